Context: an optimization exercise on an open-source flow, tuned for small area, a short achievable clock period and few clock cycles per item. The choices shown serve that exercise and are no tape-out recipe.
Where RTL was checked, it was by simulation tests only, not by an equivalence proof against the original.
The runs stand in the order in which they began. Some may have run side by side, so a run need not build on the results above it, and the first need not be the original design.
Some runs may be left out. An edit can pass the tests and still lose a function that they never use.
No functional check of the RTL was part of runs 2 to 5, 14, 15, 17, 18, 20, 25 and 35 to 43.
Power figures rest on the tool's default switching activity, not on a simulated workload.

### design/flow/run.sh
#!/bin/bash
# synth_recipe.tcl (not shown) runs the flow's synth.tcl, then flattens the netlist and writes it again
# the make line also repeats each setting of config.mk as NAME=value (left out here)
make -C /OpenROAD-flow-scripts/flow DESIGN_CONFIG=/design/flow/config.mk WORK_HOME=/design/flow/orfs CLKGATE_MAP_FILE= SYNTH_SCRIPT=/design/flow/synth_recipe.tcl finish
### design/flow/config.mk
export PLATFORM = sky130hd
export DESIGN_NAME = huffman
export DESIGN_NICKNAME = huffman
export VERILOG_FILES = /design/flow/design.v
export SDC_FILE = /design/flow/constraint.sdc
export NUM_CORES = 4
export LEC_CHECK = 0
export CAP_MARGIN = 20
export CORE_MARGIN = 2
export CORE_UTILIZATION = 40
export SLEW_MARGIN = 20
### design/flow/constraint.sdc
create_clock -name core_clock -period 5.0 [get_ports {clk}]
set_input_delay 1.0000 -clock core_clock [delete_from_list [all_inputs] [get_ports {clk}]]
set_output_delay 1.0000 -clock core_clock [all_outputs]
set_load 0.01 [all_outputs]
### design/flow/design.v
module huffman(clk, reset, gray_valid, gray_data, CNT_valid, CNT1, CNT2, CNT3, CNT4, CNT5, CNT6,
    code_valid, HC1, HC2, HC3, HC4, HC5, HC6, M1, M2, M3, M4, M5, M6 );
input clk;
input reset;
input gray_valid;
input [7:0] gray_data;
output reg CNT_valid;
output reg [7:0] CNT1, CNT2, CNT3, CNT4, CNT5, CNT6;
output reg code_valid;
output reg [7:0] HC1, HC2, HC3, HC4, HC5, HC6;
output reg [7:0] M1, M2, M3, M4, M5, M6;
	reg[2:0] HC_length[0:5] ;  
	reg[5:0] symbol[0:5] ;  
	reg[7:0] symbol_value[0:5] ;  
	reg[5:0] C1_symbol[0:4] ;  
	reg[5:0] C2_symbol[0:3] ;
	reg[5:0] C3_symbol[0:2] ;
	reg[5:0] C4_symbol[0:1] ;
	reg[7:0] C1[0:4] ;
	reg[7:0] C2[0:3] ;
	reg[7:0] C3[0:2] ;
	reg[7:0] C4[0:1] ;
	reg C1_sort ;  
	reg C2_sort ;
	reg C3_sort ;
	reg C4_sort ;
	reg[3:0] state ;
	reg[2:0] sort_stage ;
	always@( posedge clk or posedge reset )begin
		if( reset ) begin
			HC_length[0] <= 0 ;
			HC_length[1] <= 0 ;
			HC_length[2] <= 0 ;
			HC_length[3] <= 0 ;
			HC_length[4] <= 0 ;
			HC_length[5] <= 0 ;
			C1_symbol[0] <= 0 ;
			C1_symbol[1] <= 0 ;
			C1_symbol[2] <= 0 ;
			C1_symbol[3] <= 0 ;
			C1_symbol[4] <= 0 ;
			C2_symbol[0] <= 0 ;
			C2_symbol[1] <= 0 ;
			C2_symbol[2] <= 0 ;
			C2_symbol[3] <= 0 ;
			C3_symbol[0] <= 0 ;
			C3_symbol[1] <= 0 ;
			C3_symbol[2] <= 0 ;
			C4_symbol[0] <= 0 ;
			C4_symbol[1] <= 0 ;
			C1_sort <= 0 ;
			C2_sort <= 0 ;
			C3_sort <= 0 ;
			C4_sort <= 0 ;
			C1[0] <= 0 ;
			C1[1] <= 0 ;
			C1[2] <= 0 ;
			C1[3] <= 0 ;
			C1[4] <= 0 ;
			C2[0] <= 0 ;
			C2[1] <= 0 ;
			C2[2] <= 0 ;
			C2[3] <= 0 ;
			C3[0] <= 0 ;
			C3[1] <= 0 ;
			C3[2] <= 0 ;
			C4[0] <= 0 ;
			C4[1] <= 0 ;
			symbol_value[0] <= 0 ;
			symbol_value[1] <= 0 ;
			symbol_value[2] <= 0 ;
			symbol_value[3] <= 0 ;
			symbol_value[4] <= 0 ;
			symbol_value[5] <= 0 ;
			symbol[0] <= 6'b000001 ;  
			symbol[1] <= 6'b000010 ;  
			symbol[2] <= 6'b000100 ;  
			symbol[3] <= 6'b001000 ;  
			symbol[4] <= 6'b010000 ;  
			symbol[5] <= 6'b100000 ;  
			sort_stage <= 0 ;
			state <= 0 ;
			CNT_valid <= 0 ;
			CNT1 <= 0 ;
			CNT2 <= 0 ;
			CNT3 <= 0 ;
			CNT4 <= 0 ;
			CNT5 <= 0 ;
			CNT6 <= 0 ;
			code_valid <= 0 ;
			HC1 <= 0 ;
			HC2 <= 0 ;
			HC3 <= 0 ;
			HC4 <= 0 ;
			HC5 <= 0 ;
			HC6 <= 0 ;
			M1 <= 0 ;
			M2 <= 0 ;
			M3 <= 0 ;
			M4 <= 0 ;
			M5 <= 0 ;
			M6 <= 0 ;
		end
		else begin
			if( gray_valid )begin
				if( gray_data == 1 ) begin
					CNT1 <= CNT1 + 1 ;
					symbol_value[0] <= symbol_value[0] + 1 ;
				end
				if( gray_data == 2 ) begin
					CNT2 <= CNT2 + 1 ;
					symbol_value[1] <= symbol_value[1] + 1 ;
				end
				if( gray_data == 3 ) begin
					CNT3 <= CNT3 + 1 ;
					symbol_value[2] <= symbol_value[2] + 1 ;
				end
				if( gray_data == 4 ) begin
					CNT4 <= CNT4 + 1 ;
					symbol_value[3] <= symbol_value[3] + 1 ;
				end
				if( gray_data == 5 ) begin
					CNT5 <= CNT5 + 1 ;
					symbol_value[4] <= symbol_value[4] + 1 ;
				end
				if( gray_data == 6 ) begin
					CNT6 <= CNT6 + 1 ;
					symbol_value[5] <= symbol_value[5] + 1 ;
				end
			end
			else if ( state == 0 )begin
				if( sort_stage == 0 || sort_stage == 2 || sort_stage == 4 || sort_stage == 6 ) begin
					if( symbol_value[0] < symbol_value[1] ) begin
						symbol[0] <= symbol[1] ;
						symbol[1] <= symbol[0] ;
						symbol_value[0] <= symbol_value[1] ;
						symbol_value[1] <= symbol_value[0] ;
					end
					if( symbol_value[2] < symbol_value[3] ) begin
						symbol[2] <= symbol[3] ;
						symbol[3] <= symbol[2] ;
						symbol_value[2] <= symbol_value[3] ;
						symbol_value[3] <= symbol_value[2] ;
					end
					if( symbol_value[4] < symbol_value[5] ) begin
						symbol[4] <= symbol[5] ;
						symbol[5] <= symbol[4] ;
						symbol_value[4] <= symbol_value[5] ;
						symbol_value[5] <= symbol_value[4] ;
					end
				end
				else if( sort_stage == 1 || sort_stage == 3 || sort_stage == 5 || sort_stage == 7 ) begin
					if( symbol_value[1] < symbol_value[2] ) begin
						symbol[1] <= symbol[2] ;
						symbol[2] <= symbol[1] ;
						symbol_value[1] <= symbol_value[2] ;
						symbol_value[2] <= symbol_value[1] ;
					end
					if( symbol_value[3] < symbol_value[4] ) begin
						symbol[3] <= symbol[4] ;
						symbol[4] <= symbol[3] ;
						symbol_value[3] <= symbol_value[4] ;
						symbol_value[4] <= symbol_value[3] ;
					end
				end
				sort_stage <= sort_stage + 1 ;
				if ( sort_stage == 7 ) begin
					CNT_valid <= 1 ;
					state <= 1 ;
					sort_stage <= 0 ;
				end
			end  
			else if( state == 1 ) begin
				CNT_valid <= 0 ;
				if( !C1_sort ) begin
					if( symbol[5][0] == 1 ) begin
						HC1 <= 8'b00000001 ;
						M1 <= 8'b00000001 ;
						HC_length[0] <= HC_length[0] + 1 ;
					end
					if( symbol[5][1] == 1 ) begin
						HC2 <= 8'b00000001 ;
						M2 <= 8'b00000001 ;
						HC_length[1] <= HC_length[1] + 1 ;
					end
					if( symbol[5][2] == 1 ) begin
						HC3 <= 8'b00000001 ;
						M3 <= 8'b00000001 ;
						HC_length[2] <= HC_length[2] + 1 ;
					end
					if( symbol[5][3] == 1 ) begin
						HC4 <= 8'b00000001 ;
						M4 <= 8'b00000001 ;
						HC_length[3] <= HC_length[3] + 1 ;
					end
					if( symbol[5][4] == 1 ) begin
						HC5 <= 8'b00000001 ;
						M5 <= 8'b00000001 ;
						HC_length[4] <= HC_length[4] + 1 ;
					end
					if( symbol[5][5] == 1 ) begin
						HC6 <= 8'b00000001 ;
						M6 <= 8'b00000001 ;
						HC_length[5] <= HC_length[5] + 1 ;
					end
					if( symbol[4][0] == 1 ) begin
						HC1 <= 8'b00000000 ;
						M1 <= 8'b00000001 ;
						HC_length[0] <= HC_length[0] + 1 ;
					end
					if( symbol[4][1] == 1 ) begin
						HC2 <= 8'b00000000 ;
						M2 <= 8'b00000001 ;
						HC_length[1] <= HC_length[1] + 1 ;
					end
					if( symbol[4][2] == 1 ) begin
						HC3 <= 8'b00000000 ;
						M3 <= 8'b00000001 ;
						HC_length[2] <= HC_length[2] + 1 ;
					end
					if( symbol[4][3] == 1 ) begin
						HC4 <= 8'b00000000 ;
						M4 <= 8'b00000001 ;
						HC_length[3] <= HC_length[3] + 1 ;
					end
					if( symbol[4][4] == 1 ) begin
						HC5 <= 8'b00000000 ;
						M5 <= 8'b00000001 ;
						HC_length[4] <= HC_length[4] + 1 ;
					end
					if( symbol[4][5] == 1 ) begin
						HC6 <= 8'b00000000 ;
						M6 <= 8'b00000001 ;
						HC_length[5] <= HC_length[5] + 1 ;
					end
					C1_symbol[4] <= symbol[4] | symbol[5] ;
					C1_symbol[3] <= symbol[3] ;
					C1_symbol[2] <= symbol[2] ;
					C1_symbol[1] <= symbol[1] ;
					C1_symbol[0] <= symbol[0] ;
					C1[4] <= symbol_value[4] + symbol_value[5] ;
					C1[3] <= symbol_value[3] ;
					C1[2] <= symbol_value[2] ;
					C1[1] <= symbol_value[1] ;
					C1[0] <= symbol_value[0] ;
					C1_sort <= 1 ;
				end
				else if( C1_sort ) begin
					if( sort_stage == 0 ) begin
						if( C1[4] > C1[3]) begin
							C1[4] <= C1[3] ;
							C1[3] <= C1[4] ;
							C1_symbol[4] <= C1_symbol[3] ;
							C1_symbol[3] <= C1_symbol[4] ;
						end
						sort_stage <= sort_stage + 1 ;
					end
					if( sort_stage == 1 ) begin
						if( C1[3] > C1[2]) begin
							C1[3] <= C1[2] ;
							C1[2] <= C1[3] ;
							C1_symbol[2] <= C1_symbol[3] ;
							C1_symbol[3] <= C1_symbol[2] ;
						end
						sort_stage <= sort_stage + 1 ;
					end
					if( sort_stage == 2 ) begin
						if( C1[2] > C1[1]) begin
							C1[2] <= C1[1] ;
							C1[1] <= C1[2] ;
							C1_symbol[2] <= C1_symbol[1] ;
							C1_symbol[1] <= C1_symbol[2] ;
						end
						sort_stage <= sort_stage + 1 ;
					end
					if( sort_stage == 3 ) begin
						if( C1[1] > C1[0]) begin
							C1[1] <= C1[0] ;
							C1[0] <= C1[1] ;
							C1_symbol[0] <= C1_symbol[1] ;
							C1_symbol[1] <= C1_symbol[0] ;
						end
						sort_stage <= 0 ;
						state <= 2 ;
					end
				end  
			end  
			else if( state == 2 ) begin
				if( !C2_sort ) begin
					if( C1_symbol[4][0] == 1 ) begin
						HC1[HC_length[0]] <= 1 ;
						M1 <= ( M1 << 1 ) | 8'b00000001 ;
						HC_length[0] <= HC_length[0] + 1 ;
					end
					if( C1_symbol[4][1] == 1 ) begin
						HC2[HC_length[1]] <= 1 ;
						M2 <= ( M2 << 1 ) | 8'b00000001 ;
						HC_length[1] <= HC_length[1] + 1 ;
					end
					if( C1_symbol[4][2] == 1 ) begin
						HC3[HC_length[2]] <= 1 ;
						M3 <= ( M3 << 1 ) | 8'b00000001 ;
						HC_length[2] <= HC_length[2] + 1 ;
					end
					if( C1_symbol[4][3] == 1 ) begin
						HC4[HC_length[3]] <= 1 ;
						M4 <= ( M4 << 1 ) | 8'b00000001 ;
						HC_length[3] <= HC_length[3] + 1 ;
					end
					if( C1_symbol[4][4] == 1 ) begin
						HC5[HC_length[4]] <= 1 ;
						M5 <= ( M5 << 1 ) | 8'b00000001 ;
						HC_length[4] <= HC_length[4] + 1 ;
					end
					if( C1_symbol[4][5] == 1 ) begin
						HC6[HC_length[5]] <= 1 ;
						M6 <= ( M6 << 1 ) | 8'b00000001 ;
						HC_length[5] <= HC_length[5] + 1 ;
					end
					if( C1_symbol[3][0] == 1 ) begin
						HC1[HC_length[0]] <= 0 ;
						M1 <= ( M1 << 1 ) | 8'b00000001 ;
						HC_length[0] <= HC_length[0] + 1 ;
					end
					if( C1_symbol[3][1] == 1 ) begin
						HC2[HC_length[1]] <= 0 ;
						M2 <= ( M2 << 1 ) | 8'b00000001 ;
						HC_length[1] <= HC_length[1] + 1 ;
					end
					if( C1_symbol[3][2] == 1 ) begin
						HC3[HC_length[2]] <= 0 ;
						M3 <= ( M3 << 1 ) | 8'b00000001 ;
						HC_length[2] <= HC_length[2] + 1 ;
					end
					if( C1_symbol[3][3] == 1 ) begin
						HC4[HC_length[3]] <= 0 ;
						M4 <= ( M4 << 1 ) | 8'b00000001 ;
						HC_length[3] <= HC_length[3] + 1 ;
					end
					if( C1_symbol[3][4] == 1 ) begin
						HC5[HC_length[4]] <= 0 ;
						M5 <= ( M5 << 1 ) | 8'b00000001 ;
						HC_length[4] <= HC_length[4] + 1 ;
					end
					if( C1_symbol[3][5] == 1 ) begin
						HC6[HC_length[5]] <= 0 ;
						M6 <= ( M6 << 1 ) | 8'b00000001 ;
						HC_length[5] <= HC_length[5] + 1 ;
					end
					C2_symbol[3] <= C1_symbol[3] | C1_symbol[4] ;
					C2_symbol[2] <= C1_symbol[2] ;
					C2_symbol[1] <= C1_symbol[1] ;
					C2_symbol[0] <= C1_symbol[0] ;
					C2[3] <= C1[3] + C1[4] ;
					C2[2] <= C1[2] ;
					C2[1] <= C1[1] ;
					C2[0] <= C1[0] ;
					C2_sort <= 1 ;
				end
				else if( C2_sort ) begin
					if( sort_stage == 0 ) begin
						if( C2[3] > C2[2]) begin
							C2[3] <= C2[2] ;
							C2[2] <= C2[3] ;
							C2_symbol[3] <= C2_symbol[2] ;
							C2_symbol[2] <= C2_symbol[3] ;
						end
						sort_stage <= sort_stage + 1 ;
					end
					if( sort_stage == 1 ) begin
						if( C2[2] > C2[1]) begin
							C2[2] <= C2[1] ;
							C2[1] <= C2[2] ;
							C2_symbol[1] <= C2_symbol[2] ;
							C2_symbol[2] <= C2_symbol[1] ;
						end
						sort_stage <= sort_stage + 1 ;
					end
					if( sort_stage == 2 ) begin
						if( C2[1] > C2[0]) begin
							C2[1] <= C2[0] ;
							C2[0] <= C2[1] ;
							C2_symbol[1] <= C2_symbol[0] ;
							C2_symbol[0] <= C2_symbol[1] ;
						end
						sort_stage <= 0 ;
						state <= 3 ;
					end
				end  
			end  
			else if( state == 3 ) begin
				if( !C3_sort )begin
					if( C2_symbol[2][0] == 1 ) begin
						HC1[HC_length[0]] <= 0 ;
						M1 <= ( M1 << 1 ) | 8'b00000001 ;
						HC_length[0] <= HC_length[0] + 1 ;
					end
					if( C2_symbol[2][1] == 1 ) begin
						HC2[HC_length[1]] <=  0 ;
						M2 <= ( M2 << 1 ) | 8'b00000001 ;
						HC_length[1] <= HC_length[1] + 1 ;
					end
					if( C2_symbol[2][2] == 1 ) begin
						HC3[HC_length[2]] <=  0 ;
						M3 <= ( M3 << 1 ) | 8'b00000001 ;
						HC_length[2] <= HC_length[2] + 1 ;
					end
					if( C2_symbol[2][3] == 1 ) begin
						HC4[HC_length[3]] <=  0 ;
						M4 <= ( M4 << 1 ) | 8'b00000001 ;
						HC_length[3] <= HC_length[3] + 1 ;
					end
					if( C2_symbol[2][4] == 1 ) begin
						HC5[HC_length[4]] <=  0 ;
						M5 <= ( M5 << 1 ) | 8'b00000001 ;
						HC_length[4] <= HC_length[4] + 1 ;
					end
					if( C2_symbol[2][5] == 1 ) begin
						HC6[HC_length[5]] <=  0 ;
						M6 <= ( M6 << 1 ) | 8'b00000001 ;
						HC_length[5] <= HC_length[5] + 1 ;
					end
					if( C2_symbol[3][0] == 1 ) begin
						HC1[HC_length[0]] <= 1 ;
						M1 <= ( M1 << 1 ) | 8'b00000001 ;
						HC_length[0] <= HC_length[0] + 1 ;
					end
					if( C2_symbol[3][1] == 1 ) begin
						HC2[HC_length[1]] <= 1 ;
						M2 <= ( M2 << 1 ) | 8'b00000001 ;
						HC_length[1] <= HC_length[1] + 1 ;
					end
					if( C2_symbol[3][2] == 1 ) begin
						HC3[HC_length[2]] <= 1 ;
						M3 <= ( M3 << 1 ) | 8'b00000001 ;
						HC_length[2] <= HC_length[2] + 1 ;
					end
					if( C2_symbol[3][3] == 1 ) begin
						HC4[HC_length[3]] <= 1 ;
						M4 <= ( M4 << 1 ) | 8'b00000001 ;
						HC_length[3] <= HC_length[3] + 1 ;
					end
					if( C2_symbol[3][4] == 1 ) begin
						HC5[HC_length[4]] <= 1 ;
						M5 <= ( M5 << 1 ) | 8'b00000001 ;
						HC_length[4] <= HC_length[4] + 1 ;
					end
					if( C2_symbol[3][5] == 1 ) begin
						HC6[HC_length[5]] <= 1 ;
						M6 <= ( M6 << 1 ) | 8'b00000001 ;
						HC_length[5] <= HC_length[5] + 1 ;
					end
					C3_symbol[2] <= C2_symbol[2] | C2_symbol[3] ;
					C3_symbol[1] <= C2_symbol[1] ;
					C3_symbol[0] <= C2_symbol[0] ;
					C3[2] <= C2[2] + C2[3] ;
					C3[1] <= C2[1] ;
					C3[0] <= C2[0] ;
					C3_sort <= 1 ;
				end
				else if( C3_sort ) begin
					if( sort_stage == 0 ) begin
						if( C3[2] > C3[1]) begin
							C3_symbol[1] <= C3_symbol[2] ;
							C3_symbol[2] <= C3_symbol[1] ;
							C3[2] <= C3[1] ;
							C3[1] <= C3[2] ;
						end
						sort_stage <= sort_stage + 1 ;
					end
					if( sort_stage == 1 ) begin
						if( C3[1] > C3[0]) begin
							C3_symbol[1] <= C3_symbol[0] ;
							C3_symbol[0] <= C3_symbol[1] ;
							C3[1] <= C3[0] ;
							C3[0] <= C3[1] ;
						end
						sort_stage <= 0 ;
						state <= 4 ;
					end
				end  
			end  
			else if( state == 4 ) begin
				if( !C4_sort )begin
					if( C3_symbol[2][0] == 1 ) begin
						HC1[HC_length[0]] <=   1 ;
						M1 <= ( M1 << 1 ) | 8'b00000001 ;
						HC_length[0] <= HC_length[0] + 1 ;
					end
					if( C3_symbol[2][1] == 1 ) begin
						HC2[HC_length[1]] <=    1 ;
						M2 <= ( M2 << 1 ) | 8'b00000001 ;
						HC_length[1] <= HC_length[1] + 1 ;
					end
					if( C3_symbol[2][2] == 1 ) begin
						HC3[HC_length[2]] <=   1 ;
						M3 <= ( M3 << 1 ) | 8'b00000001 ;
						HC_length[2] <= HC_length[2] + 1 ;
					end
					if( C3_symbol[2][3] == 1 ) begin
						HC4[HC_length[3]] <=   1 ;
						M4 <= ( M4 << 1 ) | 8'b00000001 ;
						HC_length[3] <= HC_length[3] + 1 ;
					end
					if( C3_symbol[2][4] == 1 ) begin
						HC5[HC_length[4]] <=   1 ;
						M5 <= ( M5 << 1 ) | 8'b00000001 ;
                        HC_length[4] <= HC_length[4] + 1 ;
					end
					if( C3_symbol[2][5] == 1 ) begin
						HC6[HC_length[5]] <=   1 ;
						M6 <= ( M6 << 1 ) | 8'b00000001 ;
						HC_length[5] <= HC_length[5] + 1 ;
					end
					if( C3_symbol[1][0] == 1 ) begin
						HC1[HC_length[0]] <= 0 ;
						M1 <= ( M1 << 1 ) | 8'b00000001 ;
						HC_length[0] <= HC_length[0] + 1 ;
					end
					if( C3_symbol[1][1] == 1 ) begin
						HC2[HC_length[1]] <= 0 ;
						M2 <= ( M2 << 1 ) | 8'b00000001 ;
						HC_length[1] <= HC_length[1] + 1 ;
					end
					if( C3_symbol[1][2] == 1 ) begin
						HC3[HC_length[2]] <= 0 ;
						M3 <= ( M3 << 1 ) | 8'b00000001 ;
						HC_length[2] <= HC_length[2] + 1 ;
					end
					if( C3_symbol[1][3] == 1 ) begin
						HC4[HC_length[3]] <= 0 ;
						M4 <= ( M4 << 1 ) | 8'b00000001 ;
						HC_length[3] <= HC_length[3] + 1 ;
					end
					if( C3_symbol[1][4] == 1 ) begin
						HC5[HC_length[4]] <= 0 ;
						M5 <= ( M5 << 1 ) | 8'b00000001 ;
						HC_length[4] <= HC_length[4] + 1 ;
					end
					if( C3_symbol[1][5] == 1 ) begin
						HC6[HC_length[5]] <= 0 ;
						M6 <= ( M6 << 1 ) | 8'b00000001 ;
						HC_length[5] <= HC_length[5] + 1 ;
					end
					C4_symbol[1] <= C3_symbol[1] | C3_symbol[2] ;
					C4_symbol[0] <= C3_symbol[0] ;
					C4[1] <= C3[1] + C3[2];
					C4[0] <= C3[0] ;
					C4_sort <= 1 ;
				end
				else if( C4_sort ) begin
					if( sort_stage == 0 ) begin
						if( C4[1] > C4[0]) begin
							C4_symbol[1] <= C4_symbol[0] ;
							C4_symbol[0] <= C4_symbol[1] ;
							C4[1] <= C4[0] ;
							C4[0] <= C4[1] ;
						end
						sort_stage <= 0 ;
						state <= 5 ;
					end
				end  
			end  
			else if ( state == 5 )begin
					if( C4_symbol[0][0] == 1 ) begin
						HC1[HC_length[0]] <=  0 ;
						M1 <= ( M1 << 1 ) | 8'b00000001 ;
						HC_length[0] <= HC_length[0] + 1 ;
					end
					if( C4_symbol[0][1] == 1 ) begin
						HC2[HC_length[1]] <=  0 ;
						M2 <= ( M2 << 1 ) | 8'b00000001 ;
						HC_length[1] <= HC_length[1] + 1 ;
					end
					if( C4_symbol[0][2] == 1 ) begin
						HC3[HC_length[2]] <=  0 ;
						M3 <= ( M3 << 1 ) | 8'b00000001 ;
						HC_length[2] <= HC_length[2] + 1 ;
					end
					if( C4_symbol[0][3] == 1 ) begin
						HC4[HC_length[3]] <=  0 ;
						M4 <= ( M4 << 1 ) | 8'b00000001 ;
						HC_length[3] <= HC_length[3] + 1 ;
					end
					if( C4_symbol[0][4] == 1 ) begin
						HC5[HC_length[4]] <=  0 ;
						M5 <= ( M5 << 1 ) | 8'b00000001 ;
						HC_length[4] <= HC_length[4] + 1 ;
					end
					if( C4_symbol[0][5] == 1 ) begin
						HC6[HC_length[5]] <=  0 ;
						M6 <= ( M6 << 1 ) | 8'b00000001 ;
						HC_length[5] <= HC_length[5] + 1 ;
					end
					if( C4_symbol[1][0] == 1 ) begin
						HC1[HC_length[0]] <=  1 ;
						M1 <= ( M1 << 1 ) | 8'b00000001 ;
						HC_length[0] <= HC_length[0] + 1 ;
					end
					if( C4_symbol[1][1] == 1 ) begin
						HC2[HC_length[1]] <=  1 ;
						M2 <= ( M2 << 1 ) | 8'b00000001 ;
						HC_length[1] <= HC_length[1] + 1 ;
					end
					if( C4_symbol[1][2] == 1 ) begin
						HC3[HC_length[2]] <=  1 ;
						M3 <= ( M3 << 1 ) | 8'b00000001 ;
						HC_length[2] <= HC_length[2] + 1 ;
					end
					if( C4_symbol[1][3] == 1 ) begin
						HC4[HC_length[3]] <=  1 ;
						M4 <= ( M4 << 1 ) | 8'b00000001 ;
						HC_length[3] <= HC_length[3] + 1 ;
					end
					if( C4_symbol[1][4] == 1 ) begin
						HC5[HC_length[4]] <=  1 ;
						M5 <= ( M5 << 1 ) | 8'b00000001 ;
						HC_length[4] <= HC_length[4] + 1 ;
					end
					if( C4_symbol[1][5] == 1 ) begin
						HC6[HC_length[5]] <=  1 ;
						M6 <= ( M6 << 1 ) | 8'b00000001 ;
						HC_length[5] <= HC_length[5] + 1 ;
					end
					code_valid <= 1 ;
					state <= 6 ;
			end
		end
	end
endmodule
==> results of run 1 <==
metrics by stage:
| stage | total power, mW | instance area, um^2 | setup TNS (ns) | hold WS (ns) |
|---|---|---|---|---|
| floorplan | 4.13 | 31200 | -959.61 | 0.450 |
| global placement | 4.29 | 33700 | 0 | 0.456 |
| detailed placement | 4.29 | 33700 | 0 | 0.466 |
| CTS | 8.46 | 35500 | 0 | 0.480 |
| global route | 8.67 | 35600 | 0 | 0.492 |
| finish | 8.39 | 35600 | 0 | 0.476 |
sequential cells by signal (all words and copies together) (netlist names), 12 cells and up:
register / flops
C2: 32
C1: 40
C1_symbol: 30
HC_length: 18
C4_symbol: 12
symbol_value: 48
symbol: 36
C2_symbol: 24
C4: 16
C3: 24
C3_symbol: 18
critical path: cells and delay by family, from the launching register on:
kind	cells	cell delay, ns
DFF	1	1.11
AOI/OAI and AO/OA	1	0.24
xor gates and xnor gates	1	0.78
and+or+nand+nor	2	0.90
muxes	1	0.54
Yosys cell counts (14+ instances only):
| cell | instances | area [um^2] |
|---|---|---|
| dfrtp_1 | 448 | 11200 |
| nor3_1 | 121 | 606 |
| clkbuf_1 | 200 | 751 |
| mux2i_1 | 39 | 390 |
| or3_1 | 23 | 144 |
| a211oi_1 | 97 | 728 |
| o22ai_1 | 52 | 325 |
| buf_2 | 32 | 160 |
| nor2b_1 | 41 | 257 |
| nand2_1 | 349 | 1310 |
| nor3b_1 | 28 | 210 |
| o31ai_1 | 20 | 150 |
| xnor2_1 | 67 | 587 |
| and3_1 | 49 | 307 |
| ha_1 | 189 | 2360 |
| a31oi_1 | 82 | 513 |
| or2_2 | 16 | 100 |
| a21o_1 | 28 | 210 |
| inv_1 | 231 | 867 |
| o21a_1 | 14 | 105 |
| nand2b_1 | 55 | 344 |
| o22a_1 | 14 | 123 |
| a22o_1 | 27 | 236 |
| nor2_1 | 185 | 694 |
| o21ai_0 | 467 | 2340 |
| a22oi_1 | 17 | 128 |
| o211ai_1 | 48 | 360 |
| xor2_1 | 22 | 193 |
| nand3_1 | 109 | 546 |
| nand4_1 | 41 | 257 |
| a21oi_1 | 273 | 1370 |
| buf_1 | 20 | 75.1 |
| mux2_2 | 44 | 495 |
final timing paths:
kind	to	cells after the start	start
min in group asynchronous	C4[0][1]$_DFFE_PP0P_	2	reset
worst max-delay path	HC_length[3][1]$_DFFE_PP0P_	5	state[1]$_DFFE_PP0P_
worst max register to register	HC_length[3][1]$_DFFE_PP0P_	5	state[1]$_DFFE_PP0P_
worst min register to register	CNT3[7]$_DFFE_PP0P_	1	CNT3[7]$_DFFE_PP0P_
worst min-delay path	CNT3[7]$_DFFE_PP0P_	1	CNT3[7]$_DFFE_PP0P_
max in group asynchronous	M1[6]$_DFFE_PP0P_	4	reset
cell families after synthesis:
| family | Yosys count | synth area share, % |
|---|---|---|
| multiplexers | 84 | 2.89 |
| flip-flops | 454 | 36.5 |
| AO/OA/AOI/OAI | 1345 | 27.2 |
| adder cells (fa/ha/maj) | 193 | 7.84 |
| XOR/XNOR | 89 | 2.50 |
| buffers and inverters | 495 | 6.21 |
| AND/OR/NAND/NOR | 1072 | 16.9 |
power by group through the flow:
| stage | sequential [mW] | clock (mW) | combinational [mW] |
|---|---|---|---|
| detailed placement | 3.85 | 0 | 0.441 |
| CTS | 3.79 | 4.23 | 0.443 |
| finish | 3.79 | 4.16 | 0.439 |
| global route | 3.79 | 4.38 | 0.501 |
| global placement | 3.85 | 0 | 0.435 |
| floorplan | 3.82 | 0 | 0.308 |
metal layers:
metal  vias up  GRT usage (%)  wire length (um)
met5         -              0                 0
met4         0           6.47              2170
met3       147           3.48              6540
met2      1062           39.2             47100
met1     14100           35.7             46800
li1      13700              -                 -
cell type report:
type	count	area share, %
inverter	234	2.48
tap	1040	3.66
clock buffer	69	4.26
antenna	2	0.0141
clock inverter	30	0.915
timing repair buffer	231	6.18
multi-input combinational	2783	50.5
sequential	454	32.0
==> results.txt, run 1 <==
status=no timing/DRC/antenna violations; WL/cell=21.2 um; total track usage=24.9%; antenna violations before repair=1; root buf cell=clkbuf_16; CTS resizes=0; Comb power frac=5.2%; worst slack, placed=1.16 ns; Starting Density=40.3%; worst-path fanout max=30; Leakage Power=15.1 nW; P&R area growth vs syn=14.1%; Tcrit/Tclk final=74.2%; slowest CP cell=dfrtp_1; Startpoint Class=flop; cells after synthesis=3,732; Max Buffers Root-to-Sink=3; Flop pwr share=45.2%; footprint of the multi-input gates=18,000 um^2; Hold/Removal Path Class=reg2reg; core area=77,300 um^2; chip width=283 um; fraction of registers with async set/reset=100%; clock transition at the registers of the reported paths=0.07 ns; final setup violation count=0; CTS Buf Count=53; final WL=103,000 um; Hold Buf Count CTS=0; DR pass1 iterations=6; Cell Chain, Critical Path=nor2_1 -> xnor2_1 -> o32a_1 -> nand4b_1 -> mux2_2; FMAX=0.269 GHz; commonest non-fill, non-tap cell in the layout=o21ai_0; first-pass GRT wire length=162,000 um; 1st-iter DRT viols=2,788; Max Cap Viol=0; antenna-violating nets left=0; sequential share of the synthesized area=36.5%; H-tree levels=2; layout cells sized above 1=8.02%; post-DP HPWL=72,900 um; Reg2Reg Setup Slack=1.29 ns; drc violations=0; vias in the first global route=27,400; Final Hold Vio Count=0; Slew Limit Headroom=21.7%; Worst-Margin Slew=1.17 ns; Power Internal=6.28 mW; # IOs=157; DP Cell Count=4,742; I/O Buffers=156; Layout Cells excl Fill=4,843; CP peak stage delay=1.11 ns; post-route setup slack=1.29 ns; # Post-CTS Setup Buffers=0; Power per Cell Area=236 nW/um^2; largest net degree at the start of global routing=89; Final Skew=0.0229 ns; row count=102; EDFF count, synth=0; Max Slew Vio Count=0; NetSw=2.11 mW; die height=283 um; Core Util, Final=46.0%; Synth cell types=95; clock latency on the worst-skew pair=0.63 ns; Synth Area per Inst=8.36 um^2; peak supply drop=246 uV; routed vias/inst=5.99; fin nets=3,961; CTS tree=built; Final Critical Period=3.71 ns; GP Congestion=0.895; CP Class=reg2reg; post-synthesis register bit count=454; Most used DFF post-synth=dfrtp_1; full die area=80,200 um^2; total gr overflow=0; critical path arrival=4.22 ns; most frequent cells in the layout=466 x o21ai_0, 447 x dfrtp_1, 347 x nand2_1; Crit. End Element=flop; Critical Path RT=5.51 ns; Net Sw Frac=25.2%; clock sinks=454; clock share of power=49.6%; fill count=7,685; Mapped Area=31,200 um^2; RSZ-0062 raised after global routing=no; Reg area=11,400 um^2; yosys warns=12; vias=29,000
Testbench counts, summed over its fixed seeds: cycles 11,904, items 96.
==> run 2, diff against run 1 <==
==> design/flow/design.v (replaced) <==
module huffman(clk, reset, gray_valid, gray_data, CNT_valid, CNT1, CNT2, CNT3, CNT4, CNT5, CNT6,
    code_valid, HC1, HC2, HC3, HC4, HC5, HC6, M1, M2, M3, M4, M5, M6 );
input clk;
input reset;
input gray_valid;
input [7:0] gray_data;
output reg CNT_valid;
output [7:0] CNT1, CNT2, CNT3, CNT4, CNT5, CNT6;
output reg code_valid;
output [7:0] HC1, HC2, HC3, HC4, HC5, HC6;
output [7:0] M1, M2, M3, M4, M5, M6;
	reg [6:0] w0, w1, w2, w3, w4, w5;
	reg [5:0] m0, m1, m2, m3, m4, m5;
	reg [4:0] hc [0:5];
	reg [4:0] mk [0:5];
	reg started;
	reg [3:0] st;  
	assign CNT1 = {1'b0, w5};
	assign CNT2 = {1'b0, w0};
	assign CNT3 = {1'b0, w1};
	assign CNT4 = {1'b0, w2};
	assign CNT5 = {1'b0, w3};
	assign CNT6 = {1'b0, w4};
	assign HC1 = {3'b0, hc[0]};
	assign HC2 = {3'b0, hc[1]};
	assign HC3 = {3'b0, hc[2]};
	assign HC4 = {3'b0, hc[3]};
	assign HC5 = {3'b0, hc[4]};
	assign HC6 = {3'b0, hc[5]};
	assign M1 = {3'b0, mk[0]};
	assign M2 = {3'b0, mk[1]};
	assign M3 = {3'b0, mk[2]};
	assign M4 = {3'b0, mk[3]};
	assign M5 = {3'b0, mk[4]};
	assign M6 = {3'b0, mk[5]};
	wire ins = (st >= 4'd1) && (st <= 4'd5);
	wire mrg = (st >= 4'd6) && (st <= 4'd10);
	wire cnt = gray_valid && (st == 4'd0);
	wire [6:0] nw = w0 + (mrg ? w1 : 7'd0);
	wire [5:0] nm = m0 | (mrg ? m1 : 6'd0);
	wire l1 = w1 < nw, l2 = w2 < nw, l3 = w3 < nw, l4 = w4 < nw, l5 = w5 < nw;
	wire c1 = l1 | (st <= 4'd4);
	wire c2 = l2 | (st <= 4'd3);
	wire c3 = l3 | (st <= 4'd2);
	wire c4 = l4 | (st <= 4'd1);
	wire c5 = l5;
	wire [2:0] g = gray_data[2:0];
	wire i1 = cnt && g == 3'd1, i2 = cnt && g == 3'd2, i3 = cnt && g == 3'd3;
	wire i4 = cnt && g == 3'd4, i5 = cnt && g == 3'd5, i6 = cnt && g == 3'd6;
	always @(posedge clk or posedge reset) begin
		if (reset) begin
			w0 <= 0; w1 <= 0; w2 <= 0; w3 <= 0; w4 <= 0; w5 <= 0;
			m5 <= 6'b000001; m0 <= 6'b000010; m1 <= 6'b000100;
			m2 <= 6'b001000; m3 <= 6'b010000; m4 <= 6'b100000;
			started <= 0;
			st <= 0;
			CNT_valid <= 0;
			code_valid <= 0;
		end else begin
			if (gray_valid) started <= 1;
			CNT_valid <= (st == 4'd0) && started && !gray_valid;
			if ((st == 4'd0 && started && !gray_valid) || (st != 4'd0 && st != 4'd11)) st <= st + 1;
			if (st == 4'd10) code_valid <= 1;
			if (st == 4'd0) begin
				w5 <= w5 + i1; w0 <= w0 + i2; w1 <= w1 + i3;
				w2 <= w2 + i4; w3 <= w3 + i5; w4 <= w4 + i6;
			end else if (ins) begin
				if (c1) begin w0 <= w1; m0 <= m1; end else begin w0 <= nw; m0 <= nm; end
				if (c2) begin w1 <= w2; m1 <= m2; end else if (c1) begin w1 <= nw; m1 <= nm; end
				if (c3) begin w2 <= w3; m2 <= m3; end else if (c2) begin w2 <= nw; m2 <= nm; end
				if (c4) begin w3 <= w4; m3 <= m4; end else if (c3) begin w3 <= nw; m3 <= nm; end
				if (c5) begin w4 <= w5; m4 <= m5; end else if (c4) begin w4 <= nw; m4 <= nm; end
				if (c5) begin w5 <= nw; m5 <= nm; end
			end else if (mrg) begin
				if (l2) begin w0 <= w2; m0 <= m2; end else begin w0 <= nw; m0 <= nm; end
				if (l3) begin w1 <= w3; m1 <= m3; end else if (l2) begin w1 <= nw; m1 <= nm; end else begin w1 <= w2; m1 <= m2; end
				if (l4) begin w2 <= w4; m2 <= m4; end else if (l3) begin w2 <= nw; m2 <= nm; end else begin w2 <= w3; m2 <= m3; end
				if (l5) begin w3 <= w5; m3 <= m5; end else if (l4) begin w3 <= nw; m3 <= nm; end else begin w3 <= w4; m3 <= m4; end
				if (l5) begin w4 <= nw; m4 <= nm; end else begin w4 <= w5; m4 <= m5; end
				w5 <= 7'h7f; m5 <= 6'b0;
			end
		end
	end
	genvar i;
	generate for (i = 0; i < 6; i = i + 1) begin : sym
		wire a0 = mrg && m0[i];
		wire a = mrg && (m0[i] || m1[i]);
		always @(posedge clk or posedge reset) begin
			if (reset) begin
				hc[i] <= 0;
				mk[i] <= 0;
			end else if (a) begin
				mk[i] <= {mk[i][3:0], 1'b1};
				hc[i] <= hc[i] | ({5{a0}} & ({mk[i][3:0], 1'b1} & ~mk[i]));
			end
		end
	end endgenerate
endmodule
==> results.txt, run 2 <==
yosys warns=3 (-9); clock transition at the registers of the reported paths=0.08 ns (about the same); slowest CP cell=fa_1; post-synthesis register bit count=145 (-68%); dominant cell type by area after synthesis=dfrtp_1; antenna diode count=0 (-2); layout cells sized above 1=14.7% (+6.7 points); Most used DFF post-synth=dfrtp_1; GP Congestion=0.929 (+3.9%); I/O Buffers=109 (-30%); cells after synthesis=1,195 (-68%); # IOs=157 (unchanged); final WL=33,200 um (-68%); die height=166 um (-42%); CP Class=reg2reg; total gr overflow=0 (unchanged); Endpoint, Worst Hold=hc[0][0]$_DFFE_PP0P_; Synth cell types=92 (-3.2%); total track usage=23.6% (-1.3 points); sequential share of the synthesized area=34.8% (-1.7 points); routed vias/inst=5.88 (-1.9%); FF-to-FF End=w2[1]$_DFFE_PP0P_; full die area=27,400 um^2 (-66%); P&R area growth vs syn=21.8%; CTS tree=built; worst hold slack=0.458 ns (-0.0189 ns); Worst Reg-to-Reg Cells=21 (+16); most frequent cells in the layout=138 x dfrtp_1, 121 x nand2_1, 109 x clkdlybuf4s50_1; vias=9,831 (-66%); synth top area cells=dfrtp_1 33%, mux2i_1 5.1%, ha_1 5.0%; root buf cell=clkbuf_16; Startpoint Class=flop; EDFF count, synth=0 (unchanged); post-DP HPWL=23,800 um (-67%); CP peak stage delay=0.44 ns (-0.67 ns); fraction of registers with async set/reset=100% (unchanged); R2R Path Start=st[0]$_DFFE_PP0P_; Final Critical Period=4.80 ns (+1.09 ns); commonest non-fill, non-tap cell in the layout=dfrtp_1; core area=25,800 um^2 (-67%); final setup violation count=0 (unchanged); Final Skew=0.0159 ns (-0.00698 ns); hold path cells=1 (unchanged); post-synth top area share=33.3% (-2.7 points); Largest regs=hc x30, mk x30; Max Buffers Root-to-Sink=2 (-1); antenna violations before repair=0 (-1); status=no timing/DRC/antenna violations; Final Hold Vio Count=0 (unchanged); clock latency on the worst-skew pair=0.43 ns (-0.20 ns); Crit. End Element=flop; chip width=166 um (-42%); Synth top cells by count=139 x dfrtp_1, 120 x nand2_1, 86 x o21ai_0; largest net degree at the start of global routing=146 (+64%); Cell Chain, Critical Path=inv_1 -> ha_1 -> o21ai_2 -> o2bb2ai_4 -> and2_1 -> ha_1 -> fa_1 -> a211oi_2 -> o21bai_1 -> a21oi_1 -> xor3_2 -> inv_2 -> ha_1 -> and2_1 -> and2_1 -> o221ai_2 -> nand2_2 -> a31oi_1 -> buf_4 -> o21ai_0 -> o21ai_0; Max Slew Vio Count=0 (unchanged); row count=59 (-42%); Critical Path RT=5.31 ns (-0.20 ns); WP buf/inv=3 (+3); antenna-violating nets left=0 (unchanged); H-tree levels=4 (+2); FMAX=0.208 GHz (-23%); most frequent cell after synthesis=dfrtp_1; Slew Limit Headroom=23.8% (+2.1 points); Worst-Margin Slew=1.14 ns (-0.0283 ns); Reg2Reg Setup Slack=0.20 ns (-1.09 ns); WL/cell=19.9 um (-6.2%); Hold/Removal Path Class=reg2reg; CTS Buf Count=17 (-68%); first-pass GRT wire length=52,400 um (-68%); Tcrit/Tclk final=96.0% (+22 points); worst-path fanout max=6 (-80%); 1st-iter DRT viols=957 (-66%); Starting Density=40.4% (+0.12 points); Max Cap Viol=0 (unchanged); CP top delay family=compound AO/OA/AOI/OAI gates; DR pass1 iterations=12 (+6); Synth Area per Inst=8.74 um^2 (+4.6%); Mapped Area=10,400 um^2 (-66%); critical path arrival=5.11 ns (+0.89 ns); fin nets=1,378 (-65%); vias in the first global route=9,283 (-66%); HP Start=hc[0][0]$_DFFE_PP0P_; drc violations=0 (unchanged); clock sinks=145 (-68%)
run 2: cell count changes after synthesis, moves of 60 or more:
cell	before	now
o21ai_0	467	86
nor2_1	185	77
a21oi_1	273	60
xnor2_1	67	7
nor3_1	121	19
nand2_1	349	120
a31oi_1	82	21
ha_1	189	42
clkbuf_1	200	37
inv_1	231	44
nand3_1	109	36
a211oi_1	97	12
dfrtp_1	448	139
run 2: what timing repair did:
item                                    in CTS  in global routing
hold buffers                                 0                  0
gates resized for setup                      2                 13
setup buffers                                0                  2
pin swaps                                    0                  3
endpoints found under the setup margin       1                 59
cloned                                       0                  1
run 2: worst max-delay path by stage:
| stage | cells past startpoint | endpoint | from | slack [ns] |
|---|---|---|---|---|
| floorplan | 23 | w3[3]$_DFFE_PP0P_ | st[0]$_DFFE_PP0P_ | -0.01 |
| global placement | 21 | w3[3]$_DFFE_PP0P_ | st[0]$_DFFE_PP0P_ | 0.03 |
| detailed placement | 20 | w3[2]$_DFFE_PP0P_ | st[0]$_DFFE_PP0P_ | 0.02 |
| CTS | 21 | w3[3]$_DFFE_PP0P_ | st[0]$_DFFE_PP0P_ | 0.09 |
| global route | 20 | w2[6]$_DFFE_PP0P_ | st[0]$_DFFE_PP0P_ | -0.02 |
| finish | 21 | w2[1]$_DFFE_PP0P_ | st[0]$_DFFE_PP0P_ | 0.20 |
run 2: stage by stage:
step / setup WS, ns / util, % / cells / cell area, um^2 / setup TNS [ns]
2_1_floorplan: -0.0136 / - / 1236 / 10600 / -0.0136
3_3_place_gp: 0.0318 / 46.5 / 1637 / 12000 / 0
3_5_place_dp: 0.0183 / 46.5 / 1637 / 12000 / 0
4_1_cts: 0.0938 / 49.0 / 1669 / 12700 / 0
5_1_grt: -0.0179 / 49.3 / 1672 / 12700 / -0.0709
6_report: 0.199 / 49.3 / 1672 / 12700 / 0
run 2: worst reg2reg max path: cells and delay by family, from the launching register on:
kind | cells | cell delay (ns)
AOI/OAI and AO/OA | 9 | 1.72
xor gates and xnor gates | 1 | 0.30
adders and majority gates | 4 | 1.15
buffers and inverters | 3 | 0.41
DFF | 1 | 0.36
and+or+nand+nor | 4 | 0.76
run 2: cell type report:
type	instances	area, um^2
clock buffer	17	425
clock inverter	15	193
fill	2452	13100
inverter	44	169
multi-input combinational	940	6270
sequential	145	3640
tap	335	419
timing repair buffer	176	1620
run 2: cells by family (layout without fill, tap and decap cells):
kind of cell               count (synthesis)  after routing  synth area share (%)
buffers and inverters                    152            252                  7.60
adders and majority gates                 44             44                  5.32
and+or+nand+nor                          340            341                  15.3
AOI/OAI and AO/OA                        427            427                  28.4
DFF                                      145            145                  34.8
other                                      1             42                0.0359
muxes                                     76             76                  7.56
xor gates and xnor gates                  10             10                 0.982
run 2: per-layer routing:
metal	up-vias	share of wire (%)	track usage (%)
met5	-	0	0
met4	0	1.7	8.05
met3	55	8.5	5.73
met2	433	44	35.3
met1	4713	45	33.4
li1	4630	-	-
Power of run 2 is not shown: the default activity estimate is doubtful for this run.
==> run 3, diff against run 2 <==
==> design/flow/design.v (replaced) <==
module huffman(clk, reset, gray_valid, gray_data, CNT_valid, CNT1, CNT2, CNT3, CNT4, CNT5, CNT6,
    code_valid, HC1, HC2, HC3, HC4, HC5, HC6, M1, M2, M3, M4, M5, M6 );
input clk;
input reset;
input gray_valid;
input [7:0] gray_data;
output reg CNT_valid;
output [7:0] CNT1, CNT2, CNT3, CNT4, CNT5, CNT6;
output reg code_valid;
output [7:0] HC1, HC2, HC3, HC4, HC5, HC6;
output [7:0] M1, M2, M3, M4, M5, M6;
	reg [6:0] w [0:5];    
	reg [6:0] S;          
	reg [2:0] ptr [0:5];  
	reg [4:0] hc [0:5];
	reg [4:0] mk [0:5];
	reg started;
	reg [3:0] st;  
	assign CNT1 = {1'b0, w[5]};
	assign CNT2 = {1'b0, w[0]};
	assign CNT3 = {1'b0, w[1]};
	assign CNT4 = {1'b0, w[2]};
	assign CNT5 = {1'b0, w[3]};
	assign CNT6 = {1'b0, w[4]};
	assign HC1 = {3'b0, hc[0]};
	assign HC2 = {3'b0, hc[1]};
	assign HC3 = {3'b0, hc[2]};
	assign HC4 = {3'b0, hc[3]};
	assign HC5 = {3'b0, hc[4]};
	assign HC6 = {3'b0, hc[5]};
	assign M1 = {3'b0, mk[0]};
	assign M2 = {3'b0, mk[1]};
	assign M3 = {3'b0, mk[2]};
	assign M4 = {3'b0, mk[3]};
	assign M5 = {3'b0, mk[4]};
	assign M6 = {3'b0, mk[5]};
	wire ins = (st >= 4'd1) && (st <= 4'd5);
	wire mrg = (st >= 4'd6) && (st <= 4'd10);
	wire cnt = gray_valid && (st == 4'd0);
	wire [6:0] N = ins ? w[0] : S;
	wire [5:0] l;
	assign l[0] = 1'b1;
	genvar k;
	generate for (k = 1; k < 6; k = k + 1) begin : cmp
		assign l[k] = w[k] < N;
	end endgenerate
	wire [7:0] c = {2'b00, l[5], l[4] | (st <= 4'd1), l[3] | (st <= 4'd2),
	                l[2] | (st <= 4'd3), l[1] | (st <= 4'd4), 1'b1};
	wire [7:0] b = {2'b00, l[5:2], 2'b11};
	wire [2:0] qi = c[1] + c[2] + c[3] + c[4] + c[5];
	wire [2:0] qm = b[2] + b[3] + b[4] + b[5];
	wire [6:0] w6 = 7'h7f;
	wire [6:0] X = ins ? w[1] : w[2];
	wire [6:0] Y = ins ? w[2] : w[3];
	wire [6:0] Sn = (ins ? l[2] : l[3]) ? X + Y : X + N;
	wire [2:0] g = gray_data[2:0];
	always @(posedge clk or posedge reset) begin
		if (reset) begin
			started <= 0;
			st <= 0;
			CNT_valid <= 0;
			code_valid <= 0;
		end else begin
			if (gray_valid) started <= 1;
			CNT_valid <= (st == 4'd0) && started && !gray_valid;
			if ((st == 4'd0 && started && !gray_valid) || (st != 4'd0 && st != 4'd11)) st <= st + 1;
			if (st == 4'd10) code_valid <= 1;
		end
	end
	always @(posedge clk) if (ins || mrg) S <= Sn;
	always @(posedge clk or posedge reset) begin
		if (reset) begin
			w[0] <= 0; w[1] <= 0; w[2] <= 0; w[3] <= 0; w[4] <= 0; w[5] <= 0;
		end else if (st == 4'd0) begin
			if (cnt && g == 3'd1) w[5] <= w[5] + 1'b1;
			if (cnt && g == 3'd2) w[0] <= w[0] + 1'b1;
			if (cnt && g == 3'd3) w[1] <= w[1] + 1'b1;
			if (cnt && g == 3'd4) w[2] <= w[2] + 1'b1;
			if (cnt && g == 3'd5) w[3] <= w[3] + 1'b1;
			if (cnt && g == 3'd6) w[4] <= w[4] + 1'b1;
		end else if (ins) begin
			w[0] <= c[1] ? w[1] : N;
			w[1] <= c[2] ? w[2] : c[1] ? N : w[1];
			w[2] <= c[3] ? w[3] : c[2] ? N : w[2];
			w[3] <= c[4] ? w[4] : c[3] ? N : w[3];
			w[4] <= c[5] ? w[5] : c[4] ? N : w[4];
			w[5] <= c[5] ? N : w[5];
		end else if (mrg) begin
			w[0] <= b[2] ? w[2] : N;
			w[1] <= b[3] ? w[3] : b[2] ? N : w[2];
			w[2] <= b[4] ? w[4] : b[3] ? N : w[3];
			w[3] <= b[5] ? w[5] : b[4] ? N : w[4];
			w[4] <= b[5] ? N : w[5];
			w[5] <= w6;
		end
	end
	genvar i;
	generate for (i = 0; i < 6; i = i + 1) begin : sym
		wire [2:0] p = ptr[i];
		wire a0 = mrg && p == 3'd0;
		wire a = mrg && p <= 3'd1;
		always @(posedge clk or posedge reset) begin
			if (reset) begin
				ptr[i] <= (i == 0) ? 3'd5 : i - 1;
				hc[i] <= 0;
				mk[i] <= 0;
			end else begin
				if (ins) ptr[i] <= (p == 3'd0) ? qi : (c[p] ? p - 3'd1 : p);
				else if (mrg) ptr[i] <= (p <= 3'd1) ? qm : (b[p] ? p - 3'd2 : p - 3'd1);
				if (a) begin
					mk[i] <= {mk[i][3:0], 1'b1};
					hc[i] <= hc[i] | ({5{a0}} & ({mk[i][3:0], 1'b1} & ~mk[i]));
				end
			end
		end
	end endgenerate
endmodule
--- a/design/flow/config.mk
+++ b/design/flow/config.mk
@@ -5,7 +5,9 @@
 export SDC_FILE = /design/flow/constraint.sdc
 export NUM_CORES = 4
 export LEC_CHECK = 0
+export ABC_CLOCK_PERIOD_IN_PS = 2000
 export CAP_MARGIN = 20
 export CORE_MARGIN = 2
 export CORE_UTILIZATION = 40
+export SETUP_SLACK_MARGIN = 3.0
 export SLEW_MARGIN = 20
==> results.txt, run 3 <==
row count=62 (+5.1%); sequential share of the synthesized area=29.0% (-5.8 points); Core Util, Final=60.9% (+12 points); Most used DFF post-synth=dfrtp_1; layout cells sized above 1=40.0% (+25 points); dominant cell type by area after synthesis=dfrtp_1; vias=14,200 (+44%); Reg2Reg Setup Slack=0.43 ns (+0.24 ns); total track usage=31.8% (+8.2 points); total gr overflow=0 (unchanged); chip width=175 um (+5.7%); Critical Path RT=5.20 ns (-0.11 ns); Layout Cells excl Fill=2,262 (+35%); setup TNS=0 ns (unchanged); Max Cap Viol=0 (unchanged); yosys warns=5 (+2); commonest non-fill, non-tap cell in the layout=buf_4; clock transition at the registers of the reported paths=0.08 ns (about the same); Mapped Area=11,700 um^2 (+12%); CTS tree=built; met3 WL=6160 um (+120%); Max Slew Vio Count=0 (unchanged); CP Class=reg2reg; Slew Limit Headroom=31.2% (+7.4 points); CP most frequent cell=inv_2; vias in the first global route=12,700 (+37%); Final Critical Period=4.57 ns (-0.235 ns); Hold Buf Count CTS=0 (unchanged); Startpoint Class=flop; die height=175 um (+5.7%); post-DP HPWL=31,600 um (+33%); routed wl met2=21,800 um (+47%); Max Buffers Root-to-Sink=2 (unchanged); max FFs per register=42; Synth Area per Inst=7.85 um^2 (-10%); routed vias/inst=6.26 (+6.5%); CP peak stage delay=0.41 ns (-0.03 ns); Reg with most FFs=w; H-tree levels=4 (unchanged); post-synthesis register bit count=134 (-7.6%); antenna-violating nets left=0 (unchanged); Hold/Removal Path Class=reg2reg; DP Cell Count=1,980 (+21%); Largest regs=w x42, hc x30, mk x30; slowest CP cell=dfrtp_2; # IOs=157 (unchanged); antenna violations before repair=0 (unchanged); WL/cell=22.8 um (+15%); FMAX=0.219 GHz (+5.2%); CP top delay family=compound AO/OA/AOI/OAI gates; worst-path fanout max=7 (+1); Starting Density=40.7% (+0.26 points); Crit. End Element=flop; Final Hold Vio Count=0 (unchanged); cells after synthesis=1,493 (+25%); DRT met1 WL=20,600 um (+37%); root buf cell=clkbuf_16; fin nets=1,935 (+40%); clock latency on the worst-skew pair=0.46 ns (+0.03 ns); antenna diode count=0 (unchanged); RSZ-0062 raised after global routing=yes; Worst-Margin Slew=1.02 ns (-0.117 ns); final WL=51,500 um (+55%); status=no timing/DRC/antenna violations; Synth top cells by count=185 x nand2_1, 124 x o21ai_0, 120 x dfrtp_1; fraction of registers with async set/reset=94.8% (-5.2 points); drc violations=0 (unchanged); most frequent cell after synthesis=nand2_1; Synth cell types=92 (unchanged); final setup violation count=0 (unchanged); I/O Buffers=109 (unchanged); GP Congestion=1.03 (+11%); Max Used Layer=met4; 1st-iter DRT viols=1,822 (+90%); most frequent cells in the layout=200 x buf_4, 170 x nand2_1, 141 x buf_6; post-synth top area share=25.6% (-7.7 points); synth top area cells=dfrtp_1 26%, nand2_1 5.9%, ha_1 5.9%; P&R area growth vs syn=49.6%; full die area=30,700 um^2 (+12%); clock sinks=134 (-7.6%); critical path arrival=4.77 ns (-0.34 ns); EDFF count, synth=7 (+7); Final Skew=0.0153 ns (-0.000673 ns); core area=28,800 um^2 (+11%); largest net degree at the start of global routing=46 (-68%); DR pass1 iterations=8 (-4); Tcrit/Tclk final=91.3% (-4.7 points); first-pass GRT wire length=75,100 um (+43%); CTS Buf Count=17 (unchanged); WP buf/inv=7 (+4)
==> run 3: timing repair <==
item	in CTS	in global routing
setup buffers	162	83
gates resized for setup	702	186
pin swaps	76	98
endpoints found under the setup margin	237	207
gates cloned	5	0
==> run 3: worst reg2reg max path, cell delays in order, from the launching register on <==
cell	delay (ns)
dfrtp_2	0.41
inv_4	0.05
ha_4	0.19
xor2_4	0.21
buf_6	0.18
a21o_1	0.19
nand2_2	0.08
inv_2	0.05
buf_4	0.13
buf_4	0.17
a211o_1	0.33
a41oi_2	0.32
nand2_4	0.09
a21oi_4	0.32
nor2_2	0.11
a31oi_4	0.21
ha_4	0.17
inv_2	0.03
fa_2	0.34
inv_2	0.06
a21oi_2	0.05
o21bai_2	0.15
a21o_1	0.17
a21oi_2	0.06
xnor2_1	0.13
xnor2_1	0.13
==> run 3: layout make-up <==
cell class | instances | area (um^2)
Fill cell | 2475 | 11300
Multi-Input combinational cell | 1172 | 8480
Inverter | 95 | 404
Timing Repair Buffer | 445 | 4120
Tap cell | 384 | 480
Clock buffer | 17 | 425
Sequential cell | 134 | 3440
Clock inverter | 15 | 179
==> run 3: final timing paths <==
path                                 startpoint                   end  cells past startpoint
hold reg to reg            hc[1][0]$_DFFE_PP0P_  hc[1][0]$_DFFE_PP0P_                      1
hold / removal             hc[1][0]$_DFFE_PP0P_  hc[1][0]$_DFFE_PP0P_                      1
setup reg to reg              st[0]$_DFFE_PP0P_        S[6]$_DFFE_PP_                     25
max in group asynchronous                 reset   w[1][4]$_DFFE_PP0P_                      3
setup / recovery              st[0]$_DFFE_PP0P_        S[6]$_DFFE_PP_                     25
min in group asynchronous                 reset  hc[3][4]$_DFFE_PP0P_                      2
==> run 3: kinds of logic (layout without fill, tap and decap cells) <==
family                     count (synthesis)  after routing  synth area share [%]
muxes                                     65             65                  5.79
other                                      1             42                0.0320
buffers and inverters                    229            572                  8.86
adders and majority gates                 61             61                  6.73
AOI/OAI and AO/OA                        518            519                  30.1
and+or+nand+nor                          465            465                  17.8
xor gates and xnor gates                  20             20                  1.69
DFF                                      134            134                  29.0
==> run 3: stage by stage <==
stage	area [um^2]	hold slack [ns]	setup slack (ns)
after floorplan	12200	0.438	0.314
after detailed placement	13600	0.445	0.143
after CTS	16300	0.458	0.445
after global placement	13600	0.440	0.187
final	17500	0.448	0.434
after global routing	17500	0.474	0.320
==> run 3: routing by layer <==
layer  vias up  GRT usage, %
li1       6152             -
met1      6654          43.2
met2      1076          47.1
met3       280          7.92
met4         0          15.0
met5         -             0
Power of run 3 is not shown: the default activity estimate is doubtful for this run.
==> run 4, diff against run 3 <==
==> design/flow/design.v (replaced) <==
module huffman(clk, reset, gray_valid, gray_data, CNT_valid, CNT1, CNT2, CNT3, CNT4, CNT5, CNT6,
    code_valid, HC1, HC2, HC3, HC4, HC5, HC6, M1, M2, M3, M4, M5, M6 );
input clk;
input reset;
input gray_valid;
input [7:0] gray_data;
output reg CNT_valid;
output [7:0] CNT1, CNT2, CNT3, CNT4, CNT5, CNT6;
output reg code_valid;
output [7:0] HC1, HC2, HC3, HC4, HC5, HC6;
output [7:0] M1, M2, M3, M4, M5, M6;
	reg [6:0] w [0:5];    
	reg [2:0] ptr [0:5];  
	reg [4:0] hc [0:5];
	reg [4:0] mk [0:5];   
	reg started;          
	reg act;              
	reg ph;               
	reg [4:1] fm;         
	assign CNT1 = {1'b0, w[5]};
	assign CNT2 = {1'b0, w[0]};
	assign CNT3 = {1'b0, w[1]};
	assign CNT4 = {1'b0, w[2]};
	assign CNT5 = {1'b0, w[3]};
	assign CNT6 = {1'b0, w[4]};
	assign HC1 = {3'b0, hc[0]};
	assign HC2 = {3'b0, hc[1]};
	assign HC3 = {3'b0, hc[2]};
	assign HC4 = {3'b0, hc[3]};
	assign HC5 = {3'b0, hc[4]};
	assign HC6 = {3'b0, hc[5]};
	assign M1 = {3'b0, mk[0][4:1], 1'b1};
	assign M2 = {3'b0, mk[1][4:1], 1'b1};
	assign M3 = {3'b0, mk[2][4:1], 1'b1};
	assign M4 = {3'b0, mk[3][4:1], 1'b1};
	assign M5 = {3'b0, mk[4][4:1], 1'b1};
	assign M6 = {3'b0, mk[5][4:1], 1'b1};
	wire detect = started && !gray_valid;
	wire sum = act && ph;
	wire ins = act && !ph;
	wire last = sum && w[2][6] && w[2][5] && w[2][4];
	function lt;
		input [6:0] a, b;
		integer n;
		begin
			lt = 1'b0;
			for (n = 0; n < 7; n = n + 1) lt = (a[n] == b[n]) ? lt : b[n];
		end
	endfunction
	wire [6:0] N = w[0];
	wire [5:1] l;
	genvar k;
	generate for (k = 1; k < 6; k = k + 1) begin : cmp
		assign l[k] = lt(w[k], N);
	end endgenerate
	wire [6:0] c = {1'b0, l[5], l[4:1] | fm, 1'b1};
	wire [2:0] q = {c[4], c[2] & !c[4], (c[1] & !c[2]) | (c[3] & !c[4]) | c[5]};
	wire [6:0] ap = w[0] ^ w[1], ag = w[0] & w[1];
	wire [6:0] cy;
	assign cy[0] = 1'b0;
	assign cy[1] = ag[0];
	assign cy[2] = ag[1] | (ap[1] & ag[0]);
	wire g32 = ag[3] | (ap[3] & ag[2]), p32 = ap[3] & ap[2];
	wire g54 = ag[5] | (ap[5] & ag[4]), p54 = ap[5] & ap[4];
	assign cy[3] = ag[2] | (ap[2] & cy[2]);
	assign cy[4] = g32 | (p32 & cy[2]);
	assign cy[5] = ag[4] | (ap[4] & cy[4]);
	assign cy[6] = g54 | (p54 & cy[4]);
	wire [6:0] ws = ap ^ cy;
	always @(posedge clk or posedge reset) begin
		if (reset) begin
			started <= 0;
			act <= 0;
			ph <= 0;
			fm <= 4'b1111;
			CNT_valid <= 0;
			code_valid <= 0;
		end else begin
			started <= gray_valid || (started && !detect);
			CNT_valid <= detect;
			act <= detect || (act && !last);
			ph <= ins && !fm[1];
			if (ins) fm <= {1'b0, fm[4:2]};
			if (last) code_valid <= 1;
		end
	end
	wire [2:0] g = gray_data[2:0];
	wire [5:0] en = {gray_valid && g == 3'd6, gray_valid && g == 3'd5, gray_valid && g == 3'd4,
	                 gray_valid && g == 3'd3, gray_valid && g == 3'd2, gray_valid && g == 3'd1};
	wire [2:0] slot [0:5];
	assign slot[0] = 3'd5; assign slot[1] = 3'd0; assign slot[2] = 3'd1;
	assign slot[3] = 3'd2; assign slot[4] = 3'd3; assign slot[5] = 3'd4;
	genvar j;
	generate for (j = 0; j < 6; j = j + 1) begin : ent
		localparam integer s = (j == 5) ? 0 : j + 1;
		wire [6:0] up = (j < 5) ? w[j + 1] : 7'h7f;
		wire [6:0] ones;    
		assign ones[0] = 1'b1;
		genvar n;
		for (n = 1; n < 7; n = n + 1) begin : pre
			assign ones[n] = &w[j][n - 1:0];
		end
		wire [6:0] inc = w[j] ^ (ones & {7{en[s]}});
		always @(posedge clk or posedge reset) begin
			if (reset) w[j] <= 0;
			else if (gray_valid) w[j] <= inc;
			else if (sum) w[j] <= (j == 0) ? ws : up;
			else if (ins) w[j] <= c[j + 1] ? up : c[j] ? N : w[j];
		end
	end endgenerate
	genvar i;
	generate for (i = 0; i < 6; i = i + 1) begin : sym
		wire [2:0] p = ptr[i];
		wire [2:0] pm1 = {p[2] & (p[1] | p[0]), p[1] ^ !p[0], !p[0]};  
		wire dec = sum | c[p];
		always @(posedge clk or posedge reset) begin
			if (reset) begin
				ptr[i] <= slot[i];
				hc[i] <= 0;
				mk[i] <= 0;
			end else begin
				if (act) ptr[i] <= (p == 3'd0) ? (sum ? 3'd0 : q) : (dec ? pm1 : p);
				if (sum && p <= 3'd1) begin
					mk[i] <= {mk[i][3:0], 1'b1};
					hc[i] <= hc[i] | ({5{p == 3'd0}} & ({mk[i][3:0], 1'b1} & ~mk[i]));
				end
			end
		end
	end endgenerate
endmodule
==> design/flow/config.mk (replaced) <==
export PLATFORM = sky130hd
export DESIGN_NAME = huffman
export DESIGN_NICKNAME = huffman
export VERILOG_FILES = /design/flow/design.v
export SDC_FILE = /design/flow/constraint.sdc
export NUM_CORES = 4
export LEC_CHECK = 0
export CAP_MARGIN = 20
export CORE_MARGIN = 2
export CORE_UTILIZATION = 40
export SLEW_MARGIN = 20
==> results.txt, run 4 <==
FMAX=0.275 GHz (+26%); Synth top cells by count=118 x dfrtp_1, 82 x nand2_1, 78 x a21oi_1; Hold/Removal Path Class=reg2reg; fraction of registers with async set/reset=100% (+5.2 points); Critical Path RT=5.30 ns (+0.10 ns); Tcrit/Tclk final=72.6% (-19 points); 1st-iter DRT viols=551 (-70%); Startpoint Class=flop; routed vias/inst=5.42 (-13%); I/O Buffers=103 (-5.5%); FF-to-FF End=ptr[5][0]$_DFFE_PP0P_; vias=6,948 (-51%); final setup violation count=0 (unchanged); clock transition at the registers of the reported paths=0.07 ns (about the same); clock latency on the worst-skew pair=0.43 ns (-0.03 ns); Largest regs=w x42, hc x30, mk x30; layout cells sized above 1=10.7% (-29 points); Crit. End Element=flop; CP peak stage delay=0.83 ns (+0.42 ns); antenna diode count=0 (unchanged); setup TNS=0 ns (unchanged); WL/cell=16.8 um (-26%); critical path arrival=3.94 ns (-0.83 ns); die height=148 um (-15%); DR pass1 iterations=7 (-1); Mapped Area=8320 um^2 (-29%); slowest CP cell=a221oi_2; P&R area growth vs syn=17.8%; Crit. path cell count=8 (-68%); EDFF count, synth=0 (-7); Final Hold Vio Count=0 (unchanged); row count=52 (-16%); Cell Chain, Critical Path=clkinv_1 -> a22oi_1 -> o311ai_1 -> a21oi_1 -> nor2_1 -> a221oi_2 -> o21ai_0 -> a22o_1; R2R Path Start=w[0][5]$_DFFE_PP0P_; yosys warns=5 (unchanged); chip width=148 um (-15%); Reg2Reg Setup Slack=1.37 ns (+0.93 ns); Hold Buf Count CTS=0 (unchanged); worst hold slack=0.465 ns (+0.0167 ns); max FFs per register=42 (unchanged); core area=20,300 um^2 (-29%); Final Critical Period=3.63 ns (-0.935 ns); fill count=2,001 (-19%); worst-path fanout max=14 (+7); commonest non-fill, non-tap cell in the layout=dfrtp_1; H-tree levels=4 (unchanged); fin nets=1,039 (-46%); first-pass GRT wire length=34,300 um (-54%); sequential share of the synthesized area=39.0% (+10 points); total track usage=19.5% (-12 points); CP Class=reg2reg; most frequent cells in the layout=118 x dfrtp_1, 102 x clkdlybuf4s50_1, 82 x nand2_1; antenna violations before repair=0 (unchanged); most frequent cell after synthesis=dfrtp_1; Final Skew=0.0135 ns (-0.00178 ns); WP buf/inv=1 (-6); root buf cell=clkbuf_16; Slew Limit Headroom=34.3% (+3.1 points); antenna-violating nets left=0 (unchanged); Max Cap Viol=0 (unchanged); Synth Area per Inst=8.91 um^2 (+14%); drc violations=0 (unchanged); GP Congestion=0.807 (-21%); largest net degree at the start of global routing=108 (+130%); CP top delay family=compound AO/OA/AOI/OAI gates; CTS tree=built; Core Util, Final=48.3% (-13 points); clock sinks=129 (-3.7%); status=no timing/DRC/antenna violations; Max Slew Vio Count=0 (unchanged); vias in the first global route=6,423 (-50%); Reg with most FFs=w; final WL=21,600 um (-58%); Worst Reg-to-Reg Cells=8 (-68%); crit path capture=ptr[5][0]$_DFFE_PP0P_; synth top area cells=dfrtp_1 35%, buf_4 6.6%, a21oi_1 4.7%; post-synth top area share=35.5% (+9.9 points); CP startpoint=w[0][5]$_DFFE_PP0P_; Worst-Margin Slew=0.986 ns (-0.0357 ns); CTS Buf Count=17 (unchanged); # Post-CTS Setup Buffers=0 (-100%); cells after synthesis=934 (-37%); dominant cell type by area after synthesis=dfrtp_1; Synth cell types=81 (-12%); Max Buffers Root-to-Sink=2 (unchanged); RSZ-0062 raised after global routing=no; Starting Density=41.0% (+0.28 points); Most used DFF post-synth=dfrtp_1; post-synthesis register bit count=129 (-3.7%); post-DP HPWL=14,400 um (-54%); # IOs=157 (unchanged); full die area=22,000 um^2 (-28%); CTS resizes=0 (-100%); total gr overflow=0 (unchanged)
-- run 4: changes by cell type after synthesis, sizes merged, moves of 23 or more --
cell / previous run / this run
ha: 55 / 26
nor2: 116 / 47
nand2: 185 / 82
clkbuf: 75 / 25
o21ai: 133 / 66
buf: 59 / 86
nor3: 36 / 13
mux2i: 43 / 9
a21oi: 105 / 79
nand3: 41 / 17
-- run 4: through the flow --
stage	instance area, um^2	setup WS (ns)	cells
CTS	9800	1.42	1282
detailed placement	9200	1.51	1250
finish	9800	1.37	1282
floorplan	8490	0.577	980
global route	9800	1.18	1282
global placement	9200	1.59	1250
-- run 4: layout make-up --
| type | instances | area, um^2 | share of cell area [%] |
|---|---|---|---|
| clock buffers | 18 | 439 | 4.48 |
| clock inverters | 14 | 165 | 1.68 |
| inverters | 72 | 275 | 2.81 |
| multi-input cells | 668 | 4260 | 43.4 |
| flip-flops and latches | 129 | 3240 | 33.1 |
| well taps | 270 | 338 | 3.45 |
| repair buffers | 111 | 1090 | 11.1 |
-- run 4: worst min-delay path by stage --
stage / slack [ns] / endpoint / start / cells after the start
floorplan: 0.44 / fm[3]$_DFFE_PP1P_ / fm[4]$_DFFE_PP1P_ / 2
global placement: 0.45 / hc[4][0]$_DFFE_PP0P_ / hc[4][0]$_DFFE_PP0P_ / 1
detailed placement: 0.45 / hc[4][0]$_DFFE_PP0P_ / hc[4][0]$_DFFE_PP0P_ / 1
CTS: 0.47 / hc[4][0]$_DFFE_PP0P_ / hc[4][0]$_DFFE_PP0P_ / 1
global route: 0.49 / hc[0][1]$_DFFE_PP0P_ / hc[0][1]$_DFFE_PP0P_ / 1
finish: 0.47 / hc[4][0]$_DFFE_PP0P_ / hc[4][0]$_DFFE_PP0P_ / 1
-- run 4: cell families (layout without fill, tap and decap cells) --
logic type	Yosys count	in the layout	synth area share [%]
buffers and inverters	183	215	12.0
other	2	48	0.0903
xor gates and xnor gates	3	3	0.316
adders and majority gates	29	29	4.63
DFF	129	129	39.0
muxes	23	23	2.98
AOI/OAI and AO/OA	301	301	25.1
and+or+nand+nor	264	264	16.0
-- run 4: layer usage --
layer	track usage, %	wire (um)
met2	29.9	9720
met1	28.2	10200
met3	3.99	1390
met4	5.43	289
met5	0	0
Power of run 4 is not shown: the default activity estimate is doubtful for this run.
==> run 5, diff against run 4 <==
--- a/design/flow/config.mk
+++ b/design/flow/config.mk
@@ -8,4 +8,5 @@
 export CAP_MARGIN = 20
 export CORE_MARGIN = 2
 export CORE_UTILIZATION = 40
+export SETUP_SLACK_MARGIN = 2.8
 export SLEW_MARGIN = 20
==> results.txt, run 5 <==
status=no timing/DRC/antenna violations; H-tree levels=4 (unchanged); Hold/Removal Path Class=reg2reg; fin nets=1,213 (+17%); commonest non-fill, non-tap cell in the layout=buf_4; Final Skew=0.0166 ns (+0.00309 ns); yosys warns=5 (unchanged); Synth cell types=81 (unchanged); CTS tree=built; most frequent cell after synthesis=dfrtp_1; Reg area=3290 um^2 (+1.6%); most frequent cells in the layout=123 x buf_4, 81 x dlygate4sd2_1, 78 x dfrtp_1, 78 x nand2_1, 60 x inv_1; Endpoint, Worst Hold=hc[4][0]$_DFFE_PP0P_; clock sinks=129 (unchanged); root buf cell=clkbuf_16; dominant cell type by area after synthesis=dfrtp_1; antenna-violating nets left=0 (unchanged); CP top delay family=simple AND/OR/NAND/NOR gates; Mapped Area=8320 um^2 (unchanged); die height=148 um (unchanged); WP buf/inv=5 (+4); drc violations=0 (unchanged); layout cells sized above 1=41.0% (+30 points); vias in the first global route=7,437 (+16%); WL/cell=18.8 um (+12%); full die area=22,000 um^2 (unchanged); Most used DFF post-synth=dfrtp_1; Reg2Reg Setup Slack=2.29 ns (+0.92 ns); Layout Cells excl Fill=1,456 (+14%); sequential share of the synthesized area=39.0% (unchanged); row count=52 (unchanged); final setup violation count=0 (unchanged); HP Start=hc[4][0]$_DFFE_PP0P_; post-synthesis register bit count=129 (unchanged); Max Cap Viol=0 (unchanged); core area=20,300 um^2 (unchanged); FF-to-FF End=w[4][0]$_DFFE_PP0P_; largest net degree at the start of global routing=77 (-29%); Worst Reg-to-Reg Cells=12 (+4); Tcrit/Tclk final=54.2% (-18 points); FMAX=0.369 GHz (+34%); total track usage=23.1% (+3.6 points); Synth Area per Inst=8.91 um^2 (unchanged); footprint of the multi-input gates=5330 um^2 (+25%); # IOs=157 (unchanged); post-route setup slack=2.29 ns (+0.920 ns); clock transition at the registers of the reported paths=0.06 ns (about the same); Synth top cells by count=118 x dfrtp_1, 82 x nand2_1, 78 x a21oi_1; DP Cell Count=1,249 (-0.080%); slowest CP cell=dfrtp_2; Startpoint Class=flop; DR pass1 iterations=7 (unchanged); Max Buffers Root-to-Sink=2 (unchanged); total gr overflow=0 (unchanged); Final Critical Period=2.71 ns (-0.920 ns); fill count=1,695 (-15%); I/O Buffers=103 (unchanged); RSZ-0062 raised after global routing=yes; Largest regs=w x42, hc x30, mk x30; hold path cells=1 (unchanged); Critical Path RT=5.32 ns (+0.02 ns); Slew Limit Headroom=50.6% (+16 points); P&R area growth vs syn=48.5%; setup TNS=0 ns (unchanged); CP Class=reg2reg; CP most frequent cell=buf_6; final WL=27,300 um (+27%); Cell Chain, Critical Path=buf_6 -> buf_6 -> nor2b_4 -> a221oi_4 -> buf_4 -> nor3_4 -> a21oi_4 -> buf_6 -> or3_4 -> a21oi_4 -> buf_12 -> mux2_4; CP peak stage delay=0.46 ns (-0.37 ns); R2R Path Start=w[0][1]$_DFFE_PP0P_; EDFF count, synth=0 (unchanged); max FFs per register=42 (unchanged); clock latency on the worst-skew pair=0.44 ns (about the same); Final Hold Vio Count=0 (unchanged); worst-path fanout max=5 (-9); post-DP HPWL=14,900 um (+3.1%); antenna violations before repair=0 (unchanged); Max Slew Vio Count=0 (unchanged); antenna diode count=0 (unchanged); CTS Buf Count=17 (unchanged); cells after synthesis=934 (unchanged); critical path arrival=3.03 ns (-0.91 ns); post-synth top area share=35.5% (unchanged); chip width=148 um (unchanged); Crit. End Element=flop; routed vias/inst=5.62 (+3.7%); fraction of registers with async set/reset=100% (unchanged); Starting Density=41.0% (unchanged); first-pass GRT wire length=40,000 um (+17%); vias=8,183 (+18%); synth top area cells=dfrtp_1 35%, buf_4 6.6%, a21oi_1 4.7%; 1st-iter DRT viols=623 (+13%); worst slack, placed=1.64 ns (+0.125 ns); GP Congestion=0.819 (+1.4%); Reg with most FFs=w; Worst-Margin Slew=0.741 ns (-0.245 ns); Hold Buf Count CTS=0 (unchanged)
==> run 5: layout make-up <==
| type | instances | share of cell area, % |
|---|---|---|
| Timing Repair inverter | 1 | 0.0405 |
| Sequential cell | 129 | 26.7 |
| Tap cell | 270 | 2.73 |
| Clock buffer | 19 | 3.50 |
| Clock inverter | 13 | 0.840 |
| Multi-Input combinational cell | 672 | 43.1 |
| Timing Repair Buffer | 280 | 20.7 |
| Inverter | 72 | 2.45 |
==> run 5: logic make-up (layout without fill, tap and decap cells) <==
| family | count (synthesis) | in the layout | synth area share [%] |
|---|---|---|---|
| AOI/OAI and AO/OA | 301 | 303 | 25.1 |
| and+or+nand+nor | 264 | 266 | 16.0 |
| DFF | 129 | 129 | 39.0 |
| xor gates and xnor gates | 3 | 3 | 0.316 |
| muxes | 23 | 23 | 2.98 |
| other | 2 | 48 | 0.0903 |
| buffers and inverters | 183 | 385 | 12.0 |
| adders and majority gates | 29 | 29 | 4.63 |
==> run 5: worst max-delay path by stage <==
stage,startpoint,slack (ns),end,cells past startpoint
2_1_floorplan,reset,2.41,CNT_valid$_DFF_PP0_,1
3_3_place_gp,gray_data[1],1.70,w[4][5]$_DFFE_PP0P_,9
3_5_place_dp,act$_DFF_PP0_,1.64,ptr[5][1]$_DFFE_PP0P_,7
4_1_cts,w[5][6]$_DFFE_PP0P_,2.33,w[4][0]$_DFFE_PP0P_,10
5_1_grt,w[0][1]$_DFFE_PP0P_,2.23,w[4][0]$_DFFE_PP0P_,12
6_report,w[0][1]$_DFFE_PP0P_,2.29,w[4][0]$_DFFE_PP0P_,12
==> run 5: through the flow <==
stage | instance area (um^2) | hold slack [ns] | util, %
4_1_cts | 11500 | 0.456 | 56.5
3_3_place_gp | 9300 | 0.441 | 45.8
5_1_grt | 12400 | 0.478 | 60.9
6_report | 12400 | 0.452 | 60.9
3_5_place_dp | 9300 | 0.448 | 45.8
2_1_floorplan | 8630 | 0.441 | -
==> run 5: worst register-to-register path: cells and delay by family (launching register included) <==
family | cells | cell delay, ns
AOI/OAI and AO/OA | 3 | 0.37
and+or+nand+nor | 3 | 0.76
DFF | 1 | 0.46
muxes | 1 | 0.29
buffers and inverters | 5 | 0.72
==> run 5: what timing repair did <==
action | CTS | global route
resized for setup | 321 | 127
gates cloned | 8 | 1
pin swaps | 61 | 45
hold endpoints to repair | 0 | 0
endpoints found under the setup margin | 218 | 86
setup buffers | 123 | 43
==> run 5: layer usage <==
layer  vias to the layer above  track usage [%]  wire length, um
met3                        53             4.88             2100
met5                         -                0                0
met1                      4002             32.8            11900
met4                         0             8.14              609
li1                       3722                -                -
met2                       406             35.0            12700
Power of run 5 is not shown: the default activity estimate is doubtful for this run.
==> run 6, diff against run 5 <==
--- a/design/flow/design.v
+++ b/design/flow/design.v
@@ -54,6 +54,7 @@
 		assign l[k] = lt(w[k], N);
 	end endgenerate
 	wire [6:0] c = {1'b0, l[5], l[4:1] | fm, 1'b1};
+	wire [6:1] mv = {sum, {5{act}} & (c[5:1] | {5{ph}})};
 	wire [2:0] q = {c[4], c[2] & !c[4], (c[1] & !c[2]) | (c[3] & !c[4]) | c[5]};
 	wire [6:0] ap = w[0] ^ w[1], ag = w[0] & w[1];
 	wire [6:0] cy;
@@ -103,9 +104,13 @@
 		wire [6:0] inc = w[j] ^ (ones & {7{en[s]}});
 		always @(posedge clk or posedge reset) begin
 			if (reset) w[j] <= 0;
-			else if (gray_valid) w[j] <= inc;
-			else if (sum) w[j] <= (j == 0) ? ws : up;
-			else if (ins) w[j] <= c[j + 1] ? up : c[j] ? N : w[j];
+			else if (en[s]) w[j] <= inc;
+			else if (j == 0) begin
+				if (sum) w[j] <= ws;
+				else if (ins) w[j] <= c[1] ? up : N;
+			end
+			else if (mv[j + 1]) w[j] <= up;
+			else if (mv[j]) w[j] <= N;
 		end
 	end endgenerate
 	genvar i;
@@ -113,6 +118,8 @@
 		wire [2:0] p = ptr[i];
 		wire [2:0] pm1 = {p[2] & (p[1] | p[0]), p[1] ^ !p[0], !p[0]};  
 		wire dec = sum | c[p];
+		wire a = sum && p[2:1] == 2'd0;
+		wire a0 = sum && p == 3'd0;
 		always @(posedge clk or posedge reset) begin
 			if (reset) begin
 				ptr[i] <= slot[i];
@@ -120,10 +127,8 @@
 				mk[i] <= 0;
 			end else begin
 				if (act) ptr[i] <= (p == 3'd0) ? (sum ? 3'd0 : q) : (dec ? pm1 : p);
-				if (sum && p <= 3'd1) begin
-					mk[i] <= {mk[i][3:0], 1'b1};
-					hc[i] <= hc[i] | ({5{p == 3'd0}} & ({mk[i][3:0], 1'b1} & ~mk[i]));
-				end
+				mk[i] <= mk[i] | ({5{a}} & {mk[i][3:0], 1'b1});
+				hc[i] <= hc[i] | ({5{a0}} & {mk[i][3:0], 1'b1} & ~mk[i]);
 			end
 		end
 	end endgenerate
--- a/design/flow/config.mk
+++ b/design/flow/config.mk
@@ -8,5 +8,4 @@
 export CAP_MARGIN = 20
 export CORE_MARGIN = 2
 export CORE_UTILIZATION = 40
-export SETUP_SLACK_MARGIN = 2.8
 export SLEW_MARGIN = 20
==> results.txt, run 6 <==
vias=7,007 (-14%); Worst-Margin Slew=0.967 ns (+0.226 ns); RSZ-0062 raised after global routing=no; clock latency on the worst-skew pair=0.42 ns (-0.02 ns); first-pass GRT wire length=35,300 um (-12%); Final Hold Vio Count=0 (unchanged); routed vias/inst=5.53 (-1.5%); Reg2Reg Setup Slack=1.61 ns (-0.68 ns); Final Critical Period=3.39 ns (+0.680 ns); synth top area cells=dfrtp_1 36%, buf_4 7.0%, nand2_1 4.1%; cells after synthesis=920 (-1.5%); FMAX=0.295 GHz (-20%); Synth Area per Inst=8.99 um^2 (+0.91%); Synth cell types=86 (+6.2%); clock sinks=129 (unchanged); GR Layer Usage met2=32.1% (-2.9 points); CTS resizes=0 (-100%); layout cells sized above 1=11.9% (-29 points); fraction of registers with async set/reset=100% (unchanged); largest family of logic cells by synthesized area=compound AO/OA/AOI/OAI gates; chip width=148 um (-0.29%); placement-stage cell area=9160 um^2 (-1.5%); yosys warns=5 (unchanged); DR pass1 iterations=5 (-2); mux share of post-synthesis cell area=4.07% (+1.1 points); Cell Chain, Critical Path=inv_2 -> a222oi_1 -> nand3_1 -> o211ai_2 -> a21o_2 -> o21ai_2 -> or3_1 -> a32o_1; Max Cap Viol=0 (unchanged); total track usage=20.2% (-2.9 points); final instance area=9720 um^2 (-21%); status=no timing/DRC/antenna violations; Startpoint Class=flop; vias in the first global route=6,510 (-12%); max FFs per register=42 (unchanged); met1 usage=28.4% (-4.4 points); Tcrit/Tclk final=67.8% (+14 points); CP startpoint=w[0][3]$_DFFE_PP0P_; dominant cell type by area after synthesis=dfrtp_1; # IOs=157 (unchanged); die height=148 um (-0.29%); Simple-Gate Fraction of Synth Area=17.4% (+1.5 points); Slew Limit Headroom=35.5% (-15 points); most frequent cell after synthesis=dfrtp_1; commonest non-fill, non-tap cell in the layout=dfrtp_1; WL/cell=17.2 um (-8.5%); post-synthesis register bit count=129 (unchanged); antenna-violating nets left=0 (unchanged); CP peak stage delay=0.80 ns (+0.34 ns); root buf cell=clkbuf_16; Hold Buf Count CTS=0 (unchanged); R2R Path Start=w[0][3]$_DFFE_PP0P_; GP Congestion=0.884 (+8.0%); CTS Buf Count=17 (unchanged); core area=20,200 um^2 (-0.32%); FF-to-FF End=w[3][0]$_DFFE_PP0P_; full die area=21,800 um^2 (-0.59%); CP Class=reg2reg; fin nets=1,011 (-17%); final setup violation count=0 (unchanged); P&R area growth vs syn=17.6%; Synth top cells by count=118 x dfrtp_1, 90 x nand2_1, 77 x buf_4; clock transition at the registers of the reported paths=0.06 ns (about the same); Critical Path RT=5.31 ns (about the same); Crit. End Element=flop; post-DP HPWL=15,000 um (+0.74%); antenna diode count=0 (unchanged); Hold/Removal Path Class=reg2reg; largest net degree at the start of global routing=103 (+34%); Most used DFF post-synth=dfrtp_1; Synth Area in Compound Gates=23.9% (-1.1 points); # Post-CTS Setup Buffers=0 (-100%); CP top delay family=compound AO/OA/AOI/OAI gates; worst-path fanout max=16 (+11); sequential share of the synthesized area=39.2% (+0.24 points); 1st-iter DRT viols=485 (-22%); Reg with most FFs=w; Final Skew=0.00907 ns (-0.00749 ns); drc violations=0 (unchanged); post-synth top area share=35.7% (+0.21 points); EDFF count, synth=0 (unchanged); H-tree levels=4 (unchanged); slowest CP cell=dfrtp_1; critical path arrival=3.70 ns (+0.67 ns); Largest regs=w x42, hc x30, mk x30; final WL=21,800 um (-20%); antenna violations before repair=0 (unchanged); Starting Density=40.9% (-0.12 points); crit path capture=w[3][0]$_DFFE_PP0P_; Max Buffers Root-to-Sink=2 (unchanged); I/O Buffers=103 (unchanged); Crit. path cell count=8 (-4); most frequent cells in the layout=118 x dfrtp_1, 103 x clkdlybuf4s50_1, 90 x nand2_1; row count=52 (unchanged); met3 usage=3.70% (-1.2 points); GR peak layer=met2; CTS tree=built; Adder-Cell Fraction of Synth Area=2.97% (-1.7 points); setup TNS=0 ns (unchanged); total gr overflow=0 (unchanged); Worst Reg-to-Reg Cells=8 (-4); Max Slew Vio Count=0 (unchanged); WP buf/inv=1 (-4); Mapped Area=8270 um^2 (-0.60%); xor and xnor area share after synthesis=0.635% (+0.32 points)
-- run 6: changes by cell type in the layout (fill, tap and decap cells not counted), sizes merged, moves of 14 or more --
| cell | previous run | this run |
|---|---|---|
| dlygate4sd2 | 81 | 0 |
| buf | 183 | 10 |
| o22a | 14 | 0 |
| nor3 | 13 | 28 |
| a21oi | 79 | 49 |
| clkdlybuf4s50 | 1 | 103 |
| o21ai | 66 | 36 |
-- run 6: layout make-up --
cell class / count / area (um^2)
fill: 1943 / 10500
timing repair buffer: 113 / 1110
inverter: 62 / 238
clock buffer: 24 / 482
tap: 270 / 338
clock inverter: 8 / 82.6
sequential: 129 / 3240
multi-input combinational: 660 / 4240
-- run 6: per-stage QoR --
step	hold slack (ns)	setup slack (ns)	utilization (%)	instances
after global routing	0.473	1.44	48.1	1266
final	0.453	1.61	48.1	1266
after CTS	0.458	1.70	48.1	1266
after floorplan	0.441	0.577	-	966
after detailed placement	0.445	1.38	45.3	1234
after global placement	0.442	1.45	45.3	1234
-- run 6: worst min path at each step --
stage / cells after the start / slack, ns / startpoint / end
floorplan: 2 / 0.44 / mk[1][4]$_DFF_PP0_ / mk[1][4]$_DFF_PP0_
global placement: 1 / 0.44 / hc[4][0]$_DFF_PP0_ / hc[4][0]$_DFF_PP0_
detailed placement: 1 / 0.45 / hc[1][0]$_DFF_PP0_ / hc[1][0]$_DFF_PP0_
CTS: 1 / 0.46 / hc[1][0]$_DFF_PP0_ / hc[1][0]$_DFF_PP0_
global route: 1 / 0.47 / hc[1][0]$_DFF_PP0_ / hc[1][0]$_DFF_PP0_
finish: 1 / 0.45 / hc[1][0]$_DFF_PP0_ / hc[1][0]$_DFF_PP0_
-- run 6: kinds of logic after synthesis --
family                   Yosys count
multiplexers                      32
other                              2
adder cells (fa/ha/maj)           18
AO/OA/AOI/OAI                    267
XOR/XNOR                           6
AND/OR/NAND/NOR                  289
buffers and inverters            177
flip-flops                       129
-- run 6: layer usage --
layer | wire length, um | vias to the layer above | part of all wire [%]
li1 | - | 3353 | -
met1 | 10200 | 3377 | 47
met2 | 10100 | 254 | 46
met3 | 1220 | 23 | 5.6
met4 | 314 | 0 | 1.4
met5 | 0 | - | 0
Testbench counts for the RTL of run 6, summed over its fixed seeds: cycles 11,136, items 96.
Power of run 6 is not shown: the default activity estimate is doubtful for this run.
==> run 7, diff against run 6 <==
==> design/flow/flow/run.sh (new file) <==
#!/bin/bash
# The standard layout, with plain buffers on the ports instead of the
# resizer's default pick (a slow delay cell).
set -euo pipefail
export BUFFER_PORTS_ARGS="-buffer_cell sky130_fd_sc_hd__buf_2"
bash standard.sh > standard.log 2>&1
==> design/flow/standard.sh (new file) <==
#!/bin/bash
# synth_recipe.tcl (not shown) runs the flow's synth.tcl, then flattens the netlist and writes it again
# the make line also repeats each setting of config.mk as NAME=value (left out here)
make -C /OpenROAD-flow-scripts/flow DESIGN_CONFIG=/design/flow/config.mk WORK_HOME=/design/flow/orfs CLKGATE_MAP_FILE= SYNTH_SCRIPT=/design/flow/synth_recipe.tcl "${@:-finish}"
removed: design/flow/run.sh
==> results.txt, run 7 <==
vias=7,053 (+0.66%); antenna diode count=0 (unchanged); core area=20,200 um^2 (unchanged); RSZ-0062 raised after global routing=no; full die area=21,800 um^2 (unchanged); CTS resizes=0 (unchanged); Most used DFF post-synth=dfrtp_1; fill count=1,985 (+2.2%); Synth Area per Inst=8.99 um^2 (unchanged); Max Slew Vio Count=0 (unchanged); antenna violations before repair=0 (unchanged); Synth cell types=86 (unchanged); H-tree levels=4 (unchanged); Reg with most FFs=w; row count=52 (unchanged); drc violations=0 (unchanged); post-synth top area share=35.7% (unchanged); total gr overflow=0 (unchanged); 1st-iter DRT viols=512 (+5.6%); Critical Path RT=5.33 ns (+0.02 ns); Synth top cells by count=118 x dfrtp_1, 90 x nand2_1, 77 x buf_4; Crit. End Element=flop; xor and xnor area share after synthesis=0.635% (unchanged); post-DP HPWL=15,100 um (+0.84%); dominant cell type by area after synthesis=dfrtp_1; DR pass1 iterations=5 (unchanged); synth top area cells=dfrtp_1 36%, buf_4 7.0%, nand2_1 4.1%; fin nets=1,011 (unchanged); layout cells sized above 1=22.1% (+10 points); CTS tree=built; critical path arrival=3.78 ns (+0.08 ns); Tcrit/Tclk final=68.8% (+1.0 points); FMAX=0.291 GHz (-1.5%); post-synthesis register bit count=129 (unchanged); sequential share of the synthesized area=39.2% (unchanged); Worst-Margin Slew=0.983 ns (+0.0163 ns); largest family of logic cells by synthesized area=compound AO/OA/AOI/OAI gates; Final Critical Period=3.44 ns (+0.0503 ns); final WL=21,900 um (+0.42%); Final Hold Vio Count=0 (unchanged); Adder-Cell Fraction of Synth Area=2.97% (unchanged); root buf cell=clkbuf_16; CP Class=reg2reg; Final Skew=0.0106 ns (+0.00152 ns); mux share of post-synthesis cell area=4.07% (unchanged); most frequent cells in the layout=118 x dfrtp_1, 104 x buf_2, 90 x nand2_1; Layout Cells excl Fill=1,266 (unchanged); vias in the first global route=6,576 (+1.0%); Simple-Gate Fraction of Synth Area=17.4% (unchanged); Hold Buf Count CTS=0 (unchanged); routed vias/inst=5.57 (+0.66%); clock sinks=129 (unchanged); # IOs=157 (unchanged); final setup violation count=0 (unchanged); most frequent cell after synthesis=dfrtp_1; Hold/Removal Path Class=reg2reg; max FFs per register=42 (unchanged); Reg area=3240 um^2 (unchanged); yosys warns=5 (unchanged); setup TNS=0 ns (unchanged); GP Congestion=0.898 (+1.6%); Starting Density=40.9% (unchanged); footprint of the multi-input gates=4240 um^2 (unchanged); worst-path fanout max=16 (unchanged); Largest regs=w x42, hc x30, mk x30; I/O Buffers=103 (unchanged); Synth Area in Compound Gates=23.9% (unchanged); commonest non-fill, non-tap cell in the layout=dfrtp_1; first-pass GRT wire length=35,500 um (+0.66%); Slew Limit Headroom=34.3% (-1.2 points); P&R area growth vs syn=11.7%; largest net degree at the start of global routing=84 (-18%); Startpoint Class=flop; cells after synthesis=920 (unchanged); clock transition at the registers of the reported paths=0.05 ns (about the same); fraction of registers with async set/reset=100% (unchanged); DP Cell Count=1,234 (unchanged); Max Buffers Root-to-Sink=2 (unchanged); CTS Buf Count=17 (unchanged); chip width=148 um (unchanged); Core Util, Final=45.6% (-2.4 points); clock latency on the worst-skew pair=0.42 ns (about the same); Mapped Area=8270 um^2 (unchanged); worst hold slack=0.446 ns (-0.00699 ns); status=no timing/DRC/antenna violations; EDFF count, synth=0 (unchanged); Max Cap Viol=0 (unchanged); total track usage=20.3% (+0.11 points); # Post-CTS Setup Buffers=0 (unchanged); antenna-violating nets left=0 (unchanged); die height=148 um (unchanged); WL/cell=17.3 um (+0.42%)
[run 7: cell counts after synthesis]
Identical to the previous run, type by type.
[run 7: final cells by class]
type,count,share of cell area [%]
multi-input cells,660,45.9
flip-flops and latches,129,35.1
repair buffers,113,6.37
clock buffers,26,5.30
well taps,270,3.66
inverters,62,2.57
clock inverters,6,1.14
[run 7: per-layer routing]
| layer | part of all wire [%] | routed length, um | vias up | GRT usage [%] |
|---|---|---|---|---|
| li1 | - | - | 3349 | - |
| met4 | 1.5 | 326 | 0 | 6.35 |
| met1 | 47 | 10300 | 3434 | 28.9 |
| met3 | 5.4 | 1170 | 22 | 3.21 |
| met2 | 46 | 10000 | 248 | 31.8 |
| met5 | 0 | 0 | - | 0 |
[run 7: through the flow]
stage          cell area (um^2)  setup WS, ns
2_1_floorplan              8440         0.577
3_3_place_gp               8640          1.69
3_5_place_dp               8640          1.63
4_1_cts                    9240          1.60
5_1_grt                    9240          1.36
6_report                   9240          1.56
[run 7: cell families after synthesis]
group | count (synthesis)
multiplexers | 32
adder cells (fa/ha/maj) | 18
buffers and inverters | 177
XOR/XNOR | 6
flip-flops | 129
AO/OA/AOI/OAI | 267
other | 2
AND/OR/NAND/NOR | 289
[run 7: path summary, 6_finish.rpt]
| check | startpoint | to | slack (ns) | cells past startpoint |
|---|---|---|---|---|
| max | w[0][4]$_DFFE_PP0P_ | ptr[1][1]$_DFFE_PP0P_ | 1.56 | 9 |
| min in group asynchronous | reset | hc[0][4]$_DFF_PP0_ | 0.74 | 2 |
| max reg2reg | w[0][4]$_DFFE_PP0P_ | ptr[1][1]$_DFFE_PP0P_ | 1.56 | 9 |
| min | hc[4][0]$_DFF_PP0_ | hc[4][0]$_DFF_PP0_ | 0.45 | 1 |
| min reg2reg | hc[4][0]$_DFF_PP0_ | hc[4][0]$_DFF_PP0_ | 0.45 | 1 |
| max in group asynchronous | reset | fm[4]$_DFFE_PP1P_ | 3.33 | 3 |
[run 7: critical path: stages (launching register included)]
cell,delay [ns]
dfrtp_1,0.84
ha_1,0.39
a211o_1,0.32
o32ai_2,0.53
buf_4,0.26
nor2_1,0.05
a211oi_1,0.27
a21oi_1,0.17
a31oi_1,0.30
mux2i_1,0.24
Power of run 7 is not shown: the default activity estimate is doubtful for this run.
==> run 8, diff against run 7 <==
--- a/design/flow/config.mk
+++ b/design/flow/config.mk
@@ -8,4 +8,5 @@
 export CAP_MARGIN = 20
 export CORE_MARGIN = 2
 export CORE_UTILIZATION = 40
+export SETUP_SLACK_MARGIN = 2.6
 export SLEW_MARGIN = 20
==> results.txt, run 8 <==
row count=52 (unchanged); CTS tree=built; Synth top cells by count=118 x dfrtp_1, 90 x nand2_1, 77 x buf_4; Tcrit/Tclk final=52.6% (-16 points); WL/cell=18.8 um (+8.6%); post-synthesis register bit count=129 (unchanged); DR pass1 iterations=6 (+1); Final Skew=0.00965 ns (-0.000940 ns); FF-to-FF End=ptr[3][1]$_DFFE_PP1P_; CP Class=reg2reg; critical path arrival=2.98 ns (-0.80 ns); H-tree levels=4 (unchanged); first-pass GRT wire length=39,000 um (+9.8%); Largest regs=w x42, hc x30, mk x30; HP Start=hc[3][0]$_DFF_PP0_; total track usage=22.3% (+2.0 points); synth top area cells=dfrtp_1 36%, buf_4 7.0%, nand2_1 4.1%; Final Critical Period=2.63 ns (-0.810 ns); Worst Reg-to-Reg Cells=9 (unchanged); Endpoint, Worst Hold=hc[3][0]$_DFF_PP0_; Max Buffers Root-to-Sink=2 (unchanged); cells after synthesis=920 (unchanged); R2R Path Start=w[0][4]$_DFFE_PP0P_; RSZ-0062 raised after global routing=yes; Hold/Removal Path Class=reg2reg; fraction of registers with async set/reset=100% (unchanged); most frequent cell after synthesis=dfrtp_1; most frequent cells in the layout=105 x dfrtp_1, 100 x buf_2, 84 x nand2_1; sequential share of the synthesized area=39.2% (unchanged); setup TNS=0 ns (unchanged); EDFF count, synth=0 (unchanged); Starting Density=40.9% (unchanged); final WL=25,700 um (+17%); Max Cap Viol=0 (unchanged); Mapped Area=8270 um^2 (unchanged); worst-path fanout max=7 (-9); drc violations=0 (unchanged); Synth Area per Inst=8.99 um^2 (unchanged); status=no timing/DRC/antenna violations; Final Hold Vio Count=0 (unchanged); hold path cells=1 (unchanged); Crit. End Element=flop; Worst-Margin Slew=0.733 ns (-0.250 ns); fin nets=1,113 (+10%); # IOs=157 (unchanged); Slew Limit Headroom=51.1% (+17 points); vias=7,764 (+10%); FMAX=0.380 GHz (+31%); post-route setup slack=2.37 ns (+0.811 ns); post-DP HPWL=15,000 um (-0.75%); total gr overflow=0 (unchanged); antenna diode count=0 (unchanged); Critical Path RT=5.35 ns (+0.02 ns); commonest non-fill, non-tap cell in the layout=dfrtp_1; Hold Buf Count CTS=0 (unchanged); Reg2Reg Setup Slack=2.37 ns (+0.81 ns); core area=20,200 um^2 (unchanged); clock transition at the registers of the reported paths=0.06 ns (about the same); P&R area growth vs syn=36.9%; final setup violation count=0 (unchanged); full die area=21,800 um^2 (unchanged); Startpoint Class=flop; 1st-iter DRT viols=607 (+19%); clock sinks=129 (unchanged); vias in the first global route=7,180 (+9.2%); Max Slew Vio Count=0 (unchanged); GP Congestion=0.880 (-2.0%); CTS Buf Count=17 (unchanged); die height=148 um (unchanged); root buf cell=clkbuf_16; clock latency on the worst-skew pair=0.43 ns (about the same); post-synth top area share=35.7% (unchanged); antenna violations before repair=0 (unchanged); layout cells sized above 1=42.7% (+21 points); Most used DFF post-synth=dfrtp_1; max FFs per register=42 (unchanged); I/O Buffers=103 (unchanged); Synth cell types=86 (unchanged); yosys warns=5 (unchanged); dominant cell type by area after synthesis=dfrtp_1; antenna-violating nets left=0 (unchanged); largest net degree at the start of global routing=130 (+55%); Reg with most FFs=w; routed vias/inst=5.68 (+1.9%); chip width=148 um (unchanged); worst slack, placed=1.63 ns (+0.00185 ns)
run 8: how the worst max path moves through the flow:
| stage | start | end | slack, ns | cells after the start |
|---|---|---|---|---|
| 5_1_grt | w[0][2]$_DFFE_PP0P_ | ptr[1][0]$_DFFE_PP0P_ | 2.26 | 10 |
| 2_1_floorplan | reset | CNT_valid$_DFF_PP0_ | 2.41 | 1 |
| 3_3_place_gp | w[0][3]$_DFFE_PP0P_ | w[3][2]$_DFFE_PP0P_ | 1.64 | 8 |
| 6_report | w[0][4]$_DFFE_PP0P_ | ptr[3][1]$_DFFE_PP1P_ | 2.37 | 9 |
| 3_5_place_dp | w[0][3]$_DFFE_PP0P_ | w[3][2]$_DFFE_PP0P_ | 1.63 | 8 |
| 4_1_cts | w[0][4]$_DFFE_PP0P_ | ptr[3][1]$_DFFE_PP1P_ | 2.37 | 10 |
run 8: repair_timing:
action / 4_1_cts / 5_1_grt
resized for setup: 166 / 108
cloned: 2 / 1
pin swaps: 68 / 66
hold endpoints to repair: 0 / 0
buffers inserted: 81 / 21
setup endpoints to repair: 89 / 103
run 8: per-stage QoR:
stage | area, um^2 | std cells | hold WS (ns) | utilization [%]
floorplan | 8530 | 966 | 0.441 | -
global placement | 8710 | 1231 | 0.436 | 43.1
detailed placement | 8710 | 1231 | 0.445 | 43.1
CTS | 10600 | 1346 | 0.456 | 52.6
global route | 11300 | 1368 | 0.471 | 56.0
finish | 11300 | 1368 | 0.452 | 56.0
run 8: critical path: stages, from the launching register on:
cell      delay [ns]
dfrtp_4         0.56
buf_12          0.17
nor2b_4         0.12
maj3_2          0.34
nor2_4          0.11
o21ai_4         0.11
a2111o_1        0.56
buf_4           0.19
mux2_2          0.25
mux2i_1         0.14
run 8: layout make-up:
class                   instances  area [um^2]
clock buffers                  21          480
clock inverters                11          104
fillers                      1756         8910
inverters                      62          253
multi-input cells             662         5290
flip-flops and latches        129         3280
well taps                     270          338
repair buffers                213         1580
run 8: cell families after synthesis:
family	Yosys count	synth area share, %
AND/OR/NAND/NOR	289	17.4
adder cells (fa/ha/maj)	18	2.97
flip-flops	129	39.2
AO/OA/AOI/OAI	267	23.9
XOR/XNOR	6	0.636
buffers and inverters	177	11.7
multiplexers	32	4.07
other	2	0.0908
run 8: metal layers:
layer  vias up  GRT usage, %  wire length (um)
met2       324          35.5             12200
met3        51          3.21              1640
met4         0          8.46               676
li1       3549             -                 -
met1      3840          30.9             11200
met5         -             0                 0
Power of run 8 is not shown: the default activity estimate is doubtful for this run.
==> run 9, diff against run 8 <==
--- a/design/flow/config.mk
+++ b/design/flow/config.mk
@@ -8,5 +8,5 @@
 export CAP_MARGIN = 20
 export CORE_MARGIN = 2
 export CORE_UTILIZATION = 40
-export SETUP_SLACK_MARGIN = 2.6
+export SETUP_SLACK_MARGIN = 2.0
 export SLEW_MARGIN = 20
==> results.txt, run 9 <==
RSZ-0062 raised after global routing=yes; vias in the first global route=6,380 (-11%); Max Cap Viol=0 (unchanged); die height=148 um (unchanged); slowest CP cell=dfrtp_4; fin nets=1,013 (-9.0%); drc violations=0 (unchanged); synth top area cells=dfrtp_1 36%, buf_4 7.0%, nand2_1 4.1%; Reg area=3250 um^2 (-0.73%); status=no timing/DRC/antenna violations; largest net degree at the start of global routing=82 (-37%); Synth Area per Inst=8.99 um^2 (unchanged); FMAX=0.334 GHz (-12%); H-tree levels=4 (unchanged); post-synthesis register bit count=129 (unchanged); total track usage=20.2% (-2.1 points); first-pass GRT wire length=35,000 um (-10%); routed vias/inst=5.57 (-1.9%); Startpoint Class=flop; dominant cell type by area after synthesis=dfrtp_1; CP Class=reg2reg; critical path arrival=3.26 ns (+0.28 ns); yosys warns=5 (unchanged); met3 usage=3.49% (+0.28 points); root buf cell=clkbuf_16; DP Cell Count=1,234 (+0.24%); post-route setup slack=2.01 ns (-0.359 ns); GR Layer Usage met2=31.1% (-4.4 points); Synth cell types=86 (unchanged); vias=7,059 (-9.1%); core area=20,200 um^2 (unchanged); post-synth top area share=35.7% (unchanged); CP peak stage delay=0.58 ns (+0.02 ns); Hold/Removal Path Class=reg2reg; fill count=2,008 (+14%); CTS Buf Count=17 (unchanged); Starting Density=40.9% (unchanged); most frequent cell after synthesis=dfrtp_1; chip width=148 um (unchanged); met1 usage=28.9% (-1.9 points); final setup violation count=0 (unchanged); Worst-Margin Slew=0.967 ns (+0.234 ns); row count=52 (unchanged); most frequent cells in the layout=114 x dfrtp_1, 103 x buf_2, 90 x nand2_1; I/O Buffers=103 (unchanged); clock transition at the registers of the reported paths=0.05 ns (about the same); total gr overflow=0 (unchanged); Max Slew Vio Count=0 (unchanged); sequential share of the synthesized area=39.2% (unchanged); GP Congestion=0.907 (+3.1%); clock latency on the worst-skew pair=0.42 ns (about the same); worst slack, placed=1.48 ns (-0.148 ns); fraction of registers with async set/reset=100% (unchanged); Critical Path RT=5.26 ns (-0.09 ns); Final Hold Vio Count=0 (unchanged); # IOs=157 (unchanged); worst-path fanout max=16 (+9); Slew Limit Headroom=35.4% (-16 points); final WL=21,900 um (-15%); Reg with most FFs=w; commonest non-fill, non-tap cell in the layout=dfrtp_1; Tcrit/Tclk final=59.8% (+7.2 points); GR peak layer=met2; antenna diode count=0 (unchanged); Mapped Area=8270 um^2 (unchanged); Final Skew=0.0103 ns (+0.000612 ns); DR pass1 iterations=5 (-1); 1st-iter DRT viols=458 (-25%); Synth top cells by count=118 x dfrtp_1, 90 x nand2_1, 77 x buf_4; cells after synthesis=920 (unchanged); Largest regs=w x42, hc x30, mk x30; WL/cell=17.3 um (-7.9%); setup TNS=0 ns (unchanged); antenna-violating nets left=0 (unchanged); Final Critical Period=2.99 ns (+0.359 ns); Crit. End Element=flop; EDFF count, synth=0 (unchanged); post-DP HPWL=15,000 um (about the same); full die area=21,800 um^2 (unchanged); P&R area growth vs syn=12.6%; antenna violations before repair=0 (unchanged); CTS tree=built; Cell Chain, Critical Path=ha_1 -> nor4b_1 -> a31o_2 -> o32ai_2 -> or3_1 -> o21ai_0 -> a21oi_1 -> a21o_1 -> a41oi_1; layout cells sized above 1=24.1% (-19 points); clock sinks=129 (unchanged); max FFs per register=42 (unchanged); Hold Buf Count CTS=0 (unchanged); Most used DFF post-synth=dfrtp_1; Layout Cells excl Fill=1,268 (-7.3%); Max Buffers Root-to-Sink=2 (unchanged); footprint of the multi-input gates=4340 um^2 (-18%)
[run 9: repair_timing]
action	in CTS	in global routing
setup endpoints to repair	47	29
cloned	1	0
resized for setup	10	14
setup buffers	0	1
pin swaps	1	3
hold endpoints to repair	0	0
[run 9: layer usage]
| metal | up-vias | part of all wire (%) |
|---|---|---|
| met2 | 232 | 46 |
| met1 | 3432 | 46 |
| met4 | 0 | 1.7 |
| met5 | - | 0 |
| met3 | 25 | 5.7 |
| li1 | 3370 | - |
[run 9: kinds of logic after synthesis]
logic type | Yosys count | synth area share, %
AO/OA/AOI/OAI | 267 | 23.9
AND/OR/NAND/NOR | 289 | 17.4
flip-flops | 129 | 39.2
buffers and inverters | 177 | 11.7
adder cells (fa/ha/maj) | 18 | 2.97
XOR/XNOR | 6 | 0.636
other | 2 | 0.0908
multiplexers | 32 | 4.07
[run 9: worst max-delay path, delay by kind of cell, from the launching register on]
kind | cells | cell delay, ns
AOI/OAI and AO/OA | 6 | 1.53
and+or+nand+nor | 2 | 0.28
adders and majority gates | 1 | 0.45
DFF | 1 | 0.58
[run 9: path summary, 6_finish.rpt]
kind                            depth (start not counted)  slack (ns)                     to           startpoint
min in group asynchronous                               3        0.78     mk[0][1]$_DFF_PP0_                reset
worst max-delay path                                    9        2.01  ptr[2][1]$_DFFE_PP0P_  w[0][3]$_DFFE_PP0P_
max in group asynchronous                               3        3.63    w[0][0]$_DFFE_PP0P_                reset
worst min-delay path                                    1        0.45     hc[3][0]$_DFF_PP0_   hc[3][0]$_DFF_PP0_
worst max register to register                          9        2.01  ptr[2][1]$_DFFE_PP0P_  w[0][3]$_DFFE_PP0P_
worst min register to register                          1        0.45     hc[3][0]$_DFF_PP0_   hc[3][0]$_DFF_PP0_
[run 9: area by class of cell]
| cell class | count | share of cell area (%) |
|---|---|---|
| multi-input combinational | 661 | 46.6 |
| tap | 270 | 3.63 |
| sequential | 129 | 34.9 |
| timing repair buffer | 114 | 6.60 |
| clock inverter | 10 | 0.685 |
| inverter | 62 | 2.54 |
| clock buffer | 22 | 4.99 |
[run 9: stage by stage]
stage	util [%]	hold WS (ns)	instance area (um^2)
final	46.0	0.452	9310
after global routing	46.0	0.471	9310
after CTS	45.6	0.456	9230
after detailed placement	42.7	0.443	8640
after global placement	42.7	0.436	8640
after floorplan	-	0.441	8450
Power of run 9 is not shown: the default activity estimate is doubtful for this run.
==> run 10, diff against run 9 <==
--- a/design/flow/design.v
+++ b/design/flow/design.v
@@ -102,31 +102,45 @@
 			assign ones[n] = &w[j][n - 1:0];
 		end
 		wire [6:0] inc = w[j] ^ (ones & {7{en[s]}});
+		wire tu = (j == 0) ? ins && c[1] : mv[j + 1];
+		wire tn = (j == 0) ? act && !tu : mv[j] && !mv[j + 1];
+		wire [6:0] nv = (j == 0) ? (sum ? ws : N) : N;
+		wire [6:0] d = ({7{tu}} & up) | ({7{tn}} & nv) | ({7{!tu && !tn}} & inc);
 		always @(posedge clk or posedge reset) begin
 			if (reset) w[j] <= 0;
-			else if (en[s]) w[j] <= inc;
-			else if (j == 0) begin
-				if (sum) w[j] <= ws;
-				else if (ins) w[j] <= c[1] ? up : N;
-			end
-			else if (mv[j + 1]) w[j] <= up;
-			else if (mv[j]) w[j] <= N;
+			else w[j] <= d;
 		end
 	end endgenerate
+	reg [5:1] cr;
+	reg sr, ir;
+	always @(posedge clk or posedge reset) begin
+		if (reset) begin
+			cr <= 0;
+			sr <= 0;
+			ir <= 0;
+		end else begin
+			cr <= c[5:1];
+			sr <= sum;
+			ir <= ins;
+		end
+	end
+	wire [6:0] crx = {1'b0, cr, 1'b1};
+	wire [2:0] qr = {cr[4], cr[2] & !cr[4], (cr[1] & !cr[2]) | (cr[3] & !cr[4]) | cr[5]};
 	genvar i;
 	generate for (i = 0; i < 6; i = i + 1) begin : sym
 		wire [2:0] p = ptr[i];
 		wire [2:0] pm1 = {p[2] & (p[1] | p[0]), p[1] ^ !p[0], !p[0]};  
-		wire dec = sum | c[p];
-		wire a = sum && p[2:1] == 2'd0;
-		wire a0 = sum && p == 3'd0;
+		wire z = p == 3'd0;
+		wire [2:0] pe = (sr || ir) ? (z ? (sr ? 3'd0 : qr) : ((sr || crx[p]) ? pm1 : p)) : p;
+		wire a = sum && pe[2:1] == 2'd0;
+		wire a0 = sum && pe == 3'd0;
 		always @(posedge clk or posedge reset) begin
 			if (reset) begin
 				ptr[i] <= slot[i];
 				hc[i] <= 0;
 				mk[i] <= 0;
 			end else begin
-				if (act) ptr[i] <= (p == 3'd0) ? (sum ? 3'd0 : q) : (dec ? pm1 : p);
+				ptr[i] <= pe;
 				mk[i] <= mk[i] | ({5{a}} & {mk[i][3:0], 1'b1});
 				hc[i] <= hc[i] | ({5{a0}} & {mk[i][3:0], 1'b1} & ~mk[i]);
 			end
==> results.txt, run 10 <==
status=no timing/DRC/antenna violations; slowest CP cell=dfrtp_1; placement-stage cell area=8780 um^2 (+1.7%); layout cells sized above 1=20.5% (-3.6 points); CP top delay family=adder cells; Mapped Area=8380 um^2 (+1.3%); GP Congestion=0.863 (-4.9%); final instance area=9450 um^2 (+1.5%); Reg with most FFs=w; worst slack, placed=2.01 ns (+0.533 ns); core area=20,400 um^2 (+0.64%); synth top area cells=dfrtp_1 37%, buf_4 6.5%, dfstp_2 3.4%; Max Buffers Root-to-Sink=2 (unchanged); Synth cell types=78 (-9.3%); # IOs=157 (unchanged); chip width=149 um (+0.63%); critical path arrival=3.16 ns (-0.10 ns); CP peak stage delay=0.72 ns (+0.14 ns); fin nets=969 (-4.3%); antenna violations before repair=0 (unchanged); yosys warns=5 (unchanged); Final Hold Vio Count=0 (unchanged); worst-path fanout max=14 (-2); drc violations=0 (unchanged); vias in the first global route=6,371 (-0.14%); total track usage=19.5% (-0.64 points); max FFs per register=42 (unchanged); most frequent cells in the layout=123 x dfrtp_1, 103 x buf_2, 69 x inv_1; post-synth top area share=37.3% (+1.6 points); Crit. End Element=flop; final WL=21,100 um (-3.8%); Worst-Margin Slew=0.803 ns (-0.164 ns); FMAX=0.351 GHz (+5.0%); CTS tree=built; P&R area growth vs syn=12.8%; 1st-iter DRT viols=437 (-4.6%); Synth top cells by count=125 x dfrtp_1, 72 x buf_4, 70 x inv_1; post-synthesis register bit count=136 (+5.4%); vias=6,637 (-6.0%); RSZ-0062 raised after global routing=no; post-route setup slack=2.15 ns (+0.143 ns); WP buf/inv=1 (+1); fraction of registers with async set/reset=100% (unchanged); post-DP HPWL=14,300 um (-4.6%); full die area=22,100 um^2 (+1.3%); I/O Buffers=103 (unchanged); sequential share of the synthesized area=40.8% (+1.6 points); CP Class=reg2reg; Starting Density=41.1% (+0.27 points); EDFF count, synth=0 (unchanged); CTS resizes=0 (-10); antenna-violating nets left=0 (unchanged); Cell Chain, Critical Path=ha_1 -> inv_1 -> fa_1 -> nor2b_1 -> o21ai_0 -> nor2b_1 -> fa_1 -> xnor2_1 -> nand2_1 -> a21oi_1 -> a221o_1; clock sinks=136 (+5.4%); WL/cell=17.3 um (+0.10%); row count=52 (unchanged); Final Skew=0.0118 ns (+0.00154 ns); Slew Limit Headroom=46.0% (+11 points); commonest non-fill, non-tap cell in the layout=dfrtp_1; die height=149 um (+0.63%); Hold/Removal Path Class=reg2reg; final setup violation count=0 (unchanged); # Post-CTS Setup Buffers=0 (unchanged); DR pass1 iterations=5 (unchanged); Critical Path RT=5.31 ns (+0.05 ns); Max Slew Vio Count=0 (unchanged); CTS Buf Count=17 (unchanged); cells after synthesis=868 (-5.7%); routed vias/inst=5.44 (-2.2%); Hold Buf Count CTS=0 (unchanged); clock transition at the registers of the reported paths=0.06 ns (about the same); root buf cell=clkbuf_16; Final Critical Period=2.85 ns (-0.143 ns); setup TNS=0 ns (unchanged); largest net degree at the start of global routing=137 (+67%); Startpoint Class=flop; Synth Area per Inst=9.65 um^2 (+7.4%); Most used DFF post-synth=dfrtp_1; Reg2Reg Setup Slack=2.15 ns (+0.14 ns); clock latency on the worst-skew pair=0.44 ns (+0.02 ns); most frequent cell after synthesis=dfrtp_1; Core Util, Final=46.4% (+0.38 points); total gr overflow=0 (unchanged); dominant cell type by area after synthesis=dfrtp_1; H-tree levels=4 (unchanged); Max Cap Viol=0 (unchanged); antenna diode count=0 (unchanged); Largest regs=w x42, hc x30, mk x30; Tcrit/Tclk final=57.0% (-2.9 points); first-pass GRT wire length=34,200 um (-2.2%)
[run 10: area by class of cell]
type / instances / area (um^2)
clock buffers: 18 / 429
clock inverters: 14 / 211
fillers: 1977 / 10900
inverters: 75 / 289
multi-input cells: 597 / 4190
flip-flops and latches: 136 / 3420
well taps: 270 / 338
repair buffers: 109 / 573
[run 10: kinds of logic after synthesis]
| kind of cell | after synthesis | share of synthesized area [%] |
|---|---|---|
| adders and majority gates | 27 | 4.15 |
| other | 2 | 0.0896 |
| AOI/OAI and AO/OA | 253 | 23.4 |
| xor gates and xnor gates | 32 | 3.35 |
| muxes | 17 | 2.08 |
| buffers and inverters | 181 | 11.6 |
| DFF | 136 | 40.8 |
| and+or+nand+nor | 220 | 14.6 |
[run 10: stage by stage]
stage	instances	hold slack, ns
after floorplan	914	0.441
after global placement	1187	0.437
after detailed placement	1187	0.443
after CTS	1219	0.458
after global routing	1219	0.474
final	1219	0.457
[run 10: worst paths after layout]
check / startpoint / end / depth (start not counted)
worst max-delay path: w[0][0]$_DFF_PP0_ / w[0][5]$_DFF_PP0_ / 11
worst min-delay path: hc[5][0]$_DFF_PP0_ / hc[5][0]$_DFF_PP0_ / 1
worst max register to register: w[0][0]$_DFF_PP0_ / w[0][5]$_DFF_PP0_ / 11
worst min register to register: hc[5][0]$_DFF_PP0_ / hc[5][0]$_DFF_PP0_ / 1
max in group asynchronous: reset / w[0][1]$_DFF_PP0_ / 3
min in group asynchronous: reset / hc[5][0]$_DFF_PP0_ / 3
[run 10: metal layers]
metal  track usage, %  vias up  wire length, um
li1                 -     3174                -
met1             25.7     3264             9340
met2             32.3      172            10500
met3             4.79       27              996
met4             5.14        0              268
met5                0        -                0
Testbench counts for the RTL of run 10, summed over its fixed seeds: cycles 11,136, items 96.
Power of run 10 is not shown: the default activity estimate is doubtful for this run.
==> run 11, diff against run 10 <==
--- a/design/flow/config.mk
+++ b/design/flow/config.mk
@@ -8,5 +8,5 @@
 export CAP_MARGIN = 20
 export CORE_MARGIN = 2
 export CORE_UTILIZATION = 40
-export SETUP_SLACK_MARGIN = 2.0
+export SETUP_SLACK_MARGIN = 2.5
 export SLEW_MARGIN = 20
==> results.txt, run 11 <==
status=no timing/DRC/antenna violations; Largest regs=w x42, hc x30, mk x30; P&R area growth vs syn=16.7%; final setup violation count=0 (unchanged); final WL=21,600 um (+2.5%); most frequent cell after synthesis=dfrtp_1; cells after synthesis=868 (unchanged); routed vias/inst=5.41 (-0.63%); Mapped Area=8380 um^2 (unchanged); max FFs per register=42 (unchanged); CP top delay family=compound AO/OA/AOI/OAI gates; vias in the first global route=6,400 (+0.46%); full die area=22,100 um^2 (unchanged); DR pass1 iterations=5 (unchanged); Max Buffers Root-to-Sink=2 (unchanged); die height=149 um (unchanged); core area=20,400 um^2 (unchanged); EDFF count, synth=0 (unchanged); I/O Buffers=103 (unchanged); post-DP HPWL=14,300 um (unchanged); vias=6,714 (+1.2%); RSZ-0062 raised after global routing=yes; Most used DFF post-synth=dfrtp_1; Crit. End Element=flop; Max Cap Viol=0 (unchanged); total gr overflow=0 (unchanged); Hold/Removal Path Class=reg2reg; Synth Area per Inst=9.65 um^2 (unchanged); layout cells sized above 1=25.3% (+4.8 points); drc violations=0 (unchanged); antenna violations before repair=0 (unchanged); # IOs=157 (unchanged); dominant cell type by area after synthesis=dfrtp_1; fin nets=991 (+2.3%); sequential share of the synthesized area=40.8% (unchanged); CTS tree=built; WP buf/inv=2 (+1); critical path arrival=2.83 ns (-0.33 ns); most frequent cells in the layout=115 x dfrtp_1, 103 x buf_2, 66 x inv_1; commonest non-fill, non-tap cell in the layout=dfrtp_1; Worst-Margin Slew=0.730 ns (-0.0727 ns); setup TNS=0 ns (unchanged); worst-path fanout max=7 (-7); Starting Density=41.1% (unchanged); clock latency on the worst-skew pair=0.43 ns (about the same); FMAX=0.397 GHz (+13%); yosys warns=5 (unchanged); Synth top cells by count=125 x dfrtp_1, 72 x buf_4, 70 x inv_1; H-tree levels=4 (unchanged); GP Congestion=0.863 (unchanged); Synth cell types=78 (unchanged); WL/cell=17.4 um (+0.71%); first-pass GRT wire length=34,500 um (+0.69%); Max Slew Vio Count=0 (unchanged); Tcrit/Tclk final=50.3% (-6.6 points); Final Critical Period=2.52 ns (-0.332 ns); root buf cell=clkbuf_16; total track usage=19.7% (+0.16 points); post-synthesis register bit count=136 (unchanged); CP peak stage delay=0.45 ns (-0.27 ns); Startpoint Class=flop; slowest CP cell=dfrtp_2; fraction of registers with async set/reset=100% (unchanged); CP Class=reg2reg; largest net degree at the start of global routing=137 (unchanged); Cell Chain, Critical Path=buf_6 -> ha_4 -> mux2i_2 -> a2111oi_2 -> a2111oi_2 -> buf_4 -> a211o_1 -> o22a_1 -> o22a_1; row count=52 (unchanged); antenna-violating nets left=0 (unchanged); Slew Limit Headroom=51.3% (+5.3 points); chip width=149 um (unchanged); Final Hold Vio Count=0 (unchanged); antenna diode count=0 (unchanged); clock sinks=136 (unchanged); post-synth top area share=37.3% (unchanged); Reg2Reg Setup Slack=2.48 ns (+0.33 ns); Final Skew=0.0125 ns (+0.000736 ns); 1st-iter DRT viols=407 (-6.9%); CTS Buf Count=17 (unchanged); Critical Path RT=5.31 ns (about the same); synth top area cells=dfrtp_1 37%, buf_4 6.5%, dfstp_2 3.4%; Reg with most FFs=w; clock transition at the registers of the reported paths=0.06 ns (about the same)
==> run 11: changes by cell type in the layout (fill, tap and decap cells not counted), moves of 3 or more <==
cell     change
ha_1         -3
buf_4       +20
dfrtp_1      -8
dfrtp_4      +3
inv_1        -3
dfrtp_2      +5
==> run 11: cell type report <==
type | count | area [um^2]
fillers | 1944 | 10600
multi-input cells | 597 | 4310
flip-flops and latches | 136 | 3440
repair buffers | 131 | 746
clock buffers | 18 | 429
well taps | 270 | 338
inverters | 75 | 302
clock inverters | 14 | 211
==> run 11: stage by stage <==
stage / cells / utilization, % / hold WS [ns] / setup WS (ns) / cell area [um^2]
5_1_grt: 1241 / 48.0 / 0.474 / 2.44 / 9780
2_1_floorplan: 914 / - / 0.441 / 2.32 / 8550
6_report: 1241 / 48.0 / 0.456 / 2.48 / 9780
3_5_place_dp: 1187 / 43.1 / 0.443 / 2.01 / 8780
4_1_cts: 1227 / 46.8 / 0.458 / 2.41 / 9540
3_3_place_gp: 1187 / 43.1 / 0.437 / 1.98 / 8780
==> run 11: routing by layer <==
metal  vias up  track usage [%]  share of wire (%)
li1       3210                -                  -
met1      3282             25.9                 44
met2       193             32.6                 49
met3        29             4.63                5.1
met4         0             5.48                1.5
met5         -                0                  0
==> run 11: what timing repair did <==
| action | CTS | global route |
|---|---|---|
| endpoints found under the setup margin | 63 | 56 |
| resized for setup | 18 | 31 |
| pin swaps | 2 | 6 |
| buffers inserted | 8 | 14 |
| hold buffers | 0 | 0 |
==> run 11: cell families after synthesis <==
kind of cell | share of synthesized area (%)
fa+ha+maj | 4.15
buf+inv | 11.6
simple gates | 14.6
mux | 2.08
other cells | 0.0896
xor+xnor | 3.35
flops | 40.8
compound gates | 23.4
==> run 11: worst paths after layout <==
check,endpoint,startpoint,cells after the start
max,w[1][4]$_DFF_PP0_,w[0][1]$_DFF_PP0_,9
min,hc[5][0]$_DFF_PP0_,hc[5][0]$_DFF_PP0_,1
max reg2reg,w[1][4]$_DFF_PP0_,w[0][1]$_DFF_PP0_,9
min reg2reg,hc[5][0]$_DFF_PP0_,hc[5][0]$_DFF_PP0_,1
max in group asynchronous,w[0][3]$_DFF_PP0_,reset,3
min in group asynchronous,hc[5][1]$_DFF_PP0_,reset,3
Power of run 11 is not shown: the default activity estimate is doubtful for this run.
==> run 12, diff against run 11 <==
--- a/design/flow/config.mk
+++ b/design/flow/config.mk
@@ -8,5 +8,8 @@
 export CAP_MARGIN = 20
 export CORE_MARGIN = 2
 export CORE_UTILIZATION = 40
-export SETUP_SLACK_MARGIN = 2.5
+export CTS_BUF_LIST = sky130_fd_sc_hd__clkbuf_4 sky130_fd_sc_hd__clkbuf_8
+export CTS_CLUSTER_DIAMETER = 60
+export CTS_CLUSTER_SIZE = 30
+export SETUP_SLACK_MARGIN = 2.8
 export SLEW_MARGIN = 20
==> results.txt, run 12 <==
sequential share of the synthesized area=40.8% (unchanged); Worst-Margin Slew=0.876 ns (+0.145 ns); layout cells sized above 1=36.5% (+11 points); I/O Buffers=103 (unchanged); max FFs per register=42 (unchanged); FMAX=0.413 GHz (+4.0%); root buf cell=clkbuf_8; Cell Chain, Critical Path=ha_2 -> inv_2 -> fa_2 -> nor2b_1 -> o21ai_1 -> nor2b_4 -> fa_2 -> xnor2_1 -> nand2_1 -> a21oi_1 -> a221o_1; Mapped Area=8380 um^2 (unchanged); Max Cap Viol=0 (unchanged); fraction of registers with async set/reset=100% (unchanged); footprint of the multi-input gates=4750 um^2 (+10%); status=no timing/DRC/antenna violations; post-synthesis register bit count=136 (unchanged); routed vias/inst=5.54 (+2.3%); Largest regs=w x42, hc x30, mk x30; met3 usage=4.02% (-0.61 points); Hold Buf Count CTS=0 (unchanged); Reg with most FFs=w; setup TNS=0 ns (unchanged); 1st-iter DRT viols=353 (-13%); Startpoint Class=flop; clock latency on the worst-skew pair=0.45 ns (+0.02 ns); Synth Area per Inst=9.65 um^2 (unchanged); Starting Density=41.1% (unchanged); worst-path fanout max=4 (-3); met1 usage=27.6% (+1.7 points); yosys warns=5 (unchanged); Final Skew=0.0175 ns (+0.00497 ns); post-synth top area share=37.3% (unchanged); Synth cell types=78 (unchanged); fin nets=1,040 (+4.9%); CP Class=reg2reg; most frequent cells in the layout=103 x dfrtp_1, 98 x buf_2, 62 x inv_1; drc violations=0 (unchanged); antenna-violating nets left=0 (unchanged); chip width=149 um (unchanged); antenna violations before repair=0 (unchanged); slowest CP cell=dfrtp_1; total track usage=20.4% (+0.68 points); most frequent cell after synthesis=dfrtp_1; CP most frequent cell=fa_2; Synth top cells by count=125 x dfrtp_1, 72 x buf_4, 70 x inv_1; final setup violation count=0 (unchanged); clock transition at the registers of the reported paths=0.08 ns (+0.02 ns); Tcrit/Tclk final=48.4% (-1.9 points); post-route setup slack=2.58 ns (+0.0973 ns); final WL=23,200 um (+7.2%); dominant cell type by area after synthesis=dfrtp_1; Final Hold Vio Count=0 (unchanged); commonest non-fill, non-tap cell in the layout=dfrtp_1; Crit. End Element=flop; synth top area cells=dfrtp_1 37%, buf_4 6.5%, dfstp_2 3.4%; Slew Limit Headroom=41.5% (-9.8 points); WL/cell=18.0 um (+3.1%); CTS Buf Count=17 (unchanged); core area=20,400 um^2 (unchanged); critical path arrival=2.74 ns (-0.09 ns); vias=7,142 (+6.4%); GP Congestion=0.832 (-3.5%); die height=149 um (unchanged); # IOs=157 (unchanged); row count=52 (unchanged); Most used DFF post-synth=dfrtp_1; clock sinks=136 (unchanged); Critical Path RT=5.32 ns (about the same); DR pass1 iterations=6 (+1); cells after synthesis=868 (unchanged); Hold/Removal Path Class=reg2reg; full die area=22,100 um^2 (unchanged); H-tree levels=4 (unchanged); P&R area growth vs syn=25.4%; CP peak stage delay=0.44 ns (about the same); total gr overflow=0 (unchanged); fill count=1,863 (-4.2%); largest net degree at the start of global routing=103 (-25%); GR peak layer=met2; Reg area=3460 um^2 (+0.66%); post-DP HPWL=14,500 um (+1.1%); vias in the first global route=6,750 (+5.5%); CTS tree=built; EDFF count, synth=0 (unchanged); Final Critical Period=2.42 ns (-0.0973 ns); first-pass GRT wire length=35,700 um (+3.4%); worst slack, placed=2.07 ns (+0.0597 ns); Max Slew Vio Count=0 (unchanged); Max Buffers Root-to-Sink=2 (unchanged); antenna diode count=0 (unchanged); GR Layer Usage met2=32.2% (-0.39 points); RSZ-0062 raised after global routing=yes
run 12: worst paths after layout:
kind	start	end	slack (ns)	cells past startpoint
hold / removal	hc[2][0]$_DFF_PP0_	hc[2][0]$_DFF_PP0_	0.45	1
max in group asynchronous	reset	ptr[1][0]$_DFF_PP0_	3.23	3
setup reg to reg	w[1][0]$_DFF_PP0_	w[0][5]$_DFF_PP0_	2.58	11
hold reg to reg	hc[2][0]$_DFF_PP0_	hc[2][0]$_DFF_PP0_	0.45	1
min in group asynchronous	reset	w[0][3]$_DFF_PP0_	0.70	2
setup / recovery	w[1][0]$_DFF_PP0_	w[0][5]$_DFF_PP0_	2.58	11
run 12: area by class of cell:
cell class / count / area share (%)
tap: 270 / 3.21
clock inverter: 11 / 1.44
timing repair buffer: 179 / 11.7
inverter: 75 / 2.96
sequential: 136 / 32.9
clock buffer: 21 / 2.57
multi-input combinational: 598 / 45.2
run 12: repair_timing:
item                       CTS  global route
gates resized for setup     68            94
buffers inserted            41            29
pin swaps                   13            44
cloned                       0             1
setup endpoints to repair  111            85
run 12: cell families after synthesis:
group,count (synthesis),synth area share (%)
compound gates,253,23.4
flops,136,40.8
other cells,2,0.0896
fa+ha+maj,27,4.15
mux,17,2.08
simple gates,220,14.6
xor+xnor,32,3.35
buf+inv,181,11.6
run 12: per-layer routing:
| metal | vias up | part of all wire, % |
|---|---|---|
| li1 | 3321 | - |
| met1 | 3506 | 43 |
| met2 | 265 | 48 |
| met3 | 50 | 6.5 |
| met4 | 0 | 2.6 |
| met5 | - | 0 |
run 12: per-stage QoR:
stage	area (um^2)	util [%]	hold WS, ns	std cells
after floorplan	8640	-	0.441	914
after global placement	8860	43.5	0.435	1187
after detailed placement	8860	43.5	0.439	1187
after CTS	9860	48.4	0.458	1260
after global routing	10500	51.6	0.476	1290
final	10500	51.6	0.453	1290
run 12: worst max-delay path, delay by kind of cell (launching register included):
| kind | cells | cell delay [ns] |
|---|---|---|
| and+or+nand+nor | 3 | 0.34 |
| adders and majority gates | 3 | 0.91 |
| DFF | 1 | 0.44 |
| AOI/OAI and AO/OA | 3 | 0.43 |
| buffers and inverters | 1 | 0.04 |
| xor gates and xnor gates | 1 | 0.14 |
Power of run 12 is not shown: the default activity estimate is doubtful for this run.
==> run 13, diff against run 12 <==
--- a/design/flow/config.mk
+++ b/design/flow/config.mk
@@ -11,5 +11,5 @@
 export CTS_BUF_LIST = sky130_fd_sc_hd__clkbuf_4 sky130_fd_sc_hd__clkbuf_8
 export CTS_CLUSTER_DIAMETER = 60
 export CTS_CLUSTER_SIZE = 30
-export SETUP_SLACK_MARGIN = 2.8
+export SETUP_SLACK_MARGIN = 2.5
 export SLEW_MARGIN = 20
==> results.txt, run 13 <==
status=no timing/DRC/antenna violations; CTS tree=built; setup TNS=0 ns (unchanged); WL/cell=17.4 um (-3.2%); drc violations=0 (unchanged); worst-path fanout max=8 (+4); CP peak stage delay=0.53 ns (+0.09 ns); sequential share of the synthesized area=40.8% (unchanged); cells after synthesis=868 (unchanged); Most used DFF post-synth=dfrtp_1; total track usage=19.6% (-0.74 points); vias=6,723 (-5.9%); Max Slew Vio Count=0 (unchanged); first-pass GRT wire length=34,500 um (-3.1%); met3 usage=4.51% (+0.49 points); clock transition at the registers of the reported paths=0.08 ns (about the same); Startpoint Class=flop; full die area=22,100 um^2 (unchanged); Worst-Margin Slew=0.816 ns (-0.0600 ns); die height=149 um (unchanged); root buf cell=clkbuf_8; routed vias/inst=5.41 (-2.3%); Hold Buf Count CTS=0 (unchanged); Starting Density=41.1% (unchanged); dominant cell type by area after synthesis=dfrtp_1; Slew Limit Headroom=45.1% (+3.6 points); core area=20,400 um^2 (unchanged); clock latency on the worst-skew pair=0.47 ns (+0.02 ns); GR peak layer=met2; vias in the first global route=6,477 (-4.0%); Synth Area per Inst=9.65 um^2 (unchanged); synth top area cells=dfrtp_1 37%, buf_4 6.5%, dfstp_2 3.4%; FMAX=0.400 GHz (-3.2%); Cell Chain, Critical Path=ha_1 -> nor2_1 -> a2111oi_2 -> a2111oi_2 -> buf_4 -> a211o_1 -> o22a_1 -> o22a_1; Mapped Area=8380 um^2 (unchanged); Largest regs=w x42, hc x30, mk x30; # IOs=157 (unchanged); Final Hold Vio Count=0 (unchanged); Final Skew=0.0219 ns (+0.00444 ns); GP Congestion=0.863 (+3.6%); DR pass1 iterations=5 (-1); Synth top cells by count=125 x dfrtp_1, 72 x buf_4, 70 x inv_1; total gr overflow=0 (unchanged); Max Cap Viol=0 (unchanged); commonest non-fill, non-tap cell in the layout=dfrtp_1; clock sinks=136 (unchanged); antenna-violating nets left=0 (unchanged); Synth cell types=78 (unchanged); antenna violations before repair=0 (unchanged); max FFs per register=42 (unchanged); fill count=1,962 (+5.3%); largest net degree at the start of global routing=137 (+33%); I/O Buffers=103 (unchanged); Max Buffers Root-to-Sink=2 (unchanged); most frequent cell after synthesis=dfrtp_1; post-synth top area share=37.3% (unchanged); Final Critical Period=2.50 ns (+0.0812 ns); met1 usage=25.6% (-2.0 points); Reg with most FFs=w; antenna diode count=0 (unchanged); RSZ-0062 raised after global routing=yes; H-tree levels=4 (unchanged); Reg2Reg Setup Slack=2.50 ns (-0.08 ns); layout cells sized above 1=25.6% (-11 points); Tcrit/Tclk final=50.0% (+1.6 points); P&R area growth vs syn=14.6%; yosys warns=5 (unchanged); chip width=149 um (unchanged); hold path cells=1 (unchanged); GR Layer Usage met2=32.5% (+0.37 points); critical path arrival=2.85 ns (+0.11 ns); EDFF count, synth=0 (unchanged); most frequent cells in the layout=115 x dfrtp_1, 103 x buf_2, 66 x inv_1; CTS Buf Count=17 (unchanged); Critical Path RT=5.35 ns (+0.03 ns); final setup violation count=0 (unchanged); fin nets=993 (-4.5%); CP Class=reg2reg; Hold/Removal Path Class=reg2reg; post-synthesis register bit count=136 (unchanged); slowest CP cell=dfrtp_1; Crit. End Element=flop; post-DP HPWL=14,300 um (-1.1%); 1st-iter DRT viols=460 (+30%); row count=52 (unchanged); fraction of registers with async set/reset=100% (unchanged); Worst Reg-to-Reg Cells=8 (-3); final WL=21,600 um (-6.7%)
## run 13: changes by cell type in the layout (fill, tap and decap cells not counted), moves of 9 or more
cell / before / now
buf_6: 17 / 2
dfrtp_1: 103 / 115
dfrtp_2: 16 / 7
o21ai_0: 14 / 24
o21ai_1: 11 / 1
buf_4: 58 / 27
## run 13: critical path, delay by kind of cell (launching register included)
kind / cells / cell delay [ns]
AO/OA/AOI/OAI: 5 / 1.22
flip-flops: 1 / 0.53
adder cells (fa/ha/maj): 1 / 0.38
buffers and inverters: 1 / 0.19
AND/OR/NAND/NOR: 1 / 0.06
## run 13: cells by family after synthesis
| logic type | count (synthesis) | synth area share, % |
|---|---|---|
| xor+xnor | 32 | 3.35 |
| flops | 136 | 40.8 |
| simple gates | 220 | 14.6 |
| other cells | 2 | 0.0896 |
| mux | 17 | 2.08 |
| fa+ha+maj | 27 | 4.15 |
| compound gates | 253 | 23.4 |
| buf+inv | 181 | 11.6 |
## run 13: per-layer routing
metal | wire length, um | up-vias
met5 | 0 | -
met2 | 10700 | 196
li1 | - | 3212
met3 | 1090 | 32
met4 | 327 | 0
met1 | 9480 | 3283
## run 13: final cells by class
cell class / instances / area [um^2] / share of cell area [%]
Inverter: 75 / 302 / 3.14
Timing Repair Buffer: 133 / 761 / 7.92
Multi-Input combinational cell: 597 / 4310 / 44.9
Clock buffer: 18 / 241 / 2.52
Clock inverter: 14 / 211 / 2.20
Tap cell: 270 / 338 / 3.52
Sequential cell: 136 / 3440 / 35.8
## run 13: path summary, 6_finish.rpt
path	end	start
max in group asynchronous	w[0][3]$_DFF_PP0_	reset
setup / recovery	w[1][4]$_DFF_PP0_	w[1][2]$_DFF_PP0_
min in group asynchronous	hc[5][0]$_DFF_PP0_	reset
setup reg to reg	w[1][4]$_DFF_PP0_	w[1][2]$_DFF_PP0_
hold / removal	hc[5][0]$_DFF_PP0_	hc[5][0]$_DFF_PP0_
hold reg to reg	hc[5][0]$_DFF_PP0_	hc[5][0]$_DFF_PP0_
## run 13: stage by stage
stage	cell area [um^2]	utilization (%)	hold WS, ns	instances	setup WS [ns]
6_report	9600	47.1	0.462	1243	2.50
5_1_grt	9600	47.1	0.483	1243	2.44
4_1_cts	9360	46.0	0.465	1229	2.40
3_5_place_dp	8780	43.1	0.443	1187	2.01
3_3_place_gp	8780	43.1	0.437	1187	1.98
2_1_floorplan	8550	-	0.441	914	2.32
## run 13: timing repair
action                     CTS  global route
setup endpoints to repair   64            53
resized for setup           18            30
setup buffers               10            14
gates cloned                 0             0
pin swaps                    2             5
Power of run 13 is not shown: the default activity estimate is doubtful for this run.
==> run 14, diff against run 13 <==
--- a/design/flow/design.v
+++ b/design/flow/design.v
@@ -4,9 +4,9 @@
 input reset;
 input gray_valid;
 input [7:0] gray_data;
-output reg CNT_valid;
+output CNT_valid;
 output [7:0] CNT1, CNT2, CNT3, CNT4, CNT5, CNT6;
-output reg code_valid;
+output code_valid;
 output [7:0] HC1, HC2, HC3, HC4, HC5, HC6;
 output [7:0] M1, M2, M3, M4, M5, M6;
 	reg [6:0] w [0:5];    
@@ -36,6 +36,8 @@
 	assign M5 = {3'b0, mk[4][4:1], 1'b1};
 	assign M6 = {3'b0, mk[5][4:1], 1'b1};
 	wire detect = started && !gray_valid;
+	assign CNT_valid = act && fm[4];
+	assign code_valid = !act && !fm[1];
 	wire sum = act && ph;
 	wire ins = act && !ph;
 	wire last = sum && w[2][6] && w[2][5] && w[2][4];
@@ -74,15 +76,11 @@
 			act <= 0;
 			ph <= 0;
 			fm <= 4'b1111;
-			CNT_valid <= 0;
-			code_valid <= 0;
 		end else begin
 			started <= gray_valid || (started && !detect);
-			CNT_valid <= detect;
 			act <= detect || (act && !last);
 			ph <= ins && !fm[1];
 			if (ins) fm <= {1'b0, fm[4:2]};
-			if (last) code_valid <= 1;
 		end
 	end
 	wire [2:0] g = gray_data[2:0];
--- a/design/flow/config.mk
+++ b/design/flow/config.mk
@@ -7,9 +7,8 @@
 export LEC_CHECK = 0
 export CAP_MARGIN = 20
 export CORE_MARGIN = 2
-export CORE_UTILIZATION = 40
+export CORE_UTILIZATION = 65
 export CTS_BUF_LIST = sky130_fd_sc_hd__clkbuf_4 sky130_fd_sc_hd__clkbuf_8
-export CTS_CLUSTER_DIAMETER = 60
-export CTS_CLUSTER_SIZE = 30
+export PLACE_DENSITY = 0.75
 export SETUP_SLACK_MARGIN = 2.5
 export SLEW_MARGIN = 20
==> results.txt, run 14 <==
status=no timing/DRC/antenna violations; first-pass GRT wire length=35,900 um (+4.0%); antenna-violating nets left=0 (unchanged); CP Class=reg2reg; fraction of registers with async set/reset=100% (unchanged); EDFF count, synth=0 (unchanged); CP peak stage delay=0.51 ns (-0.02 ns); Startpoint Class=flop; Worst-Margin Slew=0.883 ns (+0.0673 ns); Slew Limit Headroom=41.1% (-4.1 points); Largest regs=w x42, hc x30, mk x30; full die area=13,800 um^2 (-38%); max FFs per register=42 (unchanged); total track usage=32.0% (+12 points); Hold Buf Count CTS=0 (unchanged); CP most frequent cell=a2111oi_4; Reg with most FFs=w; Hold/Removal Path Class=reg2reg; I/O Buffers=103 (unchanged); DR pass1 iterations=9 (+4); antenna violations before repair=0 (unchanged); antenna diode count=0 (unchanged); routed vias/inst=6.34 (+17%); sequential share of the synthesized area=40.2% (-0.62 points); clock latency on the worst-skew pair=0.47 ns (about the same); vias in the first global route=7,119 (+9.9%); Final Skew=0.0141 ns (-0.00788 ns); GP Congestion=0.922 (+6.8%); most frequent cell after synthesis=dfrtp_1; cells after synthesis=887 (+2.2%); synth top area cells=dfrtp_1 37%, buf_4 6.4%, inv_1 3.5%; Starting Density=66.4% (+25 points); Synth Area per Inst=9.45 um^2 (-2.1%); largest net degree at the start of global routing=135 (-1.5%); post-DP HPWL=14,400 um (+0.66%); Cell Chain, Critical Path=ha_4 -> a2111oi_4 -> a2111oi_4 -> or3_4 -> inv_8 -> o21ai_4 -> a221o_1; slowest CP cell=a2111oi_4; Crit. End Element=flop; Tcrit/Tclk final=53.3% (+3.3 points); drc violations=0 (unchanged); clock transition at the registers of the reported paths=0.08 ns (about the same); critical path arrival=3.00 ns (+0.15 ns); layout cells sized above 1=31.1% (+5.5 points); WL/cell=19.7 um (+14%); dominant cell type by area after synthesis=dfrtp_1; RSZ-0062 raised after global routing=yes; Most used DFF post-synth=dfrtp_1; H-tree levels=4 (unchanged); total gr overflow=0 (unchanged); root buf cell=clkbuf_8; worst-path fanout max=8 (unchanged); CTS tree=built; setup TNS=0 ns (unchanged); chip width=118 um (-21%); die height=118 um (-21%); Max Slew Vio Count=0 (unchanged); final WL=23,400 um (+8.3%); 1st-iter DRT viols=1,015 (+120%); # IOs=157 (unchanged); P&R area growth vs syn=18.8%; post-synthesis register bit count=134 (-1.5%); commonest non-fill, non-tap cell in the layout=dfrtp_1; yosys warns=5 (unchanged); Synth cell types=80 (+2.6%); most frequent cells in the layout=106 x dfrtp_1, 103 x buf_2, 75 x inv_1; Max Buffers Root-to-Sink=2 (unchanged); Final Hold Vio Count=0 (unchanged); Critical Path RT=5.34 ns (about the same); core area=12,600 um^2 (-38%); post-synth top area share=36.7% (-0.61 points); CTS Buf Count=17 (unchanged); fill count=833 (-58%); row count=41 (-21%); Max Cap Viol=0 (unchanged); fin nets=1,034 (+4.1%); Final Critical Period=2.66 ns (+0.165 ns); vias=7,514 (+12%); Mapped Area=8380 um^2 (about the same); FMAX=0.375 GHz (-6.2%); clock sinks=134 (-1.5%); final setup violation count=0 (unchanged); Synth top cells by count=123 x dfrtp_1, 79 x inv_1, 72 x buf_4
[run 14: cell count changes after synthesis, sizes merged, moves of 10 or more]
cell	change
o31ai	+10
nor2	+26
nor3	+13
buf	-10
o211ai	-16
a31o	-11
clkbuf	+11
o22a	-13
nand2b	-10
inv	+13
[run 14: critical path: cells and delay by family (launching register included)]
family / cells / cell delay [ns]
compound gates: 4 / 1.12
simple gates: 1 / 0.50
flops: 1 / 0.49
fa+ha+maj: 1 / 0.31
buf+inv: 1 / 0.11
[run 14: what timing repair did]
item,in CTS,in global routing
setup endpoints to repair,106,79
hold endpoints to repair,0,0
pin swaps,16,18
cloned,0,0
gates resized for setup,52,66
setup buffers,32,18
[run 14: path summary, 6_finish.rpt]
kind	startpoint	endpoint	slack, ns	cells after the start
setup / recovery	w[1][3]$_DFF_PP0_	w[1][3]$_DFF_PP0_	2.34	7
hold / removal	hc[3][2]$_DFF_PP0_	hc[3][2]$_DFF_PP0_	0.47	2
setup reg to reg	w[1][3]$_DFF_PP0_	w[1][3]$_DFF_PP0_	2.34	7
hold reg to reg	hc[3][2]$_DFF_PP0_	hc[3][2]$_DFF_PP0_	0.47	2
max in group asynchronous	reset	ph$_DFF_PP0_	3.66	3
min in group asynchronous	reset	started$_DFF_PP0_	0.68	3
[run 14: final cells by class]
cell class	count	area, um^2	share of cell area, %
Clock buffer	18	248	2.49
Clock inverter	14	129	1.29
Inverter	84	334	3.35
Multi-Input combinational cell	608	4670	46.9
Sequential cell	134	3400	34.1
Tap cell	172	215	2.16
Timing Repair Buffer	156	965	9.69
[run 14: cell families (layout without fill, tap and decap cells)]
family / count (synthesis) / after routing / synth area share (%)
compound gates: 228 / 228 / 22.5
flops: 134 / 134 / 40.2
other cells: 2 / 48 / 0.0896
simple gates: 260 / 260 / 16.2
buf+inv: 191 / 272 / 11.9
fa+ha+maj: 26 / 26 / 4.03
xor+xnor: 30 / 30 / 3.13
mux: 16 / 16 / 1.99
[run 14: through the flow]
step	util (%)	cell area [um^2]	cells	hold WS (ns)	worst slack, ns
finish	78.9	9960	1186	0.465	2.34
CTS	75.5	9530	1168	0.468	2.38
detailed placement	68.8	8680	1104	0.448	1.81
floorplan	-	8590	933	0.449	2.34
global placement	68.8	8680	1104	0.445	1.88
global route	78.9	9960	1186	0.485	2.29
[run 14: per-layer routing]
layer	vias to the layer above	GRT usage (%)	routed length, um
met4	0	12.5	707
met3	89	6.73	2060
met2	452	50.0	11200
met5	-	0	0
li1	3328	-	-
met1	3645	44.2	9470
Power of run 14 is not shown: the default activity estimate is doubtful for this run.
==> run 15, diff against run 14 <==
==> design/flow/flow/run.sh (replaced) <==
#!/bin/bash
# The standard layout, with plain buffers on the ports instead of the
# resizer's default pick (a slow delay cell), and a clock tree without the
# dummy balancing loads.
set -euo pipefail
export BUFFER_PORTS_ARGS="-buffer_cell sky130_fd_sc_hd__buf_2"
export CTS_ARGS="-sink_clustering_enable -repair_clock_nets -dont_use_dummy_load -buf_list {sky130_fd_sc_hd__clkbuf_4 sky130_fd_sc_hd__clkbuf_8}"
bash standard.sh > standard.log 2>&1
==> design/flow/config.mk (replaced) <==
export PLATFORM = sky130hd
export DESIGN_NAME = huffman
export DESIGN_NICKNAME = huffman
export VERILOG_FILES = /design/flow/design.v
export SDC_FILE = /design/flow/constraint.sdc
export NUM_CORES = 4
export LEC_CHECK = 0
export CAP_MARGIN = 20
export CORE_MARGIN = 2
export CORE_UTILIZATION = 40
export SETUP_SLACK_MARGIN = 2.5
export SLEW_MARGIN = 20
==> results.txt, run 15 <==
max FFs per register=42 (unchanged); Largest regs=w x42, hc x30, mk x30; CTS Buf Count=17 (unchanged); total gr overflow=0 (unchanged); Cell Chain, Critical Path=buf_12 -> ha_4 -> nor3b_4 -> a2111oi_4 -> buf_4 -> a2111oi_4 -> or3_4 -> buf_12 -> clkinv_8 -> o21ai_4 -> a221o_1; GP Congestion=0.844 (-8.5%); yosys warns=5 (unchanged); final WL=22,300 um (-4.6%); Mapped Area=8380 um^2 (unchanged); status=no timing/DRC/antenna violations; Synth cell types=80 (unchanged); Critical Path RT=5.31 ns (-0.03 ns); Worst Reg-to-Reg Cells=11 (+4); post-synthesis register bit count=134 (unchanged); cells after synthesis=887 (unchanged); CP peak stage delay=0.42 ns (-0.09 ns); chip width=149 um (+27%); Synth top cells by count=123 x dfrtp_1, 79 x inv_1, 72 x buf_4; antenna violations before repair=0 (unchanged); antenna diode count=0 (unchanged); post-synth top area share=36.7% (unchanged); vias=6,973 (-7.2%); row count=52 (+27%); setup TNS=0 ns (unchanged); Most used DFF post-synth=dfrtp_1; Reg with most FFs=w; Slew Limit Headroom=46.3% (+5.2 points); Worst-Margin Slew=0.805 ns (-0.0776 ns); clock transition at the registers of the reported paths=0.06 ns (-0.02 ns); sequential share of the synthesized area=40.2% (unchanged); FMAX=0.397 GHz (+5.8%); Reg2Reg Setup Slack=2.48 ns (+0.15 ns); Hold Buf Count CTS=0 (unchanged); # IOs=157 (unchanged); fin nets=1,041 (+0.68%); routed vias/inst=5.46 (-14%); Startpoint Class=flop; most frequent cell after synthesis=dfrtp_1; commonest non-fill, non-tap cell in the layout=dfrtp_1; first-pass GRT wire length=35,500 um (-1.2%); DR pass1 iterations=5 (-4); Tcrit/Tclk final=50.4% (-2.9 points); antenna-violating nets left=0 (unchanged); WL/cell=17.5 um (-11%); die height=149 um (+27%); Starting Density=41.0% (-25 points); root buf cell=clkbuf_8; Synth Area per Inst=9.45 um^2 (unchanged); RSZ-0062 raised after global routing=yes; Max Slew Vio Count=0 (unchanged); Reg area=3390 um^2 (-0.26%); dominant cell type by area after synthesis=dfrtp_1; P&R area growth vs syn=17.9%; layout cells sized above 1=28.7% (-2.3 points); largest net degree at the start of global routing=57 (-58%); CTS tree=built; slowest CP cell=or3_4; Final Skew=0.0387 ns (+0.0246 ns); total track usage=20.3% (-12 points); synth top area cells=dfrtp_1 37%, buf_4 6.4%, inv_1 3.5%; EDFF count, synth=0 (unchanged); critical path arrival=2.83 ns (-0.17 ns); CP Class=reg2reg; Crit. End Element=flop; clock latency on the worst-skew pair=0.46 ns (about the same); hold path cells=1 (-1); Hold/Removal Path Class=reg2reg; post-DP HPWL=15,100 um (+4.9%); final setup violation count=0 (unchanged); fill count=1,995 (+140%); full die area=22,100 um^2 (+60%); worst-path fanout max=6 (-2); footprint of the multi-input gates=4540 um^2 (-2.8%); drc violations=0 (unchanged); Max Cap Viol=0 (unchanged); most frequent cells in the layout=109 x dfrtp_1, 103 x buf_2, 75 x inv_1; Final Hold Vio Count=0 (unchanged); 1st-iter DRT viols=554 (-45%); vias in the first global route=6,612 (-7.1%); Final Critical Period=2.52 ns (-0.145 ns); core area=20,400 um^2 (+62%); I/O Buffers=103 (unchanged); fraction of registers with async set/reset=100% (unchanged); H-tree levels=4 (unchanged); Max Buffers Root-to-Sink=2 (unchanged); clock sinks=134 (unchanged)
run 15: cell counts after synthesis:
No cell type changed its count.
run 15: final timing paths:
kind / end / startpoint
setup / recovery: w[1][1]$_DFF_PP0_ / w[0][3]$_DFF_PP0_
hold / removal: hc[3][3]$_DFF_PP0_ / hc[3][3]$_DFF_PP0_
setup reg to reg: w[1][1]$_DFF_PP0_ / w[0][3]$_DFF_PP0_
hold reg to reg: hc[3][3]$_DFF_PP0_ / hc[3][3]$_DFF_PP0_
max in group asynchronous: ptr[1][0]$_DFF_PP0_ / reset
min in group asynchronous: w[4][6]$_DFF_PP0_ / reset
run 15: logic make-up (layout without fill, tap and decap cells):
family,count (synthesis),in the layout,synth area share (%)
AOI/OAI and AO/OA,228,228,22.5
xor gates and xnor gates,30,30,3.13
adders and majority gates,26,26,4.03
buffers and inverters,191,264,11.9
DFF,134,134,40.2
muxes,16,16,1.99
other,2,48,0.0896
and+or+nand+nor,260,260,16.2
run 15: cell type report:
class / count / share of cell area, %
Tap cell: 270 / 3.42
Timing Repair Buffer: 163 / 10.6
Clock buffer: 17 / 2.37
Multi-Input combinational cell: 608 / 46.0
Inverter: 84 / 3.39
Sequential cell: 134 / 34.3
run 15: worst max-delay path: cells and delay by family, from the launching register on:
family,cells,cell delay [ns]
AOI/OAI and AO/OA,4,0.67
adders and majority gates,1,0.30
buffers and inverters,4,0.54
DFF,1,0.40
and+or+nand+nor,2,0.48
run 15: through the flow:
step                      setup WS, ns  cell area, um^2  cells  hold WS, ns  util (%)
after floorplan                   2.34             8590    933        0.449         -
after global placement            1.89             8820   1206        0.440      43.2
after detailed placement          1.79             8820   1206        0.448      43.2
after CTS                         2.44             9490   1256        0.462      46.5
after global routing              2.41             9880   1276        0.485      48.4
final                             2.48             9880   1276        0.458      48.4
run 15: metal layers:
| metal | share of wire (%) | vias to the layer above | GRT usage (%) |
|---|---|---|---|
| met5 | 0 | - | 0 |
| met4 | 1.6 | 0 | 5.14 |
| met3 | 5.5 | 29 | 5.63 |
| li1 | - | 3325 | - |
| met1 | 43 | 3458 | 26.1 |
| met2 | 50 | 161 | 33.8 |
run 15: repair_timing:
| item | in CTS | in global routing |
|---|---|---|
| setup endpoints to repair | 95 | 81 |
| pin swaps | 13 | 26 |
| resized for setup | 39 | 49 |
| setup buffers | 33 | 20 |
| endpoints found under the hold margin | 0 | 0 |
| cloned | 0 | 0 |
Power of run 15 is not shown: the default activity estimate is doubtful for this run.
==> run 16, diff against run 15 <==
--- a/design/flow/design.v
+++ b/design/flow/design.v
@@ -4,9 +4,9 @@
 input reset;
 input gray_valid;
 input [7:0] gray_data;
-output CNT_valid;
+output reg CNT_valid;
 output [7:0] CNT1, CNT2, CNT3, CNT4, CNT5, CNT6;
-output code_valid;
+output reg code_valid;
 output [7:0] HC1, HC2, HC3, HC4, HC5, HC6;
 output [7:0] M1, M2, M3, M4, M5, M6;
 	reg [6:0] w [0:5];    
@@ -36,8 +36,6 @@
 	assign M5 = {3'b0, mk[4][4:1], 1'b1};
 	assign M6 = {3'b0, mk[5][4:1], 1'b1};
 	wire detect = started && !gray_valid;
-	assign CNT_valid = act && fm[4];
-	assign code_valid = !act && !fm[1];
 	wire sum = act && ph;
 	wire ins = act && !ph;
 	wire last = sum && w[2][6] && w[2][5] && w[2][4];
@@ -76,11 +74,15 @@
 			act <= 0;
 			ph <= 0;
 			fm <= 4'b1111;
+			CNT_valid <= 0;
+			code_valid <= 0;
 		end else begin
 			started <= gray_valid || (started && !detect);
+			CNT_valid <= detect;
 			act <= detect || (act && !last);
 			ph <= ins && !fm[1];
 			if (ins) fm <= {1'b0, fm[4:2]};
+			if (last) code_valid <= 1;
 		end
 	end
 	wire [2:0] g = gray_data[2:0];
==> results.txt, run 16 <==
status=no timing/DRC/antenna violations; total track usage=19.5% (-0.77 points); EDFF count, synth=0 (unchanged); FF-to-FF End=w[1][4]$_DFF_PP0_; footprint of the multi-input gates=4240 um^2 (-6.5%); Startpoint Class=flop; 1st-iter DRT viols=477 (-14%); Synth top cells by count=125 x dfrtp_1, 72 x buf_4, 70 x inv_1; Reg with most FFs=w; row count=52 (unchanged); most frequent cell after synthesis=dfrtp_1; routed wl met2=10,500 um (-5.5%); H-tree levels=4 (unchanged); Largest regs=w x42, hc x30, mk x30; Max Slew Vio Count=0 (unchanged); Worst-Margin Slew=0.818 ns (+0.0128 ns); Crit. End Element=flop; met3 WL=1040 um (-15%); Cell Chain, Critical Path=ha_1 -> nor2_1 -> a2111oi_2 -> a2111oi_2 -> buf_4 -> a211o_1 -> o22a_1 -> o22a_1; setup TNS=0 ns (unchanged); CP top delay family=compound AO/OA/AOI/OAI gates; placement-stage cell area=8780 um^2 (-0.43%); CP startpoint=w[0][2]$_DFF_PP0_; RSZ-0062 raised after global routing=yes; slowest CP cell=dfrtp_4; CP peak stage delay=0.58 ns (+0.16 ns); Final Hold Vio Count=0 (unchanged); CP Class=reg2reg; GP Congestion=0.863 (+2.2%); WL/cell=17.4 um (-0.50%); CTS Buf Count=17 (unchanged); I/O Buffers=103 (unchanged); # IOs=157 (unchanged); final setup violation count=0 (unchanged); DR pass1 iterations=5 (unchanged); Critical Path RT=5.35 ns (+0.04 ns); drc violations=0 (unchanged); antenna diode count=0 (unchanged); Tcrit/Tclk final=49.4% (-1.0 points); P&R area growth vs syn=10.3%; Max Used Layer=met4; sequential share of the synthesized area=40.8% (+0.62 points); antenna-violating nets left=0 (unchanged); vias=6,643 (-4.7%); max FFs per register=42 (unchanged); R2R Path Start=w[0][2]$_DFF_PP0_; antenna violations before repair=0 (unchanged); Core Util, Final=45.4% (-3.0 points); first-pass GRT wire length=34,200 um (-3.7%); worst-path fanout max=17 (+11); final WL=21,300 um (-4.9%); Final Skew=0.0435 ns (+0.00484 ns); Max Buffers Root-to-Sink=2 (unchanged); fraction of registers with async set/reset=100% (unchanged); FMAX=0.405 GHz (+2.0%); fin nets=985 (-5.4%); Synth cell types=78 (-2.5%); worst slack, placed=2.01 ns (+0.227 ns); WP buf/inv=1 (-3); commonest non-fill, non-tap cell in the layout=dfrtp_1; vias in the first global route=6,421 (-2.9%); Max Cap Viol=0 (unchanged); Most used DFF post-synth=dfrtp_1; clock sinks=136 (+1.5%); Synth Area per Inst=9.65 um^2 (+2.1%); core area=20,400 um^2 (-0.32%); routed vias/inst=5.45 (-0.36%); critical path arrival=2.82 ns (about the same); fill count=1,992 (-0.15%); total gr overflow=0 (unchanged); clock latency on the worst-skew pair=0.47 ns (about the same); Worst Reg-to-Reg Cells=8 (-3); crit path capture=w[1][4]$_DFF_PP0_; final instance area=9240 um^2 (-6.4%); full die area=22,100 um^2 (about the same); post-DP HPWL=14,300 um (-5.3%); Reg area=3430 um^2 (+1.4%); Final Critical Period=2.47 ns (-0.0503 ns); CTS tree=built; cells after synthesis=868 (-2.1%); HP Start=hc[5][0]$_DFF_PP0_; most frequent cells in the layout=116 x dfrtp_1, 103 x buf_2, 67 x inv_1; Starting Density=41.1% (+0.11 points); largest net degree at the start of global routing=137 (+140%); DRT met1 WL=9480 um (-2.2%); Slew Limit Headroom=45.0% (-1.3 points); yosys warns=5 (unchanged); layout cells sized above 1=22.7% (-6.0 points); Hold/Removal Path Class=reg2reg; Hold Buf Count CTS=0 (unchanged); post-synthesis register bit count=136 (+1.5%); clock transition at the registers of the reported paths=0.08 ns (+0.02 ns); root buf cell=clkbuf_8; die height=149 um (about the same); synth top area cells=dfrtp_1 37%, buf_4 6.5%, dfstp_2 3.4%; post-route setup slack=2.53 ns (+0.0503 ns); post-synth top area share=37.3% (+0.61 points); dominant cell type by area after synthesis=dfrtp_1; Reg2Reg Setup Slack=2.53 ns (+0.05 ns); Mapped Area=8380 um^2 (about the same); chip width=149 um (about the same); Crit. path cell count=8 (-3)
run 16: cell types whose count changed after synthesis, sizes merged, moves of 8 or more:
cell,previous run,this run
nor2,48,22
o211ai,3,19
inv,84,71
nor3,25,12
o22a,1,14
a31o,4,15
clkbuf,29,18
buf,78,88
nand2b,17,27
o31ai,17,7
a221o,19,10
a31oi,14,5
a2bb2oi,4,12
a41o,12,4
run 16: cell type report:
class | instances | share of cell area (%)
clock buffer | 17 | 2.53
inverter | 75 | 3.22
multi-input combinational | 597 | 45.9
sequential | 136 | 37.1
tap | 270 | 3.65
timing repair buffer | 125 | 7.54
run 16: timing repair:
| action | in CTS | in global routing |
|---|---|---|
| endpoints found under the setup margin | 62 | 51 |
| gates resized for setup | 19 | 13 |
| setup buffers | 13 | 3 |
| pin swaps | 2 | 3 |
run 16: how the worst min path moves through the flow:
stage,cells after the start,endpoint,slack (ns)
after floorplan,2,mk[2][4]$_DFF_PP0_,0.44
after global placement,1,hc[2][0]$_DFF_PP0_,0.44
after detailed placement,1,hc[2][0]$_DFF_PP0_,0.44
after CTS,1,hc[2][0]$_DFF_PP0_,0.47
after global routing,1,code_valid$_DFFE_PP0P_,0.48
final,1,hc[5][0]$_DFF_PP0_,0.46
run 16: kinds of logic (layout without fill, tap and decap cells):
family | count (synthesis) | after routing | share of synthesized area, %
buffers and inverters | 181 | 217 | 11.6
xor gates and xnor gates | 32 | 32 | 3.35
muxes | 17 | 17 | 2.08
other | 2 | 48 | 0.0896
adders and majority gates | 27 | 27 | 4.15
DFF | 136 | 136 | 40.8
AOI/OAI and AO/OA | 253 | 253 | 23.4
and+or+nand+nor | 220 | 220 | 14.6
run 16: layer usage:
| metal | GRT usage [%] | vias to the layer above |
|---|---|---|
| met1 | 25.4 | 3253 |
| met2 | 32.4 | 184 |
| li1 | - | 3182 |
| met3 | 4.79 | 24 |
| met4 | 5.38 | 0 |
| met5 | 0 | - |
run 16: stage by stage:
step	hold WS [ns]	instances
4_1_cts	0.465	1217
5_1_grt	0.478	1220
3_5_place_dp	0.443	1187
6_report	0.459	1220
2_1_floorplan	0.441	914
3_3_place_gp	0.437	1187
Testbench counts for the RTL of run 16, summed over its fixed seeds: cycles 11,136, items 96.
Power of run 16 is not shown: the default activity estimate is doubtful for this run.
==> run 17, diff against run 16 <==
--- a/design/flow/design.v
+++ b/design/flow/design.v
@@ -4,15 +4,15 @@
 input reset;
 input gray_valid;
 input [7:0] gray_data;
-output reg CNT_valid;
+output CNT_valid;
 output [7:0] CNT1, CNT2, CNT3, CNT4, CNT5, CNT6;
-output reg code_valid;
+output code_valid;
 output [7:0] HC1, HC2, HC3, HC4, HC5, HC6;
 output [7:0] M1, M2, M3, M4, M5, M6;
 	reg [6:0] w [0:5];    
 	reg [2:0] ptr [0:5];  
-	reg [4:0] hc [0:5];
-	reg [4:0] mk [0:5];   
+	reg [3:0] hc [0:5];
+	reg [3:0] mk [0:5];   
 	reg started;          
 	reg act;              
 	reg ph;               
@@ -23,19 +23,21 @@
 	assign CNT4 = {1'b0, w[2]};
 	assign CNT5 = {1'b0, w[3]};
 	assign CNT6 = {1'b0, w[4]};
-	assign HC1 = {3'b0, hc[0]};
-	assign HC2 = {3'b0, hc[1]};
-	assign HC3 = {3'b0, hc[2]};
-	assign HC4 = {3'b0, hc[3]};
-	assign HC5 = {3'b0, hc[4]};
-	assign HC6 = {3'b0, hc[5]};
-	assign M1 = {3'b0, mk[0][4:1], 1'b1};
-	assign M2 = {3'b0, mk[1][4:1], 1'b1};
-	assign M3 = {3'b0, mk[2][4:1], 1'b1};
-	assign M4 = {3'b0, mk[3][4:1], 1'b1};
-	assign M5 = {3'b0, mk[4][4:1], 1'b1};
-	assign M6 = {3'b0, mk[5][4:1], 1'b1};
+	assign HC1 = {3'b0, ptr[0][1], hc[0]};
+	assign HC2 = {3'b0, ptr[1][1], hc[1]};
+	assign HC3 = {3'b0, ptr[2][1], hc[2]};
+	assign HC4 = {3'b0, ptr[3][1], hc[3]};
+	assign HC5 = {3'b0, ptr[4][1], hc[4]};
+	assign HC6 = {3'b0, ptr[5][1], hc[5]};
+	assign M1 = {3'b0, ptr[0][0], mk[0][3:1], 1'b1};
+	assign M2 = {3'b0, ptr[1][0], mk[1][3:1], 1'b1};
+	assign M3 = {3'b0, ptr[2][0], mk[2][3:1], 1'b1};
+	assign M4 = {3'b0, ptr[3][0], mk[3][3:1], 1'b1};
+	assign M5 = {3'b0, ptr[4][0], mk[4][3:1], 1'b1};
+	assign M6 = {3'b0, ptr[5][0], mk[5][3:1], 1'b1};
 	wire detect = started && !gray_valid;
+	assign CNT_valid = act && fm[4];
+	assign code_valid = !act && !fm[1];
 	wire sum = act && ph;
 	wire ins = act && !ph;
 	wire last = sum && w[2][6] && w[2][5] && w[2][4];
@@ -74,15 +76,11 @@
 			act <= 0;
 			ph <= 0;
 			fm <= 4'b1111;
-			CNT_valid <= 0;
-			code_valid <= 0;
 		end else begin
 			started <= gray_valid || (started && !detect);
-			CNT_valid <= detect;
 			act <= detect || (act && !last);
 			ph <= ins && !fm[1];
 			if (ins) fm <= {1'b0, fm[4:2]};
-			if (last) code_valid <= 1;
 		end
 	end
 	wire [2:0] g = gray_data[2:0];
@@ -120,7 +118,7 @@
 			ir <= 0;
 		end else begin
 			cr <= c[5:1];
-			sr <= sum;
+			sr <= sum && !last;
 			ir <= ins;
 		end
 	end
@@ -140,9 +138,9 @@
 				hc[i] <= 0;
 				mk[i] <= 0;
 			end else begin
-				ptr[i] <= pe;
-				mk[i] <= mk[i] | ({5{a}} & {mk[i][3:0], 1'b1});
-				hc[i] <= hc[i] | ({5{a0}} & {mk[i][3:0], 1'b1} & ~mk[i]);
+				ptr[i] <= last ? {1'b0, mk[i][3] && a0, mk[i][3]} : pe;
+				mk[i] <= mk[i] | ({4{a}} & {mk[i][2:0], 1'b1});
+				hc[i] <= hc[i] | ({4{a0}} & {mk[i][2:0], 1'b1} & ~mk[i]);
 			end
 		end
 	end endgenerate
==> results.txt, run 17 <==
status=no timing/DRC/antenna violations; Most used DFF post-synth=dfrtp_1; vias=7,078 (+6.5%); sequential share of the synthesized area=37.1% (-3.7 points); Final Hold Vio Count=0 (unchanged); yosys warns=5 (unchanged); post-DP HPWL=14,900 um (+4.2%); critical path arrival=2.79 ns (-0.03 ns); Synth cell types=80 (+2.6%); Adder-Cell Fraction of Synth Area=4.10% (-0.051 points); WL/cell=17.9 um (+3.0%); drc violations=0 (unchanged); Slew Limit Headroom=44.4% (-0.53 points); fin nets=1,037 (+5.3%); Max Cap Viol=0 (unchanged); fraction of registers with async set/reset=100% (unchanged); FMAX=0.402 GHz (-0.64%); Crit. End Element=flop; clock latency on the worst-skew pair=0.44 ns (-0.03 ns); CTS tree=built; row count=52 (unchanged); Hold Buf Count CTS=0 (unchanged); Synth top cells by count=111 x dfrtp_1, 80 x buf_4, 76 x inv_1; Hold/Removal Path Class=reg2reg; first-pass GRT wire length=35,500 um (+4.0%); mux share of post-synthesis cell area=2.51% (+0.44 points); setup TNS=0 ns (unchanged); Final Critical Period=2.49 ns (+0.0160 ns); total track usage=20.5% (+1.0 points); I/O Buffers=103 (unchanged); most frequent cell after synthesis=dfrtp_1; Worst-Margin Slew=0.832 ns (+0.0136 ns); clock sinks=122 (-10%); Largest regs=w x42, hc x24, mk x24; most frequent cells in the layout=104 x dfrtp_1, 103 x buf_2, 71 x inv_1; post-synth top area share=33.6% (-3.7 points); CP Class=reg2reg; die height=148 um (-0.64%); Synth Area in Compound Gates=22.5% (-0.93 points); dominant cell type by area after synthesis=dfrtp_1; Startpoint Class=flop; CTS Buf Count=17 (unchanged); largest net degree at the start of global routing=123 (-10%); # IOs=157 (unchanged); largest family of logic cells by synthesized area=compound AO/OA/AOI/OAI gates; RSZ-0062 raised after global routing=no; CP peak stage delay=0.47 ns (-0.11 ns); antenna violations before repair=0 (unchanged); final WL=22,800 um (+7.4%); GR Layer Usage met2=34.2% (+1.8 points); full die area=21,800 um^2 (-1.3%); total gr overflow=0 (unchanged); xor and xnor area share after synthesis=3.28% (-0.061 points); vias in the first global route=6,619 (+3.1%); Reg with most FFs=w; GR peak layer=met2; post-synthesis register bit count=122 (-10%); root buf cell=clkbuf_8; EDFF count, synth=0 (unchanged); Simple-Gate Fraction of Synth Area=17.5% (+2.9 points); core area=20,200 um^2 (-0.64%); commonest non-fill, non-tap cell in the layout=dfrtp_1; worst-path fanout max=6 (-11); GP Congestion=0.872 (+1.1%); routed vias/inst=5.56 (+2.2%); P&R area growth vs syn=13.3%; synth top area cells=dfrtp_1 34%, buf_4 7.3%, dfstp_2 3.5%; Max Slew Vio Count=0 (unchanged); 1st-iter DRT viols=492 (+3.1%); clock transition at the registers of the reported paths=0.08 ns (about the same); Final Skew=0.0210 ns (-0.0225 ns); Synth Area per Inst=9.05 um^2 (-6.3%); final setup violation count=0 (unchanged); met1 usage=28.1% (+2.6 points); Cell Chain, Critical Path=ha_1 -> mux2i_1 -> nand2_1 -> a221oi_4 -> nor2_4 -> buf_6 -> buf_4 -> and4_1 -> a221o_1; Max Buffers Root-to-Sink=2 (unchanged); Mapped Area=8270 um^2 (-1.3%); DR pass1 iterations=5 (unchanged); H-tree levels=4 (unchanged); Critical Path RT=5.30 ns (-0.05 ns); chip width=148 um (-0.64%); cells after synthesis=914 (+5.3%); max FFs per register=42 (unchanged); met3 usage=3.18% (-1.6 points); Starting Density=40.9% (-0.28 points); layout cells sized above 1=25.7% (+3.0 points); antenna-violating nets left=0 (unchanged); Tcrit/Tclk final=49.7% (+0.32 points); slowest CP cell=dfrtp_1; antenna diode count=0 (unchanged)
[run 17: changes by cell type after synthesis, moves of 11 or more]
cell / delta
a21oi_1: +19
nor2_1: +39
a31oi_1: +12
dfrtp_1: -14
and4_1: +11
clkbuf_1: +11
a2bb2oi_1: -11
o22a_1: -13
[run 17: cell type report]
type	count	area (um^2)
Timing Repair Buffer	145	888
Inverter	78	315
Clock buffer	17	234
Tap cell	270	338
Sequential cell	122	3080
Multi-Input combinational cell	640	4510
Fill cell	2045	10900
[run 17: per-layer routing]
metal | vias up | wire [um]
met5 | - | 0
met4 | 0 | 276
met3 | 19 | 1030
met2 | 199 | 11100
met1 | 3521 | 10500
li1 | 3339 | -
[run 17: through the flow]
step	hold slack [ns]	instance area (um^2)	utilization [%]	std cells	setup slack, ns
floorplan	0.449	8440	-	960	2.50
global placement	0.437	8600	42.5	1220	1.76
detailed placement	0.439	8600	42.5	1220	1.72
CTS	0.458	9060	44.8	1253	2.49
global route	0.470	9370	46.3	1272	2.45
finish	0.450	9370	46.3	1272	2.51
[run 17: path summary, 6_finish.rpt]
kind	startpoint	to	slack, ns	cells after the start
max	w[1][1]$_DFF_PP0_	w[1][6]$_DFF_PP0_	2.51	9
min in group asynchronous	reset	hc[3][3]$_DFF_PP0_	0.76	3
max in group asynchronous	reset	act$_DFF_PP0_	3.68	3
min reg2reg	hc[4][0]$_DFF_PP0_	hc[4][0]$_DFF_PP0_	0.45	1
max reg2reg	w[1][1]$_DFF_PP0_	w[1][6]$_DFF_PP0_	2.51	9
min	hc[4][0]$_DFF_PP0_	hc[4][0]$_DFF_PP0_	0.45	1
[run 17: critical path, delay by kind of cell, from the launching register on]
family                     cells  cell delay, ns
adders and majority gates      1            0.33
and+or+nand+nor                3            0.44
AOI/OAI and AO/OA              2            0.64
buffers and inverters          2            0.30
DFF                            1            0.47
muxes                          1            0.20
[run 17: kinds of logic (layout without fill, tap and decap cells)]
logic type               Yosys count  after routing
AO/OA/AOI/OAI                    246            247
adder cells (fa/ha/maj)           26             26
XOR/XNOR                          31             31
flip-flops                       122            122
buffers and inverters            199            240
multiplexers                      20             20
AND/OR/NAND/NOR                  268            268
other                              2             48
[run 17: what timing repair did]
| action | 4_1_cts | 5_1_grt |
|---|---|---|
| endpoints found under the hold margin | 0 | 0 |
| setup endpoints to repair | 97 | 40 |
| buffers inserted | 16 | 17 |
| gates cloned | 0 | 2 |
| gates resized for setup | 30 | 33 |
| pin swaps | 3 | 8 |
Power of run 17 is not shown: the default activity estimate is doubtful for this run.
==> run 18, diff against run 17 <==
--- a/design/flow/design.v
+++ b/design/flow/design.v
@@ -46,7 +46,7 @@
 		integer n;
 		begin
 			lt = 1'b0;
-			for (n = 0; n < 7; n = n + 1) lt = (a[n] == b[n]) ? lt : b[n];
+			for (n = 0; n < 7; n = n + 1) lt = (!a[n] && b[n]) || (!(a[n] && !b[n]) && lt);
 		end
 	endfunction
 	wire [6:0] N = w[0];
==> results.txt, run 18 <==
post-synth top area share=32.2% (-1.4 points); Tcrit/Tclk final=48.2% (-1.5 points); fraction of registers with async set/reset=100% (unchanged); total track usage=20.8% (+0.26 points); Worst-Margin Slew=0.909 ns (+0.0775 ns); core area=21,100 um^2 (+4.2%); most frequent cell after synthesis=dfrtp_1; antenna violations before repair=0 (unchanged); largest family of logic cells by synthesized area=compound AO/OA/AOI/OAI gates; total gr overflow=0 (unchanged); Max Slew Vio Count=0 (unchanged); Largest regs=w x42, hc x24, mk x24; Critical Path RT=5.31 ns (about the same); Worst Reg-to-Reg Cells=7 (-2); Most used DFF post-synth=dfrtp_1; row count=53 (+1.9%); root buf cell=clkbuf_8; antenna diode count=0 (unchanged); layout cells sized above 1=23.6% (-2.2 points); clock latency on the worst-skew pair=0.45 ns (about the same); fill count=2,068 (+1.1%); dominant cell type by area after synthesis=dfrtp_1; Synth Area per Inst=9.26 um^2 (+2.4%); Hold/Removal Path Class=reg2reg; CTS tree=built; Startpoint Class=flop; GP Congestion=0.853 (-2.1%); clock sinks=122 (unchanged); cells after synthesis=931 (+1.9%); FMAX=0.415 GHz (+3.1%); Endpoint, Worst Hold=hc[5][0]$_DFF_PP0_; status=no timing/DRC/antenna violations; Starting Density=40.9% (about the same); Synth Area in Compound Gates=22.4% (-0.13 points); vias=7,287 (+3.0%); Max Buffers Root-to-Sink=2 (unchanged); largest net degree at the start of global routing=83 (-33%); Final Critical Period=2.41 ns (-0.0758 ns); Reg2Reg Setup Slack=2.59 ns (+0.08 ns); final instance area=9550 um^2 (+2.0%); Final Hold Vio Count=0 (unchanged); critical path arrival=2.72 ns (-0.07 ns); # IOs=157 (unchanged); Max Cap Viol=0 (unchanged); final setup violation count=0 (unchanged); I/O Buffers=103 (unchanged); Reg with most FFs=w; max FFs per register=42 (unchanged); antenna-violating nets left=0 (unchanged); 1st-iter DRT viols=520 (+5.7%); full die area=22,800 um^2 (+4.2%); routed vias/inst=5.66 (+1.7%); Adder-Cell Fraction of Synth Area=5.99% (+1.9 points); mux share of post-synthesis cell area=3.02% (+0.51 points); hold path cells=1 (unchanged); post-synthesis register bit count=122 (unchanged); R2R Path Start=w[0][3]$_DFF_PP0_; placement-stage cell area=8930 um^2 (+3.9%); synth top area cells=dfrtp_1 32%, buf_4 6.8%, ha_1 4.4%; Hold Buf Count CTS=0 (unchanged); worst-path fanout max=12 (+6); RSZ-0062 raised after global routing=yes; P&R area growth vs syn=10.8%; Final Skew=0.0278 ns (+0.00679 ns); vias in the first global route=6,765 (+2.2%); yosys warns=5 (unchanged); clock transition at the registers of the reported paths=0.07 ns (about the same); final WL=23,600 um (+3.3%); Synth top cells by count=111 x dfrtp_1, 78 x buf_4, 74 x inv_1; chip width=151 um (+2.1%); most frequent cells in the layout=103 x buf_2, 100 x dfrtp_1, 71 x inv_1; Synth cell types=94 (+18%); drc violations=0 (unchanged); H-tree levels=4 (unchanged); die height=151 um (+2.1%); FF-to-FF End=w[2][0]$_DFF_PP0_; worst hold slack=0.452 ns (+0.00212 ns); EDFF count, synth=0 (unchanged); first-pass GRT wire length=36,800 um (+3.6%); sequential share of the synthesized area=35.6% (-1.5 points); Simple-Gate Fraction of Synth Area=16.4% (-1.1 points); Mapped Area=8620 um^2 (+4.3%); post-DP HPWL=16,000 um (+7.0%); xor and xnor area share after synthesis=3.55% (+0.27 points); commonest non-fill, non-tap cell in the layout=buf_2; Crit. End Element=flop; fin nets=1,059 (+2.1%); setup TNS=0 ns (unchanged); HP Start=mk[5][0]$_DFF_PP0_; Slew Limit Headroom=39.3% (-5.2 points); DR pass1 iterations=7 (+2); CTS Buf Count=17 (unchanged); CP Class=reg2reg; WL/cell=18.3 um (+2.0%)
run 18: cell count changes after synthesis, moves of 11 or more:
cell | before | now
a22oi_1 | 15 | 2
and4_1 | 13 | 2
a31o_2 | 20 | 0
o31ai_1 | 1 | 12
ha_1 | 19 | 30
a21oi_1 | 42 | 29
nor2_1 | 60 | 44
nor3_1 | 16 | 28
run 18: cell families (layout without fill, tap and decap cells):
family          count (synthesis)  in the layout
other cells                     2             48
flops                         122            122
xor+xnor                       35             35
fa+ha+maj                      41             41
mux                            25             25
buf+inv                       206            241
simple gates                  259            260
compound gates                241            241
run 18: critical path: stages (launching register included):
cell	delay (ns)
dfrtp_2	0.53
inv_2	0.21
a222oi_1	0.35
a222oi_1	0.11
buf_4	0.17
o22ai_4	0.27
mux2_2	0.38
mux2_2	0.25
run 18: cell type report:
| cell class | count | area, um^2 | area share, % |
|---|---|---|---|
| Timing Repair Buffer | 138 | 802 | 8.40 |
| Tap cell | 275 | 344 | 3.60 |
| Clock buffer | 17 | 234 | 2.45 |
| Inverter | 86 | 347 | 3.63 |
| Multi-Input combinational cell | 650 | 4740 | 49.7 |
| Sequential cell | 122 | 3080 | 32.3 |
run 18: through the flow:
step                utilization (%)  worst slack [ns]  std cells
detailed placement             42.4              2.01       1242
CTS                            44.2              2.50       1273
finish                         45.3              2.59       1288
global route                   45.3              2.47       1288
floorplan                         -              2.51        977
global placement               42.3              2.02       1241
run 18: worst max-delay path by stage:
stage / start / to / slack [ns] / depth (start not counted)
floorplan: reset / act$_DFF_PP0_ / 2.51 / 1
detailed placement: gray_valid / w[2][5]$_DFF_PP0_ / 2.01 / 7
global placement: gray_valid / w[2][5]$_DFF_PP0_ / 2.02 / 7
global route: ptr[5][1]$_DFF_PP0_ / hc[5][2]$_DFF_PP0_ / 2.47 / 8
CTS: w[0][3]$_DFF_PP0_ / w[1][2]$_DFF_PP0_ / 2.50 / 6
finish: w[0][3]$_DFF_PP0_ / w[2][0]$_DFF_PP0_ / 2.59 / 7
run 18: routing by layer:
metal | part of all wire (%) | GRT usage (%) | wire length (um)
met5 | 0 | 0 | 0
met4 | 2.6 | 6.59 | 612
met3 | 5.2 | 3.73 | 1220
met2 | 49 | 34.4 | 11400
met1 | 44 | 27.6 | 10300
run 18: what timing repair did:
action	in CTS	in global routing
endpoints found under the setup margin	61	59
resized for setup	19	26
pin swaps	2	10
endpoints found under the hold margin	0	0
setup buffers	14	14
cloned	0	1
Power of run 18 is not shown: the default activity estimate is doubtful for this run.
==> run 19, diff against run 18 <==
--- a/design/flow/design.v
+++ b/design/flow/design.v
@@ -46,7 +46,7 @@
 		integer n;
 		begin
 			lt = 1'b0;
-			for (n = 0; n < 7; n = n + 1) lt = (!a[n] && b[n]) || (!(a[n] && !b[n]) && lt);
+			for (n = 0; n < 7; n = n + 1) lt = (a[n] == b[n]) ? lt : b[n];
 		end
 	endfunction
 	wire [6:0] N = w[0];
@@ -109,27 +109,17 @@
 			else w[j] <= d;
 		end
 	end endgenerate
-	reg [5:1] cr;
-	reg sr, ir;
+	reg [2:0] qr;
 	always @(posedge clk or posedge reset) begin
-		if (reset) begin
-			cr <= 0;
-			sr <= 0;
-			ir <= 0;
-		end else begin
-			cr <= c[5:1];
-			sr <= sum && !last;
-			ir <= ins;
-		end
+		if (reset) qr <= 0;
+		else qr <= (sum && !last) ? 3'd7 : ins ? q : 3'd0;
 	end
-	wire [6:0] crx = {1'b0, cr, 1'b1};
-	wire [2:0] qr = {cr[4], cr[2] & !cr[4], (cr[1] & !cr[2]) | (cr[3] & !cr[4]) | cr[5]};
 	genvar i;
 	generate for (i = 0; i < 6; i = i + 1) begin : sym
 		wire [2:0] p = ptr[i];
 		wire [2:0] pm1 = {p[2] & (p[1] | p[0]), p[1] ^ !p[0], !p[0]};  
 		wire z = p == 3'd0;
-		wire [2:0] pe = (sr || ir) ? (z ? (sr ? 3'd0 : qr) : ((sr || crx[p]) ? pm1 : p)) : p;
+		wire [2:0] pe = z ? ((qr == 3'd7) ? 3'd0 : qr) : ((p <= qr) ? pm1 : p);
 		wire a = sum && pe[2:1] == 2'd0;
 		wire a0 = sum && pe == 3'd0;
 		always @(posedge clk or posedge reset) begin
==> results.txt, run 19 <==
status=no timing/DRC/antenna violations; H-tree levels=4 (unchanged); Mapped Area=7920 um^2 (-8.2%); row count=51 (-3.8%); RSZ-0062 raised after global routing=yes; WP buf/inv=0 (-2); Max Cap Viol=0 (unchanged); fraction of registers with async set/reset=100% (unchanged); layout cells sized above 1=24.9% (+1.3 points); total track usage=20.1% (-0.67 points); root buf cell=clkbuf_8; worst-path fanout max=16 (+4); Reg area=2990 um^2 (-3.1%); WL/cell=17.8 um (-3.0%); post-DP HPWL=14,300 um (-10%); CP peak stage delay=0.59 ns (+0.06 ns); final WL=20,600 um (-12%); Hold/Removal Path Class=reg2reg; antenna violations before repair=0 (unchanged); Hold Buf Count CTS=0 (unchanged); max FFs per register=42 (unchanged); DR pass1 iterations=5 (-2); Reg2Reg Setup Slack=2.56 ns (-0.03 ns); EDFF count, synth=0 (unchanged); Reg with most FFs=w; Max Buffers Root-to-Sink=2 (unchanged); yosys warns=5 (unchanged); clock transition at the registers of the reported paths=0.06 ns (about the same); clock latency on the worst-skew pair=0.45 ns (about the same); commonest non-fill, non-tap cell in the layout=buf_2; Critical Path RT=5.32 ns (about the same); first-pass GRT wire length=32,300 um (-12%); I/O Buffers=103 (unchanged); routed wl met2=10,300 um (-10%); Largest regs=w x42, hc x24, mk x24; CP most frequent cell=nor3_4; Max Slew Vio Count=0 (unchanged); dominant cell type by area after synthesis=dfrtp_1; Crit. End Element=flop; Synth top cells by count=107 x dfrtp_1, 79 x buf_4, 62 x inv_1; FMAX=0.410 GHz (-1.2%); Synth Area per Inst=9.62 um^2 (+3.9%); post-synth top area share=33.8% (+1.6 points); Tcrit/Tclk final=48.8% (+0.60 points); DRT met1 WL=8920 um (-13%); Cell Chain, Critical Path=ha_2 -> nand3b_1 -> a21oi_1 -> nor3_4 -> nor3_4 -> and2_2 -> a221o_1; placement-stage cell area=8270 um^2 (-7.5%); Startpoint Class=flop; FF-to-FF End=w[1][1]$_DFF_PP0_; Worst-Margin Slew=1.06 ns (+0.147 ns); final instance area=8770 um^2 (-8.2%); CP Class=reg2reg; final setup violation count=0 (unchanged); CTS Buf Count=17 (unchanged); clock sinks=118 (-3.3%); 1st-iter DRT viols=367 (-29%); total gr overflow=0 (unchanged); die height=145 um (-4.1%); slowest CP cell=dfrtp_4; met3 WL=1120 um (-7.8%); critical path arrival=2.76 ns (+0.04 ns); R2R Path Start=w[0][3]$_DFF_PP0_; setup TNS=0 ns (unchanged); largest net degree at the start of global routing=119 (+43%); cells after synthesis=823 (-12%); most frequent cells in the layout=103 x buf_2, 99 x dfrtp_1, 60 x inv_1; fill count=1,922 (-7.1%); Final Hold Vio Count=0 (unchanged); post-synthesis register bit count=118 (-3.3%); most frequent cell after synthesis=dfrtp_1; Starting Density=40.7% (-0.20 points); sequential share of the synthesized area=37.5% (+1.9 points); Worst Reg-to-Reg Cells=7 (unchanged); antenna diode count=0 (unchanged); footprint of the multi-input gates=4370 um^2 (-8.0%); drc violations=0 (unchanged); Max Used Layer=met4; DP Cell Count=1,138 (-8.4%); vias=6,272 (-14%); GP Congestion=0.799 (-6.3%); Crit. path cell count=7 (unchanged); Synth cell types=74 (-21%); synth top area cells=dfrtp_1 34%, buf_4 7.5%, ha_1 5.8%; CP startpoint=w[0][3]$_DFF_PP0_; core area=19,500 um^2 (-7.7%); worst slack, placed=2.14 ns (+0.125 ns); fin nets=950 (-10%); Most used DFF post-synth=dfrtp_1; CTS tree=built; chip width=145 um (-4.1%); P&R area growth vs syn=10.7% (about the same); CP top delay family=simple AND/OR/NAND/NOR gates; Layout Cells excl Fill=1,162 (-9.8%); Final Skew=0.0192 ns (-0.00854 ns); # IOs=157 (unchanged); post-route setup slack=2.56 ns (-0.0299 ns); routed vias/inst=5.40 (-4.6%); antenna-violating nets left=0 (unchanged); vias in the first global route=5,906 (-13%); crit path capture=w[1][1]$_DFF_PP0_; Slew Limit Headroom=28.9% (-10 points); Final Critical Period=2.44 ns (+0.0299 ns); full die area=20,900 um^2 (-7.9%)
==> run 19: kinds of logic after synthesis <==
group,synth area share (%)
buf+inv,12.1
simple gates,14.1
fa+ha+maj,7.42
flops,37.5
compound gates,20.6
xor+xnor,4.42
mux,3.73
other cells,0.0948
==> run 19: area by class of cell <==
cell class              count  area share, %
clock buffers              17           2.67
inverters                  65           2.82
multi-input cells         584           49.8
flip-flops and latches    118           34.0
well taps                 265           3.78
repair buffers            113           6.92
==> run 19: per-layer routing <==
metal / GRT usage, % / up-vias
li1: - / 2981
met1: 25.7 / 3087
met2: 34.7 / 179
met3: 4.18 / 25
met4: 5.26 / 0
met5: 0 / -
==> run 19: repair_timing <==
item | in CTS | in global routing
resized for setup | 28 | 19
setup endpoints to repair | 68 | 52
setup buffers | 5 | 2
endpoints found under the hold margin | 0 | 0
pin swaps | 2 | 3
==> run 19: worst min-delay path by stage <==
| stage | startpoint | endpoint | slack, ns | depth (start not counted) |
|---|---|---|---|---|
| finish | hc[4][2]$_DFF_PP0_ | hc[4][2]$_DFF_PP0_ | 0.46 | 1 |
| global route | hc[3][0]$_DFF_PP0_ | hc[3][0]$_DFF_PP0_ | 0.48 | 1 |
| CTS | hc[4][2]$_DFF_PP0_ | hc[4][2]$_DFF_PP0_ | 0.46 | 1 |
| detailed placement | hc[4][2]$_DFF_PP0_ | hc[4][2]$_DFF_PP0_ | 0.45 | 1 |
| global placement | hc[2][3]$_DFF_PP0_ | hc[2][3]$_DFF_PP0_ | 0.44 | 1 |
| floorplan | mk[1][0]$_DFF_PP0_ | mk[1][0]$_DFF_PP0_ | 0.45 | 2 |
==> run 19: metrics by stage <==
stage	hold slack (ns)	utilization, %
floorplan	0.449	-
global placement	0.442	42.5
detailed placement	0.450	42.5
CTS	0.463	44.5
global route	0.480	45.1
finish	0.458	45.1
Testbench counts for the RTL of run 19, summed over its fixed seeds: cycles 11,136, items 96.
Power of run 19 is not shown: the default activity estimate is doubtful for this run.
==> run 20, diff against run 19 <==
--- a/design/flow/design.v
+++ b/design/flow/design.v
@@ -11,8 +11,12 @@
 output [7:0] M1, M2, M3, M4, M5, M6;
 	reg [6:0] w [0:5];    
 	reg [2:0] ptr [0:5];  
-	reg [3:0] hc [0:5];
-	reg [3:0] mk [0:5];   
+	reg [2:0] hco [0:5];
+	reg [2:0] mko [0:5];
+	wire [3:0] hc [0:5];  
+	wire [3:0] mk [0:5];
+	wire [3:0] hcn [0:5];  
+	wire [3:0] mkn [0:5];
 	reg started;          
 	reg act;              
 	reg ph;               
@@ -23,18 +27,18 @@
 	assign CNT4 = {1'b0, w[2]};
 	assign CNT5 = {1'b0, w[3]};
 	assign CNT6 = {1'b0, w[4]};
-	assign HC1 = {3'b0, ptr[0][1], hc[0]};
-	assign HC2 = {3'b0, ptr[1][1], hc[1]};
-	assign HC3 = {3'b0, ptr[2][1], hc[2]};
-	assign HC4 = {3'b0, ptr[3][1], hc[3]};
-	assign HC5 = {3'b0, ptr[4][1], hc[4]};
-	assign HC6 = {3'b0, ptr[5][1], hc[5]};
-	assign M1 = {3'b0, ptr[0][0], mk[0][3:1], 1'b1};
-	assign M2 = {3'b0, ptr[1][0], mk[1][3:1], 1'b1};
-	assign M3 = {3'b0, ptr[2][0], mk[2][3:1], 1'b1};
-	assign M4 = {3'b0, ptr[3][0], mk[3][3:1], 1'b1};
-	assign M5 = {3'b0, ptr[4][0], mk[4][3:1], 1'b1};
-	assign M6 = {3'b0, ptr[5][0], mk[5][3:1], 1'b1};
+	assign HC1 = {3'b0, ptr[0][1], w[2][1], w[5][1], hco[0][1:0]};
+	assign HC2 = {3'b0, ptr[1][1], w[2][3], w[5][3], hco[1][1:0]};
+	assign HC3 = {3'b0, ptr[2][1], w[3][1], hco[2]};
+	assign HC4 = {3'b0, ptr[3][1], w[3][3], hco[3]};
+	assign HC5 = {3'b0, ptr[4][1], w[4][1], hco[4]};
+	assign HC6 = {3'b0, ptr[5][1], w[4][3], hco[5]};
+	assign M1 = {3'b0, ptr[0][0], w[2][0], w[5][0], mko[0][1], 1'b1};
+	assign M2 = {3'b0, ptr[1][0], w[2][2], w[5][2], mko[1][1], 1'b1};
+	assign M3 = {3'b0, ptr[2][0], w[3][0], mko[2][2:1], 1'b1};
+	assign M4 = {3'b0, ptr[3][0], w[3][2], mko[3][2:1], 1'b1};
+	assign M5 = {3'b0, ptr[4][0], w[4][0], mko[4][2:1], 1'b1};
+	assign M6 = {3'b0, ptr[5][0], w[4][2], mko[5][2:1], 1'b1};
 	wire detect = started && !gray_valid;
 	assign CNT_valid = act && fm[4];
 	assign code_valid = !act && !fm[1];
@@ -89,6 +93,30 @@
 	wire [2:0] slot [0:5];
 	assign slot[0] = 3'd5; assign slot[1] = 3'd0; assign slot[2] = 3'd1;
 	assign slot[3] = 3'd2; assign slot[4] = 3'd3; assign slot[5] = 3'd4;
+	wire [5:2] dead;
+	wire [3:0] sv [2:5];  
+	wire [3:0] cn [2:5];
+	genvar e;
+	generate for (e = 2; e < 6; e = e + 1) begin : dd
+		assign dead[e] = &w[e][6:4];
+		assign sv[e] = {4{dead[e]}} & w[e][3:0];
+	end endgenerate
+	assign cn[2] = {hcn[1][3], mkn[1][3], hcn[0][3], mkn[0][3]};
+	assign cn[3] = {hcn[3][3], mkn[3][3], hcn[2][3], mkn[2][3]};
+	assign cn[4] = {hcn[5][3], mkn[5][3], hcn[4][3], mkn[4][3]};
+	assign cn[5] = {hcn[1][2], mkn[1][2], hcn[0][2], mkn[0][2]};
+	assign hc[0] = {sv[2][1], sv[5][1], hco[0][1:0]};
+	assign mk[0] = {sv[2][0], sv[5][0], mko[0][1:0]};
+	assign hc[1] = {sv[2][3], sv[5][3], hco[1][1:0]};
+	assign mk[1] = {sv[2][2], sv[5][2], mko[1][1:0]};
+	assign hc[2] = {sv[3][1], hco[2]};
+	assign mk[2] = {sv[3][0], mko[2]};
+	assign hc[3] = {sv[3][3], hco[3]};
+	assign mk[3] = {sv[3][2], mko[3]};
+	assign hc[4] = {sv[4][1], hco[4]};
+	assign mk[4] = {sv[4][0], mko[4]};
+	assign hc[5] = {sv[4][3], hco[5]};
+	assign mk[5] = {sv[4][2], mko[5]};
 	genvar j;
 	generate for (j = 0; j < 6; j = j + 1) begin : ent
 		localparam integer s = (j == 5) ? 0 : j + 1;
@@ -104,9 +132,17 @@
 		wire tn = (j == 0) ? act && !tu : mv[j] && !mv[j + 1];
 		wire [6:0] nv = (j == 0) ? (sum ? ws : N) : N;
 		wire [6:0] d = ({7{tu}} & up) | ({7{tn}} & nv) | ({7{!tu && !tn}} & inc);
-		always @(posedge clk or posedge reset) begin
-			if (reset) w[j] <= 0;
-			else w[j] <= d;
+		if (j < 2) begin : live
+			always @(posedge clk or posedge reset) begin
+				if (reset) w[j] <= 0;
+				else w[j] <= d;
+			end
+		end else begin : spare
+			wire cm = dead[j] || (sum && (j == 5 || dead[j + 1]));
+			always @(posedge clk or posedge reset) begin
+				if (reset) w[j] <= 0;
+				else w[j] <= {d[6:4], cm ? cn[j] : d[3:0]};
+			end
 		end
 	end endgenerate
 	reg [2:0] qr;
@@ -122,15 +158,17 @@
 		wire [2:0] pe = z ? ((qr == 3'd7) ? 3'd0 : qr) : ((p <= qr) ? pm1 : p);
 		wire a = sum && pe[2:1] == 2'd0;
 		wire a0 = sum && pe == 3'd0;
+		assign mkn[i] = mk[i] | ({4{a}} & {mk[i][2:0], 1'b1});
+		assign hcn[i] = hc[i] | ({4{a0}} & {mk[i][2:0], 1'b1} & ~mk[i]);
 		always @(posedge clk or posedge reset) begin
 			if (reset) begin
 				ptr[i] <= slot[i];
-				hc[i] <= 0;
-				mk[i] <= 0;
+				hco[i] <= 0;
+				mko[i] <= 0;
 			end else begin
 				ptr[i] <= last ? {1'b0, mk[i][3] && a0, mk[i][3]} : pe;
-				mk[i] <= mk[i] | ({4{a}} & {mk[i][2:0], 1'b1});
-				hc[i] <= hc[i] | ({4{a0}} & {mk[i][2:0], 1'b1} & ~mk[i]);
+				mko[i] <= mkn[i][2:0];
+				hco[i] <= hcn[i][2:0];
 			end
 		end
 	end endgenerate
==> results.txt, run 20 <==
Synth cell types=81 (+9.5%); antenna diode count=0 (unchanged); max FFs per register=42 (unchanged); final WL=22,800 um (+10%); antenna violations before repair=0 (unchanged); clock sinks=102 (-14%); Slew Limit Headroom=57.6% (+29 points); 1st-iter DRT viols=539 (+47%); root buf cell=clkbuf_8; FMAX=0.392 GHz (-4.3%); EDFF count, synth=0 (unchanged); I/O Buffers=103 (unchanged); row count=51 (unchanged); GP Congestion=0.864 (+8.1%); Tcrit/Tclk final=51.0% (+2.2 points); sequential share of the synthesized area=32.6% (-4.9 points); post-synth top area share=28.9% (-4.9 points); Final Critical Period=2.55 ns (+0.109 ns); commonest non-fill, non-tap cell in the layout=buf_2; full die area=20,800 um^2 (-0.54%); Final Skew=0.0291 ns (+0.00990 ns); core area=19,400 um^2 (-0.33%); Reg area=2590 um^2 (-13%); Hold/Removal Path Class=reg2reg; total gr overflow=0 (unchanged); yosys warns=6 (+1); clock transition at the registers of the reported paths=0.09 ns (+0.03 ns); post-DP HPWL=16,000 um (+12%); routed vias/inst=5.46 (+1.1%); worst-path fanout max=5 (-11); layout cells sized above 1=29.2% (+4.3 points); Synth Area per Inst=8.72 um^2 (-9.4%); CTS tree=built; Max Cap Viol=0 (unchanged); cells after synthesis=903 (+9.7%); Most used DFF post-synth=dfrtp_1; most frequent cells in the layout=103 x buf_2, 86 x nand2_1, 79 x dfrtp_1; Hold Buf Count CTS=0 (unchanged); CP peak stage delay=0.40 ns (-0.19 ns); Max Slew Vio Count=0 (unchanged); critical path arrival=2.84 ns (+0.08 ns); footprint of the multi-input gates=4730 um^2 (+8.3%); dominant cell type by area after synthesis=dfrtp_1; P&R area growth vs syn=15.1%; Final Hold Vio Count=0 (unchanged); CP top delay family=compound AO/OA/AOI/OAI gates; CTS Buf Count=9 (-8); # IOs=157 (unchanged); status=no timing/DRC/antenna violations; Synth top cells by count=91 x dfrtp_1, 91 x nand2_1, 88 x buf_4; Crit. End Element=flop; Startpoint Class=flop; WL/cell=18.0 um (+1.5%); fraction of registers with async set/reset=100% (unchanged); antenna-violating nets left=0 (unchanged); Critical Path RT=5.29 ns (-0.03 ns); first-pass GRT wire length=35,200 um (+9.0%); final setup violation count=0 (unchanged); DR pass1 iterations=7 (+2); WP buf/inv=3 (+3); fin nets=1,053 (+11%); largest net degree at the start of global routing=52 (-56%); Reg with most FFs=w; Max Buffers Root-to-Sink=2 (unchanged); H-tree levels=3 (-1); total track usage=21.7% (+1.6 points); Largest regs=w x42, ptr x18; Cell Chain, Critical Path=clkinvlp_4 -> buf_12 -> buf_4 -> ha_1 -> nand3b_1 -> a32o_2 -> mux2i_4 -> a2111oi_4 -> and2_1 -> nand4_1 -> o2111ai_1; synth top area cells=dfrtp_1 29%, buf_4 8.4%, ha_1 5.9%; clock latency on the worst-skew pair=0.40 ns (-0.05 ns); CP Class=reg2reg; fill count=1,946 (+1.2%); die height=144 um (-0.27%); RSZ-0062 raised after global routing=yes; drc violations=0 (unchanged); vias=6,905 (+10%); Starting Density=40.6% (-0.092 points); Worst-Margin Slew=0.637 ns (-0.420 ns); Mapped Area=7880 um^2 (-0.55%); setup TNS=0 ns (unchanged); chip width=144 um (-0.27%); slowest CP cell=dfrtp_1; post-synthesis register bit count=102 (-14%); vias in the first global route=6,385 (+8.1%)
-- run 20: cell type report --
class / instances / area share (%)
clock buffer: 9 / 1.37
inverter: 62 / 2.69
multi-input combinational: 661 / 52.2
sequential: 102 / 28.5
tap: 265 / 3.66
timing repair buffer: 166 / 11.6
-- run 20: worst reg2reg max path, cell delays in order (launching register included) --
cell	delay [ns]
dfrtp_1	0.40
clkinvlp_4	0.12
buf_12	0.15
buf_4	0.12
ha_1	0.28
nand3b_1	0.08
a32o_2	0.30
mux2i_4	0.21
a2111oi_4	0.31
and2_1	0.23
nand4_1	0.12
o2111ai_1	0.14
-- run 20: per-layer routing --
| layer | global-route usage (%) | routed length, um |
|---|---|---|
| met1 | 30.7 | 10200 |
| met2 | 33.4 | 10600 |
| met3 | 3.41 | 1260 |
| met4 | 8.43 | 687 |
| met5 | 0 | 0 |
-- run 20: kinds of logic after synthesis --
group,Yosys count,synth area share (%)
muxes,22,2.94
and+or+nand+nor,272,17.6
AOI/OAI and AO/OA,239,22.1
adders and majority gates,44,7.19
DFF,102,32.6
xor gates and xnor gates,36,4.00
buffers and inverters,186,13.5
other,2,0.0953
-- run 20: path summary, 6_finish.rpt --
| kind | from | endpoint | slack, ns | cells past startpoint |
|---|---|---|---|---|
| min in group asynchronous | reset | hco[5][1]$_DFF_PP0_ | 0.59 | 2 |
| worst min-delay path | hco[0][1]$_DFF_PP0_ | hco[0][1]$_DFF_PP0_ | 0.47 | 1 |
| max in group asynchronous | reset | w[0][2]$_DFF_PP0_ | 3.39 | 3 |
| worst max register to register | qr[1]$_DFF_PP0_ | w[2][1]$_DFF_PP0_ | 2.45 | 11 |
| worst max-delay path | qr[1]$_DFF_PP0_ | w[2][1]$_DFF_PP0_ | 2.45 | 11 |
| worst min register to register | hco[0][1]$_DFF_PP0_ | hco[0][1]$_DFF_PP0_ | 0.47 | 1 |
-- run 20: what timing repair did --
action / CTS / global route
setup buffers: 22 / 35
endpoints found under the hold margin: 0 / 0
gates resized for setup: 45 / 54
setup endpoints to repair: 70 / 60
pin swaps: 16 / 25
-- run 20: per-stage QoR --
| step | hold slack [ns] | std cells | instance area [um^2] | utilization (%) | setup slack [ns] |
|---|---|---|---|---|---|
| 3_5_place_dp | 0.451 | 1199 | 8120 | 41.9 | 1.96 |
| 5_1_grt | 0.491 | 1265 | 9070 | 46.7 | 2.30 |
| 4_1_cts | 0.473 | 1230 | 8570 | 44.2 | 2.41 |
| 2_1_floorplan | 0.463 | 949 | 8060 | - | 2.53 |
| 6_report | 0.467 | 1265 | 9070 | 46.7 | 2.45 |
| 3_3_place_gp | 0.447 | 1199 | 8120 | 41.9 | 1.99 |
Power of run 20 is not shown: the default activity estimate is doubtful for this run.
==> run 21, diff against run 20 <==
==> design/flow/design.v: back to that of run 19 <==
--- a/design/flow/config.mk
+++ b/design/flow/config.mk
@@ -8,5 +8,5 @@
 export CAP_MARGIN = 20
 export CORE_MARGIN = 2
 export CORE_UTILIZATION = 40
-export SETUP_SLACK_MARGIN = 2.5
+export SETUP_SLACK_MARGIN = 2.2
 export SLEW_MARGIN = 20
==> results.txt, run 21 <==
antenna violations before repair=0 (unchanged); row count=51 (unchanged); clock sinks=118 (+16%); CP peak stage delay=0.64 ns (+0.24 ns); final setup violation count=0 (unchanged); Largest regs=w x42, hc x24, mk x24; routed vias/inst=5.34 (-2.3%); Startpoint Class=flop; Worst Reg-to-Reg Cells=8 (-3); Reg2Reg Setup Slack=2.37 ns (-0.08 ns); Max Buffers Root-to-Sink=2 (unchanged); Simple-Gate Fraction of Synth Area=14.1% (-3.5 points); Max Cap Viol=0 (unchanged); vias=6,162 (-11%); Crit. End Element=output pin; WL/cell=16.7 um (-7.4%); Worst-Margin Slew=0.872 ns (+0.236 ns); sequential share of the synthesized area=37.5% (+4.9 points); max FFs per register=42 (unchanged); H-tree levels=4 (+1); 1st-iter DRT viols=354 (-34%); RSZ-0062 raised after global routing=no; Tcrit/Tclk final=54.2% (+3.2 points); mux share of post-synthesis cell area=3.73% (+0.79 points); Mapped Area=7920 um^2 (+0.56%); Final Skew=0.0237 ns (-0.00546 ns); Starting Density=40.7% (+0.092 points); HP Start=hc[2][0]$_DFF_PP0_; most frequent cells in the layout=103 x buf_2, 102 x dfrtp_1, 61 x inv_1; Reg area=2970 um^2 (+15%); antenna diode count=0 (unchanged); final WL=19,300 um (-15%); FF-to-FF End=hc[3][1]$_DFF_PP0_; post-synthesis register bit count=118 (+16%); CTS tree=built; total gr overflow=0 (unchanged); Endpoint, Worst Hold=hc[2][0]$_DFF_PP0_; xor and xnor area share after synthesis=4.42% (+0.42 points); synth top area cells=dfrtp_1 34%, buf_4 7.5%, ha_1 5.8%; hold path cells=1 (unchanged); Synth cell types=74 (-8.6%); die height=145 um (+0.27%); worst-path fanout max=30 (+25); Final Hold Vio Count=0 (unchanged); WP buf/inv=2 (-1); EDFF count, synth=0 (unchanged); clock transition at the registers of the reported paths=0.07 ns (-0.02 ns); most frequent cell after synthesis=dfrtp_1; drc violations=0 (unchanged); CTS Buf Count=17 (+8); # Post-CTS Setup Buffers=0 (-100%); fin nets=943 (-10%); Slew Limit Headroom=41.7% (-16 points); R2R Path Start=qr[1]$_DFF_PP0_; largest net degree at the start of global routing=99 (+90%); status=no timing/DRC/antenna violations; core area=19,500 um^2 (+0.33%); post-route setup slack=2.29 ns (-0.160 ns); Cell Chain, Critical Path=buf_6 -> and2_1 -> buf_2; CP Class=reg2out; Synth Area per Inst=9.62 um^2 (+10%); total track usage=18.9% (-2.9 points); yosys warns=5 (-1); GP Congestion=0.848 (-1.9%); full die area=20,900 um^2 (+0.54%); cells after synthesis=823 (-8.9%); dominant cell type by area after synthesis=dfrtp_1; fraction of registers with async set/reset=100% (unchanged); # IOs=157 (unchanged); first-pass GRT wire length=30,600 um (-13%); commonest non-fill, non-tap cell in the layout=buf_2; Synth top cells by count=107 x dfrtp_1, 79 x buf_4, 62 x inv_1; Final Critical Period=2.71 ns (+0.160 ns); slowest CP cell=dfrtp_1; Synth Area in Compound Gates=20.6% (-1.5 points); P&R area growth vs syn=8.09%; worst hold slack=0.464 ns (-0.00278 ns); Reg with most FFs=w; critical path arrival=1.71 ns (-1.13 ns); I/O Buffers=103 (unchanged); Max Slew Vio Count=0 (unchanged); root buf cell=clkbuf_8; largest family of logic cells by synthesized area=compound AO/OA/AOI/OAI gates; layout cells sized above 1=21.7% (-7.5 points); Hold/Removal Path Class=reg2reg; vias in the first global route=5,897 (-7.6%); DR pass1 iterations=5 (-2); clock latency on the worst-skew pair=0.44 ns (+0.04 ns); Most used DFF post-synth=dfrtp_1; post-DP HPWL=14,000 um (-13%); Critical Path RT=4.00 ns (-1.29 ns); worst slack, placed=1.86 ns (-0.106 ns); antenna-violating nets left=0 (unchanged); CP top delay family=flip-flops; footprint of the multi-input gates=4220 um^2 (-11%); fill count=1,908 (-2.0%); setup TNS=0 ns (unchanged); FMAX=0.369 GHz (-5.9%); Adder-Cell Fraction of Synth Area=7.42% (+0.23 points); post-synth top area share=33.8% (+4.9 points); chip width=145 um (+0.27%); Hold Buf Count CTS=0 (unchanged)
[run 21: metrics by stage]
step	area [um^2]	cells	util (%)
6_report	8560	1155	44.0
5_1_grt	8560	1155	44.0
2_1_floorplan	8100	869	-
4_1_cts	8510	1155	43.7
3_3_place_gp	8260	1138	42.4
3_5_place_dp	8260	1138	42.4
[run 21: how the worst max path moves through the flow]
stage                                   end               from  depth (start not counted)
final                             CNT_valid      act$_DFF_PP0_                          3
after global routing              CNT_valid      act$_DFF_PP0_                          3
after CTS                 w[0][4]$_DFF_PP0_  w[0][1]$_DFF_PP0_                          7
after detailed placement  w[2][5]$_DFF_PP0_         gray_valid                          7
after global placement    w[2][5]$_DFF_PP0_         gray_valid                          7
after floorplan           w[2][5]$_DFF_PP0_         gray_valid                          6
[run 21: kinds of logic (layout without fill, tap and decap cells)]
group | count (synthesis) | after routing
muxes | 28 | 28
AOI/OAI and AO/OA | 208 | 208
other | 2 | 48
adders and majority gates | 46 | 46
xor gates and xnor gates | 40 | 40
and+or+nand+nor | 214 | 214
buffers and inverters | 167 | 188
DFF | 118 | 118
[run 21: timing repair]
| action | CTS | global route |
|---|---|---|
| endpoints found under the setup margin | 9 | 30 |
| gates resized for setup | 3 | 11 |
| endpoints found under the hold margin | 0 | 0 |
[run 21: layout make-up]
cell class	count	area share, %
Sequential cell	118	34.7
Inverter	65	2.89
Timing Repair Buffer	106	6.47
Tap cell	265	3.87
Multi-Input combinational cell	584	49.3
Clock buffer	17	2.73
[run 21: per-layer routing]
metal | vias up | track usage, % | wire length [um]
met4 | 0 | 4.45 | 184
met5 | - | 0 | 0
met1 | 3035 | 23.7 | 8400
met3 | 13 | 4.94 | 1040
met2 | 152 | 32.6 | 9650
li1 | 2962 | - | -
Testbench counts for the RTL of run 21, summed over its fixed seeds: cycles 11,136, items 96.
Power of run 21 is not shown: the default activity estimate is doubtful for this run.
==> run 22, diff against run 21 <==
--- a/design/flow/config.mk
+++ b/design/flow/config.mk
@@ -8,5 +8,5 @@
 export CAP_MARGIN = 20
 export CORE_MARGIN = 2
 export CORE_UTILIZATION = 40
-export SETUP_SLACK_MARGIN = 2.2
+export SETUP_SLACK_MARGIN = 2.7
 export SLEW_MARGIN = 20
==> results.txt, run 22 <==
status=no timing/DRC/antenna violations; row count=51 (unchanged); hold path cells=1 (unchanged); 1st-iter DRT viols=434 (+23%); Starting Density=40.7% (unchanged); CTS tree=built; clock latency on the worst-skew pair=0.44 ns (about the same); Endpoint, Worst Hold=hc[2][2]$_DFF_PP0_; RSZ-0062 raised after global routing=yes; largest net degree at the start of global routing=49 (-51%); CP Class=reg2reg; CTS Buf Count=17 (unchanged); R2R Path Start=w[0][0]$_DFF_PP0_; Hold/Removal Path Class=reg2reg; final setup violation count=0 (unchanged); vias in the first global route=6,276 (+6.4%); Final Skew=0.0263 ns (+0.00265 ns); Max Buffers Root-to-Sink=2 (unchanged); Crit. End Element=flop; fraction of registers with async set/reset=100% (unchanged); Mapped Area=7920 um^2 (unchanged); chip width=145 um (unchanged); FMAX=0.441 GHz (+20%); drc violations=0 (unchanged); setup TNS=0 ns (unchanged); WL/cell=18.4 um (+10%); total gr overflow=0 (unchanged); fin nets=1,000 (+6.0%); sequential share of the synthesized area=37.5% (unchanged); P&R area growth vs syn=21.6%; Largest regs=w x42, hc x24, mk x24; Synth Area per Inst=9.62 um^2 (unchanged); cells after synthesis=823 (unchanged); I/O Buffers=103 (unchanged); commonest non-fill, non-tap cell in the layout=buf_2; synth top area cells=dfrtp_1 34%, buf_4 7.5%, ha_1 5.8%; most frequent cells in the layout=100 x buf_2, 96 x dfrtp_1, 58 x inv_1; critical path arrival=2.57 ns (+0.86 ns); H-tree levels=4 (unchanged); Critical Path RT=5.30 ns (+1.30 ns); Synth top cells by count=107 x dfrtp_1, 79 x buf_4, 62 x inv_1; DR pass1 iterations=6 (+1); Startpoint Class=flop; root buf cell=clkbuf_8; placement-stage cell area=8340 um^2 (+0.97%); vias=6,636 (+7.7%); Final Hold Vio Count=0 (unchanged); core area=19,500 um^2 (unchanged); worst-path fanout max=10 (-67%); Synth cell types=74 (unchanged); most frequent cell after synthesis=dfrtp_1; max FFs per register=42 (unchanged); antenna-violating nets left=0 (unchanged); Worst Reg-to-Reg Cells=9 (+1); Slew Limit Headroom=44.9% (+3.2 points); # IOs=157 (unchanged); Worst-Margin Slew=0.825 ns (-0.0472 ns); worst hold slack=0.458 ns (-0.00570 ns); Most used DFF post-synth=dfrtp_1; Reg area=2990 um^2 (+0.59%); post-synth top area share=33.8% (unchanged); FF-to-FF End=w[1][6]$_DFF_PP0_; die height=145 um (unchanged); yosys warns=5 (unchanged); Max Cap Viol=0 (unchanged); post-DP HPWL=14,500 um (+3.6%); total track usage=21.1% (+2.2 points); footprint of the multi-input gates=4730 um^2 (+12%); EDFF count, synth=0 (unchanged); final WL=22,300 um (+16%); HP Start=hc[2][2]$_DFF_PP0_; clock transition at the registers of the reported paths=0.06 ns (about the same); first-pass GRT wire length=33,900 um (+11%); Tcrit/Tclk final=45.3% (-8.9 points); dominant cell type by area after synthesis=dfrtp_1; post-synthesis register bit count=118 (unchanged); layout cells sized above 1=32.9% (+11 points); antenna violations before repair=0 (unchanged); Reg with most FFs=w; clock sinks=118 (unchanged); GP Congestion=0.851 (+0.40%); full die area=20,900 um^2 (unchanged); fill count=1,858 (-2.6%); Max Slew Vio Count=0 (unchanged); routed vias/inst=5.48 (+2.6%); final instance area=9630 um^2 (+12%); Final Critical Period=2.27 ns (-0.443 ns); antenna diode count=0 (unchanged); Reg2Reg Setup Slack=2.73 ns (+0.36 ns)
## run 22: repair_timing
item,CTS,global route
gates resized for setup,51,73
hold buffers,0,0
setup endpoints to repair,107,94
pin swaps,13,36
buffers inserted,26,24
gates cloned,1,1
## run 22: cell type report
class                   count  area share (%)
inverters                  65            2.66
repair buffers            163            11.3
well taps                 265            3.44
clock buffers              17            2.43
multi-input cells         584            49.1
flip-flops and latches    118            31.1
## run 22: cells by family (layout without fill, tap and decap cells)
group	count (synthesis)	in the layout	synth area share [%]
AND/OR/NAND/NOR	214	214	14.1
AO/OA/AOI/OAI	208	208	20.6
buffers and inverters	167	245	12.1
flip-flops	118	118	37.5
multiplexers	28	28	3.73
XOR/XNOR	40	40	4.42
adder cells (fa/ha/maj)	46	46	7.42
other	2	48	0.0948
## run 22: through the flow
step | worst slack (ns) | util [%] | cells
5_1_grt | 2.63 | 49.5 | 1212
2_1_floorplan | 2.57 | - | 869
3_3_place_gp | 2.18 | 42.9 | 1143
3_5_place_dp | 2.18 | 42.9 | 1143
4_1_cts | 2.68 | 46.7 | 1187
6_report | 2.73 | 49.5 | 1212
## run 22: metal layers
layer  wire length, um  up-vias  global-route usage (%)  share of wire [%]
li1                  -     3076                       -                  -
met1              9570     3294                    27.9                 43
met2             11300      236                    35.4                 50
met3              1210       30                    4.18                5.4
met4               265        0                    5.77                1.2
met5                 0        -                       0                  0
## run 22: critical path, cell delays in order, from the launching register on
cell and delay (ns):
dfrtp_2 0.40, buf_12 0.14, buf_4 0.10, nand2b_1 0.06, maj3_2 0.34, o2111ai_4 0.26
nand3_4 0.20, buf_4 0.19, o311a_4 0.15, a221o_1 0.31
## run 22: how the worst max path moves through the flow
stage / endpoint / from / cells past startpoint
after floorplan: act$_DFF_PP0_ / reset / 1
after global placement: w[2][3]$_DFF_PP0_ / w[0][2]$_DFF_PP0_ / 6
after detailed placement: w[2][3]$_DFF_PP0_ / w[0][2]$_DFF_PP0_ / 6
after CTS: ptr[0][1]$_DFF_PP0_ / ph$_DFF_PP0_ / 6
after global routing: w[4][4]$_DFF_PP0_ / w[0][0]$_DFF_PP0_ / 7
final: w[1][6]$_DFF_PP0_ / w[0][0]$_DFF_PP0_ / 9
Power of run 22 is not shown: the default activity estimate is doubtful for this run.
==> run 23, diff against run 22 <==
==> design/flow/flow/run.sh (replaced) <==
#!/bin/bash
# The standard layout, with plain buffers on the ports instead of the
# resizer's default pick (a slow delay cell), and a shallow clock tree of
# large clusters without dummy balancing loads.
set -euo pipefail
export BUFFER_PORTS_ARGS="-buffer_cell sky130_fd_sc_hd__buf_2"
export CTS_ARGS="-sink_clustering_enable -repair_clock_nets -dont_use_dummy_load -sink_clustering_size 30 -sink_clustering_max_diameter 150 -buf_list {sky130_fd_sc_hd__clkbuf_16}"
bash standard.sh > standard.log 2>&1
--- a/design/flow/config.mk
+++ b/design/flow/config.mk
@@ -8,5 +8,5 @@
 export CAP_MARGIN = 20
 export CORE_MARGIN = 2
 export CORE_UTILIZATION = 40
-export SETUP_SLACK_MARGIN = 2.7
+export SETUP_SLACK_MARGIN = 2.5
 export SLEW_MARGIN = 20
==> results.txt, run 23 <==
status=no timing/DRC/antenna violations; CP startpoint=gray_valid; CTS tree=built; total gr overflow=0 (unchanged); RSZ-0062 raised after global routing=yes; Slew Limit Headroom=27.5% (-17 points); antenna-violating nets left=0 (unchanged); CTS Buf Count=17 (unchanged); 1st-iter DRT viols=405 (-6.7%); Hold/Removal Path Class=reg2reg; Final Skew=0.0136 ns (-0.0127 ns); Endpoint, Worst Hold=hc[4][2]$_DFF_PP0_; most frequent cells in the layout=103 x buf_2, 99 x dfrtp_1, 60 x inv_1; antenna violations before repair=0 (unchanged); clock transition at the registers of the reported paths=0.05 ns (about the same); H-tree levels=4 (unchanged); drc violations=0 (unchanged); WP buf/inv=1 (-2); final WL=20,700 um (-7.2%); fraction of registers with async set/reset=100% (unchanged); first-pass GRT wire length=32,000 um (-5.6%); sequential share of the synthesized area=37.5% (unchanged); dominant cell type by area after synthesis=dfrtp_1; Reg2Reg Setup Slack=2.53 ns (-0.21 ns); Adder-Cell Fraction of Synth Area=7.42% (unchanged); Final Hold Vio Count=0 (unchanged); Max Cap Viol=0 (unchanged); cells after synthesis=823 (unchanged); clock latency on the worst-skew pair=0.41 ns (-0.03 ns); Simple-Gate Fraction of Synth Area=14.1% (unchanged); Mapped Area=7920 um^2 (unchanged); Synth Area in Compound Gates=20.6% (unchanged); max FFs per register=42 (unchanged); root buf cell=clkbuf_16; Synth cell types=74 (unchanged); Crit. End Element=flop; yosys warns=5 (unchanged); hold path cells=1 (unchanged); Final Critical Period=2.47 ns (+0.208 ns); xor and xnor area share after synthesis=4.42% (unchanged); antenna diode count=0 (unchanged); fill count=1,894 (+1.9%); EDFF count, synth=0 (unchanged); most frequent cell after synthesis=dfrtp_1; largest net degree at the start of global routing=119 (+140%); Starting Density=40.7% (unchanged); worst-path fanout max=7 (-3); HP Start=hc[4][2]$_DFF_PP0_; Max Buffers Root-to-Sink=2 (unchanged); vias in the first global route=5,902 (-6.0%); core area=19,500 um^2 (unchanged); post-DP HPWL=14,300 um (-1.1%); Synth Area per Inst=9.62 um^2 (unchanged); critical path arrival=2.77 ns (+0.20 ns); FF-to-FF End=w[3][1]$_DFF_PP0_; Max Slew Vio Count=0 (unchanged); commonest non-fill, non-tap cell in the layout=buf_2; R2R Path Start=w[0][0]$_DFF_PP0_; layout cells sized above 1=25.5% (-7.5 points); post-synth top area share=33.8% (unchanged); routed vias/inst=5.40 (-1.4%); WL/cell=17.7 um (-3.7%); Hold Buf Count CTS=0 (unchanged); I/O Buffers=103 (unchanged); DR pass1 iterations=5 (-1); # IOs=157 (unchanged); Largest regs=w x42, hc x24, mk x24; Crit. path cell count=7 (-2); final setup violation count=0 (unchanged); Worst-Margin Slew=1.08 ns (+0.252 ns); row count=51 (unchanged); chip width=145 um (unchanged); Tcrit/Tclk final=49.5% (+4.2 points); CP Class=in2reg; full die area=20,900 um^2 (unchanged); setup TNS=0 ns (unchanged); synth top area cells=dfrtp_1 34%, buf_4 7.5%, ha_1 5.8%; P&R area growth vs syn=13.9%; Reg with most FFs=w; post-synthesis register bit count=118 (unchanged); FMAX=0.404 GHz (-8.4%); die height=145 um (unchanged); largest family of logic cells by synthesized area=compound AO/OA/AOI/OAI gates; slowest CP cell=nor4_2; GP Congestion=0.799 (-6.1%); clock sinks=118 (unchanged); Synth top cells by count=107 x dfrtp_1, 79 x buf_4, 62 x inv_1; Startpoint Class=input port; Most used DFF post-synth=dfrtp_1; mux share of post-synthesis cell area=3.73% (unchanged); fin nets=956 (-4.4%); CP top delay family=simple AND/OR/NAND/NOR gates; CP peak stage delay=0.53 ns (+0.13 ns); Critical Path RT=5.29 ns (about the same); Cell Chain, Critical Path=buf_2 -> nand2_1 -> nor4_2 -> nand4_1 -> xnor2_1 -> mux2_1 -> mux2_2; Worst Reg-to-Reg Cells=7 (-2); vias=6,306 (-5.0%); total track usage=19.9% (-1.2 points)
## run 23: cell counts after synthesis
Identical to the previous run, type by type.
## run 23: through the flow
step           instance area [um^2]  worst slack (ns)  util (%)  instances  hold WS, ns
4_1_cts                        8790              2.39      45.2       1155        0.460
5_1_grt                        9020              2.40      46.4       1168        0.475
3_3_place_gp                   8270              2.16      42.5       1138        0.442
6_report                       9020              2.53      46.4       1168        0.455
2_1_floorplan                  8100              2.54         -        869        0.449
3_5_place_dp                   8270              2.14      42.5       1138        0.450
## run 23: kinds of logic (layout without fill, tap and decap cells)
logic type | after synthesis | in the layout
compound gates | 208 | 208
xor+xnor | 40 | 40
fa+ha+maj | 46 | 46
buf+inv | 167 | 200
flops | 118 | 118
mux | 28 | 28
other cells | 2 | 48
simple gates | 214 | 215
## run 23: layer usage
layer	vias to the layer above	track usage (%)	wire length, um
li1	2998	-	-
met1	3107	25.3	8970
met2	184	34.7	10500
met3	17	4.08	1060
met4	0	5.31	219
met5	-	0	0
## run 23: worst max path at each step
stage	endpoint	slack, ns
2_1_floorplan	w[4][6]$_DFF_PP0_	2.54
3_5_place_dp	w[2][5]$_DFF_PP0_	2.14
3_3_place_gp	w[4][5]$_DFF_PP0_	2.16
6_report	w[2][5]$_DFF_PP0_	2.53
4_1_cts	w[0][4]$_DFF_PP0_	2.39
5_1_grt	w[2][5]$_DFF_PP0_	2.40
## run 23: timing repair
| action | 4_1_cts | 5_1_grt |
|---|---|---|
| setup endpoints to repair | 64 | 72 |
| setup buffers | 0 | 12 |
| resized for setup | 23 | 27 |
| cloned | 0 | 1 |
| pin swaps | 2 | 5 |
## run 23: layout make-up
| type | instances | area (um^2) | area share [%] |
|---|---|---|---|
| clock buffer | 17 | 425 | 4.72 |
| inverter | 65 | 248 | 2.75 |
| multi-input combinational | 585 | 4380 | 48.6 |
| sequential | 118 | 2990 | 33.2 |
| tap | 265 | 332 | 3.68 |
| timing repair buffer | 118 | 644 | 7.14 |
Power of run 23 is not shown: the default activity estimate is doubtful for this run.
==> run 24, diff against run 23 <==
--- a/design/flow/design.v
+++ b/design/flow/design.v
@@ -50,10 +50,11 @@
 		end
 	endfunction
 	wire [6:0] N = w[0];
+	reg [6:0] Nc;
 	wire [5:1] l;
 	genvar k;
 	generate for (k = 1; k < 6; k = k + 1) begin : cmp
-		assign l[k] = lt(w[k], N);
+		assign l[k] = lt(w[k], Nc);
 	end endgenerate
 	wire [6:0] c = {1'b0, l[5], l[4:1] | fm, 1'b1};
 	wire [6:1] mv = {sum, {5{act}} & (c[5:1] | {5{ph}})};
@@ -108,6 +109,9 @@
 			if (reset) w[j] <= 0;
 			else w[j] <= d;
 		end
+		if (j == 0) begin : copy
+			always @(posedge clk) Nc <= d;
+		end
 	end endgenerate
 	reg [2:0] qr;
 	always @(posedge clk or posedge reset) begin
==> design/flow/flow/run.sh (replaced) <==
#!/bin/bash
# The standard layout, with plain buffers on the ports instead of the
# resizer's default pick (a slow delay cell), and a clock tree without the
# dummy balancing loads.
set -euo pipefail
export BUFFER_PORTS_ARGS="-buffer_cell sky130_fd_sc_hd__buf_2"
export CTS_ARGS="-sink_clustering_enable -repair_clock_nets -dont_use_dummy_load -buf_list {sky130_fd_sc_hd__clkbuf_4 sky130_fd_sc_hd__clkbuf_8}"
bash standard.sh > standard.log 2>&1
==> results.txt, run 24 <==
status=no timing/DRC/antenna violations; RSZ-0062 raised after global routing=yes; CP top delay family=buffers and inverters; fin nets=942 (-1.5%); antenna diode count=0 (unchanged); Final Critical Period=2.36 ns (-0.118 ns); vias in the first global route=6,127 (+3.8%); largest net degree at the start of global routing=75 (-37%); Final Hold Vio Count=0 (unchanged); row count=51 (unchanged); most frequent cell after synthesis=dfrtp_1; fraction of registers with async set/reset=94.4% (-5.6 points); sequential share of the synthesized area=39.0% (+1.6 points); clock latency on the worst-skew pair=0.45 ns (+0.04 ns); vias=6,136 (-2.7%); Synth cell types=82 (+11%); Slew Limit Headroom=25.0% (-2.6 points); WP buf/inv=2 (+1); Startpoint Class=flop; clock transition at the registers of the reported paths=0.07 ns (+0.02 ns); H-tree levels=4 (unchanged); max FFs per register=42 (unchanged); Final Skew=0.0176 ns (+0.00399 ns); GP Congestion=0.822 (+2.9%); cells after synthesis=805 (-2.2%); final setup violation count=0 (unchanged); R2R Path Start=qr[0]$_DFF_PP0_; full die area=21,100 um^2 (+0.51%); chip width=145 um (+0.25%); EDFF count, synth=0 (unchanged); Most used DFF post-synth=dfrtp_1; Critical Path RT=4.00 ns (-1.29 ns); CTS Buf Count=17 (unchanged); Starting Density=40.8% (+0.078 points); post-synthesis register bit count=125 (+5.9%); Mapped Area=7960 um^2 (+0.52%); total gr overflow=0 (unchanged); post-synth top area share=33.6% (-0.18 points); CP startpoint=act$_DFF_PP0_; WL/cell=17.1 um (-3.7%); most frequent cells in the layout=103 x buf_2, 101 x dfrtp_1, 63 x inv_1; critical path arrival=1.36 ns (-1.41 ns); post-DP HPWL=14,500 um (+1.5%); Max Cap Viol=0 (unchanged); total track usage=19.1% (-0.82 points); layout cells sized above 1=24.0% (-1.4 points); antenna-violating nets left=0 (unchanged); Tcrit/Tclk final=47.1% (-2.4 points); FMAX=0.424 GHz (+5.0%); GR peak layer=met2; yosys warns=5 (unchanged); Largest regs=w x42, hc x24, mk x24; final WL=19,700 um (-4.7%); GR Layer Usage met2=31.5% (-3.1 points); core area=19,500 um^2 (+0.33%); # IOs=157 (unchanged); I/O Buffers=103 (unchanged); Worst-Margin Slew=1.12 ns (+0.0380 ns); first-pass GRT wire length=32,500 um (+1.4%); antenna violations before repair=0 (unchanged); commonest non-fill, non-tap cell in the layout=buf_2; CP Class=reg2out; P&R area growth vs syn=10.4%; Hold Buf Count CTS=0 (unchanged); Synth top cells by count=107 x dfrtp_1, 78 x buf_4, 67 x inv_1; die height=145 um (+0.25%); Crit. End Element=output pin; worst-path fanout max=21 (+14); crit path capture=CNT_valid; met3 usage=4.12% (+0.039 points); Reg2Reg Setup Slack=2.65 ns (+0.12 ns); Hold/Removal Path Class=reg2reg; Synth Area per Inst=9.89 um^2 (+2.8%); DR pass1 iterations=7 (+2); Cell Chain, Critical Path=buf_4 -> and2_1 -> buf_2; routed vias/inst=5.31 (-1.6%); Worst Reg-to-Reg Cells=3 (-4); Max Buffers Root-to-Sink=2 (unchanged); synth top area cells=dfrtp_1 34%, buf_4 7.4%, ha_1 5.7%; root buf cell=clkbuf_8; dominant cell type by area after synthesis=dfrtp_1; 1st-iter DRT viols=350 (-14%); clock sinks=125 (+5.9%); met1 usage=25.6% (+0.32 points); Reg with most FFs=w; CTS tree=built; Max Slew Vio Count=0 (unchanged); Crit. path cell count=3 (-4); CP peak stage delay=0.32 ns (-0.21 ns); setup TNS=0 ns (unchanged); FF-to-FF End=hc[1][3]$_DFF_PP0_; slowest CP cell=dfrtp_1; drc violations=0 (unchanged)
run 24: cell count changes in the layout (fill, tap and decap cells not counted), sizes merged, moves of 7 or more:
cell / previous run / this run
nand2: 51 / 62
mux2: 12 / 0
a21oi: 34 / 26
dfxtp: 0 / 7
o22ai: 17 / 7
o221ai: 3 / 29
a221o: 16 / 2
nand3: 30 / 18
nor2: 43 / 34
nor3: 13 / 4
run 24: worst min path at each step:
| stage | cells past startpoint | slack [ns] | end | start |
|---|---|---|---|---|
| CTS | 1 | 0.46 | hc[4][3]$_DFF_PP0_ | hc[4][3]$_DFF_PP0_ |
| detailed placement | 1 | 0.45 | hc[4][3]$_DFF_PP0_ | hc[4][3]$_DFF_PP0_ |
| global route | 1 | 0.48 | hc[4][3]$_DFF_PP0_ | hc[4][3]$_DFF_PP0_ |
| global placement | 1 | 0.44 | hc[2][2]$_DFF_PP0_ | hc[2][2]$_DFF_PP0_ |
| finish | 1 | 0.46 | hc[4][3]$_DFF_PP0_ | hc[4][3]$_DFF_PP0_ |
| floorplan | 2 | 0.44 | fm[1]$_DFFE_PP1P_ | fm[2]$_DFFE_PP1P_ |
run 24: logic make-up (layout without fill, tap and decap cells):
logic type | Yosys count | after routing | synth area share, %
compound gates | 216 | 216 | 22.4
simple gates | 206 | 206 | 14.4
flops | 125 | 125 | 39.0
buf+inv | 162 | 201 | 11.5
mux | 10 | 10 | 1.26
xor+xnor | 44 | 44 | 4.84
other cells | 2 | 48 | 0.0943
fa+ha+maj | 40 | 40 | 6.55
run 24: per-stage QoR:
| stage | cell area [um^2] | std cells | hold slack [ns] | util (%) | setup WS, ns |
|---|---|---|---|---|---|
| floorplan | 8140 | 851 | 0.442 | - | 2.57 |
| global placement | 8380 | 1131 | 0.444 | 42.9 | 2.22 |
| detailed placement | 8380 | 1131 | 0.450 | 42.9 | 2.22 |
| CTS | 8710 | 1152 | 0.464 | 44.6 | 2.51 |
| global route | 8790 | 1155 | 0.485 | 45.0 | 2.49 |
| finish | 8790 | 1155 | 0.459 | 45.0 | 2.64 |
run 24: worst register-to-register path, stage by stage, from the launching register on:
cell      delay (ns)
dfrtp_1         0.52
a21boi_0        0.92
mux2i_1         0.44
a41o_1          0.36
run 24: layer usage:
metal / vias to the layer above / wire length (um)
met5: - / 0
met4: 0 / 267
met3: 18 / 926
met2: 158 / 9460
met1: 2998 / 9070
li1: 2962 / -
run 24: repair_timing:
item,CTS,global route
resized for setup,13,14
pin swaps,3,1
setup buffers,4,2
setup endpoints to repair,54,68
run 24: layout make-up:
type | instances | area [um^2]
clock buffer | 17 | 234
tap | 265 | 332
fill | 1950 | 10700
sequential | 125 | 3120
timing repair buffer | 115 | 631
inverter | 69 | 267
multi-input combinational | 564 | 4210
Testbench counts for the RTL of run 24, summed over its fixed seeds: cycles 11,136, items 96.
Power of run 24 is not shown: the default activity estimate is doubtful for this run.
==> run 25, diff against run 24 <==
--- a/design/flow/design.v
+++ b/design/flow/design.v
@@ -40,7 +40,7 @@
 	assign code_valid = !act && !fm[1];
 	wire sum = act && ph;
 	wire ins = act && !ph;
-	wire last = sum && w[2][6] && w[2][5] && w[2][4];
+	wire last = ins && w[2][6] && w[2][5] && w[2][4];
 	function lt;
 		input [6:0] a, b;
 		integer n;
@@ -116,7 +116,7 @@
 	reg [2:0] qr;
 	always @(posedge clk or posedge reset) begin
 		if (reset) qr <= 0;
-		else qr <= (sum && !last) ? 3'd7 : ins ? q : 3'd0;
+		else qr <= last ? 3'd0 : sum ? 3'd7 : ins ? q : 3'd0;
 	end
 	genvar i;
 	generate for (i = 0; i < 6; i = i + 1) begin : sym
@@ -124,8 +124,8 @@
 		wire [2:0] pm1 = {p[2] & (p[1] | p[0]), p[1] ^ !p[0], !p[0]};  
 		wire z = p == 3'd0;
 		wire [2:0] pe = z ? ((qr == 3'd7) ? 3'd0 : qr) : ((p <= qr) ? pm1 : p);
-		wire a = sum && pe[2:1] == 2'd0;
-		wire a0 = sum && pe == 3'd0;
+		wire a = (sum && pe[2:1] == 2'd0) || last;
+		wire a0 = (sum && pe == 3'd0) || (last && ((pe == 3'd0) ^ c[1]));
 		always @(posedge clk or posedge reset) begin
 			if (reset) begin
 				ptr[i] <= slot[i];
==> results.txt, run 25 <==
Reg2Reg Setup Slack=2.59 ns (-0.06 ns); Synth Area per Inst=9.14 um^2 (-7.6%); I/O Buffers=103 (unchanged); H-tree levels=4 (unchanged); Max Slew Vio Count=0 (unchanged); GR peak layer=met2; GP Congestion=0.838 (+1.9%); core area=20,100 um^2 (+3.0%); 1st-iter DRT viols=393 (+12%); fin nets=1,020 (+8.3%); Max Cap Viol=0 (unchanged); met1 usage=25.2% (-0.42 points); Hold/Removal Path Class=reg2reg; commonest non-fill, non-tap cell in the layout=buf_2; antenna-violating nets left=0 (unchanged); DR pass1 iterations=5 (-2); clock sinks=125 (unchanged); routed vias/inst=5.30 (-0.23%); Largest regs=w x42, hc x24, mk x24; most frequent cell after synthesis=dfrtp_1; synth top area cells=dfrtp_1 33%, buf_4 7.3%, ha_1 5.5%; Worst Reg-to-Reg Cells=11 (+8); critical path arrival=1.45 ns (+0.09 ns); FF-to-FF End=hc[5][1]$_DFF_PP0_; Critical Path RT=4.00 ns (about the same); final WL=20,800 um (+5.3%); full die area=21,500 um^2 (+1.9%); most frequent cells in the layout=103 x buf_2, 102 x dfrtp_1, 82 x nand2_1; status=no timing/DRC/antenna violations; total gr overflow=0 (unchanged); max FFs per register=42 (unchanged); setup TNS=0 ns (unchanged); die height=146 um (+0.96%); Tcrit/Tclk final=49.0% (+1.8 points); fraction of registers with async set/reset=94.4% (unchanged); row count=52 (+2.0%); CP Class=reg2out; met3 usage=3.62% (-0.49 points); EDFF count, synth=0 (unchanged); slowest CP cell=dfrtp_1; largest net degree at the start of global routing=119 (+59%); Final Hold Vio Count=0 (unchanged); total track usage=19.4% (+0.23 points); HP Start=hc[2][0]$_DFF_PP0_; Final Skew=0.0297 ns (+0.0121 ns); Most used DFF post-synth=dfrtp_1; Worst-Margin Slew=0.717 ns (-0.398 ns); Startpoint Class=flop; CTS Buf Count=17 (unchanged); Starting Density=40.4% (-0.39 points); hold path cells=1 (unchanged); dominant cell type by area after synthesis=dfrtp_1; vias in the first global route=6,227 (+1.6%); R2R Path Start=qr[1]$_DFF_PP0_; first-pass GRT wire length=32,900 um (+1.3%); # IOs=157 (unchanged); Synth top cells by count=107 x dfrtp_1, 87 x nand2_1, 79 x buf_4; final setup violation count=0 (unchanged); chip width=146 um (+0.96%); FMAX=0.408 GHz (-3.7%); clock latency on the worst-skew pair=0.44 ns (about the same); Max Buffers Root-to-Sink=2 (unchanged); Synth cell types=65 (-21%); sequential share of the synthesized area=38.3% (-0.76 points); Hold Buf Count CTS=0 (unchanged); layout cells sized above 1=21.6% (-2.5 points); drc violations=0 (unchanged); vias=6,562 (+6.9%); CP peak stage delay=0.75 ns (+0.43 ns); CP startpoint=w[0][4]$_DFF_PP0_; Crit. End Element=output pin; root buf cell=clkbuf_8; Slew Limit Headroom=52.1% (+27 points); Final Critical Period=2.45 ns (+0.0918 ns); Endpoint, Worst Hold=hc[2][0]$_DFF_PP0_; WL/cell=16.8 um (-1.7%); Cell Chain, Critical Path=buf_2; cells after synthesis=888 (+10%); yosys warns=5 (unchanged); post-synthesis register bit count=125 (unchanged); post-DP HPWL=14,300 um (-1.5%); GR Layer Usage met2=33.0% (+1.5 points); P&R area growth vs syn=11.4%; worst-path fanout max=11 (-48%); antenna diode count=0 (unchanged); CP top delay family=flip-flops; Reg with most FFs=w; CTS tree=built; post-synth top area share=33.0% (-0.65 points); RSZ-0062 raised after global routing=yes; antenna violations before repair=0 (unchanged); Mapped Area=8120 um^2 (+2.0%); clock transition at the registers of the reported paths=0.07 ns (about the same); WP buf/inv=1 (-1)
==> run 25: layout make-up <==
cell class | count | area [um^2]
clock buffers | 17 | 234
repair buffers | 121 | 667
fillers | 1955 | 11100
flip-flops and latches | 125 | 3110
multi-input cells | 640 | 4440
well taps | 270 | 338
inverters | 65 | 250
==> run 25: worst max-delay path by stage <==
stage / cells past startpoint / slack (ns) / to
6_report: 1 / 2.55 / CNT2[4]
5_1_grt: 9 / 2.45 / w[0][2]$_DFF_PP0_
4_1_cts: 11 / 2.50 / w[0][5]$_DFF_PP0_
3_5_place_dp: 8 / 1.95 / w[5][6]$_DFF_PP0_
3_3_place_gp: 8 / 1.95 / w[5][6]$_DFF_PP0_
2_1_floorplan: 1 / 2.57 / act$_DFF_PP0_
==> run 25: stage by stage <==
stage               util (%)  hold slack [ns]  std cells  setup WS, ns  cell area [um^2]
finish                  45.0            0.459       1238          2.55              9050
global route            45.0            0.479       1238          2.45              9050
CTS                     44.0            0.465       1230          2.50              8840
detailed placement      42.4            0.450       1209          1.95              8510
global placement        42.4            0.447       1209          1.95              8510
floorplan                  -            0.468        934          2.57              8300
==> run 25: cell families (layout without fill, tap and decap cells) <==
logic type / count (synthesis) / in the layout / share of synthesized area [%]
and+or+nand+nor: 252 / 252 / 15.3
adders and majority gates: 43 / 43 / 6.81
DFF: 125 / 125 / 38.3
buffers and inverters: 169 / 203 / 11.5
AOI/OAI and AO/OA: 235 / 235 / 21.0
xor gates and xnor gates: 42 / 42 / 4.53
muxes: 20 / 20 / 2.53
other: 2 / 48 / 0.0925
==> run 25: layer usage <==
layer  part of all wire (%)  vias up
li1                       -     3170
met1                     45     3188
met2                     49      188
met3                    4.7       16
met4                    1.1        0
met5                      0        -
==> run 25: what timing repair did <==
| action | CTS | global route |
|---|---|---|
| pin swaps | 1 | 5 |
| resized for setup | 20 | 32 |
| endpoints found under the setup margin | 44 | 43 |
| hold endpoints to repair | 0 | 0 |
| buffers inserted | 4 | 8 |
Power of run 25 is not shown: the default activity estimate is doubtful for this run.
==> run 26, diff against run 25 <==
--- a/design/flow/design.v
+++ b/design/flow/design.v
@@ -40,7 +40,7 @@
 	assign code_valid = !act && !fm[1];
 	wire sum = act && ph;
 	wire ins = act && !ph;
-	wire last = ins && w[2][6] && w[2][5] && w[2][4];
+	wire last = sum && w[2][6] && w[2][5] && w[2][4];
 	function lt;
 		input [6:0] a, b;
 		integer n;
@@ -116,7 +116,7 @@
 	reg [2:0] qr;
 	always @(posedge clk or posedge reset) begin
 		if (reset) qr <= 0;
-		else qr <= last ? 3'd0 : sum ? 3'd7 : ins ? q : 3'd0;
+		else qr <= (sum && !last) ? 3'd7 : ins ? q : 3'd0;
 	end
 	genvar i;
 	generate for (i = 0; i < 6; i = i + 1) begin : sym
@@ -124,8 +124,8 @@
 		wire [2:0] pm1 = {p[2] & (p[1] | p[0]), p[1] ^ !p[0], !p[0]};  
 		wire z = p == 3'd0;
 		wire [2:0] pe = z ? ((qr == 3'd7) ? 3'd0 : qr) : ((p <= qr) ? pm1 : p);
-		wire a = (sum && pe[2:1] == 2'd0) || last;
-		wire a0 = (sum && pe == 3'd0) || (last && ((pe == 3'd0) ^ c[1]));
+		wire a = sum && pe[2:1] == 2'd0;
+		wire a0 = sum && pe == 3'd0;
 		always @(posedge clk or posedge reset) begin
 			if (reset) begin
 				ptr[i] <= slot[i];
==> design/flow/flow/run.sh (replaced) <==
#!/bin/bash
# The standard layout, with plain buffers on the ports instead of the
# resizer's default pick (a slow delay cell), a clock tree without the
# dummy balancing loads, and synthesis's single tie cells kept.
set -euo pipefail
export BUFFER_PORTS_ARGS="-buffer_cell sky130_fd_sc_hd__buf_2"
export CTS_ARGS="-sink_clustering_enable -repair_clock_nets -dont_use_dummy_load -buf_list {sky130_fd_sc_hd__clkbuf_4 sky130_fd_sc_hd__clkbuf_8}"
export SKIP_REPAIR_TIE_FANOUT=1
bash standard.sh > standard.log 2>&1
==> results.txt, run 26 <==
Tcrit/Tclk final=47.4% (-1.5 points); RSZ-0062 raised after global routing=yes; Most used DFF post-synth=dfrtp_1; Largest regs=w x42, hc x24, mk x24; Reg2Reg Setup Slack=2.63 ns (+0.04 ns); CTS Buf Count=17 (unchanged); drc violations=0 (unchanged); antenna-violating nets left=0 (unchanged); Reg area=3110 um^2 (about the same); Worst Reg-to-Reg Cells=5 (-6); most frequent cells in the layout=103 x buf_2, 101 x dfrtp_1, 63 x inv_1; antenna violations before repair=0 (unchanged); row count=51 (-1.9%); Final Critical Period=2.37 ns (-0.0770 ns); I/O Buffers=103 (unchanged); Max Slew Vio Count=0 (unchanged); die height=145 um (-0.95%); slowest CP cell=dfrtp_2; critical path arrival=2.66 ns (+1.21 ns); yosys warns=5 (unchanged); footprint of the multi-input gates=4040 um^2 (-9.1%); DR pass1 iterations=5 (unchanged); Cell Chain, Critical Path=clkinvlp_4 -> nand2_1 -> nor3_4 -> nand2_1 -> o2111ai_1; Synth top cells by count=107 x dfrtp_1, 78 x buf_4, 67 x inv_1; Reg with most FFs=w; fin nets=897 (-12%); fraction of registers with async set/reset=94.4% (unchanged); total gr overflow=0 (unchanged); Max Buffers Root-to-Sink=2 (unchanged); clock sinks=125 (unchanged); final WL=19,600 um (-5.9%); GP Congestion=0.806 (-3.8%); Startpoint Class=flop; fill count=1,922 (-1.7%); CP Class=reg2reg; Slew Limit Headroom=44.5% (-7.6 points); CP peak stage delay=0.65 ns (-0.10 ns); setup TNS=0 ns (unchanged); first-pass GRT wire length=32,100 um (-2.6%); Worst-Margin Slew=0.830 ns (+0.113 ns); CP startpoint=ph$_DFF_PP0_; total track usage=18.9% (-0.50 points); H-tree levels=4 (unchanged); CP most frequent cell=nand2_1; layout cells sized above 1=25.3% (+3.7 points); 1st-iter DRT viols=276 (-30%); CTS tree=built; Final Hold Vio Count=0 (unchanged); Hold/Removal Path Class=reg2reg; WL/cell=17.6 um (+5.0%); post-synth top area share=33.6% (+0.65 points); Synth Area per Inst=9.89 um^2 (+8.2%); commonest non-fill, non-tap cell in the layout=buf_2; crit path capture=qr[0]$_DFF_PP0_; core area=19,500 um^2 (-2.9%); post-synthesis register bit count=125 (unchanged); Critical Path RT=5.29 ns (+1.29 ns); synth top area cells=dfrtp_1 34%, buf_4 7.4%, ha_1 5.7%; final setup violation count=0 (unchanged); clock latency on the worst-skew pair=0.44 ns (about the same); Hold Buf Count CTS=0 (unchanged); Synth cell types=82 (+26%); FF-to-FF End=qr[0]$_DFF_PP0_; worst-path fanout max=16 (+5); full die area=21,100 um^2 (-1.9%); Mapped Area=7960 um^2 (-1.9%); Starting Density=40.8% (+0.39 points); sequential share of the synthesized area=39.0% (+0.76 points); most frequent cell after synthesis=dfrtp_1; EDFF count, synth=0 (unchanged); FMAX=0.422 GHz (+3.2%); R2R Path Start=ph$_DFF_PP0_; Crit. End Element=flop; Max Cap Viol=0 (unchanged); vias=6,054 (-7.7%); # IOs=157 (unchanged); dominant cell type by area after synthesis=dfrtp_1; clock transition at the registers of the reported paths=0.07 ns (about the same); Final Skew=0.0207 ns (-0.00898 ns); root buf cell=clkbuf_8; P&R area growth vs syn=7.97%; post-DP HPWL=14,500 um (+1.1%); status=no timing/DRC/antenna violations; largest net degree at the start of global routing=48 (-60%); cells after synthesis=805 (-9.3%); routed vias/inst=5.45 (+2.9%); vias in the first global route=6,011 (-3.5%); antenna diode count=0 (unchanged); chip width=145 um (-0.95%); max FFs per register=42 (unchanged)
-- run 26: layer usage --
metal | vias up | routed length (um) | global-route usage (%)
met4 | 0 | 237 | 4.12
li1 | 2919 | - | -
met3 | 19 | 904 | 4.40
met2 | 152 | 9280 | 31.3
met1 | 2964 | 9140 | 25.2
met5 | - | 0 | 0
-- run 26: metrics by stage --
stage / hold WS [ns] / instances / setup slack (ns) / utilization (%) / area, um^2
floorplan: 0.442 / 805 / 2.57 / - / 7970
global placement: 0.441 / 1085 / 2.10 / 42.0 / 8200
detailed placement: 0.451 / 1085 / 2.02 / 42.0 / 8200
CTS: 0.467 / 1106 / 2.51 / 43.6 / 8520
global route: 0.479 / 1110 / 2.50 / 44.0 / 8600
finish: 0.461 / 1110 / 2.63 / 44.0 / 8600
-- run 26: worst min-delay path by stage --
stage | end | slack (ns) | cells after the start | start
2_1_floorplan | fm[1]$_DFFE_PP1P_ | 0.44 | 2 | fm[2]$_DFFE_PP1P_
3_3_place_gp | hc[2][3]$_DFF_PP0_ | 0.44 | 1 | hc[2][3]$_DFF_PP0_
3_5_place_dp | hc[4][2]$_DFF_PP0_ | 0.45 | 1 | hc[4][2]$_DFF_PP0_
4_1_cts | hc[4][2]$_DFF_PP0_ | 0.47 | 1 | hc[4][2]$_DFF_PP0_
5_1_grt | hc[4][2]$_DFF_PP0_ | 0.48 | 1 | hc[4][2]$_DFF_PP0_
6_report | hc[1][2]$_DFF_PP0_ | 0.46 | 1 | hc[1][2]$_DFF_PP0_
-- run 26: worst max-delay path: cells and delay by family, from the launching register on --
kind	cells	cell delay, ns
simple gates	3	0.91
buf+inv	1	0.47
compound gates	1	0.17
flops	1	0.65
-- run 26: cells by family after synthesis --
logic type,Yosys count,synth area share [%]
DFF,125,39.0
muxes,10,1.26
and+or+nand+nor,206,14.4
AOI/OAI and AO/OA,216,22.4
xor gates and xnor gates,44,4.84
adders and majority gates,40,6.55
buffers and inverters,162,11.5
other,2,0.0943
-- run 26: area by class of cell --
class	instances	area share [%]
clock buffer	17	2.72
inverter	69	3.10
multi-input combinational	518	47.0
sequential	125	36.2
tap	265	3.86
timing repair buffer	116	7.13
-- run 26: repair_timing --
| action | 4_1_cts | 5_1_grt |
|---|---|---|
| setup endpoints to repair | 70 | 62 |
| gates resized for setup | 14 | 14 |
| pin swaps | 2 | 0 |
| buffers inserted | 4 | 4 |
Testbench counts for the RTL of run 26, summed over its fixed seeds: cycles 11,136, items 96.
Power of run 26 is not shown: the default activity estimate is doubtful for this run.
==> run 27, diff against run 26 <==
==> design/flow/flow/run.sh (replaced) <==
#!/bin/bash
# The standard layout, with plain buffers on the ports instead of the
# resizer's default pick (a slow delay cell), a clock tree without the
# dummy balancing loads, and synthesis's single tie cells kept.
set -euo pipefail
export BUFFER_PORTS_ARGS="-buffer_cell sky130_fd_sc_hd__buf_1"
export CTS_ARGS="-sink_clustering_enable -repair_clock_nets -dont_use_dummy_load -buf_list {sky130_fd_sc_hd__clkbuf_4 sky130_fd_sc_hd__clkbuf_8}"
export SKIP_REPAIR_TIE_FANOUT=1
bash standard.sh > standard.log 2>&1
==> results.txt, run 27 <==
CTS Buf Count=17 (unchanged); post-synth top area share=33.6% (unchanged); # IOs=157 (unchanged); fin nets=895 (-0.22%); CP Class=reg2reg; Critical Path RT=5.33 ns (+0.04 ns); critical path arrival=2.72 ns (+0.06 ns); most frequent cell after synthesis=dfrtp_1; row count=51 (unchanged); clock sinks=125 (unchanged); antenna diode count=0 (unchanged); sequential share of the synthesized area=39.0% (unchanged); CP top delay family=compound AO/OA/AOI/OAI gates; total track usage=19.1% (+0.20 points); DR pass1 iterations=5 (unchanged); RSZ-0062 raised after global routing=yes; setup TNS=0 ns (unchanged); status=no timing/DRC/antenna violations; WL/cell=17.8 um (+1.0%); Synth Area per Inst=9.89 um^2 (unchanged); post-route setup slack=2.61 ns (-0.0214 ns); root buf cell=clkbuf_8; slowest CP cell=a21boi_0; most frequent cells in the layout=103 x buf_1, 102 x dfrtp_1, 63 x inv_1; Starting Density=40.8% (unchanged); clock transition at the registers of the reported paths=0.07 ns (about the same); cells after synthesis=805 (unchanged); fraction of registers with async set/reset=94.4% (unchanged); 1st-iter DRT viols=338 (+22%); FMAX=0.418 GHz (-0.89%); commonest non-fill, non-tap cell in the layout=buf_1; Worst-Margin Slew=1.17 ns (+0.344 ns); full die area=21,100 um^2 (unchanged); largest net degree at the start of global routing=47 (-2.1%); Crit. End Element=flop; antenna violations before repair=0 (unchanged); Cell Chain, Critical Path=a21boi_0 -> mux2i_1 -> a41o_1; chip width=145 um (unchanged); Hold/Removal Path Class=reg2reg; Mapped Area=7960 um^2 (unchanged); Max Cap Viol=0 (unchanged); EDFF count, synth=0 (unchanged); Final Skew=0.0239 ns (+0.00315 ns); worst-path fanout max=9 (-7); Max Buffers Root-to-Sink=2 (unchanged); final setup violation count=0 (unchanged); Core Util, Final=43.3% (-0.72 points); GP Congestion=0.820 (+1.8%); final WL=19,700 um (+0.84%); P&R area growth vs syn=6.21%; WP buf/inv=0 (-1); H-tree levels=4 (unchanged); CP peak stage delay=0.97 ns (+0.32 ns); Final Hold Vio Count=0 (unchanged); Synth top cells by count=107 x dfrtp_1, 78 x buf_4, 67 x inv_1; worst slack, placed=2.01 ns (-0.00561 ns); Startpoint Class=flop; post-synthesis register bit count=125 (unchanged); synth top area cells=dfrtp_1 34%, buf_4 7.4%, ha_1 5.7%; Synth cell types=82 (unchanged); total gr overflow=0 (unchanged); drc violations=0 (unchanged); CTS tree=built; Most used DFF post-synth=dfrtp_1; Largest regs=w x42, hc x24, mk x24; first-pass GRT wire length=32,200 um (+0.34%); die height=145 um (unchanged); vias in the first global route=5,874 (-2.3%); Hold Buf Count CTS=0 (unchanged); max FFs per register=42 (unchanged); post-DP HPWL=14,300 um (-1.0%); dominant cell type by area after synthesis=dfrtp_1; Final Critical Period=2.39 ns (+0.0214 ns); core area=19,500 um^2 (unchanged); Tcrit/Tclk final=47.9% (+0.43 points); routed vias/inst=5.46 (about the same); Slew Limit Headroom=21.0% (-24 points); antenna-violating nets left=0 (unchanged); layout cells sized above 1=12.8% (-13 points); clock latency on the worst-skew pair=0.45 ns (about the same); yosys warns=5 (unchanged); Max Slew Vio Count=0 (unchanged); Reg with most FFs=w; vias=6,048 (-0.099%); I/O Buffers=103 (unchanged)
-- run 27: changes by cell type in the layout (fill, tap and decap cells not counted), sizes merged --
cell	delta
buf	-3
nor4b	+1
-- run 27: metal layers --
layer,track usage [%],vias to the layer above,routed length [um]
met1,26.2,2946,9280
met2,30.1,173,9140
met4,5.78,0,316
li1,-,2908,-
met5,0,-,0
met3,4.25,21,994
-- run 27: worst paths after layout --
check | slack (ns) | from | depth (start not counted) | endpoint
worst max-delay path | 2.61 | qr[0]$_DFF_PP0_ | 3 | ptr[1][1]$_DFF_PP0_
min in group asynchronous | 0.74 | reset | 2 | mk[1][0]$_DFF_PP0_
worst min-delay path | 0.46 | hc[0][1]$_DFF_PP0_ | 1 | hc[0][1]$_DFF_PP0_
max in group asynchronous | 3.13 | reset | 3 | qr[1]$_DFF_PP0_
worst min register to register | 0.46 | hc[0][1]$_DFF_PP0_ | 1 | hc[0][1]$_DFF_PP0_
worst max register to register | 2.61 | qr[0]$_DFF_PP0_ | 3 | ptr[1][1]$_DFF_PP0_
-- run 27: final cells by class --
class | instances | area (um^2)
Multi-Input combinational cell | 519 | 4050
Sequential cell | 125 | 3110
Tap cell | 265 | 332
Timing Repair Buffer | 113 | 462
Fill cell | 1967 | 11100
Clock buffer | 17 | 234
Inverter | 69 | 267
-- run 27: stage by stage --
stage / instance area (um^2) / hold slack (ns) / cells
finish: 8460 / 0.463 / 1108
floorplan: 7970 / 0.442 / 805
global placement: 8070 / 0.445 / 1085
CTS: 8400 / 0.472 / 1105
detailed placement: 8070 / 0.454 / 1085
global route: 8460 / 0.487 / 1108
-- run 27: repair_timing --
| item | 4_1_cts | 5_1_grt |
|---|---|---|
| gates resized for setup | 14 | 12 |
| cloned | 1 | 0 |
| pin swaps | 3 | 3 |
| setup buffers | 2 | 3 |
| setup endpoints to repair | 62 | 65 |
-- run 27: cell families (layout without fill, tap and decap cells) --
kind of cell / after synthesis / after routing / share of synthesized area [%]
buffers and inverters: 162 / 199 / 11.5
xor gates and xnor gates: 44 / 44 / 4.84
other: 2 / 2 / 0.0943
muxes: 10 / 10 / 1.26
adders and majority gates: 40 / 40 / 6.55
AOI/OAI and AO/OA: 216 / 216 / 22.4
DFF: 125 / 125 / 39.0
and+or+nand+nor: 206 / 207 / 14.4
Power of run 27 is not shown: the default activity estimate is doubtful for this run.
==> run 28, diff against run 27 <==
--- a/design/flow/config.mk
+++ b/design/flow/config.mk
@@ -8,5 +8,5 @@
 export CAP_MARGIN = 20
 export CORE_MARGIN = 2
 export CORE_UTILIZATION = 40
-export SETUP_SLACK_MARGIN = 2.5
+export SETUP_SLACK_MARGIN = 2.4
 export SLEW_MARGIN = 20
==> results.txt, run 28 <==
cells after synthesis=805 (unchanged); Hold Buf Count CTS=0 (unchanged); P&R area growth vs syn=5.59%; Max Slew Vio Count=0 (unchanged); final WL=19,600 um (-0.62%); Final Hold Vio Count=0 (unchanged); Max Buffers Root-to-Sink=2 (unchanged); root buf cell=clkbuf_8; Synth Area per Inst=9.89 um^2 (unchanged); CTS tree=built; DR pass1 iterations=5 (unchanged); most frequent cells in the layout=104 x dfrtp_1, 103 x buf_1, 64 x inv_1; core area=19,500 um^2 (unchanged); Most used DFF post-synth=dfrtp_1; post-DP HPWL=14,300 um (unchanged); vias=6,046 (-0.033%); Mapped Area=7960 um^2 (unchanged); Worst-Margin Slew=1.11 ns (-0.0644 ns); antenna violations before repair=0 (unchanged); antenna diode count=0 (unchanged); Final Critical Period=2.44 ns (+0.0425 ns); total track usage=18.9% (-0.20 points); EDFF count, synth=0 (unchanged); yosys warns=5 (unchanged); Tcrit/Tclk final=48.7% (+0.85 points); worst hold slack=0.463 ns (+0.0000110 ns); clock sinks=125 (unchanged); FMAX=0.411 GHz (-1.7%); Critical Path RT=5.29 ns (-0.04 ns); RSZ-0062 raised after global routing=no; total gr overflow=0 (unchanged); Synth top cells by count=107 x dfrtp_1, 78 x buf_4, 67 x inv_1; sequential share of the synthesized area=39.0% (unchanged); fraction of registers with async set/reset=94.4% (unchanged); Starting Density=40.8% (unchanged); layout cells sized above 1=11.6% (-1.2 points); Worst Reg-to-Reg Cells=10 (+7); post-synthesis register bit count=125 (unchanged); most frequent cell after synthesis=dfrtp_1; worst-path fanout max=8 (-1); hold path cells=1 (unchanged); Largest regs=w x42, hc x24, mk x24; Synth cell types=82 (unchanged); row count=51 (unchanged); HP Start=hc[0][1]$_DFF_PP0_; antenna-violating nets left=0 (unchanged); drc violations=0 (unchanged); Hold/Removal Path Class=reg2reg; vias in the first global route=5,851 (-0.39%); Reg2Reg Setup Slack=2.57 ns (-0.04 ns); commonest non-fill, non-tap cell in the layout=dfrtp_1; routed vias/inst=5.46 (about the same); Core Util, Final=43.1% (-0.25 points); CP Class=in2reg; fin nets=894 (-0.11%); post-synth top area share=33.6% (unchanged); Startpoint Class=input port; final setup violation count=0 (unchanged); first-pass GRT wire length=31,900 um (-0.98%); chip width=145 um (unchanged); worst slack, placed=2.01 ns (unchanged); synth top area cells=dfrtp_1 34%, buf_4 7.4%, ha_1 5.7%; die height=145 um (unchanged); CTS Buf Count=17 (unchanged); WL/cell=17.7 um (-0.53%); Crit. End Element=flop; clock transition at the registers of the reported paths=0.06 ns (about the same); FF-to-FF End=w[0][4]$_DFF_PP0_; max FFs per register=42 (unchanged); Final Skew=0.0232 ns (-0.000681 ns); setup TNS=0 ns (unchanged); # IOs=157 (unchanged); largest net degree at the start of global routing=47 (unchanged); Reg with most FFs=w; Slew Limit Headroom=25.7% (+4.7 points); Max Cap Viol=0 (unchanged); critical path arrival=2.72 ns (about the same); Endpoint, Worst Hold=hc[0][1]$_DFF_PP0_; 1st-iter DRT viols=304 (-10%); dominant cell type by area after synthesis=dfrtp_1; GP Congestion=0.820 (unchanged); status=no timing/DRC/antenna violations; post-route setup slack=2.56 ns (-0.0425 ns); clock latency on the worst-skew pair=0.45 ns (about the same); full die area=21,100 um^2 (unchanged); H-tree levels=4 (unchanged); R2R Path Start=w[1][0]$_DFF_PP0_; I/O Buffers=103 (unchanged)
## run 28: cell families after synthesis
family / share of synthesized area (%)
simple gates: 14.4
buf+inv: 11.5
compound gates: 22.4
xor+xnor: 4.84
other cells: 0.0943
fa+ha+maj: 6.55
mux: 1.26
flops: 39.0
## run 28: how the worst max path moves through the flow
| stage | from | endpoint | cells past startpoint |
|---|---|---|---|
| final | gray_valid | w[2][6]$_DFF_PP0_ | 7 |
| after global routing | w[1][0]$_DFF_PP0_ | w[0][4]$_DFF_PP0_ | 10 |
| after CTS | w[0][0]$_DFF_PP0_ | w[0][4]$_DFF_PP0_ | 10 |
| after detailed placement | ph$_DFF_PP0_ | w[0][6]$_DFF_PP0_ | 6 |
| after global placement | ph$_DFF_PP0_ | w[0][6]$_DFF_PP0_ | 6 |
| after floorplan | reset | act$_DFF_PP0_ | 1 |
## run 28: timing repair
action	4_1_cts	5_1_grt
endpoints found under the setup margin	30	38
gates resized for setup	5	10
setup buffers	2	3
pin swaps	2	1
gates cloned	0	0
## run 28: metrics by stage
stage / cells / cell area (um^2)
after floorplan: 805 / 7970
final: 1107 / 8410
after global placement: 1085 / 8070
after detailed placement: 1085 / 8070
after global routing: 1107 / 8410
after CTS: 1104 / 8340
## run 28: final cells by class
cell class,instances,area [um^2]
Fill cell,1977,11100
Multi-Input combinational cell,518,4000
Clock buffer,17,234
Tap cell,265,332
Inverter,69,267
Timing Repair Buffer,113,462
Sequential cell,125,3110
## run 28: routing by layer
metal | share of wire (%) | track usage, % | wire, um | vias up
met4 | 1.7 | 5.78 | 326 | 0
li1 | - | - | - | 2905
met3 | 5.0 | 4.25 | 980 | 23
met2 | 46 | 29.7 | 8990 | 170
met5 | 0 | 0 | 0 | -
met1 | 47 | 25.9 | 9310 | 2948
## run 28: worst max-delay path: stages
cell and delay (ns):
buf_1 0.30, nand2_1 0.12, nor4_1 0.63, nand3_1 0.24, nor2_1 0.16, xnor2_1 0.15, o221ai_2 0.12
Power of run 28 is not shown: the default activity estimate is doubtful for this run.
==> run 29, diff against run 28 <==
==> design/flow/flow/run.sh (replaced) <==
#!/bin/bash
# The standard layout, with plain buffers on the ports instead of the
# resizer's default pick (a slow delay cell), a clock tree without the
# dummy balancing loads, and synthesis's single tie cells kept.
set -euo pipefail
export BUFFER_PORTS_ARGS="-buffer_cell sky130_fd_sc_hd__buf_1"
export CTS_ARGS="-sink_clustering_enable -repair_clock_nets -dont_use_dummy_load -sink_buffer_max_cap_derate 1.0 -sink_clustering_size 40 -sink_clustering_max_diameter 150 -buf_list {sky130_fd_sc_hd__clkbuf_4 sky130_fd_sc_hd__clkbuf_8}"
export SKIP_REPAIR_TIE_FANOUT=1
bash standard.sh > standard.log 2>&1
--- a/design/flow/config.mk
+++ b/design/flow/config.mk
@@ -8,5 +8,5 @@
 export CAP_MARGIN = 20
 export CORE_MARGIN = 2
 export CORE_UTILIZATION = 40
-export SETUP_SLACK_MARGIN = 2.4
+export SETUP_SLACK_MARGIN = 2.5
 export SLEW_MARGIN = 20
==> results.txt, run 29 <==
clock transition at the registers of the reported paths=0.06 ns (about the same); Tcrit/Tclk final=48.6% (-0.10 points); Final Critical Period=2.43 ns (-0.00508 ns); Critical Path RT=4.00 ns (-1.29 ns); DR pass1 iterations=5 (unchanged); critical path arrival=1.43 ns (-1.29 ns); vias=6,077 (+0.51%); Startpoint Class=flop; commonest non-fill, non-tap cell in the layout=buf_1; fin nets=898 (+0.45%); cells after synthesis=805 (unchanged); Starting Density=40.8% (unchanged); antenna-violating nets left=0 (unchanged); Max Cap Viol=0 (unchanged); Slew Limit Headroom=20.9% (-4.9 points); max FFs per register=42 (unchanged); die height=145 um (unchanged); fraction of registers with async set/reset=94.4% (unchanged); Hold Buf Count CTS=0 (unchanged); antenna violations before repair=0 (unchanged); Synth top cells by count=107 x dfrtp_1, 78 x buf_4, 67 x inv_1; 1st-iter DRT viols=321 (+5.6%); Largest regs=w x42, hc x24, mk x24; Worst-Margin Slew=1.18 ns (+0.0668 ns); EDFF count, synth=0 (unchanged); Max Slew Vio Count=0 (unchanged); post-synth top area share=33.6% (unchanged); P&R area growth vs syn=6.74%; total gr overflow=0 (unchanged); post-DP HPWL=14,300 um (unchanged); full die area=21,100 um^2 (unchanged); vias in the first global route=5,875 (+0.41%); root buf cell=clkbuf_4; clock latency on the worst-skew pair=0.59 ns (+0.14 ns); # IOs=157 (unchanged); H-tree levels=4 (unchanged); setup TNS=0 ns (unchanged); Reg2Reg Setup Slack=2.61 ns (+0.04 ns); most frequent cells in the layout=102 x buf_1, 101 x dfrtp_1, 63 x inv_1; yosys warns=5 (unchanged); Mapped Area=7960 um^2 (unchanged); Reg with most FFs=w; Synth cell types=82 (unchanged); synth top area cells=dfrtp_1 34%, buf_4 7.4%, ha_1 5.7%; total track usage=19.1% (+0.20 points); Cell Chain, Critical Path=buf_12 -> nor2_1 -> buf_1; Hold/Removal Path Class=reg2reg; post-synthesis register bit count=125 (unchanged); WL/cell=17.9 um (+1.3%); sequential share of the synthesized area=39.0% (unchanged); slowest CP cell=dfrtp_2; Final Hold Vio Count=0 (unchanged); final setup violation count=0 (unchanged); GP Congestion=0.820 (unchanged); Max Buffers Root-to-Sink=2 (unchanged); CTS Buf Count=17 (unchanged); Synth Area per Inst=9.89 um^2 (unchanged); final WL=19,900 um (+1.7%); Final Skew=0.0229 ns (-0.000256 ns); layout cells sized above 1=13.2% (+1.6 points); Most used DFF post-synth=dfrtp_1; RSZ-0062 raised after global routing=yes; routed vias/inst=5.47 (+0.15%); largest net degree at the start of global routing=47 (unchanged); drc violations=0 (unchanged); fill count=1,965 (-0.61%); antenna diode count=0 (unchanged); I/O Buffers=103 (unchanged); worst-path fanout max=11 (+3); clock sinks=125 (unchanged); first-pass GRT wire length=32,200 um (+1.0%); row count=51 (unchanged); FMAX=0.411 GHz (+0.21%); CP Class=reg2out; CP peak stage delay=0.42 ns (-0.21 ns); core area=19,500 um^2 (unchanged); most frequent cell after synthesis=dfrtp_1; chip width=145 um (unchanged); Crit. End Element=output pin; status=no timing/DRC/antenna violations; CTS tree=built; dominant cell type by area after synthesis=dfrtp_1
[run 29: cell counts after synthesis]
Identical to the previous run, type by type.
[run 29: metal layers]
metal / share of wire, % / global-route usage, %
met1: 47 / 26.2
met2: 46 / 30.1
met3: 4.8 / 4.25
met4: 1.5 / 5.78
met5: 0 / 0
[run 29: cells by family (layout without fill, tap and decap cells)]
kind of cell	count (synthesis)	after routing	synth area share, %
AOI/OAI and AO/OA	216	216	22.4
xor gates and xnor gates	44	44	4.84
and+or+nand+nor	206	207	14.4
adders and majority gates	40	40	6.55
buffers and inverters	162	202	11.5
DFF	125	125	39.0
muxes	10	10	1.26
other	2	2	0.0943
[run 29: critical path, delay by kind of cell, from the launching register on]
family | cells | cell delay [ns]
DFF | 1 | 0.42
and+or+nand+nor | 1 | 0.12
buffers and inverters | 2 | 0.31
[run 29: repair_timing]
action | 4_1_cts | 5_1_grt
gates cloned | 1 | 1
setup endpoints to repair | 63 | 65
pin swaps | 3 | 4
gates resized for setup | 16 | 14
buffers inserted | 2 | 5
[run 29: cell type report]
type,instances,area (um^2),area share [%]
Timing Repair Buffer,116,515,6.07
Multi-Input combinational cell,519,4040,47.6
Inverter,69,267,3.14
Sequential cell,125,3110,36.6
Tap cell,265,332,3.90
Clock buffer,17,228,2.68
[run 29: final timing paths]
kind	endpoint	cells after the start	from
max in group asynchronous	qr[1]$_DFF_PP0_	3	reset
worst min register to register	hc[0][1]$_DFF_PP0_	1	hc[0][1]$_DFF_PP0_
worst min-delay path	hc[0][1]$_DFF_PP0_	1	hc[0][1]$_DFF_PP0_
worst max-delay path	code_valid	3	act$_DFF_PP0_
worst max register to register	ptr[1][1]$_DFF_PP0_	3	qr[0]$_DFF_PP0_
min in group asynchronous	mk[1][0]$_DFF_PP0_	2	reset
[run 29: per-stage QoR]
stage	std cells	hold WS, ns	worst slack (ns)	instance area, um^2	util (%)
3_5_place_dp	1085	0.454	2.01	8070	41.3
3_3_place_gp	1085	0.445	2.02	8070	41.3
4_1_cts	1105	0.473	2.50	8400	43.0
2_1_floorplan	805	0.442	2.57	7970	-
5_1_grt	1111	0.488	2.50	8500	43.5
6_report	1111	0.463	2.57	8500	43.5
Power of run 29 is not shown: the default activity estimate is doubtful for this run.
==> run 30, diff against run 29 <==
==> design/flow/flow/run.sh (replaced) <==
#!/bin/bash
# The standard layout, with plain buffers on the ports instead of the
# resizer's default pick (a slow delay cell), a clock tree without the
# dummy balancing loads, and synthesis's single tie cells kept.
set -euo pipefail
export BUFFER_PORTS_ARGS="-buffer_cell sky130_fd_sc_hd__buf_1"
export CTS_ARGS="-sink_clustering_enable -repair_clock_nets -dont_use_dummy_load -buf_list {sky130_fd_sc_hd__clkbuf_4 sky130_fd_sc_hd__clkbuf_8}"
export SKIP_REPAIR_TIE_FANOUT=1
bash standard.sh > standard.log 2>&1
--- a/design/flow/config.mk
+++ b/design/flow/config.mk
@@ -8,5 +8,5 @@
 export CAP_MARGIN = 20
 export CORE_MARGIN = 2
 export CORE_UTILIZATION = 40
-export SETUP_SLACK_MARGIN = 2.5
+export SETUP_SLACK_MARGIN = 2.7
 export SLEW_MARGIN = 20
==> results.txt, run 30 <==
post-synthesis register bit count=125 (unchanged); final setup violation count=0 (unchanged); Most used DFF post-synth=dfrtp_1; final WL=20,300 um (+1.8%); clock sinks=125 (unchanged); FMAX=0.438 GHz (+6.3%); Tcrit/Tclk final=45.7% (-2.9 points); yosys warns=5 (unchanged); routed vias/inst=5.48 (+0.11%); CP most frequent cell=fa_2; sequential share of the synthesized area=39.0% (unchanged); setup TNS=0 ns (unchanged); die height=145 um (unchanged); Final Hold Vio Count=0 (unchanged); Cell Chain, Critical Path=ha_4 -> inv_2 -> fa_2 -> nor2b_2 -> o21ai_1 -> nand2b_1 -> fa_2 -> nand2_1 -> o31ai_1 -> a221o_1; slowest CP cell=fa_2; largest net degree at the start of global routing=47 (unchanged); CTS Buf Count=17 (unchanged); Synth cell types=82 (unchanged); dominant cell type by area after synthesis=dfrtp_1; Worst-Margin Slew=1.08 ns (-0.0923 ns); worst-path fanout max=2 (-9); commonest non-fill, non-tap cell in the layout=buf_1; antenna diode count=0 (unchanged); WP buf/inv=1 (-1); RSZ-0062 raised after global routing=yes; Synth top cells by count=107 x dfrtp_1, 78 x buf_4, 67 x inv_1; clock transition at the registers of the reported paths=0.06 ns (about the same); Reg2Reg Setup Slack=2.71 ns (+0.10 ns); drc violations=0 (unchanged); synth top area cells=dfrtp_1 34%, buf_4 7.4%, ha_1 5.7%; Starting Density=40.8% (unchanged); CP top delay family=adder cells; most frequent cell after synthesis=dfrtp_1; vias in the first global route=5,939 (+1.1%); Startpoint Class=flop; Critical Path RT=5.30 ns (+1.30 ns); Core Util, Final=45.4% (+1.8 points); Reg with most FFs=w; max FFs per register=42 (unchanged); CP peak stage delay=0.44 ns (+0.02 ns); Final Critical Period=2.29 ns (-0.145 ns); first-pass GRT wire length=32,700 um (+1.6%); clock latency on the worst-skew pair=0.45 ns (-0.14 ns); fin nets=916 (+2.0%); vias=6,182 (+1.7%); total track usage=19.4% (+0.35 points); final instance area=8860 um^2 (+4.2%); Max Slew Vio Count=0 (unchanged); DR pass1 iterations=5 (unchanged); antenna violations before repair=0 (unchanged); Hold/Removal Path Class=reg2reg; antenna-violating nets left=0 (unchanged); # IOs=157 (unchanged); WL/cell=18.0 um (+0.14%); Max Cap Viol=0 (unchanged); CP Class=reg2reg; Mapped Area=7960 um^2 (unchanged); 1st-iter DRT viols=297 (-7.5%); placement-stage cell area=8070 um^2 (unchanged); EDFF count, synth=0 (unchanged); root buf cell=clkbuf_8; GP Congestion=0.820 (unchanged); Max Buffers Root-to-Sink=2 (unchanged); I/O Buffers=103 (unchanged); chip width=145 um (unchanged); critical path arrival=2.59 ns (+1.16 ns); core area=19,500 um^2 (unchanged); post-synth top area share=33.6% (unchanged); row count=51 (unchanged); Synth Area per Inst=9.89 um^2 (unchanged); CTS tree=built; H-tree levels=4 (unchanged); total gr overflow=0 (unchanged); fill count=1,934 (-1.6%); Largest regs=w x42, hc x24, mk x24; fraction of registers with async set/reset=94.4% (unchanged); Slew Limit Headroom=27.5% (+6.6 points); full die area=21,100 um^2 (unchanged); post-DP HPWL=14,300 um (unchanged); cells after synthesis=805 (unchanged); P&R area growth vs syn=11.2%; Crit. End Element=flop; Final Skew=0.0238 ns (+0.000873 ns); most frequent cells in the layout=100 x buf_1, 99 x dfrtp_1, 62 x inv_1; status=no timing/DRC/antenna violations; layout cells sized above 1=18.2% (+4.9 points)
## run 30: cell counts after synthesis
Identical to the previous run, type by type.
## run 30: cell type report
class	count	area [um^2]	area share [%]
Multi-Input combinational cell	519	4240	47.9
Tap cell	265	332	3.74
Timing Repair Buffer	134	664	7.50
Clock buffer	17	234	2.64
Sequential cell	125	3120	35.2
Inverter	69	269	3.04
## run 30: kinds of logic after synthesis
family / count (synthesis) / synth area share [%]
AO/OA/AOI/OAI: 216 / 22.4
AND/OR/NAND/NOR: 206 / 14.4
buffers and inverters: 162 / 11.5
flip-flops: 125 / 39.0
XOR/XNOR: 44 / 4.84
adder cells (fa/ha/maj): 40 / 6.55
multiplexers: 10 / 1.26
other: 2 / 0.0943
## run 30: per-stage QoR
stage,hold slack (ns),instances,worst slack [ns]
CTS,0.472,1115,2.69
global placement,0.445,1085,2.02
floorplan,0.442,805,2.57
finish,0.463,1129,2.71
detailed placement,0.454,1085,2.01
global route,0.487,1129,2.63
## run 30: path summary, 6_finish.rpt
path,depth (start not counted),end,start
setup / recovery,10,w[0][4]$_DFF_PP0_,w[1][0]$_DFF_PP0_
hold / removal,1,hc[0][1]$_DFF_PP0_,hc[0][1]$_DFF_PP0_
setup reg to reg,10,w[0][4]$_DFF_PP0_,w[1][0]$_DFF_PP0_
hold reg to reg,1,hc[0][1]$_DFF_PP0_,hc[0][1]$_DFF_PP0_
max in group asynchronous,3,qr[1]$_DFF_PP0_,reset
min in group asynchronous,2,hc[0][3]$_DFF_PP0_,reset
## run 30: routing by layer
metal  GRT usage, %  vias up  wire length, um
met1           26.8     2991             9510
li1               -     2965                -
met3           4.25       29              996
met5              0        -                0
met2           30.5      197             9390
met4           6.03        0              391
## run 30: repair_timing
item / CTS / global route
gates resized for setup: 34 / 41
hold buffers: 0 / 0
buffers inserted: 11 / 14
pin swaps: 7 / 21
cloned: 2 / 0
setup endpoints to repair: 91 / 97
Power of run 30 is not shown: the default activity estimate is doubtful for this run.
==> run 31, diff against run 30 <==
--- a/design/flow/config.mk
+++ b/design/flow/config.mk
@@ -8,5 +8,5 @@
 export CAP_MARGIN = 20
 export CORE_MARGIN = 2
 export CORE_UTILIZATION = 40
-export SETUP_SLACK_MARGIN = 2.7
+export SETUP_SLACK_MARGIN = 2.8
 export SLEW_MARGIN = 20
==> results.txt, run 31 <==
Max Slew Vio Count=0 (unchanged); Final Skew=0.0222 ns (-0.00159 ns); antenna-violating nets left=0 (unchanged); total gr overflow=0 (unchanged); Max Cap Viol=0 (unchanged); 1st-iter DRT viols=351 (+18%); Most used DFF post-synth=dfrtp_1; first-pass GRT wire length=33,000 um (+1.0%); core area=19,500 um^2 (unchanged); Crit. End Element=output pin; antenna violations before repair=0 (unchanged); Max Buffers Root-to-Sink=2 (unchanged); Simple-Gate Fraction of Synth Area=14.4% (unchanged); CTS tree=built; full die area=21,100 um^2 (unchanged); post-DP HPWL=14,100 um (-1.3%); Final Hold Vio Count=0 (unchanged); worst-path fanout max=8 (+6); GP Congestion=0.798 (-2.7%); clock latency on the worst-skew pair=0.46 ns (about the same); Mapped Area=7960 um^2 (unchanged); Synth Area in Compound Gates=22.4% (unchanged); FF-to-FF End=w[0][4]$_DFF_PP0_; Startpoint Class=flop; setup TNS=0 ns (unchanged); synth top area cells=dfrtp_1 34%, buf_4 7.4%, ha_1 5.7%; DR pass1 iterations=5 (unchanged); fin nets=922 (+0.66%); total track usage=19.6% (+0.16 points); Critical Path RT=4.00 ns (-1.30 ns); WL/cell=18.4 um (+2.3%); Reg area=3140 um^2 (+0.52%); commonest non-fill, non-tap cell in the layout=buf_1; routed wl met2=9840 um (+4.8%); sequential share of the synthesized area=39.0% (unchanged); root buf cell=clkbuf_8; layout cells sized above 1=22.6% (+4.5 points); Synth Area per Inst=9.89 um^2 (unchanged); final setup violation count=0 (unchanged); RSZ-0062 raised after global routing=yes; FMAX=0.438 GHz (+0.18%); final WL=20,900 um (+2.9%); Largest regs=w x42, hc x24, mk x24; mux share of post-synthesis cell area=1.26% (unchanged); post-synth top area share=33.6% (unchanged); hold path cells=1 (unchanged); Adder-Cell Fraction of Synth Area=6.55% (unchanged); clock transition at the registers of the reported paths=0.07 ns (about the same); CTS Buf Count=17 (unchanged); most frequent cell after synthesis=dfrtp_1; max FFs per register=42 (unchanged); CP Class=reg2out; Starting Density=40.8% (unchanged); Endpoint, Worst Hold=hc[0][0]$_DFF_PP0_; fraction of registers with async set/reset=94.4% (unchanged); met3 WL=1160 um (+16%); CP startpoint=w[0][0]$_DFF_PP0_; Synth cell types=82 (unchanged); Synth top cells by count=107 x dfrtp_1, 78 x buf_4, 67 x inv_1; clock sinks=125 (unchanged); R2R Path Start=w[1][0]$_DFF_PP0_; vias=6,245 (+1.0%); yosys warns=5 (unchanged); P&R area growth vs syn=14.2%; Hold/Removal Path Class=reg2reg; most frequent cells in the layout=96 x buf_1, 89 x dfrtp_1, 61 x inv_1; Final Critical Period=2.28 ns (-0.00404 ns); xor and xnor area share after synthesis=4.84% (unchanged); dominant cell type by area after synthesis=dfrtp_1; Reg2Reg Setup Slack=2.76 ns (+0.05 ns); status=no timing/DRC/antenna violations; cells after synthesis=805 (unchanged); I/O Buffers=103 (unchanged); Tcrit/Tclk final=45.6% (-0.081 points); Worst-Margin Slew=0.779 ns (-0.306 ns); vias in the first global route=5,958 (+0.32%); post-synthesis register bit count=125 (unchanged); footprint of the multi-input gates=4370 um^2 (+3.1%); Reg with most FFs=w; Max Used Layer=met4; antenna diode count=0 (unchanged); EDFF count, synth=0 (unchanged); routed vias/inst=5.50 (+0.49%); Hold Buf Count CTS=0 (unchanged); Slew Limit Headroom=48.0% (+21 points); Worst Reg-to-Reg Cells=10 (unchanged); DRT met1 WL=9490 um (-0.19%); critical path arrival=1.28 ns (-1.31 ns); chip width=145 um (unchanged); fill count=1,886 (-2.5%); largest net degree at the start of global routing=119 (+150%); largest family of logic cells by synthesized area=compound AO/OA/AOI/OAI gates; HP Start=hc[0][0]$_DFF_PP0_; row count=51 (unchanged); H-tree levels=4 (unchanged); die height=145 um (unchanged); drc violations=0 (unchanged); # IOs=157 (unchanged)
-- run 31: cell counts after synthesis --
No cell type changed its count.
-- run 31: critical path, stage by stage (launching register included) --
cell and delay [ns]:
dfrtp_2 0.43, buf_4 0.14, buf_6 0.13, buf_1 0.12
-- run 31: area by class of cell --
type	instances	area share [%]
clock buffers	17	2.57
inverters	69	3.01
flip-flops and latches	125	34.5
repair buffers	139	8.22
well taps	265	3.65
multi-input cells	520	48.1
-- run 31: worst max path at each step --
stage                                     to  slack (ns)
after CTS                          CNT_valid        2.75
after floorplan                act$_DFF_PP0_        2.57
after global routing      hc[4][2]$_DFF_PP0_        2.68
after global placement     w[1][1]$_DFF_PP0_        2.25
after detailed placement   w[1][4]$_DFF_PP0_        2.19
final                                CNT2[0]        2.72
-- run 31: cells by family (layout without fill, tap and decap cells) --
logic type | Yosys count | count (layout)
AOI/OAI and AO/OA | 216 | 216
and+or+nand+nor | 206 | 208
buffers and inverters | 162 | 225
DFF | 125 | 125
xor gates and xnor gates | 44 | 44
adders and majority gates | 40 | 40
muxes | 10 | 10
other | 2 | 2
-- run 31: timing repair --
item                       in CTS  in global routing
setup buffers                  24                  6
resized for setup              59                 71
setup endpoints to repair     100                104
pin swaps                      18                 32
gates cloned                    3                  0
-- run 31: per-stage QoR --
step | cells | cell area, um^2 | util [%] | hold slack (ns) | setup slack [ns]
floorplan | 805 | 7980 | - | 0.442 | 2.57
global placement | 1085 | 8090 | 41.4 | 0.445 | 2.25
detailed placement | 1085 | 8090 | 41.4 | 0.456 | 2.19
CTS | 1129 | 8800 | 45.0 | 0.470 | 2.75
global route | 1135 | 9090 | 46.6 | 0.482 | 2.68
finish | 1135 | 9090 | 46.6 | 0.465 | 2.72
-- run 31: metal layers --
metal  up-vias  track usage, %
li1       2975               -
met3        32            4.65
met5         -               0
met4         0            5.05
met1      3054            27.0
met2       184            31.1
Power of run 31 is not shown: the default activity estimate is doubtful for this run.
==> run 32, diff against run 31 <==
--- a/design/flow/config.mk
+++ b/design/flow/config.mk
@@ -8,5 +8,5 @@
 export CAP_MARGIN = 20
 export CORE_MARGIN = 2
 export CORE_UTILIZATION = 40
-export SETUP_SLACK_MARGIN = 2.8
+export SETUP_SLACK_MARGIN = 2.6
 export SLEW_MARGIN = 20
==> results.txt, run 32 <==
full die area=21,100 um^2 (unchanged); Tcrit/Tclk final=46.1% (+0.51 points); cells after synthesis=805 (unchanged); Crit. End Element=output pin; Reg2Reg Setup Slack=2.69 ns (-0.07 ns); core area=19,500 um^2 (unchanged); FMAX=0.433 GHz (-1.1%); final WL=19,800 um (-4.9%); Worst Reg-to-Reg Cells=9 (-1); most frequent cells in the layout=103 x buf_1, 100 x dfrtp_1, 63 x inv_1; # IOs=157 (unchanged); crit path capture=CNT_valid; Slew Limit Headroom=25.0% (-23 points); final setup violation count=0 (unchanged); RSZ-0062 raised after global routing=no; I/O Buffers=103 (unchanged); worst-path fanout max=21 (+13); Startpoint Class=flop; Final Hold Vio Count=0 (unchanged); status=no timing/DRC/antenna violations; first-pass GRT wire length=32,200 um (-2.5%); post-DP HPWL=14,300 um (+1.3%); vias in the first global route=5,889 (-1.2%); placement-stage cell area=8070 um^2 (-0.29%); Max Buffers Root-to-Sink=2 (unchanged); Reg with most FFs=w; Starting Density=40.8% (unchanged); fill count=1,962 (+4.0%); Final Critical Period=2.31 ns (+0.0254 ns); antenna diode count=0 (unchanged); vias=6,080 (-2.6%); Largest regs=w x42, hc x24, mk x24; Synth top cells by count=107 x dfrtp_1, 78 x buf_4, 67 x inv_1; clock sinks=125 (unchanged); total track usage=19.1% (-0.50 points); critical path arrival=1.31 ns (+0.03 ns); clock latency on the worst-skew pair=0.45 ns (about the same); final instance area=8580 um^2 (-5.6%); row count=51 (unchanged); Reg area=3120 um^2 (-0.60%); CP startpoint=act$_DFF_PP0_; Critical Path RT=4.00 ns (about the same); post-synthesis register bit count=125 (unchanged); DR pass1 iterations=5 (unchanged); CTS Buf Count=17 (unchanged); P&R area growth vs syn=7.78%; EDFF count, synth=0 (unchanged); Final Skew=0.0224 ns (+0.000219 ns); Core Util, Final=44.0% (-2.6 points); total gr overflow=0 (unchanged); routed vias/inst=5.45 (-0.90%); drc violations=0 (unchanged); WL/cell=17.8 um (-3.2%); layout cells sized above 1=14.9% (-7.7 points); sequential share of the synthesized area=39.0% (unchanged); CTS tree=built; commonest non-fill, non-tap cell in the layout=buf_1; max FFs per register=42 (unchanged); setup TNS=0 ns (unchanged); FF-to-FF End=mk[2][0]$_DFF_PP0_; synth top area cells=dfrtp_1 34%, buf_4 7.4%, ha_1 5.7%; 1st-iter DRT viols=327 (-6.8%); fraction of registers with async set/reset=94.4% (unchanged); die height=145 um (unchanged); GP Congestion=0.820 (+2.8%); largest net degree at the start of global routing=47 (-61%); Worst-Margin Slew=1.12 ns (+0.342 ns); fin nets=902 (-2.2%); Most used DFF post-synth=dfrtp_1; worst hold slack=0.463 ns (-0.00176 ns); dominant cell type by area after synthesis=dfrtp_1; Synth cell types=82 (unchanged); Mapped Area=7960 um^2 (unchanged); chip width=145 um (unchanged); root buf cell=clkbuf_8; most frequent cell after synthesis=dfrtp_1; CP Class=reg2out; post-synth top area share=33.6% (unchanged); H-tree levels=4 (unchanged); Max Slew Vio Count=0 (unchanged); Max Cap Viol=0 (unchanged); yosys warns=5 (unchanged); antenna violations before repair=0 (unchanged); clock transition at the registers of the reported paths=0.06 ns (about the same); R2R Path Start=qr[1]$_DFF_PP0_; footprint of the multi-input gates=4110 um^2 (-5.9%); Hold/Removal Path Class=reg2reg; antenna-violating nets left=0 (unchanged); Synth Area per Inst=9.89 um^2 (unchanged)
## run 32: cell counts after synthesis
Identical to the previous run, type by type.
## run 32: critical path, cell delays in order (launching register included)
cell     delay [ns]
dfrtp_1        0.35
buf_8          0.20
and2_1         0.17
buf_1          0.15
## run 32: worst min-delay path by stage
stage | startpoint | end | slack, ns | depth (start not counted)
floorplan | fm[2]$_DFFE_PP1P_ | fm[1]$_DFFE_PP1P_ | 0.44 | 2
global placement | hc[2][2]$_DFF_PP0_ | hc[2][2]$_DFF_PP0_ | 0.44 | 1
finish | hc[0][1]$_DFF_PP0_ | hc[0][1]$_DFF_PP0_ | 0.46 | 1
detailed placement | hc[4][1]$_DFF_PP0_ | hc[4][1]$_DFF_PP0_ | 0.45 | 1
global route | hc[4][2]$_DFF_PP0_ | hc[4][2]$_DFF_PP0_ | 0.49 | 1
CTS | hc[1][1]$_DFF_PP0_ | hc[1][1]$_DFF_PP0_ | 0.47 | 1
## run 32: per-layer routing
metal	global-route usage [%]	up-vias	share of wire, %
met3	4.25	22	4.5
met5	0	-	0
met4	5.78	0	1.6
met2	30.1	154	47
met1	26.2	2977	47
li1	-	2927	-
## run 32: cell families (layout without fill, tap and decap cells)
family | Yosys count | in the layout | share of synthesized area [%]
AOI/OAI and AO/OA | 216 | 216 | 22.4
xor gates and xnor gates | 44 | 44 | 4.84
adders and majority gates | 40 | 40 | 6.55
buffers and inverters | 162 | 206 | 11.5
DFF | 125 | 125 | 39.0
muxes | 10 | 10 | 1.26
other | 2 | 2 | 0.0943
and+or+nand+nor | 206 | 207 | 14.4
## run 32: final cells by class
type	count	share of cell area (%)
repair buffers	120	6.08
inverters	69	3.11
multi-input cells	519	47.9
flip-flops and latches	125	36.3
well taps	265	3.86
clock buffers	17	2.73
## run 32: stage by stage
stage                     setup slack [ns]  std cells
final                                 2.69       1115
after global routing                  2.60       1115
after CTS                             2.61       1107
after detailed placement              2.01       1085
after global placement                2.02       1085
after floorplan                       2.57        805
## run 32: timing repair
| item | in CTS | in global routing |
|---|---|---|
| resized for setup | 19 | 26 |
| gates cloned | 1 | 0 |
| setup buffers | 4 | 8 |
| setup endpoints to repair | 75 | 87 |
| hold buffers | 0 | 0 |
| pin swaps | 4 | 6 |
Power of run 32 is not shown: the default activity estimate is doubtful for this run.
==> run 33, diff against run 32 <==
--- a/design/flow/config.mk
+++ b/design/flow/config.mk
@@ -10,3 +10,4 @@
 export CORE_UTILIZATION = 40
 export SETUP_SLACK_MARGIN = 2.6
 export SLEW_MARGIN = 20
+export TNS_END_PERCENT = 50
==> results.txt, run 33 <==
status=no timing/DRC/antenna violations; worst hold slack=0.463 ns (+0.0000270 ns); mux share of post-synthesis cell area=1.26% (unchanged); yosys warns=5 (unchanged); P&R area growth vs syn=6.58%; Largest regs=w x42, hc x24, mk x24; EDFF count, synth=0 (unchanged); Final Critical Period=2.39 ns (+0.0798 ns); clock transition at the registers of the reported paths=0.06 ns (about the same); Tcrit/Tclk final=47.7% (+1.6 points); Final Skew=0.0222 ns (-0.000192 ns); Slew Limit Headroom=26.4% (+1.4 points); CTS Buf Count=17 (unchanged); 1st-iter DRT viols=301 (-8.0%); routed vias/inst=5.49 (+0.72%); vias=6,091 (+0.18%); Core Util, Final=43.5% (-0.49 points); final WL=19,700 um (-0.83%); total track usage=18.9% (-0.15 points); layout cells sized above 1=13.9% (-1.1 points); critical path arrival=1.39 ns (+0.08 ns); setup TNS=0 ns (unchanged); Critical Path RT=4.00 ns (about the same); Hold/Removal Path Class=reg2reg; Reg with most FFs=w; CTS tree=built; Synth Area in Compound Gates=22.4% (unchanged); Mapped Area=7960 um^2 (unchanged); Reg area=3120 um^2 (unchanged); WL/cell=17.7 um (-0.29%); Max Buffers Root-to-Sink=2 (unchanged); most frequent cell after synthesis=dfrtp_1; die height=145 um (unchanged); total gr overflow=0 (unchanged); Synth top cells by count=107 x dfrtp_1, 78 x buf_4, 67 x inv_1; most frequent cells in the layout=103 x buf_1, 100 x dfrtp_1, 63 x inv_1; DR pass1 iterations=5 (unchanged); placement-stage cell area=8070 um^2 (unchanged); Final Hold Vio Count=0 (unchanged); commonest non-fill, non-tap cell in the layout=buf_1; Crit. End Element=output pin; cells after synthesis=805 (unchanged); root buf cell=clkbuf_8; Synth cell types=82 (unchanged); Synth Area per Inst=9.89 um^2 (unchanged); CP Class=reg2out; core area=19,500 um^2 (unchanged); post-synth top area share=33.6% (unchanged); row count=51 (unchanged); final setup violation count=0 (unchanged); fraction of registers with async set/reset=94.4% (unchanged); fill count=1,962 (unchanged); antenna-violating nets left=0 (unchanged); max FFs per register=42 (unchanged); Startpoint Class=flop; footprint of the multi-input gates=4060 um^2 (-1.2%); first-pass GRT wire length=32,000 um (-0.79%); H-tree levels=4 (unchanged); GP Congestion=0.820 (unchanged); clock sinks=125 (unchanged); # IOs=157 (unchanged); full die area=21,100 um^2 (unchanged); Worst-Margin Slew=1.10 ns (-0.0213 ns); largest family of logic cells by synthesized area=compound AO/OA/AOI/OAI gates; clock latency on the worst-skew pair=0.45 ns (about the same); largest net degree at the start of global routing=47 (unchanged); RSZ-0062 raised after global routing=yes; worst-path fanout max=21 (unchanged); Simple-Gate Fraction of Synth Area=14.4% (unchanged); sequential share of the synthesized area=39.0% (unchanged); synth top area cells=dfrtp_1 34%, buf_4 7.4%, ha_1 5.7%; post-synthesis register bit count=125 (unchanged); final instance area=8490 um^2 (-1.1%); xor and xnor area share after synthesis=4.84% (unchanged); vias in the first global route=5,862 (-0.46%); antenna diode count=0 (unchanged); drc violations=0 (unchanged); chip width=145 um (unchanged); FMAX=0.419 GHz (-3.3%); antenna violations before repair=0 (unchanged); fin nets=896 (-0.67%); Adder-Cell Fraction of Synth Area=6.55% (unchanged); Most used DFF post-synth=dfrtp_1; Starting Density=40.8% (unchanged); dominant cell type by area after synthesis=dfrtp_1; post-DP HPWL=14,300 um (unchanged); Max Slew Vio Count=0 (unchanged); Max Cap Viol=0 (unchanged); I/O Buffers=103 (unchanged)
## run 33: per-layer routing
layer	vias to the layer above	global-route usage [%]	wire [um]
li1	2915	-	-
met1	2958	26.0	9250
met2	198	29.8	9090
met3	20	4.25	1020
met4	0	5.78	316
met5	-	0	0
## run 33: logic make-up after synthesis
group                    Yosys count
AO/OA/AOI/OAI                    216
XOR/XNOR                          44
adder cells (fa/ha/maj)           40
buffers and inverters            162
flip-flops                       125
multiplexers                      10
other                              2
AND/OR/NAND/NOR                  206
## run 33: area by class of cell
class                      instances  area share [%]
multi-input combinational        518            47.9
sequential                       125            36.7
timing repair buffer             115            5.62
tap                              265            3.91
inverter                          69            3.14
clock buffer                      17            2.76
## run 33: timing repair
action	in CTS	in global routing
hold buffers	0	0
gates resized for setup	14	23
pin swaps	3	3
endpoints found under the setup margin	75	86
setup buffers	3	4
gates cloned	0	0
## run 33: path summary, 6_finish.rpt
| check | from | end | slack, ns | cells past startpoint |
|---|---|---|---|---|
| min in group asynchronous | reset | hc[0][3]$_DFF_PP0_ | 0.74 | 2 |
| max reg2reg | qr[1]$_DFF_PP0_ | mk[1][0]$_DFF_PP0_ | 2.66 | 9 |
| max in group asynchronous | reset | qr[1]$_DFF_PP0_ | 3.14 | 3 |
| min | hc[0][1]$_DFF_PP0_ | hc[0][1]$_DFF_PP0_ | 0.46 | 1 |
| max | act$_DFF_PP0_ | CNT_valid | 2.61 | 3 |
| min reg2reg | hc[0][1]$_DFF_PP0_ | hc[0][1]$_DFF_PP0_ | 0.46 | 1 |
## run 33: through the flow
stage	setup WS, ns	cells
6_report	2.61	1109
2_1_floorplan	2.57	805
3_3_place_gp	2.02	1085
4_1_cts	2.53	1105
5_1_grt	2.53	1109
3_5_place_dp	2.01	1085
## run 33: worst max-delay path, cell delays in order (launching register included)
cell	delay, ns
dfrtp_1	0.32
buf_4	0.28
and2_1	0.20
buf_1	0.15
Power of run 33 is not shown: the default activity estimate is doubtful for this run.
==> run 34, diff against run 33 <==
--- a/design/flow/config.mk
+++ b/design/flow/config.mk
@@ -7,7 +7,6 @@
 export LEC_CHECK = 0
 export CAP_MARGIN = 20
 export CORE_MARGIN = 2
-export CORE_UTILIZATION = 40
+export CORE_UTILIZATION = 50
 export SETUP_SLACK_MARGIN = 2.6
 export SLEW_MARGIN = 20
-export TNS_END_PERCENT = 50
==> results.txt, run 34 <==
final WL=20,100 um (+2.2%); Critical Path RT=4.00 ns (about the same); fill count=1,496 (-24%); drc violations=0 (unchanged); largest net degree at the start of global routing=51 (+8.5%); Synth cell types=82 (unchanged); most frequent cell after synthesis=dfrtp_1; core area=15,700 um^2 (-20%); setup TNS=0 ns (unchanged); sequential share of the synthesized area=39.0% (unchanged); clock sinks=125 (unchanged); H-tree levels=4 (unchanged); yosys warns=5 (unchanged); vias in the first global route=6,116 (+4.3%); CTS tree=built; EDFF count, synth=0 (unchanged); Max Buffers Root-to-Sink=2 (unchanged); final setup violation count=0 (unchanged); post-DP HPWL=14,700 um (+3.0%); Synth Area per Inst=9.89 um^2 (unchanged); worst-path fanout max=12 (-43%); Largest regs=w x42, hc x24, mk x24; synth top area cells=dfrtp_1 34%, buf_4 7.4%, ha_1 5.7%; met1 usage=31.4% (+5.4 points); footprint of the multi-input gates=4130 um^2 (+1.6%); met3 usage=4.80% (+0.55 points); vias=6,168 (+1.3%); Hold/Removal Path Class=reg2reg; Most used DFF post-synth=dfrtp_1; P&R area growth vs syn=6.95%; Crit. End Element=output pin; Starting Density=50.7% (+9.9 points); antenna-violating nets left=0 (unchanged); first-pass GRT wire length=32,100 um (+0.28%); Reg area=3120 um^2 (about the same); Cell Chain, Critical Path=nor2_1 -> buf_1; RSZ-0062 raised after global routing=yes; post-synthesis register bit count=125 (unchanged); Max Cap Viol=0 (unchanged); total gr overflow=0 (unchanged); max FFs per register=42 (unchanged); Max Slew Vio Count=0 (unchanged); clock transition at the registers of the reported paths=0.06 ns (about the same); Final Critical Period=2.34 ns (-0.0457 ns); slowest CP cell=dfrtp_4; I/O Buffers=103 (unchanged); antenna violations before repair=0 (unchanged); full die area=17,000 um^2 (-19%); critical path arrival=1.34 ns (-0.05 ns); GP Congestion=0.900 (+9.7%); most frequent cells in the layout=103 x buf_1, 101 x dfrtp_1, 63 x inv_1; die height=130 um (-10%); clock latency on the worst-skew pair=0.46 ns (about the same); Worst-Margin Slew=0.921 ns (-0.179 ns); routed vias/inst=5.80 (+5.6%); Slew Limit Headroom=38.5% (+12 points); Hold Buf Count CTS=0 (unchanged); status=no timing/DRC/antenna violations; CP peak stage delay=0.57 ns (+0.25 ns); post-synth top area share=33.6% (unchanged); Reg with most FFs=w; layout cells sized above 1=14.9% (+1.0 points); Synth top cells by count=107 x dfrtp_1, 78 x buf_4, 67 x inv_1; Final Hold Vio Count=0 (unchanged); Mapped Area=7960 um^2 (unchanged); commonest non-fill, non-tap cell in the layout=buf_1; chip width=130 um (-10%); # IOs=157 (unchanged); Startpoint Class=flop; dominant cell type by area after synthesis=dfrtp_1; cells after synthesis=805 (unchanged); DR pass1 iterations=5 (unchanged); Final Skew=0.0301 ns (+0.00784 ns); CTS Buf Count=17 (unchanged); FMAX=0.427 GHz (+2.0%); total track usage=24.5% (+5.6 points); root buf cell=clkbuf_8; fraction of registers with async set/reset=94.4% (unchanged); GR Layer Usage met2=41.3% (+11 points); Tcrit/Tclk final=46.8% (-0.91 points); WL/cell=18.9 um (+6.6%); antenna diode count=0 (unchanged); row count=46 (-9.8%); 1st-iter DRT viols=350 (+16%); GR peak layer=met2; CP Class=reg2out; fin nets=899 (+0.33%)
run 34: cell counts after synthesis:
No cell type changed its count.
run 34: timing repair:
action                     in CTS  in global routing
resized for setup              19                 29
hold endpoints to repair        0                  0
buffers inserted                7                  4
setup endpoints to repair      83                 80
pin swaps                       3                  5
run 34: final cells by class:
type / count / share of cell area, %
clock buffer: 17 / 2.75
inverter: 69 / 3.16
multi-input combinational: 518 / 48.4
sequential: 125 / 36.6
tap: 216 / 3.17
timing repair buffer: 118 / 5.86
run 34: metal layers:
metal | up-vias | wire length (um)
met1 | 3069 | 8780
met3 | 27 | 853
met4 | 0 | 400
met2 | 162 | 10100
met5 | - | 0
li1 | 2910 | -
run 34: stage by stage:
stage	hold WS, ns	cell area, um^2	util (%)	std cells	setup WS (ns)
2_1_floorplan	0.442	7970	-	805	2.57
3_3_place_gp	0.446	8000	50.9	1035	2.19
3_5_place_dp	0.455	8000	50.9	1035	2.20
4_1_cts	0.469	8360	53.2	1059	2.60
5_1_grt	0.478	8520	54.2	1063	2.60
6_report	0.464	8520	54.2	1063	2.66
run 34: final timing paths:
check                           slack, ns  depth (start not counted)                  to          startpoint
worst max-delay path                 2.66                          2          code_valid       act$_DFF_PP0_
worst min-delay path                 0.46                          1  hc[1][3]$_DFF_PP0_  hc[1][3]$_DFF_PP0_
worst max register to register       2.67                          6   w[4][6]$_DFF_PP0_       Nc[6]$_DFF_P_
worst min register to register       0.46                          1  hc[1][3]$_DFF_PP0_  hc[1][3]$_DFF_PP0_
max in group asynchronous            3.05                          3       act$_DFF_PP0_               reset
min in group asynchronous            0.70                          2  mk[0][1]$_DFF_PP0_               reset
run 34: kinds of logic (layout without fill, tap and decap cells):
kind of cell / after synthesis / after routing / synth area share (%)
flip-flops: 125 / 125 / 39.0
AND/OR/NAND/NOR: 206 / 206 / 14.4
XOR/XNOR: 44 / 44 / 4.84
AO/OA/AOI/OAI: 216 / 216 / 22.4
buffers and inverters: 162 / 204 / 11.5
other: 2 / 2 / 0.0943
multiplexers: 10 / 10 / 1.26
adder cells (fa/ha/maj): 40 / 40 / 6.55
run 34: critical path: cells and delay by family (launching register included):
| family | cells | cell delay [ns] |
|---|---|---|
| flops | 1 | 0.57 |
| simple gates | 1 | 0.16 |
| buf+inv | 1 | 0.17 |
Power of run 34 is not shown: the default activity estimate is doubtful for this run.
==> run 35, diff against run 34 <==
--- a/design/flow/design.v
+++ b/design/flow/design.v
@@ -62,14 +62,10 @@
 	wire [6:0] ap = w[0] ^ w[1], ag = w[0] & w[1];
 	wire [6:0] cy;
 	assign cy[0] = 1'b0;
-	assign cy[1] = ag[0];
-	assign cy[2] = ag[1] | (ap[1] & ag[0]);
-	wire g32 = ag[3] | (ap[3] & ag[2]), p32 = ap[3] & ap[2];
-	wire g54 = ag[5] | (ap[5] & ag[4]), p54 = ap[5] & ap[4];
-	assign cy[3] = ag[2] | (ap[2] & cy[2]);
-	assign cy[4] = g32 | (p32 & cy[2]);
-	assign cy[5] = ag[4] | (ap[4] & cy[4]);
-	assign cy[6] = g54 | (p54 & cy[4]);
+	genvar m;
+	generate for (m = 1; m < 7; m = m + 1) begin : carry
+		assign cy[m] = ag[m - 1] | (ap[m - 1] & cy[m - 1]);
+	end endgenerate
 	wire [6:0] ws = ap ^ cy;
 	always @(posedge clk or posedge reset) begin
 		if (reset) begin
--- a/design/flow/config.mk
+++ b/design/flow/config.mk
@@ -7,6 +7,6 @@
 export LEC_CHECK = 0
 export CAP_MARGIN = 20
 export CORE_MARGIN = 2
-export CORE_UTILIZATION = 50
+export CORE_UTILIZATION = 40
 export SETUP_SLACK_MARGIN = 2.6
 export SLEW_MARGIN = 20
==> results.txt, run 35 <==
Cell Chain, Critical Path=ha_4 -> inv_2 -> fa_2 -> fa_2 -> fa_2 -> fa_2 -> fa_2 -> xor2_1 -> o311a_1 -> a22oi_2; Final Critical Period=3.02 ns (+0.680 ns); Slew Limit Headroom=47.7% (+9.2 points); Final Hold Vio Count=0 (unchanged); Mapped Area=7920 um^2 (-0.60%); Hold/Removal Path Class=reg2reg; sequential share of the synthesized area=39.3% (+0.23 points); FMAX=0.331 GHz (-23%); antenna-violating nets left=0 (unchanged); max FFs per register=42 (unchanged); CTS Buf Count=17 (unchanged); Critical Path RT=5.35 ns (+1.35 ns); fin nets=895 (-0.44%); setup TNS=0 ns (unchanged); Startpoint Class=flop; 1st-iter DRT viols=336 (-4.0%); dominant cell type by area after synthesis=dfrtp_1; full die area=20,900 um^2 (+23%); layout cells sized above 1=14.1% (-0.81 points); Most used DFF post-synth=dfrtp_1; core area=19,500 um^2 (+24%); WP buf/inv=1 (unchanged); H-tree levels=4 (unchanged); Layout Cells excl Fill=1,111 (+4.5%); CP Class=reg2reg; fill count=1,915 (+28%); worst-path fanout max=3 (-9); Max Buffers Root-to-Sink=2 (unchanged); vias=6,183 (+0.24%); clock latency on the worst-skew pair=0.45 ns (about the same); vias in the first global route=6,097 (-0.31%); first-pass GRT wire length=32,900 um (+2.7%); Final Skew=0.0254 ns (-0.00469 ns); CP top delay family=adder cells; worst slack, placed=1.82 ns (-0.373 ns); clock sinks=125 (unchanged); drc violations=0 (unchanged); row count=51 (+11%); CTS tree=built; final instance area=8600 um^2 (+0.96%); final WL=20,800 um (+3.3%); total gr overflow=0 (unchanged); Worst-Margin Slew=0.783 ns (-0.138 ns); Reg2Reg Setup Slack=1.98 ns (-0.69 ns); die height=145 um (+11%); Synth cell types=85 (+3.7%); post-synthesis register bit count=125 (unchanged); fraction of registers with async set/reset=94.4% (unchanged); yosys warns=5 (unchanged); largest net degree at the start of global routing=88 (+73%); chip width=145 um (+11%); WL/cell=18.7 um (-1.1%); cells after synthesis=807 (+0.25%); RSZ-0062 raised after global routing=yes; most frequent cells in the layout=103 x buf_1, 102 x dfrtp_1, 63 x inv_1; Tcrit/Tclk final=60.4% (+14 points); CP most frequent cell=fa_2; total track usage=20.5% (-4.0 points); antenna violations before repair=0 (unchanged); Crit. End Element=flop; DP Cell Count=1,084 (+4.7%); critical path arrival=3.37 ns (+2.03 ns); Hold Buf Count CTS=0 (unchanged); I/O Buffers=103 (unchanged); commonest non-fill, non-tap cell in the layout=buf_1; post-route setup slack=1.98 ns (-0.680 ns); post-DP HPWL=14,600 um (-0.63%); status=no timing/DRC/antenna violations; slowest CP cell=dfrtp_2; Starting Density=40.7% (-10 points); CP peak stage delay=0.39 ns (-0.18 ns); Synth Area per Inst=9.81 um^2 (-0.84%); antenna diode count=0 (unchanged); # IOs=157 (unchanged); DR pass1 iterations=6 (+1); root buf cell=clkbuf_8; GP Congestion=0.846 (-6.0%); Max Slew Vio Count=0 (unchanged); Largest regs=w x42, hc x24, mk x24; Max Cap Viol=0 (unchanged); placement-stage cell area=8050 um^2 (+0.66%); Synth top cells by count=107 x dfrtp_1, 79 x buf_4, 66 x inv_1; post-synth top area share=33.8% (+0.20 points); EDFF count, synth=0 (unchanged); clock transition at the registers of the reported paths=0.06 ns (about the same); P&R area growth vs syn=8.62%; routed vias/inst=5.57 (-4.1%); final setup violation count=0 (unchanged); synth top area cells=dfrtp_1 34%, buf_4 7.5%, ha_1 4.9%; Reg with most FFs=w; most frequent cell after synthesis=dfrtp_1
run 35: cell count changes after synthesis, moves of 5 or more:
cell	change
a31oi_1	+5
o21ai_1	+6
ha_1	-5
a21o_1	-5
nor2_1	+5
o221ai_1	-8
run 35: cells by family after synthesis:
kind of cell | share of synthesized area (%)
AOI/OAI and AO/OA | 22.5
and+or+nand+nor | 13.9
other | 0.0949
xor gates and xnor gates | 4.65
buffers and inverters | 11.7
DFF | 39.3
adders and majority gates | 6.43
muxes | 1.52
run 35: final timing paths:
path                                    startpoint            endpoint  cells after the start
worst min register to register  hc[5][2]$_DFF_PP0_  hc[5][2]$_DFF_PP0_                      1
worst max register to register   w[0][0]$_DFF_PP0_   w[0][6]$_DFF_PP0_                     10
min in group asynchronous                    reset  mk[3][3]$_DFF_PP0_                      2
worst max-delay path             w[0][0]$_DFF_PP0_   w[0][6]$_DFF_PP0_                     10
worst min-delay path            hc[5][2]$_DFF_PP0_  hc[5][2]$_DFF_PP0_                      1
max in group asynchronous                    reset   w[0][0]$_DFF_PP0_                      3
run 35: per-stage QoR:
| step | hold WS (ns) | util, % |
|---|---|---|
| floorplan | 0.442 | - |
| global placement | 0.451 | 41.4 |
| detailed placement | 0.455 | 41.4 |
| CTS | 0.466 | 43.3 |
| global route | 0.473 | 44.2 |
| finish | 0.457 | 44.2 |
run 35: final cells by class:
type	instances	area, um^2	share of cell area (%)
repair buffers	118	554	6.45
flip-flops and latches	125	3110	36.2
inverters	68	259	3.01
well taps	265	332	3.86
clock buffers	17	234	2.72
multi-input cells	518	4100	47.7
run 35: routing by layer:
metal  global-route usage (%)  vias up  wire length (um)
li1                         -     2911                 -
met1                     26.8     3089              9320
met2                     34.5      163             10200
met3                     4.21       20              1030
met4                     6.13        0               227
met5                        0        -                 0
run 35: worst register-to-register path, cell delays in order (launching register included):
cell and delay (ns):
dfrtp_2 0.39, ha_4 0.14, inv_2 0.03, fa_2 0.33
fa_2 0.35, fa_2 0.36, fa_2 0.35, fa_2 0.36
xor2_1 0.15, o311a_1 0.31, a22oi_2 0.17
run 35: what timing repair did:
action | in CTS | in global routing
pin swaps | 3 | 6
buffers inserted | 4 | 4
cloned | 1 | 1
endpoints found under the setup margin | 47 | 91
gates resized for setup | 16 | 22
Power of run 35 is not shown: the default activity estimate is doubtful for this run.
==> run 36, diff against run 35 <==
--- a/design/flow/design.v
+++ b/design/flow/design.v
@@ -46,7 +46,7 @@
 		integer n;
 		begin
 			lt = 1'b0;
-			for (n = 0; n < 7; n = n + 1) lt = (a[n] == b[n]) ? lt : b[n];
+			for (n = 0; n < 7; n = n + 1) lt = (!a[n] && b[n]) || (!(a[n] && !b[n]) && lt);
 		end
 	endfunction
 	wire [6:0] N = w[0];
@@ -62,10 +62,14 @@
 	wire [6:0] ap = w[0] ^ w[1], ag = w[0] & w[1];
 	wire [6:0] cy;
 	assign cy[0] = 1'b0;
-	genvar m;
-	generate for (m = 1; m < 7; m = m + 1) begin : carry
-		assign cy[m] = ag[m - 1] | (ap[m - 1] & cy[m - 1]);
-	end endgenerate
+	assign cy[1] = ag[0];
+	assign cy[2] = ag[1] | (ap[1] & ag[0]);
+	wire g32 = ag[3] | (ap[3] & ag[2]), p32 = ap[3] & ap[2];
+	wire g54 = ag[5] | (ap[5] & ag[4]), p54 = ap[5] & ap[4];
+	assign cy[3] = ag[2] | (ap[2] & cy[2]);
+	assign cy[4] = g32 | (p32 & cy[2]);
+	assign cy[5] = ag[4] | (ap[4] & cy[4]);
+	assign cy[6] = g54 | (p54 & cy[4]);
 	wire [6:0] ws = ap ^ cy;
 	always @(posedge clk or posedge reset) begin
 		if (reset) begin
==> results.txt, run 36 <==
Hold Buf Count CTS=0 (unchanged); row count=51 (unchanged); CTS Buf Count=17 (unchanged); max FFs per register=42 (unchanged); Critical Path RT=4.00 ns (-1.35 ns); DP Cell Count=1,114 (+2.8%); CTS tree=built; vias in the first global route=6,307 (+3.4%); antenna-violating nets left=0 (unchanged); DR pass1 iterations=5 (-1); root buf cell=clkbuf_8; final WL=20,400 um (-1.9%); post-DP HPWL=14,500 um (-0.77%); worst-path fanout max=11 (+8); post-synthesis register bit count=125 (unchanged); die height=145 um (+0.52%); total gr overflow=0 (unchanged); Startpoint Class=flop; # IOs=157 (unchanged); CP Class=reg2out; Largest regs=w x42, hc x24, mk x24; WP buf/inv=1 (unchanged); antenna diode count=0 (unchanged); post-synth top area share=33.5% (-0.36 points); Max Used Layer=met4; Slew Limit Headroom=38.7% (-9.0 points); EDFF count, synth=0 (unchanged); clock latency on the worst-skew pair=0.45 ns (about the same); Cell Chain, Critical Path=buf_1; P&R area growth vs syn=6.54%; first-pass GRT wire length=33,000 um (about the same); yosys warns=5 (unchanged); Synth Area per Inst=9.42 um^2 (-3.9%); RSZ-0062 raised after global routing=yes; Final Skew=0.0357 ns (+0.0103 ns); cells after synthesis=849 (+5.2%); layout cells sized above 1=13.9% (-0.14 points); fill count=1,958 (+2.2%); CP top delay family=flip-flops; setup TNS=0 ns (unchanged); I/O Buffers=103 (unchanged); final setup violation count=0 (unchanged); Max Buffers Root-to-Sink=2 (unchanged); Layout Cells excl Fill=1,148 (+3.3%); worst slack, placed=2.13 ns (+0.309 ns); DRT met1 WL=9160 um (-1.7%); most frequent cells in the layout=102 x dfrtp_1, 101 x buf_1, 82 x nand2_1; H-tree levels=4 (unchanged); chip width=145 um (+0.52%); Final Hold Vio Count=0 (unchanged); Most used DFF post-synth=dfrtp_1; sequential share of the synthesized area=38.8% (-0.42 points); synth top area cells=dfrtp_1 33%, buf_4 7.5%, ha_1 5.5%; Hold/Removal Path Class=reg2reg; Starting Density=41.0% (+0.30 points); FMAX=0.429 GHz (+30%); fraction of registers with async set/reset=94.4% (unchanged); Max Slew Vio Count=0 (unchanged); Tcrit/Tclk final=46.6% (-14 points); dominant cell type by area after synthesis=dfrtp_1; fin nets=934 (+4.4%); Synth cell types=81 (-4.7%); Max Cap Viol=0 (unchanged); critical path arrival=1.33 ns (-2.04 ns); Crit. End Element=output pin; drc violations=0 (unchanged); core area=19,500 um^2 (+0.33%); Mapped Area=8000 um^2 (+1.1%); WL/cell=17.8 um (-5.1%); status=no timing/DRC/antenna violations; routed vias/inst=5.42 (-2.6%); clock sinks=125 (unchanged); routed wl met2=10,000 um (-1.6%); most frequent cell after synthesis=dfrtp_1; Core Util, Final=43.6% (-0.52 points); Worst-Margin Slew=0.917 ns (+0.135 ns); Final Critical Period=2.33 ns (-0.689 ns); Synth top cells by count=107 x dfrtp_1, 84 x nand2_1, 80 x buf_4; vias=6,223 (+0.65%); antenna violations before repair=0 (unchanged); largest net degree at the start of global routing=56 (-36%); GP Congestion=0.796 (-5.9%); clock transition at the registers of the reported paths=0.06 ns (about the same); full die area=21,100 um^2 (+1.0%); commonest non-fill, non-tap cell in the layout=dfrtp_1; CP peak stage delay=0.65 ns (+0.26 ns); met3 WL=919 um (-11%); 1st-iter DRT viols=384 (+14%); total track usage=19.4% (-1.1 points); Reg with most FFs=w; post-route setup slack=2.67 ns (+0.689 ns); slowest CP cell=dfrtp_1
## run 36: changes by cell type after synthesis, moves of 7 or more
cell / before / now
a21o_1: 4 / 13
a21oi_1: 23 / 43
a221o_1: 5 / 16
a41o_1: 19 / 12
nand2_1: 58 / 84
nand2b_1: 20 / 13
nor2b_1: 26 / 16
o21a_1: 13 / 4
o21ai_1: 10 / 3
o21bai_1: 0 / 7
## run 36: cell type report
cell class | count | area, um^2 | share of cell area (%)
Clock buffer | 17 | 234 | 2.75
Inverter | 69 | 265 | 3.11
Tap cell | 265 | 332 | 3.89
Sequential cell | 125 | 3110 | 36.5
Multi-Input combinational cell | 547 | 3980 | 46.7
Timing Repair Buffer | 125 | 597 | 7.00
## run 36: metal layers
metal,up-vias,track usage [%]
met5,-,0
met4,0,5.74
met3,25,3.67
met1,3056,25.1
li1,2962,-
met2,180,33.2
## run 36: path summary, 6_finish.rpt
path	startpoint	endpoint	slack, ns	cells past startpoint
max	w[0][4]$_DFF_PP0_	CNT2[4]	2.67	1
min	hc[4][3]$_DFF_PP0_	hc[4][3]$_DFF_PP0_	0.47	1
max reg2reg	Nc[1]$_DFF_P_	w[2][5]$_DFF_PP0_	2.73	6
min reg2reg	hc[4][3]$_DFF_PP0_	hc[4][3]$_DFF_PP0_	0.47	1
max in group asynchronous	reset	w[0][1]$_DFF_PP0_	3.39	3
min in group asynchronous	reset	w[5][1]$_DFF_PP0_	0.54	2
## run 36: what timing repair did
| item | CTS | global route |
|---|---|---|
| buffers inserted | 7 | 9 |
| gates cloned | 0 | 1 |
| pin swaps | 5 | 11 |
| endpoints found under the setup margin | 60 | 57 |
| gates resized for setup | 15 | 26 |
## run 36: kinds of logic (layout without fill, tap and decap cells)
family,Yosys count,count (layout),synth area share [%]
AO/OA/AOI/OAI,213,213,20.9
XOR/XNOR,46,46,5.04
other,2,2,0.0939
adder cells (fa/ha/maj),44,44,6.99
buffers and inverters,177,211,12.4
multiplexers,10,10,1.30
flip-flops,125,125,38.8
AND/OR/NAND/NOR,232,232,14.5
## run 36: stage by stage
| step | cell area, um^2 | hold slack [ns] |
|---|---|---|
| after floorplan | 8000 | 0.463 |
| after global placement | 8030 | 0.447 |
| after detailed placement | 8030 | 0.453 |
| after CTS | 8350 | 0.468 |
| after global routing | 8520 | 0.486 |
| final | 8520 | 0.465 |
Power of run 36 is not shown: the default activity estimate is doubtful for this run.
==> run 37, diff against run 36 <==
--- a/design/flow/design.v
+++ b/design/flow/design.v
@@ -46,7 +46,7 @@
 		integer n;
 		begin
 			lt = 1'b0;
-			for (n = 0; n < 7; n = n + 1) lt = (!a[n] && b[n]) || (!(a[n] && !b[n]) && lt);
+			for (n = 0; n < 7; n = n + 1) lt = (a[n] == b[n]) ? lt : b[n];
 		end
 	endfunction
 	wire [6:0] N = w[0];
@@ -124,8 +124,9 @@
 		wire [2:0] pm1 = {p[2] & (p[1] | p[0]), p[1] ^ !p[0], !p[0]};  
 		wire z = p == 3'd0;
 		wire [2:0] pe = z ? ((qr == 3'd7) ? 3'd0 : qr) : ((p <= qr) ? pm1 : p);
-		wire a = sum && pe[2:1] == 2'd0;
-		wire a0 = sum && pe == 3'd0;
+		wire p1 = p == 3'd1, p2 = p == 3'd2;
+		wire a = sum && ((z && qr[2:1] == 2'd0) || p1 || (p2 && qr[2:1] != 2'd0));
+		wire a0 = sum && ((z && qr == 3'd0) || (p1 && qr != 3'd0));
 		always @(posedge clk or posedge reset) begin
 			if (reset) begin
 				ptr[i] <= slot[i];
==> results.txt, run 37 <==
cells after synthesis=864 (+1.8%); GP Congestion=0.853 (+7.1%); Adder-Cell Fraction of Synth Area=8.33% (+1.3 points); setup TNS=0 ns (unchanged); clock sinks=125 (unchanged); total gr overflow=0 (unchanged); Hold Buf Count CTS=0 (unchanged); Hold/Removal Path Class=reg2reg; Mapped Area=8190 um^2 (+2.3%); Startpoint Class=flop; first-pass GRT wire length=33,900 um (+2.8%); CTS Buf Count=17 (unchanged); RSZ-0062 raised after global routing=yes; Max Cap Viol=0 (unchanged); largest family of logic cells by synthesized area=compound AO/OA/AOI/OAI gates; Synth Area in Compound Gates=18.3% (-2.6 points); fill count=2,047 (+4.5%); antenna-violating nets left=0 (unchanged); EDFF count, synth=0 (unchanged); CTS tree=built; routed vias/inst=5.45 (+0.52%); fraction of registers with async set/reset=94.4% (unchanged); Final Hold Vio Count=0 (unchanged); total track usage=19.8% (+0.42 points); Max Slew Vio Count=0 (unchanged); Slew Limit Headroom=27.6% (-11 points); WL/cell=18.0 um (+1.2%); root buf cell=clkbuf_8; core area=20,200 um^2 (+3.3%); DP Cell Count=1,146 (+2.9%); synth top area cells=dfrtp_1 33%, ha_1 7.3%, buf_4 7.2%; clock transition at the registers of the reported paths=0.06 ns (about the same); antenna diode count=0 (unchanged); met1 usage=26.3% (+1.2 points); fin nets=963 (+3.1%); 1st-iter DRT viols=376 (-2.1%); Largest regs=w x42, hc x24, mk x24; worst-path fanout max=6 (-5); met3 usage=4.44% (+0.77 points); Final Critical Period=2.36 ns (+0.0311 ns); Core Util, Final=42.9% (-0.78 points); Layout Cells excl Fill=1,169 (+1.8%); dominant cell type by area after synthesis=dfrtp_1; GR peak layer=met2; final setup violation count=0 (unchanged); Final Skew=0.0197 ns (-0.0160 ns); Reg area=3120 um^2 (+0.12%); max FFs per register=42 (unchanged); commonest non-fill, non-tap cell in the layout=buf_1; drc violations=0 (unchanged); post-synthesis register bit count=125 (unchanged); GR Layer Usage met2=32.6% (-0.56 points); Max Buffers Root-to-Sink=2 (unchanged); DR pass1 iterations=5 (unchanged); Most used DFF post-synth=dfrtp_1; post-DP HPWL=15,000 um (+2.8%); Synth top cells by count=107 x dfrtp_1, 95 x nand2_1, 78 x buf_4; antenna violations before repair=0 (unchanged); status=no timing/DRC/antenna violations; CP Class=reg2reg; most frequent cells in the layout=103 x buf_1, 102 x dfrtp_1, 94 x nand2_1; worst hold slack=0.453 ns (-0.0125 ns); Reg with most FFs=w; vias=6,370 (+2.4%); Starting Density=40.6% (-0.38 points); xor and xnor area share after synthesis=3.96% (-1.1 points); mux share of post-synthesis cell area=2.98% (+1.7 points); full die area=21,600 um^2 (+2.3%); yosys warns=5 (unchanged); Crit. End Element=flop; largest net degree at the start of global routing=43 (-23%); Synth cell types=77 (-4.9%); P&R area growth vs syn=5.61%; die height=147 um (+1.1%); footprint of the multi-input gates=4180 um^2 (+4.9%); FMAX=0.423 GHz (-1.3%); I/O Buffers=103 (unchanged); layout cells sized above 1=13.6% (-0.36 points); Tcrit/Tclk final=47.3% (+0.62 points); H-tree levels=4 (unchanged); # IOs=157 (unchanged); Synth Area per Inst=9.48 um^2 (+0.55%); sequential share of the synthesized area=37.9% (-0.88 points); Critical Path RT=5.31 ns (+1.31 ns); most frequent cell after synthesis=dfrtp_1; clock latency on the worst-skew pair=0.44 ns (about the same); chip width=147 um (+1.1%); Simple-Gate Fraction of Synth Area=16.3% (+1.9 points); row count=52 (+2.0%); Worst-Margin Slew=1.08 ns (+0.159 ns); vias in the first global route=6,234 (-1.2%); post-synth top area share=32.7% (-0.76 points); final WL=21,000 um (+3.1%); critical path arrival=2.68 ns (+1.35 ns)
[run 37: cell types whose count changed after synthesis, sizes merged, moves of 14 or more]
cell	delta
a21oi	-16
xnor2	-15
a31o	+18
o221ai	+14
nor3	+16
mux2i	+14
[run 37: final cells by class]
class                      instances  share of cell area [%]
multi-input combinational        564                    48.3
sequential                       125                    36.0
timing repair buffer             115                    5.51
tap                              270                    3.91
inverter                          78                    3.52
clock buffer                      17                    2.71
[run 37: final timing paths]
| path | startpoint | end | slack, ns | cells past startpoint |
|---|---|---|---|---|
| max | w[1][0]$_DFF_PP0_ | Nc[4]$_DFF_P_ | 2.64 | 10 |
| min | hc[1][0]$_DFF_PP0_ | hc[1][0]$_DFF_PP0_ | 0.45 | 1 |
| max reg2reg | w[1][0]$_DFF_PP0_ | Nc[4]$_DFF_P_ | 2.64 | 10 |
| min reg2reg | hc[1][0]$_DFF_PP0_ | hc[1][0]$_DFF_PP0_ | 0.45 | 1 |
| max in group asynchronous | reset | act$_DFF_PP0_ | 3.21 | 3 |
| min in group asynchronous | reset | hc[4][0]$_DFF_PP0_ | 0.70 | 2 |
[run 37: per-stage QoR]
| step | setup slack [ns] | cell area [um^2] |
|---|---|---|
| 6_report | 2.64 | 8650 |
| 5_1_grt | 2.55 | 8650 |
| 4_1_cts | 2.53 | 8550 |
| 3_5_place_dp | 2.11 | 8270 |
| 3_3_place_gp | 2.10 | 8270 |
| 2_1_floorplan | 2.57 | 8190 |
[run 37: cells by family after synthesis]
kind of cell             count (synthesis)
XOR/XNOR                                37
other                                    2
adder cells (fa/ha/maj)                 53
AND/OR/NAND/NOR                        261
buffers and inverters                  175
AO/OA/AOI/OAI                          187
multiplexers                            24
flip-flops                             125
[run 37: per-layer routing]
metal  vias to the layer above  wire length, um
met5                         -                0
met4                         0              394
met3                        19              852
met2                       151            10200
met1                      3150             9590
li1                       3050                -
[run 37: worst max-delay path: stages (launching register included)]
cell	delay, ns
dfrtp_2	0.43
ha_4	0.14
inv_1	0.05
fa_2	0.42
nor2b_4	0.14
o21ai_1	0.07
nand2b_1	0.09
fa_1	0.41
nand2_1	0.08
o31ai_1	0.07
a221o_1	0.35
[run 37: timing repair]
item                                    in CTS  in global routing
resized for setup                            9                 18
endpoints found under the setup margin      24                 36
endpoints found under the hold margin        0                  0
pin swaps                                    0                  2
setup buffers                                3                  3
Power of run 37 is not shown: the default activity estimate is doubtful for this run.
==> run 38, diff against run 37 <==
--- a/design/flow/design.v
+++ b/design/flow/design.v
@@ -46,7 +46,7 @@
 		integer n;
 		begin
 			lt = 1'b0;
-			for (n = 0; n < 7; n = n + 1) lt = (a[n] == b[n]) ? lt : b[n];
+			for (n = 0; n < 7; n = n + 1) lt = (!a[n] && b[n]) || (!(a[n] && !b[n]) && lt);
 		end
 	endfunction
 	wire [6:0] N = w[0];
@@ -124,9 +124,8 @@
 		wire [2:0] pm1 = {p[2] & (p[1] | p[0]), p[1] ^ !p[0], !p[0]};  
 		wire z = p == 3'd0;
 		wire [2:0] pe = z ? ((qr == 3'd7) ? 3'd0 : qr) : ((p <= qr) ? pm1 : p);
-		wire p1 = p == 3'd1, p2 = p == 3'd2;
-		wire a = sum && ((z && qr[2:1] == 2'd0) || p1 || (p2 && qr[2:1] != 2'd0));
-		wire a0 = sum && ((z && qr == 3'd0) || (p1 && qr != 3'd0));
+		wire a = sum && pe[2:1] == 2'd0;
+		wire a0 = sum && pe == 3'd0;
 		always @(posedge clk or posedge reset) begin
 			if (reset) begin
 				ptr[i] <= slot[i];
--- a/design/flow/config.mk
+++ b/design/flow/config.mk
@@ -6,6 +6,8 @@
 export NUM_CORES = 4
 export LEC_CHECK = 0
 export CAP_MARGIN = 20
+export CELL_PAD_IN_SITES_DETAIL_PLACEMENT = 0
+export CELL_PAD_IN_SITES_GLOBAL_PLACEMENT = 0
 export CORE_MARGIN = 2
 export CORE_UTILIZATION = 40
 export SETUP_SLACK_MARGIN = 2.6
==> results.txt, run 38 <==
post-synthesis register bit count=125 (unchanged); cells after synthesis=849 (-1.7%); CTS tree=built; Critical Path RT=4.00 ns (-1.31 ns); antenna-violating nets left=0 (unchanged); chip width=145 um (-1.1%); Largest regs=w x42, hc x24, mk x24; clock latency on the worst-skew pair=0.45 ns (about the same); layout cells sized above 1=13.9% (+0.36 points); synth top area cells=dfrtp_1 33%, buf_4 7.5%, ha_1 5.5%; slowest CP cell=dfrtp_1; yosys warns=5 (unchanged); Slew Limit Headroom=38.7% (+11 points); Synth top cells by count=107 x dfrtp_1, 84 x nand2_1, 80 x buf_4; FMAX=0.429 GHz (+1.3%); full die area=21,100 um^2 (-2.2%); post-DP HPWL=14,500 um (-2.8%); FF-to-FF End=w[2][5]$_DFF_PP0_; total gr overflow=0 (unchanged); Most used DFF post-synth=dfrtp_1; vias in the first global route=6,307 (+1.2%); final setup violation count=0 (unchanged); EDFF count, synth=0 (unchanged); Final Skew=0.0357 ns (+0.0160 ns); Core Util, Final=43.6% (+0.78 points); CP Class=reg2out; CTS Buf Count=17 (unchanged); commonest non-fill, non-tap cell in the layout=dfrtp_1; fin nets=934 (-3.0%); Starting Density=41.0% (+0.38 points); root buf cell=clkbuf_8; first-pass GRT wire length=33,000 um (-2.8%); total track usage=19.4% (-0.42 points); R2R Path Start=Nc[1]$_DFF_P_; Hold Buf Count CTS=0 (unchanged); WP buf/inv=1 (unchanged); crit path capture=CNT2[4]; # IOs=157 (unchanged); clock sinks=125 (unchanged); worst-path fanout max=11 (+5); Worst Reg-to-Reg Cells=6 (-4); WL/cell=17.8 um (-1.2%); Reg2Reg Setup Slack=2.73 ns (+0.09 ns); dominant cell type by area after synthesis=dfrtp_1; status=no timing/DRC/antenna violations; setup TNS=0 ns (unchanged); CP startpoint=w[0][4]$_DFF_PP0_; Startpoint Class=flop; I/O Buffers=103 (unchanged); drc violations=0 (unchanged); post-synth top area share=33.5% (+0.76 points); vias=6,223 (-2.3%); Max Buffers Root-to-Sink=2 (unchanged); Crit. End Element=output pin; Hold/Removal Path Class=reg2reg; H-tree levels=4 (unchanged); antenna violations before repair=0 (unchanged); most frequent cell after synthesis=dfrtp_1; Final Critical Period=2.33 ns (-0.0311 ns); 1st-iter DRT viols=384 (+2.1%); Tcrit/Tclk final=46.6% (-0.62 points); Synth Area per Inst=9.42 um^2 (-0.55%); Worst-Margin Slew=0.917 ns (-0.159 ns); routed vias/inst=5.42 (-0.52%); Crit. path cell count=1 (-9); core area=19,500 um^2 (-3.2%); P&R area growth vs syn=6.54%; largest net degree at the start of global routing=56 (+30%); max FFs per register=42 (unchanged); CP top delay family=flip-flops; Reg with most FFs=w; row count=51 (-1.9%); post-route setup slack=2.67 ns (+0.0311 ns); Mapped Area=8000 um^2 (-2.3%); worst slack, placed=2.13 ns (+0.0196 ns); CP peak stage delay=0.65 ns (+0.22 ns); most frequent cells in the layout=102 x dfrtp_1, 101 x buf_1, 82 x nand2_1; RSZ-0062 raised after global routing=yes; Cell Chain, Critical Path=buf_1; Max Slew Vio Count=0 (unchanged); sequential share of the synthesized area=38.8% (+0.88 points); final WL=20,400 um (-3.0%); DR pass1 iterations=5 (unchanged); Max Cap Viol=0 (unchanged); antenna diode count=0 (unchanged); Synth cell types=81 (+5.2%); critical path arrival=1.33 ns (-1.35 ns); clock transition at the registers of the reported paths=0.06 ns (about the same); die height=145 um (-1.1%); fraction of registers with async set/reset=94.4% (unchanged); GP Congestion=0.796 (-6.7%); Final Hold Vio Count=0 (unchanged)
## run 38: cell count changes in the layout (fill, tap and decap cells not counted), moves of 13 or more
cell / before / now
a31o_2: 19 / 1
mux2i_1: 21 / 7
xnor2_1: 21 / 35
nor3_1: 20 / 4
o221ai_2: 14 / 1
ha_1: 47 / 34
and2_1: 3 / 16
a21oi_1: 28 / 41
## run 38: how the worst min path moves through the flow
stage	slack, ns	depth (start not counted)	startpoint	endpoint
finish	0.47	1	hc[4][3]$_DFF_PP0_	hc[4][3]$_DFF_PP0_
global route	0.49	2	hc[4][2]$_DFF_PP0_	hc[4][2]$_DFF_PP0_
CTS	0.47	1	hc[4][3]$_DFF_PP0_	hc[4][3]$_DFF_PP0_
detailed placement	0.45	2	hc[4][2]$_DFF_PP0_	hc[4][2]$_DFF_PP0_
global placement	0.45	2	hc[3][2]$_DFF_PP0_	hc[3][2]$_DFF_PP0_
floorplan	0.46	1	mk[0][0]$_DFF_PP0_	hc[0][0]$_DFF_PP0_
## run 38: kinds of logic after synthesis
family                   share of synthesized area, %
AND/OR/NAND/NOR                                  14.5
other                                          0.0939
adder cells (fa/ha/maj)                          6.99
multiplexers                                     1.30
AO/OA/AOI/OAI                                    20.9
XOR/XNOR                                         5.04
buffers and inverters                            12.4
flip-flops                                       38.8
## run 38: stage by stage
step                instances  cell area (um^2)  hold WS (ns)
floorplan                 849              8000         0.463
global placement         1114              8030         0.447
detailed placement       1114              8030         0.453
CTS                      1138              8350         0.468
global route             1148              8520         0.486
finish                   1148              8520         0.465
## run 38: metal layers
layer	track usage, %	wire length, um
met5	0	0
met4	5.74	265
met3	3.67	919
met2	33.2	10000
met1	25.1	9160
## run 38: area by class of cell
cell class                 instances  area (um^2)
timing repair buffer             125          597
tap                              265          332
fill                            1958        11000
inverter                          69          265
clock buffer                      17          234
multi-input combinational        547         3980
sequential                       125         3110
## run 38: repair_timing
action	CTS	global route
cloned	0	1
setup endpoints to repair	60	57
gates resized for setup	15	26
pin swaps	5	11
buffers inserted	7	9
Power of run 38 is not shown: the default activity estimate is doubtful for this run.
==> run 39, diff against run 38 <==
==> design/flow/config.mk (replaced) <==
export PLATFORM = sky130hd
export DESIGN_NAME = huffman
export DESIGN_NICKNAME = huffman
export VERILOG_FILES = /design/flow/design.v
export SDC_FILE = /design/flow/constraint.sdc
export NUM_CORES = 4
export LEC_CHECK = 0
export CAP_MARGIN = 20
export CORE_MARGIN = 2
export CORE_UTILIZATION = 40
export SETUP_SLACK_MARGIN = 2.65
export SLEW_MARGIN = 20
==> results.txt, run 39 <==
status=no timing/DRC/antenna violations; DR pass1 iterations=5 (unchanged); Final Skew=0.0347 ns (-0.00102 ns); Crit. End Element=output pin; H-tree levels=4 (unchanged); antenna diode count=0 (unchanged); post-synth top area share=33.5% (unchanged); Critical Path RT=4.00 ns (about the same); clock transition at the registers of the reported paths=0.08 ns (+0.02 ns); Max Cap Viol=0 (unchanged); die height=145 um (unchanged); met3 WL=905 um (-1.5%); full die area=21,100 um^2 (unchanged); Synth Area per Inst=9.42 um^2 (unchanged); FMAX=0.436 GHz (+1.8%); Max Used Layer=met4; critical path arrival=1.29 ns (-0.04 ns); Largest regs=w x42, hc x24, mk x24; # IOs=157 (unchanged); cells after synthesis=849 (unchanged); root buf cell=clkbuf_8; CP peak stage delay=0.43 ns (-0.22 ns); GP Congestion=0.796 (unchanged); slowest CP cell=dfrtp_2; post-DP HPWL=14,500 um (unchanged); Slew Limit Headroom=35.5% (-3.2 points); CP Class=reg2out; Max Buffers Root-to-Sink=2 (unchanged); vias=6,247 (+0.39%); final setup violation count=0 (unchanged); WP buf/inv=2 (+1); Starting Density=41.0% (unchanged); sequential share of the synthesized area=38.8% (unchanged); Max Slew Vio Count=0 (unchanged); Synth cell types=81 (unchanged); max FFs per register=42 (unchanged); CP top delay family=flip-flops; 1st-iter DRT viols=355 (-7.6%); Most used DFF post-synth=dfrtp_1; CTS Buf Count=17 (unchanged); Final Hold Vio Count=0 (unchanged); Worst-Margin Slew=0.957 ns (+0.0398 ns); EDFF count, synth=0 (unchanged); total track usage=19.7% (+0.30 points); Mapped Area=8000 um^2 (unchanged); Hold Buf Count CTS=0 (unchanged); Startpoint Class=flop; drc violations=0 (unchanged); row count=51 (unchanged); antenna-violating nets left=0 (unchanged); final WL=20,600 um (+0.95%); chip width=145 um (unchanged); Reg2Reg Setup Slack=2.73 ns (about the same); P&R area growth vs syn=9.02%; placement-stage cell area=8030 um^2 (unchanged); first-pass GRT wire length=33,400 um (+1.3%); antenna violations before repair=0 (unchanged); I/O Buffers=103 (unchanged); clock sinks=125 (unchanged); synth top area cells=dfrtp_1 33%, buf_4 7.5%, ha_1 5.5%; core area=19,500 um^2 (unchanged); yosys warns=5 (unchanged); worst-path fanout max=14 (+3); fill count=1,953 (-0.26%); CTS tree=built; Synth top cells by count=107 x dfrtp_1, 84 x nand2_1, 80 x buf_4; Tcrit/Tclk final=45.8% (-0.80 points); most frequent cell after synthesis=dfrtp_1; setup TNS=0 ns (unchanged); WL/cell=17.8 um (about the same); clock latency on the worst-skew pair=0.45 ns (about the same); routed vias/inst=5.39 (-0.48%); Cell Chain, Critical Path=buf_12 -> and2_1 -> clkbuf_2; fraction of registers with async set/reset=94.4% (unchanged); routed wl met2=10,200 um (+1.7%); Reg with most FFs=w; vias in the first global route=6,341 (+0.54%); total gr overflow=0 (unchanged); final instance area=8720 um^2 (+2.3%); Final Critical Period=2.29 ns (-0.0402 ns); most frequent cells in the layout=100 x buf_1, 99 x dfrtp_1, 79 x nand2_1; largest net degree at the start of global routing=56 (unchanged); post-synthesis register bit count=125 (unchanged); RSZ-0062 raised after global routing=yes; DRT met1 WL=9210 um (+0.47%); dominant cell type by area after synthesis=dfrtp_1; Hold/Removal Path Class=reg2reg; commonest non-fill, non-tap cell in the layout=buf_1; fin nets=944 (+1.1%); layout cells sized above 1=16.8% (+2.9 points)
[run 39: cell counts after synthesis]
Identical to the previous run, type by type.
[run 39: kinds of logic after synthesis]
logic type / share of synthesized area [%]
AOI/OAI and AO/OA: 20.9
xor gates and xnor gates: 5.04
adders and majority gates: 6.99
buffers and inverters: 12.4
DFF: 38.8
muxes: 1.30
other: 0.0939
and+or+nand+nor: 14.5
[run 39: path summary, 6_finish.rpt]
path | startpoint | to | cells past startpoint
max | act$_DFF_PP0_ | CNT_valid | 3
max reg2reg | qr[1]$_DFF_PP0_ | mk[4][0]$_DFF_PP0_ | 10
min reg2reg | hc[4][3]$_DFF_PP0_ | hc[4][3]$_DFF_PP0_ | 1
max in group asynchronous | reset | w[0][4]$_DFF_PP0_ | 3
min | hc[4][3]$_DFF_PP0_ | hc[4][3]$_DFF_PP0_ | 1
min in group asynchronous | reset | w[5][1]$_DFF_PP0_ | 2
[run 39: layer usage]
layer | track usage, % | vias to the layer above
met4 | 5.98 | 0
met3 | 3.76 | 19
met1 | 25.6 | 3084
li1 | - | 2974
met5 | 0 | -
met2 | 33.5 | 170
[run 39: cell type report]
class                           count  area (um^2)  area share, %
Tap cell                          265          332           3.80
Clock buffer                       17          234           2.68
Sequential cell                   125         3120           35.7
Timing Repair Buffer              135          684           7.85
Inverter                           69          265           3.04
Multi-Input combinational cell    547         4090           46.9
[run 39: per-stage QoR]
step,util [%],instances,setup slack (ns),hold slack [ns]
global placement,41.1,1114,2.21,0.447
global route,44.7,1158,2.55,0.486
detailed placement,41.1,1114,2.13,0.453
finish,44.7,1158,2.71,0.466
CTS,43.0,1140,2.65,0.468
floorplan,-,849,2.57,0.463
[run 39: timing repair]
action	CTS	global route
setup buffers	8	18
gates cloned	1	0
gates resized for setup	24	40
pin swaps	5	19
endpoints found under the setup margin	71	67
Power of run 39 is not shown: the default activity estimate is doubtful for this run.
==> run 40, diff against run 39 <==
==> design/flow/config.mk (replaced) <==
export PLATFORM = sky130hd
export DESIGN_NAME = huffman
export DESIGN_NICKNAME = huffman
export VERILOG_FILES = /design/flow/design.v
export SDC_FILE = /design/flow/constraint.sdc
export NUM_CORES = 4
export LEC_CHECK = 0
export CAP_MARGIN = 0
export CORE_MARGIN = 2
export CORE_UTILIZATION = 40
export SETUP_SLACK_MARGIN = 2.6
export SLEW_MARGIN = 0
==> results.txt, run 40 <==
Hold/Removal Path Class=reg2reg; yosys warns=5 (unchanged); antenna violations before repair=0 (unchanged); drc violations=0 (unchanged); Most used DFF post-synth=dfrtp_1; final setup violation count=0 (unchanged); CP peak stage delay=0.65 ns (+0.22 ns); Reg with most FFs=w; CP Class=reg2out; max FFs per register=42 (unchanged); core area=19,500 um^2 (unchanged); Max Buffers Root-to-Sink=2 (unchanged); fin nets=934 (-1.1%); root buf cell=clkbuf_8; RSZ-0062 raised after global routing=yes; Max Slew Vio Count=0 (unchanged); Crit. End Element=output pin; Slew Limit Headroom=38.7% (+3.2 points); worst-path fanout max=11 (-3); R2R Path Start=Nc[1]$_DFF_P_; WL/cell=17.8 um (about the same); Synth cell types=81 (unchanged); Endpoint, Worst Hold=hc[4][3]$_DFF_PP0_; EDFF count, synth=0 (unchanged); commonest non-fill, non-tap cell in the layout=dfrtp_1; Startpoint Class=flop; vias in the first global route=6,307 (-0.54%); # IOs=157 (unchanged); Reg2Reg Setup Slack=2.73 ns (about the same); fraction of registers with async set/reset=94.4% (unchanged); hold path cells=1 (unchanged); worst hold slack=0.465 ns (-0.000979 ns); die height=145 um (unchanged); chip width=145 um (unchanged); post-synth top area share=33.5% (unchanged); Synth Area per Inst=9.42 um^2 (unchanged); Final Critical Period=2.33 ns (+0.0402 ns); slowest CP cell=dfrtp_1; 1st-iter DRT viols=384 (+8.2%); Mapped Area=8000 um^2 (unchanged); sequential share of the synthesized area=38.8% (unchanged); FF-to-FF End=w[2][5]$_DFF_PP0_; P&R area growth vs syn=6.54%; Critical Path RT=4.00 ns (about the same); routed vias/inst=5.42 (+0.48%); Final Skew=0.0357 ns (+0.00102 ns); CP top delay family=flip-flops; Cell Chain, Critical Path=buf_1; Worst Reg-to-Reg Cells=6 (-4); GP Congestion=0.796 (unchanged); DR pass1 iterations=5 (unchanged); clock transition at the registers of the reported paths=0.06 ns (-0.02 ns); clock latency on the worst-skew pair=0.45 ns (about the same); Reg area=3110 um^2 (-0.12%); footprint of the multi-input gates=3980 um^2 (-2.6%); Tcrit/Tclk final=46.6% (+0.80 points); critical path arrival=1.33 ns (+0.04 ns); post-synthesis register bit count=125 (unchanged); Worst-Margin Slew=0.917 ns (-0.0398 ns); Max Cap Viol=0 (unchanged); most frequent cells in the layout=102 x dfrtp_1, 101 x buf_1, 82 x nand2_1; first-pass GRT wire length=33,000 um (-1.3%); row count=51 (unchanged); status=no timing/DRC/antenna violations; antenna-violating nets left=0 (unchanged); fill count=1,958 (+0.26%); FMAX=0.429 GHz (-1.7%); dominant cell type by area after synthesis=dfrtp_1; largest net degree at the start of global routing=56 (unchanged); clock sinks=125 (unchanged); post-DP HPWL=14,500 um (unchanged); layout cells sized above 1=13.9% (-2.9 points); H-tree levels=4 (unchanged); CTS Buf Count=17 (unchanged); worst slack, placed=2.13 ns (unchanged); cells after synthesis=849 (unchanged); Starting Density=41.0% (unchanged); post-route setup slack=2.67 ns (-0.0402 ns); total track usage=19.4% (-0.30 points); final WL=20,400 um (-0.94%); HP Start=hc[4][3]$_DFF_PP0_; antenna diode count=0 (unchanged); full die area=21,100 um^2 (unchanged); WP buf/inv=1 (-1); setup TNS=0 ns (unchanged); Core Util, Final=43.6% (-1.0 points); most frequent cell after synthesis=dfrtp_1; vias=6,223 (-0.38%); CTS tree=built; Synth top cells by count=107 x dfrtp_1, 84 x nand2_1, 80 x buf_4; total gr overflow=0 (unchanged); Final Hold Vio Count=0 (unchanged); Largest regs=w x42, hc x24, mk x24; I/O Buffers=103 (unchanged); synth top area cells=dfrtp_1 33%, buf_4 7.5%, ha_1 5.5%
[run 40: cell counts after synthesis]
No cell type changed its count.
[run 40: metrics by stage]
| step | std cells | area [um^2] |
|---|---|---|
| global placement | 1114 | 8030 |
| floorplan | 849 | 8000 |
| detailed placement | 1114 | 8030 |
| CTS | 1138 | 8350 |
| finish | 1148 | 8520 |
| global route | 1148 | 8520 |
[run 40: cell families (layout without fill, tap and decap cells)]
logic type / after synthesis / after routing / share of synthesized area [%]
AND/OR/NAND/NOR: 232 / 232 / 14.5
AO/OA/AOI/OAI: 213 / 213 / 20.9
buffers and inverters: 177 / 211 / 12.4
flip-flops: 125 / 125 / 38.8
XOR/XNOR: 46 / 46 / 5.04
adder cells (fa/ha/maj): 44 / 44 / 6.99
multiplexers: 10 / 10 / 1.30
other: 2 / 2 / 0.0939
[run 40: layout make-up]
class | count | share of cell area (%)
Sequential cell | 125 | 36.5
Inverter | 69 | 3.11
Tap cell | 265 | 3.89
Timing Repair Buffer | 125 | 7.00
Clock buffer | 17 | 2.75
Multi-Input combinational cell | 547 | 46.7
[run 40: worst max path at each step]
stage,start,end,slack [ns],cells past startpoint
2_1_floorplan,reset,act$_DFF_PP0_,2.57,1
3_5_place_dp,ph$_DFF_PP0_,hc[1][2]$_DFF_PP0_,2.13,6
6_report,w[0][4]$_DFF_PP0_,CNT2[4],2.67,1
5_1_grt,qr[1]$_DFF_PP0_,hc[0][1]$_DFF_PP0_,2.56,9
4_1_cts,qr[2]$_DFF_PP0_,mk[3][0]$_DFF_PP0_,2.51,8
3_3_place_gp,ph$_DFF_PP0_,hc[1][2]$_DFF_PP0_,2.21,6
[run 40: metal layers]
layer	track usage, %	part of all wire, %
met1	25.1	45
met2	33.2	49
met3	3.67	4.5
met4	5.74	1.3
met5	0	0
[run 40: worst reg2reg max path, stage by stage, from the launching register on]
cell,delay (ns)
dfxtp_1,0.41
inv_1,0.14
maj3_2,0.34
o221a_2,0.27
o22ai_4,0.40
or2_1,0.36
o221ai_1,0.19
[run 40: what timing repair did]
item,4_1_cts,5_1_grt
cloned,0,1
hold buffers,0,0
resized for setup,15,26
buffers inserted,7,9
endpoints found under the setup margin,60,57
pin swaps,5,11
Power of run 40 is not shown: the default activity estimate is doubtful for this run.
==> run 41, diff against run 40 <==
--- a/design/flow/config.mk
+++ b/design/flow/config.mk
@@ -5,8 +5,9 @@
 export SDC_FILE = /design/flow/constraint.sdc
 export NUM_CORES = 4
 export LEC_CHECK = 0
-export CAP_MARGIN = 0
+export CAP_MARGIN = 20
 export CORE_MARGIN = 2
 export CORE_UTILIZATION = 40
+export GPL_ROUTABILITY_DRIVEN = 0
 export SETUP_SLACK_MARGIN = 2.6
-export SLEW_MARGIN = 0
+export SLEW_MARGIN = 20
==> results.txt, run 41 <==
status=no timing/DRC/antenna violations; first-pass GRT wire length=33,000 um (unchanged); DR pass1 iterations=5 (unchanged); worst hold slack=0.465 ns (unchanged); Most used DFF post-synth=dfrtp_1; WP buf/inv=1 (unchanged); Hold/Removal Path Class=reg2reg; Max Cap Viol=0 (unchanged); Synth cell types=81 (unchanged); clock transition at the registers of the reported paths=0.06 ns (about the same); fin nets=934 (unchanged); full die area=21,100 um^2 (unchanged); total gr overflow=0 (unchanged); Max Slew Vio Count=0 (unchanged); # IOs=157 (unchanged); post-DP HPWL=14,500 um (unchanged); antenna violations before repair=0 (unchanged); CP peak stage delay=0.65 ns (about the same); fill count=1,958 (unchanged); P&R area growth vs syn=6.54% (unchanged); EDFF count, synth=0 (unchanged); dominant cell type by area after synthesis=dfrtp_1; slowest CP cell=dfrtp_1; sequential share of the synthesized area=38.8% (unchanged); 1st-iter DRT viols=384 (unchanged); core area=19,500 um^2 (unchanged); FMAX=0.429 GHz (unchanged); fraction of registers with async set/reset=94.4% (unchanged); CTS Buf Count=17 (unchanged); Crit. End Element=output pin; final instance area=8520 um^2 (unchanged); vias=6,223 (unchanged); Mapped Area=8000 um^2 (unchanged); die height=145 um (unchanged); Tcrit/Tclk final=46.6% (unchanged); commonest non-fill, non-tap cell in the layout=dfrtp_1; hold path cells=1 (unchanged); vias in the first global route=6,307 (unchanged); critical path arrival=1.33 ns (about the same); antenna diode count=0 (unchanged); Synth top cells by count=107 x dfrtp_1, 84 x nand2_1, 80 x buf_4; max FFs per register=42 (unchanged); layout cells sized above 1=13.9% (unchanged); Synth Area per Inst=9.42 um^2 (unchanged); Max Buffers Root-to-Sink=2 (unchanged); placement-stage cell area=8030 um^2 (unchanged); row count=51 (unchanged); Hold Buf Count CTS=0 (unchanged); R2R Path Start=Nc[1]$_DFF_P_; yosys warns=5 (unchanged); Reg with most FFs=w; setup TNS=0 ns (unchanged); Largest regs=w x42, hc x24, mk x24; Worst Reg-to-Reg Cells=6 (unchanged); Endpoint, Worst Hold=hc[4][3]$_DFF_PP0_; Final Skew=0.0357 ns (unchanged); Reg2Reg Setup Slack=2.73 ns (about the same); H-tree levels=4 (unchanged); root buf cell=clkbuf_8; synth top area cells=dfrtp_1 33%, buf_4 7.5%, ha_1 5.5%; worst-path fanout max=11 (unchanged); total track usage=19.4% (unchanged); Core Util, Final=43.6% (unchanged); FF-to-FF End=w[2][5]$_DFF_PP0_; Final Hold Vio Count=0 (unchanged); Crit. path cell count=1 (unchanged); drc violations=0 (unchanged); Starting Density=41.0% (unchanged); RSZ-0062 raised after global routing=yes; most frequent cell after synthesis=dfrtp_1; WL/cell=17.8 um (unchanged); final WL=20,400 um (unchanged); most frequent cells in the layout=102 x dfrtp_1, 101 x buf_1, 82 x nand2_1; post-synthesis register bit count=125 (unchanged); clock sinks=125 (unchanged); I/O Buffers=103 (unchanged); chip width=145 um (unchanged); antenna-violating nets left=0 (unchanged); cells after synthesis=849 (unchanged); Critical Path RT=4.00 ns (about the same); routed vias/inst=5.42 (unchanged); post-synth top area share=33.5% (unchanged); Slew Limit Headroom=38.7% (unchanged); CP Class=reg2out; clock latency on the worst-skew pair=0.45 ns (about the same); HP Start=hc[4][3]$_DFF_PP0_; final setup violation count=0 (unchanged); CP top delay family=flip-flops; largest net degree at the start of global routing=56 (unchanged); Final Critical Period=2.33 ns (unchanged); Cell Chain, Critical Path=buf_1; CTS tree=built; Worst-Margin Slew=0.917 ns (unchanged); Startpoint Class=flop
==> run 41: cell counts after synthesis <==
Identical to the previous run, type by type.
==> run 41: cells by family after synthesis <==
| group | count (synthesis) | share of synthesized area (%) |
|---|---|---|
| mux | 10 | 1.30 |
| fa+ha+maj | 44 | 6.99 |
| other cells | 2 | 0.0939 |
| compound gates | 213 | 20.9 |
| simple gates | 232 | 14.5 |
| flops | 125 | 38.8 |
| buf+inv | 177 | 12.4 |
| xor+xnor | 46 | 5.04 |
==> run 41: cell type report <==
cell class	count	area [um^2]	area share, %
clock buffer	17	234	2.75
inverter	69	265	3.11
multi-input combinational	547	3980	46.7
sequential	125	3110	36.5
tap	265	332	3.89
timing repair buffer	125	597	7.00
==> run 41: stage by stage <==
step	instances	setup slack (ns)
after floorplan	849	2.57
after global placement	1114	2.21
after detailed placement	1114	2.13
after CTS	1138	2.51
after global routing	1148	2.56
final	1148	2.67
==> run 41: timing repair <==
action                     in CTS  in global routing
buffers inserted                7                  9
pin swaps                       5                 11
setup endpoints to repair      60                 57
gates resized for setup        15                 26
gates cloned                    0                  1
==> run 41: how the worst max path moves through the flow <==
stage	start	endpoint
6_report	w[0][4]$_DFF_PP0_	CNT2[4]
5_1_grt	qr[1]$_DFF_PP0_	hc[0][1]$_DFF_PP0_
4_1_cts	qr[2]$_DFF_PP0_	mk[3][0]$_DFF_PP0_
3_5_place_dp	ph$_DFF_PP0_	hc[1][2]$_DFF_PP0_
3_3_place_gp	ph$_DFF_PP0_	hc[1][2]$_DFF_PP0_
2_1_floorplan	reset	act$_DFF_PP0_
==> run 41: layer usage <==
| metal | wire length (um) | share of wire (%) | GRT usage (%) |
|---|---|---|---|
| met1 | 9160 | 45 | 25.1 |
| met2 | 10000 | 49 | 33.2 |
| met3 | 919 | 4.5 | 3.67 |
| met4 | 265 | 1.3 | 5.74 |
| met5 | 0 | 0 | 0 |
Power of run 41 is not shown: the default activity estimate is doubtful for this run.
==> run 42, diff against run 41 <==
--- a/design/flow/design.v
+++ b/design/flow/design.v
@@ -40,7 +40,7 @@
 	assign code_valid = !act && !fm[1];
 	wire sum = act && ph;
 	wire ins = act && !ph;
-	wire last = sum && w[2][6] && w[2][5] && w[2][4];
+	wire last = ins && w[2][6] && w[2][5] && w[2][4];
 	function lt;
 		input [6:0] a, b;
 		integer n;
@@ -116,7 +116,7 @@
 	reg [2:0] qr;
 	always @(posedge clk or posedge reset) begin
 		if (reset) qr <= 0;
-		else qr <= (sum && !last) ? 3'd7 : ins ? q : 3'd0;
+		else qr <= last ? 3'd0 : sum ? 3'd7 : ins ? q : 3'd0;
 	end
 	genvar i;
 	generate for (i = 0; i < 6; i = i + 1) begin : sym
@@ -124,8 +124,8 @@
 		wire [2:0] pm1 = {p[2] & (p[1] | p[0]), p[1] ^ !p[0], !p[0]};  
 		wire z = p == 3'd0;
 		wire [2:0] pe = z ? ((qr == 3'd7) ? 3'd0 : qr) : ((p <= qr) ? pm1 : p);
-		wire a = sum && pe[2:1] == 2'd0;
-		wire a0 = sum && pe == 3'd0;
+		wire a = (sum && pe[2:1] == 2'd0) || last;
+		wire a0 = (sum && pe == 3'd0) || (last && ((pe == 3'd0) ^ c[1]));
 		always @(posedge clk or posedge reset) begin
 			if (reset) begin
 				ptr[i] <= slot[i];
--- a/design/flow/config.mk
+++ b/design/flow/config.mk
@@ -8,6 +8,5 @@
 export CAP_MARGIN = 20
 export CORE_MARGIN = 2
 export CORE_UTILIZATION = 40
-export GPL_ROUTABILITY_DRIVEN = 0
 export SETUP_SLACK_MARGIN = 2.6
 export SLEW_MARGIN = 20
==> results.txt, run 42 <==
final instance area=9380 um^2 (+10%); row count=52 (+2.0%); critical path arrival=2.74 ns (+1.41 ns); status=no timing/DRC/antenna violations; I/O Buffers=103 (unchanged); 1st-iter DRT viols=465 (+21%); Mapped Area=8350 um^2 (+4.3%); post-synth top area share=32.1% (-1.4 points); full die area=22,000 um^2 (+4.2%); setup TNS=0 ns (unchanged); first-pass GRT wire length=36,800 um (+12%); antenna violations before repair=0 (unchanged); Synth cell types=74 (-8.6%); CTS tree=built; worst-path fanout max=6 (-5); dominant cell type by area after synthesis=dfrtp_1; DR pass1 iterations=5 (unchanged); drc violations=0 (unchanged); clock latency on the worst-skew pair=0.45 ns (about the same); Hold Buf Count CTS=0 (unchanged); die height=148 um (+2.1%); chip width=148 um (+2.1%); EDFF count, synth=0 (unchanged); Final Hold Vio Count=0 (unchanged); Starting Density=41.0% (about the same); Largest regs=w x42, hc x24, mk x24; root buf cell=clkbuf_8; sequential share of the synthesized area=37.2% (-1.6 points); worst hold slack=0.464 ns (-0.00110 ns); FMAX=0.415 GHz (-3.1%); Critical Path RT=5.33 ns (+1.33 ns); antenna diode count=0 (unchanged); Max Slew Vio Count=0 (unchanged); Most used DFF post-synth=dfrtp_1; synth top area cells=dfrtp_1 32%, buf_4 7.3%, ha_1 5.2%; fraction of registers with async set/reset=94.4% (unchanged); most frequent cells in the layout=101 x buf_1, 100 x dfrtp_1, 79 x inv_1; layout cells sized above 1=17.7% (+3.7 points); Reg2Reg Setup Slack=2.59 ns (-0.14 ns); H-tree levels=4 (unchanged); post-synthesis register bit count=125 (unchanged); P&R area growth vs syn=12.4%; antenna-violating nets left=0 (unchanged); Tcrit/Tclk final=48.2% (+1.5 points); final setup violation count=0 (unchanged); clock transition at the registers of the reported paths=0.07 ns (about the same); GP Congestion=0.837; Synth Area per Inst=9.11 um^2 (-3.3%); Crit. End Element=flop; Startpoint Class=flop; Max Cap Viol=0 (unchanged); CTS Buf Count=17 (unchanged); Final Skew=0.0242 ns (-0.0115 ns); Synth top cells by count=107 x dfrtp_1, 85 x inv_1, 81 x buf_4; Worst-Margin Slew=0.768 ns (-0.150 ns); largest net degree at the start of global routing=119 (+110%); most frequent cell after synthesis=dfrtp_1; max FFs per register=42 (unchanged); total gr overflow=0 (unchanged); CP startpoint=qr[2]$_DFF_PP0_; cells after synthesis=916 (+7.9%); vias=6,950 (+12%); core area=20,400 um^2 (+4.3%); final WL=23,400 um (+15%); fill count=1,986 (+1.4%); Slew Limit Headroom=48.7% (+10 points); Max Buffers Root-to-Sink=2 (unchanged); routed vias/inst=5.67 (+4.6%); clock sinks=125 (unchanged); CP Class=reg2reg; vias in the first global route=6,769 (+7.3%); Hold/Removal Path Class=reg2reg; post-DP HPWL=15,000 um (+3.5%); R2R Path Start=qr[2]$_DFF_PP0_; yosys warns=5 (unchanged); HP Start=hc[0][2]$_DFF_PP0_; Reg with most FFs=w; fin nets=1,007 (+7.8%); WL/cell=19.1 um (+7.6%); Final Critical Period=2.41 ns (+0.0754 ns); placement-stage cell area=8390 um^2 (+4.5%); # IOs=157 (unchanged); commonest non-fill, non-tap cell in the layout=buf_1; RSZ-0062 raised after global routing=yes; total track usage=21.4% (+1.9 points)
[run 42: worst paths after layout]
kind	to	cells past startpoint
worst max-delay path	hc[5][2]$_DFF_PP0_	9
worst min-delay path	hc[0][2]$_DFF_PP0_	2
worst max register to register	hc[5][2]$_DFF_PP0_	9
worst min register to register	hc[0][2]$_DFF_PP0_	2
max in group asynchronous	w[1][0]$_DFF_PP0_	3
min in group asynchronous	hc[0][2]$_DFF_PP0_	3
[run 42: routing by layer]
metal	vias up	part of all wire, %	global-route usage (%)
met1	3434	46	29.9
met2	208	47	33.6
met3	44	5.6	4.11
li1	3264	-	-
met4	0	2.0	6.71
met5	-	0	0
[run 42: metrics by stage]
step / cells / worst slack (ns) / util, %
6_report: 1226 / 2.59 / 46.1
5_1_grt: 1226 / 2.47 / 46.1
4_1_cts: 1206 / 2.51 / 43.9
3_5_place_dp: 1180 / 1.75 / 41.2
3_3_place_gp: 1180 / 1.87 / 41.2
2_1_floorplan: 916 / 2.57 / -
[run 42: cell type report]
cell class,count,area (um^2),share of cell area (%)
multi-input cells,590,4630,49.3
flip-flops and latches,125,3120,33.2
repair buffers,138,736,7.84
well taps,270,338,3.60
inverters,86,329,3.51
clock buffers,17,234,2.49
[run 42: logic make-up after synthesis]
kind of cell               Yosys count  share of synthesized area [%]
buffers and inverters              202                           12.9
xor gates and xnor gates            42                           4.41
AOI/OAI and AO/OA                  213                           19.4
adders and majority gates           41                           6.32
DFF                                125                           37.2
other                                2                         0.0900
and+or+nand+nor                    271                           17.1
muxes                               20                           2.50
[run 42: critical path, cell delays in order, from the launching register on]
cell and delay (ns):
dfrtp_1 0.43, inv_4 0.11, ha_4 0.29, nand3b_1 0.10
a32oi_2 0.32, xnor2_2 0.17, o211ai_1 0.20, buf_4 0.21
nor4_4 0.34, o41ai_1 0.10
[run 42: timing repair]
item / in CTS / in global routing
buffers inserted: 7 / 19
pin swaps: 4 / 28
resized for setup: 48 / 56
setup endpoints to repair: 92 / 82
gates cloned: 2 / 1
Power of run 42 is not shown: the default activity estimate is doubtful for this run.
==> run 43, diff against run 42 <==
--- a/design/flow/config.mk
+++ b/design/flow/config.mk
@@ -8,5 +8,5 @@
 export CAP_MARGIN = 20
 export CORE_MARGIN = 2
 export CORE_UTILIZATION = 40
-export SETUP_SLACK_MARGIN = 2.6
+export SETUP_SLACK_MARGIN = 2.5
 export SLEW_MARGIN = 20
==> results.txt, run 43 <==
worst-path fanout max=12 (+6); root buf cell=clkbuf_8; GP Congestion=0.837 (unchanged); CTS tree=built; Final Critical Period=2.44 ns (+0.0328 ns); crit path capture=hc[0][1]$_DFF_PP0_; total gr overflow=0 (unchanged); WL/cell=18.9 um (-1.2%); Hold Buf Count CTS=0 (unchanged); Slew Limit Headroom=51.1% (+2.4 points); vias=6,877 (-1.1%); status=no timing/DRC/antenna violations; chip width=148 um (unchanged); Max Buffers Root-to-Sink=2 (unchanged); Reg2Reg Setup Slack=2.56 ns (-0.03 ns); Starting Density=41.0% (unchanged); most frequent cells in the layout=103 x dfrtp_1, 102 x buf_1, 82 x inv_1; DR pass1 iterations=5 (unchanged); FMAX=0.410 GHz (-1.3%); Startpoint Class=flop; Final Skew=0.0271 ns (+0.00294 ns); setup TNS=0 ns (unchanged); fraction of registers with async set/reset=94.4% (unchanged); sequential share of the synthesized area=37.2% (unchanged); H-tree levels=4 (unchanged); 1st-iter DRT viols=470 (+1.1%); Cell Chain, Critical Path=inv_1 -> a222oi_1 -> a221o_2 -> a211oi_2 -> buf_4 -> nor4_2 -> o41ai_1; slowest CP cell=dfxtp_1; antenna violations before repair=0 (unchanged); # IOs=157 (unchanged); RSZ-0062 raised after global routing=yes; full die area=22,000 um^2 (unchanged); Hold/Removal Path Class=reg2reg; clock latency on the worst-skew pair=0.45 ns (about the same); antenna-violating nets left=0 (unchanged); max FFs per register=42 (unchanged); FF-to-FF End=hc[0][1]$_DFF_PP0_; CP Class=reg2reg; fin nets=990 (-1.7%); Synth Area per Inst=9.11 um^2 (unchanged); first-pass GRT wire length=36,100 um (-1.9%); I/O Buffers=103 (unchanged); Mapped Area=8350 um^2 (unchanged); clock sinks=125 (unchanged); post-synth top area share=32.1% (unchanged); worst hold slack=0.464 ns (+0.000439 ns); drc violations=0 (unchanged); cells after synthesis=916 (unchanged); Reg with most FFs=w; CTS Buf Count=17 (unchanged); commonest non-fill, non-tap cell in the layout=dfrtp_1; synth top area cells=dfrtp_1 32%, buf_4 7.3%, ha_1 5.2%; critical path arrival=2.76 ns (+0.02 ns); Critical Path RT=5.32 ns (about the same); CP startpoint=Nc[3]$_DFF_P_; antenna diode count=0 (unchanged); yosys warns=5 (unchanged); largest net degree at the start of global routing=119 (unchanged); placement-stage cell area=8390 um^2 (unchanged); Final Hold Vio Count=0 (unchanged); post-DP HPWL=15,000 um (unchanged); Crit. End Element=flop; EDFF count, synth=0 (unchanged); fill count=2,016 (+1.5%); P&R area growth vs syn=8.20%; Synth top cells by count=107 x dfrtp_1, 85 x inv_1, 81 x buf_4; final WL=22,800 um (-2.6%); CP peak stage delay=0.49 ns (+0.06 ns); clock transition at the registers of the reported paths=0.07 ns (about the same); footprint of the multi-input gates=4440 um^2 (-4.0%); post-synthesis register bit count=125 (unchanged); final instance area=9030 um^2 (-3.7%); Tcrit/Tclk final=48.8% (+0.66 points); die height=148 um (unchanged); row count=52 (unchanged); total track usage=20.9% (-0.50 points); most frequent cell after synthesis=dfrtp_1; Reg area=3110 um^2 (-0.12%); dominant cell type by area after synthesis=dfrtp_1; layout cells sized above 1=13.1% (-4.6 points); Worst Reg-to-Reg Cells=7 (-2); Largest regs=w x42, hc x24, mk x24; Synth cell types=74 (unchanged); Most used DFF post-synth=dfrtp_1; routed vias/inst=5.69 (+0.34%); vias in the first global route=6,653 (-1.7%); Core Util, Final=44.4% (-1.7 points); Max Cap Viol=0 (unchanged); Max Slew Vio Count=0 (unchanged); final setup violation count=0 (unchanged); core area=20,400 um^2 (unchanged); Worst-Margin Slew=0.732 ns (-0.0358 ns); R2R Path Start=Nc[3]$_DFF_P_
run 43: cell count changes in the layout (fill, tap and decap cells not counted), moves of 4 or more:
cell and change:
o41ai_1 +6, buf_4 -15, a2111oi_1 +4, a2111oi_2 -4, o41ai_2 -5, ha_1 +4
run 43: worst min path at each step:
stage,startpoint,endpoint,depth (start not counted)
6_report,hc[2][3]$_DFF_PP0_,hc[2][3]$_DFF_PP0_,2
5_1_grt,hc[2][3]$_DFF_PP0_,hc[2][3]$_DFF_PP0_,2
2_1_floorplan,fm[2]$_DFFE_PP1P_,fm[1]$_DFFE_PP1P_,2
4_1_cts,hc[5][2]$_DFF_PP0_,hc[5][2]$_DFF_PP0_,2
3_5_place_dp,hc[4][2]$_DFF_PP0_,hc[4][2]$_DFF_PP0_,2
3_3_place_gp,hc[3][2]$_DFF_PP0_,hc[3][2]$_DFF_PP0_,2
run 43: repair_timing:
item	CTS	global route
pin swaps	3	16
resized for setup	21	45
endpoints found under the setup margin	64	68
cloned	0	2
setup buffers	5	5
hold endpoints to repair	0	0
run 43: through the flow:
step           std cells  setup WS (ns)
2_1_floorplan        916           2.57
3_3_place_gp        1180           1.87
3_5_place_dp        1180           1.75
4_1_cts             1202           2.44
5_1_grt             1209           2.42
6_report            1209           2.56
run 43: critical path: cells and delay by family, from the launching register on:
kind	cells	cell delay (ns)
AO/OA/AOI/OAI	4	0.88
flip-flops	1	0.49
buffers and inverters	2	0.48
AND/OR/NAND/NOR	1	0.47
run 43: cells by family after synthesis:
family          synth area share [%]
simple gates                    17.1
buf+inv                         12.9
compound gates                  19.4
other cells                   0.0900
fa+ha+maj                       6.32
xor+xnor                        4.41
flops                           37.2
mux                             2.50
run 43: area by class of cell:
type | count | area share, %
Tap cell | 270 | 3.74
Multi-Input combinational cell | 590 | 49.2
Clock buffer | 17 | 2.59
Sequential cell | 125 | 34.5
Timing Repair Buffer | 121 | 6.40
Inverter | 86 | 3.62
run 43: metal layers:
layer	wire, um	vias to the layer above	GRT usage, %
met5	0	-	0
met4	453	0	6.57
met3	1390	32	4.05
met2	10500	228	32.3
met1	10500	3384	29.6
li1	-	3233	-
Power of run 43 is not shown: the default activity estimate is doubtful for this run.
==> run 44, diff against run 43 <==
--- a/design/flow/design.v
+++ b/design/flow/design.v
@@ -40,13 +40,13 @@
 	assign code_valid = !act && !fm[1];
 	wire sum = act && ph;
 	wire ins = act && !ph;
-	wire last = ins && w[2][6] && w[2][5] && w[2][4];
+	wire last = sum && w[2][6] && w[2][5] && w[2][4];
 	function lt;
 		input [6:0] a, b;
 		integer n;
 		begin
 			lt = 1'b0;
-			for (n = 0; n < 7; n = n + 1) lt = (!a[n] && b[n]) || (!(a[n] && !b[n]) && lt);
+			for (n = 0; n < 7; n = n + 1) lt = (a[n] == b[n]) ? lt : b[n];
 		end
 	endfunction
 	wire [6:0] N = w[0];
@@ -116,7 +116,7 @@
 	reg [2:0] qr;
 	always @(posedge clk or posedge reset) begin
 		if (reset) qr <= 0;
-		else qr <= last ? 3'd0 : sum ? 3'd7 : ins ? q : 3'd0;
+		else qr <= (sum && !last) ? 3'd7 : ins ? q : 3'd0;
 	end
 	genvar i;
 	generate for (i = 0; i < 6; i = i + 1) begin : sym
@@ -124,8 +124,8 @@
 		wire [2:0] pm1 = {p[2] & (p[1] | p[0]), p[1] ^ !p[0], !p[0]};  
 		wire z = p == 3'd0;
 		wire [2:0] pe = z ? ((qr == 3'd7) ? 3'd0 : qr) : ((p <= qr) ? pm1 : p);
-		wire a = (sum && pe[2:1] == 2'd0) || last;
-		wire a0 = (sum && pe == 3'd0) || (last && ((pe == 3'd0) ^ c[1]));
+		wire a = sum && pe[2:1] == 2'd0;
+		wire a0 = sum && pe == 3'd0;
 		always @(posedge clk or posedge reset) begin
 			if (reset) begin
 				ptr[i] <= slot[i];
--- a/design/flow/config.mk
+++ b/design/flow/config.mk
@@ -7,6 +7,6 @@
 export LEC_CHECK = 0
 export CAP_MARGIN = 20
 export CORE_MARGIN = 2
-export CORE_UTILIZATION = 40
-export SETUP_SLACK_MARGIN = 2.5
+export CORE_UTILIZATION = 30
+export SETUP_SLACK_MARGIN = 2.6
 export SLEW_MARGIN = 20
==> results.txt, run 44 <==
mux share of post-synthesis cell area=1.26% (-1.2 points); Crit. End Element=output pin; GP Congestion=0.790 (-5.6%); Synth cell types=82 (+11%); RSZ-0062 raised after global routing=yes; EDFF count, synth=0 (unchanged); Starting Density=30.6% (-10 points); Max Slew Vio Count=0 (unchanged); H-tree levels=4 (unchanged); cells after synthesis=805 (-12%); chip width=167 um (+12%); critical path arrival=1.33 ns (-1.43 ns); largest family of logic cells by synthesized area=compound AO/OA/AOI/OAI gates; CTS tree=built; root buf cell=clkbuf_8; fin nets=904 (-8.7%); clock sinks=125 (unchanged); final WL=20,800 um (-9.0%); Synth Area per Inst=9.89 um^2 (+8.5%); synth top area cells=dfrtp_1 34%, buf_4 7.4%, ha_1 5.7%; routed vias/inst=5.15 (-9.4%); Reg with most FFs=w; drc violations=0 (unchanged); DR pass1 iterations=7 (+2); Final Skew=0.0262 ns (-0.000902 ns); status=no timing/DRC/antenna violations; Hold/Removal Path Class=reg2reg; post-synth top area share=33.6% (+1.6 points); vias in the first global route=5,979 (-10%); post-synthesis register bit count=125 (unchanged); total gr overflow=0 (unchanged); clock transition at the registers of the reported paths=0.06 ns (about the same); row count=59 (+13%); Largest regs=w x42, hc x24, mk x24; full die area=27,900 um^2 (+26%); setup TNS=0 ns (unchanged); CTS Buf Count=17 (unchanged); total track usage=14.9% (-5.9 points); largest net degree at the start of global routing=119 (unchanged); FMAX=0.430 GHz (+4.9%); sequential share of the synthesized area=39.0% (+1.8 points); commonest non-fill, non-tap cell in the layout=buf_1; final setup violation count=0 (unchanged); fill count=2,727 (+35%); yosys warns=5 (unchanged); dominant cell type by area after synthesis=dfrtp_1; Most used DFF post-synth=dfrtp_1; antenna violations before repair=0 (unchanged); Tcrit/Tclk final=46.5% (-2.3 points); fraction of registers with async set/reset=94.4% (unchanged); Final Critical Period=2.33 ns (-0.115 ns); Worst-Margin Slew=0.757 ns (+0.0256 ns); Slew Limit Headroom=49.4% (-1.7 points); most frequent cell after synthesis=dfrtp_1; post-DP HPWL=14,900 um (-0.74%); Startpoint Class=flop; xor and xnor area share after synthesis=4.84% (+0.43 points); antenna-violating nets left=0 (unchanged); I/O Buffers=103 (unchanged); Mapped Area=7960 um^2 (-4.6%); layout cells sized above 1=15.1% (+2.0 points); Synth Area in Compound Gates=22.4% (+3.0 points); most frequent cells in the layout=103 x buf_1, 99 x dfrtp_1, 62 x nand2_1, 62 x inv_1, 35 x ha_1; Adder-Cell Fraction of Synth Area=6.55% (+0.23 points); Synth top cells by count=107 x dfrtp_1, 78 x buf_4, 67 x inv_1; Final Hold Vio Count=0 (unchanged); 1st-iter DRT viols=464 (-1.3%); clock latency on the worst-skew pair=0.45 ns (about the same); Simple-Gate Fraction of Synth Area=14.4% (-2.7 points); core area=26,100 um^2 (+28%); CP Class=reg2out; die height=167 um (+12%); vias=6,117 (-11%); WL/cell=17.5 um (-7.3%); max FFs per register=42 (unchanged); antenna diode count=0 (unchanged); worst-path fanout max=12 (unchanged); Critical Path RT=4.00 ns (-1.32 ns); first-pass GRT wire length=33,300 um (-7.7%); # IOs=157 (unchanged); P&R area growth vs syn=9.07%; Max Cap Viol=0 (unchanged); Max Buffers Root-to-Sink=2 (unchanged)
-- run 44: changes by cell type in the layout (fill, tap and decap cells not counted), sizes merged, moves of 8 or more --
cell / delta
nand3b: -8
nor4: -21
o41ai: -18
nand3: +9
inv: -19
o211ai: -9
o221ai: +21
a21o: -17
nand2b: -8
a41o: +21
nor2: -35
nand4: -10
nor3: -19
nor2b: +12
-- run 44: kinds of logic (layout without fill, tap and decap cells) --
family	after synthesis	after routing
compound gates	216	216
xor+xnor	44	44
mux	10	10
simple gates	206	206
other cells	2	2
buf+inv	162	209
flops	125	125
fa+ha+maj	40	40
-- run 44: layout make-up --
cell class / instances / area, um^2 / area share (%)
well taps: 335 / 419 / 4.83
multi-input cells: 518 / 4090 / 47.1
inverters: 69 / 269 / 3.10
repair buffers: 123 / 553 / 6.37
flip-flops and latches: 125 / 3120 / 35.9
clock buffers: 17 / 234 / 2.69
-- run 44: layer usage --
layer	routed length [um]	part of all wire, %	up-vias	GRT usage (%)
met2	9910	48	175	24.4
met3	1180	5.7	18	3.30
met4	194	0.93	0	2.77
met5	0	0	-	0
met1	9480	46	2997	20.5
li1	-	-	2927	-
-- run 44: metrics by stage --
stage                     hold slack (ns)  setup WS (ns)  cell area (um^2)  cells  util [%]
after floorplan                     0.442           2.57              7970    805         -
after global placement              0.445           2.15              8160   1154      31.3
after detailed placement            0.454           2.12              8160   1154      31.3
after CTS                           0.469           2.57              8520   1177      32.7
after global routing                0.476           2.56              8680   1187      33.3
final                               0.464           2.67              8680   1187      33.3
-- run 44: timing repair --
action | in CTS | in global routing
setup endpoints to repair | 76 | 86
gates resized for setup | 22 | 24
pin swaps | 4 | 6
endpoints found under the hold margin | 0 | 0
hold buffers | 0 | 0
setup buffers | 6 | 10
-- run 44: path summary, 6_finish.rpt --
path	from	endpoint	slack [ns]	cells past startpoint
setup / recovery	act$_DFF_PP0_	code_valid	2.67	2
hold / removal	hc[2][3]$_DFF_PP0_	hc[2][3]$_DFF_PP0_	0.46	1
setup reg to reg	qr[1]$_DFF_PP0_	ptr[3][1]$_DFF_PP1_	2.70	8
hold reg to reg	hc[2][3]$_DFF_PP0_	hc[2][3]$_DFF_PP0_	0.46	1
max in group asynchronous	reset	qr[1]$_DFF_PP0_	3.67	3
min in group asynchronous	reset	hc[0][0]$_DFF_PP0_	0.68	3
-- run 44: critical path: stages (launching register included) --
cell and delay, ns:
dfrtp_4 0.57, nor2_1 0.13, buf_1 0.20
Testbench counts for the RTL of run 44, summed over its fixed seeds: cycles 11,136, items 96.
Power of run 44 is not shown: the default activity estimate is doubtful for this run.
==> run 45, diff against run 44 <==
--- a/design/flow/config.mk
+++ b/design/flow/config.mk
@@ -7,6 +7,7 @@
 export LEC_CHECK = 0
 export CAP_MARGIN = 20
 export CORE_MARGIN = 2
-export CORE_UTILIZATION = 30
+export CORE_UTILIZATION = 40
+export PLACE_DENSITY = 0.75
 export SETUP_SLACK_MARGIN = 2.6
 export SLEW_MARGIN = 20
==> results.txt, run 45 <==
final WL=19,700 um (-5.3%); final setup violation count=0 (unchanged); root buf cell=clkbuf_8; Tcrit/Tclk final=46.7% (+0.18 points); row count=51 (-14%); Worst-Margin Slew=0.726 ns (-0.0310 ns); chip width=145 um (-13%); core area=19,500 um^2 (-25%); antenna diode count=0 (unchanged); worst hold slack=0.463 ns (-0.000647 ns); clock sinks=125 (unchanged); Starting Density=40.8% (+10 points); most frequent cell after synthesis=dfrtp_1; fill count=1,924 (-29%); Slew Limit Headroom=51.5% (+2.1 points); FMAX=0.428 GHz (-0.39%); commonest non-fill, non-tap cell in the layout=buf_1; post-route setup slack=2.67 ns (-0.00904 ns); status=no timing/DRC/antenna violations; CTS tree=built; Startpoint Class=flop; largest net degree at the start of global routing=72 (-39%); EDFF count, synth=0 (unchanged); Hold/Removal Path Class=reg2reg; Max Cap Viol=0 (unchanged); worst-path fanout max=9 (-3); Reg with most FFs=w; Final Skew=0.0320 ns (+0.00580 ns); post-DP HPWL=14,200 um (-5.0%); fin nets=897 (-0.77%); Largest regs=w x42, hc x24, mk x24; Critical Path RT=5.27 ns (+1.27 ns); vias=6,183 (+1.1%); 1st-iter DRT viols=447 (-3.7%); Max Buffers Root-to-Sink=2 (unchanged); Mapped Area=7960 um^2 (unchanged); I/O Buffers=103 (unchanged); Most used DFF post-synth=dfrtp_1; Synth top cells by count=107 x dfrtp_1, 78 x buf_4, 67 x inv_1; DP Cell Count=1,083 (-6.2%); full die area=21,100 um^2 (-24%); Synth Area per Inst=9.89 um^2 (unchanged); GP Congestion=0.828 (+4.8%); antenna violations before repair=0 (unchanged); worst slack, placed=1.86 ns (-0.261 ns); first-pass GRT wire length=31,900 um (-4.1%); # IOs=157 (unchanged); H-tree levels=4 (unchanged); cells after synthesis=805 (unchanged); routed vias/inst=5.57 (+8.1%); critical path arrival=2.60 ns (+1.27 ns); sequential share of the synthesized area=39.0% (unchanged); synth top area cells=dfrtp_1 34%, buf_4 7.4%, ha_1 5.7%; Final Hold Vio Count=0 (unchanged); clock latency on the worst-skew pair=0.44 ns (about the same); total gr overflow=0 (unchanged); die height=145 um (-13%); vias in the first global route=5,966 (-0.22%); setup TNS=0 ns (unchanged); most frequent cells in the layout=103 x buf_1, 100 x dfrtp_1, 63 x inv_1; post-synthesis register bit count=125 (unchanged); yosys warns=5 (unchanged); layout cells sized above 1=14.7% (-0.47 points); dominant cell type by area after synthesis=dfrtp_1; max FFs per register=42 (unchanged); Final Critical Period=2.33 ns (+0.00904 ns); DR pass1 iterations=7 (unchanged); Max Slew Vio Count=0 (unchanged); fraction of registers with async set/reset=94.4% (unchanged); CTS Buf Count=17 (unchanged); Crit. End Element=flop; antenna-violating nets left=0 (unchanged); P&R area growth vs syn=7.84%; drc violations=0 (unchanged); total track usage=18.6% (+3.7 points); post-synth top area share=33.6% (unchanged); clock transition at the registers of the reported paths=0.06 ns (about the same); WL/cell=17.7 um (+1.2%); CP Class=reg2reg; Layout Cells excl Fill=1,110 (-6.5%); RSZ-0062 raised after global routing=yes; Synth cell types=82 (unchanged)
-- run 45: cell types whose count changed in the layout (fill, tap and decap cells not counted), sizes merged --
| cell | before | now |
|---|---|---|
| buf | 123 | 116 |
-- run 45: routing by layer --
metal	share of wire [%]	vias to the layer above	GRT usage (%)
li1	-	2915	-
met5	0	-	0
met4	0.95	0	4.51
met1	45	3027	25.3
met3	5.6	22	3.65
met2	49	219	30.8
-- run 45: layout make-up --
type / count / area (um^2) / share of cell area, %
multi-input cells: 518 / 4130 / 48.1
flip-flops and latches: 125 / 3120 / 36.3
repair buffers: 116 / 509 / 5.93
well taps: 265 / 332 / 3.86
inverters: 69 / 268 / 3.12
clock buffers: 17 / 234 / 2.72
-- run 45: cells by family after synthesis --
group / Yosys count / synth area share, %
AO/OA/AOI/OAI: 216 / 22.4
XOR/XNOR: 44 / 4.84
adder cells (fa/ha/maj): 40 / 6.55
buffers and inverters: 162 / 11.5
flip-flops: 125 / 39.0
multiplexers: 10 / 1.26
other: 2 / 0.0943
AND/OR/NAND/NOR: 206 / 14.4
-- run 45: final timing paths --
| check | start | to | slack, ns | cells after the start |
|---|---|---|---|---|
| worst min register to register | hc[0][2]$_DFF_PP0_ | hc[0][2]$_DFF_PP0_ | 0.46 | 1 |
| worst min-delay path | hc[0][2]$_DFF_PP0_ | hc[0][2]$_DFF_PP0_ | 0.46 | 1 |
| worst max register to register | Nc[6]$_DFF_P_ | w[4][1]$_DFF_PP0_ | 2.67 | 6 |
| worst max-delay path | Nc[6]$_DFF_P_ | w[4][1]$_DFF_PP0_ | 2.67 | 6 |
| max in group asynchronous | reset | ptr[5][2]$_DFF_PP1_ | 3.66 | 3 |
| min in group asynchronous | reset | w[0][2]$_DFF_PP0_ | 0.58 | 2 |
-- run 45: critical path, cell delays in order, from the launching register on --
cell and delay (ns):
dfxtp_1 0.44, ha_1 0.33, o21ai_0 0.14, o21bai_1 0.48, nor2_4 0.14, a41oi_2 0.42
o221ai_1 0.22
-- run 45: timing repair --
action                                  CTS  global route
resized for setup                        21            26
pin swaps                                 3             5
endpoints found under the setup margin  108            74
setup buffers                             6             4
hold endpoints to repair                  0             0
hold buffers                              0             0
cloned                                    0             0
-- run 45: through the flow --
step	util [%]	instance area, um^2
6_report	44.0	8590
5_1_grt	44.0	8590
4_1_cts	43.2	8430
3_5_place_dp	41.4	8080
3_3_place_gp	41.3	8060
2_1_floorplan	-	7970
Power of run 45 is not shown: the default activity estimate is doubtful for this run.

[port drivers added, routing unchanged]
The flow's constraints put no driver on any port. The routed layouts listed below were extracted and timed again, unchanged, in two steps. Step 1 (the two cells are an assumption about what drives the block):
set clk [get_ports {clk}]
set_driving_cell -lib_cell sky130_fd_sc_hd__clkbuf_16 $clk
set_driving_cell -lib_cell sky130_fd_sc_hd__buf_2 [delete_from_list [all_inputs] $clk]
Step 2 times the ports against the registers' clock, not the clock port: input delays grow and output delays shrink by t, the midpoint of the rising clock arrivals with the driver on. Three values: ideal ports, drivers, drivers and shift; two values: the first two.
run	shift t [ns]	setup slack, ns	hold WS [ns]	worst setup path at the end	clock arrival spread, ns
run 1	0.687	1.289 / 1.289 / 1.149	0.476 / 0.476 / 0.476	input to register	0.026 / 0.026
run 2	0.473	0.199 / 0.199 / 0.199	0.458 / 0.458 / 0.458	register to register	0.017 / 0.017
run 3	0.499	0.434 / 0.434 / 0.434	0.448 / 0.448 / 0.448	register to register	0.017 / 0.017
run 4	0.465	1.369 / 1.369 / 1.369	0.465 / 0.465 / 0.465	register to register	0.014 / 0.014
run 5	0.469	2.289 / 2.289 / 2.018	0.452 / 0.452 / 0.452	input to register	0.017 / 0.016
run 6	0.462	1.609 / 1.609 / 1.334	0.453 / 0.453 / 0.453	input to register	0.009 / 0.009
run 7	0.460	1.559 / 1.559 / 1.559	0.446 / 0.446 / 0.446	register to register	0.011 / 0.011
run 8	0.470	2.369 / 2.369 / 2.178	0.452 / 0.452 / 0.452	input to register	0.010 / 0.010
run 9	0.465	2.010 / 2.010 / 1.860	0.452 / 0.452 / 0.452	input to register	0.010 / 0.011
run 10	0.472	2.152 / 2.152 / 1.965	0.457 / 0.457 / 0.457	input to register	0.012 / 0.012
run 11	0.470	2.484 / 2.484 / 2.122	0.456 / 0.456 / 0.456	input to register	0.013 / 0.013
run 12	0.483	2.581 / 2.581 / 2.289	0.453 / 0.453 / 0.453	input to register	0.020 / 0.020
run 13	0.497	2.500 / 2.500 / 2.146	0.462 / 0.462 / 0.462	input to register	0.022 / 0.022
run 14	0.496	2.335 / 2.335 / 2.002	0.465 / 0.465 / 0.465	input to register	0.015 / 0.014
run 15	0.477	2.480 / 2.480 / 2.070	0.458 / 0.458 / 0.458	input to register	0.039 / 0.040
run 16	0.487	2.530 / 2.530 / 2.133	0.459 / 0.459 / 0.459	input to register	0.045 / 0.045
run 17	0.468	2.514 / 2.514 / 2.134	0.450 / 0.450 / 0.450	input to register	0.023 / 0.023
run 18	0.477	2.590 / 2.572 / 2.144	0.452 / 0.452 / 0.452	input to register	0.028 / 0.028
run 19	0.471	2.560 / 2.525 / 2.229	0.458 / 0.458 / 0.458	input to register	0.033 / 0.032
run 20	0.430	2.451 / 2.451 / 2.127	0.467 / 0.467 / 0.467	input to register	0.029 / 0.029
run 21	0.465	2.291 / 2.255 / 2.086	0.464 / 0.464 / 0.464	input to register	0.028 / 0.027
run 22	0.465	2.734 / 2.702 / 2.313	0.458 / 0.458 / 0.458	input to register	0.027 / 0.026
run 23	0.448	2.526 / 2.526 / 2.098	0.455 / 0.455 / 0.455	input to register	0.021 / 0.021
run 24	0.474	2.643 / 2.605 / 2.536	0.459 / 0.459 / 0.459	input to register	0.025 / 0.025
run 25	0.464	2.551 / 2.514 / 2.128	0.459 / 0.459 / 0.459	input to register	0.030 / 0.030
run 26	0.471	2.628 / 2.618 / 2.257	0.461 / 0.461 / 0.461	input to register	0.031 / 0.030
run 27	0.475	2.607 / 2.580 / 2.316	0.463 / 0.463 / 0.463	input to register	0.026 / 0.026
run 28	0.476	2.564 / 2.569 / 2.109	0.463 / 0.463 / 0.463	input to register	0.025 / 0.025
run 29	0.622	2.570 / 2.529 / 2.108	0.463 / 0.464 / 0.464	input to register	0.024 / 0.024
run 30	0.479	2.714 / 2.701 / 2.415	0.463 / 0.463 / 0.463	input to register	0.024 / 0.025
run 31	0.488	2.718 / 2.677 / 2.491	0.465 / 0.465 / 0.465	input to register	0.022 / 0.022
run 32	0.475	2.693 / 2.653 / 2.297	0.463 / 0.463 / 0.463	input to register	0.023 / 0.023
run 33	0.477	2.613 / 2.572 / 2.310	0.463 / 0.463 / 0.463	input to register	0.023 / 0.024
run 34	0.481	2.659 / 2.621 / 2.358	0.464 / 0.464 / 0.464	input to register	0.030 / 0.030
run 35	0.482	1.979 / 1.979 / 1.979	0.457 / 0.457 / 0.457	register to register	0.034 / 0.033
run 36	0.468	2.668 / 2.631 / 2.309	0.465 / 0.465 / 0.465	input to register	0.036 / 0.036
run 37	0.474	2.637 / 2.637 / 2.318	0.453 / 0.453 / 0.453	input to register	0.020 / 0.020
run 38	0.468	2.668 / 2.631 / 2.309	0.465 / 0.465 / 0.465	input to register	0.036 / 0.036
run 39	0.469	2.708 / 2.671 / 2.305	0.466 / 0.466 / 0.466	input to register	0.035 / 0.035
run 40	0.468	2.668 / 2.631 / 2.309	0.465 / 0.465 / 0.465	input to register	0.036 / 0.036
run 41	0.468	2.668 / 2.631 / 2.309	0.465 / 0.465 / 0.465	input to register	0.036 / 0.036
run 42	0.481	2.592 / 2.592 / 2.251	0.464 / 0.464 / 0.464	input to register	0.024 / 0.025
run 43	0.482	2.559 / 2.559 / 2.172	0.464 / 0.464 / 0.464	input to register	0.028 / 0.027
run 44	0.469	2.674 / 2.635 / 2.275	0.464 / 0.464 / 0.464	input to register	0.032 / 0.032
run 45	0.460	2.665 / 2.665 / 2.319	0.463 / 0.463 / 0.463	input to register	0.034 / 0.033
After both steps every run listed still meets setup and hold. The setup slack of run 29, which loses most, moves by -0.041 ns with the drivers and by -0.462 ns with both steps.
